This design comes from an exercise in tuning for small area, a short achievable clock period and few clock cycles on the open sky130 flow, not from production work.
RTL that was checked went through simulation tests only; none was proved equivalent to the original.
Runs are listed by start time; runs that overlapped did not see each other's results, and the first one shown may already differ from the original design.
The series may have gaps, and a smaller design here may also do less where the tests do not look.
Only the layout flow was run in run 3; the RTL was not checked for function there.
Power and IR drop assume default switching activity.

$ cat flow/constraint.sdc
create_clock -name core_clock -period 11.0 [get_ports {clk}]
set_input_delay 2.2000 -clock core_clock [delete_from_list [all_inputs] [get_ports {clk}]]
set_output_delay 2.2000 -clock core_clock [all_outputs]
set_load 0.01 [all_outputs]
$ cat flow/design.v
module regfile(
		input [4:0] wr_num, input [31:0] wr_data, input wr_en,
		input [4:0] rd0_num, output [31:0] rd0_data,
		input [4:0] rd1_num, output [31:0] rd1_data,
		input clk);
    reg[31:0] data [1:31];  
	always @(posedge clk)
        if(wr_en && wr_num!=0) data[wr_num] <= wr_data;
   	assign rd0_data = (rd0_num!=0) ? data[rd0_num] : 32'h00000000;
   	assign rd1_data = (rd1_num!=0) ? data[rd1_num] : 32'h00000000;
endmodule
module mips(input clk, reset,
            input  [31:0] instr_in, data_in,
            output [31:0] instr_addr, data_addr, data_out,
            output        data_rd_wr);
    parameter [31:0] pc_init = 32'h80020000;
    localparam OP_SPECIAL  = 6'b000000, OP_SPECIAL2 = 6'b011100,
               OP_J = 6'b000010, OP_JAL = 6'b000011,
               OP_BEQ = 6'b000100, OP_BNE = 6'b000101,
               OP_ADDIU = 6'b001001, OP_SLTI = 6'b001010, OP_LUI = 6'b001111,
               OP_LW = 6'b100011, OP_SW = 6'b101011;
    localparam FN_SLL = 6'b000000, FN_JR = 6'b001000,
               FN_ADDU = 6'b100001, FN_SUBU = 6'b100011, FN_MUL = 6'b000010;
    localparam A_ADD = 3'd0, A_SUB = 3'd1, A_SLT = 3'd2, A_SLL = 3'd3,
               A_MUL = 3'd4, A_LUI = 3'd5, A_LINK = 3'd6;
    reg  [31:0] pc;
    reg         id_valid;
    reg  [31:0] id_instr, id_pc4;
    wire        stall;
    wire        id_redirect;
    wire [31:0] id_target;
    assign instr_addr = pc;
    always @(posedge clk) begin
        if (reset) begin
            pc       <= pc_init;
            id_valid <= 1'b0;
        end else if (!stall) begin
            pc       <= id_redirect ? id_target : pc + 32'd4;
            id_valid <= 1'b1;
        end
        if (reset || !stall) begin
            id_instr <= instr_in;
            id_pc4   <= pc + 32'd4;
        end
    end
    wire [5:0]  op    = id_instr[31:26];
    wire [4:0]  f_rs  = id_instr[25:21];
    wire [4:0]  f_rt  = id_instr[20:16];
    wire [4:0]  f_rd  = id_instr[15:11];
    wire [4:0]  f_sa  = id_instr[10:6];
    wire [5:0]  fn    = id_instr[5:0];
    wire [15:0] f_imm = id_instr[15:0];
    wire [31:0] simm  = {{16{f_imm[15]}}, f_imm};
    reg        d_use_rs, d_use_rt, d_wr, d_load, d_store, d_imm, d_br_rs;
    reg        d_beq, d_bne, d_j, d_jr;
    reg [4:0]  d_dst;
    reg [2:0]  d_alu;
    always @* begin
        d_use_rs = 1'b0; d_use_rt = 1'b0; d_wr = 1'b0; d_load = 1'b0;
        d_store = 1'b0; d_imm = 1'b0; d_beq = 1'b0; d_bne = 1'b0;
        d_j = 1'b0; d_jr = 1'b0; d_dst = 5'd0; d_alu = A_ADD; d_br_rs = 1'b0;
        case (op)
            OP_ADDIU: begin d_use_rs = 1'b1; d_wr = 1'b1; d_dst = f_rt; d_imm = 1'b1; d_alu = A_ADD; end
            OP_SLTI:  begin d_use_rs = 1'b1; d_wr = 1'b1; d_dst = f_rt; d_imm = 1'b1; d_alu = A_SLT; end
            OP_LUI:   begin d_wr = 1'b1; d_dst = f_rt; d_alu = A_LUI; end
            OP_LW:    begin d_use_rs = 1'b1; d_wr = 1'b1; d_dst = f_rt; d_imm = 1'b1; d_load = 1'b1; end
            OP_SW:    begin d_use_rs = 1'b1; d_use_rt = 1'b1; d_imm = 1'b1; d_store = 1'b1; end
            OP_BEQ:   begin d_use_rs = 1'b1; d_use_rt = 1'b1; d_beq = 1'b1; end
            OP_BNE:   begin d_use_rs = 1'b1; d_use_rt = 1'b1; d_bne = 1'b1; end
            OP_J:     begin d_j = 1'b1; end
            OP_JAL:   begin d_j = 1'b1; d_wr = 1'b1; d_dst = 5'd31; d_alu = A_LINK; end
            OP_SPECIAL: case (fn)
                FN_SLL:  begin d_use_rt = 1'b1; d_wr = 1'b1; d_dst = f_rd; d_alu = A_SLL; end
                FN_JR:   begin d_use_rs = 1'b1; d_jr = 1'b1; end
                FN_SUBU: begin d_use_rs = 1'b1; d_use_rt = 1'b1; d_wr = 1'b1; d_dst = f_rd; d_alu = A_SUB; end
                default: begin d_use_rs = 1'b1; d_use_rt = 1'b1; d_wr = 1'b1; d_dst = f_rd; d_alu = A_ADD; end  
            endcase
            OP_SPECIAL2: if (fn == FN_MUL) begin
                d_use_rs = 1'b1; d_use_rt = 1'b1; d_wr = 1'b1; d_dst = f_rd; d_alu = A_MUL;
            end
            default: ;
        endcase
        if (d_dst == 5'd0) d_wr = 1'b0;
    end
    wire d_branch = d_beq | d_bne | d_jr;    
    reg        wb_wr;
    reg [4:0]  wb_dst;
    reg [31:0] wb_res;
    wire [31:0] rf_rs, rf_rt;
    regfile regs(.wr_num(wb_dst), .wr_data(wb_res), .wr_en(wb_wr),
                 .rd0_num(f_rs), .rd0_data(rf_rs),
                 .rd1_num(f_rt), .rd1_data(rf_rt),
                 .clk(clk));
    wire [31:0] id_rs_wb = (wb_wr && wb_dst == f_rs) ? wb_res : rf_rs;
    wire [31:0] id_rt_wb = (wb_wr && wb_dst == f_rt) ? wb_res : rf_rt;
    reg        ex_valid, ex_wr, ex_load, ex_store, ex_imm;
    reg [4:0]  ex_dst, ex_rs, ex_rt, ex_sa;
    reg [2:0]  ex_alu;
    reg [31:0] ex_a, ex_b, ex_simm, ex_link;
    reg        me_valid, me_wr, me_load, me_store;
    reg [4:0]  me_dst;
    reg [31:0] me_res, me_sdata;
    wire [31:0] br_rs = (me_valid && me_wr && me_dst == f_rs) ? me_res : id_rs_wb;
    wire [31:0] br_rt = (me_valid && me_wr && me_dst == f_rt) ? me_res : id_rt_wb;
    wire hz_rs = d_use_rs && f_rs != 5'd0;
    wire hz_rt = d_use_rt && f_rt != 5'd0;
    wire ex_hit = ex_valid && ex_wr && ((hz_rs && ex_dst == f_rs) || (hz_rt && ex_dst == f_rt));
    wire me_hit = me_valid && me_wr && me_load && ((hz_rs && me_dst == f_rs) || (hz_rt && me_dst == f_rt));
    assign stall = id_valid && ((ex_hit && (ex_load || d_branch)) || (me_hit && d_branch));
    wire br_eq = (br_rs == br_rt);
    assign id_redirect = id_valid && !stall &&
                         (d_j || d_jr || (d_beq && br_eq) || (d_bne && !br_eq));
    assign id_target = d_jr ? br_rs :
                       d_j  ? {id_pc4[31:28], id_instr[25:0], 2'b00} :
                              id_pc4 + {simm[29:0], 2'b00};
    always @(posedge clk) begin
        if (reset) begin
            ex_valid <= 1'b0;
        end else begin
            ex_valid <= id_valid && !stall;
        end
        ex_wr    <= d_wr && id_valid && !stall;
        ex_load  <= d_load;
        ex_store <= d_store && id_valid && !stall;
        ex_imm   <= d_imm;
        ex_alu   <= d_alu;
        ex_dst   <= d_dst;
        ex_rs    <= f_rs;
        ex_rt    <= f_rt;
        ex_sa    <= f_sa;
        ex_a     <= id_rs_wb;
        ex_b     <= id_rt_wb;
        ex_simm  <= simm;
        ex_link  <= id_pc4 + 32'd4;
    end
    wire [31:0] fa = (me_valid && me_wr && me_dst == ex_rs) ? me_res :
                     (wb_wr && wb_dst == ex_rs) ? wb_res : ex_a;
    wire [31:0] fb = (me_valid && me_wr && me_dst == ex_rt) ? me_res :
                     (wb_wr && wb_dst == ex_rt) ? wb_res : ex_b;
    wire [31:0] opb = ex_imm ? ex_simm : fb;
    reg [31:0] alu_y;
    always @* begin
        case (ex_alu)
            A_SUB:   alu_y = fa - opb;
            A_SLT:   alu_y = {31'd0, $signed(fa) < $signed(opb)};
            A_SLL:   alu_y = fb << ex_sa;
            A_MUL:   alu_y = fa * fb;
            A_LUI:   alu_y = {ex_simm[15:0], 16'd0};
            A_LINK:  alu_y = ex_link;
            default: alu_y = fa + opb;
        endcase
    end
    always @(posedge clk) begin
        if (reset) begin
            me_valid <= 1'b0;
            me_store <= 1'b0;
        end else begin
            me_valid <= ex_valid;
            me_store <= ex_valid && ex_store;
        end
        me_wr    <= ex_valid && ex_wr;
        me_load  <= ex_load;
        me_dst   <= ex_dst;
        me_res   <= alu_y;
        me_sdata <= fb;
    end
    assign data_addr  = me_res;
    assign data_out   = me_sdata;
    assign data_rd_wr = ~me_store;
    always @(posedge clk) begin
        if (reset) wb_wr <= 1'b0;
        else       wb_wr <= me_valid && me_wr;
        wb_dst <= me_dst;
        wb_res <= me_load ? data_in : me_res;
    end
endmodule
$ cat flow/run.sh
#!/bin/bash
# synth_recipe.tcl (not shown) runs the flow's synth.tcl, then flattens the netlist and writes it again
# the make line also repeats each setting of config.mk as NAME=value (left out here)
make -C /OpenROAD-flow-scripts/flow DESIGN_CONFIG=/design/flow/config.mk WORK_HOME=/design/flow/orfs CLKGATE_MAP_FILE= SYNTH_SCRIPT=/design/flow/synth_recipe.tcl finish
$ cat flow/config.mk
export PLATFORM = sky130hd
export DESIGN_NAME = mips
export DESIGN_NICKNAME = mips
export VERILOG_FILES = /design/flow/design.v
export SDC_FILE = /design/flow/constraint.sdc
export NUM_CORES = 4
export LEC_CHECK = 0
export CAP_MARGIN = 20
export CORE_MARGIN = 2
export CORE_UTILIZATION = 40
export PLACE_DENSITY = 0.6
export SLEW_MARGIN = 20
==> results of run 1 <==
## Yosys cell counts, types with 34 or more instances
| cell type | number |
|---|---|
| a31oi_1 | 56 |
| a211oi_1 | 75 |
| nand3_1 | 153 |
| nor3_1 | 129 |
| o211ai_1 | 48 |
| a21oi_1 | 237 |
| a31o_2 | 67 |
| nand2b_1 | 38 |
| nand2_1 | 518 |
| and2_1 | 37 |
| buf_4 | 34 |
| a22oi_1 | 82 |
| buf_2 | 53 |
| mux4_2 | 471 |
| dfxtp_1 | 289 |
| a211o_1 | 49 |
| mux2i_1 | 141 |
| nor2_1 | 677 |
| a221oi_1 | 50 |
| edfxtp_1 | 1056 |
| o21ai_0 | 262 |
| a21o_1 | 50 |
| inv_1 | 554 |
| mux2_2 | 38 |
| xor2_1 | 63 |
| xnor2_1 | 175 |
| buf_1 | 51 |
| clkbuf_1 | 309 |
| a22o_1 | 35 |
| fa_1 | 411 |
| ha_1 | 217 |
| o22ai_1 | 87 |
| and3_1 | 43 |
## layer usage
metal / share of wire (%) / vias up
met2: 45 / 4103
met5: 0.011 / -
met1: 38 / 32720
met3: 10 / 869
li1: - / 26313
met4: 6.3 / 6
## kinds of logic after synthesis
family          share of synthesized area [%]
simple gates                             9.23
compound gates                           11.2
flops                                    44.3
buf+inv                                  5.11
mux                                      14.7
fa+ha+maj                                12.9
xor+xnor                                 2.62
## final cells by class
class	count	share of cell area (%)
clock inverters	86	1.11
repair buffers	405	3.70
inverters	582	2.30
well taps	2805	3.69
flip-flops and latches	1345	39.5
multi-input cells	4662	45.5
clock buffers	189	4.23
diodes	5	0.0132
## final timing paths
| check | startpoint | to | cells past startpoint |
|---|---|---|---|
| max | wb_dst[4] | me_res[31] | 29 |
| min | ex_load | me_load | 0 |
| max reg2reg | wb_dst[4] | me_res[31] | 29 |
| min reg2reg | ex_load | me_load | 0 |
## state kept, by name (all words and copies together), names as in the netlist, 3 cells and up, named ones only
signal	cells
ex_dst	5
pc	32
ex_rt	5
me_sdata	32
ex_rs	5
ex_a	32
id_pc4	32
ex_link	32
ex_alu	3
ex_simm	16
me_dst	5
regs.data	992
me_res	32
ex_b	32
id_instr	32
wb_res	32
wb_dst	5
## metrics by stage
step                      util [%]  cells  instance area (um^2)
after floorplan                  -   7058                 84700
after CTS                     45.3  10072                 95000
after detailed placement      42.8   9797                 90000
after global routing          45.3  10076                 95100
after global placement        42.8   9795                 89900
final                         45.3  10079                 95100
## critical path, delay by kind of cell, from the launching register on
| family | cells | cell delay [ps] |
|---|---|---|
| AO/OA/AOI/OAI | 5 | 1870 |
| buffers and inverters | 3 | 620 |
| AND/OR/NAND/NOR | 2 | 1070 |
| adder cells (fa/ha/maj) | 8 | 3730 |
| flip-flops | 1 | 600 |
| XOR/XNOR | 11 | 2420 |
==> impl_metrics.toml, run 1 <==
[run_status]
outcome = "complete, no violations"

[critical_path]
slowest_delay_ps = 860
critPathArrivalTime_ps = 11130
cp_max_fo = 20
critPathLaunchType = "flop"
end_kind = "flop"
required_ps = 11730
critical_path_class = "flop to flop"
r2r_slack_ps = 600
slowest_stage = "and4_1"

[synthesis]
ys_types = 91
synth_top_cell_by_area = "edfxtp_1"
ys_seq_area_share_pct = 44.3
synth_edf_count = 1056
syn_inst = 7058
synth.avg_cell_area_um2 = 12.0
synth_nets = 7752
async_flop_share_pct = 0
synth_warnings = 2
ys_ff_latch = 1345
yosys_most_used_dff = "edfxtp_1"
synth.area.top_cells = "edfxtp_1 37%, mux4_2 13%, fa_1 9.7%, dfxtp_1 6.8%, ha_1 3.2%"
yosysTopAreaCellShare_pct = 37.4
mappedNetlistArea_mm2 = 0.0847

[route]
wl_um = 332000
drt-pass1-iter-count = 8
wl_per_cell_um = 32.9
drc_errors = 0
post_drt_via_cell_ratio = 6.35
postRouteAntennaNets = 0
first_iter_violations = 8536
num_vias = 64011

[placed_design]
place_hpwl_um = 235000
portBuffers = 162
pre_cts_ws_ps = 776
gp_congestion = 1.01

[grt]
use_met3_pct = 6.73
grt_max_degree = 101
grt.busiest_layer = "met2"
antenna_found_initial = 15
grt_util_all_layers_pct = 30.3
grt_first_pass_wirelength_um = 469000
met1_usage_pct = 39.2
first_global_vias = 63621
overflow = 0
grt_use_met2_pct = 47.4

[clock_network]
clockRootBuffer = "clkbuf_16"
htreeDepth = 4
clock_sinks = 1345
hold_buffers = 0
cts-buffers-inserted = 151
cts_max_path_buffers = 3
clk-insertion-delay-late_ps = 860
post_cts_buffers = 0
cts_tree = "done"
cts-resized-gates = 0
cts.clk_slew.worst_paths_ps = 60

[final_layout]
nets = 7841
fill_cells = 18992
drive_gt1_share_pct = 15.9
layout_common_cells = "1056 x edfxtp_1, 640 x nor2_1, 552 x inv_1, 518 x nand2_1, 471 x mux4_2"
syn_to_final_growth_pct = 12.2
multiInputGateArea_mm2 = 0.0432
mostFrequentLayoutCell = "edfxtp_1"
regArea_mm2 = 0.0375

[die]
dieArea_mm2 = 0.216
rows = 168
initial_core_util_pct = 40.3
core-area_mm2 = 0.210
num_io_pins = 163
die_width_um = 464
fp.dieH_um = 464

[timing]
setup_tns_ps = 0
worst_clock_skew_ps = 98.8
worst_pin_slew_ps = 1250
maxSlewViolCount = 0
max_freq_ghz = 0.0961
worst_hold_slack_ps = 377
finalCriticalPeriod_ps = 10400
setup_viol = 0
fin_ws_ps = 597
rsz0062_at_grt = "no"
finalCritPeriodShare_pct = 94.6
finalHoldViolCount = 0
relSlewSlack_pct = 16.4

[job]
maxCapViolations = 0

[worst_hold_path]
hp-class = "flop to flop"
Testbench counts, summed over its fixed seeds: cycles 112,991.
Power of run 1 is not shown: the default activity estimate is doubtful for this run.
==> run 2, diff against run 1 <==
==> flow/design.v (replaced) <==
module regfile(
		input [4:0] wr_num, input [31:0] wr_data, input wr_en,
		input [4:0] rd0_num, output [31:0] rd0_data,
		input [4:0] rd1_num, output [31:0] rd1_data,
		input clk);
    reg[31:0] data [1:31];  
	always @(posedge clk)
        if(wr_en && wr_num!=0) data[wr_num] <= wr_data;
   	assign rd0_data = (rd0_num!=0) ? data[rd0_num] : 32'h00000000;
   	assign rd1_data = (rd1_num!=0) ? data[rd1_num] : 32'h00000000;
endmodule
module mips(input clk, reset,
            input  [31:0] instr_in, data_in,
            output [31:0] instr_addr, data_addr, data_out,
            output        data_rd_wr);
    parameter [31:0] pc_init = 32'h80020000;
    localparam OP_SPECIAL  = 6'b000000, OP_SPECIAL2 = 6'b011100,
               OP_J = 6'b000010, OP_JAL = 6'b000011,
               OP_BEQ = 6'b000100, OP_BNE = 6'b000101,
               OP_ADDIU = 6'b001001, OP_SLTI = 6'b001010, OP_LUI = 6'b001111,
               OP_LW = 6'b100011, OP_SW = 6'b101011;
    localparam FN_SLL = 6'b000000, FN_JR = 6'b001000,
               FN_ADDU = 6'b100001, FN_SUBU = 6'b100011, FN_MUL = 6'b000010;
    reg  [31:0] pc;
    reg         id_valid;
    reg  [31:0] id_instr, id_pc4;
    wire        stall;
    wire        id_redirect;
    wire [31:0] id_target;
    wire [31:0] pc4 = pc + 32'd4;
    assign instr_addr = pc;
    always @(posedge clk) begin
        if (reset) begin
            pc       <= pc_init;
            id_valid <= 1'b0;
        end else if (!stall) begin
            pc       <= id_redirect ? id_target : pc4;
            id_valid <= 1'b1;
        end
        if (reset || !stall) begin
            id_instr <= instr_in;
            id_pc4   <= pc4;
        end
    end
    wire [5:0]  op    = id_instr[31:26];
    wire [4:0]  f_rs  = id_instr[25:21];
    wire [4:0]  f_rt  = id_instr[20:16];
    wire [4:0]  f_rd  = id_instr[15:11];
    wire [4:0]  f_sa  = id_instr[10:6];
    wire [5:0]  fn    = id_instr[5:0];
    wire [15:0] f_imm = id_instr[15:0];
    wire [31:0] simm  = {{16{f_imm[15]}}, f_imm};
    reg        d_use_rs, d_use_rt, d_wr, d_load, d_store, d_mul, d_sll, d_slt;
    reg        d_beq, d_bne, d_j, d_jr;
    reg        d_a_rt, d_a_const, d_b_imm, d_b_zero, d_inv;
    reg [4:0]  d_dst;
    always @* begin
        d_use_rs = 1'b0; d_use_rt = 1'b0; d_wr = 1'b0; d_load = 1'b0;
        d_store = 1'b0; d_mul = 1'b0; d_sll = 1'b0; d_slt = 1'b0;
        d_beq = 1'b0; d_bne = 1'b0; d_j = 1'b0; d_jr = 1'b0;
        d_a_rt = 1'b0; d_a_const = 1'b0; d_b_imm = 1'b0; d_b_zero = 1'b0; d_inv = 1'b0;
        d_dst = 5'd0;
        case (op)
            OP_ADDIU: begin d_use_rs = 1'b1; d_wr = 1'b1; d_dst = f_rt; d_b_imm = 1'b1; end
            OP_SLTI:  begin d_use_rs = 1'b1; d_wr = 1'b1; d_dst = f_rt; d_b_imm = 1'b1; d_inv = 1'b1; d_slt = 1'b1; end
            OP_LUI:   begin d_wr = 1'b1; d_dst = f_rt; d_a_const = 1'b1; d_b_zero = 1'b1; end
            OP_LW:    begin d_use_rs = 1'b1; d_wr = 1'b1; d_dst = f_rt; d_b_imm = 1'b1; d_load = 1'b1; end
            OP_SW:    begin d_use_rs = 1'b1; d_use_rt = 1'b1; d_b_imm = 1'b1; d_store = 1'b1; end
            OP_BEQ:   begin d_use_rs = 1'b1; d_use_rt = 1'b1; d_beq = 1'b1; end
            OP_BNE:   begin d_use_rs = 1'b1; d_use_rt = 1'b1; d_bne = 1'b1; end
            OP_J:     begin d_j = 1'b1; end
            OP_JAL:   begin d_j = 1'b1; d_wr = 1'b1; d_dst = 5'd31; d_a_const = 1'b1; d_b_zero = 1'b1; end
            OP_SPECIAL: case (fn)
                FN_SLL:  begin d_use_rt = 1'b1; d_wr = 1'b1; d_dst = f_rd; d_a_rt = 1'b1; d_b_zero = 1'b1; d_sll = 1'b1; end
                FN_JR:   begin d_use_rs = 1'b1; d_jr = 1'b1; end
                FN_SUBU: begin d_use_rs = 1'b1; d_use_rt = 1'b1; d_wr = 1'b1; d_dst = f_rd; d_inv = 1'b1; end
                default: begin d_use_rs = 1'b1; d_use_rt = 1'b1; d_wr = 1'b1; d_dst = f_rd; end  
            endcase
            OP_SPECIAL2: if (fn == FN_MUL) begin
                d_use_rs = 1'b1; d_use_rt = 1'b1; d_wr = 1'b1; d_dst = f_rd; d_mul = 1'b1;
            end
            default: ;
        endcase
        if (d_dst == 5'd0) d_wr = 1'b0;
    end
    wire        me_we;
    wire [4:0]  me_wdst;
    wire [31:0] me_fwd;
    wire [31:0] rf_rs, rf_rt;
    regfile regs(.wr_num(me_wdst), .wr_data(me_fwd), .wr_en(me_we),
                 .rd0_num(f_rs), .rd0_data(rf_rs),
                 .rd1_num(f_rt), .rd1_data(rf_rt),
                 .clk(clk));
    reg        ex_wr, ex_load, ex_store, ex_mul, ex_sll, ex_slt, ex_cin;
    reg [4:0]  ex_dst, ex_sa;
    reg [31:0] ex_a, ex_b, ex_sd;
    reg        me_wr, me_load, me_store, me_mul;
    reg [4:0]  me_dst;
    reg [31:0] me_res, me_sd, me_ms, me_mc;
    wire [31:0] alu_y;
    wire        alu_sum31;
    wire ex_hit_rs = ex_wr && ex_dst == f_rs;
    wire ex_hit_rt = ex_wr && ex_dst == f_rt;
    wire me_hit_rs = me_wr && me_dst == f_rs;
    wire me_hit_rt = me_wr && me_dst == f_rt;
    wire ex_late   = ex_load | ex_mul;           
    wire me_late   = me_load | me_mul;
    wire d_branch  = d_beq | d_bne | d_jr;
    wire use_ex_rs = d_use_rs && ex_hit_rs;
    wire use_ex_rt = d_use_rt && ex_hit_rt;
    wire use_me_rs = d_use_rs && me_hit_rs;
    wire use_me_rt = d_use_rt && me_hit_rt;
    wire [31:0] br_rs = me_hit_rs ? me_res : rf_rs;
    wire [31:0] br_rt = me_hit_rt ? me_res : rf_rt;
    wire st_late = ex_late && (use_ex_rs || use_ex_rt);
    wire st_br   = d_branch && (
                     ((use_ex_rs || use_ex_rt) && (ex_sll || d_jr)) ||
                     (me_late && (use_me_rs || use_me_rt)));
    assign stall = id_valid && (st_late || st_br);
    wire [31:0] bk   = ex_hit_rs ? br_rt : br_rs;
    wire [31:0] kc   = (ex_a & ex_b) | ((ex_a | ex_b) & ~bk);
    wire        eq_add = ((ex_a ^ ex_b ^ bk) == {kc[30:0], ex_cin});
    wire        lt   = (ex_a[31] == ex_b[31]) ? ex_a[31] : alu_sum31;
    wire        eq_slt = (bk[31:1] == 31'd0) && (bk[0] == lt);
    wire        eq_ex  = (f_rs == f_rt) || (ex_slt ? eq_slt : eq_add);
    wire        br_eq  = (ex_hit_rs || ex_hit_rt) ? eq_ex : (br_rs == br_rt);
    assign id_redirect = id_valid && !stall &&
                         (d_j || d_jr || (d_beq && br_eq) || (d_bne && !br_eq));
    assign id_target = d_jr ? br_rs :
                       d_j  ? {id_pc4[31:28], id_instr[25:0], 2'b00} :
                              id_pc4 + {simm[29:0], 2'b00};
    wire [31:0] a_const = d_a_const ? (d_j ? id_pc4 + 32'd4 : {f_imm, 16'd0}) : 32'd0;
    wire [31:0] a_base  = d_a_const ? a_const : d_a_rt ? rf_rt : rf_rs;
    wire        a_ex    = d_a_rt ? use_ex_rt : (!d_a_const && use_ex_rs);
    wire        a_me    = d_a_rt ? use_me_rt : (!d_a_const && use_me_rs);
    wire [31:0] a_val   = a_ex ? alu_y : a_me ? me_fwd : a_base;
    wire [31:0] b_base  = d_b_imm ? simm : d_b_zero ? 32'd0 : rf_rt;
    wire        b_reg   = !d_b_imm && !d_b_zero;
    wire [31:0] rt_val  = use_ex_rt ? alu_y : use_me_rt ? me_fwd : rf_rt;
    wire [31:0] b_val   = (b_reg && use_ex_rt) ? alu_y : (b_reg && use_me_rt) ? me_fwd : b_base;
    wire issue = id_valid && !stall;
    always @(posedge clk) begin
        if (reset) begin
            ex_wr    <= 1'b0;
            ex_load  <= 1'b0;
            ex_store <= 1'b0;
            ex_mul   <= 1'b0;
        end else begin
            ex_wr    <= d_wr && issue;
            ex_load  <= d_load && issue;
            ex_store <= d_store && issue;
            ex_mul   <= d_mul && issue;
        end
        ex_sll <= d_sll;
        ex_slt <= d_slt;
        ex_cin <= d_inv;
        ex_dst <= d_dst;
        ex_sa  <= f_sa;
        ex_a   <= a_val;
        ex_b   <= b_val ^ {32{d_inv}};
        ex_sd  <= rt_val;
    end
    wire [32:0] sum1 = {ex_a, 1'b1} + {ex_b, ex_cin};
    wire [31:0] sum  = sum1[32:1];
    assign alu_sum31 = sum[31];
    assign alu_y = ex_sll ? (ex_a << ex_sa) :
                   ex_slt ? {31'd0, lt} : sum;
    wire [31:0] mul_s, mul_c;
    mul32cs mul(.a(ex_a), .b(ex_sd), .s(mul_s), .c(mul_c));
    always @(posedge clk) begin
        if (reset) begin
            me_wr    <= 1'b0;
            me_load  <= 1'b0;
            me_store <= 1'b0;
            me_mul   <= 1'b0;
        end else begin
            me_wr    <= ex_wr;
            me_load  <= ex_load;
            me_store <= ex_store;
            me_mul   <= ex_mul;
        end
        me_dst <= ex_dst;
        me_res <= alu_y;
        me_sd  <= ex_sd;
        me_ms  <= mul_s;
        me_mc  <= mul_c;
    end
    assign data_addr  = me_res;
    assign data_out   = me_sd;
    assign data_rd_wr = ~me_store;
    assign me_fwd  = me_load ? data_in : me_mul ? (me_ms + me_mc) : me_res;
    assign me_we   = me_wr;
    assign me_wdst = me_dst;
endmodule
module mul32cs(input [31:0] a, input [31:0] b, output [31:0] s, output [31:0] c);
    wire [32:0] bx = {b, 1'b0};
    wire [15:0] one, two, neg;
    genvar i;
    generate for (i = 0; i < 16; i = i + 1) begin : enc
        assign one[i] = bx[2*i+1] ^ bx[2*i];
        assign two[i] = (bx[2*i+2] & ~bx[2*i+1] & ~bx[2*i]) | (~bx[2*i+2] & bx[2*i+1] & bx[2*i]);
        assign neg[i] = bx[2*i+2];
    end endgenerate
    wire p0_0 = ((one[0] & a[0]) | (two[0] & 1'b0)) ^ neg[0];
    wire p0_1 = ((one[0] & a[1]) | (two[0] & a[0])) ^ neg[0];
    wire p0_2 = ((one[0] & a[2]) | (two[0] & a[1])) ^ neg[0];
    wire p0_3 = ((one[0] & a[3]) | (two[0] & a[2])) ^ neg[0];
    wire p0_4 = ((one[0] & a[4]) | (two[0] & a[3])) ^ neg[0];
    wire p0_5 = ((one[0] & a[5]) | (two[0] & a[4])) ^ neg[0];
    wire p0_6 = ((one[0] & a[6]) | (two[0] & a[5])) ^ neg[0];
    wire p0_7 = ((one[0] & a[7]) | (two[0] & a[6])) ^ neg[0];
    wire p0_8 = ((one[0] & a[8]) | (two[0] & a[7])) ^ neg[0];
    wire p0_9 = ((one[0] & a[9]) | (two[0] & a[8])) ^ neg[0];
    wire p0_10 = ((one[0] & a[10]) | (two[0] & a[9])) ^ neg[0];
    wire p0_11 = ((one[0] & a[11]) | (two[0] & a[10])) ^ neg[0];
    wire p0_12 = ((one[0] & a[12]) | (two[0] & a[11])) ^ neg[0];
    wire p0_13 = ((one[0] & a[13]) | (two[0] & a[12])) ^ neg[0];
    wire p0_14 = ((one[0] & a[14]) | (two[0] & a[13])) ^ neg[0];
    wire p0_15 = ((one[0] & a[15]) | (two[0] & a[14])) ^ neg[0];
    wire p0_16 = ((one[0] & a[16]) | (two[0] & a[15])) ^ neg[0];
    wire p0_17 = ((one[0] & a[17]) | (two[0] & a[16])) ^ neg[0];
    wire p0_18 = ((one[0] & a[18]) | (two[0] & a[17])) ^ neg[0];
    wire p0_19 = ((one[0] & a[19]) | (two[0] & a[18])) ^ neg[0];
    wire p0_20 = ((one[0] & a[20]) | (two[0] & a[19])) ^ neg[0];
    wire p0_21 = ((one[0] & a[21]) | (two[0] & a[20])) ^ neg[0];
    wire p0_22 = ((one[0] & a[22]) | (two[0] & a[21])) ^ neg[0];
    wire p0_23 = ((one[0] & a[23]) | (two[0] & a[22])) ^ neg[0];
    wire p0_24 = ((one[0] & a[24]) | (two[0] & a[23])) ^ neg[0];
    wire p0_25 = ((one[0] & a[25]) | (two[0] & a[24])) ^ neg[0];
    wire p0_26 = ((one[0] & a[26]) | (two[0] & a[25])) ^ neg[0];
    wire p0_27 = ((one[0] & a[27]) | (two[0] & a[26])) ^ neg[0];
    wire p0_28 = ((one[0] & a[28]) | (two[0] & a[27])) ^ neg[0];
    wire p0_29 = ((one[0] & a[29]) | (two[0] & a[28])) ^ neg[0];
    wire p0_30 = ((one[0] & a[30]) | (two[0] & a[29])) ^ neg[0];
    wire p0_31 = ((one[0] & a[31]) | (two[0] & a[30])) ^ neg[0];
    wire p1_0 = ((one[1] & a[0]) | (two[1] & 1'b0)) ^ neg[1];
    wire p1_1 = ((one[1] & a[1]) | (two[1] & a[0])) ^ neg[1];
    wire p1_2 = ((one[1] & a[2]) | (two[1] & a[1])) ^ neg[1];
    wire p1_3 = ((one[1] & a[3]) | (two[1] & a[2])) ^ neg[1];
    wire p1_4 = ((one[1] & a[4]) | (two[1] & a[3])) ^ neg[1];
    wire p1_5 = ((one[1] & a[5]) | (two[1] & a[4])) ^ neg[1];
    wire p1_6 = ((one[1] & a[6]) | (two[1] & a[5])) ^ neg[1];
    wire p1_7 = ((one[1] & a[7]) | (two[1] & a[6])) ^ neg[1];
    wire p1_8 = ((one[1] & a[8]) | (two[1] & a[7])) ^ neg[1];
    wire p1_9 = ((one[1] & a[9]) | (two[1] & a[8])) ^ neg[1];
    wire p1_10 = ((one[1] & a[10]) | (two[1] & a[9])) ^ neg[1];
    wire p1_11 = ((one[1] & a[11]) | (two[1] & a[10])) ^ neg[1];
    wire p1_12 = ((one[1] & a[12]) | (two[1] & a[11])) ^ neg[1];
    wire p1_13 = ((one[1] & a[13]) | (two[1] & a[12])) ^ neg[1];
    wire p1_14 = ((one[1] & a[14]) | (two[1] & a[13])) ^ neg[1];
    wire p1_15 = ((one[1] & a[15]) | (two[1] & a[14])) ^ neg[1];
    wire p1_16 = ((one[1] & a[16]) | (two[1] & a[15])) ^ neg[1];
    wire p1_17 = ((one[1] & a[17]) | (two[1] & a[16])) ^ neg[1];
    wire p1_18 = ((one[1] & a[18]) | (two[1] & a[17])) ^ neg[1];
    wire p1_19 = ((one[1] & a[19]) | (two[1] & a[18])) ^ neg[1];
    wire p1_20 = ((one[1] & a[20]) | (two[1] & a[19])) ^ neg[1];
    wire p1_21 = ((one[1] & a[21]) | (two[1] & a[20])) ^ neg[1];
    wire p1_22 = ((one[1] & a[22]) | (two[1] & a[21])) ^ neg[1];
    wire p1_23 = ((one[1] & a[23]) | (two[1] & a[22])) ^ neg[1];
    wire p1_24 = ((one[1] & a[24]) | (two[1] & a[23])) ^ neg[1];
    wire p1_25 = ((one[1] & a[25]) | (two[1] & a[24])) ^ neg[1];
    wire p1_26 = ((one[1] & a[26]) | (two[1] & a[25])) ^ neg[1];
    wire p1_27 = ((one[1] & a[27]) | (two[1] & a[26])) ^ neg[1];
    wire p1_28 = ((one[1] & a[28]) | (two[1] & a[27])) ^ neg[1];
    wire p1_29 = ((one[1] & a[29]) | (two[1] & a[28])) ^ neg[1];
    wire p2_0 = ((one[2] & a[0]) | (two[2] & 1'b0)) ^ neg[2];
    wire p2_1 = ((one[2] & a[1]) | (two[2] & a[0])) ^ neg[2];
    wire p2_2 = ((one[2] & a[2]) | (two[2] & a[1])) ^ neg[2];
    wire p2_3 = ((one[2] & a[3]) | (two[2] & a[2])) ^ neg[2];
    wire p2_4 = ((one[2] & a[4]) | (two[2] & a[3])) ^ neg[2];
    wire p2_5 = ((one[2] & a[5]) | (two[2] & a[4])) ^ neg[2];
    wire p2_6 = ((one[2] & a[6]) | (two[2] & a[5])) ^ neg[2];
    wire p2_7 = ((one[2] & a[7]) | (two[2] & a[6])) ^ neg[2];
    wire p2_8 = ((one[2] & a[8]) | (two[2] & a[7])) ^ neg[2];
    wire p2_9 = ((one[2] & a[9]) | (two[2] & a[8])) ^ neg[2];
    wire p2_10 = ((one[2] & a[10]) | (two[2] & a[9])) ^ neg[2];
    wire p2_11 = ((one[2] & a[11]) | (two[2] & a[10])) ^ neg[2];
    wire p2_12 = ((one[2] & a[12]) | (two[2] & a[11])) ^ neg[2];
    wire p2_13 = ((one[2] & a[13]) | (two[2] & a[12])) ^ neg[2];
    wire p2_14 = ((one[2] & a[14]) | (two[2] & a[13])) ^ neg[2];
    wire p2_15 = ((one[2] & a[15]) | (two[2] & a[14])) ^ neg[2];
    wire p2_16 = ((one[2] & a[16]) | (two[2] & a[15])) ^ neg[2];
    wire p2_17 = ((one[2] & a[17]) | (two[2] & a[16])) ^ neg[2];
    wire p2_18 = ((one[2] & a[18]) | (two[2] & a[17])) ^ neg[2];
    wire p2_19 = ((one[2] & a[19]) | (two[2] & a[18])) ^ neg[2];
    wire p2_20 = ((one[2] & a[20]) | (two[2] & a[19])) ^ neg[2];
    wire p2_21 = ((one[2] & a[21]) | (two[2] & a[20])) ^ neg[2];
    wire p2_22 = ((one[2] & a[22]) | (two[2] & a[21])) ^ neg[2];
    wire p2_23 = ((one[2] & a[23]) | (two[2] & a[22])) ^ neg[2];
    wire p2_24 = ((one[2] & a[24]) | (two[2] & a[23])) ^ neg[2];
    wire p2_25 = ((one[2] & a[25]) | (two[2] & a[24])) ^ neg[2];
    wire p2_26 = ((one[2] & a[26]) | (two[2] & a[25])) ^ neg[2];
    wire p2_27 = ((one[2] & a[27]) | (two[2] & a[26])) ^ neg[2];
    wire p3_0 = ((one[3] & a[0]) | (two[3] & 1'b0)) ^ neg[3];
    wire p3_1 = ((one[3] & a[1]) | (two[3] & a[0])) ^ neg[3];
    wire p3_2 = ((one[3] & a[2]) | (two[3] & a[1])) ^ neg[3];
    wire p3_3 = ((one[3] & a[3]) | (two[3] & a[2])) ^ neg[3];
    wire p3_4 = ((one[3] & a[4]) | (two[3] & a[3])) ^ neg[3];
    wire p3_5 = ((one[3] & a[5]) | (two[3] & a[4])) ^ neg[3];
    wire p3_6 = ((one[3] & a[6]) | (two[3] & a[5])) ^ neg[3];
    wire p3_7 = ((one[3] & a[7]) | (two[3] & a[6])) ^ neg[3];
    wire p3_8 = ((one[3] & a[8]) | (two[3] & a[7])) ^ neg[3];
    wire p3_9 = ((one[3] & a[9]) | (two[3] & a[8])) ^ neg[3];
    wire p3_10 = ((one[3] & a[10]) | (two[3] & a[9])) ^ neg[3];
    wire p3_11 = ((one[3] & a[11]) | (two[3] & a[10])) ^ neg[3];
    wire p3_12 = ((one[3] & a[12]) | (two[3] & a[11])) ^ neg[3];
    wire p3_13 = ((one[3] & a[13]) | (two[3] & a[12])) ^ neg[3];
    wire p3_14 = ((one[3] & a[14]) | (two[3] & a[13])) ^ neg[3];
    wire p3_15 = ((one[3] & a[15]) | (two[3] & a[14])) ^ neg[3];
    wire p3_16 = ((one[3] & a[16]) | (two[3] & a[15])) ^ neg[3];
    wire p3_17 = ((one[3] & a[17]) | (two[3] & a[16])) ^ neg[3];
    wire p3_18 = ((one[3] & a[18]) | (two[3] & a[17])) ^ neg[3];
    wire p3_19 = ((one[3] & a[19]) | (two[3] & a[18])) ^ neg[3];
    wire p3_20 = ((one[3] & a[20]) | (two[3] & a[19])) ^ neg[3];
    wire p3_21 = ((one[3] & a[21]) | (two[3] & a[20])) ^ neg[3];
    wire p3_22 = ((one[3] & a[22]) | (two[3] & a[21])) ^ neg[3];
    wire p3_23 = ((one[3] & a[23]) | (two[3] & a[22])) ^ neg[3];
    wire p3_24 = ((one[3] & a[24]) | (two[3] & a[23])) ^ neg[3];
    wire p3_25 = ((one[3] & a[25]) | (two[3] & a[24])) ^ neg[3];
    wire p4_0 = ((one[4] & a[0]) | (two[4] & 1'b0)) ^ neg[4];
    wire p4_1 = ((one[4] & a[1]) | (two[4] & a[0])) ^ neg[4];
    wire p4_2 = ((one[4] & a[2]) | (two[4] & a[1])) ^ neg[4];
    wire p4_3 = ((one[4] & a[3]) | (two[4] & a[2])) ^ neg[4];
    wire p4_4 = ((one[4] & a[4]) | (two[4] & a[3])) ^ neg[4];
    wire p4_5 = ((one[4] & a[5]) | (two[4] & a[4])) ^ neg[4];
    wire p4_6 = ((one[4] & a[6]) | (two[4] & a[5])) ^ neg[4];
    wire p4_7 = ((one[4] & a[7]) | (two[4] & a[6])) ^ neg[4];
    wire p4_8 = ((one[4] & a[8]) | (two[4] & a[7])) ^ neg[4];
    wire p4_9 = ((one[4] & a[9]) | (two[4] & a[8])) ^ neg[4];
    wire p4_10 = ((one[4] & a[10]) | (two[4] & a[9])) ^ neg[4];
    wire p4_11 = ((one[4] & a[11]) | (two[4] & a[10])) ^ neg[4];
    wire p4_12 = ((one[4] & a[12]) | (two[4] & a[11])) ^ neg[4];
    wire p4_13 = ((one[4] & a[13]) | (two[4] & a[12])) ^ neg[4];
    wire p4_14 = ((one[4] & a[14]) | (two[4] & a[13])) ^ neg[4];
    wire p4_15 = ((one[4] & a[15]) | (two[4] & a[14])) ^ neg[4];
    wire p4_16 = ((one[4] & a[16]) | (two[4] & a[15])) ^ neg[4];
    wire p4_17 = ((one[4] & a[17]) | (two[4] & a[16])) ^ neg[4];
    wire p4_18 = ((one[4] & a[18]) | (two[4] & a[17])) ^ neg[4];
    wire p4_19 = ((one[4] & a[19]) | (two[4] & a[18])) ^ neg[4];
    wire p4_20 = ((one[4] & a[20]) | (two[4] & a[19])) ^ neg[4];
    wire p4_21 = ((one[4] & a[21]) | (two[4] & a[20])) ^ neg[4];
    wire p4_22 = ((one[4] & a[22]) | (two[4] & a[21])) ^ neg[4];
    wire p4_23 = ((one[4] & a[23]) | (two[4] & a[22])) ^ neg[4];
    wire p5_0 = ((one[5] & a[0]) | (two[5] & 1'b0)) ^ neg[5];
    wire p5_1 = ((one[5] & a[1]) | (two[5] & a[0])) ^ neg[5];
    wire p5_2 = ((one[5] & a[2]) | (two[5] & a[1])) ^ neg[5];
    wire p5_3 = ((one[5] & a[3]) | (two[5] & a[2])) ^ neg[5];
    wire p5_4 = ((one[5] & a[4]) | (two[5] & a[3])) ^ neg[5];
    wire p5_5 = ((one[5] & a[5]) | (two[5] & a[4])) ^ neg[5];
    wire p5_6 = ((one[5] & a[6]) | (two[5] & a[5])) ^ neg[5];
    wire p5_7 = ((one[5] & a[7]) | (two[5] & a[6])) ^ neg[5];
    wire p5_8 = ((one[5] & a[8]) | (two[5] & a[7])) ^ neg[5];
    wire p5_9 = ((one[5] & a[9]) | (two[5] & a[8])) ^ neg[5];
    wire p5_10 = ((one[5] & a[10]) | (two[5] & a[9])) ^ neg[5];
    wire p5_11 = ((one[5] & a[11]) | (two[5] & a[10])) ^ neg[5];
    wire p5_12 = ((one[5] & a[12]) | (two[5] & a[11])) ^ neg[5];
    wire p5_13 = ((one[5] & a[13]) | (two[5] & a[12])) ^ neg[5];
    wire p5_14 = ((one[5] & a[14]) | (two[5] & a[13])) ^ neg[5];
    wire p5_15 = ((one[5] & a[15]) | (two[5] & a[14])) ^ neg[5];
    wire p5_16 = ((one[5] & a[16]) | (two[5] & a[15])) ^ neg[5];
    wire p5_17 = ((one[5] & a[17]) | (two[5] & a[16])) ^ neg[5];
    wire p5_18 = ((one[5] & a[18]) | (two[5] & a[17])) ^ neg[5];
    wire p5_19 = ((one[5] & a[19]) | (two[5] & a[18])) ^ neg[5];
    wire p5_20 = ((one[5] & a[20]) | (two[5] & a[19])) ^ neg[5];
    wire p5_21 = ((one[5] & a[21]) | (two[5] & a[20])) ^ neg[5];
    wire p6_0 = ((one[6] & a[0]) | (two[6] & 1'b0)) ^ neg[6];
    wire p6_1 = ((one[6] & a[1]) | (two[6] & a[0])) ^ neg[6];
    wire p6_2 = ((one[6] & a[2]) | (two[6] & a[1])) ^ neg[6];
    wire p6_3 = ((one[6] & a[3]) | (two[6] & a[2])) ^ neg[6];
    wire p6_4 = ((one[6] & a[4]) | (two[6] & a[3])) ^ neg[6];
    wire p6_5 = ((one[6] & a[5]) | (two[6] & a[4])) ^ neg[6];
    wire p6_6 = ((one[6] & a[6]) | (two[6] & a[5])) ^ neg[6];
    wire p6_7 = ((one[6] & a[7]) | (two[6] & a[6])) ^ neg[6];
    wire p6_8 = ((one[6] & a[8]) | (two[6] & a[7])) ^ neg[6];
    wire p6_9 = ((one[6] & a[9]) | (two[6] & a[8])) ^ neg[6];
    wire p6_10 = ((one[6] & a[10]) | (two[6] & a[9])) ^ neg[6];
    wire p6_11 = ((one[6] & a[11]) | (two[6] & a[10])) ^ neg[6];
    wire p6_12 = ((one[6] & a[12]) | (two[6] & a[11])) ^ neg[6];
    wire p6_13 = ((one[6] & a[13]) | (two[6] & a[12])) ^ neg[6];
    wire p6_14 = ((one[6] & a[14]) | (two[6] & a[13])) ^ neg[6];
    wire p6_15 = ((one[6] & a[15]) | (two[6] & a[14])) ^ neg[6];
    wire p6_16 = ((one[6] & a[16]) | (two[6] & a[15])) ^ neg[6];
    wire p6_17 = ((one[6] & a[17]) | (two[6] & a[16])) ^ neg[6];
    wire p6_18 = ((one[6] & a[18]) | (two[6] & a[17])) ^ neg[6];
    wire p6_19 = ((one[6] & a[19]) | (two[6] & a[18])) ^ neg[6];
    wire p7_0 = ((one[7] & a[0]) | (two[7] & 1'b0)) ^ neg[7];
    wire p7_1 = ((one[7] & a[1]) | (two[7] & a[0])) ^ neg[7];
    wire p7_2 = ((one[7] & a[2]) | (two[7] & a[1])) ^ neg[7];
    wire p7_3 = ((one[7] & a[3]) | (two[7] & a[2])) ^ neg[7];
    wire p7_4 = ((one[7] & a[4]) | (two[7] & a[3])) ^ neg[7];
    wire p7_5 = ((one[7] & a[5]) | (two[7] & a[4])) ^ neg[7];
    wire p7_6 = ((one[7] & a[6]) | (two[7] & a[5])) ^ neg[7];
    wire p7_7 = ((one[7] & a[7]) | (two[7] & a[6])) ^ neg[7];
    wire p7_8 = ((one[7] & a[8]) | (two[7] & a[7])) ^ neg[7];
    wire p7_9 = ((one[7] & a[9]) | (two[7] & a[8])) ^ neg[7];
    wire p7_10 = ((one[7] & a[10]) | (two[7] & a[9])) ^ neg[7];
    wire p7_11 = ((one[7] & a[11]) | (two[7] & a[10])) ^ neg[7];
    wire p7_12 = ((one[7] & a[12]) | (two[7] & a[11])) ^ neg[7];
    wire p7_13 = ((one[7] & a[13]) | (two[7] & a[12])) ^ neg[7];
    wire p7_14 = ((one[7] & a[14]) | (two[7] & a[13])) ^ neg[7];
    wire p7_15 = ((one[7] & a[15]) | (two[7] & a[14])) ^ neg[7];
    wire p7_16 = ((one[7] & a[16]) | (two[7] & a[15])) ^ neg[7];
    wire p7_17 = ((one[7] & a[17]) | (two[7] & a[16])) ^ neg[7];
    wire p8_0 = ((one[8] & a[0]) | (two[8] & 1'b0)) ^ neg[8];
    wire p8_1 = ((one[8] & a[1]) | (two[8] & a[0])) ^ neg[8];
    wire p8_2 = ((one[8] & a[2]) | (two[8] & a[1])) ^ neg[8];
    wire p8_3 = ((one[8] & a[3]) | (two[8] & a[2])) ^ neg[8];
    wire p8_4 = ((one[8] & a[4]) | (two[8] & a[3])) ^ neg[8];
    wire p8_5 = ((one[8] & a[5]) | (two[8] & a[4])) ^ neg[8];
    wire p8_6 = ((one[8] & a[6]) | (two[8] & a[5])) ^ neg[8];
    wire p8_7 = ((one[8] & a[7]) | (two[8] & a[6])) ^ neg[8];
    wire p8_8 = ((one[8] & a[8]) | (two[8] & a[7])) ^ neg[8];
    wire p8_9 = ((one[8] & a[9]) | (two[8] & a[8])) ^ neg[8];
    wire p8_10 = ((one[8] & a[10]) | (two[8] & a[9])) ^ neg[8];
    wire p8_11 = ((one[8] & a[11]) | (two[8] & a[10])) ^ neg[8];
    wire p8_12 = ((one[8] & a[12]) | (two[8] & a[11])) ^ neg[8];
    wire p8_13 = ((one[8] & a[13]) | (two[8] & a[12])) ^ neg[8];
    wire p8_14 = ((one[8] & a[14]) | (two[8] & a[13])) ^ neg[8];
    wire p8_15 = ((one[8] & a[15]) | (two[8] & a[14])) ^ neg[8];
    wire p9_0 = ((one[9] & a[0]) | (two[9] & 1'b0)) ^ neg[9];
    wire p9_1 = ((one[9] & a[1]) | (two[9] & a[0])) ^ neg[9];
    wire p9_2 = ((one[9] & a[2]) | (two[9] & a[1])) ^ neg[9];
    wire p9_3 = ((one[9] & a[3]) | (two[9] & a[2])) ^ neg[9];
    wire p9_4 = ((one[9] & a[4]) | (two[9] & a[3])) ^ neg[9];
    wire p9_5 = ((one[9] & a[5]) | (two[9] & a[4])) ^ neg[9];
    wire p9_6 = ((one[9] & a[6]) | (two[9] & a[5])) ^ neg[9];
    wire p9_7 = ((one[9] & a[7]) | (two[9] & a[6])) ^ neg[9];
    wire p9_8 = ((one[9] & a[8]) | (two[9] & a[7])) ^ neg[9];
    wire p9_9 = ((one[9] & a[9]) | (two[9] & a[8])) ^ neg[9];
    wire p9_10 = ((one[9] & a[10]) | (two[9] & a[9])) ^ neg[9];
    wire p9_11 = ((one[9] & a[11]) | (two[9] & a[10])) ^ neg[9];
    wire p9_12 = ((one[9] & a[12]) | (two[9] & a[11])) ^ neg[9];
    wire p9_13 = ((one[9] & a[13]) | (two[9] & a[12])) ^ neg[9];
    wire p10_0 = ((one[10] & a[0]) | (two[10] & 1'b0)) ^ neg[10];
    wire p10_1 = ((one[10] & a[1]) | (two[10] & a[0])) ^ neg[10];
    wire p10_2 = ((one[10] & a[2]) | (two[10] & a[1])) ^ neg[10];
    wire p10_3 = ((one[10] & a[3]) | (two[10] & a[2])) ^ neg[10];
    wire p10_4 = ((one[10] & a[4]) | (two[10] & a[3])) ^ neg[10];
    wire p10_5 = ((one[10] & a[5]) | (two[10] & a[4])) ^ neg[10];
    wire p10_6 = ((one[10] & a[6]) | (two[10] & a[5])) ^ neg[10];
    wire p10_7 = ((one[10] & a[7]) | (two[10] & a[6])) ^ neg[10];
    wire p10_8 = ((one[10] & a[8]) | (two[10] & a[7])) ^ neg[10];
    wire p10_9 = ((one[10] & a[9]) | (two[10] & a[8])) ^ neg[10];
    wire p10_10 = ((one[10] & a[10]) | (two[10] & a[9])) ^ neg[10];
    wire p10_11 = ((one[10] & a[11]) | (two[10] & a[10])) ^ neg[10];
    wire p11_0 = ((one[11] & a[0]) | (two[11] & 1'b0)) ^ neg[11];
    wire p11_1 = ((one[11] & a[1]) | (two[11] & a[0])) ^ neg[11];
    wire p11_2 = ((one[11] & a[2]) | (two[11] & a[1])) ^ neg[11];
    wire p11_3 = ((one[11] & a[3]) | (two[11] & a[2])) ^ neg[11];
    wire p11_4 = ((one[11] & a[4]) | (two[11] & a[3])) ^ neg[11];
    wire p11_5 = ((one[11] & a[5]) | (two[11] & a[4])) ^ neg[11];
    wire p11_6 = ((one[11] & a[6]) | (two[11] & a[5])) ^ neg[11];
    wire p11_7 = ((one[11] & a[7]) | (two[11] & a[6])) ^ neg[11];
    wire p11_8 = ((one[11] & a[8]) | (two[11] & a[7])) ^ neg[11];
    wire p11_9 = ((one[11] & a[9]) | (two[11] & a[8])) ^ neg[11];
    wire p12_0 = ((one[12] & a[0]) | (two[12] & 1'b0)) ^ neg[12];
    wire p12_1 = ((one[12] & a[1]) | (two[12] & a[0])) ^ neg[12];
    wire p12_2 = ((one[12] & a[2]) | (two[12] & a[1])) ^ neg[12];
    wire p12_3 = ((one[12] & a[3]) | (two[12] & a[2])) ^ neg[12];
    wire p12_4 = ((one[12] & a[4]) | (two[12] & a[3])) ^ neg[12];
    wire p12_5 = ((one[12] & a[5]) | (two[12] & a[4])) ^ neg[12];
    wire p12_6 = ((one[12] & a[6]) | (two[12] & a[5])) ^ neg[12];
    wire p12_7 = ((one[12] & a[7]) | (two[12] & a[6])) ^ neg[12];
    wire p13_0 = ((one[13] & a[0]) | (two[13] & 1'b0)) ^ neg[13];
    wire p13_1 = ((one[13] & a[1]) | (two[13] & a[0])) ^ neg[13];
    wire p13_2 = ((one[13] & a[2]) | (two[13] & a[1])) ^ neg[13];
    wire p13_3 = ((one[13] & a[3]) | (two[13] & a[2])) ^ neg[13];
    wire p13_4 = ((one[13] & a[4]) | (two[13] & a[3])) ^ neg[13];
    wire p13_5 = ((one[13] & a[5]) | (two[13] & a[4])) ^ neg[13];
    wire p14_0 = ((one[14] & a[0]) | (two[14] & 1'b0)) ^ neg[14];
    wire p14_1 = ((one[14] & a[1]) | (two[14] & a[0])) ^ neg[14];
    wire p14_2 = ((one[14] & a[2]) | (two[14] & a[1])) ^ neg[14];
    wire p14_3 = ((one[14] & a[3]) | (two[14] & a[2])) ^ neg[14];
    wire p15_0 = ((one[15] & a[0]) | (two[15] & 1'b0)) ^ neg[15];
    wire p15_1 = ((one[15] & a[1]) | (two[15] & a[0])) ^ neg[15];
    wire s1 = p0_24 ^ p1_22;
    wire c2 = p0_24 & p1_22;
    wire s3 = p0_25 ^ p1_23;
    wire c4 = p0_25 & p1_23;
    wire s5 = p0_26 ^ p1_24 ^ p2_22;
    wire c6 = (p0_26 & p1_24) | (p0_26 & p2_22) | (p1_24 & p2_22);
    wire s7 = p3_20 ^ p4_18;
    wire c8 = p3_20 & p4_18;
    wire s9 = p0_27 ^ p1_25 ^ p2_23;
    wire c10 = (p0_27 & p1_25) | (p0_27 & p2_23) | (p1_25 & p2_23);
    wire s11 = p3_21 ^ p4_19;
    wire c12 = p3_21 & p4_19;
    wire s13 = p0_28 ^ p1_26 ^ p2_24;
    wire c14 = (p0_28 & p1_26) | (p0_28 & p2_24) | (p1_26 & p2_24);
    wire s15 = p3_22 ^ p4_20 ^ p5_18;
    wire c16 = (p3_22 & p4_20) | (p3_22 & p5_18) | (p4_20 & p5_18);
    wire s17 = p6_16 ^ p7_14;
    wire c18 = p6_16 & p7_14;
    wire s19 = p0_29 ^ p1_27 ^ p2_25;
    wire c20 = (p0_29 & p1_27) | (p0_29 & p2_25) | (p1_27 & p2_25);
    wire s21 = p3_23 ^ p4_21 ^ p5_19;
    wire c22 = (p3_23 & p4_21) | (p3_23 & p5_19) | (p4_21 & p5_19);
    wire s23 = p6_17 ^ p7_15;
    wire c24 = p6_17 & p7_15;
    wire s25 = p0_30 ^ p1_28 ^ p2_26;
    wire c26 = (p0_30 & p1_28) | (p0_30 & p2_26) | (p1_28 & p2_26);
    wire s27 = p3_24 ^ p4_22 ^ p5_20;
    wire c28 = (p3_24 & p4_22) | (p3_24 & p5_20) | (p4_22 & p5_20);
    wire s29 = p6_18 ^ p7_16 ^ p8_14;
    wire c30 = (p6_18 & p7_16) | (p6_18 & p8_14) | (p7_16 & p8_14);
    wire s31 = p9_12 ^ p10_10;
    wire c32 = p9_12 & p10_10;
    wire s33 = p0_31 ^ p1_29 ^ p2_27;
    wire s35 = p3_25 ^ p4_23 ^ p5_21;
    wire s37 = p6_19 ^ p7_17 ^ p8_15;
    wire s39 = p9_13 ^ p10_11;
    wire s41 = p0_16 ^ p1_14;
    wire c42 = p0_16 & p1_14;
    wire s43 = p0_17 ^ p1_15;
    wire c44 = p0_17 & p1_15;
    wire s45 = p0_18 ^ p1_16 ^ p2_14;
    wire c46 = (p0_18 & p1_16) | (p0_18 & p2_14) | (p1_16 & p2_14);
    wire s47 = p3_12 ^ p4_10;
    wire c48 = p3_12 & p4_10;
    wire s49 = p0_19 ^ p1_17 ^ p2_15;
    wire c50 = (p0_19 & p1_17) | (p0_19 & p2_15) | (p1_17 & p2_15);
    wire s51 = p3_13 ^ p4_11;
    wire c52 = p3_13 & p4_11;
    wire s53 = p0_20 ^ p1_18 ^ p2_16;
    wire c54 = (p0_20 & p1_18) | (p0_20 & p2_16) | (p1_18 & p2_16);
    wire s55 = p3_14 ^ p4_12 ^ p5_10;
    wire c56 = (p3_14 & p4_12) | (p3_14 & p5_10) | (p4_12 & p5_10);
    wire s57 = p6_8 ^ p7_6;
    wire c58 = p6_8 & p7_6;
    wire s59 = p0_21 ^ p1_19 ^ p2_17;
    wire c60 = (p0_21 & p1_19) | (p0_21 & p2_17) | (p1_19 & p2_17);
    wire s61 = p3_15 ^ p4_13 ^ p5_11;
    wire c62 = (p3_15 & p4_13) | (p3_15 & p5_11) | (p4_13 & p5_11);
    wire s63 = p6_9 ^ p7_7;
    wire c64 = p6_9 & p7_7;
    wire s65 = p0_22 ^ p1_20 ^ p2_18;
    wire c66 = (p0_22 & p1_20) | (p0_22 & p2_18) | (p1_20 & p2_18);
    wire s67 = p3_16 ^ p4_14 ^ p5_12;
    wire c68 = (p3_16 & p4_14) | (p3_16 & p5_12) | (p4_14 & p5_12);
    wire s69 = p6_10 ^ p7_8 ^ p8_6;
    wire c70 = (p6_10 & p7_8) | (p6_10 & p8_6) | (p7_8 & p8_6);
    wire s71 = p9_4 ^ p10_2;
    wire c72 = p9_4 & p10_2;
    wire s73 = p0_23 ^ p1_21 ^ p2_19;
    wire c74 = (p0_23 & p1_21) | (p0_23 & p2_19) | (p1_21 & p2_19);
    wire s75 = p3_17 ^ p4_15 ^ p5_13;
    wire c76 = (p3_17 & p4_15) | (p3_17 & p5_13) | (p4_15 & p5_13);
    wire s77 = p6_11 ^ p7_9 ^ p8_7;
    wire c78 = (p6_11 & p7_9) | (p6_11 & p8_7) | (p7_9 & p8_7);
    wire s79 = p9_5 ^ p10_3;
    wire c80 = p9_5 & p10_3;
    wire s81 = s1 ^ p2_20 ^ p3_18;
    wire c82 = (s1 & p2_20) | (s1 & p3_18) | (p2_20 & p3_18);
    wire s83 = p4_16 ^ p5_14 ^ p6_12;
    wire c84 = (p4_16 & p5_14) | (p4_16 & p6_12) | (p5_14 & p6_12);
    wire s85 = p7_10 ^ p8_8 ^ p9_6;
    wire c86 = (p7_10 & p8_8) | (p7_10 & p9_6) | (p8_8 & p9_6);
    wire s87 = p10_4 ^ p11_2 ^ p12_0;
    wire c88 = (p10_4 & p11_2) | (p10_4 & p12_0) | (p11_2 & p12_0);
    wire s89 = s3 ^ p2_21 ^ p3_19;
    wire c90 = (s3 & p2_21) | (s3 & p3_19) | (p2_21 & p3_19);
    wire s91 = p4_17 ^ p5_15 ^ p6_13;
    wire c92 = (p4_17 & p5_15) | (p4_17 & p6_13) | (p5_15 & p6_13);
    wire s93 = p7_11 ^ p8_9 ^ p9_7;
    wire c94 = (p7_11 & p8_9) | (p7_11 & p9_7) | (p8_9 & p9_7);
    wire s95 = p10_5 ^ p11_3 ^ p12_1;
    wire c96 = (p10_5 & p11_3) | (p10_5 & p12_1) | (p11_3 & p12_1);
    wire s97 = s5 ^ s7 ^ p5_16;
    wire c98 = (s5 & s7) | (s5 & p5_16) | (s7 & p5_16);
    wire s99 = p6_14 ^ p7_12 ^ p8_10;
    wire c100 = (p6_14 & p7_12) | (p6_14 & p8_10) | (p7_12 & p8_10);
    wire s101 = p9_8 ^ p10_6 ^ p11_4;
    wire c102 = (p9_8 & p10_6) | (p9_8 & p11_4) | (p10_6 & p11_4);
    wire s103 = p12_2 ^ p13_0 ^ neg[13];
    wire c104 = (p12_2 & p13_0) | (p12_2 & neg[13]) | (p13_0 & neg[13]);
    wire s105 = s9 ^ s11 ^ p5_17;
    wire c106 = (s9 & s11) | (s9 & p5_17) | (s11 & p5_17);
    wire s107 = p6_15 ^ p7_13 ^ p8_11;
    wire c108 = (p6_15 & p7_13) | (p6_15 & p8_11) | (p7_13 & p8_11);
    wire s109 = p9_9 ^ p10_7 ^ p11_5;
    wire c110 = (p9_9 & p10_7) | (p9_9 & p11_5) | (p10_7 & p11_5);
    wire s111 = p12_3 ^ p13_1 ^ c6;
    wire c112 = (p12_3 & p13_1) | (p12_3 & c6) | (p13_1 & c6);
    wire s113 = s13 ^ s15 ^ s17;
    wire c114 = (s13 & s15) | (s13 & s17) | (s15 & s17);
    wire s115 = p8_12 ^ p9_10 ^ p10_8;
    wire c116 = (p8_12 & p9_10) | (p8_12 & p10_8) | (p9_10 & p10_8);
    wire s117 = p11_6 ^ p12_4 ^ p13_2;
    wire c118 = (p11_6 & p12_4) | (p11_6 & p13_2) | (p12_4 & p13_2);
    wire s119 = p14_0 ^ neg[14] ^ c10;
    wire c120 = (p14_0 & neg[14]) | (p14_0 & c10) | (neg[14] & c10);
    wire s121 = s19 ^ s21 ^ s23;
    wire c122 = (s19 & s21) | (s19 & s23) | (s21 & s23);
    wire s123 = p8_13 ^ p9_11 ^ p10_9;
    wire c124 = (p8_13 & p9_11) | (p8_13 & p10_9) | (p9_11 & p10_9);
    wire s125 = p11_7 ^ p12_5 ^ p13_3;
    wire c126 = (p11_7 & p12_5) | (p11_7 & p13_3) | (p12_5 & p13_3);
    wire s127 = p14_1 ^ c14 ^ c16;
    wire c128 = (p14_1 & c14) | (p14_1 & c16) | (c14 & c16);
    wire s129 = s25 ^ s27 ^ s29;
    wire c130 = (s25 & s27) | (s25 & s29) | (s27 & s29);
    wire s131 = s31 ^ p11_8 ^ p12_6;
    wire c132 = (s31 & p11_8) | (s31 & p12_6) | (p11_8 & p12_6);
    wire s133 = p13_4 ^ p14_2 ^ p15_0;
    wire c134 = (p13_4 & p14_2) | (p13_4 & p15_0) | (p14_2 & p15_0);
    wire s135 = neg[15] ^ c20 ^ c22;
    wire c136 = (neg[15] & c20) | (neg[15] & c22) | (c20 & c22);
    wire s137 = s33 ^ s35 ^ s37;
    wire s139 = s39 ^ p11_9 ^ p12_7;
    wire s141 = p13_5 ^ p14_3 ^ p15_1;
    wire s143 = c26 ^ c28 ^ c30;
    wire s145 = p0_10 ^ p1_8;
    wire c146 = p0_10 & p1_8;
    wire s147 = p0_11 ^ p1_9;
    wire c148 = p0_11 & p1_9;
    wire s149 = p0_12 ^ p1_10 ^ p2_8;
    wire c150 = (p0_12 & p1_10) | (p0_12 & p2_8) | (p1_10 & p2_8);
    wire s151 = p3_6 ^ p4_4;
    wire c152 = p3_6 & p4_4;
    wire s153 = p0_13 ^ p1_11 ^ p2_9;
    wire c154 = (p0_13 & p1_11) | (p0_13 & p2_9) | (p1_11 & p2_9);
    wire s155 = p3_7 ^ p4_5;
    wire c156 = p3_7 & p4_5;
    wire s157 = p0_14 ^ p1_12 ^ p2_10;
    wire c158 = (p0_14 & p1_12) | (p0_14 & p2_10) | (p1_12 & p2_10);
    wire s159 = p3_8 ^ p4_6 ^ p5_4;
    wire c160 = (p3_8 & p4_6) | (p3_8 & p5_4) | (p4_6 & p5_4);
    wire s161 = p6_2 ^ p7_0;
    wire c162 = p6_2 & p7_0;
    wire s163 = p0_15 ^ p1_13 ^ p2_11;
    wire c164 = (p0_15 & p1_13) | (p0_15 & p2_11) | (p1_13 & p2_11);
    wire s165 = p3_9 ^ p4_7 ^ p5_5;
    wire c166 = (p3_9 & p4_7) | (p3_9 & p5_5) | (p4_7 & p5_5);
    wire s167 = p6_3 ^ p7_1;
    wire c168 = p6_3 & p7_1;
    wire s169 = s41 ^ p2_12 ^ p3_10;
    wire c170 = (s41 & p2_12) | (s41 & p3_10) | (p2_12 & p3_10);
    wire s171 = p4_8 ^ p5_6 ^ p6_4;
    wire c172 = (p4_8 & p5_6) | (p4_8 & p6_4) | (p5_6 & p6_4);
    wire s173 = p7_2 ^ p8_0 ^ neg[8];
    wire c174 = (p7_2 & p8_0) | (p7_2 & neg[8]) | (p8_0 & neg[8]);
    wire s175 = s43 ^ p2_13 ^ p3_11;
    wire c176 = (s43 & p2_13) | (s43 & p3_11) | (p2_13 & p3_11);
    wire s177 = p4_9 ^ p5_7 ^ p6_5;
    wire c178 = (p4_9 & p5_7) | (p4_9 & p6_5) | (p5_7 & p6_5);
    wire s179 = p7_3 ^ p8_1 ^ c42;
    wire c180 = (p7_3 & p8_1) | (p7_3 & c42) | (p8_1 & c42);
    wire s181 = s45 ^ s47 ^ p5_8;
    wire c182 = (s45 & s47) | (s45 & p5_8) | (s47 & p5_8);
    wire s183 = p6_6 ^ p7_4 ^ p8_2;
    wire c184 = (p6_6 & p7_4) | (p6_6 & p8_2) | (p7_4 & p8_2);
    wire s185 = p9_0 ^ neg[9] ^ c44;
    wire c186 = (p9_0 & neg[9]) | (p9_0 & c44) | (neg[9] & c44);
    wire s187 = s49 ^ s51 ^ p5_9;
    wire c188 = (s49 & s51) | (s49 & p5_9) | (s51 & p5_9);
    wire s189 = p6_7 ^ p7_5 ^ p8_3;
    wire c190 = (p6_7 & p7_5) | (p6_7 & p8_3) | (p7_5 & p8_3);
    wire s191 = p9_1 ^ c46 ^ c48;
    wire c192 = (p9_1 & c46) | (p9_1 & c48) | (c46 & c48);
    wire s193 = s53 ^ s55 ^ s57;
    wire c194 = (s53 & s55) | (s53 & s57) | (s55 & s57);
    wire s195 = p8_4 ^ p9_2 ^ p10_0;
    wire c196 = (p8_4 & p9_2) | (p8_4 & p10_0) | (p9_2 & p10_0);
    wire s197 = neg[10] ^ c50 ^ c52;
    wire c198 = (neg[10] & c50) | (neg[10] & c52) | (c50 & c52);
    wire s199 = s59 ^ s61 ^ s63;
    wire c200 = (s59 & s61) | (s59 & s63) | (s61 & s63);
    wire s201 = p8_5 ^ p9_3 ^ p10_1;
    wire c202 = (p8_5 & p9_3) | (p8_5 & p10_1) | (p9_3 & p10_1);
    wire s203 = c54 ^ c56 ^ c58;
    wire c204 = (c54 & c56) | (c54 & c58) | (c56 & c58);
    wire s205 = s65 ^ s67 ^ s69;
    wire c206 = (s65 & s67) | (s65 & s69) | (s67 & s69);
    wire s207 = s71 ^ p11_0 ^ neg[11];
    wire c208 = (s71 & p11_0) | (s71 & neg[11]) | (p11_0 & neg[11]);
    wire s209 = c60 ^ c62 ^ c64;
    wire c210 = (c60 & c62) | (c60 & c64) | (c62 & c64);
    wire s211 = s73 ^ s75 ^ s77;
    wire c212 = (s73 & s75) | (s73 & s77) | (s75 & s77);
    wire s213 = s79 ^ p11_1 ^ c66;
    wire c214 = (s79 & p11_1) | (s79 & c66) | (p11_1 & c66);
    wire s215 = c68 ^ c70 ^ c72;
    wire c216 = (c68 & c70) | (c68 & c72) | (c70 & c72);
    wire s217 = s81 ^ s83 ^ s85;
    wire c218 = (s81 & s83) | (s81 & s85) | (s83 & s85);
    wire s219 = s87 ^ neg[12] ^ c74;
    wire c220 = (s87 & neg[12]) | (s87 & c74) | (neg[12] & c74);
    wire s221 = c76 ^ c78 ^ c80;
    wire c222 = (c76 & c78) | (c76 & c80) | (c78 & c80);
    wire s223 = s89 ^ s91 ^ s93;
    wire c224 = (s89 & s91) | (s89 & s93) | (s91 & s93);
    wire s225 = s95 ^ c2 ^ c82;
    wire c226 = (s95 & c2) | (s95 & c82) | (c2 & c82);
    wire s227 = c84 ^ c86 ^ c88;
    wire c228 = (c84 & c86) | (c84 & c88) | (c86 & c88);
    wire s229 = s97 ^ s99 ^ s101;
    wire c230 = (s97 & s99) | (s97 & s101) | (s99 & s101);
    wire s231 = s103 ^ c4 ^ c90;
    wire c232 = (s103 & c4) | (s103 & c90) | (c4 & c90);
    wire s233 = c92 ^ c94 ^ c96;
    wire c234 = (c92 & c94) | (c92 & c96) | (c94 & c96);
    wire s235 = s105 ^ s107 ^ s109;
    wire c236 = (s105 & s107) | (s105 & s109) | (s107 & s109);
    wire s237 = s111 ^ c8 ^ c98;
    wire c238 = (s111 & c8) | (s111 & c98) | (c8 & c98);
    wire s239 = c100 ^ c102 ^ c104;
    wire c240 = (c100 & c102) | (c100 & c104) | (c102 & c104);
    wire s241 = s113 ^ s115 ^ s117;
    wire c242 = (s113 & s115) | (s113 & s117) | (s115 & s117);
    wire s243 = s119 ^ c12 ^ c106;
    wire c244 = (s119 & c12) | (s119 & c106) | (c12 & c106);
    wire s245 = c108 ^ c110 ^ c112;
    wire c246 = (c108 & c110) | (c108 & c112) | (c110 & c112);
    wire s247 = s121 ^ s123 ^ s125;
    wire c248 = (s121 & s123) | (s121 & s125) | (s123 & s125);
    wire s249 = s127 ^ c18 ^ c114;
    wire c250 = (s127 & c18) | (s127 & c114) | (c18 & c114);
    wire s251 = c116 ^ c118 ^ c120;
    wire c252 = (c116 & c118) | (c116 & c120) | (c118 & c120);
    wire s253 = s129 ^ s131 ^ s133;
    wire c254 = (s129 & s131) | (s129 & s133) | (s131 & s133);
    wire s255 = s135 ^ c24 ^ c122;
    wire c256 = (s135 & c24) | (s135 & c122) | (c24 & c122);
    wire s257 = c124 ^ c126 ^ c128;
    wire c258 = (c124 & c126) | (c124 & c128) | (c126 & c128);
    wire s259 = s137 ^ s139 ^ s141;
    wire s261 = s143 ^ c32 ^ c130;
    wire s263 = c132 ^ c134 ^ c136;
    wire s265 = p0_6 ^ p1_4;
    wire c266 = p0_6 & p1_4;
    wire s267 = p0_7 ^ p1_5;
    wire c268 = p0_7 & p1_5;
    wire s269 = p0_8 ^ p1_6 ^ p2_4;
    wire c270 = (p0_8 & p1_6) | (p0_8 & p2_4) | (p1_6 & p2_4);
    wire s271 = p3_2 ^ p4_0;
    wire c272 = p3_2 & p4_0;
    wire s273 = p0_9 ^ p1_7 ^ p2_5;
    wire c274 = (p0_9 & p1_7) | (p0_9 & p2_5) | (p1_7 & p2_5);
    wire s275 = p3_3 ^ p4_1;
    wire c276 = p3_3 & p4_1;
    wire s277 = s145 ^ p2_6 ^ p3_4;
    wire c278 = (s145 & p2_6) | (s145 & p3_4) | (p2_6 & p3_4);
    wire s279 = p4_2 ^ p5_0 ^ neg[5];
    wire c280 = (p4_2 & p5_0) | (p4_2 & neg[5]) | (p5_0 & neg[5]);
    wire s281 = s147 ^ p2_7 ^ p3_5;
    wire c282 = (s147 & p2_7) | (s147 & p3_5) | (p2_7 & p3_5);
    wire s283 = p4_3 ^ p5_1 ^ c146;
    wire c284 = (p4_3 & p5_1) | (p4_3 & c146) | (p5_1 & c146);
    wire s285 = s149 ^ s151 ^ p5_2;
    wire c286 = (s149 & s151) | (s149 & p5_2) | (s151 & p5_2);
    wire s287 = p6_0 ^ neg[6] ^ c148;
    wire c288 = (p6_0 & neg[6]) | (p6_0 & c148) | (neg[6] & c148);
    wire s289 = s153 ^ s155 ^ p5_3;
    wire c290 = (s153 & s155) | (s153 & p5_3) | (s155 & p5_3);
    wire s291 = p6_1 ^ c150 ^ c152;
    wire c292 = (p6_1 & c150) | (p6_1 & c152) | (c150 & c152);
    wire s293 = s157 ^ s159 ^ s161;
    wire c294 = (s157 & s159) | (s157 & s161) | (s159 & s161);
    wire s295 = neg[7] ^ c154 ^ c156;
    wire c296 = (neg[7] & c154) | (neg[7] & c156) | (c154 & c156);
    wire s297 = s163 ^ s165 ^ s167;
    wire c298 = (s163 & s165) | (s163 & s167) | (s165 & s167);
    wire s299 = c158 ^ c160 ^ c162;
    wire c300 = (c158 & c160) | (c158 & c162) | (c160 & c162);
    wire s301 = s169 ^ s171 ^ s173;
    wire c302 = (s169 & s171) | (s169 & s173) | (s171 & s173);
    wire s303 = c164 ^ c166 ^ c168;
    wire c304 = (c164 & c166) | (c164 & c168) | (c166 & c168);
    wire s305 = s175 ^ s177 ^ s179;
    wire c306 = (s175 & s177) | (s175 & s179) | (s177 & s179);
    wire s307 = c170 ^ c172 ^ c174;
    wire c308 = (c170 & c172) | (c170 & c174) | (c172 & c174);
    wire s309 = s181 ^ s183 ^ s185;
    wire c310 = (s181 & s183) | (s181 & s185) | (s183 & s185);
    wire s311 = c176 ^ c178 ^ c180;
    wire c312 = (c176 & c178) | (c176 & c180) | (c178 & c180);
    wire s313 = s187 ^ s189 ^ s191;
    wire c314 = (s187 & s189) | (s187 & s191) | (s189 & s191);
    wire s315 = c182 ^ c184 ^ c186;
    wire c316 = (c182 & c184) | (c182 & c186) | (c184 & c186);
    wire s317 = s193 ^ s195 ^ s197;
    wire c318 = (s193 & s195) | (s193 & s197) | (s195 & s197);
    wire s319 = c188 ^ c190 ^ c192;
    wire c320 = (c188 & c190) | (c188 & c192) | (c190 & c192);
    wire s321 = s199 ^ s201 ^ s203;
    wire c322 = (s199 & s201) | (s199 & s203) | (s201 & s203);
    wire s323 = c194 ^ c196 ^ c198;
    wire c324 = (c194 & c196) | (c194 & c198) | (c196 & c198);
    wire s325 = s205 ^ s207 ^ s209;
    wire c326 = (s205 & s207) | (s205 & s209) | (s207 & s209);
    wire s327 = c200 ^ c202 ^ c204;
    wire c328 = (c200 & c202) | (c200 & c204) | (c202 & c204);
    wire s329 = s211 ^ s213 ^ s215;
    wire c330 = (s211 & s213) | (s211 & s215) | (s213 & s215);
    wire s331 = c206 ^ c208 ^ c210;
    wire c332 = (c206 & c208) | (c206 & c210) | (c208 & c210);
    wire s333 = s217 ^ s219 ^ s221;
    wire c334 = (s217 & s219) | (s217 & s221) | (s219 & s221);
    wire s335 = c212 ^ c214 ^ c216;
    wire c336 = (c212 & c214) | (c212 & c216) | (c214 & c216);
    wire s337 = s223 ^ s225 ^ s227;
    wire c338 = (s223 & s225) | (s223 & s227) | (s225 & s227);
    wire s339 = c218 ^ c220 ^ c222;
    wire c340 = (c218 & c220) | (c218 & c222) | (c220 & c222);
    wire s341 = s229 ^ s231 ^ s233;
    wire c342 = (s229 & s231) | (s229 & s233) | (s231 & s233);
    wire s343 = c224 ^ c226 ^ c228;
    wire c344 = (c224 & c226) | (c224 & c228) | (c226 & c228);
    wire s345 = s235 ^ s237 ^ s239;
    wire c346 = (s235 & s237) | (s235 & s239) | (s237 & s239);
    wire s347 = c230 ^ c232 ^ c234;
    wire c348 = (c230 & c232) | (c230 & c234) | (c232 & c234);
    wire s349 = s241 ^ s243 ^ s245;
    wire c350 = (s241 & s243) | (s241 & s245) | (s243 & s245);
    wire s351 = c236 ^ c238 ^ c240;
    wire c352 = (c236 & c238) | (c236 & c240) | (c238 & c240);
    wire s353 = s247 ^ s249 ^ s251;
    wire c354 = (s247 & s249) | (s247 & s251) | (s249 & s251);
    wire s355 = c242 ^ c244 ^ c246;
    wire c356 = (c242 & c244) | (c242 & c246) | (c244 & c246);
    wire s357 = s253 ^ s255 ^ s257;
    wire c358 = (s253 & s255) | (s253 & s257) | (s255 & s257);
    wire s359 = c248 ^ c250 ^ c252;
    wire c360 = (c248 & c250) | (c248 & c252) | (c250 & c252);
    wire s361 = s259 ^ s261 ^ s263;
    wire s363 = c254 ^ c256 ^ c258;
    wire s365 = p0_4 ^ p1_2;
    wire c366 = p0_4 & p1_2;
    wire s367 = p0_5 ^ p1_3;
    wire c368 = p0_5 & p1_3;
    wire s369 = s265 ^ p2_2 ^ p3_0;
    wire c370 = (s265 & p2_2) | (s265 & p3_0) | (p2_2 & p3_0);
    wire s371 = s267 ^ p2_3 ^ p3_1;
    wire c372 = (s267 & p2_3) | (s267 & p3_1) | (p2_3 & p3_1);
    wire s373 = s269 ^ s271 ^ neg[4];
    wire c374 = (s269 & s271) | (s269 & neg[4]) | (s271 & neg[4]);
    wire s375 = s273 ^ s275 ^ c270;
    wire c376 = (s273 & s275) | (s273 & c270) | (s275 & c270);
    wire s377 = s277 ^ s279 ^ c274;
    wire c378 = (s277 & s279) | (s277 & c274) | (s279 & c274);
    wire s379 = s281 ^ s283 ^ c278;
    wire c380 = (s281 & s283) | (s281 & c278) | (s283 & c278);
    wire s381 = s285 ^ s287 ^ c282;
    wire c382 = (s285 & s287) | (s285 & c282) | (s287 & c282);
    wire s383 = s289 ^ s291 ^ c286;
    wire c384 = (s289 & s291) | (s289 & c286) | (s291 & c286);
    wire s385 = s293 ^ s295 ^ c290;
    wire c386 = (s293 & s295) | (s293 & c290) | (s295 & c290);
    wire s387 = s297 ^ s299 ^ c294;
    wire c388 = (s297 & s299) | (s297 & c294) | (s299 & c294);
    wire s389 = s301 ^ s303 ^ c298;
    wire c390 = (s301 & s303) | (s301 & c298) | (s303 & c298);
    wire s391 = s305 ^ s307 ^ c302;
    wire c392 = (s305 & s307) | (s305 & c302) | (s307 & c302);
    wire s393 = s309 ^ s311 ^ c306;
    wire c394 = (s309 & s311) | (s309 & c306) | (s311 & c306);
    wire s395 = s313 ^ s315 ^ c310;
    wire c396 = (s313 & s315) | (s313 & c310) | (s315 & c310);
    wire s397 = s317 ^ s319 ^ c314;
    wire c398 = (s317 & s319) | (s317 & c314) | (s319 & c314);
    wire s399 = s321 ^ s323 ^ c318;
    wire c400 = (s321 & s323) | (s321 & c318) | (s323 & c318);
    wire s401 = s325 ^ s327 ^ c322;
    wire c402 = (s325 & s327) | (s325 & c322) | (s327 & c322);
    wire s403 = s329 ^ s331 ^ c326;
    wire c404 = (s329 & s331) | (s329 & c326) | (s331 & c326);
    wire s405 = s333 ^ s335 ^ c330;
    wire c406 = (s333 & s335) | (s333 & c330) | (s335 & c330);
    wire s407 = s337 ^ s339 ^ c334;
    wire c408 = (s337 & s339) | (s337 & c334) | (s339 & c334);
    wire s409 = s341 ^ s343 ^ c338;
    wire c410 = (s341 & s343) | (s341 & c338) | (s343 & c338);
    wire s411 = s345 ^ s347 ^ c342;
    wire c412 = (s345 & s347) | (s345 & c342) | (s347 & c342);
    wire s413 = s349 ^ s351 ^ c346;
    wire c414 = (s349 & s351) | (s349 & c346) | (s351 & c346);
    wire s415 = s353 ^ s355 ^ c350;
    wire c416 = (s353 & s355) | (s353 & c350) | (s355 & c350);
    wire s417 = s357 ^ s359 ^ c354;
    wire c418 = (s357 & s359) | (s357 & c354) | (s359 & c354);
    wire s419 = s361 ^ s363 ^ c358;
    wire s421 = p0_2 ^ p1_0;
    wire c422 = p0_2 & p1_0;
    wire s423 = p0_3 ^ p1_1;
    wire c424 = p0_3 & p1_1;
    wire s425 = s365 ^ p2_0 ^ neg[2];
    wire c426 = (s365 & p2_0) | (s365 & neg[2]) | (p2_0 & neg[2]);
    wire s427 = s367 ^ p2_1 ^ c366;
    wire c428 = (s367 & p2_1) | (s367 & c366) | (p2_1 & c366);
    wire s429 = s369 ^ neg[3] ^ c368;
    wire c430 = (s369 & neg[3]) | (s369 & c368) | (neg[3] & c368);
    wire s431 = s371 ^ c266 ^ c370;
    wire c432 = (s371 & c266) | (s371 & c370) | (c266 & c370);
    wire s433 = s373 ^ c268 ^ c372;
    wire c434 = (s373 & c268) | (s373 & c372) | (c268 & c372);
    wire s435 = s375 ^ c272 ^ c374;
    wire c436 = (s375 & c272) | (s375 & c374) | (c272 & c374);
    wire s437 = s377 ^ c276 ^ c376;
    wire c438 = (s377 & c276) | (s377 & c376) | (c276 & c376);
    wire s439 = s379 ^ c280 ^ c378;
    wire c440 = (s379 & c280) | (s379 & c378) | (c280 & c378);
    wire s441 = s381 ^ c284 ^ c380;
    wire c442 = (s381 & c284) | (s381 & c380) | (c284 & c380);
    wire s443 = s383 ^ c288 ^ c382;
    wire c444 = (s383 & c288) | (s383 & c382) | (c288 & c382);
    wire s445 = s385 ^ c292 ^ c384;
    wire c446 = (s385 & c292) | (s385 & c384) | (c292 & c384);
    wire s447 = s387 ^ c296 ^ c386;
    wire c448 = (s387 & c296) | (s387 & c386) | (c296 & c386);
    wire s449 = s389 ^ c300 ^ c388;
    wire c450 = (s389 & c300) | (s389 & c388) | (c300 & c388);
    wire s451 = s391 ^ c304 ^ c390;
    wire c452 = (s391 & c304) | (s391 & c390) | (c304 & c390);
    wire s453 = s393 ^ c308 ^ c392;
    wire c454 = (s393 & c308) | (s393 & c392) | (c308 & c392);
    wire s455 = s395 ^ c312 ^ c394;
    wire c456 = (s395 & c312) | (s395 & c394) | (c312 & c394);
    wire s457 = s397 ^ c316 ^ c396;
    wire c458 = (s397 & c316) | (s397 & c396) | (c316 & c396);
    wire s459 = s399 ^ c320 ^ c398;
    wire c460 = (s399 & c320) | (s399 & c398) | (c320 & c398);
    wire s461 = s401 ^ c324 ^ c400;
    wire c462 = (s401 & c324) | (s401 & c400) | (c324 & c400);
    wire s463 = s403 ^ c328 ^ c402;
    wire c464 = (s403 & c328) | (s403 & c402) | (c328 & c402);
    wire s465 = s405 ^ c332 ^ c404;
    wire c466 = (s405 & c332) | (s405 & c404) | (c332 & c404);
    wire s467 = s407 ^ c336 ^ c406;
    wire c468 = (s407 & c336) | (s407 & c406) | (c336 & c406);
    wire s469 = s409 ^ c340 ^ c408;
    wire c470 = (s409 & c340) | (s409 & c408) | (c340 & c408);
    wire s471 = s411 ^ c344 ^ c410;
    wire c472 = (s411 & c344) | (s411 & c410) | (c344 & c410);
    wire s473 = s413 ^ c348 ^ c412;
    wire c474 = (s413 & c348) | (s413 & c412) | (c348 & c412);
    wire s475 = s415 ^ c352 ^ c414;
    wire c476 = (s415 & c352) | (s415 & c414) | (c352 & c414);
    wire s477 = s417 ^ c356 ^ c416;
    wire c478 = (s417 & c356) | (s417 & c416) | (c356 & c416);
    wire s479 = s419 ^ c360 ^ c418;
    assign s = {s479, s477, s475, s473, s471, s469, s467, s465, s463, s461, s459, s457, s455, s453, s451, s449, s447, s445, s443, s441, s439, s437, s435, s433, s431, s429, s427, s425, s423, s421, p0_1, p0_0};
    assign c = {c478, c476, c474, c472, c470, c468, c466, c464, c462, c460, c458, c456, c454, c452, c450, c448, c446, c444, c442, c440, c438, c436, c434, c432, c430, c428, c426, c424, c422, neg[1], 1'b0, neg[0]};
endmodule
==> impl_metrics.toml, run 2 <==
[run_status]
outcome = "complete, no violations"

[timing]
finalCriticalPeriod_ps = 8110
max_freq_ghz = 0.123
fin_ws_ps = 2890
relSlewSlack_pct = 16.4
maxSlewViolCount = 0
setup_tns_ps = 0
rsz0062_at_grt = "no"
worst_pin_slew_ps = 1220
setup_viol = 0
finalHoldViolCount = 0
worst_clock_skew_ps = 73.9
finalCritPeriodShare_pct = 73.7

[clock_network]
clk-insertion-delay-late_ps = 850
clockRootBuffer = "clkbuf_16"
cts_tree = "done"
cts-buffers-inserted = 149
post_cts_buffers = 0
hold_buffers = 0
cts_max_path_buffers = 3
cts-resized-gates = 0
htreeDepth = 4
cts.clk_slew.worst_paths_ps = 70
clock_sinks = 1346

[worst_hold_path]
hp-start = "ex_dst[3]"
hold_path_end = "me_dst[3]"
min_path_cells = 0
hp-class = "flop to flop"

[synthesis]
ys_seq_area_share_pct = 44.3
syn_inst = 7524
synthXorXnorAreaFrac_pct = 3.67
synth_warnings = 2
yosysTopAreaCellShare_pct = 37.4
async_flop_share_pct = 0
mappedNetlistArea_mm2 = 0.0848
synth_nets = 7964
synth.area.top_cells = "edfxtp_1 37%, mux4_2 11%, dfxtp_1 6.8%, fa_1 5.2%, mux2i_1 3.6%"
yosys_most_used_dff = "edfxtp_1"
synth.avg_cell_area_um2 = 11.3
synthSimpleGateAreaFrac_pct = 9.23
synth-compound-area-share_pct = 15.4
ys_ff_latch = 1346
ys_types = 93
synth_top_family_by_area = "compound AO/OA/AOI/OAI gates"
yosysMostFrequentCell = "edfxtp_1"
synth_edf_count = 1056
synth_common_cells = "1056 x edfxtp_1, 599 x nor2_1, 528 x a21oi_1, 528 x nand2_1, 415 x clkbuf_1"
muxShareOfSynthArea_pct = 15.0
synth_top_cell_by_area = "edfxtp_1"
synthAdderAreaFrac_pct = 7.68

[pwr]
swShare_pct = 42.5
intPower_w = 0.0136
clkPwrFrac_pct = 21.6
p_seq_share_pct = 30.0
vdd_drop_max_v = 0.000541
power.density_mw_per_mm2 = 249
comb_power_share_pct = 48.4
p_leak_nw = 33.6
p_switching_w = 0.0100

[critical_path]
critPathArrivalTime_ps = 8840
r2r_end = "pc[11]"
cp_max_fo = 63
critPathLaunchType = "flop"
r2r_slack_ps = 2890
end_kind = "flop"
required_ps = 11730
r2r_cells = 20
critical_path_class = "flop to flop"

[route]
wl_per_cell_um = 36.2
postRouteAntennaNets = 0
drc_errors = 0
post_drt_via_cell_ratio = 6.68
wl_um = 376000
num_vias = 69402
first_iter_violations = 11809
drt-pass1-iter-count = 8

[final_layout]
layout_common_cells = "1056 x edfxtp_1, 568 x nor2_1, 528 x nand2_1, 527 x a21oi_1, 412 x mux4_2"
fin_area_mm2 = 0.0946
largest_reg_flops = 992
drive_gt1_share_pct = 14.3
largest_register = "regs.data"
mostFrequentLayoutCell = "edfxtp_1"
nets = 7888
fill_cells = 19250
finish.utilization_pct = 45.0
syn_to_final_growth_pct = 11.6

[die]
rows = 168
dieArea_mm2 = 0.216
die_width_um = 464
num_io_pins = 163
initial_core_util_pct = 40.3
fp.dieH_um = 464
core-area_mm2 = 0.210

[placed_design]
gp_congestion = 1.04
portBuffers = 162
pre_cts_ws_ps = 3210
place_hpwl_um = 259000
placed_cell_area_mm2 = 0.0896

[grt]
grt_first_pass_wirelength_um = 516000
grt_util_all_layers_pct = 33.8
antenna_found_initial = 19
grt_max_degree = 128
first_global_vias = 64916
overflow = 0

[job]
maxCapViolations = 0
[run 2: area by class of cell]
type	count	area (um^2)	area share, %
antenna	11	27.5	0.0291
clock inverter	88	927	0.980
sequential	1346	37600	39.7
multi-input combinational	5202	43600	46.1
clock buffer	187	3980	4.20
timing repair buffer	422	3730	3.94
inverter	327	1230	1.30
tap	2805	3510	3.71
[run 2: cells by family after synthesis]
kind of cell | Yosys count
flip-flops | 1346
AND/OR/NAND/NOR | 1716
adder cells (fa/ha/maj) | 391
XOR/XNOR | 354
buffers and inverters | 976
AO/OA/AOI/OAI | 1989
multiplexers | 752
[run 2: how the worst max path moves through the flow]
stage               cells after the start  slack, ps        start        to
CTS                                    20       3170         flop    pc[12]
detailed placement                     20       3210         flop    pc[12]
floorplan                               6       5810  data_in[26]  ex_b[26]
finish                                 20       2890         flop    pc[11]
global route                           21       2730         flop    pc[12]
global placement                       20       3130         flop    pc[11]
[run 2: worst max-delay path: stages, from the launching register on]
cell and delay [ps]:
dfxtp_4 1010, buf_4 730, mux4_2 340, o22ai_1 110
a211o_1 320, a21oi_1 780, mux2i_1 310, mux2i_1 620
fa_1 550, xnor2_1 150, nor4_1 340, nand4_1 160
nor2_1 220, o21ai_0 160, a21oi_1 170, a31oi_1 110
o31ai_4 150, mux2i_4 470, buf_4 630, mux2i_1 160
a311o_1 340
[run 2: power by group through the flow]
stage,combinational [W],sequential [W],clock (W)
CTS,0.0111,0.00702,0.00513
global route,0.0122,0.00705,0.00532
global placement,0.0109,0.00713,0
floorplan,0.00649,0.00677,0
detailed placement,0.0109,0.00712,0
finish,0.0114,0.00707,0.00510
[run 2: metrics by stage]
stage / instances / total power, W / hold WS [ps]
finish: 10388 / 0.0236 / 398
global route: 10378 / 0.0246 / 409
CTS: 10376 / 0.0233 / 399
detailed placement: 10101 / 0.0180 / 387
global placement: 10101 / 0.0180 / 401
floorplan: 7524 / 0.0133 / 329
[run 2: per-layer routing]
layer	GRT usage, %	vias to the layer above	part of all wire [%]
li1	-	28362	-
met1	43.5	34726	37
met3	8.72	1113	12
met5	0	-	0.011
met2	50.4	5195	43
met4	22.3	6	8.0
Testbench counts for the RTL of run 2, summed over its fixed seeds: cycles 101,853.
==> run 3, diff against run 2 <==
==> flow/design.v (replaced) <==
module regfile(
        input clk,
        input [4:0] wr_num, input [31:0] wr_data, input wr_en,
        input [31:1] rd0_sel, output reg [31:0] rd0_data,
        input [31:1] rd1_sel, output reg [31:0] rd1_data);
    reg [31:0] data [1:31];
    always @(posedge clk)
        if (wr_en && wr_num != 5'd0) data[wr_num] <= wr_data;
    integer i;
    always @* begin
        rd0_data = 32'd0;
        rd1_data = 32'd0;
        for (i = 1; i < 32; i = i + 1) begin
            rd0_data = rd0_data | ({32{rd0_sel[i]}} & data[i]);
            rd1_data = rd1_data | ({32{rd1_sel[i]}} & data[i]);
        end
    end
endmodule
module mips(input clk, reset,
            input  [31:0] instr_in, data_in,
            output [31:0] instr_addr, data_addr, data_out,
            output        data_rd_wr);
    parameter [31:0] pc_init = 32'h80020000;
    localparam OP_SPECIAL  = 6'b000000, OP_SPECIAL2 = 6'b011100,
               OP_J = 6'b000010, OP_JAL = 6'b000011,
               OP_BEQ = 6'b000100, OP_BNE = 6'b000101,
               OP_ADDIU = 6'b001001, OP_SLTI = 6'b001010, OP_LUI = 6'b001111,
               OP_LW = 6'b100011, OP_SW = 6'b101011;
    localparam FN_SLL = 6'b000000, FN_JR = 6'b001000,
               FN_ADDU = 6'b100001, FN_SUBU = 6'b100011, FN_MUL = 6'b000010;
    localparam MB = 119;    
    wire        stall;
    wire        id_taken;
    wire [31:0] id_target;
    reg  [31:0] f_seq, f_tgt;
    reg         f_sel;
    wire [31:0] pc = f_sel ? f_tgt : f_seq;
    assign instr_addr = pc;
    reg         id_valid;
    reg  [31:0] id_instr;
    always @(posedge clk) begin
        if (reset) begin
            f_seq    <= pc_init;
            f_sel    <= 1'b0;
            id_valid <= 1'b0;
        end else if (!stall) begin
            f_seq    <= pc + 32'd4;
            f_sel    <= id_taken;
            id_valid <= 1'b1;
        end
        if (!stall) f_tgt <= id_target;
        if (reset || !stall) id_instr <= instr_in;
    end
    wire [5:0]  op    = id_instr[31:26];
    wire [4:0]  f_rs  = id_instr[25:21];
    wire [4:0]  f_rt  = id_instr[20:16];
    wire [4:0]  f_rd  = id_instr[15:11];
    wire [4:0]  f_sa  = id_instr[10:6];
    wire [5:0]  fn    = id_instr[5:0];
    wire [15:0] f_imm = id_instr[15:0];
    wire [31:0] simm  = {{16{f_imm[15]}}, f_imm};
    reg        d_use_rs, d_use_rt, d_wr, d_load, d_store, d_mul, d_sll, d_slt;
    reg        d_beq, d_bne, d_j, d_jr;
    reg        d_a_rt, d_a_const, d_b_imm, d_b_zero, d_inv;
    reg [4:0]  d_dst;
    always @* begin
        d_use_rs = 1'b0; d_use_rt = 1'b0; d_wr = 1'b0; d_load = 1'b0;
        d_store = 1'b0; d_mul = 1'b0; d_sll = 1'b0; d_slt = 1'b0;
        d_beq = 1'b0; d_bne = 1'b0; d_j = 1'b0; d_jr = 1'b0;
        d_a_rt = 1'b0; d_a_const = 1'b0; d_b_imm = 1'b0; d_b_zero = 1'b0; d_inv = 1'b0;
        d_dst = 5'd0;
        case (op)
            OP_ADDIU: begin d_use_rs = 1'b1; d_wr = 1'b1; d_dst = f_rt; d_b_imm = 1'b1; end
            OP_SLTI:  begin d_use_rs = 1'b1; d_wr = 1'b1; d_dst = f_rt; d_b_imm = 1'b1; d_inv = 1'b1; d_slt = 1'b1; end
            OP_LUI:   begin d_wr = 1'b1; d_dst = f_rt; d_a_const = 1'b1; d_b_zero = 1'b1; end
            OP_LW:    begin d_use_rs = 1'b1; d_wr = 1'b1; d_dst = f_rt; d_b_imm = 1'b1; d_load = 1'b1; end
            OP_SW:    begin d_use_rs = 1'b1; d_use_rt = 1'b1; d_b_imm = 1'b1; d_store = 1'b1; end
            OP_BEQ:   begin d_use_rs = 1'b1; d_use_rt = 1'b1; d_beq = 1'b1; end
            OP_BNE:   begin d_use_rs = 1'b1; d_use_rt = 1'b1; d_bne = 1'b1; end
            OP_J:     begin d_j = 1'b1; end
            OP_JAL:   begin d_j = 1'b1; d_wr = 1'b1; d_dst = 5'd31; d_a_const = 1'b1; d_b_zero = 1'b1; end
            OP_SPECIAL: case (fn)
                FN_SLL:  begin d_use_rt = 1'b1; d_wr = 1'b1; d_dst = f_rd; d_a_rt = 1'b1; d_b_zero = 1'b1; d_sll = 1'b1; end
                FN_JR:   begin d_use_rs = 1'b1; d_jr = 1'b1; end
                FN_SUBU: begin d_use_rs = 1'b1; d_use_rt = 1'b1; d_wr = 1'b1; d_dst = f_rd; d_inv = 1'b1; end
                default: begin d_use_rs = 1'b1; d_use_rt = 1'b1; d_wr = 1'b1; d_dst = f_rd; end  
            endcase
            OP_SPECIAL2: if (fn == FN_MUL) begin
                d_use_rs = 1'b1; d_use_rt = 1'b1; d_wr = 1'b1; d_dst = f_rd; d_mul = 1'b1;
            end
            default: ;
        endcase
        if (d_dst == 5'd0) d_wr = 1'b0;
    end
    reg        ex_wr, ex_load, ex_store, ex_mul, ex_sll, ex_slt, ex_cin;
    reg [4:0]  ex_dst, ex_sa;
    reg [31:0] ex_a, ex_b, ex_sd;
    reg        me_wr, me_load, me_store, me_mul;
    reg [4:0]  me_dst;
    reg [31:0] me_res, me_sd;
    reg        wb_wr;
    reg [4:0]  wb_dst;
    reg [31:0] wb_res;
    wire [31:0] alu_y, me_fwd;
    wire        alu_sum31;
    reg  [31:1] rs_oh, rt_oh;
    reg         rs_ex, rs_me, rs_wb, rt_ex, rt_me, rt_wb, rs_eq_rt;
    wire        issue = id_valid && !stall;
    wire [4:0]  n_rs  = stall ? f_rs : instr_in[25:21];
    wire [4:0]  n_rt  = stall ? f_rt : instr_in[20:16];
    wire        n_rs_ex = issue && d_wr && d_dst == n_rs;
    wire        n_rt_ex = issue && d_wr && d_dst == n_rt;
    wire        n_rs_me = ex_wr && ex_dst == n_rs;
    wire        n_rt_me = ex_wr && ex_dst == n_rt;
    wire        n_rs_wb = me_wr && me_dst == n_rs && !n_rs_me;
    wire        n_rt_wb = me_wr && me_dst == n_rt && !n_rt_me;
    wire [31:0] n_rs_dec = 32'd1 << n_rs;
    wire [31:0] n_rt_dec = 32'd1 << n_rt;
    always @(posedge clk) begin
        if (reset) begin
            rs_ex <= 1'b0; rs_me <= 1'b0; rs_wb <= 1'b0;
            rt_ex <= 1'b0; rt_me <= 1'b0; rt_wb <= 1'b0;
            rs_oh <= 31'd0; rt_oh <= 31'd0;
        end else begin
            rs_ex <= n_rs_ex; rs_me <= n_rs_me; rs_wb <= n_rs_wb;
            rt_ex <= n_rt_ex; rt_me <= n_rt_me; rt_wb <= n_rt_wb;
            rs_oh <= (n_rs_me || n_rs_wb) ? 31'd0 : n_rs_dec[31:1];
            rt_oh <= (n_rt_me || n_rt_wb) ? 31'd0 : n_rt_dec[31:1];
        end
        rs_eq_rt <= n_rs == n_rt;
    end
    wire [31:0] rf_rs, rf_rt;
    regfile regs(.clk(clk), .wr_num(wb_dst), .wr_data(wb_res), .wr_en(wb_wr),
                 .rd0_sel(rs_oh), .rd0_data(rf_rs),
                 .rd1_sel(rt_oh), .rd1_data(rf_rt));
    wire [31:0] rs_v = rf_rs | ({32{rs_wb}} & wb_res) | ({32{rs_me}} & me_res);
    wire [31:0] rt_v = rf_rt | ({32{rt_wb}} & wb_res) | ({32{rt_me}} & me_res);
    wire ex_late  = ex_load | ex_mul;            
    wire me_late  = me_load | me_mul;
    wire d_branch = d_beq | d_bne | d_jr;
    wire use_ex_rs = d_use_rs && rs_ex;
    wire use_ex_rt = d_use_rt && rt_ex;
    wire use_me_rs = d_use_rs && rs_me;
    wire use_me_rt = d_use_rt && rt_me;
    wire st_late = ex_late && (use_ex_rs || use_ex_rt);
    wire st_br   = d_branch && (
                     ((use_ex_rs || use_ex_rt) && (ex_sll || d_jr)) ||
                     (me_late && (use_me_rs || use_me_rt)));
    assign stall = id_valid && (st_late || st_br);
    wire [31:0] bk     = rs_ex ? rt_v : rs_v;
    wire [31:0] kc     = (ex_a & ex_b) | ((ex_a | ex_b) & ~bk);
    wire        eq_add = ((ex_a ^ ex_b ^ bk) == {kc[30:0], ex_cin});
    wire        lt     = (ex_a[31] == ex_b[31]) ? ex_a[31] : alu_sum31;
    wire        eq_slt = (bk[31:1] == 31'd0) && (bk[0] == lt);
    wire        eq_ex  = ex_slt ? eq_slt : eq_add;
    wire        br_eq  = rs_eq_rt || ((rs_ex || rt_ex) ? eq_ex : (rs_v == rt_v));
    assign id_taken  = id_valid && (d_j || d_jr || (d_beq && br_eq) || (d_bne && !br_eq));
    assign id_target = d_jr ? rs_v :
                       d_j  ? {f_seq[31:28], id_instr[25:0], 2'b00} :
                              f_seq + {simm[29:0], 2'b00};
    wire [31:0] a_const = d_j ? f_seq + 32'd4 : {f_imm, 16'd0};
    wire [31:0] a_base  = d_a_const ? a_const : d_a_rt ? rt_v : rs_v;
    wire        a_ex    = d_a_rt ? use_ex_rt : (!d_a_const && use_ex_rs);
    wire        a_me    = me_late && (d_a_rt ? use_me_rt : (!d_a_const && use_me_rs));
    wire [31:0] a_val   = a_ex ? alu_y : a_me ? me_fwd : a_base;
    wire        b_reg   = !d_b_imm && !d_b_zero;
    wire [31:0] b_base  = d_b_imm ? simm : d_b_zero ? 32'd0 : rt_v;
    wire        b_ex    = b_reg && use_ex_rt;
    wire        b_me    = b_reg && me_late && use_me_rt;
    wire [31:0] b_val   = b_ex ? alu_y : b_me ? me_fwd : b_base;
    wire [31:0] rt_val  = use_ex_rt ? alu_y : (me_late && use_me_rt) ? me_fwd : rt_v;
    always @(posedge clk) begin
        if (reset) begin
            ex_wr    <= 1'b0;
            ex_load  <= 1'b0;
            ex_store <= 1'b0;
            ex_mul   <= 1'b0;
        end else begin
            ex_wr    <= d_wr && issue;
            ex_load  <= d_load && issue;
            ex_store <= d_store && issue;
            ex_mul   <= d_mul && issue;
        end
        ex_sll <= d_sll;
        ex_slt <= d_slt;
        ex_cin <= d_inv;
        ex_dst <= d_dst;
        ex_sa  <= f_sa;
        ex_a   <= a_val;
        ex_b   <= b_val ^ {32{d_inv}};
        ex_sd  <= rt_val;
    end
    wire [32:0] sum1 = {ex_a, 1'b1} + {ex_b, ex_cin};
    wire [31:0] sum  = sum1[32:1];
    assign alu_sum31 = sum[31];
    assign alu_y = ex_sll ? (ex_a << ex_sa) :
                   ex_slt ? {31'd0, lt} : sum;
    wire [MB-1:0] mul_m;
    mul_st1 mul1(.a(ex_a), .b(ex_sd), .m(mul_m));
    reg [MB-1:0] me_m;
    always @(posedge clk) begin
        if (reset) begin
            me_wr    <= 1'b0;
            me_load  <= 1'b0;
            me_store <= 1'b0;
            me_mul   <= 1'b0;
        end else begin
            me_wr    <= ex_wr;
            me_load  <= ex_load;
            me_store <= ex_store;
            me_mul   <= ex_mul;
        end
        me_dst <= ex_dst;
        me_res <= alu_y;
        me_sd  <= ex_sd;
        me_m   <= mul_m;
    end
    assign data_addr  = me_res;
    assign data_out   = me_sd;
    assign data_rd_wr = ~me_store;
    wire [31:0] mul_p;
    mul_st2 mul2(.m(me_m), .p(mul_p));
    assign me_fwd = me_load ? data_in : me_mul ? mul_p : me_res;
    always @(posedge clk) begin
        if (reset) wb_wr <= 1'b0;
        else       wb_wr <= me_wr;
        wb_dst <= me_dst;
        wb_res <= me_fwd;
    end
endmodule
module mul_st1(input [31:0] a, input [31:0] b, output [118:0] m);
    wire [32:0] bx = {b, 1'b0};
    wire [15:0] one, two, neg;
    genvar i;
    generate for (i = 0; i < 16; i = i + 1) begin : enc
        assign one[i] = bx[2*i+1] ^ bx[2*i];
        assign two[i] = (bx[2*i+2] & ~bx[2*i+1] & ~bx[2*i]) | (~bx[2*i+2] & bx[2*i+1] & bx[2*i]);
        assign neg[i] = bx[2*i+2];
    end endgenerate
    wire p0_0 = ((one[0] & a[0]) | (two[0] & 1'b0)) ^ neg[0];
    wire p0_1 = ((one[0] & a[1]) | (two[0] & a[0])) ^ neg[0];
    wire p0_2 = ((one[0] & a[2]) | (two[0] & a[1])) ^ neg[0];
    wire p0_3 = ((one[0] & a[3]) | (two[0] & a[2])) ^ neg[0];
    wire p0_4 = ((one[0] & a[4]) | (two[0] & a[3])) ^ neg[0];
    wire p0_5 = ((one[0] & a[5]) | (two[0] & a[4])) ^ neg[0];
    wire p0_6 = ((one[0] & a[6]) | (two[0] & a[5])) ^ neg[0];
    wire p0_7 = ((one[0] & a[7]) | (two[0] & a[6])) ^ neg[0];
    wire p0_8 = ((one[0] & a[8]) | (two[0] & a[7])) ^ neg[0];
    wire p0_9 = ((one[0] & a[9]) | (two[0] & a[8])) ^ neg[0];
    wire p0_10 = ((one[0] & a[10]) | (two[0] & a[9])) ^ neg[0];
    wire p0_11 = ((one[0] & a[11]) | (two[0] & a[10])) ^ neg[0];
    wire p0_12 = ((one[0] & a[12]) | (two[0] & a[11])) ^ neg[0];
    wire p0_13 = ((one[0] & a[13]) | (two[0] & a[12])) ^ neg[0];
    wire p0_14 = ((one[0] & a[14]) | (two[0] & a[13])) ^ neg[0];
    wire p0_15 = ((one[0] & a[15]) | (two[0] & a[14])) ^ neg[0];
    wire p0_16 = ((one[0] & a[16]) | (two[0] & a[15])) ^ neg[0];
    wire p0_17 = ((one[0] & a[17]) | (two[0] & a[16])) ^ neg[0];
    wire p0_18 = ((one[0] & a[18]) | (two[0] & a[17])) ^ neg[0];
    wire p0_19 = ((one[0] & a[19]) | (two[0] & a[18])) ^ neg[0];
    wire p0_20 = ((one[0] & a[20]) | (two[0] & a[19])) ^ neg[0];
    wire p0_21 = ((one[0] & a[21]) | (two[0] & a[20])) ^ neg[0];
    wire p0_22 = ((one[0] & a[22]) | (two[0] & a[21])) ^ neg[0];
    wire p0_23 = ((one[0] & a[23]) | (two[0] & a[22])) ^ neg[0];
    wire p0_24 = ((one[0] & a[24]) | (two[0] & a[23])) ^ neg[0];
    wire p0_25 = ((one[0] & a[25]) | (two[0] & a[24])) ^ neg[0];
    wire p0_26 = ((one[0] & a[26]) | (two[0] & a[25])) ^ neg[0];
    wire p0_27 = ((one[0] & a[27]) | (two[0] & a[26])) ^ neg[0];
    wire p0_28 = ((one[0] & a[28]) | (two[0] & a[27])) ^ neg[0];
    wire p0_29 = ((one[0] & a[29]) | (two[0] & a[28])) ^ neg[0];
    wire p0_30 = ((one[0] & a[30]) | (two[0] & a[29])) ^ neg[0];
    wire p0_31 = ((one[0] & a[31]) | (two[0] & a[30])) ^ neg[0];
    wire p1_0 = ((one[1] & a[0]) | (two[1] & 1'b0)) ^ neg[1];
    wire p1_1 = ((one[1] & a[1]) | (two[1] & a[0])) ^ neg[1];
    wire p1_2 = ((one[1] & a[2]) | (two[1] & a[1])) ^ neg[1];
    wire p1_3 = ((one[1] & a[3]) | (two[1] & a[2])) ^ neg[1];
    wire p1_4 = ((one[1] & a[4]) | (two[1] & a[3])) ^ neg[1];
    wire p1_5 = ((one[1] & a[5]) | (two[1] & a[4])) ^ neg[1];
    wire p1_6 = ((one[1] & a[6]) | (two[1] & a[5])) ^ neg[1];
    wire p1_7 = ((one[1] & a[7]) | (two[1] & a[6])) ^ neg[1];
    wire p1_8 = ((one[1] & a[8]) | (two[1] & a[7])) ^ neg[1];
    wire p1_9 = ((one[1] & a[9]) | (two[1] & a[8])) ^ neg[1];
    wire p1_10 = ((one[1] & a[10]) | (two[1] & a[9])) ^ neg[1];
    wire p1_11 = ((one[1] & a[11]) | (two[1] & a[10])) ^ neg[1];
    wire p1_12 = ((one[1] & a[12]) | (two[1] & a[11])) ^ neg[1];
    wire p1_13 = ((one[1] & a[13]) | (two[1] & a[12])) ^ neg[1];
    wire p1_14 = ((one[1] & a[14]) | (two[1] & a[13])) ^ neg[1];
    wire p1_15 = ((one[1] & a[15]) | (two[1] & a[14])) ^ neg[1];
    wire p1_16 = ((one[1] & a[16]) | (two[1] & a[15])) ^ neg[1];
    wire p1_17 = ((one[1] & a[17]) | (two[1] & a[16])) ^ neg[1];
    wire p1_18 = ((one[1] & a[18]) | (two[1] & a[17])) ^ neg[1];
    wire p1_19 = ((one[1] & a[19]) | (two[1] & a[18])) ^ neg[1];
    wire p1_20 = ((one[1] & a[20]) | (two[1] & a[19])) ^ neg[1];
    wire p1_21 = ((one[1] & a[21]) | (two[1] & a[20])) ^ neg[1];
    wire p1_22 = ((one[1] & a[22]) | (two[1] & a[21])) ^ neg[1];
    wire p1_23 = ((one[1] & a[23]) | (two[1] & a[22])) ^ neg[1];
    wire p1_24 = ((one[1] & a[24]) | (two[1] & a[23])) ^ neg[1];
    wire p1_25 = ((one[1] & a[25]) | (two[1] & a[24])) ^ neg[1];
    wire p1_26 = ((one[1] & a[26]) | (two[1] & a[25])) ^ neg[1];
    wire p1_27 = ((one[1] & a[27]) | (two[1] & a[26])) ^ neg[1];
    wire p1_28 = ((one[1] & a[28]) | (two[1] & a[27])) ^ neg[1];
    wire p1_29 = ((one[1] & a[29]) | (two[1] & a[28])) ^ neg[1];
    wire p2_0 = ((one[2] & a[0]) | (two[2] & 1'b0)) ^ neg[2];
    wire p2_1 = ((one[2] & a[1]) | (two[2] & a[0])) ^ neg[2];
    wire p2_2 = ((one[2] & a[2]) | (two[2] & a[1])) ^ neg[2];
    wire p2_3 = ((one[2] & a[3]) | (two[2] & a[2])) ^ neg[2];
    wire p2_4 = ((one[2] & a[4]) | (two[2] & a[3])) ^ neg[2];
    wire p2_5 = ((one[2] & a[5]) | (two[2] & a[4])) ^ neg[2];
    wire p2_6 = ((one[2] & a[6]) | (two[2] & a[5])) ^ neg[2];
    wire p2_7 = ((one[2] & a[7]) | (two[2] & a[6])) ^ neg[2];
    wire p2_8 = ((one[2] & a[8]) | (two[2] & a[7])) ^ neg[2];
    wire p2_9 = ((one[2] & a[9]) | (two[2] & a[8])) ^ neg[2];
    wire p2_10 = ((one[2] & a[10]) | (two[2] & a[9])) ^ neg[2];
    wire p2_11 = ((one[2] & a[11]) | (two[2] & a[10])) ^ neg[2];
    wire p2_12 = ((one[2] & a[12]) | (two[2] & a[11])) ^ neg[2];
    wire p2_13 = ((one[2] & a[13]) | (two[2] & a[12])) ^ neg[2];
    wire p2_14 = ((one[2] & a[14]) | (two[2] & a[13])) ^ neg[2];
    wire p2_15 = ((one[2] & a[15]) | (two[2] & a[14])) ^ neg[2];
    wire p2_16 = ((one[2] & a[16]) | (two[2] & a[15])) ^ neg[2];
    wire p2_17 = ((one[2] & a[17]) | (two[2] & a[16])) ^ neg[2];
    wire p2_18 = ((one[2] & a[18]) | (two[2] & a[17])) ^ neg[2];
    wire p2_19 = ((one[2] & a[19]) | (two[2] & a[18])) ^ neg[2];
    wire p2_20 = ((one[2] & a[20]) | (two[2] & a[19])) ^ neg[2];
    wire p2_21 = ((one[2] & a[21]) | (two[2] & a[20])) ^ neg[2];
    wire p2_22 = ((one[2] & a[22]) | (two[2] & a[21])) ^ neg[2];
    wire p2_23 = ((one[2] & a[23]) | (two[2] & a[22])) ^ neg[2];
    wire p2_24 = ((one[2] & a[24]) | (two[2] & a[23])) ^ neg[2];
    wire p2_25 = ((one[2] & a[25]) | (two[2] & a[24])) ^ neg[2];
    wire p2_26 = ((one[2] & a[26]) | (two[2] & a[25])) ^ neg[2];
    wire p2_27 = ((one[2] & a[27]) | (two[2] & a[26])) ^ neg[2];
    wire p3_0 = ((one[3] & a[0]) | (two[3] & 1'b0)) ^ neg[3];
    wire p3_1 = ((one[3] & a[1]) | (two[3] & a[0])) ^ neg[3];
    wire p3_2 = ((one[3] & a[2]) | (two[3] & a[1])) ^ neg[3];
    wire p3_3 = ((one[3] & a[3]) | (two[3] & a[2])) ^ neg[3];
    wire p3_4 = ((one[3] & a[4]) | (two[3] & a[3])) ^ neg[3];
    wire p3_5 = ((one[3] & a[5]) | (two[3] & a[4])) ^ neg[3];
    wire p3_6 = ((one[3] & a[6]) | (two[3] & a[5])) ^ neg[3];
    wire p3_7 = ((one[3] & a[7]) | (two[3] & a[6])) ^ neg[3];
    wire p3_8 = ((one[3] & a[8]) | (two[3] & a[7])) ^ neg[3];
    wire p3_9 = ((one[3] & a[9]) | (two[3] & a[8])) ^ neg[3];
    wire p3_10 = ((one[3] & a[10]) | (two[3] & a[9])) ^ neg[3];
    wire p3_11 = ((one[3] & a[11]) | (two[3] & a[10])) ^ neg[3];
    wire p3_12 = ((one[3] & a[12]) | (two[3] & a[11])) ^ neg[3];
    wire p3_13 = ((one[3] & a[13]) | (two[3] & a[12])) ^ neg[3];
    wire p3_14 = ((one[3] & a[14]) | (two[3] & a[13])) ^ neg[3];
    wire p3_15 = ((one[3] & a[15]) | (two[3] & a[14])) ^ neg[3];
    wire p3_16 = ((one[3] & a[16]) | (two[3] & a[15])) ^ neg[3];
    wire p3_17 = ((one[3] & a[17]) | (two[3] & a[16])) ^ neg[3];
    wire p3_18 = ((one[3] & a[18]) | (two[3] & a[17])) ^ neg[3];
    wire p3_19 = ((one[3] & a[19]) | (two[3] & a[18])) ^ neg[3];
    wire p3_20 = ((one[3] & a[20]) | (two[3] & a[19])) ^ neg[3];
    wire p3_21 = ((one[3] & a[21]) | (two[3] & a[20])) ^ neg[3];
    wire p3_22 = ((one[3] & a[22]) | (two[3] & a[21])) ^ neg[3];
    wire p3_23 = ((one[3] & a[23]) | (two[3] & a[22])) ^ neg[3];
    wire p3_24 = ((one[3] & a[24]) | (two[3] & a[23])) ^ neg[3];
    wire p3_25 = ((one[3] & a[25]) | (two[3] & a[24])) ^ neg[3];
    wire p4_0 = ((one[4] & a[0]) | (two[4] & 1'b0)) ^ neg[4];
    wire p4_1 = ((one[4] & a[1]) | (two[4] & a[0])) ^ neg[4];
    wire p4_2 = ((one[4] & a[2]) | (two[4] & a[1])) ^ neg[4];
    wire p4_3 = ((one[4] & a[3]) | (two[4] & a[2])) ^ neg[4];
    wire p4_4 = ((one[4] & a[4]) | (two[4] & a[3])) ^ neg[4];
    wire p4_5 = ((one[4] & a[5]) | (two[4] & a[4])) ^ neg[4];
    wire p4_6 = ((one[4] & a[6]) | (two[4] & a[5])) ^ neg[4];
    wire p4_7 = ((one[4] & a[7]) | (two[4] & a[6])) ^ neg[4];
    wire p4_8 = ((one[4] & a[8]) | (two[4] & a[7])) ^ neg[4];
    wire p4_9 = ((one[4] & a[9]) | (two[4] & a[8])) ^ neg[4];
    wire p4_10 = ((one[4] & a[10]) | (two[4] & a[9])) ^ neg[4];
    wire p4_11 = ((one[4] & a[11]) | (two[4] & a[10])) ^ neg[4];
    wire p4_12 = ((one[4] & a[12]) | (two[4] & a[11])) ^ neg[4];
    wire p4_13 = ((one[4] & a[13]) | (two[4] & a[12])) ^ neg[4];
    wire p4_14 = ((one[4] & a[14]) | (two[4] & a[13])) ^ neg[4];
    wire p4_15 = ((one[4] & a[15]) | (two[4] & a[14])) ^ neg[4];
    wire p4_16 = ((one[4] & a[16]) | (two[4] & a[15])) ^ neg[4];
    wire p4_17 = ((one[4] & a[17]) | (two[4] & a[16])) ^ neg[4];
    wire p4_18 = ((one[4] & a[18]) | (two[4] & a[17])) ^ neg[4];
    wire p4_19 = ((one[4] & a[19]) | (two[4] & a[18])) ^ neg[4];
    wire p4_20 = ((one[4] & a[20]) | (two[4] & a[19])) ^ neg[4];
    wire p4_21 = ((one[4] & a[21]) | (two[4] & a[20])) ^ neg[4];
    wire p4_22 = ((one[4] & a[22]) | (two[4] & a[21])) ^ neg[4];
    wire p4_23 = ((one[4] & a[23]) | (two[4] & a[22])) ^ neg[4];
    wire p5_0 = ((one[5] & a[0]) | (two[5] & 1'b0)) ^ neg[5];
    wire p5_1 = ((one[5] & a[1]) | (two[5] & a[0])) ^ neg[5];
    wire p5_2 = ((one[5] & a[2]) | (two[5] & a[1])) ^ neg[5];
    wire p5_3 = ((one[5] & a[3]) | (two[5] & a[2])) ^ neg[5];
    wire p5_4 = ((one[5] & a[4]) | (two[5] & a[3])) ^ neg[5];
    wire p5_5 = ((one[5] & a[5]) | (two[5] & a[4])) ^ neg[5];
    wire p5_6 = ((one[5] & a[6]) | (two[5] & a[5])) ^ neg[5];
    wire p5_7 = ((one[5] & a[7]) | (two[5] & a[6])) ^ neg[5];
    wire p5_8 = ((one[5] & a[8]) | (two[5] & a[7])) ^ neg[5];
    wire p5_9 = ((one[5] & a[9]) | (two[5] & a[8])) ^ neg[5];
    wire p5_10 = ((one[5] & a[10]) | (two[5] & a[9])) ^ neg[5];
    wire p5_11 = ((one[5] & a[11]) | (two[5] & a[10])) ^ neg[5];
    wire p5_12 = ((one[5] & a[12]) | (two[5] & a[11])) ^ neg[5];
    wire p5_13 = ((one[5] & a[13]) | (two[5] & a[12])) ^ neg[5];
    wire p5_14 = ((one[5] & a[14]) | (two[5] & a[13])) ^ neg[5];
    wire p5_15 = ((one[5] & a[15]) | (two[5] & a[14])) ^ neg[5];
    wire p5_16 = ((one[5] & a[16]) | (two[5] & a[15])) ^ neg[5];
    wire p5_17 = ((one[5] & a[17]) | (two[5] & a[16])) ^ neg[5];
    wire p5_18 = ((one[5] & a[18]) | (two[5] & a[17])) ^ neg[5];
    wire p5_19 = ((one[5] & a[19]) | (two[5] & a[18])) ^ neg[5];
    wire p5_20 = ((one[5] & a[20]) | (two[5] & a[19])) ^ neg[5];
    wire p5_21 = ((one[5] & a[21]) | (two[5] & a[20])) ^ neg[5];
    wire p6_0 = ((one[6] & a[0]) | (two[6] & 1'b0)) ^ neg[6];
    wire p6_1 = ((one[6] & a[1]) | (two[6] & a[0])) ^ neg[6];
    wire p6_2 = ((one[6] & a[2]) | (two[6] & a[1])) ^ neg[6];
    wire p6_3 = ((one[6] & a[3]) | (two[6] & a[2])) ^ neg[6];
    wire p6_4 = ((one[6] & a[4]) | (two[6] & a[3])) ^ neg[6];
    wire p6_5 = ((one[6] & a[5]) | (two[6] & a[4])) ^ neg[6];
    wire p6_6 = ((one[6] & a[6]) | (two[6] & a[5])) ^ neg[6];
    wire p6_7 = ((one[6] & a[7]) | (two[6] & a[6])) ^ neg[6];
    wire p6_8 = ((one[6] & a[8]) | (two[6] & a[7])) ^ neg[6];
    wire p6_9 = ((one[6] & a[9]) | (two[6] & a[8])) ^ neg[6];
    wire p6_10 = ((one[6] & a[10]) | (two[6] & a[9])) ^ neg[6];
    wire p6_11 = ((one[6] & a[11]) | (two[6] & a[10])) ^ neg[6];
    wire p6_12 = ((one[6] & a[12]) | (two[6] & a[11])) ^ neg[6];
    wire p6_13 = ((one[6] & a[13]) | (two[6] & a[12])) ^ neg[6];
    wire p6_14 = ((one[6] & a[14]) | (two[6] & a[13])) ^ neg[6];
    wire p6_15 = ((one[6] & a[15]) | (two[6] & a[14])) ^ neg[6];
    wire p6_16 = ((one[6] & a[16]) | (two[6] & a[15])) ^ neg[6];
    wire p6_17 = ((one[6] & a[17]) | (two[6] & a[16])) ^ neg[6];
    wire p6_18 = ((one[6] & a[18]) | (two[6] & a[17])) ^ neg[6];
    wire p6_19 = ((one[6] & a[19]) | (two[6] & a[18])) ^ neg[6];
    wire p7_0 = ((one[7] & a[0]) | (two[7] & 1'b0)) ^ neg[7];
    wire p7_1 = ((one[7] & a[1]) | (two[7] & a[0])) ^ neg[7];
    wire p7_2 = ((one[7] & a[2]) | (two[7] & a[1])) ^ neg[7];
    wire p7_3 = ((one[7] & a[3]) | (two[7] & a[2])) ^ neg[7];
    wire p7_4 = ((one[7] & a[4]) | (two[7] & a[3])) ^ neg[7];
    wire p7_5 = ((one[7] & a[5]) | (two[7] & a[4])) ^ neg[7];
    wire p7_6 = ((one[7] & a[6]) | (two[7] & a[5])) ^ neg[7];
    wire p7_7 = ((one[7] & a[7]) | (two[7] & a[6])) ^ neg[7];
    wire p7_8 = ((one[7] & a[8]) | (two[7] & a[7])) ^ neg[7];
    wire p7_9 = ((one[7] & a[9]) | (two[7] & a[8])) ^ neg[7];
    wire p7_10 = ((one[7] & a[10]) | (two[7] & a[9])) ^ neg[7];
    wire p7_11 = ((one[7] & a[11]) | (two[7] & a[10])) ^ neg[7];
    wire p7_12 = ((one[7] & a[12]) | (two[7] & a[11])) ^ neg[7];
    wire p7_13 = ((one[7] & a[13]) | (two[7] & a[12])) ^ neg[7];
    wire p7_14 = ((one[7] & a[14]) | (two[7] & a[13])) ^ neg[7];
    wire p7_15 = ((one[7] & a[15]) | (two[7] & a[14])) ^ neg[7];
    wire p7_16 = ((one[7] & a[16]) | (two[7] & a[15])) ^ neg[7];
    wire p7_17 = ((one[7] & a[17]) | (two[7] & a[16])) ^ neg[7];
    wire p8_0 = ((one[8] & a[0]) | (two[8] & 1'b0)) ^ neg[8];
    wire p8_1 = ((one[8] & a[1]) | (two[8] & a[0])) ^ neg[8];
    wire p8_2 = ((one[8] & a[2]) | (two[8] & a[1])) ^ neg[8];
    wire p8_3 = ((one[8] & a[3]) | (two[8] & a[2])) ^ neg[8];
    wire p8_4 = ((one[8] & a[4]) | (two[8] & a[3])) ^ neg[8];
    wire p8_5 = ((one[8] & a[5]) | (two[8] & a[4])) ^ neg[8];
    wire p8_6 = ((one[8] & a[6]) | (two[8] & a[5])) ^ neg[8];
    wire p8_7 = ((one[8] & a[7]) | (two[8] & a[6])) ^ neg[8];
    wire p8_8 = ((one[8] & a[8]) | (two[8] & a[7])) ^ neg[8];
    wire p8_9 = ((one[8] & a[9]) | (two[8] & a[8])) ^ neg[8];
    wire p8_10 = ((one[8] & a[10]) | (two[8] & a[9])) ^ neg[8];
    wire p8_11 = ((one[8] & a[11]) | (two[8] & a[10])) ^ neg[8];
    wire p8_12 = ((one[8] & a[12]) | (two[8] & a[11])) ^ neg[8];
    wire p8_13 = ((one[8] & a[13]) | (two[8] & a[12])) ^ neg[8];
    wire p8_14 = ((one[8] & a[14]) | (two[8] & a[13])) ^ neg[8];
    wire p8_15 = ((one[8] & a[15]) | (two[8] & a[14])) ^ neg[8];
    wire p9_0 = ((one[9] & a[0]) | (two[9] & 1'b0)) ^ neg[9];
    wire p9_1 = ((one[9] & a[1]) | (two[9] & a[0])) ^ neg[9];
    wire p9_2 = ((one[9] & a[2]) | (two[9] & a[1])) ^ neg[9];
    wire p9_3 = ((one[9] & a[3]) | (two[9] & a[2])) ^ neg[9];
    wire p9_4 = ((one[9] & a[4]) | (two[9] & a[3])) ^ neg[9];
    wire p9_5 = ((one[9] & a[5]) | (two[9] & a[4])) ^ neg[9];
    wire p9_6 = ((one[9] & a[6]) | (two[9] & a[5])) ^ neg[9];
    wire p9_7 = ((one[9] & a[7]) | (two[9] & a[6])) ^ neg[9];
    wire p9_8 = ((one[9] & a[8]) | (two[9] & a[7])) ^ neg[9];
    wire p9_9 = ((one[9] & a[9]) | (two[9] & a[8])) ^ neg[9];
    wire p9_10 = ((one[9] & a[10]) | (two[9] & a[9])) ^ neg[9];
    wire p9_11 = ((one[9] & a[11]) | (two[9] & a[10])) ^ neg[9];
    wire p9_12 = ((one[9] & a[12]) | (two[9] & a[11])) ^ neg[9];
    wire p9_13 = ((one[9] & a[13]) | (two[9] & a[12])) ^ neg[9];
    wire p10_0 = ((one[10] & a[0]) | (two[10] & 1'b0)) ^ neg[10];
    wire p10_1 = ((one[10] & a[1]) | (two[10] & a[0])) ^ neg[10];
    wire p10_2 = ((one[10] & a[2]) | (two[10] & a[1])) ^ neg[10];
    wire p10_3 = ((one[10] & a[3]) | (two[10] & a[2])) ^ neg[10];
    wire p10_4 = ((one[10] & a[4]) | (two[10] & a[3])) ^ neg[10];
    wire p10_5 = ((one[10] & a[5]) | (two[10] & a[4])) ^ neg[10];
    wire p10_6 = ((one[10] & a[6]) | (two[10] & a[5])) ^ neg[10];
    wire p10_7 = ((one[10] & a[7]) | (two[10] & a[6])) ^ neg[10];
    wire p10_8 = ((one[10] & a[8]) | (two[10] & a[7])) ^ neg[10];
    wire p10_9 = ((one[10] & a[9]) | (two[10] & a[8])) ^ neg[10];
    wire p10_10 = ((one[10] & a[10]) | (two[10] & a[9])) ^ neg[10];
    wire p10_11 = ((one[10] & a[11]) | (two[10] & a[10])) ^ neg[10];
    wire p11_0 = ((one[11] & a[0]) | (two[11] & 1'b0)) ^ neg[11];
    wire p11_1 = ((one[11] & a[1]) | (two[11] & a[0])) ^ neg[11];
    wire p11_2 = ((one[11] & a[2]) | (two[11] & a[1])) ^ neg[11];
    wire p11_3 = ((one[11] & a[3]) | (two[11] & a[2])) ^ neg[11];
    wire p11_4 = ((one[11] & a[4]) | (two[11] & a[3])) ^ neg[11];
    wire p11_5 = ((one[11] & a[5]) | (two[11] & a[4])) ^ neg[11];
    wire p11_6 = ((one[11] & a[6]) | (two[11] & a[5])) ^ neg[11];
    wire p11_7 = ((one[11] & a[7]) | (two[11] & a[6])) ^ neg[11];
    wire p11_8 = ((one[11] & a[8]) | (two[11] & a[7])) ^ neg[11];
    wire p11_9 = ((one[11] & a[9]) | (two[11] & a[8])) ^ neg[11];
    wire p12_0 = ((one[12] & a[0]) | (two[12] & 1'b0)) ^ neg[12];
    wire p12_1 = ((one[12] & a[1]) | (two[12] & a[0])) ^ neg[12];
    wire p12_2 = ((one[12] & a[2]) | (two[12] & a[1])) ^ neg[12];
    wire p12_3 = ((one[12] & a[3]) | (two[12] & a[2])) ^ neg[12];
    wire p12_4 = ((one[12] & a[4]) | (two[12] & a[3])) ^ neg[12];
    wire p12_5 = ((one[12] & a[5]) | (two[12] & a[4])) ^ neg[12];
    wire p12_6 = ((one[12] & a[6]) | (two[12] & a[5])) ^ neg[12];
    wire p12_7 = ((one[12] & a[7]) | (two[12] & a[6])) ^ neg[12];
    wire p13_0 = ((one[13] & a[0]) | (two[13] & 1'b0)) ^ neg[13];
    wire p13_1 = ((one[13] & a[1]) | (two[13] & a[0])) ^ neg[13];
    wire p13_2 = ((one[13] & a[2]) | (two[13] & a[1])) ^ neg[13];
    wire p13_3 = ((one[13] & a[3]) | (two[13] & a[2])) ^ neg[13];
    wire p13_4 = ((one[13] & a[4]) | (two[13] & a[3])) ^ neg[13];
    wire p13_5 = ((one[13] & a[5]) | (two[13] & a[4])) ^ neg[13];
    wire p14_0 = ((one[14] & a[0]) | (two[14] & 1'b0)) ^ neg[14];
    wire p14_1 = ((one[14] & a[1]) | (two[14] & a[0])) ^ neg[14];
    wire p14_2 = ((one[14] & a[2]) | (two[14] & a[1])) ^ neg[14];
    wire p14_3 = ((one[14] & a[3]) | (two[14] & a[2])) ^ neg[14];
    wire p15_0 = ((one[15] & a[0]) | (two[15] & 1'b0)) ^ neg[15];
    wire p15_1 = ((one[15] & a[1]) | (two[15] & a[0])) ^ neg[15];
    wire s1 = p0_24 ^ p1_22;
    wire c2 = p0_24 & p1_22;
    wire s3 = p0_25 ^ p1_23;
    wire c4 = p0_25 & p1_23;
    wire s5 = p0_26 ^ p1_24 ^ p2_22;
    wire c6 = (p0_26 & p1_24) | (p0_26 & p2_22) | (p1_24 & p2_22);
    wire s7 = p3_20 ^ p4_18;
    wire c8 = p3_20 & p4_18;
    wire s9 = p0_27 ^ p1_25 ^ p2_23;
    wire c10 = (p0_27 & p1_25) | (p0_27 & p2_23) | (p1_25 & p2_23);
    wire s11 = p3_21 ^ p4_19;
    wire c12 = p3_21 & p4_19;
    wire s13 = p0_28 ^ p1_26 ^ p2_24;
    wire c14 = (p0_28 & p1_26) | (p0_28 & p2_24) | (p1_26 & p2_24);
    wire s15 = p3_22 ^ p4_20 ^ p5_18;
    wire c16 = (p3_22 & p4_20) | (p3_22 & p5_18) | (p4_20 & p5_18);
    wire s17 = p6_16 ^ p7_14;
    wire c18 = p6_16 & p7_14;
    wire s19 = p0_29 ^ p1_27 ^ p2_25;
    wire c20 = (p0_29 & p1_27) | (p0_29 & p2_25) | (p1_27 & p2_25);
    wire s21 = p3_23 ^ p4_21 ^ p5_19;
    wire c22 = (p3_23 & p4_21) | (p3_23 & p5_19) | (p4_21 & p5_19);
    wire s23 = p6_17 ^ p7_15;
    wire c24 = p6_17 & p7_15;
    wire s25 = p0_30 ^ p1_28 ^ p2_26;
    wire c26 = (p0_30 & p1_28) | (p0_30 & p2_26) | (p1_28 & p2_26);
    wire s27 = p3_24 ^ p4_22 ^ p5_20;
    wire c28 = (p3_24 & p4_22) | (p3_24 & p5_20) | (p4_22 & p5_20);
    wire s29 = p6_18 ^ p7_16 ^ p8_14;
    wire c30 = (p6_18 & p7_16) | (p6_18 & p8_14) | (p7_16 & p8_14);
    wire s31 = p9_12 ^ p10_10;
    wire c32 = p9_12 & p10_10;
    wire s33 = p0_31 ^ p1_29 ^ p2_27;
    wire s34 = p3_25 ^ p4_23 ^ p5_21;
    wire s35 = p6_19 ^ p7_17 ^ p8_15;
    wire s36 = p9_13 ^ p10_11;
    wire s37 = p0_16 ^ p1_14;
    wire c38 = p0_16 & p1_14;
    wire s39 = p0_17 ^ p1_15;
    wire c40 = p0_17 & p1_15;
    wire s41 = p0_18 ^ p1_16 ^ p2_14;
    wire c42 = (p0_18 & p1_16) | (p0_18 & p2_14) | (p1_16 & p2_14);
    wire s43 = p3_12 ^ p4_10;
    wire c44 = p3_12 & p4_10;
    wire s45 = p0_19 ^ p1_17 ^ p2_15;
    wire c46 = (p0_19 & p1_17) | (p0_19 & p2_15) | (p1_17 & p2_15);
    wire s47 = p3_13 ^ p4_11;
    wire c48 = p3_13 & p4_11;
    wire s49 = p0_20 ^ p1_18 ^ p2_16;
    wire c50 = (p0_20 & p1_18) | (p0_20 & p2_16) | (p1_18 & p2_16);
    wire s51 = p3_14 ^ p4_12 ^ p5_10;
    wire c52 = (p3_14 & p4_12) | (p3_14 & p5_10) | (p4_12 & p5_10);
    wire s53 = p6_8 ^ p7_6;
    wire c54 = p6_8 & p7_6;
    wire s55 = p0_21 ^ p1_19 ^ p2_17;
    wire c56 = (p0_21 & p1_19) | (p0_21 & p2_17) | (p1_19 & p2_17);
    wire s57 = p3_15 ^ p4_13 ^ p5_11;
    wire c58 = (p3_15 & p4_13) | (p3_15 & p5_11) | (p4_13 & p5_11);
    wire s59 = p6_9 ^ p7_7;
    wire c60 = p6_9 & p7_7;
    wire s61 = p0_22 ^ p1_20 ^ p2_18;
    wire c62 = (p0_22 & p1_20) | (p0_22 & p2_18) | (p1_20 & p2_18);
    wire s63 = p3_16 ^ p4_14 ^ p5_12;
    wire c64 = (p3_16 & p4_14) | (p3_16 & p5_12) | (p4_14 & p5_12);
    wire s65 = p6_10 ^ p7_8 ^ p8_6;
    wire c66 = (p6_10 & p7_8) | (p6_10 & p8_6) | (p7_8 & p8_6);
    wire s67 = p9_4 ^ p10_2;
    wire c68 = p9_4 & p10_2;
    wire s69 = p0_23 ^ p1_21 ^ p2_19;
    wire c70 = (p0_23 & p1_21) | (p0_23 & p2_19) | (p1_21 & p2_19);
    wire s71 = p3_17 ^ p4_15 ^ p5_13;
    wire c72 = (p3_17 & p4_15) | (p3_17 & p5_13) | (p4_15 & p5_13);
    wire s73 = p6_11 ^ p7_9 ^ p8_7;
    wire c74 = (p6_11 & p7_9) | (p6_11 & p8_7) | (p7_9 & p8_7);
    wire s75 = p9_5 ^ p10_3;
    wire c76 = p9_5 & p10_3;
    wire s77 = s1 ^ p2_20 ^ p3_18;
    wire c78 = (s1 & p2_20) | (s1 & p3_18) | (p2_20 & p3_18);
    wire s79 = p4_16 ^ p5_14 ^ p6_12;
    wire c80 = (p4_16 & p5_14) | (p4_16 & p6_12) | (p5_14 & p6_12);
    wire s81 = p7_10 ^ p8_8 ^ p9_6;
    wire c82 = (p7_10 & p8_8) | (p7_10 & p9_6) | (p8_8 & p9_6);
    wire s83 = p10_4 ^ p11_2 ^ p12_0;
    wire c84 = (p10_4 & p11_2) | (p10_4 & p12_0) | (p11_2 & p12_0);
    wire s85 = s3 ^ p2_21 ^ p3_19;
    wire c86 = (s3 & p2_21) | (s3 & p3_19) | (p2_21 & p3_19);
    wire s87 = p4_17 ^ p5_15 ^ p6_13;
    wire c88 = (p4_17 & p5_15) | (p4_17 & p6_13) | (p5_15 & p6_13);
    wire s89 = p7_11 ^ p8_9 ^ p9_7;
    wire c90 = (p7_11 & p8_9) | (p7_11 & p9_7) | (p8_9 & p9_7);
    wire s91 = p10_5 ^ p11_3 ^ p12_1;
    wire c92 = (p10_5 & p11_3) | (p10_5 & p12_1) | (p11_3 & p12_1);
    wire s93 = s5 ^ s7 ^ p5_16;
    wire c94 = (s5 & s7) | (s5 & p5_16) | (s7 & p5_16);
    wire s95 = p6_14 ^ p7_12 ^ p8_10;
    wire c96 = (p6_14 & p7_12) | (p6_14 & p8_10) | (p7_12 & p8_10);
    wire s97 = p9_8 ^ p10_6 ^ p11_4;
    wire c98 = (p9_8 & p10_6) | (p9_8 & p11_4) | (p10_6 & p11_4);
    wire s99 = p12_2 ^ p13_0 ^ neg[13];
    wire c100 = (p12_2 & p13_0) | (p12_2 & neg[13]) | (p13_0 & neg[13]);
    wire s101 = s9 ^ s11 ^ p5_17;
    wire c102 = (s9 & s11) | (s9 & p5_17) | (s11 & p5_17);
    wire s103 = p6_15 ^ p7_13 ^ p8_11;
    wire c104 = (p6_15 & p7_13) | (p6_15 & p8_11) | (p7_13 & p8_11);
    wire s105 = p9_9 ^ p10_7 ^ p11_5;
    wire c106 = (p9_9 & p10_7) | (p9_9 & p11_5) | (p10_7 & p11_5);
    wire s107 = p12_3 ^ p13_1 ^ c6;
    wire c108 = (p12_3 & p13_1) | (p12_3 & c6) | (p13_1 & c6);
    wire s109 = s13 ^ s15 ^ s17;
    wire c110 = (s13 & s15) | (s13 & s17) | (s15 & s17);
    wire s111 = p8_12 ^ p9_10 ^ p10_8;
    wire c112 = (p8_12 & p9_10) | (p8_12 & p10_8) | (p9_10 & p10_8);
    wire s113 = p11_6 ^ p12_4 ^ p13_2;
    wire c114 = (p11_6 & p12_4) | (p11_6 & p13_2) | (p12_4 & p13_2);
    wire s115 = p14_0 ^ neg[14] ^ c10;
    wire c116 = (p14_0 & neg[14]) | (p14_0 & c10) | (neg[14] & c10);
    wire s117 = s19 ^ s21 ^ s23;
    wire c118 = (s19 & s21) | (s19 & s23) | (s21 & s23);
    wire s119 = p8_13 ^ p9_11 ^ p10_9;
    wire c120 = (p8_13 & p9_11) | (p8_13 & p10_9) | (p9_11 & p10_9);
    wire s121 = p11_7 ^ p12_5 ^ p13_3;
    wire c122 = (p11_7 & p12_5) | (p11_7 & p13_3) | (p12_5 & p13_3);
    wire s123 = p14_1 ^ c14 ^ c16;
    wire c124 = (p14_1 & c14) | (p14_1 & c16) | (c14 & c16);
    wire s125 = s25 ^ s27 ^ s29;
    wire c126 = (s25 & s27) | (s25 & s29) | (s27 & s29);
    wire s127 = s31 ^ p11_8 ^ p12_6;
    wire c128 = (s31 & p11_8) | (s31 & p12_6) | (p11_8 & p12_6);
    wire s129 = p13_4 ^ p14_2 ^ p15_0;
    wire c130 = (p13_4 & p14_2) | (p13_4 & p15_0) | (p14_2 & p15_0);
    wire s131 = neg[15] ^ c20 ^ c22;
    wire c132 = (neg[15] & c20) | (neg[15] & c22) | (c20 & c22);
    wire s133 = s33 ^ s34 ^ s35;
    wire s134 = s36 ^ p11_9 ^ p12_7;
    wire s135 = p13_5 ^ p14_3 ^ p15_1;
    wire s136 = c26 ^ c28 ^ c30;
    wire s137 = p0_10 ^ p1_8;
    wire c138 = p0_10 & p1_8;
    wire s139 = p0_11 ^ p1_9;
    wire c140 = p0_11 & p1_9;
    wire s141 = p0_12 ^ p1_10 ^ p2_8;
    wire c142 = (p0_12 & p1_10) | (p0_12 & p2_8) | (p1_10 & p2_8);
    wire s143 = p3_6 ^ p4_4;
    wire c144 = p3_6 & p4_4;
    wire s145 = p0_13 ^ p1_11 ^ p2_9;
    wire c146 = (p0_13 & p1_11) | (p0_13 & p2_9) | (p1_11 & p2_9);
    wire s147 = p3_7 ^ p4_5;
    wire c148 = p3_7 & p4_5;
    wire s149 = p0_14 ^ p1_12 ^ p2_10;
    wire c150 = (p0_14 & p1_12) | (p0_14 & p2_10) | (p1_12 & p2_10);
    wire s151 = p3_8 ^ p4_6 ^ p5_4;
    wire c152 = (p3_8 & p4_6) | (p3_8 & p5_4) | (p4_6 & p5_4);
    wire s153 = p6_2 ^ p7_0;
    wire c154 = p6_2 & p7_0;
    wire s155 = p0_15 ^ p1_13 ^ p2_11;
    wire c156 = (p0_15 & p1_13) | (p0_15 & p2_11) | (p1_13 & p2_11);
    wire s157 = p3_9 ^ p4_7 ^ p5_5;
    wire c158 = (p3_9 & p4_7) | (p3_9 & p5_5) | (p4_7 & p5_5);
    wire s159 = p6_3 ^ p7_1;
    wire c160 = p6_3 & p7_1;
    wire s161 = s37 ^ p2_12 ^ p3_10;
    wire c162 = (s37 & p2_12) | (s37 & p3_10) | (p2_12 & p3_10);
    wire s163 = p4_8 ^ p5_6 ^ p6_4;
    wire c164 = (p4_8 & p5_6) | (p4_8 & p6_4) | (p5_6 & p6_4);
    wire s165 = p7_2 ^ p8_0 ^ neg[8];
    wire c166 = (p7_2 & p8_0) | (p7_2 & neg[8]) | (p8_0 & neg[8]);
    wire s167 = s39 ^ p2_13 ^ p3_11;
    wire c168 = (s39 & p2_13) | (s39 & p3_11) | (p2_13 & p3_11);
    wire s169 = p4_9 ^ p5_7 ^ p6_5;
    wire c170 = (p4_9 & p5_7) | (p4_9 & p6_5) | (p5_7 & p6_5);
    wire s171 = p7_3 ^ p8_1 ^ c38;
    wire c172 = (p7_3 & p8_1) | (p7_3 & c38) | (p8_1 & c38);
    wire s173 = s41 ^ s43 ^ p5_8;
    wire c174 = (s41 & s43) | (s41 & p5_8) | (s43 & p5_8);
    wire s175 = p6_6 ^ p7_4 ^ p8_2;
    wire c176 = (p6_6 & p7_4) | (p6_6 & p8_2) | (p7_4 & p8_2);
    wire s177 = p9_0 ^ neg[9] ^ c40;
    wire c178 = (p9_0 & neg[9]) | (p9_0 & c40) | (neg[9] & c40);
    wire s179 = s45 ^ s47 ^ p5_9;
    wire c180 = (s45 & s47) | (s45 & p5_9) | (s47 & p5_9);
    wire s181 = p6_7 ^ p7_5 ^ p8_3;
    wire c182 = (p6_7 & p7_5) | (p6_7 & p8_3) | (p7_5 & p8_3);
    wire s183 = p9_1 ^ c42 ^ c44;
    wire c184 = (p9_1 & c42) | (p9_1 & c44) | (c42 & c44);
    wire s185 = s49 ^ s51 ^ s53;
    wire c186 = (s49 & s51) | (s49 & s53) | (s51 & s53);
    wire s187 = p8_4 ^ p9_2 ^ p10_0;
    wire c188 = (p8_4 & p9_2) | (p8_4 & p10_0) | (p9_2 & p10_0);
    wire s189 = neg[10] ^ c46 ^ c48;
    wire c190 = (neg[10] & c46) | (neg[10] & c48) | (c46 & c48);
    wire s191 = s55 ^ s57 ^ s59;
    wire c192 = (s55 & s57) | (s55 & s59) | (s57 & s59);
    wire s193 = p8_5 ^ p9_3 ^ p10_1;
    wire c194 = (p8_5 & p9_3) | (p8_5 & p10_1) | (p9_3 & p10_1);
    wire s195 = c50 ^ c52 ^ c54;
    wire c196 = (c50 & c52) | (c50 & c54) | (c52 & c54);
    wire s197 = s61 ^ s63 ^ s65;
    wire c198 = (s61 & s63) | (s61 & s65) | (s63 & s65);
    wire s199 = s67 ^ p11_0 ^ neg[11];
    wire c200 = (s67 & p11_0) | (s67 & neg[11]) | (p11_0 & neg[11]);
    wire s201 = c56 ^ c58 ^ c60;
    wire c202 = (c56 & c58) | (c56 & c60) | (c58 & c60);
    wire s203 = s69 ^ s71 ^ s73;
    wire c204 = (s69 & s71) | (s69 & s73) | (s71 & s73);
    wire s205 = s75 ^ p11_1 ^ c62;
    wire c206 = (s75 & p11_1) | (s75 & c62) | (p11_1 & c62);
    wire s207 = c64 ^ c66 ^ c68;
    wire c208 = (c64 & c66) | (c64 & c68) | (c66 & c68);
    wire s209 = s77 ^ s79 ^ s81;
    wire c210 = (s77 & s79) | (s77 & s81) | (s79 & s81);
    wire s211 = s83 ^ neg[12] ^ c70;
    wire c212 = (s83 & neg[12]) | (s83 & c70) | (neg[12] & c70);
    wire s213 = c72 ^ c74 ^ c76;
    wire c214 = (c72 & c74) | (c72 & c76) | (c74 & c76);
    wire s215 = s85 ^ s87 ^ s89;
    wire c216 = (s85 & s87) | (s85 & s89) | (s87 & s89);
    wire s217 = s91 ^ c2 ^ c78;
    wire c218 = (s91 & c2) | (s91 & c78) | (c2 & c78);
    wire s219 = c80 ^ c82 ^ c84;
    wire c220 = (c80 & c82) | (c80 & c84) | (c82 & c84);
    wire s221 = s93 ^ s95 ^ s97;
    wire c222 = (s93 & s95) | (s93 & s97) | (s95 & s97);
    wire s223 = s99 ^ c4 ^ c86;
    wire c224 = (s99 & c4) | (s99 & c86) | (c4 & c86);
    wire s225 = c88 ^ c90 ^ c92;
    wire c226 = (c88 & c90) | (c88 & c92) | (c90 & c92);
    wire s227 = s101 ^ s103 ^ s105;
    wire c228 = (s101 & s103) | (s101 & s105) | (s103 & s105);
    wire s229 = s107 ^ c8 ^ c94;
    wire c230 = (s107 & c8) | (s107 & c94) | (c8 & c94);
    wire s231 = c96 ^ c98 ^ c100;
    wire c232 = (c96 & c98) | (c96 & c100) | (c98 & c100);
    wire s233 = s109 ^ s111 ^ s113;
    wire c234 = (s109 & s111) | (s109 & s113) | (s111 & s113);
    wire s235 = s115 ^ c12 ^ c102;
    wire c236 = (s115 & c12) | (s115 & c102) | (c12 & c102);
    wire s237 = c104 ^ c106 ^ c108;
    wire c238 = (c104 & c106) | (c104 & c108) | (c106 & c108);
    wire s239 = s117 ^ s119 ^ s121;
    wire c240 = (s117 & s119) | (s117 & s121) | (s119 & s121);
    wire s241 = s123 ^ c18 ^ c110;
    wire c242 = (s123 & c18) | (s123 & c110) | (c18 & c110);
    wire s243 = c112 ^ c114 ^ c116;
    wire c244 = (c112 & c114) | (c112 & c116) | (c114 & c116);
    wire s245 = s125 ^ s127 ^ s129;
    wire c246 = (s125 & s127) | (s125 & s129) | (s127 & s129);
    wire s247 = s131 ^ c24 ^ c118;
    wire c248 = (s131 & c24) | (s131 & c118) | (c24 & c118);
    wire s249 = c120 ^ c122 ^ c124;
    wire c250 = (c120 & c122) | (c120 & c124) | (c122 & c124);
    wire s251 = s133 ^ s134 ^ s135;
    wire s252 = s136 ^ c32 ^ c126;
    wire s253 = c128 ^ c130 ^ c132;
    wire s254 = p0_6 ^ p1_4;
    wire c255 = p0_6 & p1_4;
    wire s256 = p0_7 ^ p1_5;
    wire c257 = p0_7 & p1_5;
    wire s258 = p0_8 ^ p1_6 ^ p2_4;
    wire c259 = (p0_8 & p1_6) | (p0_8 & p2_4) | (p1_6 & p2_4);
    wire s260 = p3_2 ^ p4_0;
    wire c261 = p3_2 & p4_0;
    wire s262 = p0_9 ^ p1_7 ^ p2_5;
    wire c263 = (p0_9 & p1_7) | (p0_9 & p2_5) | (p1_7 & p2_5);
    wire s264 = p3_3 ^ p4_1;
    wire c265 = p3_3 & p4_1;
    wire s266 = s137 ^ p2_6 ^ p3_4;
    wire c267 = (s137 & p2_6) | (s137 & p3_4) | (p2_6 & p3_4);
    wire s268 = p4_2 ^ p5_0 ^ neg[5];
    wire c269 = (p4_2 & p5_0) | (p4_2 & neg[5]) | (p5_0 & neg[5]);
    wire s270 = s139 ^ p2_7 ^ p3_5;
    wire c271 = (s139 & p2_7) | (s139 & p3_5) | (p2_7 & p3_5);
    wire s272 = p4_3 ^ p5_1 ^ c138;
    wire c273 = (p4_3 & p5_1) | (p4_3 & c138) | (p5_1 & c138);
    wire s274 = s141 ^ s143 ^ p5_2;
    wire c275 = (s141 & s143) | (s141 & p5_2) | (s143 & p5_2);
    wire s276 = p6_0 ^ neg[6] ^ c140;
    wire c277 = (p6_0 & neg[6]) | (p6_0 & c140) | (neg[6] & c140);
    wire s278 = s145 ^ s147 ^ p5_3;
    wire c279 = (s145 & s147) | (s145 & p5_3) | (s147 & p5_3);
    wire s280 = p6_1 ^ c142 ^ c144;
    wire c281 = (p6_1 & c142) | (p6_1 & c144) | (c142 & c144);
    wire s282 = s149 ^ s151 ^ s153;
    wire c283 = (s149 & s151) | (s149 & s153) | (s151 & s153);
    wire s284 = neg[7] ^ c146 ^ c148;
    wire c285 = (neg[7] & c146) | (neg[7] & c148) | (c146 & c148);
    wire s286 = s155 ^ s157 ^ s159;
    wire c287 = (s155 & s157) | (s155 & s159) | (s157 & s159);
    wire s288 = c150 ^ c152 ^ c154;
    wire c289 = (c150 & c152) | (c150 & c154) | (c152 & c154);
    wire s290 = s161 ^ s163 ^ s165;
    wire c291 = (s161 & s163) | (s161 & s165) | (s163 & s165);
    wire s292 = c156 ^ c158 ^ c160;
    wire c293 = (c156 & c158) | (c156 & c160) | (c158 & c160);
    wire s294 = s167 ^ s169 ^ s171;
    wire c295 = (s167 & s169) | (s167 & s171) | (s169 & s171);
    wire s296 = c162 ^ c164 ^ c166;
    wire c297 = (c162 & c164) | (c162 & c166) | (c164 & c166);
    wire s298 = s173 ^ s175 ^ s177;
    wire c299 = (s173 & s175) | (s173 & s177) | (s175 & s177);
    wire s300 = c168 ^ c170 ^ c172;
    wire c301 = (c168 & c170) | (c168 & c172) | (c170 & c172);
    wire s302 = s179 ^ s181 ^ s183;
    wire c303 = (s179 & s181) | (s179 & s183) | (s181 & s183);
    wire s304 = c174 ^ c176 ^ c178;
    wire c305 = (c174 & c176) | (c174 & c178) | (c176 & c178);
    wire s306 = s185 ^ s187 ^ s189;
    wire c307 = (s185 & s187) | (s185 & s189) | (s187 & s189);
    wire s308 = c180 ^ c182 ^ c184;
    wire c309 = (c180 & c182) | (c180 & c184) | (c182 & c184);
    wire s310 = s191 ^ s193 ^ s195;
    wire c311 = (s191 & s193) | (s191 & s195) | (s193 & s195);
    wire s312 = c186 ^ c188 ^ c190;
    wire c313 = (c186 & c188) | (c186 & c190) | (c188 & c190);
    wire s314 = s197 ^ s199 ^ s201;
    wire c315 = (s197 & s199) | (s197 & s201) | (s199 & s201);
    wire s316 = c192 ^ c194 ^ c196;
    wire c317 = (c192 & c194) | (c192 & c196) | (c194 & c196);
    wire s318 = s203 ^ s205 ^ s207;
    wire c319 = (s203 & s205) | (s203 & s207) | (s205 & s207);
    wire s320 = c198 ^ c200 ^ c202;
    wire c321 = (c198 & c200) | (c198 & c202) | (c200 & c202);
    wire s322 = s209 ^ s211 ^ s213;
    wire c323 = (s209 & s211) | (s209 & s213) | (s211 & s213);
    wire s324 = c204 ^ c206 ^ c208;
    wire c325 = (c204 & c206) | (c204 & c208) | (c206 & c208);
    wire s326 = s215 ^ s217 ^ s219;
    wire c327 = (s215 & s217) | (s215 & s219) | (s217 & s219);
    wire s328 = c210 ^ c212 ^ c214;
    wire c329 = (c210 & c212) | (c210 & c214) | (c212 & c214);
    wire s330 = s221 ^ s223 ^ s225;
    wire c331 = (s221 & s223) | (s221 & s225) | (s223 & s225);
    wire s332 = c216 ^ c218 ^ c220;
    wire c333 = (c216 & c218) | (c216 & c220) | (c218 & c220);
    wire s334 = s227 ^ s229 ^ s231;
    wire c335 = (s227 & s229) | (s227 & s231) | (s229 & s231);
    wire s336 = c222 ^ c224 ^ c226;
    wire c337 = (c222 & c224) | (c222 & c226) | (c224 & c226);
    wire s338 = s233 ^ s235 ^ s237;
    wire c339 = (s233 & s235) | (s233 & s237) | (s235 & s237);
    wire s340 = c228 ^ c230 ^ c232;
    wire c341 = (c228 & c230) | (c228 & c232) | (c230 & c232);
    wire s342 = s239 ^ s241 ^ s243;
    wire c343 = (s239 & s241) | (s239 & s243) | (s241 & s243);
    wire s344 = c234 ^ c236 ^ c238;
    wire c345 = (c234 & c236) | (c234 & c238) | (c236 & c238);
    wire s346 = s245 ^ s247 ^ s249;
    wire c347 = (s245 & s247) | (s245 & s249) | (s247 & s249);
    wire s348 = c240 ^ c242 ^ c244;
    wire c349 = (c240 & c242) | (c240 & c244) | (c242 & c244);
    wire s350 = s251 ^ s252 ^ s253;
    wire s351 = c246 ^ c248 ^ c250;
    assign m = {c349, c347, s351, s350, c345, c343, s348, s346, c341, c339, s344, s342, c337, c335, s340, s338, c333, c331, s336, s334, c329, c327, s332, s330, c325, c323, s328, s326, c321, c319, s324, s322, c317, c315, s320, s318, c313, c311, s316, s314, c309, c307, s312, s310, c305, c303, s308, s306, c301, c299, s304, s302, c297, c295, s300, s298, c293, c291, s296, s294, c289, c287, s292, s290, c285, c283, s288, s286, c281, c279, s284, s282, c277, c275, s280, s278, c273, c271, s276, s274, c269, c267, s272, s270, c265, c263, s268, s266, c261, c259, s264, s262, c257, neg[4], s260, s258, c255, p3_1, p2_3, s256, neg[3], p3_0, p2_2, s254, p2_1, p1_3, p0_5, neg[2], p2_0, p1_2, p0_4, p1_1, p0_3, neg[1], p1_0, p0_2, p0_1, neg[0], p0_0};
endmodule
module mul_st2(input [118:0] m, output [31:0] p);
    wire s352 = m[8] ^ m[9];
    wire c353 = m[8] & m[9];
    wire s354 = m[12] ^ m[13];
    wire c355 = m[12] & m[13];
    wire s356 = m[15] ^ m[16] ^ m[17];
    wire c357 = (m[15] & m[16]) | (m[15] & m[17]) | (m[16] & m[17]);
    wire s358 = m[19] ^ m[20] ^ m[21];
    wire c359 = (m[19] & m[20]) | (m[19] & m[21]) | (m[20] & m[21]);
    wire s360 = m[23] ^ m[24] ^ m[25];
    wire c361 = (m[23] & m[24]) | (m[23] & m[25]) | (m[24] & m[25]);
    wire s362 = m[27] ^ m[28] ^ m[29];
    wire c363 = (m[27] & m[28]) | (m[27] & m[29]) | (m[28] & m[29]);
    wire s364 = m[31] ^ m[32] ^ m[33];
    wire c365 = (m[31] & m[32]) | (m[31] & m[33]) | (m[32] & m[33]);
    wire s366 = m[35] ^ m[36] ^ m[37];
    wire c367 = (m[35] & m[36]) | (m[35] & m[37]) | (m[36] & m[37]);
    wire s368 = m[39] ^ m[40] ^ m[41];
    wire c369 = (m[39] & m[40]) | (m[39] & m[41]) | (m[40] & m[41]);
    wire s370 = m[43] ^ m[44] ^ m[45];
    wire c371 = (m[43] & m[44]) | (m[43] & m[45]) | (m[44] & m[45]);
    wire s372 = m[47] ^ m[48] ^ m[49];
    wire c373 = (m[47] & m[48]) | (m[47] & m[49]) | (m[48] & m[49]);
    wire s374 = m[51] ^ m[52] ^ m[53];
    wire c375 = (m[51] & m[52]) | (m[51] & m[53]) | (m[52] & m[53]);
    wire s376 = m[55] ^ m[56] ^ m[57];
    wire c377 = (m[55] & m[56]) | (m[55] & m[57]) | (m[56] & m[57]);
    wire s378 = m[59] ^ m[60] ^ m[61];
    wire c379 = (m[59] & m[60]) | (m[59] & m[61]) | (m[60] & m[61]);
    wire s380 = m[63] ^ m[64] ^ m[65];
    wire c381 = (m[63] & m[64]) | (m[63] & m[65]) | (m[64] & m[65]);
    wire s382 = m[67] ^ m[68] ^ m[69];
    wire c383 = (m[67] & m[68]) | (m[67] & m[69]) | (m[68] & m[69]);
    wire s384 = m[71] ^ m[72] ^ m[73];
    wire c385 = (m[71] & m[72]) | (m[71] & m[73]) | (m[72] & m[73]);
    wire s386 = m[75] ^ m[76] ^ m[77];
    wire c387 = (m[75] & m[76]) | (m[75] & m[77]) | (m[76] & m[77]);
    wire s388 = m[79] ^ m[80] ^ m[81];
    wire c389 = (m[79] & m[80]) | (m[79] & m[81]) | (m[80] & m[81]);
    wire s390 = m[83] ^ m[84] ^ m[85];
    wire c391 = (m[83] & m[84]) | (m[83] & m[85]) | (m[84] & m[85]);
    wire s392 = m[87] ^ m[88] ^ m[89];
    wire c393 = (m[87] & m[88]) | (m[87] & m[89]) | (m[88] & m[89]);
    wire s394 = m[91] ^ m[92] ^ m[93];
    wire c395 = (m[91] & m[92]) | (m[91] & m[93]) | (m[92] & m[93]);
    wire s396 = m[95] ^ m[96] ^ m[97];
    wire c397 = (m[95] & m[96]) | (m[95] & m[97]) | (m[96] & m[97]);
    wire s398 = m[99] ^ m[100] ^ m[101];
    wire c399 = (m[99] & m[100]) | (m[99] & m[101]) | (m[100] & m[101]);
    wire s400 = m[103] ^ m[104] ^ m[105];
    wire c401 = (m[103] & m[104]) | (m[103] & m[105]) | (m[104] & m[105]);
    wire s402 = m[107] ^ m[108] ^ m[109];
    wire c403 = (m[107] & m[108]) | (m[107] & m[109]) | (m[108] & m[109]);
    wire s404 = m[111] ^ m[112] ^ m[113];
    wire c405 = (m[111] & m[112]) | (m[111] & m[113]) | (m[112] & m[113]);
    wire s406 = m[115] ^ m[116] ^ m[117];
    wire s407 = m[3] ^ m[4];
    wire c408 = m[3] & m[4];
    wire s409 = m[6] ^ m[7];
    wire c410 = m[6] & m[7];
    wire s411 = s352 ^ m[10] ^ m[11];
    wire c412 = (s352 & m[10]) | (s352 & m[11]) | (m[10] & m[11]);
    wire s413 = s354 ^ m[14] ^ c353;
    wire c414 = (s354 & m[14]) | (s354 & c353) | (m[14] & c353);
    wire s415 = s356 ^ m[18] ^ c355;
    wire c416 = (s356 & m[18]) | (s356 & c355) | (m[18] & c355);
    wire s417 = s358 ^ m[22] ^ c357;
    wire c418 = (s358 & m[22]) | (s358 & c357) | (m[22] & c357);
    wire s419 = s360 ^ m[26] ^ c359;
    wire c420 = (s360 & m[26]) | (s360 & c359) | (m[26] & c359);
    wire s421 = s362 ^ m[30] ^ c361;
    wire c422 = (s362 & m[30]) | (s362 & c361) | (m[30] & c361);
    wire s423 = s364 ^ m[34] ^ c363;
    wire c424 = (s364 & m[34]) | (s364 & c363) | (m[34] & c363);
    wire s425 = s366 ^ m[38] ^ c365;
    wire c426 = (s366 & m[38]) | (s366 & c365) | (m[38] & c365);
    wire s427 = s368 ^ m[42] ^ c367;
    wire c428 = (s368 & m[42]) | (s368 & c367) | (m[42] & c367);
    wire s429 = s370 ^ m[46] ^ c369;
    wire c430 = (s370 & m[46]) | (s370 & c369) | (m[46] & c369);
    wire s431 = s372 ^ m[50] ^ c371;
    wire c432 = (s372 & m[50]) | (s372 & c371) | (m[50] & c371);
    wire s433 = s374 ^ m[54] ^ c373;
    wire c434 = (s374 & m[54]) | (s374 & c373) | (m[54] & c373);
    wire s435 = s376 ^ m[58] ^ c375;
    wire c436 = (s376 & m[58]) | (s376 & c375) | (m[58] & c375);
    wire s437 = s378 ^ m[62] ^ c377;
    wire c438 = (s378 & m[62]) | (s378 & c377) | (m[62] & c377);
    wire s439 = s380 ^ m[66] ^ c379;
    wire c440 = (s380 & m[66]) | (s380 & c379) | (m[66] & c379);
    wire s441 = s382 ^ m[70] ^ c381;
    wire c442 = (s382 & m[70]) | (s382 & c381) | (m[70] & c381);
    wire s443 = s384 ^ m[74] ^ c383;
    wire c444 = (s384 & m[74]) | (s384 & c383) | (m[74] & c383);
    wire s445 = s386 ^ m[78] ^ c385;
    wire c446 = (s386 & m[78]) | (s386 & c385) | (m[78] & c385);
    wire s447 = s388 ^ m[82] ^ c387;
    wire c448 = (s388 & m[82]) | (s388 & c387) | (m[82] & c387);
    wire s449 = s390 ^ m[86] ^ c389;
    wire c450 = (s390 & m[86]) | (s390 & c389) | (m[86] & c389);
    wire s451 = s392 ^ m[90] ^ c391;
    wire c452 = (s392 & m[90]) | (s392 & c391) | (m[90] & c391);
    wire s453 = s394 ^ m[94] ^ c393;
    wire c454 = (s394 & m[94]) | (s394 & c393) | (m[94] & c393);
    wire s455 = s396 ^ m[98] ^ c395;
    wire c456 = (s396 & m[98]) | (s396 & c395) | (m[98] & c395);
    wire s457 = s398 ^ m[102] ^ c397;
    wire c458 = (s398 & m[102]) | (s398 & c397) | (m[102] & c397);
    wire s459 = s400 ^ m[106] ^ c399;
    wire c460 = (s400 & m[106]) | (s400 & c399) | (m[106] & c399);
    wire s461 = s402 ^ m[110] ^ c401;
    wire c462 = (s402 & m[110]) | (s402 & c401) | (m[110] & c401);
    wire s463 = s404 ^ m[114] ^ c403;
    wire c464 = (s404 & m[114]) | (s404 & c403) | (m[114] & c403);
    wire s465 = s406 ^ m[118] ^ c405;
    wire [31:0] s = {s465, s463, s461, s459, s457, s455, s453, s451, s449, s447, s445, s443, s441, s439, s437, s435, s433, s431, s429, s427, s425, s423, s421, s419, s417, s415, s413, s411, s409, s407, m[2], m[0]};
    wire [31:0] c = {c464, c462, c460, c458, c456, c454, c452, c450, c448, c446, c444, c442, c440, c438, c436, c434, c432, c430, c428, c426, c424, c422, c420, c418, c416, c414, c412, c410, c408, m[5], 1'b0, m[1]};
    assign p = s + c;
endmodule
--- a/flow/config.mk
+++ b/flow/config.mk
@@ -9,4 +9,5 @@
 export CORE_MARGIN = 2
 export CORE_UTILIZATION = 40
 export PLACE_DENSITY = 0.6
+export SETUP_SLACK_MARGIN = 5
 export SLEW_MARGIN = 20
==> impl_metrics.toml, run 3 <==
[final_layout]
top_regs = "regs.data: 992 flops, me_m: 119 flops"
drive_gt1_share_pct = 9.44
nets = 8280
largest_reg_flops = 992
layout_common_cells = "1056 x edfxtp_1, 758 x a22oi_1, 585 x nand2_1, 472 x nor2_1, 447 x a21oi_1"
syn_to_final_growth_pct = 12.4
mostFrequentLayoutCell = "edfxtp_1"
largest_register = "regs.data"
fill_cells = 19250
finish.utilization_pct = 45.3
fin_area_mm2 = 0.0939

[synthesis]
yosysTopAreaCellShare_pct = 37.9
synth.avg_cell_area_um2 = 10.5
mappedNetlistArea_mm2 = 0.0836
synth_common_cells = "1056 x edfxtp_1, 758 x a22oi_1, 586 x nand2_1, 523 x clkbuf_1, 507 x nor2_1"
yosys_most_used_dff = "edfxtp_1"
synth_edf_count = 1056
synth_nets = 8401
synth.area.top_cells = "edfxtp_1 38%, dfxtp_1 11%, a22oi_1 6.8%, fa_1 5.3%, o21ai_0 2.7%"
async_flop_share_pct = 0
ys_types = 96
synthAdderAreaFrac_pct = 8.29
synth-compound-area-share_pct = 22.3
synth_top_cell_by_area = "edfxtp_1"
yosysMostFrequentCell = "edfxtp_1"
synth_top_family_by_area = "compound AO/OA/AOI/OAI gates"
synthXorXnorAreaFrac_pct = 3.82
ys_seq_area_share_pct = 48.5
muxShareOfSynthArea_pct = 2.07
syn_inst = 7960
synthSimpleGateAreaFrac_pct = 10.7
ys_ff_latch = 1497
synth_warnings = 2

[route]
drc_errors = 0
wl_um = 434000
post_drt_via_cell_ratio = 7.19
num_vias = 77488
drt-pass1-iter-count = 14
wl_per_cell_um = 40.2
first_iter_violations = 16147
postRouteAntennaNets = 0

[grt]
first_global_vias = 72066
grt_util_all_layers_pct = 39.6
grt_max_degree = 97
grt_first_pass_wirelength_um = 587000
antenna_found_initial = 35
overflow = 0

[placed_design]
placed_cell_area_mm2 = 0.0883
place_hpwl_um = 277000
gp_congestion = 1.04
portBuffers = 162
pre_cts_ws_ps = 4970

[die]
num_io_pins = 163
dieArea_mm2 = 0.213
fp.dieH_um = 461
initial_core_util_pct = 40.3
core-area_mm2 = 0.207
die_width_um = 461
rows = 167

[clock_network]
htreeDepth = 4
clk-insertion-delay-late_ps = 870
post_cts_buffers = 0
clockRootBuffer = "clkbuf_16"
cts_max_path_buffers = 3
cts-buffers-inserted = 162
cts_tree = "done"
clock_sinks = 1497
cts.clk_slew.worst_paths_ps = 60
hold_buffers = 0

[critical_path]
r2r_cells = 16
r2r_end = "f_sel"
critPathTopFamily = "simple AND/OR/NAND/NOR gates"
slowest_stage = "dfxtp_2"
critPathArrivalTime_ps = 6440
r2r_start = "rs_oh[21]"
cp_cell_sequence = "buf_4 -> a22oi_1 -> nand4_1 -> nor4_1 -> nand2_1 -> nor2_1 -> a31oi_1 -> fa_1 -> xnor2_1 -> nor4_1 -> nand4_1 -> nor4_1 -> a41oi_1 -> nand3_1 -> xnor2_1 -> o31ai_1"
slowest_delay_ps = 740
critical_path_class = "flop to flop"
cp-endpoint = "f_sel"
required_ps = 11760
cp_max_fo = 23
path_depth = 16
r2r_slack_ps = 5330
critPathLaunchType = "flop"
cp_common_cell = "nor4_1"
end_kind = "flop"
startpoint = "rs_oh[21]"
crit_buf_inv = 1

[timing]
max_freq_ghz = 0.176
finalHoldViolCount = 0
setup_tns_ps = 0
finalCriticalPeriod_ps = 5670
maxSlewViolCount = 0
relSlewSlack_pct = 10.9
rsz0062_at_grt = "no"
worst_clock_skew_ps = 78.0
worst_pin_slew_ps = 1330
setup_viol = 0
fin_ws_ps = 5330
finalCritPeriodShare_pct = 51.6

[pwr]
power.density_mw_per_mm2 = 224
vdd_drop_max_v = 0.000339
p_leak_nw = 32.6

[job]
maxCapViolations = 0

[run_status]
outcome = "complete, no violations"

[worst_hold_path]
hp-class = "flop to flop"
run 3: cell types whose count changed in the layout (fill, tap and decap cells not counted), moves of 103 or more:
cell      before  now
o21ai_0      327  445
a221oi_1      67  215
mux4_2       412    9
a22oi_1      244  758
nand4_1       52  181
nor4_1        24  127
a22o_1         7  162
mux2i_1      308   97
run 3: where the power goes:
group / total, W / switching, W / internal [W]
clock: 0.00577 / 0.00253 / 0.00324
combinational: 0.00773 / 0.00514 / 0.00259
sequential: 0.00754 / 0.000745 / 0.00679
total: 0.0210 / 0.00842 / 0.0126
run 3: worst register-to-register path: cells and delay by family (launching register included):
kind / cells / cell delay [ps]
xor gates and xnor gates: 2 / 320
and+or+nand+nor: 8 / 2090
DFF: 1 / 740
adders and majority gates: 1 / 550
AOI/OAI and AO/OA: 4 / 1120
buffers and inverters: 1 / 740
run 3: through the flow:
stage | std cells | hold slack [ps] | total power (W)
after floorplan | 7960 | 329 | 0.0116
after global placement | 10460 | 377 | 0.0148
after detailed placement | 10463 | 373 | 0.0149
after CTS | 10765 | 380 | 0.0206
after global routing | 10767 | 391 | 0.0216
final | 10784 | 384 | 0.0210
run 3: worst min-delay path by stage:
stage          startpoint         to  slack, ps  depth (start not counted)
3_5_place_dp    ex_dst[1]  me_dst[1]        370                          0
5_1_grt         ex_dst[1]  me_dst[1]        390                          0
2_1_floorplan    ex_sd[5]   me_m[11]        330                          0
4_1_cts         ex_dst[1]  me_dst[1]        380                          0
6_report        ex_dst[1]  me_dst[1]        380                          0
3_3_place_gp    ex_dst[1]  me_dst[1]        380                          0
run 3: cell families (layout without fill, tap and decap cells):
kind of cell / count (synthesis) / in the layout
compound gates: 2696 / 2696
xor+xnor: 358 / 358
flops: 1497 / 1497
fa+ha+maj: 432 / 432
simple gates: 1878 / 1878
buf+inv: 945 / 962
mux: 154 / 154
other cells: 0 / 19
run 3: cell type report:
cell class / count / area [um^2] / share of cell area, %
clock inverter: 78 / 1010 / 1.08
tap: 2788 / 3490 / 3.71
inverter: 239 / 900 / 0.958
multi-input combinational: 5518 / 39700 / 42.3
antenna: 19 / 47.5 / 0.0506
timing repair buffer: 421 / 3570 / 3.80
sequential: 1497 / 40700 / 43.3
clock buffer: 224 / 4510 / 4.80
run 3: timing repair:
item	4_1_cts	5_1_grt
endpoints found under the setup margin	0	32
resized for setup	0	4
hold endpoints to repair	0	0
run 3: per-layer routing:
layer / up-vias / routed length [um] / GRT usage, %
met4: 52 / 44200 / 30.6
li1: 30270 / - / -
met1: 37056 / 146000 / 46.4
met3: 2545 / 66300 / 17.2
met2: 7565 / 177000 / 56.7
met5: - / 452 / 0.161
==> run 4, diff against run 3 <==
==> flow/design.v (replaced) <==
module regfile(
        input clk,
        input [4:0] wr_num, input [31:0] wr_data, input wr_en,
        input [31:1] rd0_sel, output reg [31:0] rd0_data,
        input [31:1] rd1_sel, output reg [31:0] rd1_data);
    reg [31:0] data [1:31];
    always @(posedge clk)
        if (wr_en && wr_num != 5'd0) data[wr_num] <= wr_data;
    integer i;
    always @* begin
        rd0_data = 32'd0;
        rd1_data = 32'd0;
        for (i = 1; i < 32; i = i + 1) begin
            rd0_data = rd0_data | ({32{rd0_sel[i]}} & data[i]);
            rd1_data = rd1_data | ({32{rd1_sel[i]}} & data[i]);
        end
    end
endmodule
module mips(input clk, reset,
            input  [31:0] instr_in, data_in,
            output [31:0] instr_addr, data_addr, data_out,
            output        data_rd_wr);
    parameter [31:0] pc_init = 32'h80020000;
    localparam OP_SPECIAL  = 6'b000000, OP_SPECIAL2 = 6'b011100,
               OP_J = 6'b000010, OP_JAL = 6'b000011,
               OP_BEQ = 6'b000100, OP_BNE = 6'b000101,
               OP_ADDIU = 6'b001001, OP_SLTI = 6'b001010, OP_LUI = 6'b001111,
               OP_LW = 6'b100011, OP_SW = 6'b101011;
    localparam FN_SLL = 6'b000000, FN_JR = 6'b001000,
               FN_ADDU = 6'b100001, FN_SUBU = 6'b100011, FN_MUL = 6'b000010;
    localparam MB = 104;    
    wire        stall;
    wire        id_taken;
    wire [31:0] id_target;
    reg  [31:0] f_seq, f_tgt;
    reg         f_sel;
    wire [31:0] pc = f_sel ? f_tgt : f_seq;
    assign instr_addr = pc;
    reg         id_valid;
    reg  [31:0] id_instr;
    always @(posedge clk) begin
        if (reset) begin
            f_seq    <= pc_init;
            f_sel    <= 1'b0;
            id_valid <= 1'b0;
        end else if (!stall) begin
            f_seq    <= pc + 32'd4;
            f_sel    <= id_taken;
            id_valid <= 1'b1;
        end
        if (!stall) f_tgt <= id_target;
        if (reset || !stall) id_instr <= instr_in;
    end
    wire [5:0]  op    = id_instr[31:26];
    wire [5:0]  fn    = id_instr[5:0];
    wire [4:0]  f_rd  = id_instr[15:11];
    wire [4:0]  f_rs  = id_instr[25:21];
    wire [4:0]  f_rt  = id_instr[20:16];
    wire [4:0]  f_sa  = id_instr[10:6];
    wire [15:0] f_imm = id_instr[15:0];
    wire [31:0] simm  = {{16{f_imm[15]}}, f_imm};
    wire [4:0]  i_rs  = instr_in[25:21];
    wire [4:0]  i_rt  = instr_in[20:16];
    reg        d_use_rs, d_use_rt, d_wr, d_load, d_store, d_mul, d_sll, d_slt;
    reg        d_beq, d_bne, d_j, d_jr;
    reg        d_a_rt, d_a_const, d_b_imm, d_b_zero, d_inv;
    reg [4:0]  d_dst;
    always @* begin
        d_use_rs = 1'b0; d_use_rt = 1'b0; d_wr = 1'b0; d_load = 1'b0;
        d_store = 1'b0; d_mul = 1'b0; d_sll = 1'b0; d_slt = 1'b0;
        d_beq = 1'b0; d_bne = 1'b0; d_j = 1'b0; d_jr = 1'b0;
        d_a_rt = 1'b0; d_a_const = 1'b0; d_b_imm = 1'b0; d_b_zero = 1'b0; d_inv = 1'b0;
        d_dst = 5'd0;
        case (op)
            OP_ADDIU: begin d_use_rs = 1'b1; d_wr = 1'b1; d_dst = f_rt; d_b_imm = 1'b1; end
            OP_SLTI:  begin d_use_rs = 1'b1; d_wr = 1'b1; d_dst = f_rt; d_b_imm = 1'b1; d_inv = 1'b1; d_slt = 1'b1; end
            OP_LUI:   begin d_wr = 1'b1; d_dst = f_rt; d_a_const = 1'b1; d_b_zero = 1'b1; end
            OP_LW:    begin d_use_rs = 1'b1; d_wr = 1'b1; d_dst = f_rt; d_b_imm = 1'b1; d_load = 1'b1; end
            OP_SW:    begin d_use_rs = 1'b1; d_use_rt = 1'b1; d_b_imm = 1'b1; d_store = 1'b1; end
            OP_BEQ:   begin d_use_rs = 1'b1; d_use_rt = 1'b1; d_beq = 1'b1; end
            OP_BNE:   begin d_use_rs = 1'b1; d_use_rt = 1'b1; d_bne = 1'b1; end
            OP_J:     begin d_j = 1'b1; end
            OP_JAL:   begin d_j = 1'b1; d_wr = 1'b1; d_dst = 5'd31; d_a_const = 1'b1; d_b_zero = 1'b1; end
            OP_SPECIAL: case (fn)
                FN_SLL:  begin d_use_rt = 1'b1; d_wr = 1'b1; d_dst = f_rd; d_a_rt = 1'b1; d_b_zero = 1'b1; d_sll = 1'b1; end
                FN_JR:   begin d_use_rs = 1'b1; d_jr = 1'b1; end
                FN_SUBU: begin d_use_rs = 1'b1; d_use_rt = 1'b1; d_wr = 1'b1; d_dst = f_rd; d_inv = 1'b1; end
                default: begin d_use_rs = 1'b1; d_use_rt = 1'b1; d_wr = 1'b1; d_dst = f_rd; end  
            endcase
            OP_SPECIAL2: if (fn == FN_MUL) begin
                d_use_rs = 1'b1; d_use_rt = 1'b1; d_wr = 1'b1; d_dst = f_rd; d_mul = 1'b1;
            end
            default: ;
        endcase
        if (d_dst == 5'd0) d_wr = 1'b0;
    end
    reg        ex_wr, ex_load, ex_store, ex_mul, ex_sll, ex_slt, ex_cin;
    reg [4:0]  ex_dst, ex_sa;
    reg [31:0] ex_a, ex_b, ex_sd;
    reg        me_wr, me_load, me_store, me_mul;
    reg [4:0]  me_dst;
    reg [31:0] me_res, me_sd;
    reg        wb_wr;
    reg [4:0]  wb_dst;
    reg [31:0] wb_res;
    wire [31:0] alu_y, me_fwd;
    wire        alu_sum31;
    reg  [31:1] rs_oh, rt_oh;
    reg         rs_ex, rs_me, rs_wb, rt_ex, rt_me, rt_wb, rs_eq_rt;
    wire        issue = id_valid && !stall;
    wire        g_rs_ex = id_valid && d_wr && d_dst == i_rs;
    wire        g_rt_ex = id_valid && d_wr && d_dst == i_rt;
    wire        g_rs_me = ex_wr && ex_dst == i_rs;
    wire        g_rt_me = ex_wr && ex_dst == i_rt;
    wire        g_rs_wb = me_wr && me_dst == i_rs && !g_rs_me;
    wire        g_rt_wb = me_wr && me_dst == i_rt && !g_rt_me;
    wire [31:0] g_rs_dec = 32'd1 << i_rs;
    wire [31:0] g_rt_dec = 32'd1 << i_rt;
    wire        s_rs_wb = rs_me && !rs_ex;
    wire        s_rt_wb = rt_me && !rt_ex;
    wire [31:0] s_rs_dec = 32'd1 << f_rs;
    wire [31:0] s_rt_dec = 32'd1 << f_rt;
    always @(posedge clk) begin
        if (reset) begin
            rs_ex <= 1'b0; rs_me <= 1'b0; rs_wb <= 1'b0;
            rt_ex <= 1'b0; rt_me <= 1'b0; rt_wb <= 1'b0;
            rs_oh <= 31'd0; rt_oh <= 31'd0;
        end else if (stall) begin
            rs_ex <= 1'b0; rs_me <= rs_ex; rs_wb <= s_rs_wb;
            rt_ex <= 1'b0; rt_me <= rt_ex; rt_wb <= s_rt_wb;
            rs_oh <= s_rs_dec[31:1]; rt_oh <= s_rt_dec[31:1];
        end else begin
            rs_ex <= g_rs_ex; rs_me <= g_rs_me; rs_wb <= g_rs_wb;
            rt_ex <= g_rt_ex; rt_me <= g_rt_me; rt_wb <= g_rt_wb;
            rs_oh <= g_rs_dec[31:1]; rt_oh <= g_rt_dec[31:1];
        end
        if (!stall) rs_eq_rt <= i_rs == i_rt;
    end
    wire [31:0] rf_rs, rf_rt;
    regfile regs(.clk(clk), .wr_num(wb_dst), .wr_data(wb_res), .wr_en(wb_wr),
                 .rd0_sel(rs_oh), .rd0_data(rf_rs),
                 .rd1_sel(rt_oh), .rd1_data(rf_rt));
    wire [31:0] rs_v = ({32{!rs_me && !rs_wb}} & rf_rs) | ({32{rs_wb}} & wb_res) | ({32{rs_me}} & me_res);
    wire [31:0] rt_v = ({32{!rt_me && !rt_wb}} & rf_rt) | ({32{rt_wb}} & wb_res) | ({32{rt_me}} & me_res);
    wire ex_late  = ex_load | ex_mul;            
    wire me_late  = me_load | me_mul;
    wire d_branch = d_beq | d_bne | d_jr;
    wire use_ex_rs = d_use_rs && rs_ex;
    wire use_ex_rt = d_use_rt && rt_ex;
    wire use_me_rs = d_use_rs && rs_me;
    wire use_me_rt = d_use_rt && rt_me;
    wire st_late = ex_late && (use_ex_rs || use_ex_rt);
    wire st_br   = d_branch && (
                     ((use_ex_rs || use_ex_rt) && (ex_sll || d_jr)) ||
                     (me_late && (use_me_rs || use_me_rt)));
    assign stall = id_valid && (st_late || st_br);
    wire [31:0] bk     = rs_ex ? rt_v : rs_v;
    wire [31:0] kc     = (ex_a & ex_b) | ((ex_a | ex_b) & ~bk);
    wire        eq_add = ((ex_a ^ ex_b ^ bk) == {kc[30:0], ex_cin});
    wire        lt     = (ex_a[31] == ex_b[31]) ? ex_a[31] : alu_sum31;
    wire        eq_slt = (bk[31:1] == 31'd0) && (bk[0] == lt);
    wire        eq_ex  = ex_slt ? eq_slt : eq_add;
    wire        br_eq  = rs_eq_rt || ((rs_ex || rt_ex) ? eq_ex : (rs_v == rt_v));
    assign id_taken  = id_valid && (d_j || d_jr || (d_beq && br_eq) || (d_bne && !br_eq));
    assign id_target = d_jr ? rs_v :
                       d_j  ? {f_seq[31:28], id_instr[25:0], 2'b00} :
                              f_seq + {simm[29:0], 2'b00};
    wire [31:0] a_const = d_j ? f_seq + 32'd4 : {f_imm, 16'd0};
    wire [31:0] a_base  = d_a_const ? a_const : d_a_rt ? rt_v : rs_v;
    wire        a_ex    = d_a_rt ? use_ex_rt : (!d_a_const && use_ex_rs);
    wire        a_me    = me_late && (d_a_rt ? use_me_rt : (!d_a_const && use_me_rs));
    wire [31:0] a_val   = a_ex ? alu_y : a_me ? me_fwd : a_base;
    wire        b_reg   = !d_b_imm && !d_b_zero;
    wire [31:0] b_base  = d_b_imm ? simm : d_b_zero ? 32'd0 : rt_v;
    wire        b_ex    = b_reg && use_ex_rt;
    wire        b_me    = b_reg && me_late && use_me_rt;
    wire [31:0] b_val   = b_ex ? alu_y : b_me ? me_fwd : b_base;
    wire [31:0] rt_val  = use_ex_rt ? alu_y : (me_late && use_me_rt) ? me_fwd : rt_v;
    always @(posedge clk) begin
        if (reset) begin
            ex_wr    <= 1'b0;
            ex_load  <= 1'b0;
            ex_store <= 1'b0;
            ex_mul   <= 1'b0;
        end else begin
            ex_wr    <= d_wr && issue;
            ex_load  <= d_load && issue;
            ex_store <= d_store && issue;
            ex_mul   <= d_mul && issue;
        end
        ex_sll <= d_sll;
        ex_slt <= d_slt;
        ex_cin <= d_inv;
        ex_dst <= d_dst;
        ex_sa  <= f_sa;
        ex_a   <= a_val;
        ex_b   <= b_val ^ {32{d_inv}};
        ex_sd  <= rt_val;
    end
    wire [32:0] sum1 = {ex_a, 1'b1} + {ex_b, ex_cin};
    wire [31:0] sum  = sum1[32:1];
    assign alu_sum31 = sum[31];
    assign alu_y = ex_sll ? (ex_a << ex_sa) :
                   ex_slt ? {31'd0, lt} : sum;
    wire [MB-1:0] mul_m;
    mul_st1 mul1(.a(ex_a), .b(ex_sd), .m(mul_m));
    reg [MB-1:0] me_m;
    always @(posedge clk) begin
        if (reset) begin
            me_wr    <= 1'b0;
            me_load  <= 1'b0;
            me_store <= 1'b0;
            me_mul   <= 1'b0;
        end else begin
            me_wr    <= ex_wr;
            me_load  <= ex_load;
            me_store <= ex_store;
            me_mul   <= ex_mul;
        end
        me_dst <= ex_dst;
        me_res <= alu_y;
        me_sd  <= ex_sd;
        me_m   <= mul_m;
    end
    assign data_addr  = me_res;
    assign data_out   = me_sd;
    assign data_rd_wr = ~me_store;
    wire [31:0] mul_p;
    mul_st2 mul2(.m(me_m), .p(mul_p));
    assign me_fwd = me_load ? data_in : me_mul ? mul_p : me_res;
    always @(posedge clk) begin
        if (reset) wb_wr <= 1'b0;
        else       wb_wr <= me_wr;
        wb_dst <= me_dst;
        wb_res <= me_fwd;
    end
endmodule
module mul_st1(input [31:0] a, input [31:0] b, output [103:0] m);
    wire [32:0] bx = {b, 1'b0};
    wire [15:0] one, two, neg;
    genvar i;
    generate for (i = 0; i < 16; i = i + 1) begin : enc
        assign one[i] = bx[2*i+1] ^ bx[2*i];
        assign two[i] = (bx[2*i+2] & ~bx[2*i+1] & ~bx[2*i]) | (~bx[2*i+2] & bx[2*i+1] & bx[2*i]);
        assign neg[i] = bx[2*i+2];
    end endgenerate
    wire p0_0 = ((one[0] & a[0]) | (two[0] & 1'b0)) ^ neg[0];
    wire p0_1 = ((one[0] & a[1]) | (two[0] & a[0])) ^ neg[0];
    wire p0_2 = ((one[0] & a[2]) | (two[0] & a[1])) ^ neg[0];
    wire p0_3 = ((one[0] & a[3]) | (two[0] & a[2])) ^ neg[0];
    wire p0_4 = ((one[0] & a[4]) | (two[0] & a[3])) ^ neg[0];
    wire p0_5 = ((one[0] & a[5]) | (two[0] & a[4])) ^ neg[0];
    wire p0_6 = ((one[0] & a[6]) | (two[0] & a[5])) ^ neg[0];
    wire p0_7 = ((one[0] & a[7]) | (two[0] & a[6])) ^ neg[0];
    wire p0_8 = ((one[0] & a[8]) | (two[0] & a[7])) ^ neg[0];
    wire p0_9 = ((one[0] & a[9]) | (two[0] & a[8])) ^ neg[0];
    wire p0_10 = ((one[0] & a[10]) | (two[0] & a[9])) ^ neg[0];
    wire p0_11 = ((one[0] & a[11]) | (two[0] & a[10])) ^ neg[0];
    wire p0_12 = ((one[0] & a[12]) | (two[0] & a[11])) ^ neg[0];
    wire p0_13 = ((one[0] & a[13]) | (two[0] & a[12])) ^ neg[0];
    wire p0_14 = ((one[0] & a[14]) | (two[0] & a[13])) ^ neg[0];
    wire p0_15 = ((one[0] & a[15]) | (two[0] & a[14])) ^ neg[0];
    wire p0_16 = ((one[0] & a[16]) | (two[0] & a[15])) ^ neg[0];
    wire p0_17 = ((one[0] & a[17]) | (two[0] & a[16])) ^ neg[0];
    wire p0_18 = ((one[0] & a[18]) | (two[0] & a[17])) ^ neg[0];
    wire p0_19 = ((one[0] & a[19]) | (two[0] & a[18])) ^ neg[0];
    wire p0_20 = ((one[0] & a[20]) | (two[0] & a[19])) ^ neg[0];
    wire p0_21 = ((one[0] & a[21]) | (two[0] & a[20])) ^ neg[0];
    wire p0_22 = ((one[0] & a[22]) | (two[0] & a[21])) ^ neg[0];
    wire p0_23 = ((one[0] & a[23]) | (two[0] & a[22])) ^ neg[0];
    wire p0_24 = ((one[0] & a[24]) | (two[0] & a[23])) ^ neg[0];
    wire p0_25 = ((one[0] & a[25]) | (two[0] & a[24])) ^ neg[0];
    wire p0_26 = ((one[0] & a[26]) | (two[0] & a[25])) ^ neg[0];
    wire p0_27 = ((one[0] & a[27]) | (two[0] & a[26])) ^ neg[0];
    wire p0_28 = ((one[0] & a[28]) | (two[0] & a[27])) ^ neg[0];
    wire p0_29 = ((one[0] & a[29]) | (two[0] & a[28])) ^ neg[0];
    wire p0_30 = ((one[0] & a[30]) | (two[0] & a[29])) ^ neg[0];
    wire p0_31 = ((one[0] & a[31]) | (two[0] & a[30])) ^ neg[0];
    wire p1_0 = ((one[1] & a[0]) | (two[1] & 1'b0)) ^ neg[1];
    wire p1_1 = ((one[1] & a[1]) | (two[1] & a[0])) ^ neg[1];
    wire p1_2 = ((one[1] & a[2]) | (two[1] & a[1])) ^ neg[1];
    wire p1_3 = ((one[1] & a[3]) | (two[1] & a[2])) ^ neg[1];
    wire p1_4 = ((one[1] & a[4]) | (two[1] & a[3])) ^ neg[1];
    wire p1_5 = ((one[1] & a[5]) | (two[1] & a[4])) ^ neg[1];
    wire p1_6 = ((one[1] & a[6]) | (two[1] & a[5])) ^ neg[1];
    wire p1_7 = ((one[1] & a[7]) | (two[1] & a[6])) ^ neg[1];
    wire p1_8 = ((one[1] & a[8]) | (two[1] & a[7])) ^ neg[1];
    wire p1_9 = ((one[1] & a[9]) | (two[1] & a[8])) ^ neg[1];
    wire p1_10 = ((one[1] & a[10]) | (two[1] & a[9])) ^ neg[1];
    wire p1_11 = ((one[1] & a[11]) | (two[1] & a[10])) ^ neg[1];
    wire p1_12 = ((one[1] & a[12]) | (two[1] & a[11])) ^ neg[1];
    wire p1_13 = ((one[1] & a[13]) | (two[1] & a[12])) ^ neg[1];
    wire p1_14 = ((one[1] & a[14]) | (two[1] & a[13])) ^ neg[1];
    wire p1_15 = ((one[1] & a[15]) | (two[1] & a[14])) ^ neg[1];
    wire p1_16 = ((one[1] & a[16]) | (two[1] & a[15])) ^ neg[1];
    wire p1_17 = ((one[1] & a[17]) | (two[1] & a[16])) ^ neg[1];
    wire p1_18 = ((one[1] & a[18]) | (two[1] & a[17])) ^ neg[1];
    wire p1_19 = ((one[1] & a[19]) | (two[1] & a[18])) ^ neg[1];
    wire p1_20 = ((one[1] & a[20]) | (two[1] & a[19])) ^ neg[1];
    wire p1_21 = ((one[1] & a[21]) | (two[1] & a[20])) ^ neg[1];
    wire p1_22 = ((one[1] & a[22]) | (two[1] & a[21])) ^ neg[1];
    wire p1_23 = ((one[1] & a[23]) | (two[1] & a[22])) ^ neg[1];
    wire p1_24 = ((one[1] & a[24]) | (two[1] & a[23])) ^ neg[1];
    wire p1_25 = ((one[1] & a[25]) | (two[1] & a[24])) ^ neg[1];
    wire p1_26 = ((one[1] & a[26]) | (two[1] & a[25])) ^ neg[1];
    wire p1_27 = ((one[1] & a[27]) | (two[1] & a[26])) ^ neg[1];
    wire p1_28 = ((one[1] & a[28]) | (two[1] & a[27])) ^ neg[1];
    wire p1_29 = ((one[1] & a[29]) | (two[1] & a[28])) ^ neg[1];
    wire p2_0 = ((one[2] & a[0]) | (two[2] & 1'b0)) ^ neg[2];
    wire p2_1 = ((one[2] & a[1]) | (two[2] & a[0])) ^ neg[2];
    wire p2_2 = ((one[2] & a[2]) | (two[2] & a[1])) ^ neg[2];
    wire p2_3 = ((one[2] & a[3]) | (two[2] & a[2])) ^ neg[2];
    wire p2_4 = ((one[2] & a[4]) | (two[2] & a[3])) ^ neg[2];
    wire p2_5 = ((one[2] & a[5]) | (two[2] & a[4])) ^ neg[2];
    wire p2_6 = ((one[2] & a[6]) | (two[2] & a[5])) ^ neg[2];
    wire p2_7 = ((one[2] & a[7]) | (two[2] & a[6])) ^ neg[2];
    wire p2_8 = ((one[2] & a[8]) | (two[2] & a[7])) ^ neg[2];
    wire p2_9 = ((one[2] & a[9]) | (two[2] & a[8])) ^ neg[2];
    wire p2_10 = ((one[2] & a[10]) | (two[2] & a[9])) ^ neg[2];
    wire p2_11 = ((one[2] & a[11]) | (two[2] & a[10])) ^ neg[2];
    wire p2_12 = ((one[2] & a[12]) | (two[2] & a[11])) ^ neg[2];
    wire p2_13 = ((one[2] & a[13]) | (two[2] & a[12])) ^ neg[2];
    wire p2_14 = ((one[2] & a[14]) | (two[2] & a[13])) ^ neg[2];
    wire p2_15 = ((one[2] & a[15]) | (two[2] & a[14])) ^ neg[2];
    wire p2_16 = ((one[2] & a[16]) | (two[2] & a[15])) ^ neg[2];
    wire p2_17 = ((one[2] & a[17]) | (two[2] & a[16])) ^ neg[2];
    wire p2_18 = ((one[2] & a[18]) | (two[2] & a[17])) ^ neg[2];
    wire p2_19 = ((one[2] & a[19]) | (two[2] & a[18])) ^ neg[2];
    wire p2_20 = ((one[2] & a[20]) | (two[2] & a[19])) ^ neg[2];
    wire p2_21 = ((one[2] & a[21]) | (two[2] & a[20])) ^ neg[2];
    wire p2_22 = ((one[2] & a[22]) | (two[2] & a[21])) ^ neg[2];
    wire p2_23 = ((one[2] & a[23]) | (two[2] & a[22])) ^ neg[2];
    wire p2_24 = ((one[2] & a[24]) | (two[2] & a[23])) ^ neg[2];
    wire p2_25 = ((one[2] & a[25]) | (two[2] & a[24])) ^ neg[2];
    wire p2_26 = ((one[2] & a[26]) | (two[2] & a[25])) ^ neg[2];
    wire p2_27 = ((one[2] & a[27]) | (two[2] & a[26])) ^ neg[2];
    wire p3_0 = ((one[3] & a[0]) | (two[3] & 1'b0)) ^ neg[3];
    wire p3_1 = ((one[3] & a[1]) | (two[3] & a[0])) ^ neg[3];
    wire p3_2 = ((one[3] & a[2]) | (two[3] & a[1])) ^ neg[3];
    wire p3_3 = ((one[3] & a[3]) | (two[3] & a[2])) ^ neg[3];
    wire p3_4 = ((one[3] & a[4]) | (two[3] & a[3])) ^ neg[3];
    wire p3_5 = ((one[3] & a[5]) | (two[3] & a[4])) ^ neg[3];
    wire p3_6 = ((one[3] & a[6]) | (two[3] & a[5])) ^ neg[3];
    wire p3_7 = ((one[3] & a[7]) | (two[3] & a[6])) ^ neg[3];
    wire p3_8 = ((one[3] & a[8]) | (two[3] & a[7])) ^ neg[3];
    wire p3_9 = ((one[3] & a[9]) | (two[3] & a[8])) ^ neg[3];
    wire p3_10 = ((one[3] & a[10]) | (two[3] & a[9])) ^ neg[3];
    wire p3_11 = ((one[3] & a[11]) | (two[3] & a[10])) ^ neg[3];
    wire p3_12 = ((one[3] & a[12]) | (two[3] & a[11])) ^ neg[3];
    wire p3_13 = ((one[3] & a[13]) | (two[3] & a[12])) ^ neg[3];
    wire p3_14 = ((one[3] & a[14]) | (two[3] & a[13])) ^ neg[3];
    wire p3_15 = ((one[3] & a[15]) | (two[3] & a[14])) ^ neg[3];
    wire p3_16 = ((one[3] & a[16]) | (two[3] & a[15])) ^ neg[3];
    wire p3_17 = ((one[3] & a[17]) | (two[3] & a[16])) ^ neg[3];
    wire p3_18 = ((one[3] & a[18]) | (two[3] & a[17])) ^ neg[3];
    wire p3_19 = ((one[3] & a[19]) | (two[3] & a[18])) ^ neg[3];
    wire p3_20 = ((one[3] & a[20]) | (two[3] & a[19])) ^ neg[3];
    wire p3_21 = ((one[3] & a[21]) | (two[3] & a[20])) ^ neg[3];
    wire p3_22 = ((one[3] & a[22]) | (two[3] & a[21])) ^ neg[3];
    wire p3_23 = ((one[3] & a[23]) | (two[3] & a[22])) ^ neg[3];
    wire p3_24 = ((one[3] & a[24]) | (two[3] & a[23])) ^ neg[3];
    wire p3_25 = ((one[3] & a[25]) | (two[3] & a[24])) ^ neg[3];
    wire p4_0 = ((one[4] & a[0]) | (two[4] & 1'b0)) ^ neg[4];
    wire p4_1 = ((one[4] & a[1]) | (two[4] & a[0])) ^ neg[4];
    wire p4_2 = ((one[4] & a[2]) | (two[4] & a[1])) ^ neg[4];
    wire p4_3 = ((one[4] & a[3]) | (two[4] & a[2])) ^ neg[4];
    wire p4_4 = ((one[4] & a[4]) | (two[4] & a[3])) ^ neg[4];
    wire p4_5 = ((one[4] & a[5]) | (two[4] & a[4])) ^ neg[4];
    wire p4_6 = ((one[4] & a[6]) | (two[4] & a[5])) ^ neg[4];
    wire p4_7 = ((one[4] & a[7]) | (two[4] & a[6])) ^ neg[4];
    wire p4_8 = ((one[4] & a[8]) | (two[4] & a[7])) ^ neg[4];
    wire p4_9 = ((one[4] & a[9]) | (two[4] & a[8])) ^ neg[4];
    wire p4_10 = ((one[4] & a[10]) | (two[4] & a[9])) ^ neg[4];
    wire p4_11 = ((one[4] & a[11]) | (two[4] & a[10])) ^ neg[4];
    wire p4_12 = ((one[4] & a[12]) | (two[4] & a[11])) ^ neg[4];
    wire p4_13 = ((one[4] & a[13]) | (two[4] & a[12])) ^ neg[4];
    wire p4_14 = ((one[4] & a[14]) | (two[4] & a[13])) ^ neg[4];
    wire p4_15 = ((one[4] & a[15]) | (two[4] & a[14])) ^ neg[4];
    wire p4_16 = ((one[4] & a[16]) | (two[4] & a[15])) ^ neg[4];
    wire p4_17 = ((one[4] & a[17]) | (two[4] & a[16])) ^ neg[4];
    wire p4_18 = ((one[4] & a[18]) | (two[4] & a[17])) ^ neg[4];
    wire p4_19 = ((one[4] & a[19]) | (two[4] & a[18])) ^ neg[4];
    wire p4_20 = ((one[4] & a[20]) | (two[4] & a[19])) ^ neg[4];
    wire p4_21 = ((one[4] & a[21]) | (two[4] & a[20])) ^ neg[4];
    wire p4_22 = ((one[4] & a[22]) | (two[4] & a[21])) ^ neg[4];
    wire p4_23 = ((one[4] & a[23]) | (two[4] & a[22])) ^ neg[4];
    wire p5_0 = ((one[5] & a[0]) | (two[5] & 1'b0)) ^ neg[5];
    wire p5_1 = ((one[5] & a[1]) | (two[5] & a[0])) ^ neg[5];
    wire p5_2 = ((one[5] & a[2]) | (two[5] & a[1])) ^ neg[5];
    wire p5_3 = ((one[5] & a[3]) | (two[5] & a[2])) ^ neg[5];
    wire p5_4 = ((one[5] & a[4]) | (two[5] & a[3])) ^ neg[5];
    wire p5_5 = ((one[5] & a[5]) | (two[5] & a[4])) ^ neg[5];
    wire p5_6 = ((one[5] & a[6]) | (two[5] & a[5])) ^ neg[5];
    wire p5_7 = ((one[5] & a[7]) | (two[5] & a[6])) ^ neg[5];
    wire p5_8 = ((one[5] & a[8]) | (two[5] & a[7])) ^ neg[5];
    wire p5_9 = ((one[5] & a[9]) | (two[5] & a[8])) ^ neg[5];
    wire p5_10 = ((one[5] & a[10]) | (two[5] & a[9])) ^ neg[5];
    wire p5_11 = ((one[5] & a[11]) | (two[5] & a[10])) ^ neg[5];
    wire p5_12 = ((one[5] & a[12]) | (two[5] & a[11])) ^ neg[5];
    wire p5_13 = ((one[5] & a[13]) | (two[5] & a[12])) ^ neg[5];
    wire p5_14 = ((one[5] & a[14]) | (two[5] & a[13])) ^ neg[5];
    wire p5_15 = ((one[5] & a[15]) | (two[5] & a[14])) ^ neg[5];
    wire p5_16 = ((one[5] & a[16]) | (two[5] & a[15])) ^ neg[5];
    wire p5_17 = ((one[5] & a[17]) | (two[5] & a[16])) ^ neg[5];
    wire p5_18 = ((one[5] & a[18]) | (two[5] & a[17])) ^ neg[5];
    wire p5_19 = ((one[5] & a[19]) | (two[5] & a[18])) ^ neg[5];
    wire p5_20 = ((one[5] & a[20]) | (two[5] & a[19])) ^ neg[5];
    wire p5_21 = ((one[5] & a[21]) | (two[5] & a[20])) ^ neg[5];
    wire p6_0 = ((one[6] & a[0]) | (two[6] & 1'b0)) ^ neg[6];
    wire p6_1 = ((one[6] & a[1]) | (two[6] & a[0])) ^ neg[6];
    wire p6_2 = ((one[6] & a[2]) | (two[6] & a[1])) ^ neg[6];
    wire p6_3 = ((one[6] & a[3]) | (two[6] & a[2])) ^ neg[6];
    wire p6_4 = ((one[6] & a[4]) | (two[6] & a[3])) ^ neg[6];
    wire p6_5 = ((one[6] & a[5]) | (two[6] & a[4])) ^ neg[6];
    wire p6_6 = ((one[6] & a[6]) | (two[6] & a[5])) ^ neg[6];
    wire p6_7 = ((one[6] & a[7]) | (two[6] & a[6])) ^ neg[6];
    wire p6_8 = ((one[6] & a[8]) | (two[6] & a[7])) ^ neg[6];
    wire p6_9 = ((one[6] & a[9]) | (two[6] & a[8])) ^ neg[6];
    wire p6_10 = ((one[6] & a[10]) | (two[6] & a[9])) ^ neg[6];
    wire p6_11 = ((one[6] & a[11]) | (two[6] & a[10])) ^ neg[6];
    wire p6_12 = ((one[6] & a[12]) | (two[6] & a[11])) ^ neg[6];
    wire p6_13 = ((one[6] & a[13]) | (two[6] & a[12])) ^ neg[6];
    wire p6_14 = ((one[6] & a[14]) | (two[6] & a[13])) ^ neg[6];
    wire p6_15 = ((one[6] & a[15]) | (two[6] & a[14])) ^ neg[6];
    wire p6_16 = ((one[6] & a[16]) | (two[6] & a[15])) ^ neg[6];
    wire p6_17 = ((one[6] & a[17]) | (two[6] & a[16])) ^ neg[6];
    wire p6_18 = ((one[6] & a[18]) | (two[6] & a[17])) ^ neg[6];
    wire p6_19 = ((one[6] & a[19]) | (two[6] & a[18])) ^ neg[6];
    wire p7_0 = ((one[7] & a[0]) | (two[7] & 1'b0)) ^ neg[7];
    wire p7_1 = ((one[7] & a[1]) | (two[7] & a[0])) ^ neg[7];
    wire p7_2 = ((one[7] & a[2]) | (two[7] & a[1])) ^ neg[7];
    wire p7_3 = ((one[7] & a[3]) | (two[7] & a[2])) ^ neg[7];
    wire p7_4 = ((one[7] & a[4]) | (two[7] & a[3])) ^ neg[7];
    wire p7_5 = ((one[7] & a[5]) | (two[7] & a[4])) ^ neg[7];
    wire p7_6 = ((one[7] & a[6]) | (two[7] & a[5])) ^ neg[7];
    wire p7_7 = ((one[7] & a[7]) | (two[7] & a[6])) ^ neg[7];
    wire p7_8 = ((one[7] & a[8]) | (two[7] & a[7])) ^ neg[7];
    wire p7_9 = ((one[7] & a[9]) | (two[7] & a[8])) ^ neg[7];
    wire p7_10 = ((one[7] & a[10]) | (two[7] & a[9])) ^ neg[7];
    wire p7_11 = ((one[7] & a[11]) | (two[7] & a[10])) ^ neg[7];
    wire p7_12 = ((one[7] & a[12]) | (two[7] & a[11])) ^ neg[7];
    wire p7_13 = ((one[7] & a[13]) | (two[7] & a[12])) ^ neg[7];
    wire p7_14 = ((one[7] & a[14]) | (two[7] & a[13])) ^ neg[7];
    wire p7_15 = ((one[7] & a[15]) | (two[7] & a[14])) ^ neg[7];
    wire p7_16 = ((one[7] & a[16]) | (two[7] & a[15])) ^ neg[7];
    wire p7_17 = ((one[7] & a[17]) | (two[7] & a[16])) ^ neg[7];
    wire p8_0 = ((one[8] & a[0]) | (two[8] & 1'b0)) ^ neg[8];
    wire p8_1 = ((one[8] & a[1]) | (two[8] & a[0])) ^ neg[8];
    wire p8_2 = ((one[8] & a[2]) | (two[8] & a[1])) ^ neg[8];
    wire p8_3 = ((one[8] & a[3]) | (two[8] & a[2])) ^ neg[8];
    wire p8_4 = ((one[8] & a[4]) | (two[8] & a[3])) ^ neg[8];
    wire p8_5 = ((one[8] & a[5]) | (two[8] & a[4])) ^ neg[8];
    wire p8_6 = ((one[8] & a[6]) | (two[8] & a[5])) ^ neg[8];
    wire p8_7 = ((one[8] & a[7]) | (two[8] & a[6])) ^ neg[8];
    wire p8_8 = ((one[8] & a[8]) | (two[8] & a[7])) ^ neg[8];
    wire p8_9 = ((one[8] & a[9]) | (two[8] & a[8])) ^ neg[8];
    wire p8_10 = ((one[8] & a[10]) | (two[8] & a[9])) ^ neg[8];
    wire p8_11 = ((one[8] & a[11]) | (two[8] & a[10])) ^ neg[8];
    wire p8_12 = ((one[8] & a[12]) | (two[8] & a[11])) ^ neg[8];
    wire p8_13 = ((one[8] & a[13]) | (two[8] & a[12])) ^ neg[8];
    wire p8_14 = ((one[8] & a[14]) | (two[8] & a[13])) ^ neg[8];
    wire p8_15 = ((one[8] & a[15]) | (two[8] & a[14])) ^ neg[8];
    wire p9_0 = ((one[9] & a[0]) | (two[9] & 1'b0)) ^ neg[9];
    wire p9_1 = ((one[9] & a[1]) | (two[9] & a[0])) ^ neg[9];
    wire p9_2 = ((one[9] & a[2]) | (two[9] & a[1])) ^ neg[9];
    wire p9_3 = ((one[9] & a[3]) | (two[9] & a[2])) ^ neg[9];
    wire p9_4 = ((one[9] & a[4]) | (two[9] & a[3])) ^ neg[9];
    wire p9_5 = ((one[9] & a[5]) | (two[9] & a[4])) ^ neg[9];
    wire p9_6 = ((one[9] & a[6]) | (two[9] & a[5])) ^ neg[9];
    wire p9_7 = ((one[9] & a[7]) | (two[9] & a[6])) ^ neg[9];
    wire p9_8 = ((one[9] & a[8]) | (two[9] & a[7])) ^ neg[9];
    wire p9_9 = ((one[9] & a[9]) | (two[9] & a[8])) ^ neg[9];
    wire p9_10 = ((one[9] & a[10]) | (two[9] & a[9])) ^ neg[9];
    wire p9_11 = ((one[9] & a[11]) | (two[9] & a[10])) ^ neg[9];
    wire p9_12 = ((one[9] & a[12]) | (two[9] & a[11])) ^ neg[9];
    wire p9_13 = ((one[9] & a[13]) | (two[9] & a[12])) ^ neg[9];
    wire p10_0 = ((one[10] & a[0]) | (two[10] & 1'b0)) ^ neg[10];
    wire p10_1 = ((one[10] & a[1]) | (two[10] & a[0])) ^ neg[10];
    wire p10_2 = ((one[10] & a[2]) | (two[10] & a[1])) ^ neg[10];
    wire p10_3 = ((one[10] & a[3]) | (two[10] & a[2])) ^ neg[10];
    wire p10_4 = ((one[10] & a[4]) | (two[10] & a[3])) ^ neg[10];
    wire p10_5 = ((one[10] & a[5]) | (two[10] & a[4])) ^ neg[10];
    wire p10_6 = ((one[10] & a[6]) | (two[10] & a[5])) ^ neg[10];
    wire p10_7 = ((one[10] & a[7]) | (two[10] & a[6])) ^ neg[10];
    wire p10_8 = ((one[10] & a[8]) | (two[10] & a[7])) ^ neg[10];
    wire p10_9 = ((one[10] & a[9]) | (two[10] & a[8])) ^ neg[10];
    wire p10_10 = ((one[10] & a[10]) | (two[10] & a[9])) ^ neg[10];
    wire p10_11 = ((one[10] & a[11]) | (two[10] & a[10])) ^ neg[10];
    wire p11_0 = ((one[11] & a[0]) | (two[11] & 1'b0)) ^ neg[11];
    wire p11_1 = ((one[11] & a[1]) | (two[11] & a[0])) ^ neg[11];
    wire p11_2 = ((one[11] & a[2]) | (two[11] & a[1])) ^ neg[11];
    wire p11_3 = ((one[11] & a[3]) | (two[11] & a[2])) ^ neg[11];
    wire p11_4 = ((one[11] & a[4]) | (two[11] & a[3])) ^ neg[11];
    wire p11_5 = ((one[11] & a[5]) | (two[11] & a[4])) ^ neg[11];
    wire p11_6 = ((one[11] & a[6]) | (two[11] & a[5])) ^ neg[11];
    wire p11_7 = ((one[11] & a[7]) | (two[11] & a[6])) ^ neg[11];
    wire p11_8 = ((one[11] & a[8]) | (two[11] & a[7])) ^ neg[11];
    wire p11_9 = ((one[11] & a[9]) | (two[11] & a[8])) ^ neg[11];
    wire p12_0 = ((one[12] & a[0]) | (two[12] & 1'b0)) ^ neg[12];
    wire p12_1 = ((one[12] & a[1]) | (two[12] & a[0])) ^ neg[12];
    wire p12_2 = ((one[12] & a[2]) | (two[12] & a[1])) ^ neg[12];
    wire p12_3 = ((one[12] & a[3]) | (two[12] & a[2])) ^ neg[12];
    wire p12_4 = ((one[12] & a[4]) | (two[12] & a[3])) ^ neg[12];
    wire p12_5 = ((one[12] & a[5]) | (two[12] & a[4])) ^ neg[12];
    wire p12_6 = ((one[12] & a[6]) | (two[12] & a[5])) ^ neg[12];
    wire p12_7 = ((one[12] & a[7]) | (two[12] & a[6])) ^ neg[12];
    wire p13_0 = ((one[13] & a[0]) | (two[13] & 1'b0)) ^ neg[13];
    wire p13_1 = ((one[13] & a[1]) | (two[13] & a[0])) ^ neg[13];
    wire p13_2 = ((one[13] & a[2]) | (two[13] & a[1])) ^ neg[13];
    wire p13_3 = ((one[13] & a[3]) | (two[13] & a[2])) ^ neg[13];
    wire p13_4 = ((one[13] & a[4]) | (two[13] & a[3])) ^ neg[13];
    wire p13_5 = ((one[13] & a[5]) | (two[13] & a[4])) ^ neg[13];
    wire p14_0 = ((one[14] & a[0]) | (two[14] & 1'b0)) ^ neg[14];
    wire p14_1 = ((one[14] & a[1]) | (two[14] & a[0])) ^ neg[14];
    wire p14_2 = ((one[14] & a[2]) | (two[14] & a[1])) ^ neg[14];
    wire p14_3 = ((one[14] & a[3]) | (two[14] & a[2])) ^ neg[14];
    wire p15_0 = ((one[15] & a[0]) | (two[15] & 1'b0)) ^ neg[15];
    wire p15_1 = ((one[15] & a[1]) | (two[15] & a[0])) ^ neg[15];
    wire s1 = neg[12] ^ p0_24;
    wire c2 = neg[12] & p0_24;
    wire s3 = p0_25 ^ p1_23;
    wire c4 = p0_25 & p1_23;
    wire s5 = neg[13] ^ p0_26 ^ p1_24;
    wire c6 = (neg[13] & p0_26) | (neg[13] & p1_24) | (p0_26 & p1_24);
    wire s7 = p2_22 ^ p3_20;
    wire c8 = p2_22 & p3_20;
    wire s9 = p0_27 ^ p1_25 ^ p2_23;
    wire c10 = (p0_27 & p1_25) | (p0_27 & p2_23) | (p1_25 & p2_23);
    wire s11 = p3_21 ^ p4_19;
    wire c12 = p3_21 & p4_19;
    wire s13 = neg[14] ^ p0_28 ^ p1_26;
    wire c14 = (neg[14] & p0_28) | (neg[14] & p1_26) | (p0_28 & p1_26);
    wire s15 = p2_24 ^ p3_22 ^ p4_20;
    wire c16 = (p2_24 & p3_22) | (p2_24 & p4_20) | (p3_22 & p4_20);
    wire s17 = p5_18 ^ p6_16;
    wire c18 = p5_18 & p6_16;
    wire s19 = p0_29 ^ p1_27 ^ p2_25;
    wire c20 = (p0_29 & p1_27) | (p0_29 & p2_25) | (p1_27 & p2_25);
    wire s21 = p3_23 ^ p4_21 ^ p5_19;
    wire c22 = (p3_23 & p4_21) | (p3_23 & p5_19) | (p4_21 & p5_19);
    wire s23 = p6_17 ^ p7_15;
    wire c24 = p6_17 & p7_15;
    wire s25 = neg[15] ^ p0_30 ^ p1_28;
    wire c26 = (neg[15] & p0_30) | (neg[15] & p1_28) | (p0_30 & p1_28);
    wire s27 = p2_26 ^ p3_24 ^ p4_22;
    wire c28 = (p2_26 & p3_24) | (p2_26 & p4_22) | (p3_24 & p4_22);
    wire s29 = p5_20 ^ p6_18 ^ p7_16;
    wire c30 = (p5_20 & p6_18) | (p5_20 & p7_16) | (p6_18 & p7_16);
    wire s31 = p8_14 ^ p9_12;
    wire c32 = p8_14 & p9_12;
    wire s33 = neg[8] ^ p0_16;
    wire c34 = neg[8] & p0_16;
    wire s35 = p0_17 ^ p1_15;
    wire c36 = p0_17 & p1_15;
    wire s37 = neg[9] ^ p0_18 ^ p1_16;
    wire c38 = (neg[9] & p0_18) | (neg[9] & p1_16) | (p0_18 & p1_16);
    wire s39 = p2_14 ^ p3_12;
    wire c40 = p2_14 & p3_12;
    wire s41 = p0_19 ^ p1_17 ^ p2_15;
    wire c42 = (p0_19 & p1_17) | (p0_19 & p2_15) | (p1_17 & p2_15);
    wire s43 = p3_13 ^ p4_11;
    wire c44 = p3_13 & p4_11;
    wire s45 = neg[10] ^ p0_20 ^ p1_18;
    wire c46 = (neg[10] & p0_20) | (neg[10] & p1_18) | (p0_20 & p1_18);
    wire s47 = p2_16 ^ p3_14 ^ p4_12;
    wire c48 = (p2_16 & p3_14) | (p2_16 & p4_12) | (p3_14 & p4_12);
    wire s49 = p5_10 ^ p6_8;
    wire c50 = p5_10 & p6_8;
    wire s51 = p0_21 ^ p1_19 ^ p2_17;
    wire c52 = (p0_21 & p1_19) | (p0_21 & p2_17) | (p1_19 & p2_17);
    wire s53 = p3_15 ^ p4_13 ^ p5_11;
    wire c54 = (p3_15 & p4_13) | (p3_15 & p5_11) | (p4_13 & p5_11);
    wire s55 = p6_9 ^ p7_7;
    wire c56 = p6_9 & p7_7;
    wire s57 = neg[11] ^ p0_22 ^ p1_20;
    wire c58 = (neg[11] & p0_22) | (neg[11] & p1_20) | (p0_22 & p1_20);
    wire s59 = p2_18 ^ p3_16 ^ p4_14;
    wire c60 = (p2_18 & p3_16) | (p2_18 & p4_14) | (p3_16 & p4_14);
    wire s61 = p5_12 ^ p6_10 ^ p7_8;
    wire c62 = (p5_12 & p6_10) | (p5_12 & p7_8) | (p6_10 & p7_8);
    wire s63 = p8_6 ^ p9_4;
    wire c64 = p8_6 & p9_4;
    wire s65 = p0_23 ^ p1_21 ^ p2_19;
    wire c66 = (p0_23 & p1_21) | (p0_23 & p2_19) | (p1_21 & p2_19);
    wire s67 = p3_17 ^ p4_15 ^ p5_13;
    wire c68 = (p3_17 & p4_15) | (p3_17 & p5_13) | (p4_15 & p5_13);
    wire s69 = p6_11 ^ p7_9 ^ p8_7;
    wire c70 = (p6_11 & p7_9) | (p6_11 & p8_7) | (p7_9 & p8_7);
    wire s71 = p9_5 ^ p10_3;
    wire c72 = p9_5 & p10_3;
    wire s73 = p1_22 ^ p2_20 ^ p3_18;
    wire c74 = (p1_22 & p2_20) | (p1_22 & p3_18) | (p2_20 & p3_18);
    wire s75 = p4_16 ^ p5_14 ^ p6_12;
    wire c76 = (p4_16 & p5_14) | (p4_16 & p6_12) | (p5_14 & p6_12);
    wire s77 = p7_10 ^ p8_8 ^ p9_6;
    wire c78 = (p7_10 & p8_8) | (p7_10 & p9_6) | (p8_8 & p9_6);
    wire s79 = p10_4 ^ p11_2 ^ p12_0;
    wire c80 = (p10_4 & p11_2) | (p10_4 & p12_0) | (p11_2 & p12_0);
    wire s81 = p2_21 ^ p3_19 ^ p4_17;
    wire c82 = (p2_21 & p3_19) | (p2_21 & p4_17) | (p3_19 & p4_17);
    wire s83 = p5_15 ^ p6_13 ^ p7_11;
    wire c84 = (p5_15 & p6_13) | (p5_15 & p7_11) | (p6_13 & p7_11);
    wire s85 = p8_9 ^ p9_7 ^ p10_5;
    wire c86 = (p8_9 & p9_7) | (p8_9 & p10_5) | (p9_7 & p10_5);
    wire s87 = p11_3 ^ p12_1 ^ c2;
    wire c88 = (p11_3 & p12_1) | (p11_3 & c2) | (p12_1 & c2);
    wire s89 = p4_18 ^ p5_16 ^ p6_14;
    wire c90 = (p4_18 & p5_16) | (p4_18 & p6_14) | (p5_16 & p6_14);
    wire s91 = p7_12 ^ p8_10 ^ p9_8;
    wire c92 = (p7_12 & p8_10) | (p7_12 & p9_8) | (p8_10 & p9_8);
    wire s93 = p10_6 ^ p11_4 ^ p12_2;
    wire c94 = (p10_6 & p11_4) | (p10_6 & p12_2) | (p11_4 & p12_2);
    wire s95 = p13_0 ^ c4 ^ s7;
    wire c96 = (p13_0 & c4) | (p13_0 & s7) | (c4 & s7);
    wire s97 = p5_17 ^ p6_15 ^ p7_13;
    wire c98 = (p5_17 & p6_15) | (p5_17 & p7_13) | (p6_15 & p7_13);
    wire s99 = p8_11 ^ p9_9 ^ p10_7;
    wire c100 = (p8_11 & p9_9) | (p8_11 & p10_7) | (p9_9 & p10_7);
    wire s101 = p11_5 ^ p12_3 ^ p13_1;
    wire c102 = (p11_5 & p12_3) | (p11_5 & p13_1) | (p12_3 & p13_1);
    wire s103 = c8 ^ s11 ^ c6;
    wire c104 = (c8 & s11) | (c8 & c6) | (s11 & c6);
    wire s105 = p7_14 ^ p8_12 ^ p9_10;
    wire c106 = (p7_14 & p8_12) | (p7_14 & p9_10) | (p8_12 & p9_10);
    wire s107 = p10_8 ^ p11_6 ^ p12_4;
    wire c108 = (p10_8 & p11_6) | (p10_8 & p12_4) | (p11_6 & p12_4);
    wire s109 = p13_2 ^ p14_0 ^ c12;
    wire c110 = (p13_2 & p14_0) | (p13_2 & c12) | (p14_0 & c12);
    wire s111 = s17 ^ c10 ^ s13;
    wire c112 = (s17 & c10) | (s17 & s13) | (c10 & s13);
    wire s113 = p8_13 ^ p9_11 ^ p10_9;
    wire c114 = (p8_13 & p9_11) | (p8_13 & p10_9) | (p9_11 & p10_9);
    wire s115 = p11_7 ^ p12_5 ^ p13_3;
    wire c116 = (p11_7 & p12_5) | (p11_7 & p13_3) | (p12_5 & p13_3);
    wire s117 = p14_1 ^ c18 ^ s23;
    wire c118 = (p14_1 & c18) | (p14_1 & s23) | (c18 & s23);
    wire s119 = c14 ^ c16 ^ s19;
    wire c120 = (c14 & c16) | (c14 & s19) | (c16 & s19);
    wire s121 = p10_10 ^ p11_8 ^ p12_6;
    wire c122 = (p10_10 & p11_8) | (p10_10 & p12_6) | (p11_8 & p12_6);
    wire s123 = p13_4 ^ p14_2 ^ p15_0;
    wire c124 = (p13_4 & p14_2) | (p13_4 & p15_0) | (p14_2 & p15_0);
    wire s125 = c24 ^ s31 ^ c20;
    wire c126 = (c24 & s31) | (c24 & c20) | (s31 & c20);
    wire s127 = c22 ^ s25 ^ s27;
    wire c128 = (c22 & s25) | (c22 & s27) | (s25 & s27);
    wire s129 = neg[5] ^ p0_10;
    wire c130 = neg[5] & p0_10;
    wire s131 = p0_11 ^ p1_9;
    wire c132 = p0_11 & p1_9;
    wire s133 = neg[6] ^ p0_12 ^ p1_10;
    wire c134 = (neg[6] & p0_12) | (neg[6] & p1_10) | (p0_12 & p1_10);
    wire s135 = p2_8 ^ p3_6;
    wire c136 = p2_8 & p3_6;
    wire s137 = p0_13 ^ p1_11 ^ p2_9;
    wire c138 = (p0_13 & p1_11) | (p0_13 & p2_9) | (p1_11 & p2_9);
    wire s139 = p3_7 ^ p4_5;
    wire c140 = p3_7 & p4_5;
    wire s141 = neg[7] ^ p0_14 ^ p1_12;
    wire c142 = (neg[7] & p0_14) | (neg[7] & p1_12) | (p0_14 & p1_12);
    wire s143 = p2_10 ^ p3_8 ^ p4_6;
    wire c144 = (p2_10 & p3_8) | (p2_10 & p4_6) | (p3_8 & p4_6);
    wire s145 = p5_4 ^ p6_2;
    wire c146 = p5_4 & p6_2;
    wire s147 = p0_15 ^ p1_13 ^ p2_11;
    wire c148 = (p0_15 & p1_13) | (p0_15 & p2_11) | (p1_13 & p2_11);
    wire s149 = p3_9 ^ p4_7 ^ p5_5;
    wire c150 = (p3_9 & p4_7) | (p3_9 & p5_5) | (p4_7 & p5_5);
    wire s151 = p6_3 ^ p7_1;
    wire c152 = p6_3 & p7_1;
    wire s153 = p1_14 ^ p2_12 ^ p3_10;
    wire c154 = (p1_14 & p2_12) | (p1_14 & p3_10) | (p2_12 & p3_10);
    wire s155 = p4_8 ^ p5_6 ^ p6_4;
    wire c156 = (p4_8 & p5_6) | (p4_8 & p6_4) | (p5_6 & p6_4);
    wire s157 = p7_2 ^ p8_0 ^ s33;
    wire c158 = (p7_2 & p8_0) | (p7_2 & s33) | (p8_0 & s33);
    wire s159 = p2_13 ^ p3_11 ^ p4_9;
    wire c160 = (p2_13 & p3_11) | (p2_13 & p4_9) | (p3_11 & p4_9);
    wire s161 = p5_7 ^ p6_5 ^ p7_3;
    wire c162 = (p5_7 & p6_5) | (p5_7 & p7_3) | (p6_5 & p7_3);
    wire s163 = p8_1 ^ c34 ^ s35;
    wire c164 = (p8_1 & c34) | (p8_1 & s35) | (c34 & s35);
    wire s165 = p4_10 ^ p5_8 ^ p6_6;
    wire c166 = (p4_10 & p5_8) | (p4_10 & p6_6) | (p5_8 & p6_6);
    wire s167 = p7_4 ^ p8_2 ^ p9_0;
    wire c168 = (p7_4 & p8_2) | (p7_4 & p9_0) | (p8_2 & p9_0);
    wire s169 = c36 ^ s39 ^ s37;
    wire c170 = (c36 & s39) | (c36 & s37) | (s39 & s37);
    wire s171 = p5_9 ^ p6_7 ^ p7_5;
    wire c172 = (p5_9 & p6_7) | (p5_9 & p7_5) | (p6_7 & p7_5);
    wire s173 = p8_3 ^ p9_1 ^ c40;
    wire c174 = (p8_3 & p9_1) | (p8_3 & c40) | (p9_1 & c40);
    wire s175 = s43 ^ c38 ^ s41;
    wire c176 = (s43 & c38) | (s43 & s41) | (c38 & s41);
    wire s177 = p7_6 ^ p8_4 ^ p9_2;
    wire c178 = (p7_6 & p8_4) | (p7_6 & p9_2) | (p8_4 & p9_2);
    wire s179 = p10_0 ^ c44 ^ s49;
    wire c180 = (p10_0 & c44) | (p10_0 & s49) | (c44 & s49);
    wire s181 = c42 ^ s45 ^ s47;
    wire c182 = (c42 & s45) | (c42 & s47) | (s45 & s47);
    wire s183 = p8_5 ^ p9_3 ^ p10_1;
    wire c184 = (p8_5 & p9_3) | (p8_5 & p10_1) | (p9_3 & p10_1);
    wire s185 = c50 ^ s55 ^ c46;
    wire c186 = (c50 & s55) | (c50 & c46) | (s55 & c46);
    wire s187 = c48 ^ s51 ^ s53;
    wire c188 = (c48 & s51) | (c48 & s53) | (s51 & s53);
    wire s189 = p10_2 ^ p11_0 ^ c56;
    wire c190 = (p10_2 & p11_0) | (p10_2 & c56) | (p11_0 & c56);
    wire s191 = s63 ^ c52 ^ c54;
    wire c192 = (s63 & c52) | (s63 & c54) | (c52 & c54);
    wire s193 = s57 ^ s59 ^ s61;
    wire c194 = (s57 & s59) | (s57 & s61) | (s59 & s61);
    wire s195 = p11_1 ^ c64 ^ s71;
    wire c196 = (p11_1 & c64) | (p11_1 & s71) | (c64 & s71);
    wire s197 = c58 ^ c60 ^ c62;
    wire c198 = (c58 & c60) | (c58 & c62) | (c60 & c62);
    wire s199 = s65 ^ s67 ^ s69;
    wire c200 = (s65 & s67) | (s65 & s69) | (s67 & s69);
    wire s201 = c72 ^ s1 ^ c66;
    wire c202 = (c72 & s1) | (c72 & c66) | (s1 & c66);
    wire s203 = c68 ^ c70 ^ s73;
    wire c204 = (c68 & c70) | (c68 & s73) | (c70 & s73);
    wire s205 = s75 ^ s77 ^ s79;
    wire c206 = (s75 & s77) | (s75 & s79) | (s77 & s79);
    wire s207 = s3 ^ c74 ^ c76;
    wire c208 = (s3 & c74) | (s3 & c76) | (c74 & c76);
    wire s209 = c78 ^ c80 ^ s81;
    wire c210 = (c78 & c80) | (c78 & s81) | (c80 & s81);
    wire s211 = s83 ^ s85 ^ s87;
    wire c212 = (s83 & s85) | (s83 & s87) | (s85 & s87);
    wire s213 = c82 ^ c84 ^ c86;
    wire c214 = (c82 & c84) | (c82 & c86) | (c84 & c86);
    wire s215 = s89 ^ s91 ^ s93;
    wire c216 = (s89 & s91) | (s89 & s93) | (s91 & s93);
    wire s217 = s5 ^ c88 ^ s95;
    wire c218 = (s5 & c88) | (s5 & s95) | (c88 & s95);
    wire s219 = c90 ^ c92 ^ c94;
    wire c220 = (c90 & c92) | (c90 & c94) | (c92 & c94);
    wire s221 = s97 ^ s99 ^ s101;
    wire c222 = (s97 & s99) | (s97 & s101) | (s99 & s101);
    wire s223 = s9 ^ c96 ^ s103;
    wire c224 = (s9 & c96) | (s9 & s103) | (c96 & s103);
    wire s225 = c98 ^ c100 ^ c102;
    wire c226 = (c98 & c100) | (c98 & c102) | (c100 & c102);
    wire s227 = s105 ^ s107 ^ s15;
    wire c228 = (s105 & s107) | (s105 & s15) | (s107 & s15);
    wire s229 = s109 ^ c104 ^ s111;
    wire c230 = (s109 & c104) | (s109 & s111) | (c104 & s111);
    wire s231 = c106 ^ c108 ^ s113;
    wire c232 = (c106 & c108) | (c106 & s113) | (c108 & s113);
    wire s233 = s115 ^ s21 ^ c110;
    wire c234 = (s115 & s21) | (s115 & c110) | (s21 & c110);
    wire s235 = s117 ^ c112 ^ s119;
    wire c236 = (s117 & c112) | (s117 & s119) | (c112 & s119);
    wire s237 = c114 ^ c116 ^ s121;
    wire c238 = (c114 & c116) | (c114 & s121) | (c116 & s121);
    wire s239 = s123 ^ s29 ^ c118;
    wire c240 = (s123 & s29) | (s123 & c118) | (s29 & c118);
    wire s241 = s125 ^ c120 ^ s127;
    wire c242 = (s125 & c120) | (s125 & s127) | (c120 & s127);
    wire s243 = neg[3] ^ p0_6;
    wire c244 = neg[3] & p0_6;
    wire s245 = p0_7 ^ p1_5;
    wire c246 = p0_7 & p1_5;
    wire s247 = neg[4] ^ p0_8 ^ p1_6;
    wire c248 = (neg[4] & p0_8) | (neg[4] & p1_6) | (p0_8 & p1_6);
    wire s249 = p2_4 ^ p3_2;
    wire c250 = p2_4 & p3_2;
    wire s251 = p0_9 ^ p1_7 ^ p2_5;
    wire c252 = (p0_9 & p1_7) | (p0_9 & p2_5) | (p1_7 & p2_5);
    wire s253 = p3_3 ^ p4_1;
    wire c254 = p3_3 & p4_1;
    wire s255 = p1_8 ^ p2_6 ^ p3_4;
    wire c256 = (p1_8 & p2_6) | (p1_8 & p3_4) | (p2_6 & p3_4);
    wire s257 = p4_2 ^ p5_0 ^ s129;
    wire c258 = (p4_2 & p5_0) | (p4_2 & s129) | (p5_0 & s129);
    wire s259 = p2_7 ^ p3_5 ^ p4_3;
    wire c260 = (p2_7 & p3_5) | (p2_7 & p4_3) | (p3_5 & p4_3);
    wire s261 = p5_1 ^ c130 ^ s131;
    wire c262 = (p5_1 & c130) | (p5_1 & s131) | (c130 & s131);
    wire s263 = p4_4 ^ p5_2 ^ p6_0;
    wire c264 = (p4_4 & p5_2) | (p4_4 & p6_0) | (p5_2 & p6_0);
    wire s265 = c132 ^ s135 ^ s133;
    wire c266 = (c132 & s135) | (c132 & s133) | (s135 & s133);
    wire s267 = p5_3 ^ p6_1 ^ c136;
    wire c268 = (p5_3 & p6_1) | (p5_3 & c136) | (p6_1 & c136);
    wire s269 = s139 ^ c134 ^ s137;
    wire c270 = (s139 & c134) | (s139 & s137) | (c134 & s137);
    wire s271 = p7_0 ^ c140 ^ s145;
    wire c272 = (p7_0 & c140) | (p7_0 & s145) | (c140 & s145);
    wire s273 = c138 ^ s141 ^ s143;
    wire c274 = (c138 & s141) | (c138 & s143) | (s141 & s143);
    wire s275 = c146 ^ s151 ^ c142;
    wire c276 = (c146 & s151) | (c146 & c142) | (s151 & c142);
    wire s277 = c144 ^ s147 ^ s149;
    wire c278 = (c144 & s147) | (c144 & s149) | (s147 & s149);
    wire s279 = c152 ^ c148 ^ c150;
    wire c280 = (c152 & c148) | (c152 & c150) | (c148 & c150);
    wire s281 = s153 ^ s155 ^ s157;
    wire c282 = (s153 & s155) | (s153 & s157) | (s155 & s157);
    wire s283 = c154 ^ c156 ^ s159;
    wire c284 = (c154 & c156) | (c154 & s159) | (c156 & s159);
    wire s285 = s161 ^ c158 ^ s163;
    wire c286 = (s161 & c158) | (s161 & s163) | (c158 & s163);
    wire s287 = c160 ^ c162 ^ s165;
    wire c288 = (c160 & c162) | (c160 & s165) | (c162 & s165);
    wire s289 = s167 ^ c164 ^ s169;
    wire c290 = (s167 & c164) | (s167 & s169) | (c164 & s169);
    wire s291 = c166 ^ c168 ^ s171;
    wire c292 = (c166 & c168) | (c166 & s171) | (c168 & s171);
    wire s293 = s173 ^ c170 ^ s175;
    wire c294 = (s173 & c170) | (s173 & s175) | (c170 & s175);
    wire s295 = c172 ^ s177 ^ c174;
    wire c296 = (c172 & s177) | (c172 & c174) | (s177 & c174);
    wire s297 = s179 ^ c176 ^ s181;
    wire c298 = (s179 & c176) | (s179 & s181) | (c176 & s181);
    wire s299 = c178 ^ s183 ^ c180;
    wire c300 = (c178 & s183) | (c178 & c180) | (s183 & c180);
    wire s301 = s185 ^ c182 ^ s187;
    wire c302 = (s185 & c182) | (s185 & s187) | (c182 & s187);
    wire s303 = c184 ^ s189 ^ c186;
    wire c304 = (c184 & s189) | (c184 & c186) | (s189 & c186);
    wire s305 = s191 ^ c188 ^ s193;
    wire c306 = (s191 & c188) | (s191 & s193) | (c188 & s193);
    wire s307 = c190 ^ s195 ^ c192;
    wire c308 = (c190 & s195) | (c190 & c192) | (s195 & c192);
    wire s309 = s197 ^ c194 ^ s199;
    wire c310 = (s197 & c194) | (s197 & s199) | (c194 & s199);
    wire s311 = c196 ^ c198 ^ s201;
    wire c312 = (c196 & c198) | (c196 & s201) | (c198 & s201);
    wire s313 = c200 ^ s203 ^ s205;
    wire c314 = (c200 & s203) | (c200 & s205) | (s203 & s205);
    wire s315 = c202 ^ s207 ^ c204;
    wire c316 = (c202 & s207) | (c202 & c204) | (s207 & c204);
    wire s317 = c206 ^ s209 ^ s211;
    wire c318 = (c206 & s209) | (c206 & s211) | (s209 & s211);
    wire s319 = c208 ^ s213 ^ c210;
    wire c320 = (c208 & s213) | (c208 & c210) | (s213 & c210);
    wire s321 = s215 ^ c212 ^ s217;
    wire c322 = (s215 & c212) | (s215 & s217) | (c212 & s217);
    wire s323 = c214 ^ s219 ^ c216;
    wire c324 = (c214 & s219) | (c214 & c216) | (s219 & c216);
    wire s325 = s221 ^ c218 ^ s223;
    wire c326 = (s221 & c218) | (s221 & s223) | (c218 & s223);
    wire s327 = c220 ^ s225 ^ c222;
    wire c328 = (c220 & s225) | (c220 & c222) | (s225 & c222);
    wire s329 = s227 ^ c224 ^ s229;
    wire c330 = (s227 & c224) | (s227 & s229) | (c224 & s229);
    wire s331 = c226 ^ c228 ^ s231;
    wire c332 = (c226 & c228) | (c226 & s231) | (c228 & s231);
    wire s333 = s233 ^ c230 ^ s235;
    wire c334 = (s233 & c230) | (s233 & s235) | (c230 & s235);
    wire s335 = c232 ^ c234 ^ s237;
    wire c336 = (c232 & c234) | (c232 & s237) | (c234 & s237);
    wire s337 = s239 ^ c236 ^ s241;
    wire c338 = (s239 & c236) | (s239 & s241) | (c236 & s241);
    wire s339 = neg[2] ^ p0_4;
    wire c340 = neg[2] & p0_4;
    wire s341 = p0_5 ^ p1_3;
    wire c342 = p0_5 & p1_3;
    wire s343 = p1_4 ^ p2_2 ^ p3_0;
    wire c344 = (p1_4 & p2_2) | (p1_4 & p3_0) | (p2_2 & p3_0);
    wire s345 = p2_3 ^ p3_1 ^ c244;
    wire c346 = (p2_3 & p3_1) | (p2_3 & c244) | (p3_1 & c244);
    wire s347 = p4_0 ^ c246 ^ s249;
    wire c348 = (p4_0 & c246) | (p4_0 & s249) | (c246 & s249);
    wire s349 = c250 ^ s253 ^ c248;
    wire c350 = (c250 & s253) | (c250 & c248) | (s253 & c248);
    wire s351 = c254 ^ c252 ^ s255;
    wire c352 = (c254 & c252) | (c254 & s255) | (c252 & s255);
    wire s353 = c256 ^ s259 ^ c258;
    wire c354 = (c256 & s259) | (c256 & c258) | (s259 & c258);
    wire s355 = c260 ^ s263 ^ c262;
    wire c356 = (c260 & s263) | (c260 & c262) | (s263 & c262);
    wire s357 = c264 ^ s267 ^ c266;
    wire c358 = (c264 & s267) | (c264 & c266) | (s267 & c266);
    wire s359 = c268 ^ s271 ^ c270;
    wire c360 = (c268 & s271) | (c268 & c270) | (s271 & c270);
    wire s361 = c272 ^ s275 ^ c274;
    wire c362 = (c272 & s275) | (c272 & c274) | (s275 & c274);
    wire s363 = c276 ^ s279 ^ c278;
    wire c364 = (c276 & s279) | (c276 & c278) | (s279 & c278);
    wire s365 = c280 ^ s283 ^ c282;
    wire c366 = (c280 & s283) | (c280 & c282) | (s283 & c282);
    wire s367 = c284 ^ s287 ^ c286;
    wire c368 = (c284 & s287) | (c284 & c286) | (s287 & c286);
    wire s369 = c288 ^ s291 ^ c290;
    wire c370 = (c288 & s291) | (c288 & c290) | (s291 & c290);
    wire s371 = c292 ^ s295 ^ c294;
    wire c372 = (c292 & s295) | (c292 & c294) | (s295 & c294);
    wire s373 = c296 ^ s299 ^ c298;
    wire c374 = (c296 & s299) | (c296 & c298) | (s299 & c298);
    wire s375 = c300 ^ s303 ^ c302;
    wire c376 = (c300 & s303) | (c300 & c302) | (s303 & c302);
    wire s377 = c304 ^ s307 ^ c306;
    wire c378 = (c304 & s307) | (c304 & c306) | (s307 & c306);
    wire s379 = c308 ^ s311 ^ c310;
    wire c380 = (c308 & s311) | (c308 & c310) | (s311 & c310);
    wire s381 = c312 ^ s315 ^ c314;
    wire c382 = (c312 & s315) | (c312 & c314) | (s315 & c314);
    wire s383 = c316 ^ s319 ^ c318;
    wire c384 = (c316 & s319) | (c316 & c318) | (s319 & c318);
    wire s385 = c320 ^ s323 ^ c322;
    wire c386 = (c320 & s323) | (c320 & c322) | (s323 & c322);
    wire s387 = c324 ^ s327 ^ c326;
    wire c388 = (c324 & s327) | (c324 & c326) | (s327 & c326);
    wire s389 = c328 ^ s331 ^ c330;
    wire c390 = (c328 & s331) | (c328 & c330) | (s331 & c330);
    wire s391 = c332 ^ s335 ^ c334;
    wire c392 = (c332 & s335) | (c332 & c334) | (s335 & c334);
    wire top_x = p0_31 ^ p1_29 ^ p2_27 ^ p3_25 ^ p4_23 ^ p5_21 ^ p6_19 ^ p7_17 ^ p8_15 ^ p9_13 ^ p10_11 ^ p11_9 ^ p12_7 ^ p13_5 ^ p14_3 ^ p15_1;
    assign m = {c392, c338, c336, c242, c240, c238, c128, c126, c124, c122, c30, c28, c26, c32, top_x, c390, s337, s391, c388, s333, s389, c386, s329, s387, c384, s325, s385, c382, s321, s383, c380, s317, s381, c378, s313, s379, c376, s309, s377, c374, s305, s375, c372, s301, s373, c370, s297, s371, c368, s293, s369, c366, s289, s367, c364, s285, s365, c362, s281, s363, c360, s277, s361, c358, s273, s359, c356, s269, s357, c354, s265, s355, c352, s261, s353, c350, s257, s351, c348, s251, s349, c346, s247, s347, c344, s245, s345, c342, s243, s343, c340, p2_1, s341, p2_0, p1_2, s339, p1_1, p0_3, p1_0, p0_2, neg[1], p0_1, p0_0, neg[0]};
endmodule
module mul_st2(input [103:0] m, output [31:0] p);
    wire s393 = m[3] ^ m[4];
    wire c394 = m[3] & m[4];
    wire s395 = m[6] ^ m[7];
    wire c396 = m[6] & m[7];
    wire s397 = m[8] ^ m[9] ^ m[10];
    wire c398 = (m[8] & m[9]) | (m[8] & m[10]) | (m[9] & m[10]);
    wire s399 = m[11] ^ m[12] ^ m[13];
    wire c400 = (m[11] & m[12]) | (m[11] & m[13]) | (m[12] & m[13]);
    wire s401 = m[14] ^ m[15] ^ m[16];
    wire c402 = (m[14] & m[15]) | (m[14] & m[16]) | (m[15] & m[16]);
    wire s403 = m[17] ^ m[18] ^ m[19];
    wire c404 = (m[17] & m[18]) | (m[17] & m[19]) | (m[18] & m[19]);
    wire s405 = m[20] ^ m[21] ^ m[22];
    wire c406 = (m[20] & m[21]) | (m[20] & m[22]) | (m[21] & m[22]);
    wire s407 = m[23] ^ m[24] ^ m[25];
    wire c408 = (m[23] & m[24]) | (m[23] & m[25]) | (m[24] & m[25]);
    wire s409 = m[26] ^ m[27] ^ m[28];
    wire c410 = (m[26] & m[27]) | (m[26] & m[28]) | (m[27] & m[28]);
    wire s411 = m[29] ^ m[30] ^ m[31];
    wire c412 = (m[29] & m[30]) | (m[29] & m[31]) | (m[30] & m[31]);
    wire s413 = m[32] ^ m[33] ^ m[34];
    wire c414 = (m[32] & m[33]) | (m[32] & m[34]) | (m[33] & m[34]);
    wire s415 = m[35] ^ m[36] ^ m[37];
    wire c416 = (m[35] & m[36]) | (m[35] & m[37]) | (m[36] & m[37]);
    wire s417 = m[38] ^ m[39] ^ m[40];
    wire c418 = (m[38] & m[39]) | (m[38] & m[40]) | (m[39] & m[40]);
    wire s419 = m[41] ^ m[42] ^ m[43];
    wire c420 = (m[41] & m[42]) | (m[41] & m[43]) | (m[42] & m[43]);
    wire s421 = m[44] ^ m[45] ^ m[46];
    wire c422 = (m[44] & m[45]) | (m[44] & m[46]) | (m[45] & m[46]);
    wire s423 = m[47] ^ m[48] ^ m[49];
    wire c424 = (m[47] & m[48]) | (m[47] & m[49]) | (m[48] & m[49]);
    wire s425 = m[50] ^ m[51] ^ m[52];
    wire c426 = (m[50] & m[51]) | (m[50] & m[52]) | (m[51] & m[52]);
    wire s427 = m[53] ^ m[54] ^ m[55];
    wire c428 = (m[53] & m[54]) | (m[53] & m[55]) | (m[54] & m[55]);
    wire s429 = m[56] ^ m[57] ^ m[58];
    wire c430 = (m[56] & m[57]) | (m[56] & m[58]) | (m[57] & m[58]);
    wire s431 = m[59] ^ m[60] ^ m[61];
    wire c432 = (m[59] & m[60]) | (m[59] & m[61]) | (m[60] & m[61]);
    wire s433 = m[62] ^ m[63] ^ m[64];
    wire c434 = (m[62] & m[63]) | (m[62] & m[64]) | (m[63] & m[64]);
    wire s435 = m[65] ^ m[66] ^ m[67];
    wire c436 = (m[65] & m[66]) | (m[65] & m[67]) | (m[66] & m[67]);
    wire s437 = m[68] ^ m[69] ^ m[70];
    wire c438 = (m[68] & m[69]) | (m[68] & m[70]) | (m[69] & m[70]);
    wire s439 = m[71] ^ m[72] ^ m[73];
    wire c440 = (m[71] & m[72]) | (m[71] & m[73]) | (m[72] & m[73]);
    wire s441 = m[74] ^ m[75] ^ m[76];
    wire c442 = (m[74] & m[75]) | (m[74] & m[76]) | (m[75] & m[76]);
    wire s443 = m[77] ^ m[78] ^ m[79];
    wire c444 = (m[77] & m[78]) | (m[77] & m[79]) | (m[78] & m[79]);
    wire s445 = m[80] ^ m[81] ^ m[82];
    wire c446 = (m[80] & m[81]) | (m[80] & m[82]) | (m[81] & m[82]);
    wire s447 = m[83] ^ m[84] ^ m[85];
    wire c448 = (m[83] & m[84]) | (m[83] & m[85]) | (m[84] & m[85]);
    wire s449 = m[86] ^ m[87] ^ m[88];
    wire c450 = (m[86] & m[87]) | (m[86] & m[88]) | (m[87] & m[88]);
    wire top_y = m[90] ^ m[91] ^ m[92] ^ m[93] ^ m[94] ^ m[95] ^ m[96] ^ m[97] ^ m[98] ^ m[99] ^ m[100] ^ m[101] ^ m[102] ^ m[103] ^ c450;
    wire [31:0] s = {m[89], s449, s447, s445, s443, s441, s439, s437, s435, s433, s431, s429, s427, s425, s423, s421, s419, s417, s415, s413, s411, s409, s407, s405, s403, s401, s399, s397, s395, s393, m[2], m[0]};
    wire [31:0] c = {top_y, c448, c446, c444, c442, c440, c438, c436, c434, c432, c430, c428, c426, c424, c422, c420, c418, c416, c414, c412, c410, c408, c406, c404, c402, c400, c398, c396, c394, m[5], 1'b0, m[1]};
    assign p = s + c;
endmodule
--- a/flow/config.mk
+++ b/flow/config.mk
@@ -10,4 +10,4 @@
 export CORE_UTILIZATION = 40
 export PLACE_DENSITY = 0.6
 export SETUP_SLACK_MARGIN = 5
-export SLEW_MARGIN = 20
+export SLEW_MARGIN = 60
==> impl_metrics.toml, run 4 <==
[run_status]
outcome = "complete, no violations"

[synthesis]
synth.avg_cell_area_um2 = 10.5
ys_ff_latch = 1485
synth_edf_count = 1057
synth.area.top_cells = "edfxtp_1 38%, dfxtp_1 10%, fa_1 5.4%, a22oi_1 4.5%, a221oi_1 3.4%"
synth_warnings = 2
syn_inst = 8048
synth_common_cells = "1057 x edfxtp_1, 651 x nand2_1, 537 x nor2_1, 527 x a21oi_1, 509 x a22oi_1"
ys_types = 103
synth_nets = 8496
yosys_most_used_dff = "edfxtp_1"
mappedNetlistArea_mm2 = 0.0842
yosysTopAreaCellShare_pct = 37.7
synth_top_cell_by_area = "edfxtp_1"
ys_seq_area_share_pct = 47.9
async_flop_share_pct = 0
yosysMostFrequentCell = "edfxtp_1"

[pwr]
intPower_w = 0.0123
comb_power_share_pct = 32.8
power.density_mw_per_mm2 = 206
power_w = 0.0198
p_seq_share_pct = 37.9
swShare_pct = 37.8
p_leak_nw = 33.4
vdd_drop_max_v = 0.000183
p_switching_w = 0.00750
clkPwrFrac_pct = 29.4

[clock_network]
cts-resized-gates = 0
cts_tree = "done"
post_cts_buffers = 0
clk-insertion-delay-late_ps = 880
cts-buffers-inserted = 166
hold_buffers = 0
htreeDepth = 4
clockRootBuffer = "clkbuf_16"
clock_sinks = 1485
cts_max_path_buffers = 3
cts.clk_slew.worst_paths_ps = 60

[route]
post_drt_via_cell_ratio = 7.08
wl_um = 425000
postRouteAntennaNets = 0
drc_errors = 0
first_iter_violations = 16380
drt-pass1-iter-count = 15
wl_per_cell_um = 38.7
num_vias = 77777

[final_layout]
mostFrequentLayoutCell = "edfxtp_1"
multiInputGateArea_mm2 = 0.0406
finish.utilization_pct = 46.1
top_regs = "regs.data: 992 flops, me_m: 104 flops"
layout_common_cells = "1057 x edfxtp_1, 647 x nand2_1, 525 x a21oi_1, 509 x a22oi_1, 488 x nor2_1"
regArea_mm2 = 0.0406
largest_register = "regs.data"
nets = 8469
drive_gt1_share_pct = 11.5
largest_reg_flops = 992
fill_cells = 19412
syn_to_final_growth_pct = 14.6

[timing]
finalCriticalPeriod_ps = 5050
worst_pin_slew_ps = 715
worst_clock_skew_ps = 57.5
maxSlewViolCount = 0
max_freq_ghz = 0.198
finalCritPeriodShare_pct = 45.9
rsz0062_at_grt = "no"
setup_viol = 0
relSlewSlack_pct = 52.3
setup_tns_ps = 0
finalHoldViolCount = 0

[critical_path]
r2r_start = "rs_oh[6]"
r2r_cells = 16
slowest_delay_ps = 570
critPathArrivalTime_ps = 2850
cp_max_fo = 45
required_ps = 8800
critical_path_class = "flop to output pin"
startpoint = "f_sel"
end_kind = "output pin"
slowest_stage = "mux2i_1"
critPathLaunchType = "flop"
cp_cell_sequence = "buf_6 -> mux2i_1 -> inv_1 -> clkdlybuf4s50_1"

[worst_hold_path]
hp-class = "flop to flop"
hp-start = "ex_sd[20]"
min_path_cells = 0

[die]
num_io_pins = 163
dieArea_mm2 = 0.214
core-area_mm2 = 0.209
fp.dieH_um = 463
die_width_um = 463
initial_core_util_pct = 40.2
rows = 168

[job]
maxCapViolations = 0

[grt]
overflow = 0
grt_use_met2_pct = 52.8
first_global_vias = 71585
grt_util_all_layers_pct = 38.2
grt_first_pass_wirelength_um = 578000
grt_max_degree = 101
use_met3_pct = 14.1
antenna_found_initial = 26
grt.busiest_layer = "met2"
met1_usage_pct = 50.3

[placed_design]
place_hpwl_um = 263000
portBuffers = 162
gp_congestion = 1.03
## run 4: cell count changes after synthesis, sizes merged, moves of 55 or more
cell and delta:
a22oi -250, a221oi +121, nor4 -115, clkbuf -94, a21oi +77, a22o +71, buf +68, nand2 +64
inv +60, o31a +55
## run 4: stage by stage
step                      setup slack [ps]  hold WS, ps  cell area, um^2  cells
after floorplan                       6510          329            84200   8048
after global placement                5630          345            89100  10620
after detailed placement              6200          347            90200  10640
after CTS                             5910          359            95900  10945
after global routing                  5780          364            96500  10966
final                                 5950          358            96500  10979
## run 4: worst max-delay path: cells and delay by family, from the launching register on
kind	cells	cell delay, ps
flops	1	330
buf+inv	3	1040
mux	1	570
## run 4: kinds of logic (layout without fill, tap and decap cells)
kind of cell / after synthesis / in the layout / share of synthesized area (%)
AOI/OAI and AO/OA: 2798 / 2798 / 23.4
and+or+nand+nor: 1836 / 1836 / 9.92
DFF: 1485 / 1485 / 47.9
buffers and inverters: 983 / 1093 / 4.71
adders and majority gates: 450 / 450 / 8.53
xor gates and xnor gates: 347 / 347 / 3.63
muxes: 149 / 149 / 1.94
other: 0 / 16 / 0
## run 4: final timing paths
path / endpoint / slack, ps
worst min register to register: me_sd[20] / 360
worst max-delay path: instr_addr[15] / 5950
worst max register to register: f_sel / 6060
worst min-delay path: me_sd[20] / 360
## run 4: layer usage
| layer | share of wire [%] | wire [um] |
|---|---|---|
| met1 | 36 | 155000 |
| met5 | 0.021 | 89 |
| met2 | 40 | 169000 |
| met4 | 7.9 | 33800 |
| met3 | 16 | 67200 |
## run 4: layout make-up
| type | count | area share [%] |
|---|---|---|
| Sequential cell | 1485 | 42.1 |
| Multi-Input combinational cell | 5580 | 42.1 |
| Timing Repair Buffer | 485 | 5.12 |
| Clock buffer | 200 | 4.55 |
| Tap cell | 2805 | 3.64 |
| Clock inverter | 105 | 1.30 |
| Inverter | 303 | 1.18 |
| Antenna cell | 16 | 0.0415 |
## run 4: power groups by stage
| stage | registers (W) | logic, W | clock network, W |
|---|---|---|---|
| finish | 0.00751 | 0.00650 | 0.00582 |
| global route | 0.00751 | 0.00695 | 0.00602 |
| CTS | 0.00747 | 0.00624 | 0.00581 |
| detailed placement | 0.00758 | 0.00617 | 0 |
| global placement | 0.00757 | 0.00605 | 0 |
| floorplan | 0.00724 | 0.00376 | 0 |
Testbench counts for the RTL of run 4, summed over its fixed seeds: cycles 101,853.
==> run 5, diff against run 4 <==
--- a/flow/design.v
+++ b/flow/design.v
@@ -44,7 +44,7 @@
             f_sel    <= 1'b0;
             id_valid <= 1'b0;
         end else if (!stall) begin
-            f_seq    <= pc + 32'd4;
+            f_seq    <= f_sel ? f_tgt + 32'd4 : f_seq + 32'd4;    
             f_sel    <= id_taken;
             id_valid <= 1'b1;
         end
@@ -149,11 +149,25 @@
     wire use_ex_rt = d_use_rt && rt_ex;
     wire use_me_rs = d_use_rs && rs_me;
     wire use_me_rt = d_use_rt && rt_me;
-    wire st_late = ex_late && (use_ex_rs || use_ex_rt);
-    wire st_br   = d_branch && (
-                     ((use_ex_rs || use_ex_rt) && (ex_sll || d_jr)) ||
-                     (me_late && (use_me_rs || use_me_rt)));
-    assign stall = id_valid && (st_late || st_br);
+    wire [5:0] i_op = instr_in[31:26];
+    wire [5:0] i_fn = instr_in[5:0];
+    wire i_sp     = i_op == OP_SPECIAL;
+    wire i_mul    = i_op == OP_SPECIAL2 && i_fn == FN_MUL;
+    wire i_jr     = i_sp && i_fn == FN_JR;
+    wire i_br     = i_op == OP_BEQ || i_op == OP_BNE;
+    wire i_use_rs = i_op == OP_ADDIU || i_op == OP_SLTI || i_op == OP_LW || i_op == OP_SW ||
+                    i_br || (i_sp && i_fn != FN_SLL) || i_mul;
+    wire i_use_rt = i_op == OP_SW || i_br || (i_sp && i_fn != FN_JR) || i_mul;
+    wire g_use_ex = (i_use_rs && g_rs_ex) || (i_use_rt && g_rt_ex);
+    wire g_use_me = (i_use_rs && g_rs_me) || (i_use_rt && g_rt_me);
+    wire g_stall  = (g_use_ex && (d_load || d_mul)) ||
+                    ((i_br || i_jr) && ((g_use_ex && (d_sll || i_jr)) || (ex_late && g_use_me)));
+    wire s_stall  = d_branch && ex_late && (use_ex_rs || use_ex_rt);
+    reg  stall_q;
+    always @(posedge clk)
+        if (reset) stall_q <= 1'b0;
+        else       stall_q <= stall ? s_stall : g_stall;
+    assign stall = stall_q;
     wire [31:0] bk     = rs_ex ? rt_v : rs_v;
     wire [31:0] kc     = (ex_a & ex_b) | ((ex_a | ex_b) & ~bk);
     wire        eq_add = ((ex_a ^ ex_b ^ bk) == {kc[30:0], ex_cin});
==> impl_metrics.toml, run 5 <==
[run_status]
outcome = "complete, no violations"

[synthesis]
synth_top_family_by_area = "compound AO/OA/AOI/OAI gates"
synthAdderAreaFrac_pct = 8.39
synth_nets = 8638
mappedNetlistArea_mm2 = 0.0853
synth_common_cells = "1057 x edfxtp_1, 646 x nor2_1, 562 x nand2_1, 555 x a22oi_1, 533 x a21oi_1"
ys_seq_area_share_pct = 47.3
synth_top_cell_by_area = "edfxtp_1"
synthSimpleGateAreaFrac_pct = 10.2
synth_warnings = 2
synth.area.top_cells = "edfxtp_1 37%, dfxtp_1 10%, fa_1 5.4%, a22oi_1 4.9%, a21oi_1 3.1%"
ys_ff_latch = 1486
async_flop_share_pct = 0
muxShareOfSynthArea_pct = 2.07
synth-compound-area-share_pct = 23.9
synth_edf_count = 1057
synth.avg_cell_area_um2 = 10.4
ys_types = 103
synthXorXnorAreaFrac_pct = 3.59
yosysTopAreaCellShare_pct = 37.2
syn_inst = 8190
yosys_most_used_dff = "edfxtp_1"
yosysMostFrequentCell = "edfxtp_1"

[clock_network]
clockRootBuffer = "clkbuf_16"
hold_buffers = 0
cts_max_path_buffers = 3
cts_tree = "done"
clock_sinks = 1486
clk-insertion-delay-late_ps = 880
post_cts_buffers = 0
htreeDepth = 4
cts.clk_slew.worst_paths_ps = 60
cts-buffers-inserted = 166
cts-resized-gates = 0

[grt]
grt_use_met2_pct = 54.8
grt.busiest_layer = "met2"
first_global_vias = 73534
antenna_found_initial = 29
overflow = 0
grt_first_pass_wirelength_um = 609000
grt_util_all_layers_pct = 40.3
met1_usage_pct = 52.8
use_met3_pct = 15.6
grt_max_degree = 92

[timing]
fin_ws_ps = 5540
maxSlewViolCount = 0
setup_tns_ps = 0
rsz0062_at_grt = "no"
finalCritPeriodShare_pct = 49.6
setup_viol = 0
worst_pin_slew_ps = 717
finalHoldViolCount = 0
max_freq_ghz = 0.183
relSlewSlack_pct = 52.2
worst_clock_skew_ps = 65.3
finalCriticalPeriod_ps = 5460
worst_hold_slack_ps = 351

[route]
wl_per_cell_um = 40.7
postRouteAntennaNets = 0
post_drt_via_cell_ratio = 7.15
num_vias = 79460
wl_um = 452000
drt-pass1-iter-count = 15
drc_errors = 0
first_iter_violations = 16056

[worst_hold_path]
hp-start = "ex_dst[1]"
hp-class = "flop to flop"
min_path_cells = 0

[final_layout]
regArea_mm2 = 0.0406
multiInputGateArea_mm2 = 0.0422
nets = 8597
syn_to_final_growth_pct = 14.9
layout_common_cells = "1057 x edfxtp_1, 602 x nor2_1, 559 x nand2_1, 555 x a22oi_1, 523 x a21oi_1"
largest_register = "regs.data"
fin_area_mm2 = 0.0981
drive_gt1_share_pct = 12.5
finish.utilization_pct = 46.2
fill_cells = 19339
mostFrequentLayoutCell = "edfxtp_1"
top_regs = "regs.data: 992 flops, me_m: 104 flops"
largest_reg_flops = 992

[pwr]
power.density_mw_per_mm2 = 210
p_leak_nw = 33.6
vdd_drop_max_v = 0.000237

[critical_path]
path_depth = 15
critPathLaunchType = "flop"
slowest_delay_ps = 750
cp_cell_sequence = "buf_4 -> a22oi_1 -> nand4_1 -> o41a_1 -> nor2_1 -> a21oi_1 -> fa_1 -> xnor2_1 -> nor4_1 -> nand4_1 -> nor4_1 -> a41oi_1 -> o21ai_2 -> mux2i_1 -> nand2_1"
required_ps = 11700
startpoint = "rt_oh[1]"
crit_buf_inv = 1
slowest_stage = "dfxtp_2"
cp_max_fo = 20
critPathArrivalTime_ps = 6160
end_kind = "flop"
critPathTopFamily = "compound AO/OA/AOI/OAI gates"
r2r_cells = 15
r2r_start = "rt_oh[1]"
critical_path_class = "flop to flop"

[die]
rows = 169
num_io_pins = 163
die_width_um = 466
initial_core_util_pct = 40.2
dieArea_mm2 = 0.217
core-area_mm2 = 0.212
fp.dieH_um = 466

[placed_design]
place_hpwl_um = 295000
placed_cell_area_mm2 = 0.0919
portBuffers = 162
gp_congestion = 1.02
pre_cts_ws_ps = 5910

[job]
maxCapViolations = 0
==> run 5: changes by cell type in the layout (fill, tap and decap cells not counted), sizes merged, moves of 17 or more <==
cell	previous run	this run
a221oi	336	309
a22oi	509	555
nor2	538	647
mux2	26	44
and3	45	66
nand2	651	564
mux2i	114	84
or3	30	13
and4	4	23
inv	305	284
==> run 5: area by class of cell <==
cell class                 instances  share of cell area [%]
sequential                      1486                    41.4
antenna                            9                  0.0230
clock inverter                    99                    1.17
clock buffer                     208                    4.55
timing repair buffer             499                    5.18
tap                             2821                    3.60
inverter                         289                    1.11
multi-input combinational       5707                    43.0
==> run 5: metal layers <==
| layer | vias to the layer above | wire length [um] |
|---|---|---|
| met5 | - | 134 |
| met4 | 24 | 36400 |
| met2 | 7365 | 179000 |
| met1 | 39033 | 166000 |
| li1 | 31318 | - |
| met3 | 1720 | 71000 |
==> run 5: cells by family after synthesis <==
logic type,after synthesis
buf+inv,997
fa+ha+maj,448
flops,1486
simple gates,1897
xor+xnor,348
mux,147
compound gates,2867
==> run 5: worst paths after layout <==
path,end,slack (ps)
worst max-delay path,f_sel,5540
worst min-delay path,me_dst[1],350
worst max register to register,f_sel,5540
worst min register to register,me_dst[1],350
==> run 5: worst reg2reg max path, delay by kind of cell (launching register included) <==
family,cells,cell delay (ps)
fa+ha+maj,1,550
mux,1,230
flops,1,750
compound gates,5,1560
simple gates,6,1450
xor+xnor,1,160
buf+inv,1,620
==> run 5: per-stage QoR <==
step	cells	total power, W
after global placement	10741	0.0142
after detailed placement	10783	0.0145
after floorplan	8190	0.0112
after global routing	11113	0.0213
final	11118	0.0206
after CTS	11090	0.0202
==> run 5: power breakdown <==
part | internal (W) | total [W] | switching (W) | leakage, nW
Sequential | 0.00675 | 0.00745 | 0.000697 | 13.3
Clock | 0.00326 | 0.00580 | 0.00254 | 2.65
Combinational | 0.00253 | 0.00737 | 0.00483 | 17.6
Total | 0.0125 | 0.0206 | 0.00807 | 33.6
Testbench counts for the RTL of run 5, summed over its fixed seeds: cycles 101,853.
==> run 6, diff against run 5 <==
--- a/flow/config.mk
+++ b/flow/config.mk
@@ -8,6 +8,8 @@
 export CAP_MARGIN = 20
 export CORE_MARGIN = 2
 export CORE_UTILIZATION = 40
+export CTS_CLUSTER_DIAMETER = 120
+export CTS_CLUSTER_SIZE = 20
 export PLACE_DENSITY = 0.6
 export SETUP_SLACK_MARGIN = 5
 export SLEW_MARGIN = 60
==> impl_metrics.toml, run 6 <==
[run_status]
outcome = "complete, no violations"

[critical_path]
cp_max_fo = 20
critical_path_class = "flop to flop"
critPathTopFamily = "simple AND/OR/NAND/NOR gates"
slowest_stage = "dfxtp_2"
required_ps = 11640
slowest_delay_ps = 760
critPathArrivalTime_ps = 6130
cp_cell_sequence = "buf_4 -> a22o_1 -> a221oi_1 -> nand4_1 -> o21ai_0 -> buf_4 -> and2_1 -> a21oi_1 -> fa_1 -> xnor2_1 -> nor4_1 -> nand4_1 -> nor4_1 -> a41oi_1 -> o21ai_2 -> mux2i_1 -> nand2_1"
end_kind = "flop"
critPathLaunchType = "flop"
crit_buf_inv = 2

[final_layout]
layout_common_cells = "1057 x edfxtp_1, 602 x nor2_1, 559 x nand2_1, 555 x a22oi_1, 524 x a21oi_1"
fill_cells = 19559
mostFrequentLayoutCell = "edfxtp_1"
finish.utilization_pct = 44.8
nets = 8516
top_regs = "regs.data: 992 flops, me_m: 104 flops"
syn_to_final_growth_pct = 11.4
largest_register = "regs.data"
drive_gt1_share_pct = 10.8
largest_reg_flops = 992

[grt]
grt_util_all_layers_pct = 40.0
grt_first_pass_wirelength_um = 606000
overflow = 0
grt.busiest_layer = "met2"
antenna_found_initial = 25
met1_usage_pct = 53.1
first_global_vias = 72482
use_met3_pct = 14.9
grt_use_met2_pct = 54.7
grt_max_degree = 92

[synthesis]
synth_top_cell_by_area = "edfxtp_1"
yosysTopAreaCellShare_pct = 37.2
ys_ff_latch = 1486
synth_nets = 8638
async_flop_share_pct = 0
yosysMostFrequentCell = "edfxtp_1"
synth_warnings = 2
synth_common_cells = "1057 x edfxtp_1, 646 x nor2_1, 562 x nand2_1, 555 x a22oi_1, 533 x a21oi_1"
mappedNetlistArea_mm2 = 0.0853
synth_edf_count = 1057
yosys_most_used_dff = "edfxtp_1"
ys_types = 103
synth.avg_cell_area_um2 = 10.4
ys_seq_area_share_pct = 47.3
synth.area.top_cells = "edfxtp_1 37%, dfxtp_1 10%, fa_1 5.4%, a22oi_1 4.9%, a21oi_1 3.1%"
syn_inst = 8190

[clock_network]
cts-resized-gates = 0
cts-buffers-inserted = 86
htreeDepth = 3
hold_buffers = 0
clock_sinks = 1486
clk-insertion-delay-late_ps = 830
cts_tree = "done"
post_cts_buffers = 0
clockRootBuffer = "clkbuf_16"
cts_max_path_buffers = 3
cts.clk_slew.worst_paths_ps = 100

[route]
post_drt_via_cell_ratio = 7.22
wl_um = 450000
wl_per_cell_um = 41.1
drt-pass1-iter-count = 14
drc_errors = 0
postRouteAntennaNets = 0
num_vias = 79069
first_iter_violations = 16326

[timing]
rsz0062_at_grt = "no"
finalCritPeriodShare_pct = 49.9
setup_tns_ps = 0
finalCriticalPeriod_ps = 5480
max_freq_ghz = 0.182
fin_ws_ps = 5520
relSlewSlack_pct = 52.3
worst_hold_slack_ps = 335
setup_viol = 0
finalHoldViolCount = 0
worst_pin_slew_ps = 716
maxSlewViolCount = 0
worst_clock_skew_ps = 79.8

[placed_design]
pre_cts_ws_ps = 5910
gp_congestion = 1.02
portBuffers = 162
place_hpwl_um = 295000

[pwr]
p_leak_nw = 32.2
power_w = 0.0184
vdd_drop_max_v = 0.000236
power.density_mw_per_mm2 = 194

[die]
dieArea_mm2 = 0.217
die_width_um = 466
core-area_mm2 = 0.212
initial_core_util_pct = 40.2
rows = 169
fp.dieH_um = 466
num_io_pins = 163

[job]
maxCapViolations = 0

[worst_hold_path]
hp-class = "flop to flop"
run 6: logic make-up (layout without fill, tap and decap cells):
group	after synthesis	after routing	share of synthesized area (%)
XOR/XNOR	348	348	3.59
multiplexers	147	147	2.07
adder cells (fa/ha/maj)	448	448	8.39
AND/OR/NAND/NOR	1897	1897	10.2
other	0	11	0
flip-flops	1486	1486	47.3
AO/OA/AOI/OAI	2867	2867	23.9
buffers and inverters	997	929	4.56
run 6: where the power goes:
part           internal, W  switching (W)
Clock              0.00157        0.00205
Combinational      0.00253        0.00482
Sequential         0.00674       0.000692
Total               0.0108        0.00756
run 6: area by class of cell:
| type | instances | area (um^2) | share of cell area [%] |
|---|---|---|---|
| multi-input cells | 5707 | 42100 | 44.3 |
| flip-flops and latches | 1486 | 40600 | 42.7 |
| repair buffers | 498 | 5070 | 5.33 |
| well taps | 2821 | 3530 | 3.71 |
| clock buffers | 129 | 2370 | 2.49 |
| inverters | 289 | 1090 | 1.15 |
| clock inverters | 13 | 272 | 0.286 |
| diodes | 11 | 27.5 | 0.0289 |
run 6: routing by layer:
layer | routed length, um | up-vias
li1 | - | 31055
met2 | 178000 | 7408
met5 | 317 | -
met4 | 35700 | 26
met3 | 69600 | 1727
met1 | 167000 | 38853
run 6: path summary, 6_finish.rpt:
| path | end | from | slack, ps | cells past startpoint |
|---|---|---|---|---|
| hold reg to reg | me_dst[1] | ex_dst[1] | 330 | 0 |
| setup reg to reg | f_sel | rt_oh[1] | 5520 | 17 |
| setup / recovery | f_sel | rt_oh[1] | 5520 | 17 |
| hold / removal | me_dst[1] | ex_dst[1] | 330 | 0 |
run 6: worst register-to-register path, delay by kind of cell, from the launching register on:
family,cells,cell delay [ps]
AOI/OAI and AO/OA,6,1340
buffers and inverters,2,850
and+or+nand+nor,6,1500
adders and majority gates,1,530
muxes,1,220
xor gates and xnor gates,1,170
DFF,1,760
run 6: per-stage QoR:
step / cells / instance area [um^2]
detailed placement: 10783 / 91900
global route: 10947 / 95100
CTS: 10925 / 94600
floorplan: 8190 / 85300
global placement: 10741 / 90200
finish: 10954 / 95100
==> run 7, diff against run 6 <==
--- a/flow/design.v
+++ b/flow/design.v
@@ -44,7 +44,7 @@
             f_sel    <= 1'b0;
             id_valid <= 1'b0;
         end else if (!stall) begin
-            f_seq    <= f_sel ? f_tgt + 32'd4 : f_seq + 32'd4;    
+            f_seq    <= pc + 32'd4;
             f_sel    <= id_taken;
             id_valid <= 1'b1;
         end
==> impl_metrics.toml, run 7 <==
[grt]
grt_max_degree = 110
overflow = 0
grt_util_all_layers_pct = 37.9
first_global_vias = 71677
antenna_found_initial = 17
grt_first_pass_wirelength_um = 578000

[clock_network]
cts_max_path_buffers = 3
clk-insertion-delay-late_ps = 820
cts-buffers-inserted = 87
clock_sinks = 1486
cts-resized-gates = 0
htreeDepth = 3
post_cts_buffers = 0
cts.clk_slew.worst_paths_ps = 110
hold_buffers = 0
clockRootBuffer = "clkbuf_16"
cts_tree = "done"

[synthesis]
yosys_most_used_dff = "edfxtp_1"
syn_inst = 8087
mappedNetlistArea_mm2 = 0.0849
synth.area.top_cells = "edfxtp_1 37%, dfxtp_1 10%, fa_1 5.4%, a22oi_1 4.6%, a21oi_1 2.9%"
synth_nets = 8535
synthSimpleGateAreaFrac_pct = 10.2
ys_ff_latch = 1486
ys_seq_area_share_pct = 47.5
synthXorXnorAreaFrac_pct = 3.42
yosysTopAreaCellShare_pct = 37.4
synth_top_cell_by_area = "edfxtp_1"
synth-compound-area-share_pct = 23.9
synth_top_family_by_area = "compound AO/OA/AOI/OAI gates"
synth_warnings = 2
muxShareOfSynthArea_pct = 1.93
synth_common_cells = "1057 x edfxtp_1, 597 x nand2_1, 579 x nor2_1, 515 x a22oi_1, 492 x a21oi_1"
async_flop_share_pct = 0
synth.avg_cell_area_um2 = 10.5
synthAdderAreaFrac_pct = 8.46
yosysMostFrequentCell = "edfxtp_1"
synth_edf_count = 1057
ys_types = 108

[route]
first_iter_violations = 17262
postRouteAntennaNets = 0
post_drt_via_cell_ratio = 7.18
wl_um = 424000
drt-pass1-iter-count = 17
drc_errors = 0
wl_per_cell_um = 39.0
num_vias = 77976

[critical_path]
cp_cell_sequence = "buf_6 -> mux2i_1 -> inv_1 -> clkdlybuf4s50_1"
slowest_stage = "clkdlybuf4s50_1"
critical_path_class = "flop to output pin"
slowest_delay_ps = 520
end_kind = "output pin"
r2r_slack_ps = 6130
critPathArrivalTime_ps = 2740
cp_max_fo = 39
r2r_cells = 15
required_ps = 8800
r2r_end = "f_sel"
critPathLaunchType = "flop"
r2r_start = "rt_oh[28]"

[final_layout]
drive_gt1_share_pct = 10.6
layout_common_cells = "1057 x edfxtp_1, 596 x nand2_1, 538 x nor2_1, 515 x a22oi_1, 485 x a21oi_1"
finalNonFillerCells = 10867
largest_reg_flops = 992
top_regs = "regs.data: 992 flops, me_m: 104 flops"
fill_cells = 19790
syn_to_final_growth_pct = 10.9
largest_register = "regs.data"
nets = 8418
mostFrequentLayoutCell = "edfxtp_1"

[timing]
worst_pin_slew_ps = 711
rsz0062_at_grt = "no"
relSlewSlack_pct = 52.1
setup_tns_ps = 0
max_freq_ghz = 0.202
finalHoldViolCount = 0
worst_clock_skew_ps = 52.5
finalCritPeriodShare_pct = 44.9
maxSlewViolCount = 0
setup_viol = 0
finalCriticalPeriod_ps = 4940

[job]
maxCapViolations = 0

[die]
rows = 169
die_width_um = 465
num_io_pins = 163
fp.dieH_um = 465
core-area_mm2 = 0.211
dieArea_mm2 = 0.216
initial_core_util_pct = 40.2

[placed_design]
portBuffers = 162
dp_cells = 10684
place_hpwl_um = 268000
gp_congestion = 1.06

[worst_hold_path]
hp-start = "me_dst[3]"
hold_path_end = "wb_dst[3]"
min_path_cells = 0
hp-class = "flop to flop"

[run_status]
outcome = "complete, no violations"

[pwr]
p_leak_nw = 31.9
vdd_drop_max_v = 0.000230
power.density_mw_per_mm2 = 192
-- run 7: how the worst max path moves through the flow --
stage / start / end / slack (ps)
4_1_cts: f_sel / instr_addr[18] / 6160
3_3_place_gp: rs_oh[20] / f_sel / 5990
2_1_floorplan: ex_sd[1] / me_m[83] / 6510
6_report: f_sel / instr_addr[18] / 6060
5_1_grt: rt_oh[28] / f_sel / 5990
3_5_place_dp: instr_in[0] / stall_q / 6380
-- run 7: logic make-up after synthesis --
kind of cell,Yosys count
AOI/OAI and AO/OA,2822
xor gates and xnor gates,330
muxes,135
buffers and inverters,982
adders and majority gates,450
and+or+nand+nor,1882
DFF,1486
-- run 7: layout make-up --
type / instances / area, um^2 / area share, %
repair buffers: 480 / 4730 / 5.03
inverters: 296 / 1120 / 1.19
well taps: 2821 / 3530 / 3.75
clock inverters: 15 / 307 / 0.325
flip-flops and latches: 1486 / 40600 / 43.1
diodes: 9 / 22.5 / 0.0239
clock buffers: 141 / 2390 / 2.54
multi-input cells: 5619 / 41500 / 44.0
-- run 7: through the flow --
step / setup WS (ps) / hold WS, ps / util (%) / cell area, um^2 / total power, W
after global placement: 5990 / 385 / 42.5 / 89800 / 0.0140
after detailed placement: 6380 / 382 / 43.0 / 90900 / 0.0141
final: 6060 / 382 / 44.5 / 94200 / 0.0181
after CTS: 6160 / 380 / 44.3 / 93600 / 0.0177
after floorplan: 6510 / 329 / - / 84900 / 0.0111
after global routing: 5990 / 398 / 44.5 / 94200 / 0.0187
-- run 7: power breakdown --
part           switching [W]  internal, W  total, W  leakage [nW]
sequential          0.000714      0.00674   0.00746          13.3
combinational        0.00459      0.00238   0.00697          17.4
clock                0.00208      0.00156   0.00364          1.27
-- run 7: worst max-delay path: cells and delay by family, from the launching register on --
family                 cells  cell delay [ps]
flip-flops                 1              350
multiplexers               1              500
buffers and inverters      3             1050
-- run 7: routing by layer --
metal  part of all wire [%]  GRT usage (%)
met1                     36           49.6
met2                     39           51.2
met3                     16           14.7
met4                    9.0           25.6
met5                  0.056          0.245
Testbench counts for the RTL of run 7, summed over its fixed seeds: cycles 101,853.
==> run 8, diff against run 7 <==
--- a/flow/config.mk
+++ b/flow/config.mk
@@ -10,6 +10,6 @@
 export CORE_UTILIZATION = 40
 export CTS_CLUSTER_DIAMETER = 120
 export CTS_CLUSTER_SIZE = 20
-export PLACE_DENSITY = 0.6
+export PLACE_DENSITY = 0.65
 export SETUP_SLACK_MARGIN = 5
 export SLEW_MARGIN = 60
==> impl_metrics.toml, run 8 <==
[pwr]
p_switching_w = 0.00755
clkPwrFrac_pct = 19.6
intPower_w = 0.0107
vdd_drop_max_v = 0.000241
comb_power_share_pct = 39.2
p_leak_nw = 31.9
p_seq_share_pct = 41.2
power.density_mw_per_mm2 = 194
swShare_pct = 41.3

[synthesis]
synth_edf_count = 1057
synth_warnings = 2
yosysTopAreaCellShare_pct = 37.4
yosys_most_used_dff = "edfxtp_1"
synth_common_cells = "1057 x edfxtp_1, 597 x nand2_1, 579 x nor2_1, 515 x a22oi_1, 492 x a21oi_1"
ys_types = 108
synth.area.top_cells = "edfxtp_1 37%, dfxtp_1 10%, fa_1 5.4%, a22oi_1 4.6%, a21oi_1 2.9%"
mappedNetlistArea_mm2 = 0.0849
synth.avg_cell_area_um2 = 10.5
yosysMostFrequentCell = "edfxtp_1"
async_flop_share_pct = 0
synth_top_cell_by_area = "edfxtp_1"
synth_nets = 8535
syn_inst = 8087
ys_seq_area_share_pct = 47.5
ys_ff_latch = 1486

[timing]
setup_tns_ps = 0
finalHoldViolCount = 0
maxSlewViolCount = 0
worst_clock_skew_ps = 53.4
relSlewSlack_pct = 50.4
setup_viol = 0
rsz0062_at_grt = "no"
finalCritPeriodShare_pct = 45.1
worst_pin_slew_ps = 739
finalCriticalPeriod_ps = 4960
max_freq_ghz = 0.202

[critical_path]
slowest_delay_ps = 550
r2r_start = "rt_oh[15]"
r2r_slack_ps = 6040
r2r_cells = 17
r2r_end = "f_sel"
cp-endpoint = "f_sel"
cp_cell_sequence = "buf_4 -> a22o_1 -> a221oi_1 -> nand3_1 -> o31a_1 -> a221oi_2 -> clkdlybuf4s15_2 -> mux2i_1 -> fa_1 -> xnor2_1 -> nor4_1 -> nand3_1 -> nor3_1 -> a31o_2 -> a21oi_1 -> a221oi_2 -> nand2_1"
critical_path_class = "flop to flop"
end_kind = "flop"
critPathLaunchType = "flop"
cp_max_fo = 18
critPathArrivalTime_ps = 5640
slowest_stage = "dfxtp_2"
required_ps = 11680
startpoint = "rt_oh[15]"

[final_layout]
mostFrequentLayoutCell = "edfxtp_1"
fin_area_mm2 = 0.0941
multiInputGateArea_mm2 = 0.0416
largest_register = "regs.data"
top_regs = "regs.data: 992 flops, me_m: 104 flops"
regArea_mm2 = 0.0406
drive_gt1_share_pct = 10.7
fill_cells = 19710
syn_to_final_growth_pct = 10.9
layout_common_cells = "1057 x edfxtp_1, 595 x nand2_1, 535 x nor2_1, 515 x a22oi_1, 488 x a21oi_1"
largest_reg_flops = 992
nets = 8409

[route]
drt-pass1-iter-count = 13
wl_um = 426000
post_drt_via_cell_ratio = 7.17
first_iter_violations = 16415
postRouteAntennaNets = 0
wl_per_cell_um = 39.3
num_vias = 77793
drc_errors = 0

[run_status]
outcome = "complete, no violations"

[grt]
first_global_vias = 72300
antenna_found_initial = 20
grt_max_degree = 110
grt_util_all_layers_pct = 38.0
overflow = 0
grt_first_pass_wirelength_um = 579000

[worst_hold_path]
hp-class = "flop to flop"

[clock_network]
cts_tree = "done"
clk-insertion-delay-late_ps = 810
cts.clk_slew.worst_paths_ps = 110
cts_max_path_buffers = 3
hold_buffers = 0
clock_sinks = 1486
htreeDepth = 3
clockRootBuffer = "clkbuf_16"
cts-buffers-inserted = 87
post_cts_buffers = 0
cts-resized-gates = 0

[placed_design]
gp_congestion = 1.05
placed_cell_area_mm2 = 0.0910
place_hpwl_um = 276000
portBuffers = 162

[die]
initial_core_util_pct = 40.2
fp.dieH_um = 465
rows = 169
die_width_um = 465
num_io_pins = 163
core-area_mm2 = 0.211
dieArea_mm2 = 0.216

[job]
maxCapViolations = 0
[run 8: critical path: cells and delay by family, from the launching register on]
kind | cells | cell delay [ps]
compound gates | 7 | 1850
simple gates | 5 | 880
buf+inv | 2 | 700
flops | 1 | 550
fa+ha+maj | 1 | 470
xor+xnor | 1 | 200
mux | 1 | 100
[run 8: kinds of logic after synthesis]
logic type / count (synthesis) / share of synthesized area, %
compound gates: 2822 / 23.9
xor+xnor: 330 / 3.42
fa+ha+maj: 450 / 8.46
buf+inv: 982 / 4.66
flops: 1486 / 47.5
mux: 135 / 1.93
simple gates: 1882 / 10.2
[run 8: area by class of cell]
class | instances | area share (%)
diodes | 4 | 0.0106
flip-flops and latches | 1486 | 43.2
inverters | 296 | 1.19
clock inverters | 14 | 0.243
well taps | 2821 | 3.75
repair buffers | 471 | 4.95
clock buffers | 133 | 2.52
multi-input cells | 5619 | 44.2
[run 8: per-stage QoR]
| step | hold WS (ps) | cells | total power, W | setup WS (ps) | util (%) |
|---|---|---|---|---|---|
| CTS | 380 | 10823 | 0.0179 | 6040 | 44.3 |
| detailed placement | 384 | 10676 | 0.0144 | 6240 | 43.0 |
| global route | 379 | 10841 | 0.0189 | 5950 | 44.5 |
| finish | 367 | 10844 | 0.0183 | 6040 | 44.5 |
| floorplan | 329 | 8087 | 0.0111 | 6510 | - |
| global placement | 382 | 10651 | 0.0141 | 5620 | 42.4 |
[run 8: worst min-delay path by stage]
stage               from        end  slack, ps  depth (start not counted)
6_report       ex_dst[1]  me_dst[1]        370                          0
5_1_grt        me_dst[0]  wb_dst[0]        380                          0
4_1_cts        ex_dst[1]  me_dst[1]        380                          0
3_5_place_dp   ex_dst[4]  me_dst[4]        380                          0
3_3_place_gp   ex_dst[4]  me_dst[4]        380                          0
2_1_floorplan   ex_sd[1]    me_m[0]        330                          0
[run 8: power by group through the flow]
stage          logic [W]  clock network [W]  registers (W)
3_5_place_dp     0.00678                  0        0.00763
4_1_cts          0.00684            0.00357        0.00750
2_1_floorplan    0.00388                  0        0.00726
3_3_place_gp     0.00653                  0        0.00761
6_report         0.00717            0.00358        0.00754
5_1_grt          0.00760            0.00375        0.00755
[run 8: routing by layer]
metal / global-route usage, % / part of all wire, %
met5: 0.824 / 0.065
met4: 26.2 / 9.0
met3: 14.4 / 16
met2: 52.7 / 40
met1: 48.6 / 35
==> run 9, diff against run 8 <==
--- a/flow/design.v
+++ b/flow/design.v
@@ -33,8 +33,9 @@
     wire        id_taken;
     wire [31:0] id_target;
     reg  [31:0] f_seq, f_tgt;
-    reg         f_sel;
+    reg         f_sel, f_nsel;
     wire [31:0] pc = f_sel ? f_tgt : f_seq;
+    wire [31:0] pc4 = f_nsel ? f_seq + 32'd4 : f_tgt + 32'd4;
     assign instr_addr = pc;
     reg         id_valid;
     reg  [31:0] id_instr;
@@ -42,10 +43,12 @@
         if (reset) begin
             f_seq    <= pc_init;
             f_sel    <= 1'b0;
+            f_nsel   <= 1'b1;
             id_valid <= 1'b0;
         end else if (!stall) begin
-            f_seq    <= pc + 32'd4;
+            f_seq    <= pc4;
             f_sel    <= id_taken;
+            f_nsel   <= !id_taken;
             id_valid <= 1'b1;
         end
         if (!stall) f_tgt <= id_target;
--- a/flow/config.mk
+++ b/flow/config.mk
@@ -10,6 +10,6 @@
 export CORE_UTILIZATION = 40
 export CTS_CLUSTER_DIAMETER = 120
 export CTS_CLUSTER_SIZE = 20
-export PLACE_DENSITY = 0.65
+export PLACE_DENSITY = 0.6
 export SETUP_SLACK_MARGIN = 5
 export SLEW_MARGIN = 60
==> impl_metrics.toml, run 9 <==
[run_status]
outcome = "complete, no violations"

[timing]
relSlewSlack_pct = 51.2
finalHoldViolCount = 0
rsz0062_at_grt = "no"
setup_viol = 0
worst_hold_slack_ps = 372
worst_clock_skew_ps = 40.6
max_freq_ghz = 0.191
maxSlewViolCount = 0
setup_tns_ps = 0
worst_pin_slew_ps = 733
finalCriticalPeriod_ps = 5250
finalCritPeriodShare_pct = 47.7

[critical_path]
required_ps = 11660
crit_buf_inv = 1
critPathArrivalTime_ps = 5910
startpoint = "rs_oh[26]"
critical_path_class = "flop to flop"
critPathLaunchType = "flop"
end_kind = "flop"
slowest_stage = "dfxtp_2"
cp_max_fo = 21
slowest_delay_ps = 530
critPathTopFamily = "compound AO/OA/AOI/OAI gates"
r2r_cells = 17
cp_cell_sequence = "buf_4 -> a22o_1 -> a221oi_1 -> nand4_1 -> o31a_1 -> a221oi_4 -> a21oi_1 -> fa_1 -> xnor2_1 -> nor4_1 -> nand4_1 -> nor4_1 -> a41o_1 -> and2_1 -> a31oi_1 -> a31oi_1 -> a211oi_1"
r2r_start = "rs_oh[26]"
path_depth = 17

[pwr]
swShare_pct = 40.9
vdd_drop_max_v = 0.000260
p_switching_w = 0.00736
comb_power_share_pct = 39.2
p_leak_nw = 32.0
clkPwrFrac_pct = 19.6
p_seq_share_pct = 41.2
power.density_mw_per_mm2 = 191
intPower_w = 0.0106

[synthesis]
mappedNetlistArea_mm2 = 0.0849
synth_common_cells = "1057 x edfxtp_1, 682 x a22oi_1, 629 x nand2_1, 609 x nor2_1, 509 x o21ai_0"
synth.area.top_cells = "edfxtp_1 37%, dfxtp_1 10%, a22oi_1 6.0%, fa_1 5.4%, o21ai_0 3.0%"
async_flop_share_pct = 0
yosys_most_used_dff = "edfxtp_1"
syn_inst = 8215
synth_nets = 8663
synth_top_cell_by_area = "edfxtp_1"
yosysMostFrequentCell = "edfxtp_1"
yosysTopAreaCellShare_pct = 37.4
ys_types = 91
synth.avg_cell_area_um2 = 10.3
ys_seq_area_share_pct = 47.5
synth_warnings = 2
ys_ff_latch = 1487
synth_edf_count = 1057

[placed_design]
portBuffers = 162
place_hpwl_um = 279000
placed_cell_area_mm2 = 0.0913
gp_congestion = 1.03

[die]
rows = 169
die_width_um = 465
fp.dieH_um = 465
initial_core_util_pct = 40.1
core-area_mm2 = 0.212
num_io_pins = 163
dieArea_mm2 = 0.216

[grt]
overflow = 0
first_global_vias = 72271
grt_first_pass_wirelength_um = 595000
met1_usage_pct = 52.5
antenna_found_initial = 20
grt_use_met2_pct = 54.7
grt.busiest_layer = "met2"
grt_util_all_layers_pct = 39.3
use_met3_pct = 13.7
grt_max_degree = 86

[final_layout]
drive_gt1_share_pct = 10.2
largest_register = "regs.data"
fill_cells = 19608
mostFrequentLayoutCell = "edfxtp_1"
syn_to_final_growth_pct = 11.1
top_regs = "regs.data: 992 flops, me_m: 104 flops"
largest_reg_flops = 992
fin_area_mm2 = 0.0944
layout_common_cells = "1057 x edfxtp_1, 682 x a22oi_1, 628 x nand2_1, 573 x nor2_1, 503 x a21oi_1"
nets = 8555

[clock_network]
hold_buffers = 0
cts.clk_slew.worst_paths_ps = 110
cts_tree = "done"
post_cts_buffers = 0
cts-buffers-inserted = 86
clk-insertion-delay-late_ps = 800
htreeDepth = 3
cts-resized-gates = 0
clock_sinks = 1487
clockRootBuffer = "clkbuf_16"
cts_max_path_buffers = 3

[route]
first_iter_violations = 16642
wl_per_cell_um = 40.0
drc_errors = 0
num_vias = 78395
post_drt_via_cell_ratio = 7.13
postRouteAntennaNets = 0
drt-pass1-iter-count = 15
wl_um = 440000

[worst_hold_path]
hp-class = "flop to flop"
hp-start = "me_dst[2]"
min_path_cells = 0

[job]
maxCapViolations = 0
-- run 9: changes by cell type after synthesis, sizes merged, moves of 26 or more --
cell    delta
a22oi    +167
xnor2     +26
a22o      -92
nand2     +32
nor4      +26
a221oi    -71
nand4     +85
nand3     -58
o21ai     +60
nor2      +27
-- run 9: layout make-up --
| class | count | area, um^2 | share of cell area, % |
|---|---|---|---|
| Antenna cell | 16 | 40.0 | 0.0424 |
| Clock buffer | 122 | 2310 | 2.45 |
| Clock inverter | 13 | 173 | 0.183 |
| Inverter | 301 | 1130 | 1.20 |
| Multi-Input combinational cell | 5719 | 41400 | 43.9 |
| Sequential cell | 1487 | 40600 | 43.0 |
| Tap cell | 2821 | 3530 | 3.74 |
| Timing Repair Buffer | 512 | 5160 | 5.47 |
-- run 9: power by group through the flow --
stage	sequential [W]	clock, W	combinational (W)
5_1_grt	0.00742	0.00370	0.00748
6_report	0.00741	0.00353	0.00705
3_3_place_gp	0.00749	0	0.00641
2_1_floorplan	0.00726	0	0.00379
3_5_place_dp	0.00750	0	0.00662
4_1_cts	0.00737	0.00353	0.00667
-- run 9: per-layer routing --
| metal | share of wire (%) | wire length (um) |
|---|---|---|
| met1 | 38 | 165000 |
| met5 | 0.0086 | 38 |
| met4 | 7.4 | 32600 |
| met3 | 15 | 65800 |
| met2 | 40 | 176000 |
-- run 9: cell families after synthesis --
logic type,share of synthesized area [%]
xor+xnor,3.70
simple gates,10.5
buf+inv,4.77
compound gates,23.4
mux,1.69
fa+ha+maj,8.45
flops,47.5
-- run 9: worst paths after layout --
check,slack [ps],endpoint
min,370,wb_dst[2]
min reg2reg,370,wb_dst[2]
max,5750,f_nsel
max reg2reg,5750,f_nsel
-- run 9: per-stage QoR --
stage / total power [W] / cells / setup slack (ps) / utilization (%)
floorplan: 0.0110 / 8215 / 6610 / -
global placement: 0.0139 / 10779 / 5320 / 42.4
detailed placement: 0.0141 / 10818 / 6020 / 43.1
CTS: 0.0176 / 10953 / 6010 / 44.3
global route: 0.0186 / 10980 / 5580 / 44.6
finish: 0.0180 / 10991 / 5750 / 44.6
Testbench counts for the RTL of run 9, summed over its fixed seeds: cycles 101,853.
==> run 10, diff against run 9 <==
--- a/flow/design.v
+++ b/flow/design.v
@@ -99,7 +99,7 @@
     end
     reg        ex_wr, ex_load, ex_store, ex_mul, ex_sll, ex_slt, ex_cin;
     reg [4:0]  ex_dst, ex_sa;
-    reg [31:0] ex_a, ex_b, ex_sd;
+    reg [31:0] ex_a, ex_b, ex_sd, ex_p;
     reg        me_wr, me_load, me_store, me_mul;
     reg [4:0]  me_dst;
     reg [31:0] me_res, me_sd;
@@ -173,7 +173,7 @@
     assign stall = stall_q;
     wire [31:0] bk     = rs_ex ? rt_v : rs_v;
     wire [31:0] kc     = (ex_a & ex_b) | ((ex_a | ex_b) & ~bk);
-    wire        eq_add = ((ex_a ^ ex_b ^ bk) == {kc[30:0], ex_cin});
+    wire        eq_add = ((ex_p ^ bk) == {kc[30:0], ex_cin});
     wire        lt     = (ex_a[31] == ex_b[31]) ? ex_a[31] : alu_sum31;
     wire        eq_slt = (bk[31:1] == 31'd0) && (bk[0] == lt);
     wire        eq_ex  = ex_slt ? eq_slt : eq_add;
@@ -212,6 +212,7 @@
         ex_sa  <= f_sa;
         ex_a   <= a_val;
         ex_b   <= b_val ^ {32{d_inv}};
+        ex_p   <= a_val ^ b_val ^ {32{d_inv}};
         ex_sd  <= rt_val;
     end
     wire [32:0] sum1 = {ex_a, 1'b1} + {ex_b, ex_cin};
==> impl_metrics.toml, run 10 <==
[run_status]
outcome = "complete, no violations"

[synthesis]
ys_seq_area_share_pct = 47.7
synth_edf_count = 1057
ys_types = 97
yosysTopAreaCellShare_pct = 36.9
synth_top_cell_by_area = "edfxtp_1"
yosysMostFrequentCell = "edfxtp_1"
mappedNetlistArea_mm2 = 0.0859
yosys_most_used_dff = "edfxtp_1"
synth_nets = 8652
synth_warnings = 2
synth.area.top_cells = "edfxtp_1 37%, dfxtp_1 11%, a22oi_1 5.4%, fa_1 4.6%, a21oi_1 3.0%"
ys_ff_latch = 1519
synth.avg_cell_area_um2 = 10.4
synth_common_cells = "1057 x edfxtp_1, 615 x a22oi_1, 597 x nor2_1, 581 x nand2_1, 513 x a21oi_1"
syn_inst = 8234
async_flop_share_pct = 0

[pwr]
power.density_mw_per_mm2 = 190
clkPwrFrac_pct = 19.8
comb_power_share_pct = 38.5
swShare_pct = 40.4
p_seq_share_pct = 41.7
p_leak_nw = 33.0
vdd_drop_max_v = 0.000253
intPower_w = 0.0109
p_switching_w = 0.00736

[route]
first_iter_violations = 15736
postRouteAntennaNets = 0
drt-pass1-iter-count = 10
wl_um = 433000
wl_per_cell_um = 39.3
post_drt_via_cell_ratio = 7.14
num_vias = 78807
drc_errors = 0

[critical_path]
crit_buf_inv = 3
critical_path_class = "flop to flop"
critPathLaunchType = "flop"
end_kind = "flop"
r2r_slack_ps = 5350
critPathTopFamily = "compound AO/OA/AOI/OAI gates"
r2r_cells = 21
cp_max_fo = 51
required_ps = 11720
slowest_delay_ps = 480
critPathArrivalTime_ps = 6360
slowest_stage = "fa_1"
r2r_start = "ex_a[1]"
r2r_end = "f_nsel"
cp_cell_sequence = "buf_12 -> inv_1 -> buf_4 -> ha_1 -> a211oi_1 -> o21ai_0 -> and2_1 -> nor3b_1 -> o211ai_1 -> a21o_1 -> a211oi_1 -> o31a_1 -> o21ai_0 -> nand2b_1 -> fa_1 -> xnor2_1 -> nor2_1 -> nor4b_2 -> or4_1 -> mux2_1 -> o211a_1"

[timing]
relSlewSlack_pct = 53.0
rsz0062_at_grt = "no"
setup_tns_ps = 0
finalCriticalPeriod_ps = 5650
worst_pin_slew_ps = 706
worst_clock_skew_ps = 58.3
maxSlewViolCount = 0
finalHoldViolCount = 0
setup_viol = 0
max_freq_ghz = 0.177
finalCritPeriodShare_pct = 51.3

[final_layout]
drive_gt1_share_pct = 11.3
top_regs = "regs.data: 992 flops, me_m: 104 flops"
nets = 8554
mostFrequentLayoutCell = "edfxtp_1"
finish.utilization_pct = 44.7
layout_common_cells = "1057 x edfxtp_1, 615 x a22oi_1, 575 x nand2_1, 551 x nor2_1, 498 x a21oi_1"
largest_register = "regs.data"
largest_reg_flops = 992
syn_to_final_growth_pct = 11.4
finalNonFillerCells = 11031
fill_cells = 19967

[grt]
first_global_vias = 72422
grt_max_degree = 88
antenna_found_initial = 26
grt_first_pass_wirelength_um = 585000
overflow = 0
grt_util_all_layers_pct = 38.2

[die]
dieArea_mm2 = 0.219
die_width_um = 468
num_io_pins = 163
rows = 170
initial_core_util_pct = 40.2
core-area_mm2 = 0.214
fp.dieH_um = 468

[clock_network]
clk-insertion-delay-late_ps = 830
cts_max_path_buffers = 3
cts.clk_slew.worst_paths_ps = 100
clock_sinks = 1519
cts_tree = "done"
hold_buffers = 0
htreeDepth = 3
clockRootBuffer = "clkbuf_16"
cts-buffers-inserted = 88

[placed_design]
place_hpwl_um = 281000
gp_congestion = 1.03
portBuffers = 162
dp_cells = 10862

[worst_hold_path]
hold_path_end = "me_dst[4]"
min_path_cells = 0
hp-start = "ex_dst[4]"
hp-class = "flop to flop"

[job]
maxCapViolations = 0
## run 10: changes by cell type in the layout (fill, tap and decap cells not counted), moves of 22 or more
cell	previous run	this run
nand4_1	211	177
a22oi_1	682	615
o21ai_0	476	380
a22o_1	163	213
xor2_1	117	183
fa_1	229	199
a221o_1	10	49
nand3_1	141	168
dfxtp_1	292	325
xnor2_1	224	186
nor2_1	573	551
a221oi_1	225	263
nand2_1	628	575
## run 10: worst max-delay path by stage
stage,start,end,cells after the start
CTS,ex_a[4],f_nsel,20
global route,ex_a[1],f_nsel,21
detailed placement,ex_a[6],f_nsel,20
finish,ex_a[1],f_nsel,21
floorplan,ex_a[1],f_nsel,21
global placement,ex_a[4],f_nsel,20
## run 10: repair_timing
item / CTS / global route
setup endpoints to repair: 0 / 2
buffers inserted: 0 / 1
endpoints found under the hold margin: 0 / 0
gates resized for setup: 0 / 5
## run 10: logic make-up (layout without fill, tap and decap cells)
kind of cell	count (synthesis)	in the layout	share of synthesized area (%)
other cells	0	12	0
fa+ha+maj	414	414	7.59
flops	1519	1519	47.7
compound gates	2881	2881	23.9
xor+xnor	389	389	4.05
buf+inv	1024	971	4.80
simple gates	1866	1866	9.99
mux	141	141	1.93
## run 10: area by class of cell
cell class	instances	area, um^2	share of cell area [%]
diodes	12	30.0	0.0314
clock buffers	121	2350	2.45
clock inverters	14	236	0.247
inverters	317	1200	1.26
multi-input cells	5691	42000	43.9
flip-flops and latches	1519	41300	43.1
well taps	2838	3550	3.71
repair buffers	519	5050	5.28
## run 10: worst reg2reg max path, delay by kind of cell (launching register included)
kind            cells  cell delay, ps
compound gates      8            1960
xor+xnor            1             210
fa+ha+maj           2             890
buf+inv             3             620
flops               1             350
mux                 1             310
simple gates        6            1260
## run 10: layer usage
metal	GRT usage [%]	share of wire [%]
met5	0.703	0.068
met4	25.5	8.9
met3	13.8	15
met2	55.6	41
met1	47.4	35
## run 10: power groups by stage
stage	logic [W]	clock network [W]	registers, W
CTS	0.00677	0.00359	0.00756
global placement	0.00645	0	0.00766
floorplan	0.00381	0	0.00743
detailed placement	0.00673	0	0.00769
finish	0.00701	0.00361	0.00760
global route	0.00744	0.00379	0.00762
## run 10: stage by stage
step,instance area (um^2),worst slack [ps],total power (W),hold WS (ps)
5_1_grt,95700,5050,0.0188,416
3_5_place_dp,92600,5310,0.0144,388
2_1_floorplan,85900,6170,0.0112,329
3_3_place_gp,90800,4900,0.0141,383
6_report,95700,5350,0.0182,407
4_1_cts,95200,5300,0.0179,404
Testbench counts for the RTL of run 10, summed over its fixed seeds: cycles 101,853.

-- static timing again, ports no longer ideal --
The flow's constraints put no driver on any port. The routed layouts listed below were extracted and timed again, unchanged, in two steps. Step 1 assumes that a clkbuf_16 drives the clock port and a buf_2 every other input. Step 2 times the ports against the registers' clock, not the clock port: input delays grow and output delays shrink by t, the midpoint of the rising clock arrivals with the driver on. Slacks: ideal ports / drivers / drivers and shift; pairs: ideal ports / drivers.
run	t (ns)	setup slack, ns	latest minus earliest clock arrival (ns)
run 1	0.903	0.597 / 0.597 / 0.597	0.100 / 0.099
run 2	0.912	2.894 / 2.894 / 2.894	0.075 / 0.075
run 3	0.927	5.328 / 5.328 / 5.328	0.079 / 0.080
run 4	0.940	5.946 / 5.856 / 6.064	0.060 / 0.060
run 5	0.954	5.544 / 5.544 / 5.544	0.068 / 0.069
run 6	0.888	5.516 / 5.516 / 5.516	0.085 / 0.086
run 7	0.911	6.059 / 5.946 / 6.131	0.060 / 0.060
run 8	0.889	6.041 / 5.975 / 6.041	0.055 / 0.055
run 9	0.879	5.753 / 5.753 / 5.753	0.049 / 0.048
run 10	0.895	5.352 / 5.352 / 5.352	0.060 / 0.059
After both steps setup and hold are still met in every run listed.
